This is an optimization exercise on Yosys and OpenROAD, whose aim is small area and a short achievable clock period, not a production implementation.
At most, simulation tests tie the RTL to the original design; equivalence was not proved.
Runs are listed by start time; runs that overlapped did not see each other's results, and the first one shown may already differ from the original design.
Some runs may be left out. An edit can pass the tests and still lose a function that they never use.
Function not checked in runs 3 to 5, 10, 16 to 19 and 21: the RTL went through the layout flow alone.

`design.v`:
```
`timescale 1ns / 1ps
module cmp(
    input clk,
    input rst,
    input [31:0] a,
    input [31:0] b,
    output reg [2:0] con
);
    always @(posedge clk or posedge rst) begin
        if (rst) begin
            con <= 3'b000;
        end else begin
            con[2] <= a[31];  
            con[1] <= b[31];  
            con[0] <= (a[30:0] == b[30:0]) ? 1'b1 : 1'b0;  
        end
    end
endmodule
module addsub(input clk, input rst, input [31:0] a, input [31:0] b, input x, output reg [31:0] out);
    reg [2:0] pipe1;
    reg [22:0] c, d; 
    reg [7:0] e;
    reg sign;
    always @(posedge clk or posedge rst) begin
        if (rst) begin
            pipe1 <= 3'b0;
        end else begin
            pipe1 <= {a[31], b[31], a[30:0] > b[30:0]};
        end
    end
    always @(posedge clk or posedge rst) begin
        if (rst) begin
            c <= 23'b0;
            d <= 23'b0;
            out[30:23] <= 8'b0;
            out[31] <= 1'b0;
        end else begin
            case (pipe1)
                3'b000, 3'b110: begin  
                    out[30:23] <= b[30:23];
                    c <= b[22:0];
                    d <= a[22:0] >> (b[30:23] - a[30:23]);
                    out[31] <= b[31];
                end
                3'b001, 3'b111: begin  
                    out[30:23] <= a[30:23];
                    c <= a[22:0];
                    d <= b[22:0] >> (a[30:23] - b[30:23]);
                    out[31] <= a[31];
                end
                3'b010: begin  
                    out[30:23] <= a[30:23];
                    c <= a[22:0];
                    d <= b[22:0] >> (a[30:23] - b[30:23]);
                    out[31] <= a[31];
                end
                3'b101: begin  
                    out[30:23] <= b[30:23];
                    c <= b[22:0];
                    d <= a[22:0] >> (b[30:23] - a[30:23]);
                    out[31] <= b[31];
                end
                default: begin
                    c <= 23'b0;
                    d <= 23'b0;
                    out[30:23] <= 8'b0;
                    out[31] <= 1'b0;
                end
            endcase
        end
    end
    reg [22:0] adder_a, adder_b;
    reg adder_cin;
    wire [22:0] adder_sum;
    wire adder_cout;
    kogge_stone ks_inst(.x(adder_a), .y(adder_b), .sum(adder_sum), .cin(adder_cin), .cout(adder_cout));
    always @(posedge clk or posedge rst) begin
        if (rst) begin
            adder_a <= 23'b0;
            adder_b <= 23'b0;
            adder_cin <= 1'b0;
        end else begin
            case (pipe1)
                3'b000: begin  
                    if (x == 1'b0) begin  
                        adder_a <= c;
                        adder_b <= d;
                        adder_cin <= 1'b0;
                    end else begin  
                        adder_a <= d;
                        adder_b <= ~c;
                        adder_cin <= 1'b1;
                    end
                end
                3'b001: begin  
                    if (x == 1'b0) begin  
                        adder_a <= c;
                        adder_b <= d;
                        adder_cin <= 1'b0;
                    end else begin  
                        adder_a <= c;
                        adder_b <= ~d;
                        adder_cin <= 1'b1;
                    end
                end
                3'b010: begin  
                    if (x == 1'b0) begin  
                        adder_a <= c;
                        adder_b <= d;
                        adder_cin <= 1'b0;
                    end else begin  
                        adder_a <= c;
                        adder_b <= ~d;
                        adder_cin <= 1'b1;
                    end
                end
                3'b100: begin  
                    if (x == 1'b0) begin  
                        adder_a <= c;
                        adder_b <= d;
                        adder_cin <= 1'b0;
                    end else begin  
                        adder_a <= d;
                        adder_b <= ~c;
                        adder_cin <= 1'b1;
                    end
                end
                3'b110: begin  
                    if (x == 1'b0) begin  
                        adder_a <= c;
                        adder_b <= d;
                        adder_cin <= 1'b0;
                    end else begin  
                        adder_a <= d;
                        adder_b <= ~c;
                        adder_cin <= 1'b1;
                    end
                end
                3'b111: begin  
                    if (x == 1'b0) begin  
                        adder_a <= c;
                        adder_b <= d;
                        adder_cin <= 1'b0;
                    end else begin  
                        adder_a <= c;
                        adder_b <= ~d;
                        adder_cin <= 1'b1;
                    end
                end
                default: begin
                    adder_a <= 23'b0;
                    adder_b <= 23'b0;
                    adder_cin <= 1'b0;
                end
            endcase
        end
    end
    always @(posedge clk or posedge rst) begin
        if (rst) begin
            out[22:0] <= 23'b0;
        end else begin
            out[22:0] <= adder_sum;
        end
    end
endmodule
module gray_cell(Gkj, Pik, Gik, G);
    input Gkj, Pik, Gik;
    output G;
    wire Y;
    and(Y, Gkj, Pik);
    or(G, Y, Gik);
endmodule
module black_cell(Gkj, Pik, Gik, Pkj, G, P);
    input Gkj, Pik, Gik, Pkj;
    output G, P;
    wire Y;
    and(Y, Gkj, Pik);
    or(G, Gik, Y);
    and(P, Pkj, Pik);
endmodule
module and_xor(a, b, p, g);
    input a, b;
    output p, g;
    xor(p, a, b);
    and(g, a, b);
endmodule
module kogge_stone(
    input        [22:0]  x,
    input        [22:0]  y,
    input                cin,
    output       [22:0]  sum,
    output               cout
);
    localparam STAGES = 5;  
    wire [22:0] p [0:STAGES];
    wire [22:0] g [0:STAGES];
    wire [23:0] c;
    genvar i;
    generate
        for (i = 0; i < 23; i = i + 1) begin : precomputation
            wire g_raw;
            and_xor init_pg (
                .a(x[i]), 
                .b(y[i]), 
                .p(p[0][i]), 
                .g(g_raw)
            );
            if (i == 0) begin : cin_merge
                assign g[0][i] = g_raw | (p[0][i] & cin);
            end else begin : no_cin
                assign g[0][i] = g_raw;
            end
        end
    endgenerate
    genvar s;  
    generate
        for (s = 0; s < STAGES; s = s + 1) begin : prefix_network_stage
            genvar j;  
            for (j = 0; j < 23; j = j + 1) begin : bit_logic
                if (j >= (1 << s)) begin
                    black_cell bc (
                        .Gkj(g[s][j - (1 << s)]),  
                        .Pkj(p[s][j - (1 << s)]),  
                        .Gik(g[s][j]),            
                        .Pik(p[s][j]),            
                        .G(g[s+1][j]),            
                        .P(p[s+1][j])             
                    );
                end else begin
                    assign g[s+1][j] = g[s][j];
                    assign p[s+1][j] = p[s][j];
                end
            end
        end
    endgenerate
    assign c[0] = cin;
    assign c[23:1] = g[STAGES][22:0];
    assign cout = c[23];
    assign sum = p[0] ^ c[22:0];
endmodule
`timescale 1ns / 1ps
module muldiv(
    input               clk,
    input               rst,
    input       [31:0]  a,
    input       [31:0]  b,
    output reg  [31:0]  result
);
    wire sign_a = a[31];
    wire sign_b = b[31];
    wire [7:0] exp_a = a[30:23];
    wire [7:0] exp_b = b[30:23];
    wire [23:0] mant_a = {1'b1, a[22:0]};  
    wire [23:0] mant_b = {1'b1, b[22:0]};
    wire [7:0] exp_sum_ks;
    wire       exp_sum_cout;
    wire [9:0] exp_result_logic;
    wire       in_zero = (exp_a == 8'd0) | (exp_b == 8'd0);
    kogge_stone8 exp_adder (
        .x(exp_a),
        .y(exp_b),
        .sum(exp_sum_ks),
        .cin(1'b0),
        .cout(exp_sum_cout)
    );
    assign exp_result_logic = {1'b0, exp_sum_cout, exp_sum_ks} - 10'd127;
    reg         p1_sign;
    reg [9:0]   p1_exp;
    reg         p1_zero;
    reg [23:0]  p1_mant_a;
    reg [23:0]  p1_mant_b;
    always @(posedge clk or posedge rst) begin
        if (rst) begin
            p1_sign   <= 1'b0;
            p1_exp    <= 10'd0;
            p1_zero   <= 1'b0;
            p1_mant_a <= 24'd0;
            p1_mant_b <= 24'd0;
        end else begin
            p1_sign   <= sign_a ^ sign_b;
            p1_exp    <= exp_result_logic;
            p1_zero   <= in_zero;
            p1_mant_a <= mant_a;  
            p1_mant_b <= mant_b;  
        end
    end
    wire [47:0] mant_prod;
    mult wallace_mult (
        .a(p1_mant_a),
        .b(p1_mant_b),
        .product(mant_prod)
    );
    wire [9:0] exp_incremented = p1_exp + 10'd1;
    wire [9:0] exp_decremented = p1_exp - 10'd1;
    reg [4:0] leading_zeros;
    reg [22:0] normalized_mantissa;
    reg [9:0] final_exponent;
    always @(*) begin
        leading_zeros = 5'd0;
        normalized_mantissa = 23'b0;
        final_exponent = p1_exp;
        casez (mant_prod[47:23])  
            25'b1????????????????????????: begin  
                leading_zeros = 5'd0;
                normalized_mantissa = mant_prod[46:24];
                final_exponent = exp_incremented;
            end
            25'b01???????????????????????: begin  
                leading_zeros = 5'd0;
                normalized_mantissa = mant_prod[45:23];
                final_exponent = p1_exp;
            end
            25'b001??????????????????????: begin  
                leading_zeros = 5'd1;
                normalized_mantissa = mant_prod[44:22];
                final_exponent = exp_decremented;
            end
            25'b0001?????????????????????: begin  
                leading_zeros = 5'd2;
                normalized_mantissa = mant_prod[43:21];
                final_exponent = p1_exp - 10'd2;
            end
            25'b00001????????????????????: begin  
                leading_zeros = 5'd3;
                normalized_mantissa = mant_prod[42:20];
                final_exponent = p1_exp - 10'd3;
            end
            25'b000001???????????????????: begin  
                leading_zeros = 5'd4;
                normalized_mantissa = mant_prod[41:19];
                final_exponent = p1_exp - 10'd4;
            end
            25'b0000001??????????????????: begin  
                leading_zeros = 5'd5;
                normalized_mantissa = mant_prod[40:18];
                final_exponent = p1_exp - 10'd5;
            end
            25'b00000001?????????????????: begin  
                leading_zeros = 5'd6;
                normalized_mantissa = mant_prod[39:17];
                final_exponent = p1_exp - 10'd6;
            end
            25'b000000001????????????????: begin  
                leading_zeros = 5'd7;
                normalized_mantissa = mant_prod[38:16];
                final_exponent = p1_exp - 10'd7;
            end
            25'b0000000001???????????????: begin  
                leading_zeros = 5'd8;
                normalized_mantissa = mant_prod[37:15];
                final_exponent = p1_exp - 10'd8;
            end
            25'b00000000001??????????????: begin  
                leading_zeros = 5'd9;
                normalized_mantissa = mant_prod[36:14];
                final_exponent = p1_exp - 10'd9;
            end
            25'b000000000001?????????????: begin  
                leading_zeros = 5'd10;
                normalized_mantissa = mant_prod[35:13];
                final_exponent = p1_exp - 10'd10;
            end
            25'b0000000000001????????????: begin  
                leading_zeros = 5'd11;
                normalized_mantissa = mant_prod[34:12];
                final_exponent = p1_exp - 10'd11;
            end
            25'b00000000000001???????????: begin  
                leading_zeros = 5'd12;
                normalized_mantissa = mant_prod[33:11];
                final_exponent = p1_exp - 10'd12;
            end
            25'b000000000000001??????????: begin  
                leading_zeros = 5'd13;
                normalized_mantissa = mant_prod[32:10];
                final_exponent = p1_exp - 10'd13;
            end
            25'b0000000000000001?????????: begin  
                leading_zeros = 5'd14;
                normalized_mantissa = mant_prod[31:9];
                final_exponent = p1_exp - 10'd14;
            end
            25'b00000000000000001????????: begin  
                leading_zeros = 5'd15;
                normalized_mantissa = mant_prod[30:8];
                final_exponent = p1_exp - 10'd15;
            end
            25'b000000000000000001???????: begin  
                leading_zeros = 5'd16;
                normalized_mantissa = mant_prod[29:7];
                final_exponent = p1_exp - 10'd16;
            end
            25'b0000000000000000001??????: begin  
                leading_zeros = 5'd17;
                normalized_mantissa = mant_prod[28:6];
                final_exponent = p1_exp - 10'd17;
            end
            25'b00000000000000000001?????: begin  
                leading_zeros = 5'd18;
                normalized_mantissa = mant_prod[27:5];
                final_exponent = p1_exp - 10'd18;
            end
            25'b000000000000000000001????: begin  
                leading_zeros = 5'd19;
                normalized_mantissa = mant_prod[26:4];
                final_exponent = p1_exp - 10'd19;
            end
            25'b0000000000000000000001???: begin  
                leading_zeros = 5'd20;
                normalized_mantissa = mant_prod[25:3];
                final_exponent = p1_exp - 10'd20;
            end
            25'b00000000000000000000001??: begin  
                leading_zeros = 5'd21;
                normalized_mantissa = mant_prod[24:2];
                final_exponent = p1_exp - 10'd21;
            end
            25'b000000000000000000000001?: begin  
                leading_zeros = 5'd22;
                normalized_mantissa = mant_prod[23:1];
                final_exponent = p1_exp - 10'd22;
            end
            25'b0000000000000000000000001: begin  
                leading_zeros = 5'd23;
                normalized_mantissa = mant_prod[22:0];
                final_exponent = p1_exp - 10'd23;
            end
            default: begin  
                leading_zeros = 5'd24;
                normalized_mantissa = 23'b0;
                final_exponent = 10'b0;  
            end
        endcase
    end
    always @(posedge clk or posedge rst) begin
        if (rst) begin
            result <= 32'b0;
        end else begin
            if (p1_zero || final_exponent == 10'b0 || final_exponent[9] == 1'b1) begin
                result <= {p1_sign, 31'b0};
            end else if (final_exponent >= 10'd255) begin
                result <= {p1_sign, 8'hFF, 23'b0};
            end else begin
                result <= {p1_sign, final_exponent[7:0], normalized_mantissa};
            end
        end
    end
endmodule
module mult(
    input [23:0] a,
    input [23:0] b,
    output [47:0] product
);
    wire [47:0] pp [0:23];  
    genvar i, j;
    generate
        for (i = 0; i < 24; i = i + 1) begin : pp_gen
            for (j = 0; j < 24; j = j + 1) begin : bit_gen
                if (j + i < 48) begin
                    assign pp[i][j + i] = a[j] & b[i];
                end
            end
            for (j = 0; j < i; j = j + 1) begin : zero_fill_low
                assign pp[i][j] = 1'b0;
            end
            for (j = i + 24; j < 48; j = j + 1) begin : zero_fill_high
                assign pp[i][j] = 1'b0;
            end
        end
    endgenerate
    wire [47:0] level1 [0:15];
    generate
        for (i = 0; i < 16; i = i + 1) begin : level1_reduction
            if (i < 8) begin
                wallace_csa_48bit csa1_l1 (
                    .a(pp[i*3]),
                    .b(pp[i*3 + 1]),
                    .c(pp[i*3 + 2]),
                    .sum(level1[i*2]),
                    .carry(level1[i*2 + 1])
                );
            end
        end
    endgenerate
    wire [47:0] level2 [0:10];
    generate
        for (i = 0; i < 5; i = i + 1) begin : level2_reduction
            wallace_csa_48bit csa2_l2 (
                .a(level1[i*3]),
                .b(level1[i*3 + 1]),
                .c(level1[i*3 + 2]),
                .sum(level2[i*2]),
                .carry(level2[i*2 + 1])
            );
        end
        assign level2[10] = level1[15];
    endgenerate
    wire [47:0] level3 [0:7];
    generate
        for (i = 0; i < 3; i = i + 1) begin : level3_reduction
            wallace_csa_48bit csa3_l3 (
                .a(level2[i*3]),
                .b(level2[i*3 + 1]),
                .c(level2[i*3 + 2]),
                .sum(level3[i*2]),
                .carry(level3[i*2 + 1])
            );
        end
        assign level3[6] = level2[9];
        assign level3[7] = level2[10];
    endgenerate
    wire [47:0] level4 [0:5];
    generate
        for (i = 0; i < 2; i = i + 1) begin : level4_reduction
            wallace_csa_48bit csa4_l4 (
                .a(level3[i*3]),
                .b(level3[i*3 + 1]),
                .c(level3[i*3 + 2]),
                .sum(level4[i*2]),
                .carry(level4[i*2 + 1])
            );
        end
        assign level4[4] = level3[6];
        assign level4[5] = level3[7];
    endgenerate
    wire [47:0] level5 [0:3];
    generate
        for (i = 0; i < 2; i = i + 1) begin : level5_reduction
            wallace_csa_48bit csa5_l5 (
                .a(level4[i*3]),
                .b(level4[i*3 + 1]),
                .c(level4[i*3 + 2]),
                .sum(level5[i*2]),
                .carry(level5[i*2 + 1])
            );
        end
    endgenerate
    wire [47:0] level6 [0:2];
    wallace_csa_48bit csa6_l6 (
        .a(level5[0]),
        .b(level5[1]),
        .c(level5[2]),
        .sum(level6[0]),
        .carry(level6[1])
    );
    assign level6[2] = level5[3];
    wire [47:0] final_sum, final_carry;
    wallace_csa_48bit csa7_final (
        .a(level6[0]),
        .b(level6[1]),
        .c(level6[2]),
        .sum(final_sum),
        .carry(final_carry)
    );
    wire [47:0] shifted_carry;
    assign shifted_carry = final_carry;  
    wire [5:0] carry_chain;  
    kogge_stone_48bit final_adder (
        .a(final_sum),
        .b(shifted_carry),
        .sum(product)
    );
endmodule
module wallace_csa_48bit(
    input [47:0] a,
    input [47:0] b,
    input [47:0] c,
    output [47:0] sum,
    output [47:0] carry
);
    wire [47:0] cy;
    assign carry = {cy[46:0], 1'b0};
    genvar i;
    generate
        for (i = 0; i < 48; i = i + 1) begin : csa_bits
            full_adder fa (
                .a(a[i]),
                .b(b[i]),
                .cin(c[i]),
                .sum(sum[i]),
                .cout(cy[i])
            );
        end
    endgenerate
endmodule
module kogge_stone_48bit(
    input [47:0] a,
    input [47:0] b,
    output [47:0] sum
);
    wire [5:0] carry_out;
    kogge_stone8 add0 (.x(a[7:0]),   .y(b[7:0]),   .sum(sum[7:0]),   .cin(1'b0),        .cout(carry_out[0]));
    kogge_stone8 add1 (.x(a[15:8]),  .y(b[15:8]),  .sum(sum[15:8]),  .cin(carry_out[0]), .cout(carry_out[1]));
    kogge_stone8 add2 (.x(a[23:16]), .y(b[23:16]), .sum(sum[23:16]), .cin(carry_out[1]), .cout(carry_out[2]));
    kogge_stone8 add3 (.x(a[31:24]), .y(b[31:24]), .sum(sum[31:24]), .cin(carry_out[2]), .cout(carry_out[3]));
    kogge_stone8 add4 (.x(a[39:32]), .y(b[39:32]), .sum(sum[39:32]), .cin(carry_out[3]), .cout(carry_out[4]));
    kogge_stone8 add5 (.x(a[47:40]), .y(b[47:40]), .sum(sum[47:40]), .cin(carry_out[4]), .cout(carry_out[5]));
endmodule
module full_adder(
    input a,
    input b,
    input cin,
    output sum,
    output cout
);
    assign sum = a ^ b ^ cin;
    assign cout = (a & b) | (cin & (a ^ b));
endmodule
module kogge_stone8(x, y, sum, cin, cout);
    input [7:0] y, x;
    output [7:0] sum;
    input cin;
    output cout;
    wire [7:0] G_Z, P_Z;
    wire [7:0] G_A, P_A;
    wire [7:0] G_B, P_B;
    wire [7:0] G_C, P_C;
    genvar i;
    generate
        for (i = 0; i < 8; i = i + 1) begin : gen0
            and_xor ax(x[i], y[i], P_Z[i], G_Z[i]);
        end
    endgenerate
    gray_cell gc0(cin, P_Z[0], G_Z[0], G_A[0]);
    black_cell bc1(G_Z[0], P_Z[1], G_Z[1], P_Z[0], G_A[1], P_A[1]);
    black_cell bc2(G_Z[1], P_Z[2], G_Z[2], P_Z[1], G_A[2], P_A[2]);
    black_cell bc3(G_Z[2], P_Z[3], G_Z[3], P_Z[2], G_A[3], P_A[3]);
    black_cell bc4(G_Z[3], P_Z[4], G_Z[4], P_Z[3], G_A[4], P_A[4]);
    black_cell bc5(G_Z[4], P_Z[5], G_Z[5], P_Z[4], G_A[5], P_A[5]);
    black_cell bc6(G_Z[5], P_Z[6], G_Z[6], P_Z[5], G_A[6], P_A[6]);
    black_cell bc7(G_Z[6], P_Z[7], G_Z[7], P_Z[6], G_A[7], P_A[7]);
    gray_cell gc1(cin, P_A[1], G_A[1], G_B[1]);
    gray_cell gc2(G_A[0], P_A[2], G_A[2], G_B[2]);
    black_cell bc3b(G_A[1], P_A[3], G_A[3], P_A[1], G_B[3], P_B[3]);
    black_cell bc4b(G_A[2], P_A[4], G_A[4], P_A[2], G_B[4], P_B[4]);
    black_cell bc5b(G_A[3], P_A[5], G_A[5], P_A[3], G_B[5], P_B[5]);
    black_cell bc6b(G_A[4], P_A[6], G_A[6], P_A[4], G_B[6], P_B[6]);
    black_cell bc7b(G_A[5], P_A[7], G_A[7], P_A[5], G_B[7], P_B[7]);
    gray_cell gc3(cin, P_B[3], G_B[3], G_C[3]);
    gray_cell gc4(G_A[0], P_B[4], G_B[4], G_C[4]);
    gray_cell gc5(G_B[1], P_B[5], G_B[5], G_C[5]);
    gray_cell gc6(G_B[2], P_B[6], G_B[6], G_C[6]);
    black_cell bc7c(G_B[3], P_B[7], G_B[7], P_B[3], G_C[7], P_C[7]);
    gray_cell gc7(cin, P_C[7], G_C[7], cout);
    xor(sum[0], cin, P_Z[0]);
    xor(sum[1], G_A[0], P_Z[1]);
    xor(sum[2], G_B[1], P_Z[2]);
    xor(sum[3], G_B[2], P_Z[3]);
    xor(sum[4], G_C[3], P_Z[4]);
    xor(sum[5], G_C[4], P_Z[5]);
    xor(sum[6], G_C[5], P_Z[6]);
    xor(sum[7], G_C[6], P_Z[7]);
endmodule
module fpu_top(
    input        clk,
    input        rst,
    input [31:0] a,
    input [31:0] b,
    input  [2:0] consig,  
    output reg [31:0] out,
    output reg [2:0] cmp_out
);
    wire [31:0] addsub_out;
    wire [2:0]  cmp_con;
    wire [31:0] muldiv_out;
    cmp cmp_inst (
        .clk(clk),
        .rst(rst),
        .a(a),
        .b(b),
        .con(cmp_con)
    );
    addsub addsub_inst (
        .clk(clk),
        .rst(rst),
        .a(a),
        .b(b),
        .x(consig[0]),  
        .out(addsub_out)
    );
    muldiv muldiv_inst (
        .clk(clk),
        .rst(rst),
        .a(a),
        .b(b),
        .result(muldiv_out)
    );
    always @(*) begin
        case (consig)
            3'b000: begin  
                out = 32'b0;
                cmp_out = cmp_con;
            end
            3'b001: begin  
                out = addsub_out;
                cmp_out = 3'b0;
            end
            3'b010: begin  
                out = addsub_out;
                cmp_out = 3'b0;
            end
            3'b011: begin  
                out = muldiv_out;
                cmp_out = 3'b0;
            end
            default: begin
                out = 32'b0;
                cmp_out = 3'b0;
            end
        endcase
    end
endmodule
```
`run.sh`:
```
#!/bin/bash
# synth_recipe.tcl (not shown) runs the flow's synth.tcl, then flattens the netlist and writes it again
# the make line also repeats each setting of config.mk as NAME=value (left out here)
make -C /OpenROAD-flow-scripts/flow DESIGN_CONFIG=/design/flow/config.mk WORK_HOME=/design/flow/orfs CLKGATE_MAP_FILE= SYNTH_SCRIPT=/design/flow/synth_recipe.tcl finish
```
`config.mk`:
```
export PLATFORM = sky130hd
export DESIGN_NAME = fpu_top
export DESIGN_NICKNAME = fpu_top
export VERILOG_FILES = /design/flow/design.v
export SDC_FILE = /design/flow/constraint.sdc
export NUM_CORES = 4
export LEC_CHECK = 0
export CAP_MARGIN = 20
export CORE_MARGIN = 2
export CORE_UTILIZATION = 40
export SLEW_MARGIN = 20
```
`constraint.sdc`:
```
create_clock -name core_clock -period 14.0 [get_ports {clk}]
set_input_delay 2.8000 -clock core_clock [delete_from_list [all_inputs] [get_ports {clk}]]
set_output_delay 2.8000 -clock core_clock [all_outputs]
set_load 0.01 [all_outputs]
```
==> results of run 1 <==
layout by cell type (no fill, tap or decap), types with 117 or more instances in the layout:
master and n:
a21oi_1 138, and2_1 400, buf_4 117, dfrtp_1 176
fa_1 502, ha_1 222, inv_1 537, nand2_1 411
nor2_1 164, o21ai_0 123, o22ai_1 140
what timing repair did:
action | CTS | global route
endpoints found under the setup margin | 0 | 31
resized for setup | 0 | 53
setup buffers | 0 | 2
hold buffers | 0 | 0
final timing paths:
check | to | cells after the start
setup reg to reg | muldiv_inst.result[10] | 48
hold / removal | muldiv_inst.result[31] | 0
max in group asynchronous | muldiv_inst.p1_mant_b[21] | 3
setup / recovery | muldiv_inst.result[10] | 48
min in group asynchronous | addsub_inst.out[29] | 2
hold reg to reg | muldiv_inst.result[31] | 0
registers in the layout, indices dropped and copies added (netlist names):
name and cells:
muldiv_inst.p1_exp 10, muldiv_inst.result 32, addsub_inst.out 32, addsub_inst.c 23
cmp_inst.con 1, muldiv_inst.p1_mant_b 23, muldiv_inst.p1_mant_a 24, muldiv_inst.p1_sign 1
muldiv_inst.p1_zero 1, addsub_inst.d 23, addsub_inst.adder_a 23, addsub_inst.adder_cin 1
addsub_inst.adder_b 23, addsub_inst.pipe1 3
cell type report:
class	instances	area, um2	share of cell area (%)
Antenna cell	3	7.51	0.0191
Clock buffer	35	693	1.76
Timing Repair Buffer	222	1940	4.94
Tap cell	1165	1460	3.71
Sequential cell	220	5560	14.2
Inverter	541	2040	5.19
Clock inverter	10	133	0.338
Multi-Input combinational cell	3053	27400	69.9
metal layers:
metal	vias up	GRT usage [%]	share of wire (%)	wire length [um]
met3	453	5.40	9.3	11800
met5	-	0	0.014	18
li1	13700	-	-	-
met1	15600	37.6	42	53200
met2	1768	42.9	44	55900
met4	2	10.5	5.0	6410
through the flow:
step	utilization (%)	instance area (um2)	worst slack, ps
final	44.2	39300	826
after global routing	44.2	39300	64.9
after CTS	44.1	39200	317
after detailed placement	43.2	38300	369
after global placement	43.2	38300	597
after floorplan	-	36000	1720
cells by family (layout without fill, tap and decap cells):
logic type	after synthesis	in the layout	synth area share [%]
AND/OR/NAND/NOR	1323	1323	19.1
AO/OA/AOI/OAI	840	840	16.4
buffers and inverters	819	808	8.74
adder cells (fa/ha/maj)	725	725	35.7
flip-flops	220	220	15.3
XOR/XNOR	106	106	2.58
multiplexers	58	58	2.12
other	1	4	0.0104
==> metrics.md, run 1 <==
| Metric | Value |
|---|---|
| Root Driver | `clkbuf_16` |
| Die H | `just over 300 um` |
| Routed via count | `31500` |
| Fillers | `between 8000 and 9000` |
| Most instantiated cells after synthesis | `inv_1, fa_1, nand2_1, and2_1, clkbuf_1` |
| Drt first pass iters | `8` |
| Seq/Total Area, Yosys | `15.3%` |
| CTS Sinks | `220` |
| FP Rows | `109` |
| Status | `complete, no violations` |
| Number of synthesized flops with an enable pin | `0` |
| Post-layout nets | `between 4000 and 5000` |
| H-tree depth | `1` |
| First-pass GRT wire length | `between 150000 and 200000 um` |
| Top Ports | `roughly 100` |
| Synthesis-to-layout area growth | `9.23%` |
| DPL Wire Length | `95400 um` |
| Synthesized flop and latch total | `220` |
| Initial DRC count | `between 3000 and 4000` |
| # port buffers | `between 100 and 150` |
| Largest delay contributor family on the critical path | `adder cells` |
| Cell taking the most area after synthesis | `fa_1` |
| Final WL | `about 130000 um` |
| Post-synth top flop | `dfrtp_1` |
| Slowest CP cell | `a2111oi_1` |
| Crit path from | `muldiv_inst.p1_mant_a[7]` |
| Count of different cell masters after synthesis | `97` |
| Clock transition at the registers of the reported paths | `approximately 60 ps` |
| Min Clock Period, post-route | `around 13000 ps` |
| Syn Nets | `slightly below 5000` |
| Mapped cell area | `between 30000 and 40000 um2` |
| Total global routing overflow | `0` |
| RSZ-0062 raised after global routing | `false` |
| Min Hold Slack | `about 350 ps` |
| Post-DRT Antenna Nets | `0` |
| Mean post-synth cell area | `8.79 um2` |
| Crit path largest cell delay | `about 800 ps` |
| Fin. Hold Viols | `0` |
| Via density | `between 6 and 7` |
| Clock latency on the worst-skew pair | `550 ps` |
| Most frequent cell after synthesis | `inv_1` |
| CP dominant cell by count | `fa_1` |
| All-layer global routing usage | `a little over a quarter` |
| Ys async rst share | `100%` |
| Sum of buffers and inverters on the critical path | `10` |
| Slew Limit Headroom | `about a quarter` |
| Largest net degree at the start of global routing | `roughly 140` |
| Worst Setup Start Kind | `flop` |
| CP endpoint kind | `flop` |
| Fin crit share | `a little over nine tenths` |
| Setup slack, reg-to-reg | `830 ps` |
| Final setup vio count | `0` |
| CTS tree | `yes` |
| Initial Utilization | `approximately two fifths` |
| Routability cong. | `between 1 and 1.5` |
| Data arrival, critical path | `between 10000 and 15000 ps` |
| Longest Clk Path Bufs | `3` |
| Post-Layout Cell Count | `5249` |
| Initial antenna violation count | `3` |
| Worst Tran Pin Value | `roughly 1100 ps` |
| Synth top area cells | `fa_1, dfrtp_1, ha_1` |
| Critical path fanouts, max | `23` |
| Final setup TNS | `0 ps` |
| Die W | `304 um` |
| Req. time, crit path | `~14000 ps` |
| Layout cells sized above 1 | `under 10%` |
| Min-delay src | `muldiv_inst.p1_sign` |
| Maxcap violations | `0` |
| Total number of yosys warnings | `6` |
| Vias in the first global route | `32000` |
| Die area | `around 92000 um2` |
| DRC | `0` |
| RR Startpoint | `muldiv_inst.p1_mant_a[7]` |
| Fmax | `75.9 MHz` |
| Placed insts | `5199` |
| Post-synth top area share | `between 20% and 30%` |
| Core Region | `a little under 90000 um2` |
| Syn Inst Count | `~4100` |
| Crit Path Category | `flop to flop` |
| Worst hold path type | `flop to flop` |
| Clock skew | `approximately 21 ps` |
| Routed WL per cell | `24.3 um` |
| CTS buffer count | `25` |
| Final Slew Violations | `0` |
Power of run 1 is not shown: default switching activity piles up to over one toggle a cycle in this logic, so the estimate is an artifact.
==> inputs of run 2 (changes only) <==
==> design.v (replaced) <==
`timescale 1ns / 1ps
module fpu_top(
    input         clk,
    input         rst,
    input  [31:0] a,
    input  [31:0] b,
    input  [2:0]  consig,
    output [31:0] out,
    output [2:0]  cmp_out
);
    reg         sa, sb;      
    reg         eq;          
    reg         gt;          
    reg  [22:0] ma, mb;      
    reg  [8:0]  sx;          
    reg         lsel;        
    reg         cz;          
    reg         dz;          
    reg  [4:0]  sh;          
    reg         ez;          
    reg         eo;          
    reg  [7:0]  e8;          
    wire [2:0]  p = {sa, sb, gt};            
    wire        psel_a = (p == 3'b001) | (p == 3'b111) | (p == 3'b010);
    wire        pclr   = (p == 3'b011) | (p == 3'b100);
    wire [7:0]  ea = a[30:23];
    wire [7:0]  eb = b[30:23];
    wire [7:0]  diff = psel_a ? (ea - eb) : (eb - ea);
    wire [8:0]  esum = {1'b0, ea} + {1'b0, eb};
    wire        in_zero = (ea == 8'd0) | (eb == 8'd0);
    wire        e_neg = esum < 9'd127;
    wire        e_big = esum >= 9'd382;
    wire [7:0]  e_low = esum[7:0] + 8'd129;
    always @(posedge clk or posedge rst) begin
        if (rst) begin
            sa <= 1'b0; sb <= 1'b0; eq <= 1'b0; gt <= 1'b0;
            ma <= 23'd0; mb <= 23'd0;
            sx <= 9'd0; lsel <= 1'b0; cz <= 1'b0; dz <= 1'b0; sh <= 5'd0;
            ez <= 1'b0; eo <= 1'b0; e8 <= 8'd0;
        end else begin
            sa <= a[31];
            sb <= b[31];
            eq <= a[30:0] == b[30:0];
            gt <= a[30:0] > b[30:0];
            ma <= a[22:0];
            mb <= b[22:0];
            sx <= pclr ? 9'd0 : (psel_a ? a[31:23] : b[31:23]);
            lsel <= psel_a;
            cz <= pclr;
            dz <= pclr | (diff >= 8'd23);
            sh <= diff[4:0];
            ez <= in_zero | e_neg;
            eo <= ~(in_zero | e_neg) & e_big;
            e8 <= e_low;
        end
    end
    wire [22:0] c = cz ? 23'd0 : (lsel ? ma : mb);
    wire [22:0] dsrc = lsel ? mb : ma;
    wire [22:0] d = dz ? 23'd0 : (dsrc >> sh);
    wire        x = consig[0];
    wire        aclr = (p == 3'b011) | (p == 3'b101);
    wire        swap = (p == 3'b000) | (p == 3'b100) | (p == 3'b110);
    wire [22:0] opx = (x & swap) ? d : c;
    wire [22:0] opy = (x & swap) ? c : d;
    wire [22:0] fsum = opx + (x ? ~opy : opy) + {22'd0, x};
    reg  [22:0] snext;       
    reg  [22:0] afrac;       
    wire [47:0] prod;
    mant_mul mm (.ma(ma), .mb(mb), .p(prod));
    wire        h = prod[47];
    wire        msign = sa ^ sb;
    wire        mzero = ez | (~eo & (e8 == 8'd0) & ~h);
    wire        minf  = ~mzero & (eo | ((e8 == 8'd254) & h));
    wire [7:0]  mexp  = e8 + {7'd0, h};
    wire [22:0] mfrac = h ? prod[46:24] : prod[45:23];
    reg  [31:0] mres;
    always @(posedge clk or posedge rst) begin
        if (rst) begin
            snext <= 23'd0;
            afrac <= 23'd0;
            mres  <= 32'd0;
        end else begin
            snext <= aclr ? 23'd0 : fsum;
            afrac <= snext;
            mres  <= mzero ? {msign, 31'd0} :
                     minf  ? {msign, 8'hff, 23'd0} :
                             {msign, mexp, mfrac};
        end
    end
    assign cmp_out = (consig == 3'b000) ? {sa, sb, eq} : 3'b000;
    assign out = (consig == 3'b001 || consig == 3'b010) ? {sx, afrac} :
                 (consig == 3'b011) ? mres : 32'd0;
endmodule
module mant_mul(
    input  [22:0] ma,
    input  [22:0] mb,
    output [47:0] p
);
  wire neg1 = mb[1];
  wire one2 = mb[0];
  wire two3 = mb[1] & ~mb[0];
  wire pp4 = ((one2 & ma[0])) ^ neg1;
  wire pp5 = ((one2 & ma[1]) | (two3 & ma[0])) ^ neg1;
  wire pp6 = ((one2 & ma[2]) | (two3 & ma[1])) ^ neg1;
  wire pp7 = ((one2 & ma[3]) | (two3 & ma[2])) ^ neg1;
  wire pp8 = ((one2 & ma[4]) | (two3 & ma[3])) ^ neg1;
  wire pp9 = ((one2 & ma[5]) | (two3 & ma[4])) ^ neg1;
  wire pp10 = ((one2 & ma[6]) | (two3 & ma[5])) ^ neg1;
  wire pp11 = ((one2 & ma[7]) | (two3 & ma[6])) ^ neg1;
  wire pp12 = ((one2 & ma[8]) | (two3 & ma[7])) ^ neg1;
  wire pp13 = ((one2 & ma[9]) | (two3 & ma[8])) ^ neg1;
  wire pp14 = ((one2 & ma[10]) | (two3 & ma[9])) ^ neg1;
  wire pp15 = ((one2 & ma[11]) | (two3 & ma[10])) ^ neg1;
  wire pp16 = ((one2 & ma[12]) | (two3 & ma[11])) ^ neg1;
  wire pp17 = ((one2 & ma[13]) | (two3 & ma[12])) ^ neg1;
  wire pp18 = ((one2 & ma[14]) | (two3 & ma[13])) ^ neg1;
  wire pp19 = ((one2 & ma[15]) | (two3 & ma[14])) ^ neg1;
  wire pp20 = ((one2 & ma[16]) | (two3 & ma[15])) ^ neg1;
  wire pp21 = ((one2 & ma[17]) | (two3 & ma[16])) ^ neg1;
  wire pp22 = ((one2 & ma[18]) | (two3 & ma[17])) ^ neg1;
  wire pp23 = ((one2 & ma[19]) | (two3 & ma[18])) ^ neg1;
  wire pp24 = ((one2 & ma[20]) | (two3 & ma[19])) ^ neg1;
  wire pp25 = ((one2 & ma[21]) | (two3 & ma[20])) ^ neg1;
  wire pp26 = ((one2 & ma[22]) | (two3 & ma[21])) ^ neg1;
  wire pp27 = (one2 | (two3 & ma[22])) ^ neg1;
  wire pp28 = (two3) ^ neg1;
  wire ns29 = ~neg1;
  wire neg30 = mb[3];
  wire one31 = mb[2] ^ mb[1];
  wire two32 = (mb[3] & ~mb[2] & ~mb[1]) | (~mb[3] & mb[2] & mb[1]);
  wire pp33 = ((one31 & ma[0])) ^ neg30;
  wire pp34 = ((one31 & ma[1]) | (two32 & ma[0])) ^ neg30;
  wire pp35 = ((one31 & ma[2]) | (two32 & ma[1])) ^ neg30;
  wire pp36 = ((one31 & ma[3]) | (two32 & ma[2])) ^ neg30;
  wire pp37 = ((one31 & ma[4]) | (two32 & ma[3])) ^ neg30;
  wire pp38 = ((one31 & ma[5]) | (two32 & ma[4])) ^ neg30;
  wire pp39 = ((one31 & ma[6]) | (two32 & ma[5])) ^ neg30;
  wire pp40 = ((one31 & ma[7]) | (two32 & ma[6])) ^ neg30;
  wire pp41 = ((one31 & ma[8]) | (two32 & ma[7])) ^ neg30;
  wire pp42 = ((one31 & ma[9]) | (two32 & ma[8])) ^ neg30;
  wire pp43 = ((one31 & ma[10]) | (two32 & ma[9])) ^ neg30;
  wire pp44 = ((one31 & ma[11]) | (two32 & ma[10])) ^ neg30;
  wire pp45 = ((one31 & ma[12]) | (two32 & ma[11])) ^ neg30;
  wire pp46 = ((one31 & ma[13]) | (two32 & ma[12])) ^ neg30;
  wire pp47 = ((one31 & ma[14]) | (two32 & ma[13])) ^ neg30;
  wire pp48 = ((one31 & ma[15]) | (two32 & ma[14])) ^ neg30;
  wire pp49 = ((one31 & ma[16]) | (two32 & ma[15])) ^ neg30;
  wire pp50 = ((one31 & ma[17]) | (two32 & ma[16])) ^ neg30;
  wire pp51 = ((one31 & ma[18]) | (two32 & ma[17])) ^ neg30;
  wire pp52 = ((one31 & ma[19]) | (two32 & ma[18])) ^ neg30;
  wire pp53 = ((one31 & ma[20]) | (two32 & ma[19])) ^ neg30;
  wire pp54 = ((one31 & ma[21]) | (two32 & ma[20])) ^ neg30;
  wire pp55 = ((one31 & ma[22]) | (two32 & ma[21])) ^ neg30;
  wire pp56 = (one31 | (two32 & ma[22])) ^ neg30;
  wire pp57 = (two32) ^ neg30;
  wire ns58 = ~neg30;
  wire neg59 = mb[5];
  wire one60 = mb[4] ^ mb[3];
  wire two61 = (mb[5] & ~mb[4] & ~mb[3]) | (~mb[5] & mb[4] & mb[3]);
  wire pp62 = ((one60 & ma[0])) ^ neg59;
  wire pp63 = ((one60 & ma[1]) | (two61 & ma[0])) ^ neg59;
  wire pp64 = ((one60 & ma[2]) | (two61 & ma[1])) ^ neg59;
  wire pp65 = ((one60 & ma[3]) | (two61 & ma[2])) ^ neg59;
  wire pp66 = ((one60 & ma[4]) | (two61 & ma[3])) ^ neg59;
  wire pp67 = ((one60 & ma[5]) | (two61 & ma[4])) ^ neg59;
  wire pp68 = ((one60 & ma[6]) | (two61 & ma[5])) ^ neg59;
  wire pp69 = ((one60 & ma[7]) | (two61 & ma[6])) ^ neg59;
  wire pp70 = ((one60 & ma[8]) | (two61 & ma[7])) ^ neg59;
  wire pp71 = ((one60 & ma[9]) | (two61 & ma[8])) ^ neg59;
  wire pp72 = ((one60 & ma[10]) | (two61 & ma[9])) ^ neg59;
  wire pp73 = ((one60 & ma[11]) | (two61 & ma[10])) ^ neg59;
  wire pp74 = ((one60 & ma[12]) | (two61 & ma[11])) ^ neg59;
  wire pp75 = ((one60 & ma[13]) | (two61 & ma[12])) ^ neg59;
  wire pp76 = ((one60 & ma[14]) | (two61 & ma[13])) ^ neg59;
  wire pp77 = ((one60 & ma[15]) | (two61 & ma[14])) ^ neg59;
  wire pp78 = ((one60 & ma[16]) | (two61 & ma[15])) ^ neg59;
  wire pp79 = ((one60 & ma[17]) | (two61 & ma[16])) ^ neg59;
  wire pp80 = ((one60 & ma[18]) | (two61 & ma[17])) ^ neg59;
  wire pp81 = ((one60 & ma[19]) | (two61 & ma[18])) ^ neg59;
  wire pp82 = ((one60 & ma[20]) | (two61 & ma[19])) ^ neg59;
  wire pp83 = ((one60 & ma[21]) | (two61 & ma[20])) ^ neg59;
  wire pp84 = ((one60 & ma[22]) | (two61 & ma[21])) ^ neg59;
  wire pp85 = (one60 | (two61 & ma[22])) ^ neg59;
  wire pp86 = (two61) ^ neg59;
  wire ns87 = ~neg59;
  wire neg88 = mb[7];
  wire one89 = mb[6] ^ mb[5];
  wire two90 = (mb[7] & ~mb[6] & ~mb[5]) | (~mb[7] & mb[6] & mb[5]);
  wire pp91 = ((one89 & ma[0])) ^ neg88;
  wire pp92 = ((one89 & ma[1]) | (two90 & ma[0])) ^ neg88;
  wire pp93 = ((one89 & ma[2]) | (two90 & ma[1])) ^ neg88;
  wire pp94 = ((one89 & ma[3]) | (two90 & ma[2])) ^ neg88;
  wire pp95 = ((one89 & ma[4]) | (two90 & ma[3])) ^ neg88;
  wire pp96 = ((one89 & ma[5]) | (two90 & ma[4])) ^ neg88;
  wire pp97 = ((one89 & ma[6]) | (two90 & ma[5])) ^ neg88;
  wire pp98 = ((one89 & ma[7]) | (two90 & ma[6])) ^ neg88;
  wire pp99 = ((one89 & ma[8]) | (two90 & ma[7])) ^ neg88;
  wire pp100 = ((one89 & ma[9]) | (two90 & ma[8])) ^ neg88;
  wire pp101 = ((one89 & ma[10]) | (two90 & ma[9])) ^ neg88;
  wire pp102 = ((one89 & ma[11]) | (two90 & ma[10])) ^ neg88;
  wire pp103 = ((one89 & ma[12]) | (two90 & ma[11])) ^ neg88;
  wire pp104 = ((one89 & ma[13]) | (two90 & ma[12])) ^ neg88;
  wire pp105 = ((one89 & ma[14]) | (two90 & ma[13])) ^ neg88;
  wire pp106 = ((one89 & ma[15]) | (two90 & ma[14])) ^ neg88;
  wire pp107 = ((one89 & ma[16]) | (two90 & ma[15])) ^ neg88;
  wire pp108 = ((one89 & ma[17]) | (two90 & ma[16])) ^ neg88;
  wire pp109 = ((one89 & ma[18]) | (two90 & ma[17])) ^ neg88;
  wire pp110 = ((one89 & ma[19]) | (two90 & ma[18])) ^ neg88;
  wire pp111 = ((one89 & ma[20]) | (two90 & ma[19])) ^ neg88;
  wire pp112 = ((one89 & ma[21]) | (two90 & ma[20])) ^ neg88;
  wire pp113 = ((one89 & ma[22]) | (two90 & ma[21])) ^ neg88;
  wire pp114 = (one89 | (two90 & ma[22])) ^ neg88;
  wire pp115 = (two90) ^ neg88;
  wire ns116 = ~neg88;
  wire neg117 = mb[9];
  wire one118 = mb[8] ^ mb[7];
  wire two119 = (mb[9] & ~mb[8] & ~mb[7]) | (~mb[9] & mb[8] & mb[7]);
  wire pp120 = ((one118 & ma[0])) ^ neg117;
  wire pp121 = ((one118 & ma[1]) | (two119 & ma[0])) ^ neg117;
  wire pp122 = ((one118 & ma[2]) | (two119 & ma[1])) ^ neg117;
  wire pp123 = ((one118 & ma[3]) | (two119 & ma[2])) ^ neg117;
  wire pp124 = ((one118 & ma[4]) | (two119 & ma[3])) ^ neg117;
  wire pp125 = ((one118 & ma[5]) | (two119 & ma[4])) ^ neg117;
  wire pp126 = ((one118 & ma[6]) | (two119 & ma[5])) ^ neg117;
  wire pp127 = ((one118 & ma[7]) | (two119 & ma[6])) ^ neg117;
  wire pp128 = ((one118 & ma[8]) | (two119 & ma[7])) ^ neg117;
  wire pp129 = ((one118 & ma[9]) | (two119 & ma[8])) ^ neg117;
  wire pp130 = ((one118 & ma[10]) | (two119 & ma[9])) ^ neg117;
  wire pp131 = ((one118 & ma[11]) | (two119 & ma[10])) ^ neg117;
  wire pp132 = ((one118 & ma[12]) | (two119 & ma[11])) ^ neg117;
  wire pp133 = ((one118 & ma[13]) | (two119 & ma[12])) ^ neg117;
  wire pp134 = ((one118 & ma[14]) | (two119 & ma[13])) ^ neg117;
  wire pp135 = ((one118 & ma[15]) | (two119 & ma[14])) ^ neg117;
  wire pp136 = ((one118 & ma[16]) | (two119 & ma[15])) ^ neg117;
  wire pp137 = ((one118 & ma[17]) | (two119 & ma[16])) ^ neg117;
  wire pp138 = ((one118 & ma[18]) | (two119 & ma[17])) ^ neg117;
  wire pp139 = ((one118 & ma[19]) | (two119 & ma[18])) ^ neg117;
  wire pp140 = ((one118 & ma[20]) | (two119 & ma[19])) ^ neg117;
  wire pp141 = ((one118 & ma[21]) | (two119 & ma[20])) ^ neg117;
  wire pp142 = ((one118 & ma[22]) | (two119 & ma[21])) ^ neg117;
  wire pp143 = (one118 | (two119 & ma[22])) ^ neg117;
  wire pp144 = (two119) ^ neg117;
  wire ns145 = ~neg117;
  wire neg146 = mb[11];
  wire one147 = mb[10] ^ mb[9];
  wire two148 = (mb[11] & ~mb[10] & ~mb[9]) | (~mb[11] & mb[10] & mb[9]);
  wire pp149 = ((one147 & ma[0])) ^ neg146;
  wire pp150 = ((one147 & ma[1]) | (two148 & ma[0])) ^ neg146;
  wire pp151 = ((one147 & ma[2]) | (two148 & ma[1])) ^ neg146;
  wire pp152 = ((one147 & ma[3]) | (two148 & ma[2])) ^ neg146;
  wire pp153 = ((one147 & ma[4]) | (two148 & ma[3])) ^ neg146;
  wire pp154 = ((one147 & ma[5]) | (two148 & ma[4])) ^ neg146;
  wire pp155 = ((one147 & ma[6]) | (two148 & ma[5])) ^ neg146;
  wire pp156 = ((one147 & ma[7]) | (two148 & ma[6])) ^ neg146;
  wire pp157 = ((one147 & ma[8]) | (two148 & ma[7])) ^ neg146;
  wire pp158 = ((one147 & ma[9]) | (two148 & ma[8])) ^ neg146;
  wire pp159 = ((one147 & ma[10]) | (two148 & ma[9])) ^ neg146;
  wire pp160 = ((one147 & ma[11]) | (two148 & ma[10])) ^ neg146;
  wire pp161 = ((one147 & ma[12]) | (two148 & ma[11])) ^ neg146;
  wire pp162 = ((one147 & ma[13]) | (two148 & ma[12])) ^ neg146;
  wire pp163 = ((one147 & ma[14]) | (two148 & ma[13])) ^ neg146;
  wire pp164 = ((one147 & ma[15]) | (two148 & ma[14])) ^ neg146;
  wire pp165 = ((one147 & ma[16]) | (two148 & ma[15])) ^ neg146;
  wire pp166 = ((one147 & ma[17]) | (two148 & ma[16])) ^ neg146;
  wire pp167 = ((one147 & ma[18]) | (two148 & ma[17])) ^ neg146;
  wire pp168 = ((one147 & ma[19]) | (two148 & ma[18])) ^ neg146;
  wire pp169 = ((one147 & ma[20]) | (two148 & ma[19])) ^ neg146;
  wire pp170 = ((one147 & ma[21]) | (two148 & ma[20])) ^ neg146;
  wire pp171 = ((one147 & ma[22]) | (two148 & ma[21])) ^ neg146;
  wire pp172 = (one147 | (two148 & ma[22])) ^ neg146;
  wire pp173 = (two148) ^ neg146;
  wire ns174 = ~neg146;
  wire neg175 = mb[13];
  wire one176 = mb[12] ^ mb[11];
  wire two177 = (mb[13] & ~mb[12] & ~mb[11]) | (~mb[13] & mb[12] & mb[11]);
  wire pp178 = ((one176 & ma[0])) ^ neg175;
  wire pp179 = ((one176 & ma[1]) | (two177 & ma[0])) ^ neg175;
  wire pp180 = ((one176 & ma[2]) | (two177 & ma[1])) ^ neg175;
  wire pp181 = ((one176 & ma[3]) | (two177 & ma[2])) ^ neg175;
  wire pp182 = ((one176 & ma[4]) | (two177 & ma[3])) ^ neg175;
  wire pp183 = ((one176 & ma[5]) | (two177 & ma[4])) ^ neg175;
  wire pp184 = ((one176 & ma[6]) | (two177 & ma[5])) ^ neg175;
  wire pp185 = ((one176 & ma[7]) | (two177 & ma[6])) ^ neg175;
  wire pp186 = ((one176 & ma[8]) | (two177 & ma[7])) ^ neg175;
  wire pp187 = ((one176 & ma[9]) | (two177 & ma[8])) ^ neg175;
  wire pp188 = ((one176 & ma[10]) | (two177 & ma[9])) ^ neg175;
  wire pp189 = ((one176 & ma[11]) | (two177 & ma[10])) ^ neg175;
  wire pp190 = ((one176 & ma[12]) | (two177 & ma[11])) ^ neg175;
  wire pp191 = ((one176 & ma[13]) | (two177 & ma[12])) ^ neg175;
  wire pp192 = ((one176 & ma[14]) | (two177 & ma[13])) ^ neg175;
  wire pp193 = ((one176 & ma[15]) | (two177 & ma[14])) ^ neg175;
  wire pp194 = ((one176 & ma[16]) | (two177 & ma[15])) ^ neg175;
  wire pp195 = ((one176 & ma[17]) | (two177 & ma[16])) ^ neg175;
  wire pp196 = ((one176 & ma[18]) | (two177 & ma[17])) ^ neg175;
  wire pp197 = ((one176 & ma[19]) | (two177 & ma[18])) ^ neg175;
  wire pp198 = ((one176 & ma[20]) | (two177 & ma[19])) ^ neg175;
  wire pp199 = ((one176 & ma[21]) | (two177 & ma[20])) ^ neg175;
  wire pp200 = ((one176 & ma[22]) | (two177 & ma[21])) ^ neg175;
  wire pp201 = (one176 | (two177 & ma[22])) ^ neg175;
  wire pp202 = (two177) ^ neg175;
  wire ns203 = ~neg175;
  wire neg204 = mb[15];
  wire one205 = mb[14] ^ mb[13];
  wire two206 = (mb[15] & ~mb[14] & ~mb[13]) | (~mb[15] & mb[14] & mb[13]);
  wire pp207 = ((one205 & ma[0])) ^ neg204;
  wire pp208 = ((one205 & ma[1]) | (two206 & ma[0])) ^ neg204;
  wire pp209 = ((one205 & ma[2]) | (two206 & ma[1])) ^ neg204;
  wire pp210 = ((one205 & ma[3]) | (two206 & ma[2])) ^ neg204;
  wire pp211 = ((one205 & ma[4]) | (two206 & ma[3])) ^ neg204;
  wire pp212 = ((one205 & ma[5]) | (two206 & ma[4])) ^ neg204;
  wire pp213 = ((one205 & ma[6]) | (two206 & ma[5])) ^ neg204;
  wire pp214 = ((one205 & ma[7]) | (two206 & ma[6])) ^ neg204;
  wire pp215 = ((one205 & ma[8]) | (two206 & ma[7])) ^ neg204;
  wire pp216 = ((one205 & ma[9]) | (two206 & ma[8])) ^ neg204;
  wire pp217 = ((one205 & ma[10]) | (two206 & ma[9])) ^ neg204;
  wire pp218 = ((one205 & ma[11]) | (two206 & ma[10])) ^ neg204;
  wire pp219 = ((one205 & ma[12]) | (two206 & ma[11])) ^ neg204;
  wire pp220 = ((one205 & ma[13]) | (two206 & ma[12])) ^ neg204;
  wire pp221 = ((one205 & ma[14]) | (two206 & ma[13])) ^ neg204;
  wire pp222 = ((one205 & ma[15]) | (two206 & ma[14])) ^ neg204;
  wire pp223 = ((one205 & ma[16]) | (two206 & ma[15])) ^ neg204;
  wire pp224 = ((one205 & ma[17]) | (two206 & ma[16])) ^ neg204;
  wire pp225 = ((one205 & ma[18]) | (two206 & ma[17])) ^ neg204;
  wire pp226 = ((one205 & ma[19]) | (two206 & ma[18])) ^ neg204;
  wire pp227 = ((one205 & ma[20]) | (two206 & ma[19])) ^ neg204;
  wire pp228 = ((one205 & ma[21]) | (two206 & ma[20])) ^ neg204;
  wire pp229 = ((one205 & ma[22]) | (two206 & ma[21])) ^ neg204;
  wire pp230 = (one205 | (two206 & ma[22])) ^ neg204;
  wire pp231 = (two206) ^ neg204;
  wire ns232 = ~neg204;
  wire neg233 = mb[17];
  wire one234 = mb[16] ^ mb[15];
  wire two235 = (mb[17] & ~mb[16] & ~mb[15]) | (~mb[17] & mb[16] & mb[15]);
  wire pp236 = ((one234 & ma[0])) ^ neg233;
  wire pp237 = ((one234 & ma[1]) | (two235 & ma[0])) ^ neg233;
  wire pp238 = ((one234 & ma[2]) | (two235 & ma[1])) ^ neg233;
  wire pp239 = ((one234 & ma[3]) | (two235 & ma[2])) ^ neg233;
  wire pp240 = ((one234 & ma[4]) | (two235 & ma[3])) ^ neg233;
  wire pp241 = ((one234 & ma[5]) | (two235 & ma[4])) ^ neg233;
  wire pp242 = ((one234 & ma[6]) | (two235 & ma[5])) ^ neg233;
  wire pp243 = ((one234 & ma[7]) | (two235 & ma[6])) ^ neg233;
  wire pp244 = ((one234 & ma[8]) | (two235 & ma[7])) ^ neg233;
  wire pp245 = ((one234 & ma[9]) | (two235 & ma[8])) ^ neg233;
  wire pp246 = ((one234 & ma[10]) | (two235 & ma[9])) ^ neg233;
  wire pp247 = ((one234 & ma[11]) | (two235 & ma[10])) ^ neg233;
  wire pp248 = ((one234 & ma[12]) | (two235 & ma[11])) ^ neg233;
  wire pp249 = ((one234 & ma[13]) | (two235 & ma[12])) ^ neg233;
  wire pp250 = ((one234 & ma[14]) | (two235 & ma[13])) ^ neg233;
  wire pp251 = ((one234 & ma[15]) | (two235 & ma[14])) ^ neg233;
  wire pp252 = ((one234 & ma[16]) | (two235 & ma[15])) ^ neg233;
  wire pp253 = ((one234 & ma[17]) | (two235 & ma[16])) ^ neg233;
  wire pp254 = ((one234 & ma[18]) | (two235 & ma[17])) ^ neg233;
  wire pp255 = ((one234 & ma[19]) | (two235 & ma[18])) ^ neg233;
  wire pp256 = ((one234 & ma[20]) | (two235 & ma[19])) ^ neg233;
  wire pp257 = ((one234 & ma[21]) | (two235 & ma[20])) ^ neg233;
  wire pp258 = ((one234 & ma[22]) | (two235 & ma[21])) ^ neg233;
  wire pp259 = (one234 | (two235 & ma[22])) ^ neg233;
  wire pp260 = (two235) ^ neg233;
  wire ns261 = ~neg233;
  wire neg262 = mb[19];
  wire one263 = mb[18] ^ mb[17];
  wire two264 = (mb[19] & ~mb[18] & ~mb[17]) | (~mb[19] & mb[18] & mb[17]);
  wire pp265 = ((one263 & ma[0])) ^ neg262;
  wire pp266 = ((one263 & ma[1]) | (two264 & ma[0])) ^ neg262;
  wire pp267 = ((one263 & ma[2]) | (two264 & ma[1])) ^ neg262;
  wire pp268 = ((one263 & ma[3]) | (two264 & ma[2])) ^ neg262;
  wire pp269 = ((one263 & ma[4]) | (two264 & ma[3])) ^ neg262;
  wire pp270 = ((one263 & ma[5]) | (two264 & ma[4])) ^ neg262;
  wire pp271 = ((one263 & ma[6]) | (two264 & ma[5])) ^ neg262;
  wire pp272 = ((one263 & ma[7]) | (two264 & ma[6])) ^ neg262;
  wire pp273 = ((one263 & ma[8]) | (two264 & ma[7])) ^ neg262;
  wire pp274 = ((one263 & ma[9]) | (two264 & ma[8])) ^ neg262;
  wire pp275 = ((one263 & ma[10]) | (two264 & ma[9])) ^ neg262;
  wire pp276 = ((one263 & ma[11]) | (two264 & ma[10])) ^ neg262;
  wire pp277 = ((one263 & ma[12]) | (two264 & ma[11])) ^ neg262;
  wire pp278 = ((one263 & ma[13]) | (two264 & ma[12])) ^ neg262;
  wire pp279 = ((one263 & ma[14]) | (two264 & ma[13])) ^ neg262;
  wire pp280 = ((one263 & ma[15]) | (two264 & ma[14])) ^ neg262;
  wire pp281 = ((one263 & ma[16]) | (two264 & ma[15])) ^ neg262;
  wire pp282 = ((one263 & ma[17]) | (two264 & ma[16])) ^ neg262;
  wire pp283 = ((one263 & ma[18]) | (two264 & ma[17])) ^ neg262;
  wire pp284 = ((one263 & ma[19]) | (two264 & ma[18])) ^ neg262;
  wire pp285 = ((one263 & ma[20]) | (two264 & ma[19])) ^ neg262;
  wire pp286 = ((one263 & ma[21]) | (two264 & ma[20])) ^ neg262;
  wire pp287 = ((one263 & ma[22]) | (two264 & ma[21])) ^ neg262;
  wire pp288 = (one263 | (two264 & ma[22])) ^ neg262;
  wire pp289 = (two264) ^ neg262;
  wire ns290 = ~neg262;
  wire neg291 = mb[21];
  wire one292 = mb[20] ^ mb[19];
  wire two293 = (mb[21] & ~mb[20] & ~mb[19]) | (~mb[21] & mb[20] & mb[19]);
  wire pp294 = ((one292 & ma[0])) ^ neg291;
  wire pp295 = ((one292 & ma[1]) | (two293 & ma[0])) ^ neg291;
  wire pp296 = ((one292 & ma[2]) | (two293 & ma[1])) ^ neg291;
  wire pp297 = ((one292 & ma[3]) | (two293 & ma[2])) ^ neg291;
  wire pp298 = ((one292 & ma[4]) | (two293 & ma[3])) ^ neg291;
  wire pp299 = ((one292 & ma[5]) | (two293 & ma[4])) ^ neg291;
  wire pp300 = ((one292 & ma[6]) | (two293 & ma[5])) ^ neg291;
  wire pp301 = ((one292 & ma[7]) | (two293 & ma[6])) ^ neg291;
  wire pp302 = ((one292 & ma[8]) | (two293 & ma[7])) ^ neg291;
  wire pp303 = ((one292 & ma[9]) | (two293 & ma[8])) ^ neg291;
  wire pp304 = ((one292 & ma[10]) | (two293 & ma[9])) ^ neg291;
  wire pp305 = ((one292 & ma[11]) | (two293 & ma[10])) ^ neg291;
  wire pp306 = ((one292 & ma[12]) | (two293 & ma[11])) ^ neg291;
  wire pp307 = ((one292 & ma[13]) | (two293 & ma[12])) ^ neg291;
  wire pp308 = ((one292 & ma[14]) | (two293 & ma[13])) ^ neg291;
  wire pp309 = ((one292 & ma[15]) | (two293 & ma[14])) ^ neg291;
  wire pp310 = ((one292 & ma[16]) | (two293 & ma[15])) ^ neg291;
  wire pp311 = ((one292 & ma[17]) | (two293 & ma[16])) ^ neg291;
  wire pp312 = ((one292 & ma[18]) | (two293 & ma[17])) ^ neg291;
  wire pp313 = ((one292 & ma[19]) | (two293 & ma[18])) ^ neg291;
  wire pp314 = ((one292 & ma[20]) | (two293 & ma[19])) ^ neg291;
  wire pp315 = ((one292 & ma[21]) | (two293 & ma[20])) ^ neg291;
  wire pp316 = ((one292 & ma[22]) | (two293 & ma[21])) ^ neg291;
  wire pp317 = (one292 | (two293 & ma[22])) ^ neg291;
  wire pp318 = (two293) ^ neg291;
  wire ns319 = ~neg291;
  wire one320 = mb[22] ^ mb[21];
  wire two321 = ~mb[22] & ~mb[21];
  wire pp322 = ~((one320 & ma[0]));
  wire pp323 = ~((one320 & ma[1]) | (two321 & ma[0]));
  wire pp324 = ~((one320 & ma[2]) | (two321 & ma[1]));
  wire pp325 = ~((one320 & ma[3]) | (two321 & ma[2]));
  wire pp326 = ~((one320 & ma[4]) | (two321 & ma[3]));
  wire pp327 = ~((one320 & ma[5]) | (two321 & ma[4]));
  wire pp328 = ~((one320 & ma[6]) | (two321 & ma[5]));
  wire pp329 = ~((one320 & ma[7]) | (two321 & ma[6]));
  wire pp330 = ~((one320 & ma[8]) | (two321 & ma[7]));
  wire pp331 = ~((one320 & ma[9]) | (two321 & ma[8]));
  wire pp332 = ~((one320 & ma[10]) | (two321 & ma[9]));
  wire pp333 = ~((one320 & ma[11]) | (two321 & ma[10]));
  wire pp334 = ~((one320 & ma[12]) | (two321 & ma[11]));
  wire pp335 = ~((one320 & ma[13]) | (two321 & ma[12]));
  wire pp336 = ~((one320 & ma[14]) | (two321 & ma[13]));
  wire pp337 = ~((one320 & ma[15]) | (two321 & ma[14]));
  wire pp338 = ~((one320 & ma[16]) | (two321 & ma[15]));
  wire pp339 = ~((one320 & ma[17]) | (two321 & ma[16]));
  wire pp340 = ~((one320 & ma[18]) | (two321 & ma[17]));
  wire pp341 = ~((one320 & ma[19]) | (two321 & ma[18]));
  wire pp342 = ~((one320 & ma[20]) | (two321 & ma[19]));
  wire pp343 = ~((one320 & ma[21]) | (two321 & ma[20]));
  wire pp344 = ~((one320 & ma[22]) | (two321 & ma[21]));
  wire pp345 = ~(one320 | (two321 & ma[22]));
  wire pp346 = ~(two321);
  wire s347 = neg30 ^ pp6 ^ pp33;
  wire c348 = (neg30 & pp6) | (neg30 & pp33) | (pp6 & pp33);
  wire s349 = pp7 ^ pp34 ^ c348;
  wire c350 = (pp7 & pp34) | (pp7 & c348) | (pp34 & c348);
  wire s351 = neg59 ^ pp8 ^ pp35;
  wire c352 = (neg59 & pp8) | (neg59 & pp35) | (pp8 & pp35);
  wire s353 = pp62 ^ s351 ^ c350;
  wire c354 = (pp62 & s351) | (pp62 & c350) | (s351 & c350);
  wire s355 = pp9 ^ pp36 ^ pp63;
  wire c356 = (pp9 & pp36) | (pp9 & pp63) | (pp36 & pp63);
  wire s357 = c352 ^ s355 ^ c354;
  wire c358 = (c352 & s355) | (c352 & c354) | (s355 & c354);
  wire s359 = neg88 ^ pp10 ^ pp37;
  wire c360 = (neg88 & pp10) | (neg88 & pp37) | (pp10 & pp37);
  wire s361 = pp64 ^ pp91 ^ c356;
  wire c362 = (pp64 & pp91) | (pp64 & c356) | (pp91 & c356);
  wire s363 = s359 ^ s361 ^ c358;
  wire c364 = (s359 & s361) | (s359 & c358) | (s361 & c358);
  wire s365 = pp11 ^ pp38 ^ pp65;
  wire c366 = (pp11 & pp38) | (pp11 & pp65) | (pp38 & pp65);
  wire s367 = pp92 ^ c360 ^ s365;
  wire c368 = (pp92 & c360) | (pp92 & s365) | (c360 & s365);
  wire s369 = c362 ^ s367 ^ c364;
  wire c370 = (c362 & s367) | (c362 & c364) | (s367 & c364);
  wire s371 = neg117 ^ pp12 ^ pp39;
  wire c372 = (neg117 & pp12) | (neg117 & pp39) | (pp12 & pp39);
  wire s373 = pp66 ^ pp93 ^ pp120;
  wire c374 = (pp66 & pp93) | (pp66 & pp120) | (pp93 & pp120);
  wire s375 = c366 ^ s371 ^ s373;
  wire c376 = (c366 & s371) | (c366 & s373) | (s371 & s373);
  wire s377 = c368 ^ s375;
  wire c378 = c368 & s375;
  wire s379 = pp13 ^ pp40 ^ pp67;
  wire c380 = (pp13 & pp40) | (pp13 & pp67) | (pp40 & pp67);
  wire s381 = pp94 ^ pp121 ^ c372;
  wire c382 = (pp94 & pp121) | (pp94 & c372) | (pp121 & c372);
  wire s383 = c374 ^ s379 ^ c376;
  wire c384 = (c374 & s379) | (c374 & c376) | (s379 & c376);
  wire s385 = s381 ^ c378 ^ s383;
  wire c386 = (s381 & c378) | (s381 & s383) | (c378 & s383);
  wire s387 = neg146 ^ pp14 ^ pp41;
  wire c388 = (neg146 & pp14) | (neg146 & pp41) | (pp14 & pp41);
  wire s389 = pp68 ^ pp95 ^ pp122;
  wire c390 = (pp68 & pp95) | (pp68 & pp122) | (pp95 & pp122);
  wire s391 = pp149 ^ c380 ^ s387;
  wire c392 = (pp149 & c380) | (pp149 & s387) | (c380 & s387);
  wire s393 = s389 ^ c382 ^ s391;
  wire c394 = (s389 & c382) | (s389 & s391) | (c382 & s391);
  wire s395 = c384 ^ s393 ^ c386;
  wire c396 = (c384 & s393) | (c384 & c386) | (s393 & c386);
  wire s397 = pp15 ^ pp42 ^ pp69;
  wire c398 = (pp15 & pp42) | (pp15 & pp69) | (pp42 & pp69);
  wire s399 = pp96 ^ pp123 ^ pp150;
  wire c400 = (pp96 & pp123) | (pp96 & pp150) | (pp123 & pp150);
  wire s401 = c388 ^ c390 ^ s397;
  wire c402 = (c388 & c390) | (c388 & s397) | (c390 & s397);
  wire s403 = s399 ^ c392 ^ s401;
  wire c404 = (s399 & c392) | (s399 & s401) | (c392 & s401);
  wire s405 = c394 ^ s403 ^ c396;
  wire c406 = (c394 & s403) | (c394 & c396) | (s403 & c396);
  wire s407 = neg175 ^ pp16 ^ pp43;
  wire c408 = (neg175 & pp16) | (neg175 & pp43) | (pp16 & pp43);
  wire s409 = pp70 ^ pp97 ^ pp124;
  wire c410 = (pp70 & pp97) | (pp70 & pp124) | (pp97 & pp124);
  wire s411 = pp151 ^ pp178 ^ c398;
  wire c412 = (pp151 & pp178) | (pp151 & c398) | (pp178 & c398);
  wire s413 = c400 ^ s407 ^ s409;
  wire c414 = (c400 & s407) | (c400 & s409) | (s407 & s409);
  wire s415 = c402 ^ s411 ^ s413;
  wire c416 = (c402 & s411) | (c402 & s413) | (s411 & s413);
  wire s417 = c404 ^ s415;
  wire c418 = c404 & s415;
  wire s419 = pp17 ^ pp44 ^ pp71;
  wire c420 = (pp17 & pp44) | (pp17 & pp71) | (pp44 & pp71);
  wire s421 = pp98 ^ pp125 ^ pp152;
  wire c422 = (pp98 & pp125) | (pp98 & pp152) | (pp125 & pp152);
  wire s423 = pp179 ^ c408 ^ c410;
  wire c424 = (pp179 & c408) | (pp179 & c410) | (c408 & c410);
  wire s425 = s419 ^ s421 ^ c412;
  wire c426 = (s419 & s421) | (s419 & c412) | (s421 & c412);
  wire s427 = c414 ^ s423 ^ s425;
  wire c428 = (c414 & s423) | (c414 & s425) | (s423 & s425);
  wire s429 = c416 ^ s427 ^ c418;
  wire c430 = (c416 & s427) | (c416 & c418) | (s427 & c418);
  wire s431 = neg204 ^ pp18 ^ pp45;
  wire c432 = (neg204 & pp18) | (neg204 & pp45) | (pp18 & pp45);
  wire s433 = pp72 ^ pp99 ^ pp126;
  wire c434 = (pp72 & pp99) | (pp72 & pp126) | (pp99 & pp126);
  wire s435 = pp153 ^ pp180 ^ pp207;
  wire c436 = (pp153 & pp180) | (pp153 & pp207) | (pp180 & pp207);
  wire s437 = c420 ^ c422 ^ s431;
  wire c438 = (c420 & c422) | (c420 & s431) | (c422 & s431);
  wire s439 = s433 ^ s435 ^ c424;
  wire c440 = (s433 & s435) | (s433 & c424) | (s435 & c424);
  wire s441 = s437 ^ c426 ^ s439;
  wire c442 = (s437 & c426) | (s437 & s439) | (c426 & s439);
  wire s443 = c428 ^ s441;
  wire c444 = c428 & s441;
  wire s445 = pp19 ^ pp46 ^ pp73;
  wire c446 = (pp19 & pp46) | (pp19 & pp73) | (pp46 & pp73);
  wire s447 = pp100 ^ pp127 ^ pp154;
  wire c448 = (pp100 & pp127) | (pp100 & pp154) | (pp127 & pp154);
  wire s449 = pp181 ^ pp208 ^ c432;
  wire c450 = (pp181 & pp208) | (pp181 & c432) | (pp208 & c432);
  wire s451 = c434 ^ c436 ^ s445;
  wire c452 = (c434 & c436) | (c434 & s445) | (c436 & s445);
  wire s453 = s447 ^ c438 ^ s449;
  wire c454 = (s447 & c438) | (s447 & s449) | (c438 & s449);
  wire s455 = s451 ^ c440 ^ s453;
  wire c456 = (s451 & c440) | (s451 & s453) | (c440 & s453);
  wire s457 = c442 ^ s455 ^ c444;
  wire c458 = (c442 & s455) | (c442 & c444) | (s455 & c444);
  wire s459 = neg233 ^ pp20 ^ pp47;
  wire c460 = (neg233 & pp20) | (neg233 & pp47) | (pp20 & pp47);
  wire s461 = pp74 ^ pp101 ^ pp128;
  wire c462 = (pp74 & pp101) | (pp74 & pp128) | (pp101 & pp128);
  wire s463 = pp155 ^ pp182 ^ pp209;
  wire c464 = (pp155 & pp182) | (pp155 & pp209) | (pp182 & pp209);
  wire s465 = pp236 ^ c446 ^ c448;
  wire c466 = (pp236 & c446) | (pp236 & c448) | (c446 & c448);
  wire s467 = s459 ^ s461 ^ s463;
  wire c468 = (s459 & s461) | (s459 & s463) | (s461 & s463);
  wire s469 = c450 ^ c452 ^ s465;
  wire c470 = (c450 & c452) | (c450 & s465) | (c452 & s465);
  wire s471 = s467 ^ c454 ^ s469;
  wire c472 = (s467 & c454) | (s467 & s469) | (c454 & s469);
  wire s473 = c456 ^ s471;
  wire c474 = c456 & s471;
  wire s475 = pp21 ^ pp48 ^ pp75;
  wire c476 = (pp21 & pp48) | (pp21 & pp75) | (pp48 & pp75);
  wire s477 = pp102 ^ pp129 ^ pp156;
  wire c478 = (pp102 & pp129) | (pp102 & pp156) | (pp129 & pp156);
  wire s479 = pp183 ^ pp210 ^ pp237;
  wire c480 = (pp183 & pp210) | (pp183 & pp237) | (pp210 & pp237);
  wire s481 = c460 ^ c462 ^ c464;
  wire c482 = (c460 & c462) | (c460 & c464) | (c462 & c464);
  wire s483 = s475 ^ s477 ^ s479;
  wire c484 = (s475 & s477) | (s475 & s479) | (s477 & s479);
  wire s485 = c466 ^ c468 ^ s481;
  wire c486 = (c466 & c468) | (c466 & s481) | (c468 & s481);
  wire s487 = s483 ^ c470 ^ s485;
  wire c488 = (s483 & c470) | (s483 & s485) | (c470 & s485);
  wire s489 = c472 ^ s487;
  wire c490 = c472 & s487;
  wire s491 = neg262 ^ pp22 ^ pp49;
  wire c492 = (neg262 & pp22) | (neg262 & pp49) | (pp22 & pp49);
  wire s493 = pp76 ^ pp103 ^ pp130;
  wire c494 = (pp76 & pp103) | (pp76 & pp130) | (pp103 & pp130);
  wire s495 = pp157 ^ pp184 ^ pp211;
  wire c496 = (pp157 & pp184) | (pp157 & pp211) | (pp184 & pp211);
  wire s497 = pp238 ^ pp265 ^ c476;
  wire c498 = (pp238 & pp265) | (pp238 & c476) | (pp265 & c476);
  wire s499 = c478 ^ c480 ^ s491;
  wire c500 = (c478 & c480) | (c478 & s491) | (c480 & s491);
  wire s501 = s493 ^ s495 ^ c482;
  wire c502 = (s493 & s495) | (s493 & c482) | (s495 & c482);
  wire s503 = c484 ^ s497 ^ s499;
  wire c504 = (c484 & s497) | (c484 & s499) | (s497 & s499);
  wire s505 = c486 ^ s501 ^ s503;
  wire c506 = (c486 & s501) | (c486 & s503) | (s501 & s503);
  wire s507 = c488 ^ s505;
  wire c508 = c488 & s505;
  wire s509 = pp23 ^ pp50 ^ pp77;
  wire c510 = (pp23 & pp50) | (pp23 & pp77) | (pp50 & pp77);
  wire s511 = pp104 ^ pp131 ^ pp158;
  wire c512 = (pp104 & pp131) | (pp104 & pp158) | (pp131 & pp158);
  wire s513 = pp185 ^ pp212 ^ pp239;
  wire c514 = (pp185 & pp212) | (pp185 & pp239) | (pp212 & pp239);
  wire s515 = pp266 ^ c492 ^ c494;
  wire c516 = (pp266 & c492) | (pp266 & c494) | (c492 & c494);
  wire s517 = c496 ^ s509 ^ s511;
  wire c518 = (c496 & s509) | (c496 & s511) | (s509 & s511);
  wire s519 = s513 ^ c498 ^ c500;
  wire c520 = (s513 & c498) | (s513 & c500) | (c498 & c500);
  wire s521 = s515 ^ s517 ^ c502;
  wire c522 = (s515 & s517) | (s515 & c502) | (s517 & c502);
  wire s523 = c504 ^ s519 ^ s521;
  wire c524 = (c504 & s519) | (c504 & s521) | (s519 & s521);
  wire s525 = c506 ^ s523;
  wire c526 = c506 & s523;
  wire s527 = neg291 ^ pp24 ^ pp51;
  wire c528 = (neg291 & pp24) | (neg291 & pp51) | (pp24 & pp51);
  wire s529 = pp78 ^ pp105 ^ pp132;
  wire c530 = (pp78 & pp105) | (pp78 & pp132) | (pp105 & pp132);
  wire s531 = pp159 ^ pp186 ^ pp213;
  wire c532 = (pp159 & pp186) | (pp159 & pp213) | (pp186 & pp213);
  wire s533 = pp240 ^ pp267 ^ pp294;
  wire c534 = (pp240 & pp267) | (pp240 & pp294) | (pp267 & pp294);
  wire s535 = c510 ^ c512 ^ c514;
  wire c536 = (c510 & c512) | (c510 & c514) | (c512 & c514);
  wire s537 = s527 ^ s529 ^ s531;
  wire c538 = (s527 & s529) | (s527 & s531) | (s529 & s531);
  wire s539 = s533 ^ c516 ^ c518;
  wire c540 = (s533 & c516) | (s533 & c518) | (c516 & c518);
  wire s541 = s535 ^ s537 ^ c520;
  wire c542 = (s535 & s537) | (s535 & c520) | (s537 & c520);
  wire s543 = s539 ^ c522 ^ s541;
  wire c544 = (s539 & c522) | (s539 & s541) | (c522 & s541);
  wire s545 = c524 ^ s543;
  wire c546 = c524 & s543;
  wire s547 = pp25 ^ pp52 ^ pp79;
  wire c548 = (pp25 & pp52) | (pp25 & pp79) | (pp52 & pp79);
  wire s549 = pp106 ^ pp133 ^ pp160;
  wire c550 = (pp106 & pp133) | (pp106 & pp160) | (pp133 & pp160);
  wire s551 = pp187 ^ pp214 ^ pp241;
  wire c552 = (pp187 & pp214) | (pp187 & pp241) | (pp214 & pp241);
  wire s553 = pp268 ^ pp295 ^ c528;
  wire c554 = (pp268 & pp295) | (pp268 & c528) | (pp295 & c528);
  wire s555 = c530 ^ c532 ^ c534;
  wire c556 = (c530 & c532) | (c530 & c534) | (c532 & c534);
  wire s557 = s547 ^ s549 ^ s551;
  wire c558 = (s547 & s549) | (s547 & s551) | (s549 & s551);
  wire s559 = c536 ^ c538 ^ s553;
  wire c560 = (c536 & c538) | (c536 & s553) | (c538 & s553);
  wire s561 = s555 ^ s557 ^ c540;
  wire c562 = (s555 & s557) | (s555 & c540) | (s557 & c540);
  wire s563 = s559 ^ c542 ^ s561;
  wire c564 = (s559 & c542) | (s559 & s561) | (c542 & s561);
  wire s565 = c544 ^ s563;
  wire c566 = c544 & s563;
  wire s567 = ~(pp26 ^ pp53);
  wire c568 = pp26 | pp53;
  wire s569 = pp80 ^ pp107 ^ pp134;
  wire c570 = (pp80 & pp107) | (pp80 & pp134) | (pp107 & pp134);
  wire s571 = pp161 ^ pp188 ^ pp215;
  wire c572 = (pp161 & pp188) | (pp161 & pp215) | (pp188 & pp215);
  wire s573 = pp242 ^ pp269 ^ pp296;
  wire c574 = (pp242 & pp269) | (pp242 & pp296) | (pp269 & pp296);
  wire s575 = pp322 ^ c548 ^ c550;
  wire c576 = (pp322 & c548) | (pp322 & c550) | (c548 & c550);
  wire s577 = c552 ^ s567 ^ s569;
  wire c578 = (c552 & s567) | (c552 & s569) | (s567 & s569);
  wire s579 = s571 ^ s573 ^ c554;
  wire c580 = (s571 & s573) | (s571 & c554) | (s573 & c554);
  wire s581 = c556 ^ c558 ^ s575;
  wire c582 = (c556 & c558) | (c556 & s575) | (c558 & s575);
  wire s583 = s577 ^ c560 ^ s579;
  wire c584 = (s577 & c560) | (s577 & s579) | (c560 & s579);
  wire s585 = s581 ^ c562 ^ s583;
  wire c586 = (s581 & c562) | (s581 & s583) | (c562 & s583);
  wire s587 = c564 ^ s585;
  wire c588 = c564 & s585;
  wire s589 = pp27 ^ pp54 ^ pp81;
  wire c590 = (pp27 & pp54) | (pp27 & pp81) | (pp54 & pp81);
  wire s591 = pp108 ^ pp135 ^ pp162;
  wire c592 = (pp108 & pp135) | (pp108 & pp162) | (pp135 & pp162);
  wire s593 = pp189 ^ pp216 ^ pp243;
  wire c594 = (pp189 & pp216) | (pp189 & pp243) | (pp216 & pp243);
  wire s595 = pp270 ^ pp297 ^ pp323;
  wire c596 = (pp270 & pp297) | (pp270 & pp323) | (pp297 & pp323);
  wire s597 = c568 ^ c570 ^ c572;
  wire c598 = (c568 & c570) | (c568 & c572) | (c570 & c572);
  wire s599 = c574 ^ s589 ^ s591;
  wire c600 = (c574 & s589) | (c574 & s591) | (s589 & s591);
  wire s601 = s593 ^ s595 ^ c576;
  wire c602 = (s593 & s595) | (s593 & c576) | (s595 & c576);
  wire s603 = c578 ^ s597 ^ s599;
  wire c604 = (c578 & s597) | (c578 & s599) | (s597 & s599);
  wire s605 = c580 ^ c582 ^ s601;
  wire c606 = (c580 & c582) | (c580 & s601) | (c582 & s601);
  wire s607 = s603 ^ c584 ^ s605;
  wire c608 = (s603 & c584) | (s603 & s605) | (c584 & s605);
  wire s609 = c586 ^ s607;
  wire c610 = c586 & s607;
  wire s611 = ma[0] ^ pp28 ^ pp55;
  wire c612 = (ma[0] & pp28) | (ma[0] & pp55) | (pp28 & pp55);
  wire s613 = pp82 ^ pp109 ^ pp136;
  wire c614 = (pp82 & pp109) | (pp82 & pp136) | (pp109 & pp136);
  wire s615 = pp163 ^ pp190 ^ pp217;
  wire c616 = (pp163 & pp190) | (pp163 & pp217) | (pp190 & pp217);
  wire s617 = pp244 ^ pp271 ^ pp298;
  wire c618 = (pp244 & pp271) | (pp244 & pp298) | (pp271 & pp298);
  wire s619 = pp324 ^ c590 ^ c592;
  wire c620 = (pp324 & c590) | (pp324 & c592) | (c590 & c592);
  wire s621 = c594 ^ c596 ^ s611;
  wire c622 = (c594 & c596) | (c594 & s611) | (c596 & s611);
  wire s623 = s613 ^ s615 ^ s617;
  wire c624 = (s613 & s615) | (s613 & s617) | (s615 & s617);
  wire s625 = c598 ^ c600 ^ s619;
  wire c626 = (c598 & c600) | (c598 & s619) | (c600 & s619);
  wire s627 = s621 ^ s623 ^ c602;
  wire c628 = (s621 & s623) | (s621 & c602) | (s623 & c602);
  wire s629 = c604 ^ s625 ^ c606;
  wire c630 = (c604 & s625) | (c604 & c606) | (s625 & c606);
  wire s631 = s627 ^ c608 ^ s629;
  wire c632 = (s627 & c608) | (s627 & s629) | (c608 & s629);
  wire s633 = ~(ma[1] ^ ns29);
  wire c634 = ma[1] | ns29;
  wire s635 = s633 ^ pp56 ^ pp83;
  wire c636 = (s633 & pp56) | (s633 & pp83) | (pp56 & pp83);
  wire s637 = pp110 ^ pp137 ^ pp164;
  wire c638 = (pp110 & pp137) | (pp110 & pp164) | (pp137 & pp164);
  wire s639 = pp191 ^ pp218 ^ pp245;
  wire c640 = (pp191 & pp218) | (pp191 & pp245) | (pp218 & pp245);
  wire s641 = pp272 ^ pp299 ^ pp325;
  wire c642 = (pp272 & pp299) | (pp272 & pp325) | (pp299 & pp325);
  wire s643 = c612 ^ c614 ^ c616;
  wire c644 = (c612 & c614) | (c612 & c616) | (c614 & c616);
  wire s645 = c618 ^ s635 ^ s637;
  wire c646 = (c618 & s635) | (c618 & s637) | (s635 & s637);
  wire s647 = s639 ^ s641 ^ c620;
  wire c648 = (s639 & s641) | (s639 & c620) | (s641 & c620);
  wire s649 = c622 ^ c624 ^ s643;
  wire c650 = (c622 & c624) | (c622 & s643) | (c624 & s643);
  wire s651 = s645 ^ c626 ^ s647;
  wire c652 = (s645 & c626) | (s645 & s647) | (c626 & s647);
  wire s653 = s649 ^ c628 ^ s651;
  wire c654 = (s649 & c628) | (s649 & s651) | (c628 & s651);
  wire s655 = c630 ^ s653;
  wire c656 = c630 & s653;
  wire s657 = ~(ma[2] ^ c634);
  wire c658 = ma[2] | c634;
  wire s659 = s657 ^ pp57 ^ pp84;
  wire c660 = (s657 & pp57) | (s657 & pp84) | (pp57 & pp84);
  wire s661 = pp111 ^ pp138 ^ pp165;
  wire c662 = (pp111 & pp138) | (pp111 & pp165) | (pp138 & pp165);
  wire s663 = pp192 ^ pp219 ^ pp246;
  wire c664 = (pp192 & pp219) | (pp192 & pp246) | (pp219 & pp246);
  wire s665 = pp273 ^ pp300 ^ pp326;
  wire c666 = (pp273 & pp300) | (pp273 & pp326) | (pp300 & pp326);
  wire s667 = c636 ^ c638 ^ c640;
  wire c668 = (c636 & c638) | (c636 & c640) | (c638 & c640);
  wire s669 = c642 ^ s659 ^ s661;
  wire c670 = (c642 & s659) | (c642 & s661) | (s659 & s661);
  wire s671 = s663 ^ s665 ^ c644;
  wire c672 = (s663 & s665) | (s663 & c644) | (s665 & c644);
  wire s673 = c646 ^ s667 ^ s669;
  wire c674 = (c646 & s667) | (c646 & s669) | (s667 & s669);
  wire s675 = c648 ^ c650 ^ s671;
  wire c676 = (c648 & c650) | (c648 & s671) | (c650 & s671);
  wire s677 = s673 ^ c652 ^ s675;
  wire c678 = (s673 & c652) | (s673 & s675) | (c652 & s675);
  wire s679 = c654 ^ s677;
  wire c680 = c654 & s677;
  wire s681 = ma[3] ^ ns58 ^ c658;
  wire c682 = (ma[3] & ns58) | (ma[3] & c658) | (ns58 & c658);
  wire s683 = pp85 ^ pp112 ^ pp139;
  wire c684 = (pp85 & pp112) | (pp85 & pp139) | (pp112 & pp139);
  wire s685 = pp166 ^ pp193 ^ pp220;
  wire c686 = (pp166 & pp193) | (pp166 & pp220) | (pp193 & pp220);
  wire s687 = pp247 ^ pp274 ^ pp301;
  wire c688 = (pp247 & pp274) | (pp247 & pp301) | (pp274 & pp301);
  wire s689 = pp327 ^ s681 ^ c660;
  wire c690 = (pp327 & s681) | (pp327 & c660) | (s681 & c660);
  wire s691 = c662 ^ c664 ^ c666;
  wire c692 = (c662 & c664) | (c662 & c666) | (c664 & c666);
  wire s693 = s683 ^ s685 ^ s687;
  wire c694 = (s683 & s685) | (s683 & s687) | (s685 & s687);
  wire s695 = c668 ^ c670 ^ s689;
  wire c696 = (c668 & c670) | (c668 & s689) | (c670 & s689);
  wire s697 = s691 ^ s693 ^ c672;
  wire c698 = (s691 & s693) | (s691 & c672) | (s693 & c672);
  wire s699 = c674 ^ s695 ^ c676;
  wire c700 = (c674 & s695) | (c674 & c676) | (s695 & c676);
  wire s701 = s697 ^ c678 ^ s699;
  wire c702 = (s697 & c678) | (s697 & s699) | (c678 & s699);
  wire s703 = ~(ma[4] ^ pp86);
  wire c704 = ma[4] | pp86;
  wire s705 = pp113 ^ pp140 ^ pp167;
  wire c706 = (pp113 & pp140) | (pp113 & pp167) | (pp140 & pp167);
  wire s707 = pp194 ^ pp221 ^ pp248;
  wire c708 = (pp194 & pp221) | (pp194 & pp248) | (pp221 & pp248);
  wire s709 = pp275 ^ pp302 ^ pp328;
  wire c710 = (pp275 & pp302) | (pp275 & pp328) | (pp302 & pp328);
  wire s711 = c682 ^ c684 ^ c686;
  wire c712 = (c682 & c684) | (c682 & c686) | (c684 & c686);
  wire s713 = c688 ^ s703 ^ s705;
  wire c714 = (c688 & s703) | (c688 & s705) | (s703 & s705);
  wire s715 = s707 ^ s709 ^ c690;
  wire c716 = (s707 & s709) | (s707 & c690) | (s709 & c690);
  wire s717 = c692 ^ c694 ^ s711;
  wire c718 = (c692 & c694) | (c692 & s711) | (c694 & s711);
  wire s719 = s713 ^ c696 ^ s715;
  wire c720 = (s713 & c696) | (s713 & s715) | (c696 & s715);
  wire s721 = s717 ^ c698 ^ s719;
  wire c722 = (s717 & c698) | (s717 & s719) | (c698 & s719);
  wire s723 = c700 ^ s721;
  wire c724 = c700 & s721;
  wire s725 = ma[5] ^ ns87 ^ pp114;
  wire c726 = (ma[5] & ns87) | (ma[5] & pp114) | (ns87 & pp114);
  wire s727 = pp141 ^ pp168 ^ pp195;
  wire c728 = (pp141 & pp168) | (pp141 & pp195) | (pp168 & pp195);
  wire s729 = pp222 ^ pp249 ^ pp276;
  wire c730 = (pp222 & pp249) | (pp222 & pp276) | (pp249 & pp276);
  wire s731 = pp303 ^ pp329 ^ c704;
  wire c732 = (pp303 & pp329) | (pp303 & c704) | (pp329 & c704);
  wire s733 = c706 ^ c708 ^ c710;
  wire c734 = (c706 & c708) | (c706 & c710) | (c708 & c710);
  wire s735 = s725 ^ s727 ^ s729;
  wire c736 = (s725 & s727) | (s725 & s729) | (s727 & s729);
  wire s737 = c712 ^ c714 ^ s731;
  wire c738 = (c712 & c714) | (c712 & s731) | (c714 & s731);
  wire s739 = s733 ^ s735 ^ c716;
  wire c740 = (s733 & s735) | (s733 & c716) | (s735 & c716);
  wire s741 = c718 ^ s737 ^ c720;
  wire c742 = (c718 & s737) | (c718 & c720) | (s737 & c720);
  wire s743 = s739 ^ c722 ^ s741;
  wire c744 = (s739 & c722) | (s739 & s741) | (c722 & s741);
  wire s745 = ~(ma[6] ^ pp115);
  wire c746 = ma[6] | pp115;
  wire s747 = pp142 ^ pp169 ^ pp196;
  wire c748 = (pp142 & pp169) | (pp142 & pp196) | (pp169 & pp196);
  wire s749 = pp223 ^ pp250 ^ pp277;
  wire c750 = (pp223 & pp250) | (pp223 & pp277) | (pp250 & pp277);
  wire s751 = pp304 ^ pp330 ^ c726;
  wire c752 = (pp304 & pp330) | (pp304 & c726) | (pp330 & c726);
  wire s753 = c728 ^ c730 ^ s745;
  wire c754 = (c728 & c730) | (c728 & s745) | (c730 & s745);
  wire s755 = s747 ^ s749 ^ c732;
  wire c756 = (s747 & s749) | (s747 & c732) | (s749 & c732);
  wire s757 = c734 ^ c736 ^ s751;
  wire c758 = (c734 & c736) | (c734 & s751) | (c736 & s751);
  wire s759 = s753 ^ c738 ^ s755;
  wire c760 = (s753 & c738) | (s753 & s755) | (c738 & s755);
  wire s761 = s757 ^ c740 ^ s759;
  wire c762 = (s757 & c740) | (s757 & s759) | (c740 & s759);
  wire s763 = c742 ^ s761;
  wire c764 = c742 & s761;
  wire s765 = ma[7] ^ ns116 ^ pp143;
  wire c766 = (ma[7] & ns116) | (ma[7] & pp143) | (ns116 & pp143);
  wire s767 = pp170 ^ pp197 ^ pp224;
  wire c768 = (pp170 & pp197) | (pp170 & pp224) | (pp197 & pp224);
  wire s769 = pp251 ^ pp278 ^ pp305;
  wire c770 = (pp251 & pp278) | (pp251 & pp305) | (pp278 & pp305);
  wire s771 = pp331 ^ c746 ^ c748;
  wire c772 = (pp331 & c746) | (pp331 & c748) | (c746 & c748);
  wire s773 = c750 ^ s765 ^ s767;
  wire c774 = (c750 & s765) | (c750 & s767) | (s765 & s767);
  wire s775 = s769 ^ c752 ^ c754;
  wire c776 = (s769 & c752) | (s769 & c754) | (c752 & c754);
  wire s777 = s771 ^ s773 ^ c756;
  wire c778 = (s771 & s773) | (s771 & c756) | (s773 & c756);
  wire s779 = c758 ^ s775 ^ c760;
  wire c780 = (c758 & s775) | (c758 & c760) | (s775 & c760);
  wire s781 = s777 ^ c762 ^ s779;
  wire c782 = (s777 & c762) | (s777 & s779) | (c762 & s779);
  wire s783 = ~(ma[8] ^ pp144);
  wire c784 = ma[8] | pp144;
  wire s785 = pp171 ^ pp198 ^ pp225;
  wire c786 = (pp171 & pp198) | (pp171 & pp225) | (pp198 & pp225);
  wire s787 = pp252 ^ pp279 ^ pp306;
  wire c788 = (pp252 & pp279) | (pp252 & pp306) | (pp279 & pp306);
  wire s789 = pp332 ^ c766 ^ c768;
  wire c790 = (pp332 & c766) | (pp332 & c768) | (c766 & c768);
  wire s791 = c770 ^ s783 ^ s785;
  wire c792 = (c770 & s783) | (c770 & s785) | (s783 & s785);
  wire s793 = s787 ^ c772 ^ c774;
  wire c794 = (s787 & c772) | (s787 & c774) | (c772 & c774);
  wire s795 = s789 ^ s791 ^ c776;
  wire c796 = (s789 & s791) | (s789 & c776) | (s791 & c776);
  wire s797 = s793 ^ c778 ^ s795;
  wire c798 = (s793 & c778) | (s793 & s795) | (c778 & s795);
  wire s799 = c780 ^ s797;
  wire c800 = c780 & s797;
  wire s801 = ma[9] ^ ns145 ^ pp172;
  wire c802 = (ma[9] & ns145) | (ma[9] & pp172) | (ns145 & pp172);
  wire s803 = pp199 ^ pp226 ^ pp253;
  wire c804 = (pp199 & pp226) | (pp199 & pp253) | (pp226 & pp253);
  wire s805 = pp280 ^ pp307 ^ pp333;
  wire c806 = (pp280 & pp307) | (pp280 & pp333) | (pp307 & pp333);
  wire s807 = c784 ^ c786 ^ c788;
  wire c808 = (c784 & c786) | (c784 & c788) | (c786 & c788);
  wire s809 = s801 ^ s803 ^ s805;
  wire c810 = (s801 & s803) | (s801 & s805) | (s803 & s805);
  wire s811 = c790 ^ c792 ^ s807;
  wire c812 = (c790 & c792) | (c790 & s807) | (c792 & s807);
  wire s813 = s809 ^ c794 ^ s811;
  wire c814 = (s809 & c794) | (s809 & s811) | (c794 & s811);
  wire s815 = c796 ^ s813 ^ c798;
  wire c816 = (c796 & s813) | (c796 & c798) | (s813 & c798);
  wire s817 = ~(ma[10] ^ pp173);
  wire c818 = ma[10] | pp173;
  wire s819 = pp200 ^ pp227 ^ pp254;
  wire c820 = (pp200 & pp227) | (pp200 & pp254) | (pp227 & pp254);
  wire s821 = pp281 ^ pp308 ^ pp334;
  wire c822 = (pp281 & pp308) | (pp281 & pp334) | (pp308 & pp334);
  wire s823 = c802 ^ c804 ^ c806;
  wire c824 = (c802 & c804) | (c802 & c806) | (c804 & c806);
  wire s825 = s817 ^ s819 ^ s821;
  wire c826 = (s817 & s819) | (s817 & s821) | (s819 & s821);
  wire s827 = c808 ^ c810 ^ s823;
  wire c828 = (c808 & c810) | (c808 & s823) | (c810 & s823);
  wire s829 = s825 ^ c812 ^ s827;
  wire c830 = (s825 & c812) | (s825 & s827) | (c812 & s827);
  wire s831 = c814 ^ s829;
  wire c832 = c814 & s829;
  wire s833 = ma[11] ^ ns174 ^ pp201;
  wire c834 = (ma[11] & ns174) | (ma[11] & pp201) | (ns174 & pp201);
  wire s835 = pp228 ^ pp255 ^ pp282;
  wire c836 = (pp228 & pp255) | (pp228 & pp282) | (pp255 & pp282);
  wire s837 = pp309 ^ pp335 ^ c818;
  wire c838 = (pp309 & pp335) | (pp309 & c818) | (pp335 & c818);
  wire s839 = c820 ^ c822 ^ s833;
  wire c840 = (c820 & c822) | (c820 & s833) | (c822 & s833);
  wire s841 = s835 ^ c824 ^ c826;
  wire c842 = (s835 & c824) | (s835 & c826) | (c824 & c826);
  wire s843 = s837 ^ s839 ^ c828;
  wire c844 = (s837 & s839) | (s837 & c828) | (s839 & c828);
  wire s845 = s841 ^ c830 ^ s843;
  wire c846 = (s841 & c830) | (s841 & s843) | (c830 & s843);
  wire s847 = ~(ma[12] ^ pp202);
  wire c848 = ma[12] | pp202;
  wire s849 = pp229 ^ pp256 ^ pp283;
  wire c850 = (pp229 & pp256) | (pp229 & pp283) | (pp256 & pp283);
  wire s851 = pp310 ^ pp336 ^ c834;
  wire c852 = (pp310 & pp336) | (pp310 & c834) | (pp336 & c834);
  wire s853 = c836 ^ s847 ^ s849;
  wire c854 = (c836 & s847) | (c836 & s849) | (s847 & s849);
  wire s855 = c838 ^ c840 ^ s851;
  wire c856 = (c838 & c840) | (c838 & s851) | (c840 & s851);
  wire s857 = s853 ^ c842 ^ s855;
  wire c858 = (s853 & c842) | (s853 & s855) | (c842 & s855);
  wire s859 = c844 ^ s857 ^ c846;
  wire c860 = (c844 & s857) | (c844 & c846) | (s857 & c846);
  wire s861 = ma[13] ^ ns203 ^ pp230;
  wire c862 = (ma[13] & ns203) | (ma[13] & pp230) | (ns203 & pp230);
  wire s863 = pp257 ^ pp284 ^ pp311;
  wire c864 = (pp257 & pp284) | (pp257 & pp311) | (pp284 & pp311);
  wire s865 = pp337 ^ c848 ^ c850;
  wire c866 = (pp337 & c848) | (pp337 & c850) | (c848 & c850);
  wire s867 = s861 ^ s863 ^ c852;
  wire c868 = (s861 & s863) | (s861 & c852) | (s863 & c852);
  wire s869 = c854 ^ s865 ^ c856;
  wire c870 = (c854 & s865) | (c854 & c856) | (s865 & c856);
  wire s871 = s867 ^ c858 ^ s869;
  wire c872 = (s867 & c858) | (s867 & s869) | (c858 & s869);
  wire s873 = ~(ma[14] ^ pp231);
  wire c874 = ma[14] | pp231;
  wire s875 = pp258 ^ pp285 ^ pp312;
  wire c876 = (pp258 & pp285) | (pp258 & pp312) | (pp285 & pp312);
  wire s877 = pp338 ^ c862 ^ c864;
  wire c878 = (pp338 & c862) | (pp338 & c864) | (c862 & c864);
  wire s879 = s873 ^ s875 ^ c866;
  wire c880 = (s873 & s875) | (s873 & c866) | (s875 & c866);
  wire s881 = s877 ^ c868 ^ s879;
  wire c882 = (s877 & c868) | (s877 & s879) | (c868 & s879);
  wire s883 = c870 ^ s881 ^ c872;
  wire c884 = (c870 & s881) | (c870 & c872) | (s881 & c872);
  wire s885 = ma[15] ^ ns232 ^ pp259;
  wire c886 = (ma[15] & ns232) | (ma[15] & pp259) | (ns232 & pp259);
  wire s887 = pp286 ^ pp313 ^ pp339;
  wire c888 = (pp286 & pp313) | (pp286 & pp339) | (pp313 & pp339);
  wire s889 = c874 ^ c876 ^ s885;
  wire c890 = (c874 & c876) | (c874 & s885) | (c876 & s885);
  wire s891 = s887 ^ c878 ^ s889;
  wire c892 = (s887 & c878) | (s887 & s889) | (c878 & s889);
  wire s893 = c880 ^ s891 ^ c882;
  wire c894 = (c880 & s891) | (c880 & c882) | (s891 & c882);
  wire s895 = ~(ma[16] ^ pp260);
  wire c896 = ma[16] | pp260;
  wire s897 = pp287 ^ pp314 ^ pp340;
  wire c898 = (pp287 & pp314) | (pp287 & pp340) | (pp314 & pp340);
  wire s899 = c886 ^ c888 ^ s895;
  wire c900 = (c886 & c888) | (c886 & s895) | (c888 & s895);
  wire s901 = s897 ^ c890 ^ s899;
  wire c902 = (s897 & c890) | (s897 & s899) | (c890 & s899);
  wire s903 = c892 ^ s901 ^ c894;
  wire c904 = (c892 & s901) | (c892 & c894) | (s901 & c894);
  wire s905 = ma[17] ^ ns261 ^ pp288;
  wire c906 = (ma[17] & ns261) | (ma[17] & pp288) | (ns261 & pp288);
  wire s907 = pp315 ^ pp341 ^ c896;
  wire c908 = (pp315 & pp341) | (pp315 & c896) | (pp341 & c896);
  wire s909 = c898 ^ s905 ^ c900;
  wire c910 = (c898 & s905) | (c898 & c900) | (s905 & c900);
  wire s911 = s907 ^ c902 ^ s909;
  wire c912 = (s907 & c902) | (s907 & s909) | (c902 & s909);
  wire s913 = ~(ma[18] ^ pp289);
  wire c914 = ma[18] | pp289;
  wire s915 = pp316 ^ pp342 ^ c906;
  wire c916 = (pp316 & pp342) | (pp316 & c906) | (pp342 & c906);
  wire s917 = s913 ^ c908 ^ s915;
  wire c918 = (s913 & c908) | (s913 & s915) | (c908 & s915);
  wire s919 = c910 ^ s917 ^ c912;
  wire c920 = (c910 & s917) | (c910 & c912) | (s917 & c912);
  wire s921 = ma[19] ^ ns290 ^ pp317;
  wire c922 = (ma[19] & ns290) | (ma[19] & pp317) | (ns290 & pp317);
  wire s923 = pp343 ^ c914 ^ s921;
  wire c924 = (pp343 & c914) | (pp343 & s921) | (c914 & s921);
  wire s925 = c916 ^ s923 ^ c918;
  wire c926 = (c916 & s923) | (c916 & c918) | (s923 & c918);
  wire s927 = ~(ma[20] ^ pp318);
  wire c928 = ma[20] | pp318;
  wire s929 = pp344 ^ c922 ^ s927;
  wire c930 = (pp344 & c922) | (pp344 & s927) | (c922 & s927);
  wire s931 = c924 ^ s929 ^ c926;
  wire c932 = (c924 & s929) | (c924 & c926) | (s929 & c926);
  wire s933 = ma[21] ^ ns319 ^ pp345;
  wire c934 = (ma[21] & ns319) | (ma[21] & pp345) | (ns319 & pp345);
  wire s935 = c928 ^ s933 ^ c930;
  wire c936 = (c928 & s933) | (c928 & c930) | (s933 & c930);
  wire s937 = ~(ma[22] ^ pp346);
  wire c938 = ma[22] | pp346;
  wire s939 = c934 ^ s937 ^ c936;
  wire c940 = (c934 & s937) | (c934 & c936) | (s937 & c936);
  wire s941 = ~(c938 ^ c940);
  wire c942 = c938 | c940;
  wire [47:0] r0 = {s941, s939, c932, s931, c920, s919, c904, s903, c884, s883, c860, s859, c832, c816, c800, c782, c764, c744, c724, c702, c680, c656, c632, c610, c588, c566, c546, c526, c508, c490, c474, c458, s457, c430, s429, c406, s405, s395, s385, c370, s369, s363, s357, s353, s349, s347, pp5, pp4};
  wire [47:0] r1 = {1'b0, 1'b0, s935, 1'b0, s925, 1'b0, s911, 1'b0, s893, 1'b0, s871, 1'b0, s845, s831, s815, s799, s781, s763, s743, s723, s701, s679, s655, s631, s609, s587, s565, s545, s525, s507, s489, s473, 1'b0, s443, 1'b0, s417, 1'b0, 1'b0, 1'b0, s377, 1'b0, 1'b0, 1'b0, 1'b0, 1'b0, 1'b0, 1'b0, neg1};
  assign p = r0 + r1;
endmodule
==> metrics.md, run 2 <==
| Metric | Value |
|---|---|
| Routability cong. | `0.919 (-9.0%)` |
| CP endpoint kind | `flop` |
| Most common cell after layout, fill and taps aside | `inv_1` |
| Layout cells sized above 1 | `6.38% (-1.1 points)` |
| Worst hold path type | `flop to flop` |
| Initial antenna violation count | `1 (-2)` |
| Mean post-synth cell area | `7.77 um2 (-12%)` |
| Initial DRC count | `3771 (-2.8%)` |
| Most flops, register | `mres` |
| Die area | `72900 um2 (-21%)` |
| Ant. Diodes | `0 (-3)` |
| FP Rows | `97 (-11%)` |
| CTS Sinks | `155 (-30%)` |
| Root Driver | `clkbuf_16` |
| Syn Inst Count | `3646 (-11%)` |
| Mapped cell area | `28300 um2 (-21%)` |
| Cell taking the most area after synthesis | `fa_1` |
| Worst Tran Pin Value | `1130 ps (+2.58 ps)` |
| Fillers | `7072 (-18%)` |
| Clock transition at the registers of the reported paths | `70 ps (about the same)` |
| Ys async rst share | `100% (unchanged)` |
| Final WL | `105000 um (-17%)` |
| Synthesized flop and latch total | `155 (-30%)` |
| All-layer global routing usage | `28.4% (+0.94 points)` |
| Hold-fix buffers, CTS | `0 (unchanged)` |
| Synthesis-to-layout area growth | `7.16%` |
| DRC | `0 (unchanged)` |
| H-tree depth | `4 (+3)` |
| Die H | `270 um (-11%)` |
| Vias in the first global route | `25800 (-19%)` |
| Critical path fanouts, max | `40 (+74%)` |
| DPL Wire Length | `73900 um (-23%)` |
| Max FFs per register | `32` |
| Final setup TNS | `0 ps (unchanged)` |
| Synth top area cells | `fa_1, dfrtp_1, a21oi_1` |
| Final setup vio count | `0 (unchanged)` |
| Syn Nets | `4115 (-16%)` |
| Routed WL per cell | `23.8 um (-1.8%)` |
| Setup WS pre-CTS | `5450 ps (+5080 ps)` |
| Seq/Total Area, Yosys | `13.7% (-1.6 points)` |
| Post-synth top flop | `dfrtp_1` |
| CTS tree | `yes` |
| Final Slew Violations | `0 (unchanged)` |
| Initial Utilization | `40.4% (-0.061 points)` |
| Total number of yosys warnings | `1 (-5)` |
| First-pass GRT wire length | `161000 um (-18%)` |
| Routed via count | `27300 (-13%)` |
| Post-DRT Antenna Nets | `0 (unchanged)` |
| Core Region | `70000 um2 (-21%)` |
| Crit Path Category | `flop to flop` |
| Fin. Hold Viols | `0 (unchanged)` |
| Fmax | `113 MHz (+49%)` |
| Largest net degree at the start of global routing | `96 (-32%)` |
| CTS buffer count | `17 (-32%)` |
| Post-layout nets | `3936 (-19%)` |
| Post-layout instance area | `30300 um2 (-23%)` |
| Clock skew | `18.0 ps (-3.15 ps)` |
| Slew Limit Headroom | `23.8% (-0.99 points)` |
| Drt first pass iters | `6 (-2)` |
| Most frequent cells in the layout | `inv_1, a21oi_1, nor2_1, fa_1, nand2_1` |
| Top Ports | `104 (unchanged)` |
| Post-CTS Setup Inserts | `0 (unchanged)` |
| Data arrival, critical path | `9220 ps (-4400 ps)` |
| Most instantiated cells after synthesis | `inv_1, a21oi_1, nor2_1, clkbuf_1, fa_1` |
| Placed cell area | `29700 um2 (-22%)` |
| # port buffers | `103 (unchanged)` |
| Req. time, crit path | `14350 ps (-100 ps)` |
| Clock latency on the worst-skew pair | `450 ps (-100 ps)` |
| Die W | `270 um (-11%)` |
| Fin crit share | `63.3% (-31 points)` |
| Longest Clk Path Bufs | `2 (-1)` |
| Worst setup margin | `5130 ps (+4310 ps)` |
| RSZ-0062 raised after global routing | `false` |
| Post-synth top area share | `19.1% (-8.9 points)` |
| Worst Setup Start Kind | `flop` |
| Post-CTS resize count | `0 (unchanged)` |
| Status | `complete, no violations` |
| Total global routing overflow | `0 (unchanged)` |
| Count of different cell masters after synthesis | `81 (-16%)` |
| Number of synthesized flops with an enable pin | `0 (unchanged)` |
| Most frequent cell after synthesis | `inv_1` |
| Via density | `6.19 (+3.0%)` |
| Maxcap violations | `0 (unchanged)` |
| Min Clock Period, post-route | `8870 ps (-4310 ps)` |
run 2: cells by family after synthesis:
family,share of synthesized area [%]
adders and majority gates,25.9
xor gates and xnor gates,2.62
AOI/OAI and AO/OA,28.4
buffers and inverters,10.4
DFF,13.7
muxes,6.38
and+or+nand+nor,12.6
run 2: routing by layer:
| metal | up-vias | track usage [%] | wire length [um] |
|---|---|---|---|
| met1 | 13300 | 40.7 | 44700 |
| met2 | 1482 | 41.8 | 45100 |
| met3 | 197 | 6.52 | 11800 |
| met5 | - | 0 | 10 |
| met4 | 2 | 9.91 | 3690 |
| li1 | 12400 | - | - |
run 2: critical path: stages (launching register included):
cell and delay (ps):
dfrtp_1 320, buf_4 510, clkinv_1 1080, nor2_1 410, a211oi_1 80, o22ai_1 360, fa_1 520, fa_1 450
fa_1 430, inv_1 110, fa_1 440, fa_1 420, fa_1 470, ha_1 420, nand2_1 100, nor3_1 290
nand4_1 150, a31o_1 290, and2_4 190, o41ai_4 490, xor2_2 170, a41oi_2 440, nand2b_4 270, nor4_1 350
run 2: through the flow:
step	hold slack [ps]	std cells	util, %
after floorplan	331	3646	-
after global placement	335	4388	42.5
after detailed placement	335	4388	42.5
after CTS	349	4420	43.3
after global routing	354	4420	43.3
final	348	4420	43.3
run 2: path summary, 6_finish.rpt:
kind                           from       end  slack [ps]  cells past startpoint
setup reg to reg              ma[6]   mres[4]        5130                     23
max in group asynchronous       rst    mb[13]        9680                      3
min in group asynchronous       rst   mres[1]        2900                      2
setup / recovery              ma[6]   mres[4]        5130                     23
hold / removal             snext[2]  afrac[2]         350                      0
hold reg to reg            snext[2]  afrac[2]         350                      0
run 2: final cells by class:
| class | count | area [um2] | share of cell area (%) |
|---|---|---|---|
| Multi-Input combinational cell | 2719 | 21500 | 70.9 |
| Sequential cell | 155 | 3910 | 12.9 |
| Inverter | 383 | 1440 | 4.75 |
| Tap cell | 940 | 1180 | 3.88 |
| Timing Repair Buffer | 191 | 1690 | 5.57 |
| Clock buffer | 19 | 433 | 1.43 |
| Clock inverter | 13 | 168 | 0.552 |
Power of run 2 is not shown: the default activity estimate is doubtful for this run.
## Run 3: large edit since run 2, in outline
design.v: 1044 -> 1643 lines; modules unchanged: 1
  mant_mul: edited, 951 -> 1550 lines, shown in part
==> module mant_mul as of run 3, first 63 of 1550 lines <==
module mant_mul(
    input  [22:0] ma,
    input  [22:0] mb,
    output [47:0] p
);
  wire pp1 = ma[0] & mb[0];
  wire pp2 = ma[1] & mb[0];
  wire pp3 = ma[2] & mb[0];
  wire pp4 = ma[3] & mb[0];
  wire pp5 = ma[4] & mb[0];
  wire pp6 = ma[5] & mb[0];
  wire pp7 = ma[6] & mb[0];
  wire pp8 = ma[7] & mb[0];
  wire pp9 = ma[8] & mb[0];
  wire pp10 = ma[9] & mb[0];
  wire pp11 = ma[10] & mb[0];
  wire pp12 = ma[11] & mb[0];
  wire pp13 = ma[12] & mb[0];
  wire pp14 = ma[13] & mb[0];
  wire pp15 = ma[14] & mb[0];
  wire pp16 = ma[15] & mb[0];
  wire pp17 = ma[16] & mb[0];
  wire pp18 = ma[17] & mb[0];
  wire pp19 = ma[18] & mb[0];
  wire pp20 = ma[19] & mb[0];
  wire pp21 = ma[20] & mb[0];
  wire pp22 = ma[21] & mb[0];
  wire pp23 = ma[22] & mb[0];
  wire pp24 = ma[0] & mb[1];
  wire pp25 = ma[1] & mb[1];
  wire pp26 = ma[2] & mb[1];
  wire pp27 = ma[3] & mb[1];
  wire pp28 = ma[4] & mb[1];
  wire pp29 = ma[5] & mb[1];
  wire pp30 = ma[6] & mb[1];
  wire pp31 = ma[7] & mb[1];
  wire pp32 = ma[8] & mb[1];
  wire pp33 = ma[9] & mb[1];
  wire pp34 = ma[10] & mb[1];
  wire pp35 = ma[11] & mb[1];
  wire pp36 = ma[12] & mb[1];
  wire pp37 = ma[13] & mb[1];
  wire pp38 = ma[14] & mb[1];
  wire pp39 = ma[15] & mb[1];
  wire pp40 = ma[16] & mb[1];
  wire pp41 = ma[17] & mb[1];
  wire pp42 = ma[18] & mb[1];
  wire pp43 = ma[19] & mb[1];
  wire pp44 = ma[20] & mb[1];
  wire pp45 = ma[21] & mb[1];
  wire pp46 = ma[22] & mb[1];
  wire pp47 = ma[0] & mb[2];
  wire pp48 = ma[1] & mb[2];
  wire pp49 = ma[2] & mb[2];
  wire pp50 = ma[3] & mb[2];
  wire pp51 = ma[4] & mb[2];
  wire pp52 = ma[5] & mb[2];
  wire pp53 = ma[6] & mb[2];
  wire pp54 = ma[7] & mb[2];
  wire pp55 = ma[8] & mb[2];
  wire pp56 = ma[9] & mb[2];
  wire pp57 = ma[10] & mb[2];
  wire pp58 = ma[11] & mb[2];
removed: run.sh
==> flow/run.sh (new file) <==
#!/bin/bash
# Standard synthesis, then a netlist pass that removes the inverters Yosys
# leaves around full adders, then the standard layout with a tighter
# timing-repair target.
set -euo pipefail
R=orfs/results/sky130hd/fpu_top/base
MARGIN=$(cat flow/margin.txt)
bash standard.sh synth > log_synth.txt 2>&1
python3 flow/fixinv.py $R/1_2_yosys.v $R/1_2_yosys_fixinv.v > log_fixinv.txt 2>&1
cp $R/1_2_yosys.v $R/1_2_yosys_orig.v
cp $R/1_2_yosys_fixinv.v $R/1_2_yosys.v
rm -f $R/1_synth.odb $R/1_synth.sdc
bash standard.sh SETUP_SLACK_MARGIN=$MARGIN finish > log_layout.txt 2>&1
==> flow/fixinv.py (new file) <==
#!/usr/bin/env python3
"""Remove inverters around full adders in a flat Yosys netlist.

A full adder is self-dual: FA(~a, ~b, ~c) = (~cout, ~sum). Yosys's extract_fa
often leaves an inverter on a full adder's input or output. This pass picks,
for every fa cell, whether it computes in true or complemented polarity so
that as few inverters as possible remain, then rewrites the netlist with one
inverter per net that is still needed in complemented form.
usage: fixinv.py in.v out.v
"""
import re, sys

src = open(sys.argv[1]).read()
m = re.search(r'\bmodule\s+(\w+)\s*\((.*?)\);', src, re.S)
body_start = m.end()
end = src.rindex('endmodule')
header = src[:body_start]
body = src[body_start:end]

stmts = []           # (kind, data)
pos = 0
inst_re = re.compile(r'\s*(sky130_fd_sc_hd__\w+)\s+(\S+)\s*\((.*?)\);', re.S)
decl_re = re.compile(r'\s*(input|output|wire|inout)\b([^;]*);', re.S)
while True:
    mm = decl_re.match(body, pos)
    if mm:
        stmts.append(('decl', mm.group(0)))
        pos = mm.end(); continue
    mm = inst_re.match(body, pos)
    if mm:
        pins = []
        for pm in re.finditer(r'\.(\w+)\s*\(\s*([^()]*?)\s*\)', mm.group(3)):
            pins.append([pm.group(1), pm.group(2)])
        stmts.append(('cell', [mm.group(1), mm.group(2), pins]))
        pos = mm.end(); continue
    rest = body[pos:]
    if rest.strip() == '':
        break
    raise SystemExit('cannot parse near: ' + rest[:200])

OUTS = {'X', 'Y', 'Q', 'Q_N', 'SUM', 'COUT', 'HI', 'LO'}
ports_out = set(); ports_in = set()
def expand(decl):
    mm = re.match(r'\s*(input|output|wire|inout)\s*(\[(\d+):(\d+)\])?\s*(.*)', decl, re.S)
    kind, rng, hi, lo, names = mm.groups()
    res = []
    for n in names.split(','):
        n = n.strip()
        if not n: continue
        if rng:
            a, b = int(hi), int(lo)
            for i in range(min(a, b), max(a, b) + 1):
                res.append('%s[%d]' % (n, i))
        else:
            res.append(n)
    return kind, res, (rng is not None)
for k, d in stmts:
    if k == 'decl':
        kind, nets, _ = expand(d[:-1] if d.endswith(';') else d)
        if kind == 'output': ports_out.update(nets)
        if kind == 'input': ports_in.update(nets)

def is_inv(t): return re.match(r'sky130_fd_sc_hd__(clk)?inv_\d+$', t) is not None
def is_fa(t): return re.match(r'sky130_fd_sc_hd__fa_\d+$', t) is not None

cells = [d for k, d in stmts if k == 'cell']
driver = {}
for c in cells:
    for p, n in c[2]:
        if p in OUTS: driver[n] = c
# removable inverters: output not a port
removable = set()
for c in cells:
    if is_inv(c[0]):
        y = dict(c[2])['Y']
        if y not in ports_out:
            removable.add(id(c))
def root(n):
    q = 0
    seen = 0
    while n in driver and id(driver[n]) in removable:
        n = dict(driver[n][2])['A']; q ^= 1
        seen += 1
        if seen > 100: raise SystemExit('inverter loop')
    return n, q

fas = [c for c in cells if is_fa(c[0])]
fa_of_net = {}
for i, c in enumerate(fas):
    for p, n in c[2]:
        if p in ('SUM', 'COUT'): fa_of_net[n] = i
phase = [0] * len(fas)
# consumers: (fa index or -1, root, q)
cons = []
for c in cells:
    if id(c) in removable: continue
    fi = fas.index(c) if is_fa(c[0]) else -1
    for pi, (p, n) in enumerate(c[2]):
        if p in OUTS: continue
        if n.startswith("1'b") or n == '': continue
        r, q = root(n)
        cons.append((fi, r, q, c, pi))
for po in ports_out:
    # an output port driven through removable inverters is not possible (kept)
    pass

def need(fi, r, q):
    pr = phase[fa_of_net[r]] if r in fa_of_net else 0
    return pr ^ q ^ (phase[fi] if fi >= 0 else 0)

from collections import defaultdict
by_root = defaultdict(list)
by_fa = defaultdict(list)
for k, (fi, r, q, c, pi) in enumerate(cons):
    by_root[r].append(k)
    if fi >= 0: by_fa[fi].append(k)
def root_cost(r):
    return 1 if any(need(*cons[k][:3]) for k in by_root[r]) else 0
def fa_roots(i):
    rs = set(cons[k][1] for k in by_fa[i])
    for p, n in fas[i][2]:
        if p in ('SUM', 'COUT'): rs.add(n)
    return rs
total = sum(root_cost(r) for r in by_root)
sys.stderr.write('inverters before: %d removable, cost at phase 0: %d\n' % (len(removable), total))
improved = True
it = 0
while improved and it < 50:
    improved = False; it += 1
    for i in range(len(fas)):
        rs = fa_roots(i)
        before = sum(root_cost(r) for r in rs)
        phase[i] ^= 1
        after = sum(root_cost(r) for r in rs)
        if after < before:
            improved = True
        else:
            phase[i] ^= 1
import random
random.seed(1)
cur = sum(root_cost(r) for r in by_root)
best = cur; bestph = phase[:]
T = 0.6
for step in range(60000):
    i = random.randrange(len(fas))
    rs = fa_roots(i)
    before = sum(root_cost(r) for r in rs)
    phase[i] ^= 1
    after = sum(root_cost(r) for r in rs)
    d = after - before
    if d <= 0 or random.random() < pow(2.718, -d / T):
        cur += d
        if cur < best:
            best = cur; bestph = phase[:]
    else:
        phase[i] ^= 1
    T = max(0.05, T * 0.99995)
phase[:] = bestph
total = sum(root_cost(r) for r in by_root)
sys.stderr.write('after %d passes: %d inverters, %d adders flipped\n' % (it, total, sum(phase)))

# a root whose every consumer wants its complement: use the complementary cell
COMPL = {'nand2_1': 'and2_1', 'and2_1': 'nand2_1', 'nor2_1': 'or2_1', 'or2_1': 'nor2_1',
         'xor2_1': 'xnor2_1', 'xnor2_1': 'xor2_1', 'clkbuf_1': 'clkinv_1', 'buf_1': 'inv_1'}
OUTPIN = {'and2_1': 'X', 'or2_1': 'X', 'nand2_1': 'Y', 'nor2_1': 'Y', 'xor2_1': 'X',
          'xnor2_1': 'Y', 'clkbuf_1': 'X', 'buf_1': 'X', 'inv_1': 'Y', 'clkinv_1': 'Y'}
flipped_roots = set()
for r, ks in by_root.items():
    d = driver.get(r)
    if d is None or id(d) in removable or r in ports_out: continue
    t = d[0].replace('sky130_fd_sc_hd__', '')
    if t not in COMPL or is_fa(d[0]): continue
    if all(need(*cons[k][:3]) for k in ks):
        nt = COMPL[t]
        d[0] = 'sky130_fd_sc_hd__' + nt
        for pin in d[2]:
            if pin[0] == OUTPIN[t]: pin[0] = OUTPIN[nt]
        flipped_roots.add(r)
sys.stderr.write('%d driver cells replaced by their complement\n' % len(flipped_roots))
def need2(fi, r, q):
    return need(fi, r, q) ^ (1 if r in flipped_roots else 0)

# rewrite
comp = {}
newcells = []
cnt = [0]
def compnet(r):
    if r not in comp:
        cnt[0] += 1
        comp[r] = 'fixinv_n%d' % cnt[0]
        newcells.append(('sky130_fd_sc_hd__inv_1', 'fixinv_%d' % cnt[0], [['A', r], ['Y', comp[r]]]))
    return comp[r]
for fi, r, q, c, pi in cons:
    c[2][pi][1] = compnet(r) if need2(fi, r, q) else r
removed_nets = set()
for c in cells:
    if id(c) in removable:
        removed_nets.add(dict(c[2])['Y'])
used = set()
for c in cells:
    if id(c) in removable: continue
    for p, n in c[2]: used.add(n)
def esc(n):
    return n + ' ' if n.startswith('\\') else n
out = [header]
for k, d in stmts:
    if k == 'decl':
        mm = re.match(r'(\s*)wire\s+(\S+)\s*;', d)
        if mm and not mm.group(2).startswith('[') and mm.group(2) in removed_nets and mm.group(2) not in used:
            continue
        out.append(d)
    else:
        if id(d) in removable: continue
        out.append('\n  %s %s (%s);' % (d[0], d[1], ', '.join('.%s(%s)' % (p, esc(n)) for p, n in d[2])))
for n in comp.values():
    out.append('\n  wire %s;' % n)
for t, nm, pins in newcells:
    out.append('\n  %s %s (%s);' % (t, nm, ', '.join('.%s(%s)' % (p, esc(n)) for p, n in pins)))
out.append('\nendmodule\n')
open(sys.argv[2], 'w').write(''.join(out))
==> flow/margin.txt (new file) <==
6
==> standard.sh (new file) <==
#!/bin/bash
# synth_recipe.tcl (not shown) runs the flow's synth.tcl, then flattens the netlist and writes it again
# the make line also repeats each setting of config.mk as NAME=value (left out here)
make -C /OpenROAD-flow-scripts/flow DESIGN_CONFIG=/design/flow/config.mk WORK_HOME=/design/flow/orfs CLKGATE_MAP_FILE= SYNTH_SCRIPT=/design/flow/synth_recipe.tcl "${@:-finish}"
==> metrics.md, run 3 <==
| Metric | Value |
|---|---|
| Levels on crit path | `7 (-70%)` |
| Final setup TNS | `0 ps (unchanged)` |
| Die H | `258 um (-4.5%)` |
| H-tree depth | `4 (unchanged)` |
| Status | `complete, no violations` |
| Via density | `5.68 (-8.3%)` |
| CTS tree | `yes` |
| Most frequent cells in the layout | `fa_1, nand2_1, and2_1, inv_1, nor2_1` |
| Routed WL per cell | `23.4 um (-1.7%)` |
| Slowest CP cell | `clkdlybuf4s50_1` |
| Largest delay contributor family on the critical path | `buffers and inverters` |
| CTS Sinks | `155 (unchanged)` |
| Die W | `258 um (-4.5%)` |
| Fin crit share | `56.1% (-7.2 points)` |
| Clock transition at the registers of the reported paths | `70 ps (about the same)` |
| Final Slew Violations | `0 (unchanged)` |
| Final WL | `81600 um (-23%)` |
| Worst hold path type | `flop to flop` |
| Initial antenna violation count | `2 (+1)` |
| Root Driver | `clkbuf_16` |
| Initial Utilization | `40.2% (-0.19 points)` |
| Crit path from | `consig[0]` |
| Clock skew | `21.0 ps (+3.03 ps)` |
| First-pass GRT wire length | `128000 um (-20%)` |
| RR Startpoint | `ma[8]` |
| Setup WS pre-CTS | `4760 ps (-693 ps)` |
| Layout cells sized above 1 | `6.05% (-0.33 points)` |
| Most flops, register | `mres` |
| Fin. Hold Viols | `0 (unchanged)` |
| DRC | `0 (unchanged)` |
| Total global routing overflow | `0 (unchanged)` |
| Post-layout nets | `3325 (-16%)` |
| Final setup vio count | `0 (unchanged)` |
| Synthesis-to-layout area growth | `10.4%` |
| Worst Setup EP | `out[22]` |
| Mean post-synth cell area | `9.98 um2 (+29%)` |
| Slew Limit Headroom | `31.2% (+7.4 points)` |
| Fmax | `127 MHz (+13%)` |
| Maxcap violations | `0 (unchanged)` |
| CP endpoint kind | `output port` |
| Post-DRT Antenna Nets | `0 (unchanged)` |
| Req. time, crit path | `11200 ps (-3150 ps)` |
| Min Clock Period, post-route | `7860 ps (-1010 ps)` |
| CP dominant cell by count | `clkdlybuf4s50_1` |
| CTS buffer count | `17 (unchanged)` |
| Die area | `66600 um2 (-8.7%)` |
| Drt first pass iters | `5 (-1)` |
| Core Region | `64100 um2 (-8.4%)` |
| Post-layout instance area | `28500 um2 (-6.1%)` |
| Reg-to-reg endpoint | `mres[22]` |
| Syn Inst Count | `2585 (-29%)` |
| Mapped cell area | `25800 um2 (-8.9%)` |
| Placed cell area | `27700 um2 (-6.9%)` |
| Longest Clk Path Bufs | `2 (unchanged)` |
| Max FFs per register | `32 (unchanged)` |
| DPL Wire Length | `58700 um (-21%)` |
| Worst Setup Start Kind | `input port` |
| Worst Tran Pin Value | `1020 ps (-103 ps)` |
| Largest net degree at the start of global routing | `80 (-17%)` |
| # port buffers | `103 (unchanged)` |
| Syn Nets | `3293 (-20%)` |
| Sum of buffers and inverters on the critical path | `4 (+1)` |
| Setup slack, reg-to-reg | `6260 ps (+1130 ps)` |
| Most common cell after layout, fill and taps aside | `fa_1` |
| RSZ-0062 raised after global routing | `false` |
| All-layer global routing usage | `25.4% (-3.0 points)` |
| FP Rows | `93 (-4.1%)` |
| Worst setup margin | `6140 ps (+1010 ps)` |
| Total number of yosys warnings | `1 (unchanged)` |
| Routability cong. | `0.929 (+1.1%)` |
| Routed via count | `19800 (-28%)` |
| Initial DRC count | `1729 (-54%)` |
| Vias in the first global route | `21700 (-16%)` |
| Top Ports | `104 (unchanged)` |
| Crit path largest cell delay | `560 ps (-520 ps)` |
| R2R cell count | `22 (-4.3%)` |
| Data arrival, critical path | `5060 ps (-4160 ps)` |
| CP cell instances | `clkdlybuf4s50_1, buf_4, nand2_1, nor2_4, buf_12, a22o_1, clkdlybuf4s50_1` |
| Clock latency on the worst-skew pair | `490 ps (+40 ps)` |
| Critical path fanouts, max | `36 (-10%)` |
| Crit Path Category | `input port to output port` |
## run 3: worst reg2reg max path, cell delays in order, from the launching register on
cell and delay [ps]:
dfrtp_1 320, buf_4 390, inv_1 250, nor2_1 220, fa_1 470, fa_1 420
fa_1 430, fa_1 450, fa_1 420, fa_1 510, fa_1 420, ha_1 300
ha_1 410, nand3_1 90, nor2_1 400, nand3_1 280, a211oi_1 380, o21ai_1 160
o211ai_1 440, a41o_1 270, nand2_1 100, or3_1 400, a21oi_1 150
## run 3: worst min path at each step
stage	startpoint	end	slack [ps]	cells past startpoint
CTS	snext[17]	afrac[17]	350	0
finish	snext[17]	afrac[17]	350	0
global route	snext[20]	afrac[20]	350	0
detailed placement	snext[17]	afrac[17]	330	0
global placement	snext[18]	afrac[18]	340	0
floorplan	snext[0]	afrac[0]	330	0
## run 3: timing repair
action | 4_1_cts | 5_1_grt
resized for setup | 4 | 9
pin swaps | 2 | 5
hold endpoints to repair | 0 | 0
endpoints found under the setup margin | 63 | 48
cloned | 3 | 0
setup buffers | 3 | 7
hold buffers | 0 | 0
## run 3: area by class of cell
class / count / area [um2]
clock buffer: 17 / 425
fill: 6069 / 35600
antenna: 1 / 2.50
timing repair buffer: 164 / 1550
multi-input combinational: 2084 / 20600
tap: 855 / 1070
inverter: 195 / 737
sequential: 155 / 3890
clock inverter: 15 / 171
## run 3: per-layer routing
metal / routed length, um / up-vias / part of all wire, % / global-route usage (%)
li1: - / 8438 / - / -
met2: 39600 / 883 / 49 / 42.4
met4: 2800 / 0 / 3.4 / 9.41
met5: 0 / - / 0 / 0
met3: 6060 / 189 / 7.4 / 4.44
met1: 33100 / 10300 / 41 / 33.1
## run 3: through the flow
| stage | hold slack (ps) | utilization (%) | cells |
|---|---|---|---|
| floorplan | 331 | - | 2585 |
| global placement | 338 | 43.2 | 3440 |
| detailed placement | 335 | 43.2 | 3440 |
| CTS | 352 | 44.2 | 3478 |
| global route | 353 | 44.4 | 3485 |
| finish | 348 | 44.4 | 3486 |
Power of run 3 is left out: the tool's default activity adds up to more than one toggle a clock period on the data nets, which glitch-free logic cannot reach.
==> inputs of run 4 (changes only) <==
==> flow/margin.txt (replaced) <==
7.5
==> metrics.md, run 4 <==
| Metric | Value |
|---|---|
| Clock latency on the worst-skew pair | `470 ps (-20 ps)` |
| Critical path fanouts, max | `29 (-19%)` |
| Mean post-synth cell area | `9.98 um2 (unchanged)` |
| Req. time, crit path | `14380 ps (+3180 ps)` |
| Final WL | `90100 um (+10%)` |
| Post-DRT Antenna Nets | `0 (unchanged)` |
| Initial Utilization | `40.2% (unchanged)` |
| Drt first pass iters | `6 (+1)` |
| FP Rows | `93 (unchanged)` |
| Maxcap violations | `0 (unchanged)` |
| CP endpoint kind | `flop` |
| Longest Clk Path Bufs | `2 (unchanged)` |
| Top Ports | `104 (unchanged)` |
| DPL Wire Length | `58300 um (-0.71%)` |
| CP cell instances | `buf_8, and2_1, fa_1, fa_2, fa_2, fa_2, fa_2, fa_1, fa_1, ha_4, ha_4, a21o_1, a21o_1, a221o_1, a221o_1, o21ai_2, o211ai_1, a221o_1, xnor2_1, or3_1, a21boi_2` |
| Initial antenna violation count | `7 (+5)` |
| All-layer global routing usage | `27.9% (+2.5 points)` |
| Root Driver | `clkbuf_16` |
| Slew Limit Headroom | `31.0% (-0.22 points)` |
| Min Clock Period, post-route | `7170 ps (-684 ps)` |
| RSZ-0062 raised after global routing | `true` |
| Die H | `258 um (unchanged)` |
| Largest delay contributor family on the critical path | `adder cells` |
| Die area | `66600 um2 (unchanged)` |
| Crit path largest cell delay | `560 ps (about the same)` |
| Crit Path Category | `flop to flop` |
| Layout cells sized above 1 | `19.2% (+13 points)` |
| Mapped cell area | `25800 um2 (unchanged)` |
| Fin crit share | `51.2% (-4.9 points)` |
| CP dominant cell by count | `fa_2` |
| DRC | `0 (unchanged)` |
| Max FFs per register | `32 (unchanged)` |
| Worst Setup Start Kind | `flop` |
| Final setup vio count | `0 (unchanged)` |
| CTS buffer count | `17 (unchanged)` |
| Fin. Hold Viols | `0 (unchanged)` |
| Hold-fix buffers, CTS | `0 (unchanged)` |
| Core Region | `64100 um2 (unchanged)` |
| Most flops, register | `mres` |
| Most common cell after layout, fill and taps aside | `fa_1` |
| CTS tree | `yes` |
| Worst hold path type | `flop to flop` |
| Clock transition at the registers of the reported paths | `70 ps (about the same)` |
| Syn Nets | `3293 (unchanged)` |
| Sum of buffers and inverters on the critical path | `1 (-3)` |
| Status | `complete, no violations` |
| Routed WL per cell | `24.9 um (+6.2%)` |
| Routed via count | `20800 (+5.1%)` |
| Most frequent cells in the layout | `fa_1, nand2_1, and2_1, inv_1, nor2_1` |
| Final setup TNS | `0 ps (unchanged)` |
| Fmax | `139 MHz (+9.5%)` |
| # port buffers | `103 (unchanged)` |
| Vias in the first global route | `22800 (+5.0%)` |
| Worst Tran Pin Value | `1030 ps (+3.28 ps)` |
| Clock skew | `12.3 ps (-8.68 ps)` |
| Total global routing overflow | `0 (unchanged)` |
| Routability cong. | `0.903 (-2.8%)` |
| Slowest CP cell | `fa_1` |
| Via density | `5.74 (+1.1%)` |
| First-pass GRT wire length | `139000 um (+8.3%)` |
| CTS Sinks | `155 (unchanged)` |
| Final Slew Violations | `0 (unchanged)` |
| Synthesis-to-layout area growth | `20.7%` |
| Post-layout nets | `3457 (+4.0%)` |
| Data arrival, critical path | `7550 ps (+2490 ps)` |
| Total number of yosys warnings | `1 (unchanged)` |
| Syn Inst Count | `2585 (unchanged)` |
| H-tree depth | `4 (unchanged)` |
| Initial DRC count | `1677 (-3.0%)` |
| Largest net degree at the start of global routing | `77 (-3.8%)` |
| Die W | `258 um (unchanged)` |
==> run 4: per-stage QoR <==
| stage | setup WS (ps) | hold WS [ps] | cell area [um2] | std cells | util [%] |
|---|---|---|---|---|---|
| after global routing | 6740 | 359 | 31100 | 3621 | 48.6 |
| after detailed placement | 4800 | 335 | 27800 | 3430 | 43.4 |
| final | 6830 | 348 | 31200 | 3624 | 48.6 |
| after global placement | 5150 | 334 | 27800 | 3430 | 43.3 |
| after floorplan | 7410 | 331 | 26200 | 2585 | - |
| after CTS | 6960 | 347 | 30800 | 3599 | 48.0 |
==> run 4: final cells by class <==
type,instances,area [um2]
sequential,155,3940
inverter,195,758
multi-input combinational,2085,21600
clock buffer,17,425
clock inverter,15,199
timing repair buffer,295,3130
tap,855,1070
fill,5714,33000
antenna,7,17.5
==> run 4: timing repair <==
action	in CTS	in global routing
resized for setup	447	53
buffers inserted	126	16
gates cloned	11	2
setup endpoints to repair	75	70
pin swaps	88	20
==> run 4: metal layers <==
layer	track usage [%]	share of wire, %
met5	0	0
met4	13.7	5.0
met3	6.60	9.1
met2	44.6	47
met1	35.7	39
==> run 4: final timing paths <==
kind | start | depth (start not counted) | slack [ps] | to
max in group asynchronous | rst | 3 | 10030 | afrac[4]
min in group asynchronous | rst | 2 | 2720 | ez
max reg2reg | mb[13] | 21 | 6830 | mres[18]
min | snext[22] | 0 | 350 | afrac[22]
min reg2reg | snext[22] | 0 | 350 | afrac[22]
max | mb[13] | 21 | 6830 | mres[18]
Power of run 4 is left out for the same reason.
==> inputs of run 5 (changes only) <==
--- a/design.v
+++ b/design.v
@@ -10,53 +10,36 @@
 );
     reg         sa, sb;      
     reg         eq;          
-    reg         gt;          
+    reg  [7:0]  ea, eb;      
     reg  [22:0] ma, mb;      
-    reg  [8:0]  sx;          
     reg         lsel;        
     reg         cz;          
-    reg         dz;          
-    reg  [4:0]  sh;          
-    reg         ez;          
-    reg         eo;          
-    reg  [7:0]  e8;          
-    wire [2:0]  p = {sa, sb, gt};            
+    wire        gt = {ea, ma} > {eb, mb};
+    wire [2:0]  p = {sa, sb, gt};
     wire        psel_a = (p == 3'b001) | (p == 3'b111) | (p == 3'b010);
     wire        pclr   = (p == 3'b011) | (p == 3'b100);
-    wire [7:0]  ea = a[30:23];
-    wire [7:0]  eb = b[30:23];
-    wire [7:0]  diff = psel_a ? (ea - eb) : (eb - ea);
-    wire [8:0]  esum = {1'b0, ea} + {1'b0, eb};
-    wire        in_zero = (ea == 8'd0) | (eb == 8'd0);
-    wire        e_neg = esum < 9'd127;
-    wire        e_big = esum >= 9'd382;
-    wire [7:0]  e_low = esum[7:0] + 8'd129;
     always @(posedge clk or posedge rst) begin
         if (rst) begin
-            sa <= 1'b0; sb <= 1'b0; eq <= 1'b0; gt <= 1'b0;
-            ma <= 23'd0; mb <= 23'd0;
-            sx <= 9'd0; lsel <= 1'b0; cz <= 1'b0; dz <= 1'b0; sh <= 5'd0;
-            ez <= 1'b0; eo <= 1'b0; e8 <= 8'd0;
+            sa <= 1'b0; sb <= 1'b0; eq <= 1'b0;
+            ea <= 8'd0; eb <= 8'd0; ma <= 23'd0; mb <= 23'd0;
+            lsel <= 1'b0; cz <= 1'b0;
         end else begin
             sa <= a[31];
             sb <= b[31];
             eq <= a[30:0] == b[30:0];
-            gt <= a[30:0] > b[30:0];
+            ea <= a[30:23];
+            eb <= b[30:23];
             ma <= a[22:0];
             mb <= b[22:0];
-            sx <= pclr ? 9'd0 : (psel_a ? a[31:23] : b[31:23]);
             lsel <= psel_a;
             cz <= pclr;
-            dz <= pclr | (diff >= 8'd23);
-            sh <= diff[4:0];
-            ez <= in_zero | e_neg;
-            eo <= ~(in_zero | e_neg) & e_big;
-            e8 <= e_low;
         end
     end
+    wire [8:0]  sx = cz ? 9'd0 : (lsel ? {sa, ea} : {sb, eb});
+    wire [7:0]  diff = lsel ? (ea - eb) : (eb - ea);
     wire [22:0] c = cz ? 23'd0 : (lsel ? ma : mb);
     wire [22:0] dsrc = lsel ? mb : ma;
-    wire [22:0] d = dz ? 23'd0 : (dsrc >> sh);
+    wire [22:0] d = (cz | (diff >= 8'd23)) ? 23'd0 : (dsrc >> diff[4:0]);
     wire        x = consig[0];
     wire        aclr = (p == 3'b011) | (p == 3'b101);
     wire        swap = (p == 3'b000) | (p == 3'b100) | (p == 3'b110);
@@ -69,9 +52,15 @@
     mant_mul mm (.ma(ma), .mb(mb), .p(prod));
     wire        h = prod[47];
     wire        msign = sa ^ sb;
-    wire        mzero = ez | (~eo & (e8 == 8'd0) & ~h);
-    wire        minf  = ~mzero & (eo | ((e8 == 8'd254) & h));
-    wire [7:0]  mexp  = e8 + {7'd0, h};
+    wire [8:0]  esum = {1'b0, ea} + {1'b0, eb};
+    wire        in_zero = (ea == 8'd0) | (eb == 8'd0);
+    wire        ez = in_zero | (esum < 9'd127);             
+    wire        eo = ~ez & (esum >= 9'd382);                
+    wire [7:0]  e8 = esum[7:0] + 8'd129;                    
+    wire [7:0]  e8p = esum[7:0] + 8'd130;                   
+    wire        mzero = ez | (~eo & (esum == 9'd127) & ~h);
+    wire        minf  = ~mzero & (eo | ((esum == 9'd381) & h));
+    wire [7:0]  mexp  = h ? e8p : e8;
     wire [22:0] mfrac = h ? prod[46:24] : prod[45:23];
     reg  [31:0] mres;
     always @(posedge clk or posedge rst) begin
==> flow/run.sh (replaced) <==
#!/bin/bash
# Standard synthesis, then a netlist pass that removes the inverters Yosys
# leaves around full adders, then the standard layout with a tighter
# timing-repair target and the smallest buffer on the ports.
set -euo pipefail
R=orfs/results/sky130hd/fpu_top/base
MARGIN=$(cat flow/margin.txt)
bash standard.sh synth > log_synth.txt 2>&1
python3 flow/fixinv.py $R/1_2_yosys.v $R/1_2_yosys_fixinv.v > log_fixinv.txt 2>&1
cp $R/1_2_yosys.v $R/1_2_yosys_orig.v
cp $R/1_2_yosys_fixinv.v $R/1_2_yosys.v
rm -f $R/1_synth.odb $R/1_synth.sdc
bash standard.sh SETUP_SLACK_MARGIN=$MARGIN "BUFFER_PORTS_ARGS=-buffer_cell sky130_fd_sc_hd__buf_1" finish > log_layout.txt 2>&1
==> flow/margin.txt (replaced) <==
6.5
--- a/config.mk
+++ b/config.mk
@@ -7,5 +7,5 @@
 export LEC_CHECK = 0
 export CAP_MARGIN = 20
 export CORE_MARGIN = 2
-export CORE_UTILIZATION = 40
+export CORE_UTILIZATION = 65
 export SLEW_MARGIN = 20
==> metrics.md, run 5 <==
| Metric | Value |
|---|---|
| Status | `complete, no violations` |
| Final setup TNS | `0 ps (unchanged)` |
| Most flops, register | `mres` |
| Final WL | `90000 um (-0.18%)` |
| Post-DRT Antenna Nets | `0 (unchanged)` |
| Routed WL per cell | `28.0 um (+13%)` |
| Root Driver | `clkbuf_16` |
| Crit Path Category | `flop to flop` |
| Critical path fanouts, max | `28 (-3.4%)` |
| CTS tree | `yes` |
| Fillers | `2898 (-49%)` |
| Die W | `202 um (-22%)` |
| Total global routing overflow | `0 (unchanged)` |
| Worst hold path type | `flop to flop` |
| Vias in the first global route | `22800 (-0.092%)` |
| Setup slack, reg-to-reg | `6530 ps (-300 ps)` |
| Layout cells sized above 1 | `10.8% (-8.4 points)` |
| CTS Sinks | `145 (-6.5%)` |
| Routed via count | `21300 (+2.5%)` |
| Hold Path End | `afrac[20]` |
| Die H | `202 um (-22%)` |
| Total number of yosys warnings | `1 (unchanged)` |
| DRC | `0 (unchanged)` |
| Mapped cell area | `25500 um2 (-1.0%)` |
| Routability cong. | `0.948 (+5.0%)` |
| Slew Limit Headroom | `31.3% (+0.31 points)` |
| Crit path largest cell delay | `530 ps (-30 ps)` |
| Syn Nets | `3296 (+0.091%)` |
| Core Region | `38700 um2 (-40%)` |
| H-tree depth | `4 (unchanged)` |
| Min Clock Period, post-route | `7470 ps (+301 ps)` |
| Die area | `40900 um2 (-39%)` |
| Worst Tran Pin Value | `1010 ps (-19.3 ps)` |
| CP endpoint kind | `flop` |
| Hold path cells | `0 (unchanged)` |
| Initial Utilization | `65.9% (+26 points)` |
| Longest Clk Path Bufs | `2 (unchanged)` |
| Via density | `6.63 (+16%)` |
| Mean post-synth cell area | `9.87 um2 (-1.2%)` |
| M1 wire length | `32500 um (-6.8%)` |
| Clock latency on the worst-skew pair | `440 ps (-30 ps)` |
| Clock skew | `11.0 ps (-1.28 ps)` |
| Metal2 WL | `39200 um (-7.8%)` |
| # port buffers | `103 (unchanged)` |
| Reg-to-reg endpoint | `mres[27]` |
| Drt first pass iters | `7 (+1)` |
| Req. time, crit path | `14330 ps (-50 ps)` |
| Most frequent cells in the layout | `fa_1, nand2_1, and2_1, nor2_1, inv_1` |
| Worst Setup Start Kind | `flop` |
| Post-layout nets | `3390 (-1.9%)` |
| All-layer global routing usage | `45.1% (+17 points)` |
| Fin. Hold Viols | `0 (unchanged)` |
| Fin crit share | `53.4% (+2.1 points)` |
| R2R cell count | `23 (+9.5%)` |
| Largest net degree at the start of global routing | `75 (-2.6%)` |
| CP cell instances | `buf_6, and2_1, fa_1, fa_1, fa_1, fa_2, fa_1, fa_1, fa_1, ha_1, ha_1, a21oi_2, o21bai_1, a21o_1, a2bb2oi_2, o21ai_2, a22o_2, a221o_2, o21ai_4, buf_12, mux2i_1, or3_1, a31o_2` |
| RR Startpoint | `ma[18]` |
| RSZ-0062 raised after global routing | `true` |
| Initial antenna violation count | `2 (-5)` |
| Data arrival, critical path | `7800 ps (+250 ps)` |
| Synthesis-to-layout area growth | `10.2%` |
| First-pass GRT wire length | `136000 um (-2.3%)` |
| Min-delay src | `snext[20]` |
| DPL Wire Length | `62800 um (+7.9%)` |
| Most common cell after layout, fill and taps aside | `fa_1` |
| Fmax | `134 MHz (-4.0%)` |
| Final Slew Violations | `0 (unchanged)` |
| FP Rows | `72 (-23%)` |
| Top Ports | `104 (unchanged)` |
| Clock transition at the registers of the reported paths | `70 ps (about the same)` |
| Max FFs per register | `32 (unchanged)` |
| Initial DRC count | `2853 (+70%)` |
| WL met3 | `12200 um (+48%)` |
| Slowest CP cell | `fa_1` |
| CTS buffer count | `17 (unchanged)` |
| Final setup vio count | `0 (unchanged)` |
| Maxcap violations | `0 (unchanged)` |
| Top Layer Used | `met5` |
| CP dominant cell by count | `fa_1` |
| Syn Inst Count | `2588 (+0.12%)` |
run 5: cell count changes in the layout (fill, tap and decap cells not counted), moves of 22 or more:
cell,previous run,this run
nor2_1,152,198
xor2_1,18,42
buf_2,33,0
and2_1,302,227
fa_2,70,7
o21ai_0,39,88
buf_1,0,102
ha_4,24,2
a21o_1,49,27
buf_6,56,17
fa_1,425,488
clkdlybuf4s50_1,65,0
run 5: how the worst max path moves through the flow:
| stage | start | end | slack (ps) | cells past startpoint |
|---|---|---|---|---|
| floorplan | ma[14] | mres[12] | 6920 | 24 |
| global placement | ma[17] | mres[12] | 5240 | 22 |
| detailed placement | ma[17] | mres[12] | 5130 | 22 |
| CTS | mb[18] | mres[27] | 6500 | 24 |
| global route | mb[3] | mres[27] | 6360 | 23 |
| finish | ma[18] | mres[27] | 6530 | 23 |
run 5: final cells by class:
| class | instances | area (um2) | share of cell area [%] |
|---|---|---|---|
| diodes | 2 | 5.00 | 0.0178 |
| clock buffers | 18 | 439 | 1.56 |
| clock inverters | 14 | 119 | 0.422 |
| inverters | 193 | 816 | 2.90 |
| multi-input cells | 2098 | 20700 | 73.7 |
| flip-flops and latches | 145 | 3670 | 13.0 |
| well taps | 518 | 648 | 2.30 |
| repair buffers | 227 | 1720 | 6.11 |
run 5: through the flow:
stage                     cells  hold WS (ps)  utilization, %  instance area, um2  worst slack [ps]
after floorplan            2588           331               -               25500              6920
after global placement     3106           332            68.0               26400              5240
after detailed placement   3106           335            68.0               26400              5130
after CTS                  3205           347            72.0               27900              6500
after global routing       3213           361            72.7               28100              6360
final                      3215           347            72.7               28200              6530
run 5: repair_timing:
item / CTS / global route
hold buffers: 0 / 0
buffers inserted: 64 / 6
pin swaps: 3 / 4
setup endpoints to repair: 31 / 41
resized for setup: 107 / 38
cloned: 3 / 2
run 5: critical path, delay by kind of cell, from the launching register on:
kind	cells	cell delay [ps]
adders and majority gates	9	3810
muxes	1	90
DFF	1	370
buffers and inverters	2	540
AOI/OAI and AO/OA	9	1930
and+or+nand+nor	2	580
run 5: per-layer routing:
layer	GRT usage (%)	vias to the layer above
met1	58.5	10600
met4	23.5	4
met2	68.2	1691
met3	15.0	446
met5	0	-
li1	-	8596
Power of run 5 is left out for the same reason.
==> inputs of run 6 (changes only) <==
--- a/design.v
+++ b/design.v
@@ -9,24 +9,27 @@
     output [2:0]  cmp_out
 );
     reg         sa, sb;      
-    reg         eq;          
     reg  [7:0]  ea, eb;      
     reg  [22:0] ma, mb;      
+    reg         vld;         
     reg         lsel;        
     reg         cz;          
-    wire        gt = {ea, ma} > {eb, mb};
+    wire [30:0] ra = {ea, ma};
+    wire [30:0] rb = {eb, mb};
+    wire        gt = ra > rb;
+    wire        eq = vld & (ra == rb);
     wire [2:0]  p = {sa, sb, gt};
     wire        psel_a = (p == 3'b001) | (p == 3'b111) | (p == 3'b010);
     wire        pclr   = (p == 3'b011) | (p == 3'b100);
     always @(posedge clk or posedge rst) begin
         if (rst) begin
-            sa <= 1'b0; sb <= 1'b0; eq <= 1'b0;
+            sa <= 1'b0; sb <= 1'b0; vld <= 1'b0;
             ea <= 8'd0; eb <= 8'd0; ma <= 23'd0; mb <= 23'd0;
             lsel <= 1'b0; cz <= 1'b0;
         end else begin
             sa <= a[31];
             sb <= b[31];
-            eq <= a[30:0] == b[30:0];
+            vld <= 1'b1;
             ea <= a[30:23];
             eb <= b[30:23];
             ma <= a[22:0];
@@ -35,47 +38,55 @@
             cz <= pclr;
         end
     end
+    wire        aclr = (p == 3'b011) | (p == 3'b101);
+    wire        swap = (p == 3'b000) | (p == 3'b100) | (p == 3'b110);
     wire [8:0]  sx = cz ? 9'd0 : (lsel ? {sa, ea} : {sb, eb});
     wire [7:0]  diff = lsel ? (ea - eb) : (eb - ea);
-    wire [22:0] c = cz ? 23'd0 : (lsel ? ma : mb);
+    wire [22:0] c = (cz | aclr) ? 23'd0 : (lsel ? ma : mb);
     wire [22:0] dsrc = lsel ? mb : ma;
-    wire [22:0] d = (cz | (diff >= 8'd23)) ? 23'd0 : (dsrc >> diff[4:0]);
+    wire [22:0] d = (cz | aclr | (diff >= 8'd23)) ? 23'd0 : (dsrc >> diff[4:0]);
     wire        x = consig[0];
-    wire        aclr = (p == 3'b011) | (p == 3'b101);
-    wire        swap = (p == 3'b000) | (p == 3'b100) | (p == 3'b110);
-    wire [22:0] opx = (x & swap) ? d : c;
-    wire [22:0] opy = (x & swap) ? c : d;
-    wire [22:0] fsum = opx + (x ? ~opy : opy) + {22'd0, x};
+    wire [22:0] t = c + (x ? ~d : d) + {22'd0, x & ~swap};
+    wire [22:0] fsum = (x & swap) ? ~t : t;
     reg  [22:0] snext;       
     reg  [22:0] afrac;       
     wire [47:0] prod;
     mant_mul mm (.ma(ma), .mb(mb), .p(prod));
-    wire        h = prod[47];
-    wire        msign = sa ^ sb;
     wire [8:0]  esum = {1'b0, ea} + {1'b0, eb};
     wire        in_zero = (ea == 8'd0) | (eb == 8'd0);
-    wire        ez = in_zero | (esum < 9'd127);             
-    wire        eo = ~ez & (esum >= 9'd382);                
-    wire [7:0]  e8 = esum[7:0] + 8'd129;                    
-    wire [7:0]  e8p = esum[7:0] + 8'd130;                   
-    wire        mzero = ez | (~eo & (esum == 9'd127) & ~h);
-    wire        minf  = ~mzero & (eo | ((esum == 9'd381) & h));
-    wire [7:0]  mexp  = h ? e8p : e8;
-    wire [22:0] mfrac = h ? prod[46:24] : prod[45:23];
-    reg  [31:0] mres;
+    wire        ez_n = in_zero | (esum < 9'd127);           
+    wire        eo_n = ~ez_n & (esum >= 9'd382);            
+    reg         ms;          
+    reg  [24:0] mp;          
+    reg  [7:0]  me;          
+    reg         mz, mo;      
+    reg         mz0, mo1;    
     always @(posedge clk or posedge rst) begin
         if (rst) begin
             snext <= 23'd0;
             afrac <= 23'd0;
-            mres  <= 32'd0;
+            ms <= 1'b0; mp <= 25'd0; me <= 8'd0;
+            mz <= 1'b0; mo <= 1'b0; mz0 <= 1'b0; mo1 <= 1'b0;
         end else begin
-            snext <= aclr ? 23'd0 : fsum;
+            snext <= fsum;
             afrac <= snext;
-            mres  <= mzero ? {msign, 31'd0} :
-                     minf  ? {msign, 8'hff, 23'd0} :
-                             {msign, mexp, mfrac};
+            ms  <= sa ^ sb;
+            mp  <= prod[47:23];
+            me  <= esum[7:0] + 8'd129;
+            mz  <= ez_n;
+            mo  <= eo_n;
+            mz0 <= ~ez_n & (esum == 9'd127);
+            mo1 <= ~ez_n & (esum == 9'd381);
         end
     end
+    wire        h = mp[24];
+    wire        mzero = mz | (mz0 & ~h);
+    wire        minf  = ~mzero & (mo | (mo1 & h));
+    wire [7:0]  mexp  = me + {7'd0, h};
+    wire [22:0] mfrac = h ? mp[23:1] : mp[22:0];
+    wire [31:0] mres  = mzero ? {ms, 31'd0} :
+                        minf  ? {ms, 8'hff, 23'd0} :
+                                {ms, mexp, mfrac};
     assign cmp_out = (consig == 3'b000) ? {sa, sb, eq} : 3'b000;
     assign out = (consig == 3'b001 || consig == 3'b010) ? {sx, afrac} :
                  (consig == 3'b011) ? mres : 32'd0;
--- a/flow/fixinv.py
+++ b/flow/fixinv.py
@@ -114,15 +114,35 @@
 for k, (fi, r, q, c, pi) in enumerate(cons):
     by_root[r].append(k)
     if fi >= 0: by_fa[fi].append(k)
+COMPL = {'nand2_1': 'and2_1', 'and2_1': 'nand2_1', 'nor2_1': 'or2_1', 'or2_1': 'nor2_1',
+         'xor2_1': 'xnor2_1', 'xnor2_1': 'xor2_1', 'clkbuf_1': 'clkinv_1', 'buf_1': 'inv_1'}
+OUTPIN = {'and2_1': 'X', 'or2_1': 'X', 'nand2_1': 'Y', 'nor2_1': 'Y', 'xor2_1': 'X',
+          'xnor2_1': 'Y', 'clkbuf_1': 'X', 'buf_1': 'X', 'inv_1': 'Y', 'clkinv_1': 'Y'}
+AREA = {'nand2_1': 3.754, 'and2_1': 6.256, 'nor2_1': 3.754, 'or2_1': 6.256, 'xor2_1': 8.758,
+        'xnor2_1': 8.758, 'clkbuf_1': 3.754, 'clkinv_1': 3.754, 'buf_1': 3.754, 'inv_1': 3.754}
+INV_AREA = 3.754
+def compl_delta(r):
+    d = driver.get(r)
+    if d is None or id(d) in removable or r in ports_out or is_fa(d[0]): return None
+    t = d[0].replace('sky130_fd_sc_hd__', '')
+    if t not in COMPL: return None
+    return AREA[COMPL[t]] - AREA[t]
+delta_of = {}
 def root_cost(r):
-    return 1 if any(need(*cons[k][:3]) for k in by_root[r]) else 0
+    ns = [need(*cons[k][:3]) for k in by_root[r]]
+    if not any(ns): return 0.0
+    if all(ns):
+        if r not in delta_of: delta_of[r] = compl_delta(r)
+        dl = delta_of[r]
+        if dl is not None and dl < INV_AREA: return dl
+    return INV_AREA
 def fa_roots(i):
     rs = set(cons[k][1] for k in by_fa[i])
     for p, n in fas[i][2]:
         if p in ('SUM', 'COUT'): rs.add(n)
     return rs
 total = sum(root_cost(r) for r in by_root)
-sys.stderr.write('inverters before: %d removable, cost at phase 0: %d\n' % (len(removable), total))
+sys.stderr.write('inverters before: %d removable, cost at phase 0: %.1f\n' % (len(removable), total))
 improved = True
 it = 0
 while improved and it < 50:
@@ -138,32 +158,34 @@
             phase[i] ^= 1
 import random
 random.seed(1)
-cur = sum(root_cost(r) for r in by_root)
-best = cur; bestph = phase[:]
-T = 0.6
-for step in range(60000):
-    i = random.randrange(len(fas))
-    rs = fa_roots(i)
-    before = sum(root_cost(r) for r in rs)
-    phase[i] ^= 1
-    after = sum(root_cost(r) for r in rs)
-    d = after - before
-    if d <= 0 or random.random() < pow(2.718, -d / T):
-        cur += d
-        if cur < best:
-            best = cur; bestph = phase[:]
-    else:
+def anneal(init):
+    global phase
+    phase[:] = init
+    cur = sum(root_cost(r) for r in by_root)
+    best = cur; bestph = phase[:]
+    T = 2.0
+    for step in range(150000):
+        i = random.randrange(len(fas))
+        rs = fa_roots(i)
+        before = sum(root_cost(r) for r in rs)
         phase[i] ^= 1
-    T = max(0.05, T * 0.99995)
+        after = sum(root_cost(r) for r in rs)
+        d = after - before
+        if d <= 0 or random.random() < pow(2.718, -d / T):
+            cur += d
+            if cur < best - 1e-9:
+                best = cur; bestph = phase[:]
+        else:
+            phase[i] ^= 1
+        T = max(0.1, T * 0.99996)
+    return best, bestph
+res = [anneal([0] * len(fas)), anneal([1] * len(fas))]
+sys.stderr.write('anneal from 0: %.1f, from 1: %.1f\n' % (res[0][0], res[1][0]))
+best, bestph = min(res, key=lambda x: x[0])
 phase[:] = bestph
 total = sum(root_cost(r) for r in by_root)
-sys.stderr.write('after %d passes: %d inverters, %d adders flipped\n' % (it, total, sum(phase)))
-
-# a root whose every consumer wants its complement: use the complementary cell
-COMPL = {'nand2_1': 'and2_1', 'and2_1': 'nand2_1', 'nor2_1': 'or2_1', 'or2_1': 'nor2_1',
-         'xor2_1': 'xnor2_1', 'xnor2_1': 'xor2_1', 'clkbuf_1': 'clkinv_1', 'buf_1': 'inv_1'}
-OUTPIN = {'and2_1': 'X', 'or2_1': 'X', 'nand2_1': 'Y', 'nor2_1': 'Y', 'xor2_1': 'X',
-          'xnor2_1': 'Y', 'clkbuf_1': 'X', 'buf_1': 'X', 'inv_1': 'Y', 'clkinv_1': 'Y'}
+sys.stderr.write('after %d passes: cost %.1f um2, %d adders flipped\n' % (it, total, sum(phase)))
+
 flipped_roots = set()
 for r, ks in by_root.items():
     d = driver.get(r)
==> flow/margin.txt (replaced) <==
7
==> metrics.md, run 6 <==
| Metric | Value |
|---|---|
| Hold path cells | `0 (unchanged)` |
| DPL Wire Length | `58000 um (-7.7%)` |
| Top Layer Used | `met4` |
| Most frequent cells in the layout | `fa_1, nand2_1, nor2_1, inv_1, ha_1` |
| Worst Setup Start Kind | `input port` |
| Worst Tran Pin Value | `1010 ps (+0.762 ps)` |
| Clock transition at the registers of the reported paths | `60 ps (about the same)` |
| Fin. Hold Viols | `0 (unchanged)` |
| DRC | `0 (unchanged)` |
| Initial DRC count | `2212 (-22%)` |
| Routability cong. | `1.03 (+8.5%)` |
| Largest net degree at the start of global routing | `86 (+15%)` |
| Final WL | `81900 um (-8.9%)` |
| Post-layout nets | `3260 (-3.8%)` |
| Via density | `6.47 (-2.4%)` |
| RSZ-0062 raised after global routing | `true` |
| Mean post-synth cell area | `10.2 um2 (+3.3%)` |
| Vias in the first global route | `20500 (-10%)` |
| WL met3 | `11300 um (-7.5%)` |
| Final Slew Violations | `0 (unchanged)` |
| Clock latency on the worst-skew pair | `440 ps (about the same)` |
| Synthesis-to-layout area growth | `11.6%` |
| Status | `complete, no violations` |
| Min Clock Period, post-route | `7000 ps (-477 ps)` |
| RR Startpoint | `mb[3]` |
| Post-layout instance area | `27200 um2 (-3.3%)` |
| Reg-to-reg endpoint | `mp[7]` |
| Critical path fanouts, max | `30 (+7.1%)` |
| Top Ports | `104 (unchanged)` |
| Longest Clk Path Bufs | `2 (unchanged)` |
| Die W | `198 um (-2.2%)` |
| Root Driver | `clkbuf_16` |
| Initial antenna violation count | `2 (unchanged)` |
| Worst hold path type | `flop to flop` |
| Total global routing overflow | `0 (unchanged)` |
| Drt first pass iters | `9 (+2)` |
| Most common cell after layout, fill and taps aside | `fa_1` |
| Min-delay src | `snext[13]` |
| Syn Inst Count | `2392 (-7.6%)` |
| R2R cell count | `25 (+8.7%)` |
| Core Region | `36800 um2 (-5.0%)` |
| Req. time, crit path | `11200 ps (-3130 ps)` |
| Post-DRT Antenna Nets | `0 (unchanged)` |
| Crit path from | `consig[0]` |
| Setup slack, reg-to-reg | `7160 ps (+630 ps)` |
| All-layer global routing usage | `43.9% (-1.3 points)` |
| Data arrival, critical path | `4200 ps (-3600 ps)` |
| Hold Path End | `afrac[13]` |
| CTS buffer count | `17 (unchanged)` |
| Syn Nets | `3102 (-5.9%)` |
| Slew Limit Headroom | `31.3% (-0.052 points)` |
| Final setup vio count | `0 (unchanged)` |
| Initial Utilization | `66.3% (+0.39 points)` |
| Routed via count | `19600 (-8.0%)` |
| Mapped cell area | `24400 um2 (-4.5%)` |
| Die area | `39100 um2 (-4.4%)` |
| Placed cell area | `25200 um2 (-4.3%)` |
| M1 wire length | `29900 um (-8.2%)` |
| Layout cells sized above 1 | `11.9% (+1.0 points)` |
| Max FFs per register | `25 (-22%)` |
| CTS Sinks | `151 (+4.1%)` |
| Fmax | `143 MHz (+6.8%)` |
| FP Rows | `70 (-2.8%)` |
| Die H | `198 um (-2.2%)` |
| Most flops, register | `mp` |
| Metal2 WL | `35000 um (-11%)` |
| # port buffers | `103 (unchanged)` |
| Final setup TNS | `0 ps (unchanged)` |
| Fin crit share | `50.0% (-3.4 points)` |
| CP endpoint kind | `output port` |
| H-tree depth | `4 (unchanged)` |
| Clock skew | `10.4 ps (-0.682 ps)` |
| Total number of yosys warnings | `1 (unchanged)` |
| CTS tree | `yes` |
| Maxcap violations | `0 (unchanged)` |
| Routed WL per cell | `27.0 um (-3.4%)` |
| Crit Path Category | `input port to output port` |
| Hold-fix buffers, CTS | `0 (unchanged)` |
| First-pass GRT wire length | `123000 um (-9.3%)` |
## run 6: cell types whose count changed in the layout (fill, tap and decap cells not counted), moves of 19 or more
cell,before,now
a22o_1,23,0
o211ai_1,24,4
nand2_1,326,288
nor2_1,198,218
inv_1,169,147
xnor2_1,41,76
buf_4,82,139
and2_1,227,120
o21ai_0,88,69
a21oi_1,99,59
or2_1,1,89
mux2i_1,62,97
## run 6: cell type report
| cell class | count | area, um2 |
|---|---|---|
| diodes | 2 | 5.00 |
| clock buffers | 21 | 450 |
| clock inverters | 8 | 126 |
| fillers | 2701 | 9570 |
| inverters | 183 | 823 |
| multi-input cells | 1930 | 19600 |
| flip-flops and latches | 151 | 3810 |
| well taps | 468 | 586 |
| repair buffers | 267 | 1840 |
## run 6: routing by layer
metal	global-route usage [%]	vias to the layer above
met5	0	-
li1	-	7916
met1	57.2	9762
met3	15.6	409
met2	64.4	1517
met4	24.0	0
## run 6: worst max-delay path by stage
stage / end
3_5_place_dp: mp[20]
6_report: cmp_out[0]
4_1_cts: out[9]
2_1_floorplan: afrac[0]
5_1_grt: out[23]
3_3_place_gp: out[1]
## run 6: metrics by stage
step / instances / hold WS (ps) / util (%) / worst slack [ps]
2_1_floorplan: 2392 / 331 / - / 7140
3_3_place_gp: 2882 / 332 / 68.6 / 6240
3_5_place_dp: 2882 / 335 / 68.6 / 6120
4_1_cts: 2975 / 348 / 72.1 / 6940
5_1_grt: 3029 / 351 / 74.0 / 6970
6_report: 3030 / 345 / 74.0 / 7000
## run 6: critical path, cell delays in order
cell      delay, ps
clkbuf_8        230
nor3_2          340
nand3_1         160
nor4_2          430
buf_1           210
## run 6: repair_timing
item,in CTS,in global routing
setup endpoints to repair,61,40
pin swaps,2,7
endpoints found under the hold margin,0,0
cloned,1,1
setup buffers,63,52
gates resized for setup,66,71
Power of run 6 is not shown: the default activity estimate is doubtful for this run.
==> inputs of run 7 (changes only) <==
==> flow/margin.txt (replaced) <==
7.5
==> metrics.md, run 7 <==
| Metric | Value |
|---|---|
| Crit Path Category | `input port to output port` |
| Final setup vio count | `0 (unchanged)` |
| R2R cell count | `25 (unchanged)` |
| Fin. Hold Viols | `0 (unchanged)` |
| Mean post-synth cell area | `10.2 um2 (unchanged)` |
| Slew Limit Headroom | `24.0% (-7.3 points)` |
| Most common cell after layout, fill and taps aside | `fa_1` |
| Status | `complete, no violations` |
| Crit path from | `consig[0]` |
| Final Slew Violations | `0 (unchanged)` |
| Mapped cell area | `24400 um2 (unchanged)` |
| Clock latency on the worst-skew pair | `460 ps (+20 ps)` |
| Initial DRC count | `2450 (+11%)` |
| Setup slack, reg-to-reg | `7380 ps (+220 ps)` |
| Die H | `198 um (unchanged)` |
| Initial antenna violation count | `4 (+2)` |
| Post-layout nets | `3335 (+2.3%)` |
| # port buffers | `103 (unchanged)` |
| Data arrival, critical path | `3940 ps (-260 ps)` |
| H-tree depth | `4 (unchanged)` |
| Post-DRT Antenna Nets | `0 (unchanged)` |
| Clock skew | `13.1 ps (+2.70 ps)` |
| Total number of yosys warnings | `1 (unchanged)` |
| Req. time, crit path | `11200 ps (about the same)` |
| Fillers | `2400 (-11%)` |
| Worst Setup Start Kind | `input port` |
| DPL Wire Length | `56900 um (-1.9%)` |
| Fin crit share | `48.2% (-1.8 points)` |
| Drt first pass iters | `5 (-4)` |
| Synthesis-to-layout area growth | `18.8%` |
| All-layer global routing usage | `48.5% (+4.7 points)` |
| CTS tree | `yes` |
| CTS buffer count | `17 (unchanged)` |
| Final WL | `90800 um (+11%)` |
| Max FFs per register | `25 (unchanged)` |
| Syn Inst Count | `2392 (unchanged)` |
| RSZ-0062 raised after global routing | `true` |
| First-pass GRT wire length | `134000 um (+9.2%)` |
| FP Rows | `70 (unchanged)` |
| Vias in the first global route | `22000 (+7.3%)` |
| CP endpoint kind | `output port` |
| Maxcap violations | `0 (unchanged)` |
| Final Util | `78.7% (+4.8 points)` |
| Routability cong. | `0.994 (-3.3%)` |
| RR Startpoint | `mb[9]` |
| Worst Tran Pin Value | `1130 ps (+119 ps)` |
| Die W | `198 um (unchanged)` |
| Critical path fanouts, max | `5 (-83%)` |
| Syn Nets | `3102 (unchanged)` |
| Longest Clk Path Bufs | `2 (unchanged)` |
| Die area | `39100 um2 (unchanged)` |
| Via density | `6.61 (+2.1%)` |
| Routed via count | `20600 (+4.9%)` |
| Most flops, register | `mp` |
| Initial Utilization | `66.3% (unchanged)` |
| Core Region | `36800 um2 (unchanged)` |
| Most frequent cells in the layout | `fa_1, nand2_1, nor2_1, buf_4, inv_1` |
| Largest net degree at the start of global routing | `71 (-17%)` |
| Reg-to-reg endpoint | `mp[17]` |
| Routed WL per cell | `29.2 um (+7.9%)` |
| Final setup TNS | `0 ps (unchanged)` |
| Min Clock Period, post-route | `6740 ps (-253 ps)` |
| Worst hold path type | `flop to flop` |
| Layout cells sized above 1 | `20.0% (+8.1 points)` |
| Top Ports | `104 (unchanged)` |
| Worst Setup EP | `cmp_out[0]` |
| Total global routing overflow | `0 (unchanged)` |
| DRC | `0 (unchanged)` |
| Root Driver | `clkbuf_16` |
| Fmax | `148 MHz (+3.7%)` |
| CTS Sinks | `151 (unchanged)` |
| Clock transition at the registers of the reported paths | `60 ps (about the same)` |
-- run 7: changes by cell type in the layout (fill, tap and decap cells not counted), moves of 12 or more --
cell / previous run / this run
fa_1: 492 / 466
fa_2: 3 / 29
nand2_1: 288 / 276
buf_12: 12 / 35
o21ai_2: 3 / 20
buf_6: 10 / 24
o21ai_0: 69 / 44
buf_4: 139 / 177
buf_1: 102 / 68
buf_2: 0 / 26
-- run 7: timing repair --
action	CTS	global route
gates resized for setup	258	74
buffers inserted	162	21
hold buffers	0	0
endpoints found under the setup margin	67	54
pin swaps	58	37
gates cloned	10	0
-- run 7: layout make-up --
class	instances	area, um2	area share, %
flip-flops and latches	151	3810	13.2
clock buffers	20	467	1.61
well taps	468	586	2.02
diodes	6	15.0	0.0518
repair buffers	338	2880	9.93
clock inverters	12	164	0.566
multi-input cells	1934	20200	69.8
inverters	183	822	2.84
-- run 7: critical path, cell delays in order --
cell	delay, ps
buf_8	100
buf_12	140
nor3_4	260
nand3_1	180
nor4_4	270
buf_1	190
-- run 7: metal layers --
layer,track usage [%],vias to the layer above,wire [um]
met4,32.7,2,7740
met2,69.8,1756,37900
met5,0,-,10
li1,-,8089,-
met1,60.2,10200,31500
met3,20.1,556,13800
-- run 7: stage by stage --
stage	hold slack, ps	area [um2]	worst slack [ps]	instances
after CTS	347	28500	7280	3085
after global placement	332	25400	6240	2881
after floorplan	331	24600	7470	2392
final	347	29000	7260	3112
after global routing	351	29000	7250	3106
after detailed placement	335	25400	6210	2881
-- run 7: worst min-delay path by stage --
stage	startpoint	end	slack (ps)	cells after the start
2_1_floorplan	snext[0]	afrac[0]	330	0
3_5_place_dp	snext[0]	afrac[0]	330	0
4_1_cts	snext[13]	afrac[13]	350	0
3_3_place_gp	snext[8]	afrac[8]	330	0
5_1_grt	snext[13]	afrac[13]	350	0
6_report	snext[8]	afrac[8]	350	0
Power of run 7 is not shown: the default activity estimate is doubtful for this run.
==> inputs of run 8 (changes only) <==
--- a/design.v
+++ b/design.v
@@ -11,25 +11,23 @@
     reg         sa, sb;      
     reg  [7:0]  ea, eb;      
     reg  [22:0] ma, mb;      
-    reg         vld;         
+    reg         eq;          
+    reg         gt;          
     reg         lsel;        
     reg         cz;          
-    wire [30:0] ra = {ea, ma};
-    wire [30:0] rb = {eb, mb};
-    wire        gt = ra > rb;
-    wire        eq = vld & (ra == rb);
     wire [2:0]  p = {sa, sb, gt};
     wire        psel_a = (p == 3'b001) | (p == 3'b111) | (p == 3'b010);
     wire        pclr   = (p == 3'b011) | (p == 3'b100);
     always @(posedge clk or posedge rst) begin
         if (rst) begin
-            sa <= 1'b0; sb <= 1'b0; vld <= 1'b0;
+            sa <= 1'b0; sb <= 1'b0; eq <= 1'b0; gt <= 1'b0;
             ea <= 8'd0; eb <= 8'd0; ma <= 23'd0; mb <= 23'd0;
             lsel <= 1'b0; cz <= 1'b0;
         end else begin
             sa <= a[31];
             sb <= b[31];
-            vld <= 1'b1;
+            eq <= a[30:0] == b[30:0];
+            gt <= a[30:0] > b[30:0];
             ea <= a[30:23];
             eb <= b[30:23];
             ma <= a[22:0];
@@ -1639,5 +1637,288 @@
   wire c1541 = (ma[22] & mb[22]) | (ma[22] & c1537) | (mb[22] & c1537);
   wire [47:0] r0 = {1'b0, 1'b1, c1539, c1535, c1529, c1521, c1511, c1499, c1485, c1469, c1451, c1431, c1409, c1385, c1359, c1331, c1301, c1269, c1235, c1199, c1161, c1121, c1079, c1035, c991, c949, c909, c871, c835, c801, c769, c739, c711, c685, c661, c639, c619, s618, c585, s584, s570, s558, s548, s540, s534, s530, pp2, pp1};
   wire [47:0] r1 = {1'b0, c1541, s1540, s1538, s1534, s1528, s1520, s1510, s1498, s1484, s1468, s1450, s1430, s1408, s1384, s1358, s1330, s1300, s1268, s1234, s1198, s1160, s1120, s1078, s1034, s990, s948, s908, s870, s834, s800, s768, s738, s710, s684, s660, s638, 1'b0, s600, 1'b0, 1'b0, 1'b0, 1'b0, 1'b0, 1'b0, 1'b0, pp24, 1'b0};
-  assign p = r0 + r1;
+  wire [47:0] g0 = r0 & r1;
+  wire [47:0] p0 = r0 ^ r1;
+  wire sg1 = g0[1] | (p0[1] & g0[0]);
+  wire sp1 = p0[1] & p0[0];
+  wire sg2 = g0[3] | (p0[3] & g0[2]);
+  wire sp2 = p0[3] & p0[2];
+  wire sg3 = g0[5] | (p0[5] & g0[4]);
+  wire sp3 = p0[5] & p0[4];
+  wire sg4 = g0[7] | (p0[7] & g0[6]);
+  wire sp4 = p0[7] & p0[6];
+  wire sg5 = g0[9] | (p0[9] & g0[8]);
+  wire sp5 = p0[9] & p0[8];
+  wire sg6 = g0[11] | (p0[11] & g0[10]);
+  wire sp6 = p0[11] & p0[10];
+  wire sg7 = g0[13] | (p0[13] & g0[12]);
+  wire sp7 = p0[13] & p0[12];
+  wire sg8 = g0[15] | (p0[15] & g0[14]);
+  wire sp8 = p0[15] & p0[14];
+  wire sg9 = g0[17] | (p0[17] & g0[16]);
+  wire sp9 = p0[17] & p0[16];
+  wire sg10 = g0[19] | (p0[19] & g0[18]);
+  wire sp10 = p0[19] & p0[18];
+  wire sg11 = g0[21] | (p0[21] & g0[20]);
+  wire sp11 = p0[21] & p0[20];
+  wire sg12 = g0[23] | (p0[23] & g0[22]);
+  wire sp12 = p0[23] & p0[22];
+  wire sg13 = g0[25] | (p0[25] & g0[24]);
+  wire sp13 = p0[25] & p0[24];
+  wire sg14 = g0[27] | (p0[27] & g0[26]);
+  wire sp14 = p0[27] & p0[26];
+  wire sg15 = g0[29] | (p0[29] & g0[28]);
+  wire sp15 = p0[29] & p0[28];
+  wire sg16 = g0[31] | (p0[31] & g0[30]);
+  wire sp16 = p0[31] & p0[30];
+  wire sg17 = g0[33] | (p0[33] & g0[32]);
+  wire sp17 = p0[33] & p0[32];
+  wire sg18 = g0[35] | (p0[35] & g0[34]);
+  wire sp18 = p0[35] & p0[34];
+  wire sg19 = g0[37] | (p0[37] & g0[36]);
+  wire sp19 = p0[37] & p0[36];
+  wire sg20 = g0[39] | (p0[39] & g0[38]);
+  wire sp20 = p0[39] & p0[38];
+  wire sg21 = g0[41] | (p0[41] & g0[40]);
+  wire sp21 = p0[41] & p0[40];
+  wire sg22 = g0[43] | (p0[43] & g0[42]);
+  wire sp22 = p0[43] & p0[42];
+  wire sg23 = g0[45] | (p0[45] & g0[44]);
+  wire sp23 = p0[45] & p0[44];
+  wire sg24 = g0[47] | (p0[47] & g0[46]);
+  wire sp24 = p0[47] & p0[46];
+  wire sg25 = g0[2] | (p0[2] & sg1);
+  wire sp25 = p0[2] & sp1;
+  wire sg26 = sg2 | (sp2 & sg1);
+  wire sp26 = sp2 & sp1;
+  wire sg27 = g0[6] | (p0[6] & sg3);
+  wire sp27 = p0[6] & sp3;
+  wire sg28 = sg4 | (sp4 & sg3);
+  wire sp28 = sp4 & sp3;
+  wire sg29 = g0[10] | (p0[10] & sg5);
+  wire sp29 = p0[10] & sp5;
+  wire sg30 = sg6 | (sp6 & sg5);
+  wire sp30 = sp6 & sp5;
+  wire sg31 = g0[14] | (p0[14] & sg7);
+  wire sp31 = p0[14] & sp7;
+  wire sg32 = sg8 | (sp8 & sg7);
+  wire sp32 = sp8 & sp7;
+  wire sg33 = g0[18] | (p0[18] & sg9);
+  wire sp33 = p0[18] & sp9;
+  wire sg34 = sg10 | (sp10 & sg9);
+  wire sp34 = sp10 & sp9;
+  wire sg35 = g0[22] | (p0[22] & sg11);
+  wire sp35 = p0[22] & sp11;
+  wire sg36 = sg12 | (sp12 & sg11);
+  wire sp36 = sp12 & sp11;
+  wire sg37 = g0[26] | (p0[26] & sg13);
+  wire sp37 = p0[26] & sp13;
+  wire sg38 = sg14 | (sp14 & sg13);
+  wire sp38 = sp14 & sp13;
+  wire sg39 = g0[30] | (p0[30] & sg15);
+  wire sp39 = p0[30] & sp15;
+  wire sg40 = sg16 | (sp16 & sg15);
+  wire sp40 = sp16 & sp15;
+  wire sg41 = g0[34] | (p0[34] & sg17);
+  wire sp41 = p0[34] & sp17;
+  wire sg42 = sg18 | (sp18 & sg17);
+  wire sp42 = sp18 & sp17;
+  wire sg43 = g0[38] | (p0[38] & sg19);
+  wire sp43 = p0[38] & sp19;
+  wire sg44 = sg20 | (sp20 & sg19);
+  wire sp44 = sp20 & sp19;
+  wire sg45 = g0[42] | (p0[42] & sg21);
+  wire sp45 = p0[42] & sp21;
+  wire sg46 = sg22 | (sp22 & sg21);
+  wire sp46 = sp22 & sp21;
+  wire sg47 = g0[46] | (p0[46] & sg23);
+  wire sp47 = p0[46] & sp23;
+  wire sg48 = sg24 | (sp24 & sg23);
+  wire sp48 = sp24 & sp23;
+  wire sg49 = g0[4] | (p0[4] & sg26);
+  wire sp49 = p0[4] & sp26;
+  wire sg50 = sg3 | (sp3 & sg26);
+  wire sp50 = sp3 & sp26;
+  wire sg51 = sg27 | (sp27 & sg26);
+  wire sp51 = sp27 & sp26;
+  wire sg52 = sg28 | (sp28 & sg26);
+  wire sp52 = sp28 & sp26;
+  wire sg53 = g0[12] | (p0[12] & sg30);
+  wire sp53 = p0[12] & sp30;
+  wire sg54 = sg7 | (sp7 & sg30);
+  wire sp54 = sp7 & sp30;
+  wire sg55 = sg31 | (sp31 & sg30);
+  wire sp55 = sp31 & sp30;
+  wire sg56 = sg32 | (sp32 & sg30);
+  wire sp56 = sp32 & sp30;
+  wire sg57 = g0[20] | (p0[20] & sg34);
+  wire sp57 = p0[20] & sp34;
+  wire sg58 = sg11 | (sp11 & sg34);
+  wire sp58 = sp11 & sp34;
+  wire sg59 = sg35 | (sp35 & sg34);
+  wire sp59 = sp35 & sp34;
+  wire sg60 = sg36 | (sp36 & sg34);
+  wire sp60 = sp36 & sp34;
+  wire sg61 = g0[28] | (p0[28] & sg38);
+  wire sp61 = p0[28] & sp38;
+  wire sg62 = sg15 | (sp15 & sg38);
+  wire sp62 = sp15 & sp38;
+  wire sg63 = sg39 | (sp39 & sg38);
+  wire sp63 = sp39 & sp38;
+  wire sg64 = sg40 | (sp40 & sg38);
+  wire sp64 = sp40 & sp38;
+  wire sg65 = g0[36] | (p0[36] & sg42);
+  wire sp65 = p0[36] & sp42;
+  wire sg66 = sg19 | (sp19 & sg42);
+  wire sp66 = sp19 & sp42;
+  wire sg67 = sg43 | (sp43 & sg42);
+  wire sp67 = sp43 & sp42;
+  wire sg68 = sg44 | (sp44 & sg42);
+  wire sp68 = sp44 & sp42;
+  wire sg69 = g0[44] | (p0[44] & sg46);
+  wire sp69 = p0[44] & sp46;
+  wire sg70 = sg23 | (sp23 & sg46);
+  wire sp70 = sp23 & sp46;
+  wire sg71 = sg47 | (sp47 & sg46);
+  wire sp71 = sp47 & sp46;
+  wire sg72 = sg48 | (sp48 & sg46);
+  wire sp72 = sp48 & sp46;
+  wire sg73 = g0[8] | (p0[8] & sg52);
+  wire sp73 = p0[8] & sp52;
+  wire sg74 = sg5 | (sp5 & sg52);
+  wire sp74 = sp5 & sp52;
+  wire sg75 = sg29 | (sp29 & sg52);
+  wire sp75 = sp29 & sp52;
+  wire sg76 = sg30 | (sp30 & sg52);
+  wire sp76 = sp30 & sp52;
+  wire sg77 = sg53 | (sp53 & sg52);
+  wire sp77 = sp53 & sp52;
+  wire sg78 = sg54 | (sp54 & sg52);
+  wire sp78 = sp54 & sp52;
+  wire sg79 = sg55 | (sp55 & sg52);
+  wire sp79 = sp55 & sp52;
+  wire sg80 = sg56 | (sp56 & sg52);
+  wire sp80 = sp56 & sp52;
+  wire sg81 = g0[24] | (p0[24] & sg60);
+  wire sp81 = p0[24] & sp60;
+  wire sg82 = sg13 | (sp13 & sg60);
+  wire sp82 = sp13 & sp60;
+  wire sg83 = sg37 | (sp37 & sg60);
+  wire sp83 = sp37 & sp60;
+  wire sg84 = sg38 | (sp38 & sg60);
+  wire sp84 = sp38 & sp60;
+  wire sg85 = sg61 | (sp61 & sg60);
+  wire sp85 = sp61 & sp60;
+  wire sg86 = sg62 | (sp62 & sg60);
+  wire sp86 = sp62 & sp60;
+  wire sg87 = sg63 | (sp63 & sg60);
+  wire sp87 = sp63 & sp60;
+  wire sg88 = sg64 | (sp64 & sg60);
+  wire sp88 = sp64 & sp60;
+  wire sg89 = g0[40] | (p0[40] & sg68);
+  wire sp89 = p0[40] & sp68;
+  wire sg90 = sg21 | (sp21 & sg68);
+  wire sp90 = sp21 & sp68;
+  wire sg91 = sg45 | (sp45 & sg68);
+  wire sp91 = sp45 & sp68;
+  wire sg92 = sg46 | (sp46 & sg68);
+  wire sp92 = sp46 & sp68;
+  wire sg93 = sg69 | (sp69 & sg68);
+  wire sp93 = sp69 & sp68;
+  wire sg94 = sg70 | (sp70 & sg68);
+  wire sp94 = sp70 & sp68;
+  wire sg95 = sg71 | (sp71 & sg68);
+  wire sp95 = sp71 & sp68;
+  wire sg96 = sg72 | (sp72 & sg68);
+  wire sp96 = sp72 & sp68;
+  wire sg97 = g0[16] | (p0[16] & sg80);
+  wire sp97 = p0[16] & sp80;
+  wire sg98 = sg9 | (sp9 & sg80);
+  wire sp98 = sp9 & sp80;
+  wire sg99 = sg33 | (sp33 & sg80);
+  wire sp99 = sp33 & sp80;
+  wire sg100 = sg34 | (sp34 & sg80);
+  wire sp100 = sp34 & sp80;
+  wire sg101 = sg57 | (sp57 & sg80);
+  wire sp101 = sp57 & sp80;
+  wire sg102 = sg58 | (sp58 & sg80);
+  wire sp102 = sp58 & sp80;
+  wire sg103 = sg59 | (sp59 & sg80);
+  wire sp103 = sp59 & sp80;
+  wire sg104 = sg60 | (sp60 & sg80);
+  wire sp104 = sp60 & sp80;
+  wire sg105 = sg81 | (sp81 & sg80);
+  wire sp105 = sp81 & sp80;
+  wire sg106 = sg82 | (sp82 & sg80);
+  wire sp106 = sp82 & sp80;
+  wire sg107 = sg83 | (sp83 & sg80);
+  wire sp107 = sp83 & sp80;
+  wire sg108 = sg84 | (sp84 & sg80);
+  wire sp108 = sp84 & sp80;
+  wire sg109 = sg85 | (sp85 & sg80);
+  wire sp109 = sp85 & sp80;
+  wire sg110 = sg86 | (sp86 & sg80);
+  wire sp110 = sp86 & sp80;
+  wire sg111 = sg87 | (sp87 & sg80);
+  wire sp111 = sp87 & sp80;
+  wire sg112 = sg88 | (sp88 & sg80);
+  wire sp112 = sp88 & sp80;
+  wire sg113 = g0[32] | (p0[32] & sg112);
+  wire sp113 = p0[32] & sp112;
+  wire sg114 = sg17 | (sp17 & sg112);
+  wire sp114 = sp17 & sp112;
+  wire sg115 = sg41 | (sp41 & sg112);
+  wire sp115 = sp41 & sp112;
+  wire sg116 = sg42 | (sp42 & sg112);
+  wire sp116 = sp42 & sp112;
+  wire sg117 = sg65 | (sp65 & sg112);
+  wire sp117 = sp65 & sp112;
+  wire sg118 = sg66 | (sp66 & sg112);
+  wire sp118 = sp66 & sp112;
+  wire sg119 = sg67 | (sp67 & sg112);
+  wire sp119 = sp67 & sp112;
+  wire sg120 = sg68 | (sp68 & sg112);
+  wire sp120 = sp68 & sp112;
+  wire sg121 = sg89 | (sp89 & sg112);
+  wire sp121 = sp89 & sp112;
+  wire sg122 = sg90 | (sp90 & sg112);
+  wire sp122 = sp90 & sp112;
+  wire sg123 = sg91 | (sp91 & sg112);
+  wire sp123 = sp91 & sp112;
+  wire sg124 = sg92 | (sp92 & sg112);
+  wire sp124 = sp92 & sp112;
+  wire sg125 = sg93 | (sp93 & sg112);
+  wire sp125 = sp93 & sp112;
+  wire sg126 = sg94 | (sp94 & sg112);
+  wire sp126 = sp94 & sp112;
+  wire sg127 = sg95 | (sp95 & sg112);
+  wire sp127 = sp95 & sp112;
+  wire sg128 = sg96 | (sp96 & sg112);
+  wire sp128 = sp96 & sp112;
+  assign p[22:0] = 23'd0;
+  assign p[23] = p0[23] ^ sg103;
+  assign p[24] = p0[24] ^ sg104;
+  assign p[25] = p0[25] ^ sg105;
+  assign p[26] = p0[26] ^ sg106;
+  assign p[27] = p0[27] ^ sg107;
+  assign p[28] = p0[28] ^ sg108;
+  assign p[29] = p0[29] ^ sg109;
+  assign p[30] = p0[30] ^ sg110;
+  assign p[31] = p0[31] ^ sg111;
+  assign p[32] = p0[32] ^ sg112;
+  assign p[33] = p0[33] ^ sg113;
+  assign p[34] = p0[34] ^ sg114;
+  assign p[35] = p0[35] ^ sg115;
+  assign p[36] = p0[36] ^ sg116;
+  assign p[37] = p0[37] ^ sg117;
+  assign p[38] = p0[38] ^ sg118;
+  assign p[39] = p0[39] ^ sg119;
+  assign p[40] = p0[40] ^ sg120;
+  assign p[41] = p0[41] ^ sg121;
+  assign p[42] = p0[42] ^ sg122;
+  assign p[43] = p0[43] ^ sg123;
+  assign p[44] = p0[44] ^ sg124;
+  assign p[45] = p0[45] ^ sg125;
+  assign p[46] = p0[46] ^ sg126;
+  assign p[47] = p0[47] ^ sg127;
 endmodule
==> flow/margin.txt (replaced) <==
7
==> metrics.md, run 8 <==
| Metric | Value |
|---|---|
| Status | `complete, no violations` |
| Mapped cell area | `24300 um2 (-0.29%)` |
| Final Slew Violations | `0 (unchanged)` |
| Req. time, crit path | `11200 ps (about the same)` |
| First-pass GRT wire length | `115000 um (-14%)` |
| Max FFs per register | `25 (unchanged)` |
| Synthesis-to-layout area growth | `7.49%` |
| Routed via count | `18500 (-10%)` |
| Final Util | `71.2% (-7.5 points)` |
| Vias in the first global route | `20100 (-8.8%)` |
| Maxcap violations | `0 (unchanged)` |
| Final setup vio count | `0 (unchanged)` |
| Die W | `197 um (-0.14%)` |
| Grt peak-use layer | `met2` |
| M1 GR Usage | `54.6% (-5.5 points)` |
| Total global routing overflow | `0 (unchanged)` |
| Data arrival, critical path | `4170 ps (+230 ps)` |
| Die area | `39000 um2 (-0.28%)` |
| RSZ-0062 raised after global routing | `true` |
| DPL Wire Length | `53200 um (-6.5%)` |
| Syn Inst Count | `2402 (+0.42%)` |
| GR Util met2 | `62.3% (-7.5 points)` |
| CTS buffer count | `17 (unchanged)` |
| Most flops, register | `mp` |
| CP endpoint kind | `output port` |
| Post-layout nets | `3182 (-4.6%)` |
| Via density | `6.27 (-5.1%)` |
| Most frequent cells in the layout | `fa_1, nand2_1, inv_1, ha_1, dfrtp_1` |
| Slew Limit Headroom | `28.2% (+4.2 points)` |
| Drt first pass iters | `6 (+1)` |
| Register Area | `3810 um2 (about the same)` |
| Total number of yosys warnings | `1 (unchanged)` |
| Die H | `197 um (-0.14%)` |
| Met3 Usage GRT | `10.2% (-9.9 points)` |
| Routability cong. | `0.984 (-1.0%)` |
| CTS tree | `yes` |
| Final WL | `73800 um (-19%)` |
| Largest net degree at the start of global routing | `82 (+15%)` |
| # port buffers | `103 (unchanged)` |
| Core Region | `36700 um2 (-0.24%)` |
| Fillers | `2788 (+16%)` |
| Worst hold path type | `flop to flop` |
| Layout cells sized above 1 | `6.42% (-14 points)` |
| Longest Clk Path Bufs | `2 (unchanged)` |
| Fmax | `143 MHz (-3.3%)` |
| Worst Tran Pin Value | `1080 ps (-50.4 ps)` |
| Min Clock Period, post-route | `6970 ps (+227 ps)` |
| Worst Setup Start Kind | `input port` |
| Setup WS pre-CTS | `6280 ps (+66.6 ps)` |
| Initial antenna violation count | `1 (-3)` |
| Mean post-synth cell area | `10.1 um2 (-0.70%)` |
| Routed WL per cell | `25.1 um (-14%)` |
| Fin crit share | `49.8% (+1.6 points)` |
| Clock transition at the registers of the reported paths | `60 ps (about the same)` |
| Clock latency on the worst-skew pair | `450 ps (about the same)` |
| Syn Nets | `3120 (+0.58%)` |
| Multi-input logic area | `19300 um2 (-4.4%)` |
| Worst setup margin | `7030 ps (-227 ps)` |
| Initial Utilization | `66.3% (about the same)` |
| DRC | `0 (unchanged)` |
| Root Driver | `clkbuf_16` |
| Top Ports | `104 (unchanged)` |
| Initial DRC count | `1567 (-36%)` |
| Ant. Diodes | `0 (-6)` |
| FP Rows | `70 (unchanged)` |
| Post-DRT Antenna Nets | `0 (unchanged)` |
| H-tree depth | `4 (unchanged)` |
| Critical path fanouts, max | `31 (+26)` |
| All-layer global routing usage | `40.3% (-8.2 points)` |
| Crit Path Category | `input port to output port` |
| CTS Sinks | `152 (+0.66%)` |
| Most common cell after layout, fill and taps aside | `fa_1` |
| Fin. Hold Viols | `0 (unchanged)` |
| Final setup TNS | `0 ps (unchanged)` |
| Clock skew | `11.7 ps (-1.34 ps)` |
| Hold-fix buffers, CTS | `0 (unchanged)` |
[run 8: per-stage QoR]
stage / cells / hold WS (ps) / instance area [um2]
detailed placement: 2896 / 335 / 25200
global placement: 2896 / 335 / 25200
CTS: 2930 / 345 / 25900
global route: 2944 / 359 / 26100
floorplan: 2402 / 331 / 24300
finish: 2944 / 344 / 26100
[run 8: critical path: stages]
cell and delay [ps]:
clkbuf_16 210, nor4bb_4 280, o21ai_4 150, or2_4 340, o21ai_0 210, clkbuf_2 170
[run 8: cell type report]
| class | count | share of cell area (%) |
|---|---|---|
| multi-input combinational | 1921 | 73.9 |
| sequential | 152 | 14.6 |
| timing repair buffer | 174 | 4.09 |
| inverter | 198 | 2.93 |
| tap | 468 | 2.24 |
| clock buffer | 20 | 1.67 |
| clock inverter | 11 | 0.574 |
[run 8: repair_timing]
| action | 4_1_cts | 5_1_grt |
|---|---|---|
| endpoints found under the hold margin | 0 | 0 |
| gates resized for setup | 28 | 42 |
| cloned | 1 | 1 |
| setup endpoints to repair | 45 | 37 |
| buffers inserted | 2 | 13 |
| pin swaps | 1 | 3 |
[run 8: final timing paths]
kind                           start        end  slack [ps]  depth (start not counted)
min                         snext[0]   afrac[0]         340                          0
max                        consig[0]     out[9]        7030                          6
max in group asynchronous        rst     mb[13]       10340                          3
max reg2reg                   ma[13]     mp[15]        7200                         18
min reg2reg                 snext[0]   afrac[0]         340                          0
min in group asynchronous        rst  snext[20]        2460                          2
[run 8: metal layers]
metal	up-vias	share of wire (%)
li1	7732	-
met1	9319	39
met2	1152	45
met3	245	11
met4	2	4.8
met5	-	0.015
Power of run 8 is not shown: the default activity estimate is doubtful for this run.
==> inputs of run 9 (changes only) <==
==> design.v: back to that of run 6 <==
--- a/config.mk
+++ b/config.mk
@@ -8,4 +8,5 @@
 export CAP_MARGIN = 20
 export CORE_MARGIN = 2
 export CORE_UTILIZATION = 65
+export CTS_BUF_LIST = sky130_fd_sc_hd__clkbuf_4 sky130_fd_sc_hd__clkbuf_8
 export SLEW_MARGIN = 20
==> metrics.md, run 9 <==
| Metric | Value |
|---|---|
| RSZ-0062 raised after global routing | `true` |
| Final WL | `82100 um (+11%)` |
| Min Clock Period, post-route | `6990 ps (+18.5 ps)` |
| Crit path largest cell delay | `400 ps (+60 ps)` |
| First-pass GRT wire length | `122000 um (+6.4%)` |
| Sum of buffers and inverters on the critical path | `2 (unchanged)` |
| Die H | `198 um (+0.14%)` |
| Most common cell after layout, fill and taps aside | `fa_1` |
| Final setup vio count | `0 (unchanged)` |
| Vias in the first global route | `20400 (+1.4%)` |
| WL met3 | `11700 um (+42%)` |
| Worst hold path type | `flop to flop` |
| CP cell instances | `clkbuf_8, nor3_2, nand3_1, nor4_2, buf_1` |
| Worst Setup Start Kind | `input port` |
| Syn Inst Count | `2392 (-0.42%)` |
| Drt first pass iters | `7 (+1)` |
| Fin. Hold Viols | `0 (unchanged)` |
| Most flops, register | `mp` |
| Mapped cell area | `24400 um2 (+0.29%)` |
| Largest delay contributor family on the critical path | `simple AND/OR/NAND/NOR gates` |
| Die W | `198 um (+0.14%)` |
| Synthesis-to-layout area growth | `10.9%` |
| Slew Limit Headroom | `30.7% (+2.5 points)` |
| Fillers | `2737 (-1.8%)` |
| Via density | `6.46 (+3.0%)` |
| Top Layer Used | `met4` |
| Slowest CP cell | `nor4_2` |
| M1 wire length | `29600 um (+3.4%)` |
| Final setup TNS | `0 ps (unchanged)` |
| Final Util | `73.6% (+2.3 points)` |
| Layout cells sized above 1 | `12.1% (+5.7 points)` |
| CTS buffer count | `17 (unchanged)` |
| Syn Nets | `3102 (-0.58%)` |
| Critical path fanouts, max | `30 (-3.2%)` |
| Largest net degree at the start of global routing | `86 (+4.9%)` |
| Metal2 WL | `34900 um (+4.6%)` |
| # port buffers | `103 (unchanged)` |
| Clock skew | `9.86 ps (-1.86 ps)` |
| Initial DRC count | `2162 (+38%)` |
| Clock transition at the registers of the reported paths | `70 ps (about the same)` |
| Initial antenna violation count | `1 (unchanged)` |
| Routed via count | `19600 (+6.2%)` |
| Maxcap violations | `0 (unchanged)` |
| Placed insts | `2882 (-0.48%)` |
| Routed WL per cell | `27.0 um (+7.9%)` |
| Multi-input logic area | `19600 um2 (+1.4%)` |
| Max FFs per register | `25 (unchanged)` |
| Routability cong. | `1.03 (+4.5%)` |
| Mean post-synth cell area | `10.2 um2 (+0.71%)` |
| FP Rows | `70 (unchanged)` |
| Worst Tran Pin Value | `1030 ps (-48.2 ps)` |
| Req. time, crit path | `11200 ps (about the same)` |
| H-tree depth | `4 (unchanged)` |
| Post-DRT Antenna Nets | `0 (unchanged)` |
| Die area | `39100 um2 (+0.28%)` |
| Most frequent cells in the layout | `fa_1, nand2_1, nor2_1, inv_1, ha_1` |
| Crit Path Category | `input port to output port` |
| Total number of yosys warnings | `1 (unchanged)` |
| DRC | `0 (unchanged)` |
| Root Driver | `clkbuf_8` |
| Clock latency on the worst-skew pair | `480 ps (+30 ps)` |
| Final Slew Violations | `0 (unchanged)` |
| Fin crit share | `49.9% (+0.13 points)` |
| Status | `complete, no violations` |
| Longest Clk Path Bufs | `2 (unchanged)` |
| Register Area | `3810 um2 (-0.13%)` |
| Initial Utilization | `66.3% (about the same)` |
| Fmax | `143 MHz (-0.27%)` |
| Post-Layout Cell Count | `3034 (+3.1%)` |
| Data arrival, critical path | `4190 ps (+20 ps)` |
| Hold-fix buffers, CTS | `0 (unchanged)` |
| CP endpoint kind | `output port` |
| Post-layout nets | `3262 (+2.5%)` |
| Placed cell area | `25200 um2 (+0.12%)` |
| DPL Wire Length | `58000 um (+8.9%)` |
| Post-layout instance area | `27100 um2 (+3.5%)` |
| CTS tree | `yes` |
| Core Region | `36800 um2 (+0.24%)` |
| Total global routing overflow | `0 (unchanged)` |
| All-layer global routing usage | `43.7% (+3.4 points)` |
| CTS Sinks | `151 (-0.66%)` |
| Top Ports | `104 (unchanged)` |
==> run 9: final cells by class <==
type	instances	share of cell area, %
multi-input combinational	1930	72.4
sequential	151	14.1
timing repair buffer	269	6.80
inverter	183	3.04
tap	468	2.16
clock buffer	21	0.999
clock inverter	8	0.467
antenna	4	0.0370
==> run 9: repair_timing <==
item / CTS / global route
resized for setup: 66 / 70
cloned: 1 / 1
buffers inserted: 63 / 54
endpoints found under the setup margin: 61 / 40
pin swaps: 2 / 10
==> run 9: worst reg2reg max path, stage by stage, from the launching register on <==
cell	delay [ps]
dfrtp_1	400
buf_12	190
clkinvlp_4	180
buf_4	160
buf_4	150
or2_1	230
fa_1	450
fa_1	500
inv_1	50
fa_1	380
fa_1	410
fa_1	510
fa_1	450
ha_1	310
ha_1	330
nand4_1	100
nor3_1	200
a221oi_2	90
buf_4	190
a21oi_4	240
o2111ai_2	280
a21oi_4	260
o211ai_1	140
a31oi_2	270
a21oi_2	100
xnor2_1	130
==> run 9: worst paths after layout <==
check	cells past startpoint	startpoint	end	slack, ps
worst max-delay path	5	consig[0]	cmp_out[0]	7010
worst min-delay path	0	snext[11]	afrac[11]	350
worst max register to register	25	mb[3]	mp[23]	7200
worst min register to register	0	snext[11]	afrac[11]	350
max in group asynchronous	3	rst	mb[8]	10200
min in group asynchronous	2	rst	afrac[21]	2420
==> run 9: through the flow <==
step | setup slack, ps | hold slack [ps]
2_1_floorplan | 7140 | 331
3_3_place_gp | 6240 | 332
3_5_place_dp | 6120 | 335
4_1_cts | 6930 | 351
5_1_grt | 6970 | 352
6_report | 7010 | 350
==> run 9: per-layer routing <==
layer  track usage [%]  vias to the layer above
met1              57.5                     9813
met3              15.2                      409
li1                  -                     7910
met5                 0                        -
met4              23.2                        0
met2              64.4                     1457
Power of run 9 is not shown: the default activity estimate is doubtful for this run.
==> inputs of run 10 (changes only) <==
--- a/design.v
+++ b/design.v
@@ -11,25 +11,23 @@
     reg         sa, sb;      
     reg  [7:0]  ea, eb;      
     reg  [22:0] ma, mb;      
-    reg         vld;         
+    reg         eq;          
+    reg         gt;          
     reg         lsel;        
     reg         cz;          
-    wire [30:0] ra = {ea, ma};
-    wire [30:0] rb = {eb, mb};
-    wire        gt = ra > rb;
-    wire        eq = vld & (ra == rb);
     wire [2:0]  p = {sa, sb, gt};
     wire        psel_a = (p == 3'b001) | (p == 3'b111) | (p == 3'b010);
     wire        pclr   = (p == 3'b011) | (p == 3'b100);
     always @(posedge clk or posedge rst) begin
         if (rst) begin
-            sa <= 1'b0; sb <= 1'b0; vld <= 1'b0;
+            sa <= 1'b0; sb <= 1'b0; eq <= 1'b0; gt <= 1'b0;
             ea <= 8'd0; eb <= 8'd0; ma <= 23'd0; mb <= 23'd0;
             lsel <= 1'b0; cz <= 1'b0;
         end else begin
             sa <= a[31];
             sb <= b[31];
-            vld <= 1'b1;
+            eq <= a[30:0] == b[30:0];
+            gt <= a[30:0] > b[30:0];
             ea <= a[30:23];
             eb <= b[30:23];
             ma <= a[22:0];
@@ -87,9 +85,22 @@
     wire [31:0] mres  = mzero ? {ms, 31'd0} :
                         minf  ? {ms, 8'hff, 23'd0} :
                                 {ms, mexp, mfrac};
-    assign cmp_out = (consig == 3'b000) ? {sa, sb, eq} : 3'b000;
-    assign out = (consig == 3'b001 || consig == 3'b010) ? {sx, afrac} :
-                 (consig == 3'b011) ? mres : 32'd0;
+    out_sel osel (.consig(consig), .add_res({sx, afrac}), .mul_res(mres),
+                  .cmp_res({sa, sb, eq}), .out(out), .cmp_out(cmp_out));
+endmodule
+module out_sel(
+    input  [2:0]  consig,
+    input  [31:0] add_res,
+    input  [31:0] mul_res,
+    input  [2:0]  cmp_res,
+    output [31:0] out,
+    output [2:0]  cmp_out
+);
+    wire sel_cmp = consig == 3'b000;
+    wire sel_add = consig == 3'b001 || consig == 3'b010;
+    wire sel_mul = consig == 3'b011;
+    assign cmp_out = {3{sel_cmp}} & cmp_res;
+    assign out = ({32{sel_add}} & add_res) | ({32{sel_mul}} & mul_res);
 endmodule
 module mant_mul(
     input  [22:0] ma,
@@ -1639,5 +1650,288 @@
   wire c1541 = (ma[22] & mb[22]) | (ma[22] & c1537) | (mb[22] & c1537);
   wire [47:0] r0 = {1'b0, 1'b1, c1539, c1535, c1529, c1521, c1511, c1499, c1485, c1469, c1451, c1431, c1409, c1385, c1359, c1331, c1301, c1269, c1235, c1199, c1161, c1121, c1079, c1035, c991, c949, c909, c871, c835, c801, c769, c739, c711, c685, c661, c639, c619, s618, c585, s584, s570, s558, s548, s540, s534, s530, pp2, pp1};
   wire [47:0] r1 = {1'b0, c1541, s1540, s1538, s1534, s1528, s1520, s1510, s1498, s1484, s1468, s1450, s1430, s1408, s1384, s1358, s1330, s1300, s1268, s1234, s1198, s1160, s1120, s1078, s1034, s990, s948, s908, s870, s834, s800, s768, s738, s710, s684, s660, s638, 1'b0, s600, 1'b0, 1'b0, 1'b0, 1'b0, 1'b0, 1'b0, 1'b0, pp24, 1'b0};
-  assign p = r0 + r1;
+  wire [47:0] g0 = r0 & r1;
+  wire [47:0] p0 = r0 ^ r1;
+  wire sg1 = g0[1] | (p0[1] & g0[0]);
+  wire sp1 = p0[1] & p0[0];
+  wire sg2 = g0[3] | (p0[3] & g0[2]);
+  wire sp2 = p0[3] & p0[2];
+  wire sg3 = g0[5] | (p0[5] & g0[4]);
+  wire sp3 = p0[5] & p0[4];
+  wire sg4 = g0[7] | (p0[7] & g0[6]);
+  wire sp4 = p0[7] & p0[6];
+  wire sg5 = g0[9] | (p0[9] & g0[8]);
+  wire sp5 = p0[9] & p0[8];
+  wire sg6 = g0[11] | (p0[11] & g0[10]);
+  wire sp6 = p0[11] & p0[10];
+  wire sg7 = g0[13] | (p0[13] & g0[12]);
+  wire sp7 = p0[13] & p0[12];
+  wire sg8 = g0[15] | (p0[15] & g0[14]);
+  wire sp8 = p0[15] & p0[14];
+  wire sg9 = g0[17] | (p0[17] & g0[16]);
+  wire sp9 = p0[17] & p0[16];
+  wire sg10 = g0[19] | (p0[19] & g0[18]);
+  wire sp10 = p0[19] & p0[18];
+  wire sg11 = g0[21] | (p0[21] & g0[20]);
+  wire sp11 = p0[21] & p0[20];
+  wire sg12 = g0[23] | (p0[23] & g0[22]);
+  wire sp12 = p0[23] & p0[22];
+  wire sg13 = g0[25] | (p0[25] & g0[24]);
+  wire sp13 = p0[25] & p0[24];
+  wire sg14 = g0[27] | (p0[27] & g0[26]);
+  wire sp14 = p0[27] & p0[26];
+  wire sg15 = g0[29] | (p0[29] & g0[28]);
+  wire sp15 = p0[29] & p0[28];
+  wire sg16 = g0[31] | (p0[31] & g0[30]);
+  wire sp16 = p0[31] & p0[30];
+  wire sg17 = g0[33] | (p0[33] & g0[32]);
+  wire sp17 = p0[33] & p0[32];
+  wire sg18 = g0[35] | (p0[35] & g0[34]);
+  wire sp18 = p0[35] & p0[34];
+  wire sg19 = g0[37] | (p0[37] & g0[36]);
+  wire sp19 = p0[37] & p0[36];
+  wire sg20 = g0[39] | (p0[39] & g0[38]);
+  wire sp20 = p0[39] & p0[38];
+  wire sg21 = g0[41] | (p0[41] & g0[40]);
+  wire sp21 = p0[41] & p0[40];
+  wire sg22 = g0[43] | (p0[43] & g0[42]);
+  wire sp22 = p0[43] & p0[42];
+  wire sg23 = g0[45] | (p0[45] & g0[44]);
+  wire sp23 = p0[45] & p0[44];
+  wire sg24 = g0[47] | (p0[47] & g0[46]);
+  wire sp24 = p0[47] & p0[46];
+  wire sg25 = g0[2] | (p0[2] & sg1);
+  wire sp25 = p0[2] & sp1;
+  wire sg26 = sg2 | (sp2 & sg1);
+  wire sp26 = sp2 & sp1;
+  wire sg27 = g0[6] | (p0[6] & sg3);
+  wire sp27 = p0[6] & sp3;
+  wire sg28 = sg4 | (sp4 & sg3);
+  wire sp28 = sp4 & sp3;
+  wire sg29 = g0[10] | (p0[10] & sg5);
+  wire sp29 = p0[10] & sp5;
+  wire sg30 = sg6 | (sp6 & sg5);
+  wire sp30 = sp6 & sp5;
+  wire sg31 = g0[14] | (p0[14] & sg7);
+  wire sp31 = p0[14] & sp7;
+  wire sg32 = sg8 | (sp8 & sg7);
+  wire sp32 = sp8 & sp7;
+  wire sg33 = g0[18] | (p0[18] & sg9);
+  wire sp33 = p0[18] & sp9;
+  wire sg34 = sg10 | (sp10 & sg9);
+  wire sp34 = sp10 & sp9;
+  wire sg35 = g0[22] | (p0[22] & sg11);
+  wire sp35 = p0[22] & sp11;
+  wire sg36 = sg12 | (sp12 & sg11);
+  wire sp36 = sp12 & sp11;
+  wire sg37 = g0[26] | (p0[26] & sg13);
+  wire sp37 = p0[26] & sp13;
+  wire sg38 = sg14 | (sp14 & sg13);
+  wire sp38 = sp14 & sp13;
+  wire sg39 = g0[30] | (p0[30] & sg15);
+  wire sp39 = p0[30] & sp15;
+  wire sg40 = sg16 | (sp16 & sg15);
+  wire sp40 = sp16 & sp15;
+  wire sg41 = g0[34] | (p0[34] & sg17);
+  wire sp41 = p0[34] & sp17;
+  wire sg42 = sg18 | (sp18 & sg17);
+  wire sp42 = sp18 & sp17;
+  wire sg43 = g0[38] | (p0[38] & sg19);
+  wire sp43 = p0[38] & sp19;
+  wire sg44 = sg20 | (sp20 & sg19);
+  wire sp44 = sp20 & sp19;
+  wire sg45 = g0[42] | (p0[42] & sg21);
+  wire sp45 = p0[42] & sp21;
+  wire sg46 = sg22 | (sp22 & sg21);
+  wire sp46 = sp22 & sp21;
+  wire sg47 = g0[46] | (p0[46] & sg23);
+  wire sp47 = p0[46] & sp23;
+  wire sg48 = sg24 | (sp24 & sg23);
+  wire sp48 = sp24 & sp23;
+  wire sg49 = g0[4] | (p0[4] & sg26);
+  wire sp49 = p0[4] & sp26;
+  wire sg50 = sg3 | (sp3 & sg26);
+  wire sp50 = sp3 & sp26;
+  wire sg51 = sg27 | (sp27 & sg26);
+  wire sp51 = sp27 & sp26;
+  wire sg52 = sg28 | (sp28 & sg26);
+  wire sp52 = sp28 & sp26;
+  wire sg53 = g0[12] | (p0[12] & sg30);
+  wire sp53 = p0[12] & sp30;
+  wire sg54 = sg7 | (sp7 & sg30);
+  wire sp54 = sp7 & sp30;
+  wire sg55 = sg31 | (sp31 & sg30);
+  wire sp55 = sp31 & sp30;
+  wire sg56 = sg32 | (sp32 & sg30);
+  wire sp56 = sp32 & sp30;
+  wire sg57 = g0[20] | (p0[20] & sg34);
+  wire sp57 = p0[20] & sp34;
+  wire sg58 = sg11 | (sp11 & sg34);
+  wire sp58 = sp11 & sp34;
+  wire sg59 = sg35 | (sp35 & sg34);
+  wire sp59 = sp35 & sp34;
+  wire sg60 = sg36 | (sp36 & sg34);
+  wire sp60 = sp36 & sp34;
+  wire sg61 = g0[28] | (p0[28] & sg38);
+  wire sp61 = p0[28] & sp38;
+  wire sg62 = sg15 | (sp15 & sg38);
+  wire sp62 = sp15 & sp38;
+  wire sg63 = sg39 | (sp39 & sg38);
+  wire sp63 = sp39 & sp38;
+  wire sg64 = sg40 | (sp40 & sg38);
+  wire sp64 = sp40 & sp38;
+  wire sg65 = g0[36] | (p0[36] & sg42);
+  wire sp65 = p0[36] & sp42;
+  wire sg66 = sg19 | (sp19 & sg42);
+  wire sp66 = sp19 & sp42;
+  wire sg67 = sg43 | (sp43 & sg42);
+  wire sp67 = sp43 & sp42;
+  wire sg68 = sg44 | (sp44 & sg42);
+  wire sp68 = sp44 & sp42;
+  wire sg69 = g0[44] | (p0[44] & sg46);
+  wire sp69 = p0[44] & sp46;
+  wire sg70 = sg23 | (sp23 & sg46);
+  wire sp70 = sp23 & sp46;
+  wire sg71 = sg47 | (sp47 & sg46);
+  wire sp71 = sp47 & sp46;
+  wire sg72 = sg48 | (sp48 & sg46);
+  wire sp72 = sp48 & sp46;
+  wire sg73 = g0[8] | (p0[8] & sg52);
+  wire sp73 = p0[8] & sp52;
+  wire sg74 = sg5 | (sp5 & sg52);
+  wire sp74 = sp5 & sp52;
+  wire sg75 = sg29 | (sp29 & sg52);
+  wire sp75 = sp29 & sp52;
+  wire sg76 = sg30 | (sp30 & sg52);
+  wire sp76 = sp30 & sp52;
+  wire sg77 = sg53 | (sp53 & sg52);
+  wire sp77 = sp53 & sp52;
+  wire sg78 = sg54 | (sp54 & sg52);
+  wire sp78 = sp54 & sp52;
+  wire sg79 = sg55 | (sp55 & sg52);
+  wire sp79 = sp55 & sp52;
+  wire sg80 = sg56 | (sp56 & sg52);
+  wire sp80 = sp56 & sp52;
+  wire sg81 = g0[24] | (p0[24] & sg60);
+  wire sp81 = p0[24] & sp60;
+  wire sg82 = sg13 | (sp13 & sg60);
+  wire sp82 = sp13 & sp60;
+  wire sg83 = sg37 | (sp37 & sg60);
+  wire sp83 = sp37 & sp60;
+  wire sg84 = sg38 | (sp38 & sg60);
+  wire sp84 = sp38 & sp60;
+  wire sg85 = sg61 | (sp61 & sg60);
+  wire sp85 = sp61 & sp60;
+  wire sg86 = sg62 | (sp62 & sg60);
+  wire sp86 = sp62 & sp60;
+  wire sg87 = sg63 | (sp63 & sg60);
+  wire sp87 = sp63 & sp60;
+  wire sg88 = sg64 | (sp64 & sg60);
+  wire sp88 = sp64 & sp60;
+  wire sg89 = g0[40] | (p0[40] & sg68);
+  wire sp89 = p0[40] & sp68;
+  wire sg90 = sg21 | (sp21 & sg68);
+  wire sp90 = sp21 & sp68;
+  wire sg91 = sg45 | (sp45 & sg68);
+  wire sp91 = sp45 & sp68;
+  wire sg92 = sg46 | (sp46 & sg68);
+  wire sp92 = sp46 & sp68;
+  wire sg93 = sg69 | (sp69 & sg68);
+  wire sp93 = sp69 & sp68;
+  wire sg94 = sg70 | (sp70 & sg68);
+  wire sp94 = sp70 & sp68;
+  wire sg95 = sg71 | (sp71 & sg68);
+  wire sp95 = sp71 & sp68;
+  wire sg96 = sg72 | (sp72 & sg68);
+  wire sp96 = sp72 & sp68;
+  wire sg97 = g0[16] | (p0[16] & sg80);
+  wire sp97 = p0[16] & sp80;
+  wire sg98 = sg9 | (sp9 & sg80);
+  wire sp98 = sp9 & sp80;
+  wire sg99 = sg33 | (sp33 & sg80);
+  wire sp99 = sp33 & sp80;
+  wire sg100 = sg34 | (sp34 & sg80);
+  wire sp100 = sp34 & sp80;
+  wire sg101 = sg57 | (sp57 & sg80);
+  wire sp101 = sp57 & sp80;
+  wire sg102 = sg58 | (sp58 & sg80);
+  wire sp102 = sp58 & sp80;
+  wire sg103 = sg59 | (sp59 & sg80);
+  wire sp103 = sp59 & sp80;
+  wire sg104 = sg60 | (sp60 & sg80);
+  wire sp104 = sp60 & sp80;
+  wire sg105 = sg81 | (sp81 & sg80);
+  wire sp105 = sp81 & sp80;
+  wire sg106 = sg82 | (sp82 & sg80);
+  wire sp106 = sp82 & sp80;
+  wire sg107 = sg83 | (sp83 & sg80);
+  wire sp107 = sp83 & sp80;
+  wire sg108 = sg84 | (sp84 & sg80);
+  wire sp108 = sp84 & sp80;
+  wire sg109 = sg85 | (sp85 & sg80);
+  wire sp109 = sp85 & sp80;
+  wire sg110 = sg86 | (sp86 & sg80);
+  wire sp110 = sp86 & sp80;
+  wire sg111 = sg87 | (sp87 & sg80);
+  wire sp111 = sp87 & sp80;
+  wire sg112 = sg88 | (sp88 & sg80);
+  wire sp112 = sp88 & sp80;
+  wire sg113 = g0[32] | (p0[32] & sg112);
+  wire sp113 = p0[32] & sp112;
+  wire sg114 = sg17 | (sp17 & sg112);
+  wire sp114 = sp17 & sp112;
+  wire sg115 = sg41 | (sp41 & sg112);
+  wire sp115 = sp41 & sp112;
+  wire sg116 = sg42 | (sp42 & sg112);
+  wire sp116 = sp42 & sp112;
+  wire sg117 = sg65 | (sp65 & sg112);
+  wire sp117 = sp65 & sp112;
+  wire sg118 = sg66 | (sp66 & sg112);
+  wire sp118 = sp66 & sp112;
+  wire sg119 = sg67 | (sp67 & sg112);
+  wire sp119 = sp67 & sp112;
+  wire sg120 = sg68 | (sp68 & sg112);
+  wire sp120 = sp68 & sp112;
+  wire sg121 = sg89 | (sp89 & sg112);
+  wire sp121 = sp89 & sp112;
+  wire sg122 = sg90 | (sp90 & sg112);
+  wire sp122 = sp90 & sp112;
+  wire sg123 = sg91 | (sp91 & sg112);
+  wire sp123 = sp91 & sp112;
+  wire sg124 = sg92 | (sp92 & sg112);
+  wire sp124 = sp92 & sp112;
+  wire sg125 = sg93 | (sp93 & sg112);
+  wire sp125 = sp93 & sp112;
+  wire sg126 = sg94 | (sp94 & sg112);
+  wire sp126 = sp94 & sp112;
+  wire sg127 = sg95 | (sp95 & sg112);
+  wire sp127 = sp95 & sp112;
+  wire sg128 = sg96 | (sp96 & sg112);
+  wire sp128 = sp96 & sp112;
+  assign p[22:0] = 23'd0;
+  assign p[23] = p0[23] ^ sg103;
+  assign p[24] = p0[24] ^ sg104;
+  assign p[25] = p0[25] ^ sg105;
+  assign p[26] = p0[26] ^ sg106;
+  assign p[27] = p0[27] ^ sg107;
+  assign p[28] = p0[28] ^ sg108;
+  assign p[29] = p0[29] ^ sg109;
+  assign p[30] = p0[30] ^ sg110;
+  assign p[31] = p0[31] ^ sg111;
+  assign p[32] = p0[32] ^ sg112;
+  assign p[33] = p0[33] ^ sg113;
+  assign p[34] = p0[34] ^ sg114;
+  assign p[35] = p0[35] ^ sg115;
+  assign p[36] = p0[36] ^ sg116;
+  assign p[37] = p0[37] ^ sg117;
+  assign p[38] = p0[38] ^ sg118;
+  assign p[39] = p0[39] ^ sg119;
+  assign p[40] = p0[40] ^ sg120;
+  assign p[41] = p0[41] ^ sg121;
+  assign p[42] = p0[42] ^ sg122;
+  assign p[43] = p0[43] ^ sg123;
+  assign p[44] = p0[44] ^ sg124;
+  assign p[45] = p0[45] ^ sg125;
+  assign p[46] = p0[46] ^ sg126;
+  assign p[47] = p0[47] ^ sg127;
 endmodule
--- a/config.mk
+++ b/config.mk
@@ -10,3 +10,5 @@
 export CORE_UTILIZATION = 65
 export CTS_BUF_LIST = sky130_fd_sc_hd__clkbuf_4 sky130_fd_sc_hd__clkbuf_8
 export SLEW_MARGIN = 20
+export SYNTH_HIERARCHICAL = 1
+export SYNTH_MINIMUM_KEEP_SIZE = 0
==> metrics.md, run 10 <==
| Metric | Value |
|---|---|
| Status | `complete, no violations` |
| Maxcap violations | `0 (unchanged)` |
| Reg-to-reg endpoint | `mp[15]` |
| Largest net degree at the start of global routing | `82 (-4.7%)` |
| Largest delay contributor family on the critical path | `buffers and inverters` |
| Synthesis-to-layout area growth | `8.74%` |
| Critical path fanouts, max | `48 (+60%)` |
| DPL Wire Length | `55300 um (-4.6%)` |
| Worst hold path type | `flop to flop` |
| Worst Setup Start Kind | `input port` |
| Max FFs per register | `25 (unchanged)` |
| Syn Nets | `3192 (+2.9%)` |
| DRC | `0 (unchanged)` |
| CTS buffer count | `17 (unchanged)` |
| RSZ-0062 raised after global routing | `false` |
| Routed via count | `19300 (-1.3%)` |
| Routability cong. | `0.980 (-4.6%)` |
| Initial antenna violation count | `1 (unchanged)` |
| Final Slew Violations | `0 (unchanged)` |
| Vias in the first global route | `21000 (+3.0%)` |
| Clock latency on the worst-skew pair | `490 ps (about the same)` |
| Final WL | `77500 um (-5.5%)` |
| Mapped cell area | `25100 um2 (+3.0%)` |
| Die H | `201 um (+1.5%)` |
| Final setup TNS | `0 ps (unchanged)` |
| All-layer global routing usage | `39.8% (-3.9 points)` |
| Placed cell area | `26000 um2 (+3.0%)` |
| Hold path cells | `0 (unchanged)` |
| Top Layer Used | `met4` |
| Req. time, crit path | `11200 ps (about the same)` |
| First-pass GRT wire length | `120000 um (-2.0%)` |
| M1 wire length | `29600 um (-0.18%)` |
| Setup slack, reg-to-reg | `7180 ps (-20 ps)` |
| Ant. Diodes | `0 (-4)` |
| Worst Tran Pin Value | `1060 ps (+26.8 ps)` |
| Drt first pass iters | `5 (-2)` |
| Initial DRC count | `2054 (-5.0%)` |
| Slowest CP cell | `clkbuf_8` |
| Metal2 WL | `34300 um (-1.7%)` |
| Fin crit share | `49.2% (-0.76 points)` |
| Data arrival, critical path | `4080 ps (-110 ps)` |
| Final setup vio count | `0 (unchanged)` |
| Die area | `40300 um2 (+3.0%)` |
| Via density | `6.27 (-2.9%)` |
| WL met3 | `10400 um (-11%)` |
| Syn Inst Count | `2472 (+3.3%)` |
| Mean post-synth cell area | `10.2 um2 (-0.29%)` |
| Fin. Hold Viols | `0 (unchanged)` |
| Min-delay src | `snext[21]` |
| Total number of yosys warnings | `7 (+6)` |
| Clock transition at the registers of the reported paths | `100 ps (+30 ps)` |
| Slew Limit Headroom | `28.1% (-2.6 points)` |
| CTS tree | `yes` |
| CP endpoint kind | `output port` |
| R2R cell count | `22 (-12%)` |
| Most common cell after layout, fill and taps aside | `fa_1` |
| Initial Utilization | `65.5% (-0.82 points)` |
| Most flops, register | `mp` |
| Post-layout instance area | `27300 um2 (+1.0%)` |
| Layout cells sized above 1 | `9.63% (-2.5 points)` |
| Post-layout nets | `3273 (+0.34%)` |
| Fmax | `145 MHz (+1.6%)` |
| Fillers | `2914 (+6.5%)` |
| Crit Path Category | `input port to output port` |
| CTS Sinks | `152 (+0.66%)` |
| Total global routing overflow | `0 (unchanged)` |
| Clock skew | `18.6 ps (+8.77 ps)` |
| Placed insts | `3010 (+4.4%)` |
| Most frequent cells in the layout | `fa_1, nand2_1, inv_1, ha_1, dfrtp_1` |
| Sum of buffers and inverters on the critical path | `3 (+1)` |
| Core Region | `38400 um2 (+4.3%)` |
| Root Driver | `clkbuf_8` |
| Post-Layout Cell Count | `3084 (+1.6%)` |
| RR Startpoint | `ma[17]` |
| Hold Path End | `afrac[21]` |
| H-tree depth | `4 (unchanged)` |
| Die W | `201 um (+1.5%)` |
| Crit path largest cell delay | `340 ps (-60 ps)` |
| Min Clock Period, post-route | `6880 ps (-107 ps)` |
| FP Rows | `72 (+2.9%)` |
| Post-DRT Antenna Nets | `0 (unchanged)` |
| Longest Clk Path Bufs | `2 (unchanged)` |
| # port buffers | `103 (unchanged)` |
| Top Ports | `104 (unchanged)` |
| Routed WL per cell | `25.1 um (-7.1%)` |
| Hold-fix buffers, CTS | `0 (unchanged)` |
| CP cell instances | `clkbuf_8, buf_12, mux2i_1, a211oi_1, buf_1` |
| Final Util | `71.2% (-2.3 points)` |
[run 10: stage by stage]
| stage | hold WS (ps) | setup WS (ps) |
|---|---|---|
| finish | 338 | 7120 |
| global route | 343 | 6970 |
| CTS | 341 | 7010 |
| detailed placement | 335 | 6480 |
| global placement | 332 | 6540 |
| floorplan | 331 | 7110 |
[run 10: cell type report]
type	count	area (um2)	share of cell area (%)
Clock buffer	18	241	0.883
Clock inverter	14	139	0.508
Inverter	197	790	2.89
Multi-Input combinational cell	1982	20000	73.3
Sequential cell	152	3820	14.0
Tap cell	518	648	2.37
Timing Repair Buffer	203	1640	6.02
[run 10: worst register-to-register path, delay by kind of cell, from the launching register on]
kind	cells	cell delay, ps
AOI/OAI and AO/OA	4	1210
xor gates and xnor gates	1	130
adders and majority gates	9	3700
buffers and inverters	4	620
DFF	1	400
and+or+nand+nor	4	700
[run 10: repair_timing]
| item | in CTS | in global routing |
|---|---|---|
| buffers inserted | 9 | 22 |
| cloned | 3 | 8 |
| endpoints found under the hold margin | 0 | 0 |
| setup endpoints to repair | 27 | 24 |
| gates resized for setup | 49 | 69 |
| pin swaps | 4 | 9 |
[run 10: how the worst max path moves through the flow]
stage	from	endpoint	slack, ps	depth (start not counted)
final	consig[0]	out[27]	7120	5
after global routing	mb[11]	mp[23]	6970	21
after CTS	ma[11]	mp[15]	7010	20
after detailed placement	ma[1]	mp[23]	6480	21
after global placement	ma[3]	mp[23]	6540	21
after floorplan	rst	afrac[0]	7110	1
[run 10: routing by layer]
metal	global-route usage (%)	up-vias
met1	54.0	9663
met3	13.5	262
met5	0	-
met4	14.3	0
met2	60.4	1314
li1	-	8096
Power of run 10 is not shown: the default activity estimate is doubtful for this run.
==> inputs of run 11 (changes only) <==
--- a/design.v
+++ b/design.v
@@ -85,22 +85,9 @@
     wire [31:0] mres  = mzero ? {ms, 31'd0} :
                         minf  ? {ms, 8'hff, 23'd0} :
                                 {ms, mexp, mfrac};
-    out_sel osel (.consig(consig), .add_res({sx, afrac}), .mul_res(mres),
-                  .cmp_res({sa, sb, eq}), .out(out), .cmp_out(cmp_out));
-endmodule
-module out_sel(
-    input  [2:0]  consig,
-    input  [31:0] add_res,
-    input  [31:0] mul_res,
-    input  [2:0]  cmp_res,
-    output [31:0] out,
-    output [2:0]  cmp_out
-);
-    wire sel_cmp = consig == 3'b000;
-    wire sel_add = consig == 3'b001 || consig == 3'b010;
-    wire sel_mul = consig == 3'b011;
-    assign cmp_out = {3{sel_cmp}} & cmp_res;
-    assign out = ({32{sel_add}} & add_res) | ({32{sel_mul}} & mul_res);
+    assign cmp_out = (consig == 3'b000) ? {sa, sb, eq} : 3'b000;
+    assign out = (consig == 3'b001 || consig == 3'b010) ? {sx, afrac} :
+                 (consig == 3'b011) ? mres : 32'd0;
 endmodule
 module mant_mul(
     input  [22:0] ma,
==> flow/margin.txt (replaced) <==
6.75
--- a/config.mk
+++ b/config.mk
@@ -10,5 +10,3 @@
 export CORE_UTILIZATION = 65
 export CTS_BUF_LIST = sky130_fd_sc_hd__clkbuf_4 sky130_fd_sc_hd__clkbuf_8
 export SLEW_MARGIN = 20
-export SYNTH_HIERARCHICAL = 1
-export SYNTH_MINIMUM_KEEP_SIZE = 0
==> metrics.md, run 11 <==
| Metric | Value |
|---|---|
| H-tree depth | `4 (unchanged)` |
| Root Driver | `clkbuf_8` |
| Maxcap violations | `0 (unchanged)` |
| DPL Wire Length | `53200 um (-3.7%)` |
| Fin crit share | `50.6% (+1.4 points)` |
| Routed WL per cell | `24.7 um (-1.6%)` |
| Ant. Diodes | `0 (unchanged)` |
| Drt first pass iters | `6 (+1)` |
| Min Clock Period, post-route | `7080 ps (+197 ps)` |
| Post-layout nets | `3172 (-3.1%)` |
| Syn Nets | `3120 (-2.3%)` |
| Final WL | `72500 um (-6.4%)` |
| Die W | `197 um (-1.6%)` |
| First-pass GRT wire length | `114000 um (-5.1%)` |
| Max FFs per register | `25 (unchanged)` |
| Mapped cell area | `24300 um2 (-3.2%)` |
| Crit path largest cell delay | `360 ps (+20 ps)` |
| FP Rows | `70 (-2.8%)` |
| Initial antenna violation count | `1 (unchanged)` |
| Crit Path Category | `input port to output port` |
| Fmax | `141 MHz (-2.8%)` |
| Fin. Hold Viols | `0 (unchanged)` |
| Req. time, crit path | `11200 ps (about the same)` |
| Total number of yosys warnings | `1 (-6)` |
| Slowest CP cell | `or2_4` |
| Final setup vio count | `0 (unchanged)` |
| Layout cells sized above 1 | `5.56% (-4.1 points)` |
| Via density | `6.28 (+0.20%)` |
| Longest Clk Path Bufs | `2 (unchanged)` |
| Hold-fix buffers, CTS | `0 (unchanged)` |
| Most flops, register | `mp` |
| CTS Sinks | `152 (unchanged)` |
| CTS tree | `yes` |
| Routability cong. | `0.984 (+0.35%)` |
| Final Slew Violations | `0 (unchanged)` |
| Post-DRT Antenna Nets | `0 (unchanged)` |
| RSZ-0062 raised after global routing | `false` |
| Worst hold path type | `flop to flop` |
| DRC | `0 (unchanged)` |
| Fillers | `2842 (-2.5%)` |
| Clock transition at the registers of the reported paths | `80 ps (-20 ps)` |
| Most common cell after layout, fill and taps aside | `fa_1` |
| Initial DRC count | `1453 (-29%)` |
| Clock skew | `14.5 ps (-4.11 ps)` |
| Syn Inst Count | `2402 (-2.8%)` |
| CP cell instances | `buf_8, nor4bb_2, o21ai_2, or2_4, o21ai_0, buf_1` |
| Mean post-synth cell area | `10.1 um2 (-0.41%)` |
| CP endpoint kind | `output port` |
| Most frequent cells in the layout | `fa_1, nand2_1, inv_1, ha_1, dfrtp_1` |
| Routed via count | `18400 (-4.7%)` |
| Synthesis-to-layout area growth | `5.93%` |
| Critical path fanouts, max | `31 (-35%)` |
| Data arrival, critical path | `4280 ps (+200 ps)` |
| All-layer global routing usage | `39.8% (about the same)` |
| # port buffers | `103 (unchanged)` |
| Slew Limit Headroom | `37.1% (+9.0 points)` |
| Top Ports | `104 (unchanged)` |
| Final setup TNS | `0 ps (unchanged)` |
| Die H | `197 um (-1.6%)` |
| Worst Tran Pin Value | `937 ps (-120 ps)` |
| Die area | `39000 um2 (-3.2%)` |
| Core Region | `36700 um2 (-4.4%)` |
| Vias in the first global route | `20000 (-4.8%)` |
| Clock latency on the worst-skew pair | `480 ps (about the same)` |
| Total global routing overflow | `0 (unchanged)` |
| Worst Setup Start Kind | `input port` |
| CTS buffer count | `17 (unchanged)` |
| Largest net degree at the start of global routing | `82 (unchanged)` |
| Initial Utilization | `66.3% (+0.78 points)` |
| Status | `complete, no violations` |
run 11: cell types whose count changed in the layout (fill, tap and decap cells not counted), moves of 14 or more:
cell | previous run | this run
a21oi_1 | 109 | 57
and2_1 | 59 | 94
o21ai_0 | 39 | 70
a211oi_1 | 35 | 6
nand2_1 | 474 | 446
mux2i_1 | 106 | 83
or2_1 | 28 | 47
buf_12 | 14 | 0
fa_1 | 482 | 496
fa_2 | 14 | 0
run 11: path summary, 6_finish.rpt:
kind                       slack [ps]        end  cells after the start       from
min in group asynchronous        2410  snext[20]                      2        rst
setup / recovery                 6920     out[9]                      6  consig[0]
hold / removal                    350   afrac[8]                      0   snext[8]
hold reg to reg                   350   afrac[8]                      0   snext[8]
max in group asynchronous       10400     mb[13]                      3        rst
setup reg to reg                 6960     mp[15]                     20     ma[17]
run 11: metal layers:
metal	vias up	part of all wire, %	global-route usage [%]
met1	9319	38	54.3
met3	247	12	9.78
met4	2	5.0	17.3
met5	-	0.014	0
li1	7702	-	-
met2	1162	45	61.4
run 11: through the flow:
stage | utilization, % | setup slack (ps) | hold slack, ps | instances | cell area (um2)
3_3_place_gp | 68.7 | 6380 | 335 | 2896 | 25200
5_1_grt | 70.2 | 6750 | 364 | 2934 | 25800
6_report | 70.2 | 6920 | 348 | 2934 | 25800
3_5_place_dp | 68.7 | 6280 | 335 | 2896 | 25200
4_1_cts | 69.8 | 6820 | 351 | 2927 | 25600
2_1_floorplan | - | 7110 | 331 | 2402 | 24300
run 11: timing repair:
action,in CTS,in global routing
pin swaps,0,0
endpoints found under the setup margin,28,32
gates resized for setup,4,24
setup buffers,0,7
run 11: final cells by class:
| class | instances | area [um2] | area share [%] |
|---|---|---|---|
| clock buffer | 20 | 256 | 0.995 |
| clock inverter | 11 | 150 | 0.583 |
| inverter | 198 | 759 | 2.95 |
| multi-input combinational | 1919 | 19300 | 74.8 |
| sequential | 152 | 3810 | 14.8 |
| tap | 468 | 586 | 2.27 |
| timing repair buffer | 166 | 925 | 3.59 |
run 11: critical path, delay by kind of cell:
kind / cells / cell delay [ps]
and+or+nand+nor: 2 / 660
buffers and inverters: 2 / 400
AOI/OAI and AO/OA: 2 / 390
Power of run 11 is not shown: the default activity estimate is doubtful for this run.
==> inputs of run 12 (changes only) <==
==> flow/margin.txt (replaced) <==
7
==> metrics.md, run 12 <==
| Metric | Value |
|---|---|
| Status | `complete, no violations` |
| DPL Wire Length | `53200 um (unchanged)` |
| Most flops, register | `mp` |
| RR Startpoint | `ma[17]` |
| Most frequent cells in the layout | `fa_1, nand2_1, inv_1, ha_1, dfrtp_1` |
| Min-delay src | `snext[5]` |
| Initial DRC count | `1440 (-0.89%)` |
| Register Area | `3820 um2 (+0.16%)` |
| Mean post-synth cell area | `10.1 um2 (unchanged)` |
| # port buffers | `103 (unchanged)` |
| Req. time, crit path | `11200 ps (about the same)` |
| Syn Nets | `3120 (unchanged)` |
| Final Slew Violations | `0 (unchanged)` |
| Worst Setup Start Kind | `input port` |
| Final setup TNS | `0 ps (unchanged)` |
| Crit Path Category | `input port to output port` |
| Fin. Hold Viols | `0 (unchanged)` |
| Total number of yosys warnings | `1 (unchanged)` |
| Fin crit share | `49.8% (-0.77 points)` |
| Die H | `197 um (unchanged)` |
| Die area | `39000 um2 (unchanged)` |
| Sum of buffers and inverters on the critical path | `2 (unchanged)` |
| Max FFs per register | `25 (unchanged)` |
| Slowest CP cell | `or2_4` |
| Initial antenna violation count | `0 (-1)` |
| Final Util | `71.1% (+0.85 points)` |
| DRC | `0 (unchanged)` |
| Multi-input logic area | `19300 um2 (+0.27%)` |
| Crit path largest cell delay | `340 ps (-20 ps)` |
| Layout cells sized above 1 | `7.13% (+1.6 points)` |
| Largest delay contributor family on the critical path | `simple AND/OR/NAND/NOR gates` |
| Synthesis-to-layout area growth | `7.21%` |
| Largest net degree at the start of global routing | `82 (unchanged)` |
| Hold-fix buffers, CTS | `0 (unchanged)` |
| Critical path fanouts, max | `31 (unchanged)` |
| Data arrival, critical path | `4170 ps (-110 ps)` |
| Die W | `197 um (unchanged)` |
| Mapped cell area | `24300 um2 (unchanged)` |
| Final WL | `73500 um (+1.3%)` |
| Routed WL per cell | `24.9 um (+0.82%)` |
| Worst hold path type | `flop to flop` |
| Final setup vio count | `0 (unchanged)` |
| All-layer global routing usage | `40.0% (+0.24 points)` |
| Routed via count | `18500 (+0.62%)` |
| Via density | `6.29 (+0.11%)` |
| Syn Inst Count | `2402 (unchanged)` |
| RSZ-0062 raised after global routing | `true` |
| Ant. Diodes | `0 (unchanged)` |
| Most common cell after layout, fill and taps aside | `fa_1` |
| CTS buffer count | `17 (unchanged)` |
| Maxcap violations | `0 (unchanged)` |
| Clock transition at the registers of the reported paths | `80 ps (about the same)` |
| Drt first pass iters | `6 (unchanged)` |
| CP endpoint kind | `output port` |
| Crit path from | `consig[0]` |
| Worst Tran Pin Value | `1030 ps (+97.7 ps)` |
| FP Rows | `70 (unchanged)` |
| CTS tree | `yes` |
| Routability cong. | `0.984 (unchanged)` |
| Post-layout nets | `3187 (+0.47%)` |
| Total global routing overflow | `0 (unchanged)` |
| Root Driver | `clkbuf_8` |
| Post-DRT Antenna Nets | `0 (unchanged)` |
| Fmax | `143 MHz (+1.6%)` |
| Fillers | `2806 (-1.3%)` |
| Min Clock Period, post-route | `6970 ps (-108 ps)` |
| Core Region | `36700 um2 (unchanged)` |
| Initial Utilization | `66.3% (unchanged)` |
| Longest Clk Path Bufs | `2 (unchanged)` |
| Clock skew | `15.3 ps (+0.820 ps)` |
| Clock latency on the worst-skew pair | `480 ps (about the same)` |
| Top Ports | `104 (unchanged)` |
| First-pass GRT wire length | `114000 um (+0.51%)` |
| Vias in the first global route | `20000 (+0.28%)` |
| H-tree depth | `4 (unchanged)` |
| CTS Sinks | `152 (unchanged)` |
| CP cell instances | `clkbuf_16, nor4bb_4, o21ai_4, or2_4, o21ai_0, buf_1` |
| Slew Limit Headroom | `31.0% (-6.1 points)` |
run 12: cell count changes in the layout (fill, tap and decap cells not counted), sizes merged:
cell,change
clkbuf,+10
clkinvlp,+5
inv,-5
buf,+3
or2,+2
run 12: path summary, 6_finish.rpt:
path	endpoint	slack, ps	depth (start not counted)
worst min-delay path	afrac[5]	350	0
worst max-delay path	out[5]	7030	6
worst min register to register	afrac[5]	350	0
min in group asynchronous	afrac[12]	2410	2
max in group asynchronous	ma[4]	10400	3
worst max register to register	mp[24]	7140	22
run 12: routing by layer:
metal	track usage [%]	part of all wire (%)	vias up
met5	0	0	-
met4	17.7	5.0	0
met3	9.94	12	261
met2	61.6	45	1198
met1	54.6	38	9340
li1	-	-	7747
run 12: through the flow:
step | worst slack, ps | area [um2] | instances | hold WS, ps
2_1_floorplan | 7110 | 24300 | 2402 | 331
3_3_place_gp | 6380 | 25200 | 2896 | 335
3_5_place_dp | 6280 | 25200 | 2896 | 335
4_1_cts | 7000 | 25700 | 2930 | 351
5_1_grt | 6920 | 26100 | 2949 | 364
6_report | 7030 | 26100 | 2949 | 350
run 12: worst register-to-register path, cell delays in order (launching register included):
cell        delay [ps]
dfrtp_1            370
buf_12             200
clkinvlp_4         170
or2_1              260
fa_1               510
fa_1               540
fa_1               430
fa_2               390
fa_2               380
fa_1               460
fa_1               400
fa_1               490
inv_1               40
ha_1               320
a21o_1             170
a21o_1             200
a21boi_0           190
o21a_1             220
o32ai_1            150
a21o_1             240
a211oi_2           300
o21bai_1           120
or2_1              220
run 12: what timing repair did:
item	4_1_cts	5_1_grt
endpoints found under the setup margin	45	39
setup buffers	2	17
cloned	1	2
pin swaps	1	3
gates resized for setup	25	62
run 12: area by class of cell:
class                   count  share of cell area (%)
well taps                 468                    2.25
repair buffers            179                    4.44
inverters                 198                    2.98
multi-input cells        1921                    74.1
clock buffers              20                   0.984
flip-flops and latches    152                    14.6
clock inverters            11                   0.576
Power of run 12 is not shown: the default activity estimate is doubtful for this run.
==> inputs of run 13 (changes only) <==
--- a/config.mk
+++ b/config.mk
@@ -7,6 +7,6 @@
 export LEC_CHECK = 0
 export CAP_MARGIN = 20
 export CORE_MARGIN = 2
-export CORE_UTILIZATION = 65
+export CORE_UTILIZATION = 72
 export CTS_BUF_LIST = sky130_fd_sc_hd__clkbuf_4 sky130_fd_sc_hd__clkbuf_8
 export SLEW_MARGIN = 20
==> metrics.md, run 13 <==
| Metric | Value |
|---|---|
| Status | `complete, no violations` |
| Top Ports | `104 (unchanged)` |
| DRC | `0 (unchanged)` |
| First-pass GRT wire length | `115000 um (+0.77%)` |
| Mean post-synth cell area | `10.1 um2 (unchanged)` |
| M1 GR Usage | `58.3% (+3.8 points)` |
| H-tree depth | `4 (unchanged)` |
| Final setup vio count | `0 (unchanged)` |
| RSZ-0062 raised after global routing | `true` |
| CTS buffer count | `17 (unchanged)` |
| Synthesis-to-layout area growth | `8.18%` |
| Final setup TNS | `0 ps (unchanged)` |
| Max FFs per register | `25 (unchanged)` |
| # port buffers | `103 (unchanged)` |
| Ant. Diodes | `0 (unchanged)` |
| Most flops, register | `mp` |
| FP Rows | `67 (-4.3%)` |
| Initial DRC count | `2128 (+48%)` |
| Crit Path Category | `input port to output port` |
| Met3 Usage GRT | `14.3% (+4.4 points)` |
| Layout cells sized above 1 | `8.57% (+1.4 points)` |
| Data arrival, critical path | `4160 ps (about the same)` |
| Clock latency on the worst-skew pair | `490 ps (about the same)` |
| Total number of yosys warnings | `1 (unchanged)` |
| Post-DRT Antenna Nets | `0 (unchanged)` |
| Fillers | `2221 (-21%)` |
| Grt peak-use layer | `met2` |
| Total global routing overflow | `0 (unchanged)` |
| Core Region | `33400 um2 (-9.1%)` |
| Fin crit share | `49.7% (-0.11 points)` |
| Critical path fanouts, max | `31 (unchanged)` |
| Worst Setup Start Kind | `input port` |
| Syn Nets | `3120 (unchanged)` |
| Most common cell after layout, fill and taps aside | `fa_1` |
| Min Clock Period, post-route | `6960 ps (-15.2 ps)` |
| Syn Inst Count | `2402 (unchanged)` |
| Slew Limit Headroom | `21.7% (-9.3 points)` |
| Root Driver | `clkbuf_8` |
| Drt first pass iters | `6 (unchanged)` |
| Multi-input logic area | `19300 um2 (about the same)` |
| Register Area | `3840 um2 (+0.69%)` |
| CTS Sinks | `152 (unchanged)` |
| DPL Wire Length | `53400 um (+0.24%)` |
| CTS tree | `yes` |
| All-layer global routing usage | `43.7% (+3.7 points)` |
| Via density | `6.43 (+2.2%)` |
| Initial antenna violation count | `1 (+1)` |
| Mapped cell area | `24300 um2 (unchanged)` |
| Clock transition at the registers of the reported paths | `90 ps (about the same)` |
| Worst Tran Pin Value | `1170 ps (+140 ps)` |
| Largest net degree at the start of global routing | `81 (-1.2%)` |
| Routed via count | `18900 (+2.1%)` |
| Final WL | `74500 um (+1.3%)` |
| Longest Clk Path Bufs | `2 (unchanged)` |
| Initial Utilization | `72.9% (+6.6 points)` |
| Fmax | `144 MHz (+0.22%)` |
| Fin. Hold Viols | `0 (unchanged)` |
| Most frequent cells in the layout | `fa_1, nand2_1, inv_1, ha_1, dfrtp_1` |
| Routability cong. | `0.951 (-3.4%)` |
| Final Slew Violations | `0 (unchanged)` |
| Routed WL per cell | `25.3 um (+1.5%)` |
| Die H | `188 um (-4.9%)` |
| Die W | `188 um (-4.9%)` |
| Post-layout nets | `3202 (+0.47%)` |
| Worst hold path type | `flop to flop` |
| Req. time, crit path | `11200 ps (about the same)` |
| Maxcap violations | `0 (unchanged)` |
| Die area | `35300 um2 (-9.5%)` |
| Clock skew | `22.9 ps (+7.58 ps)` |
| Hold-fix buffers, CTS | `0 (unchanged)` |
| CP endpoint kind | `output port` |
| Vias in the first global route | `20400 (+2.0%)` |
| GR Util met2 | `66.8% (+5.1 points)` |
run 13: final cells by class:
class / count / area share, %
multi-input cells: 1921 / 73.5
clock buffers: 17 / 0.889
repair buffers: 194 / 5.34
clock inverters: 15 / 0.537
inverters: 198 / 3.01
well taps: 448 / 2.13
flip-flops and latches: 152 / 14.6
run 13: worst max-delay path, stage by stage:
cell	delay, ps
clkbuf_16	200
nor4bb_4	300
o21ai_4	160
or2_4	320
o21ai_0	190
clkbuf_2	160
run 13: repair_timing:
action                                  CTS  global route
setup buffers                            19            12
pin swaps                                 3             3
endpoints found under the setup margin   48            38
gates cloned                              3             6
resized for setup                        60            61
endpoints found under the hold margin     0             0
run 13: worst paths after layout:
path / start / to / slack (ps) / cells past startpoint
worst min-delay path: snext[17] / afrac[17] / 350 / 0
worst max-delay path: consig[0] / out[11] / 7040 / 6
min in group asynchronous: rst / sb / 2400 / 2
max in group asynchronous: rst / snext[5] / 10180 / 3
worst max register to register: mb[14] / mp[24] / 7070 / 22
worst min register to register: snext[17] / afrac[17] / 350 / 0
run 13: per-stage QoR:
| step | hold WS [ps] | area [um2] | std cells | setup slack, ps | util, % |
|---|---|---|---|---|---|
| 2_1_floorplan | 331 | 24300 | 2402 | 7110 | - |
| 3_3_place_gp | 332 | 25200 | 2873 | 6390 | 75.4 |
| 3_5_place_dp | 336 | 25200 | 2873 | 6180 | 75.4 |
| 4_1_cts | 354 | 25900 | 2927 | 6930 | 77.7 |
| 5_1_grt | 357 | 26300 | 2945 | 6940 | 78.9 |
| 6_report | 350 | 26300 | 2945 | 7040 | 78.9 |
run 13: per-layer routing:
layer	wire length (um)	part of all wire, %	up-vias
met4	3820	5.1	0
met3	10500	14	328
met2	33000	44	1431
met1	27100	36	9392
met5	0	0	-
li1	-	-	7778
Power of run 13 is not shown: the default activity estimate is doubtful for this run.
==> inputs of run 14 (changes only) <==
--- a/flow/fixinv.py
+++ b/flow/fixinv.py
@@ -128,10 +128,23 @@
     if t not in COMPL: return None
     return AREA[COMPL[t]] - AREA[t]
 delta_of = {}
+# half adders whose two inputs both arrive complemented become xor2 + nor2
+partner = {}
+ha_pins = defaultdict(dict)
+for k, (fi, r, q, c, pi) in enumerate(cons):
+    if re.match(r'sky130_fd_sc_hd__ha_1$', c[0]):
+        ha_pins[id(c)][c[2][pi][0]] = k
+for d in ha_pins.values():
+    if 'A' in d and 'B' in d:
+        partner[d['A']] = d['B']; partner[d['B']] = d['A']
+def absorbed(k):
+    return k in partner and need(*cons[k][:3]) and need(*cons[partner[k]][:3])
 def root_cost(r):
-    ns = [need(*cons[k][:3]) for k in by_root[r]]
+    ks = by_root[r]
+    ab = [absorbed(k) for k in ks]
+    ns = [need(*cons[k][:3]) and not a for k, a in zip(ks, ab)]
     if not any(ns): return 0.0
-    if all(ns):
+    if all(need(*cons[k][:3]) for k in ks) and not any(ab):
         if r not in delta_of: delta_of[r] = compl_delta(r)
         dl = delta_of[r]
         if dl is not None and dl < INV_AREA: return dl
@@ -140,6 +153,9 @@
     rs = set(cons[k][1] for k in by_fa[i])
     for p, n in fas[i][2]:
         if p in ('SUM', 'COUT'): rs.add(n)
+    for r in list(rs):
+        for k in by_root[r]:
+            if k in partner: rs.add(cons[partner[k]][1])
     return rs
 total = sum(root_cost(r) for r in by_root)
 sys.stderr.write('inverters before: %d removable, cost at phase 0: %.1f\n' % (len(removable), total))
@@ -186,8 +202,20 @@
 total = sum(root_cost(r) for r in by_root)
 sys.stderr.write('after %d passes: cost %.1f um2, %d adders flipped\n' % (it, total, sum(phase)))
 
+absorbed_set = set(k for k in range(len(cons)) if absorbed(k))
+nconv = 0
+for k in absorbed_set:
+    c = cons[k][3]
+    if c[0] == 'sky130_fd_sc_hd__ha_1':
+        pins = dict(c[2])
+        c[0] = 'sky130_fd_sc_hd__xor2_1'
+        c[2] = [['A', pins['A']], ['B', pins['B']], ['X', pins['SUM']]]
+        c.append(['sky130_fd_sc_hd__nor2_1', c[1] + '_nor', [['A', pins['A']], ['B', pins['B']], ['Y', pins['COUT']]]])
+        nconv += 1
+sys.stderr.write('%d half adders turned into xor2 + nor2\n' % nconv)
 flipped_roots = set()
 for r, ks in by_root.items():
+    if any(k in absorbed_set for k in ks): continue
     d = driver.get(r)
     if d is None or id(d) in removable or r in ports_out: continue
     t = d[0].replace('sky130_fd_sc_hd__', '')
@@ -212,7 +240,12 @@
         comp[r] = 'fixinv_n%d' % cnt[0]
         newcells.append(('sky130_fd_sc_hd__inv_1', 'fixinv_%d' % cnt[0], [['A', r], ['Y', comp[r]]]))
     return comp[r]
-for fi, r, q, c, pi in cons:
+for k, (fi, r, q, c, pi) in enumerate(cons):
+    if k in absorbed_set:
+        # pins A/B keep their index in the rewritten xor2/nor2 lists
+        c[2][pi][1] = r
+        c[3][2][pi][1] = r
+        continue
     c[2][pi][1] = compnet(r) if need2(fi, r, q) else r
 removed_nets = set()
 for c in cells:
@@ -234,6 +267,9 @@
     else:
         if id(d) in removable: continue
         out.append('\n  %s %s (%s);' % (d[0], d[1], ', '.join('.%s(%s)' % (p, esc(n)) for p, n in d[2])))
+        if len(d) > 3:
+            e = d[3]
+            out.append('\n  %s %s (%s);' % (e[0], esc(e[1]), ', '.join('.%s(%s)' % (p, esc(n)) for p, n in e[2])))
 for n in comp.values():
     out.append('\n  wire %s;' % n)
 for t, nm, pins in newcells:
==> flow/margin.txt (replaced) <==
7.25
--- a/config.mk
+++ b/config.mk
@@ -7,6 +7,6 @@
 export LEC_CHECK = 0
 export CAP_MARGIN = 20
 export CORE_MARGIN = 2
-export CORE_UTILIZATION = 72
+export CORE_UTILIZATION = 65
 export CTS_BUF_LIST = sky130_fd_sc_hd__clkbuf_4 sky130_fd_sc_hd__clkbuf_8
 export SLEW_MARGIN = 20
==> metrics.md, run 14 <==
| Metric | Value |
|---|---|
| FP Rows | `70 (+4.5%)` |
| CTS buffer count | `17 (unchanged)` |
| Die W | `196 um (+4.4%)` |
| Clock skew | `22.7 ps (-0.193 ps)` |
| Final setup vio count | `0 (unchanged)` |
| Hold Path End | `afrac[19]` |
| Ant. Diodes | `0 (unchanged)` |
| Critical path fanouts, max | `6 (-81%)` |
| First-pass GRT wire length | `115000 um (-0.27%)` |
| Core Region | `36400 um2 (+9.2%)` |
| Grt peak-use layer | `met2` |
| Final setup TNS | `0 ps (unchanged)` |
| DRC | `0 (unchanged)` |
| Most flops, register | `mp` |
| Final WL | `74400 um (about the same)` |
| Sum of buffers and inverters on the critical path | `2 (unchanged)` |
| Reg-to-reg endpoint | `mp[15]` |
| All-layer global routing usage | `40.6% (-3.2 points)` |
| Crit Path Category | `input port to output port` |
| CTS Sinks | `152 (unchanged)` |
| Crit path largest cell delay | `340 ps (+20 ps)` |
| GR Util met2 | `61.8% (-5.0 points)` |
| Via density | `6.30 (-1.9%)` |
| Routability cong. | `0.956 (+0.52%)` |
| Largest net degree at the start of global routing | `74 (-8.6%)` |
| Clock latency on the worst-skew pair | `490 ps (about the same)` |
| Syn Inst Count | `2387 (-0.62%)` |
| Status | `complete, no violations` |
| R2R cell count | `20 (-9.1%)` |
| Min Clock Period, post-route | `6830 ps (-121 ps)` |
| Req. time, crit path | `11200 ps (about the same)` |
| M1 GR Usage | `55.6% (-2.7 points)` |
| CP endpoint kind | `output port` |
| Largest delay contributor family on the critical path | `simple AND/OR/NAND/NOR gates` |
| Drt first pass iters | `8 (+2)` |
| RR Startpoint | `mb[4]` |
| Fillers | `2746 (+24%)` |
| Hold-fix buffers, CTS | `0 (unchanged)` |
| Routed via count | `18700 (-1.3%)` |
| Data arrival, critical path | `4030 ps (-130 ps)` |
| Die area | `38400 um2 (+8.9%)` |
| Post-DRT Antenna Nets | `0 (unchanged)` |
| Vias in the first global route | `19900 (-2.6%)` |
| Most common cell after layout, fill and taps aside | `nand2_1` |
| Slew Limit Headroom | `39.3% (+18 points)` |
| Mapped cell area | `24000 um2 (-1.5%)` |
| Maxcap violations | `0 (unchanged)` |
| Initial antenna violation count | `1 (unchanged)` |
| Slowest CP cell | `or2_4` |
| Layout cells sized above 1 | `10.8% (+2.3 points)` |
| CP cell instances | `clkbuf_16, nor4bb_4, o21ai_4, or2_4, o21ai_2, buf_2` |
| Met3 Usage GRT | `11.2% (-3.1 points)` |
| Fin crit share | `48.8% (-0.87 points)` |
| Total global routing overflow | `0 (unchanged)` |
| Root Driver | `clkbuf_8` |
| Top Ports | `104 (unchanged)` |
| Min-delay src | `snext[19]` |
| Synthesis-to-layout area growth | `9.85%` |
| Final Slew Violations | `0 (unchanged)` |
| Post-layout nets | `3165 (-1.2%)` |
| Initial DRC count | `1990 (-6.5%)` |
| Most frequent cells in the layout | `nand2_1, fa_1, dfrtp_1, nor2_1, inv_1` |
| Fin. Hold Viols | `0 (unchanged)` |
| Mean post-synth cell area | `10.0 um2 (-0.87%)` |
| Routed WL per cell | `25.1 um (-0.68%)` |
| RSZ-0062 raised after global routing | `true` |
| Worst hold path type | `flop to flop` |
| H-tree depth | `4 (unchanged)` |
| Fmax | `146 MHz (+1.8%)` |
| Longest Clk Path Bufs | `2 (unchanged)` |
| Clock transition at the registers of the reported paths | `100 ps (about the same)` |
| Max FFs per register | `25 (unchanged)` |
| DPL Wire Length | `52400 um (-1.8%)` |
| Hold path cells | `0 (unchanged)` |
| CTS tree | `yes` |
| Syn Nets | `3070 (-1.6%)` |
| Total number of yosys warnings | `1 (unchanged)` |
| Worst Setup Start Kind | `input port` |
| Initial Utilization | `65.8% (-7.1 points)` |
| Die H | `196 um (+4.4%)` |
| Worst Tran Pin Value | `911 ps (-263 ps)` |
| # port buffers | `103 (unchanged)` |
| Setup slack, reg-to-reg | `7380 ps (+310 ps)` |
## run 14: changes by cell type in the layout (fill, tap and decap cells not counted), sizes merged, moves of 5 or more
cell    previous run  this run
inv              192       141
and2              95        17
ha               153       118
or2               52        63
nor2             109       134
nand2            446       524
xor2              41        74
buf              175       192
clkbuf            35        30
## run 14: final cells by class
class / instances / area [um2] / share of cell area [%]
tap: 468 / 586 / 2.22
timing repair buffer: 206 / 1560 / 5.92
inverter: 149 / 616 / 2.34
clock buffer: 18 / 241 / 0.917
clock inverter: 14 / 180 / 0.685
sequential: 152 / 3820 / 14.5
multi-input combinational: 1956 / 19300 / 73.4
## run 14: what timing repair did
item | in CTS | in global routing
gates resized for setup | 117 | 69
gates cloned | 6 | 4
buffers inserted | 16 | 24
endpoints found under the hold margin | 0 | 0
endpoints found under the setup margin | 52 | 52
pin swaps | 25 | 13
## run 14: routing by layer
layer / up-vias / wire (um)
li1: 7776 / -
met1: 9384 / 28000
met2: 1255 / 33000
met3: 263 / 9570
met4: 2 / 3850
met5: - / 9
## run 14: worst max path at each step
stage | start | endpoint | slack [ps] | cells past startpoint
after floorplan | consig[2] | out[11] | 7150 | 5
after global placement | consig[0] | out[11] | 6400 | 6
after detailed placement | consig[0] | out[1] | 6290 | 6
after CTS | consig[0] | out[6] | 7210 | 6
after global routing | lsel | snext[22] | 7100 | 22
final | consig[0] | out[13] | 7170 | 6
## run 14: through the flow
stage / hold slack (ps) / instances / setup WS, ps / area (um2) / util, %
floorplan: 331 / 2387 / 7150 / 24000 / -
global placement: 333 / 2881 / 6400 / 24900 / 68.2
detailed placement: 335 / 2881 / 6290 / 24900 / 68.2
CTS: 350 / 2935 / 7210 / 25800 / 70.8
global route: 363 / 2963 / 7100 / 26300 / 72.2
finish: 348 / 2963 / 7170 / 26300 / 72.2
## run 14: worst register-to-register path, stage by stage, from the launching register on
cell        delay (ps)
dfrtp_1            410
buf_12             160
clkinvlp_4         170
or2_1              260
fa_1               540
fa_1               460
fa_2               390
fa_2               400
fa_2               380
fa_1               470
fa_2               360
fa_1               480
inv_1               60
ha_4               290
nand3_1            100
or4_1              600
a21oi_4            240
o21bai_2           230
a21oi_2            150
o21bai_1           210
xor2_1             190
Power of run 14 is not shown: the default activity estimate is doubtful for this run.
==> inputs of run 15 (changes only) <==
==> flow/margin.txt (replaced) <==
7
==> metrics.md, run 15 <==
| Metric | Value |
|---|---|
| Status | `complete, no violations` |
| Worst Tran Pin Value | `1140 ps (+233 ps)` |
| Clock latency on the worst-skew pair | `480 ps (about the same)` |
| Routability cong. | `0.949 (-0.71%)` |
| Core Region | `36400 um2 (unchanged)` |
| Slew Limit Headroom | `23.8% (-16 points)` |
| Post-DRT Antenna Nets | `0 (unchanged)` |
| FP Rows | `70 (unchanged)` |
| Fillers | `2786 (+1.5%)` |
| CTS buffer count | `17 (unchanged)` |
| Final setup vio count | `0 (unchanged)` |
| Initial Utilization | `65.8% (unchanged)` |
| Top Ports | `104 (unchanged)` |
| DRC | `0 (unchanged)` |
| Largest net degree at the start of global routing | `82 (+11%)` |
| Final WL | `73900 um (-0.71%)` |
| Total number of yosys warnings | `1 (unchanged)` |
| DPL Wire Length | `53600 um (+2.2%)` |
| Total global routing overflow | `0 (unchanged)` |
| Via density | `6.31 (+0.11%)` |
| CP endpoint kind | `output port` |
| Data arrival, critical path | `4130 ps (+100 ps)` |
| Die area | `38400 um2 (unchanged)` |
| Mapped cell area | `24000 um2 (unchanged)` |
| Clock skew | `19.5 ps (-3.22 ps)` |
| Most frequent cells in the layout | `nand2_1, fa_1, dfrtp_1, inv_1, nor2_1` |
| # port buffers | `103 (unchanged)` |
| First-pass GRT wire length | `116000 um (+0.58%)` |
| Ant. Diodes | `0 (unchanged)` |
| RSZ-0062 raised after global routing | `true` |
| Drt first pass iters | `6 (-2)` |
| Synthesis-to-layout area growth | `7.12%` |
| Worst hold path type | `flop to flop` |
| H-tree depth | `4 (unchanged)` |
| Most flops, register | `mp` |
| Syn Nets | `3070 (unchanged)` |
| Fin crit share | `49.5% (+0.69 points)` |
| Maxcap violations | `0 (unchanged)` |
| Post-layout nets | `3135 (-0.95%)` |
| Req. time, crit path | `11200 ps (about the same)` |
| Longest Clk Path Bufs | `2 (unchanged)` |
| All-layer global routing usage | `40.8% (+0.20 points)` |
| Initial antenna violation count | `0 (-1)` |
| Worst Setup Start Kind | `input port` |
| Root Driver | `clkbuf_8` |
| Crit Path Category | `input port to output port` |
| Initial DRC count | `1750 (-12%)` |
| Vias in the first global route | `20100 (+1.2%)` |
| Fin. Hold Viols | `0 (unchanged)` |
| Max FFs per register | `25 (unchanged)` |
| Die H | `196 um (unchanged)` |
| Routed via count | `18500 (-0.90%)` |
| Layout cells sized above 1 | `7.26% (-3.6 points)` |
| Fmax | `144 MHz (-1.4%)` |
| Hold-fix buffers, CTS | `0 (unchanged)` |
| Routed WL per cell | `25.2 um (+0.31%)` |
| Mean post-synth cell area | `10.0 um2 (unchanged)` |
| Die W | `196 um (unchanged)` |
| Syn Inst Count | `2387 (unchanged)` |
| Min Clock Period, post-route | `6930 ps (+96.3 ps)` |
| CTS tree | `yes` |
| Clock transition at the registers of the reported paths | `90 ps (about the same)` |
| Critical path fanouts, max | `11 (+5)` |
| Final Slew Violations | `0 (unchanged)` |
| CTS Sinks | `152 (unchanged)` |
| Most common cell after layout, fill and taps aside | `nand2_1` |
| Final setup TNS | `0 ps (unchanged)` |
[run 15: through the flow]
step                instances  hold slack [ps]  util, %  setup WS [ps]  cell area (um2)
detailed placement       2880              335     68.1           6270            24800
CTS                      2928              346     70.0           7000            25500
finish                   2933              344     70.4           7070            25700
global placement         2880              332     68.1           6380            24800
floorplan                2387              331        -           7110            24000
global route             2933              363     70.4           6940            25700
[run 15: path summary, 6_finish.rpt]
check / start / to / slack (ps) / cells past startpoint
max reg2reg: mb[16] / mp[24] / 7140 / 21
max: consig[1] / out[12] / 7070 / 6
min in group asynchronous: rst / snext[20] / 2420 / 2
min: snext[17] / afrac[17] / 340 / 0
max in group asynchronous: rst / mb[9] / 10370 / 3
min reg2reg: snext[17] / afrac[17] / 340 / 0
[run 15: critical path, cell delays in order]
cell and delay, ps:
buf_2 150, nor4bb_4 360, o21ai_4 160, or2_4 330, o21ai_0 170, buf_1 160
[run 15: final cells by class]
type	count	area (um2)	area share, %
sequential	152	3810	14.9
clock inverter	15	158	0.614
clock buffer	17	234	0.912
tap	468	586	2.28
timing repair buffer	177	1100	4.29
inverter	149	602	2.34
multi-input combinational	1955	19200	74.7
[run 15: per-layer routing]
| metal | vias to the layer above | GRT usage (%) | wire length [um] |
|---|---|---|---|
| met1 | 9348 | 54.1 | 28000 |
| met4 | 0 | 15.4 | 3320 |
| li1 | 7700 | - | - |
| met3 | 246 | 13.2 | 8820 |
| met5 | - | 0 | 0 |
| met2 | 1217 | 63.4 | 33700 |
[run 15: what timing repair did]
item / 4_1_cts / 5_1_grt
buffers inserted: 15 / 3
endpoints found under the setup margin: 47 / 35
cloned: 1 / 2
resized for setup: 45 / 37
pin swaps: 1 / 3
Power of run 15 is not shown: the default activity estimate is doubtful for this run.
==> inputs of run 16 (changes only) <==
--- a/design.v
+++ b/design.v
@@ -693,8 +693,8 @@
   wire c597 = (s590 & c579) | (s590 & s592) | (c579 & s592);
   wire s598 = s594 ^ c581 ^ s596;
   wire c599 = (s594 & c581) | (s594 & s596) | (c581 & s596);
-  wire s600 = c583 ^ s598;
-  wire c601 = c583 & s598;
+  wire s600 = c583 ^ s598 ^ c585;
+  wire c601 = (c583 & s598) | (c583 & c585) | (s598 & c585);
   wire s602 = pp11 ^ pp33 ^ pp55;
   wire c603 = (pp11 & pp33) | (pp11 & pp55) | (pp33 & pp55);
   wire s604 = pp77 ^ pp99 ^ pp121;
@@ -753,8 +753,8 @@
   wire c657 = (s650 & s652) | (s650 & c633) | (s652 & c633);
   wire s658 = s654 ^ c635 ^ s656;
   wire c659 = (s654 & c635) | (s654 & s656) | (c635 & s656);
-  wire s660 = c637 ^ s658;
-  wire c661 = c637 & s658;
+  wire s660 = c637 ^ s658 ^ c639;
+  wire c661 = (c637 & s658) | (c637 & c639) | (s658 & c639);
   wire s662 = pp14 ^ pp36 ^ pp58;
   wire c663 = (pp14 & pp36) | (pp14 & pp58) | (pp36 & pp58);
   wire s664 = pp80 ^ pp102 ^ pp124;
@@ -777,8 +777,8 @@
   wire c681 = (s674 & c655) | (s674 & s676) | (c655 & s676);
   wire s682 = s678 ^ c657 ^ s680;
   wire c683 = (s678 & c657) | (s678 & s680) | (c657 & s680);
-  wire s684 = c659 ^ s682;
-  wire c685 = c659 & s682;
+  wire s684 = c659 ^ s682 ^ c661;
+  wire c685 = (c659 & s682) | (c659 & c661) | (s682 & c661);
   wire s686 = pp15 ^ pp37 ^ pp59;
   wire c687 = (pp15 & pp37) | (pp15 & pp59) | (pp37 & pp59);
   wire s688 = pp81 ^ pp103 ^ pp125;
@@ -803,8 +803,8 @@
   wire c707 = (c677 & c679) | (c677 & s702) | (c679 & s702);
   wire s708 = s704 ^ c681 ^ s706;
   wire c709 = (s704 & c681) | (s704 & s706) | (c681 & s706);
-  wire s710 = c683 ^ s708;
-  wire c711 = c683 & s708;
+  wire s710 = c683 ^ s708 ^ c685;
+  wire c711 = (c683 & s708) | (c683 & c685) | (s708 & c685);
   wire s712 = pp16 ^ pp38 ^ pp60;
   wire c713 = (pp16 & pp38) | (pp16 & pp60) | (pp38 & pp60);
   wire s714 = pp82 ^ pp104 ^ pp126;
@@ -861,8 +861,8 @@
   wire c765 = (s758 & s760) | (s758 & c733) | (s760 & c733);
   wire s766 = c735 ^ s762 ^ s764;
   wire c767 = (c735 & s762) | (c735 & s764) | (s762 & s764);
-  wire s768 = c737 ^ s766;
-  wire c769 = c737 & s766;
+  wire s768 = c737 ^ s766 ^ c739;
+  wire c769 = (c737 & s766) | (c737 & c739) | (s766 & c739);
   wire s770 = pp18 ^ pp40 ^ pp62;
   wire c771 = (pp18 & pp40) | (pp18 & pp62) | (pp40 & pp62);
   wire s772 = pp84 ^ pp106 ^ pp128;
@@ -893,8 +893,8 @@
   wire c797 = (s790 & s792) | (s790 & c763) | (s792 & c763);
   wire s798 = s794 ^ c765 ^ s796;
   wire c799 = (s794 & c765) | (s794 & s796) | (c765 & s796);
-  wire s800 = c767 ^ s798;
-  wire c801 = c767 & s798;
+  wire s800 = c767 ^ s798 ^ c769;
+  wire c801 = (c767 & s798) | (c767 & c769) | (s798 & c769);
   wire s802 = pp19 ^ pp41 ^ pp63;
   wire c803 = (pp19 & pp41) | (pp19 & pp63) | (pp41 & pp63);
   wire s804 = pp85 ^ pp107 ^ pp129;
@@ -963,8 +963,8 @@
   wire c867 = (c827 & c829) | (c827 & s862) | (c829 & s862);
   wire s868 = s864 ^ c831 ^ s866;
   wire c869 = (s864 & c831) | (s864 & s866) | (c831 & s866);
-  wire s870 = c833 ^ s868;
-  wire c871 = c833 & s868;
+  wire s870 = c833 ^ s868 ^ c835;
+  wire c871 = (c833 & s868) | (c833 & c835) | (s868 & c835);
   wire s872 = pp21 ^ pp43 ^ pp65;
   wire c873 = (pp21 & pp43) | (pp21 & pp65) | (pp43 & pp65);
   wire s874 = pp87 ^ pp109 ^ pp131;
@@ -1041,8 +1041,8 @@
   wire c945 = (c901 & c903) | (c901 & s940) | (c903 & s940);
   wire s946 = s942 ^ c905 ^ s944;
   wire c947 = (s942 & c905) | (s942 & s944) | (c905 & s944);
-  wire s948 = c907 ^ s946;
-  wire c949 = c907 & s946;
+  wire s948 = c907 ^ s946 ^ c909;
+  wire c949 = (c907 & s946) | (c907 & c909) | (s946 & c909);
   wire s950 = pp23 ^ pp45 ^ pp67;
   wire c951 = (pp23 & pp45) | (pp23 & pp67) | (pp45 & pp67);
   wire s952 = pp89 ^ pp111 ^ pp133;
@@ -1127,8 +1127,8 @@
   wire c1031 = (s1024 & s1026) | (s1024 & c985) | (s1026 & c985);
   wire s1032 = c987 ^ s1028 ^ s1030;
   wire c1033 = (c987 & s1028) | (c987 & s1030) | (s1028 & s1030);
-  wire s1034 = c989 ^ s1032;
-  wire c1035 = c989 & s1032;
+  wire s1034 = c989 ^ s1032 ^ c991;
+  wire c1035 = (c989 & s1032) | (c989 & c991) | (s1032 & c991);
   wire s1036 = ma[1] ^ mb[1] ^ pp69;
   wire c1037 = (ma[1] & mb[1]) | (ma[1] & pp69) | (mb[1] & pp69);
   wire s1038 = pp91 ^ pp113 ^ pp135;
@@ -1635,8 +1635,8 @@
   wire c1539 = (c1531 & s1536) | (c1531 & c1533) | (s1536 & c1533);
   wire s1540 = ma[22] ^ mb[22] ^ c1537;
   wire c1541 = (ma[22] & mb[22]) | (ma[22] & c1537) | (mb[22] & c1537);
-  wire [47:0] r0 = {1'b0, 1'b1, c1539, c1535, c1529, c1521, c1511, c1499, c1485, c1469, c1451, c1431, c1409, c1385, c1359, c1331, c1301, c1269, c1235, c1199, c1161, c1121, c1079, c1035, c991, c949, c909, c871, c835, c801, c769, c739, c711, c685, c661, c639, c619, s618, c585, s584, s570, s558, s548, s540, s534, s530, pp2, pp1};
-  wire [47:0] r1 = {1'b0, c1541, s1540, s1538, s1534, s1528, s1520, s1510, s1498, s1484, s1468, s1450, s1430, s1408, s1384, s1358, s1330, s1300, s1268, s1234, s1198, s1160, s1120, s1078, s1034, s990, s948, s908, s870, s834, s800, s768, s738, s710, s684, s660, s638, 1'b0, s600, 1'b0, 1'b0, 1'b0, 1'b0, 1'b0, 1'b0, 1'b0, pp24, 1'b0};
+  wire [47:0] r0 = {1'b0, 1'b1, c1539, c1535, c1529, c1521, c1511, c1499, c1485, c1469, c1451, c1431, c1409, c1385, c1359, c1331, c1301, c1269, c1235, c1199, c1161, c1121, c1079, c1035, s1034, c949, s948, c871, s870, c801, s800, s768, c711, s710, s684, s660, c619, s618, s600, s584, s570, s558, s548, s540, s534, s530, pp2, pp1};
+  wire [47:0] r1 = {1'b0, c1541, s1540, s1538, s1534, s1528, s1520, s1510, s1498, s1484, s1468, s1450, s1430, s1408, s1384, s1358, s1330, s1300, s1268, s1234, s1198, s1160, s1120, s1078, 1'b0, s990, 1'b0, s908, 1'b0, s834, 1'b0, 1'b0, s738, 1'b0, 1'b0, 1'b0, s638, 1'b0, 1'b0, 1'b0, 1'b0, 1'b0, 1'b0, 1'b0, 1'b0, 1'b0, pp24, 1'b0};
   wire [47:0] g0 = r0 & r1;
   wire [47:0] p0 = r0 ^ r1;
   wire sg1 = g0[1] | (p0[1] & g0[0]);
==> metrics.md, run 16 <==
| Metric | Value |
|---|---|
| Status | `complete, no violations` |
| Syn Nets | `3043 (-0.88%)` |
| Initial antenna violation count | `1 (+1)` |
| First-pass GRT wire length | `114000 um (-1.5%)` |
| Maxcap violations | `0 (unchanged)` |
| Most frequent cells in the layout | `nand2_1, fa_1, inv_1, dfrtp_1, nor2_1` |
| Worst Tran Pin Value | `1090 ps (-52.2 ps)` |
| Crit path from | `consig[1]` |
| Worst hold path type | `flop to flop` |
| Routed via count | `18700 (+1.3%)` |
| H-tree depth | `4 (unchanged)` |
| Syn Inst Count | `2361 (-1.1%)` |
| Post-layout nets | `3153 (+0.57%)` |
| CTS tree | `yes` |
| Most common cell after layout, fill and taps aside | `nand2_1` |
| Mapped cell area | `23900 um2 (-0.15%)` |
| Fillers | `2708 (-2.8%)` |
| Root Driver | `clkbuf_8` |
| Routability cong. | `0.939 (-1.0%)` |
| Die area | `38400 um2 (-0.15%)` |
| CP endpoint kind | `output port` |
| Fmax | `144 MHz (-0.17%)` |
| Post-Layout Cell Count | `2952 (+0.65%)` |
| Clock transition at the registers of the reported paths | `100 ps (about the same)` |
| Die W | `196 um (about the same)` |
| All-layer global routing usage | `40.0% (-0.79 points)` |
| Placed insts | `2853 (-0.94%)` |
| Fin. Hold Viols | `0 (unchanged)` |
| Largest net degree at the start of global routing | `78 (-4.9%)` |
| Die H | `196 um (about the same)` |
| RR Startpoint | `ma[20]` |
| Final setup vio count | `0 (unchanged)` |
| Initial DRC count | `1905 (+8.9%)` |
| Req. time, crit path | `11200 ps (about the same)` |
| Total number of yosys warnings | `1 (unchanged)` |
| DPL Wire Length | `51200 um (-4.4%)` |
| Min-delay src | `snext[19]` |
| Post-DRT Antenna Nets | `0 (unchanged)` |
| Clock skew | `20.2 ps (+0.693 ps)` |
| Drt first pass iters | `5 (-1)` |
| Mean post-synth cell area | `10.1 um2 (+0.95%)` |
| Worst Setup Start Kind | `input port` |
| Total global routing overflow | `0 (unchanged)` |
| Layout cells sized above 1 | `10.7% (+3.4 points)` |
| # port buffers | `103 (unchanged)` |
| Top Ports | `104 (unchanged)` |
| Clock latency on the worst-skew pair | `500 ps (+20 ps)` |
| Data arrival, critical path | `4140 ps (about the same)` |
| Initial Utilization | `65.7% (-0.10 points)` |
| DRC | `0 (unchanged)` |
| Ant. Diodes | `0 (unchanged)` |
| Vias in the first global route | `20200 (+0.31%)` |
| Routed WL per cell | `25.5 um (+1.1%)` |
| Final setup TNS | `0 ps (unchanged)` |
| Final Slew Violations | `0 (unchanged)` |
| Max FFs per register | `25 (unchanged)` |
| Synthesis-to-layout area growth | `10.9%` |
| RSZ-0062 raised after global routing | `true` |
| Hold-fix buffers, CTS | `0 (unchanged)` |
| Critical path fanouts, max | `6 (-5)` |
| Final WL | `75200 um (+1.7%)` |
| Most flops, register | `mp` |
| Register Area | `3820 um2 (+0.20%)` |
| Via density | `6.35 (+0.60%)` |
| Core Region | `36400 um2 (unchanged)` |
| FP Rows | `70 (unchanged)` |
| Fin crit share | `49.6% (+0.083 points)` |
| Slew Limit Headroom | `27.2% (+3.5 points)` |
| CTS buffer count | `17 (unchanged)` |
| Longest Clk Path Bufs | `2 (unchanged)` |
| CTS Sinks | `152 (unchanged)` |
| Min Clock Period, post-route | `6940 ps (+11.6 ps)` |
| Crit Path Category | `input port to output port` |
| Multi-input logic area | `19200 um2 (+0.38%)` |
==> run 16: final timing paths <==
path / end / slack (ps) / cells past startpoint
worst min register to register: afrac[19] / 350 / 0
worst max register to register: mp[23] / 7080 / 20
min in group asynchronous: me[6] / 2390 / 2
worst min-delay path: afrac[19] / 350 / 0
worst max-delay path: out[9] / 7060 / 6
max in group asynchronous: afrac[1] / 10220 / 3
==> run 16: area by class of cell <==
cell class,instances,area share [%]
clock buffer,18,0.911
multi-input combinational,1920,72.6
sequential,152,14.4
tap,468,2.21
inverter,154,2.34
clock inverter,14,0.656
timing repair buffer,226,6.91
==> run 16: per-layer routing <==
metal	part of all wire, %	track usage (%)
met3	12	10.8
met2	46	62.5
met1	37	53.3
met5	0.013	0
met4	5.2	17.5
==> run 16: repair_timing <==
item / 4_1_cts / 5_1_grt
setup buffers: 25 / 31
gates resized for setup: 55 / 109
endpoints found under the setup margin: 51 / 29
pin swaps: 8 / 21
hold endpoints to repair: 0 / 0
gates cloned: 3 / 8
==> run 16: through the flow <==
step | util (%) | instance area (um2) | hold slack (ps) | setup WS, ps
2_1_floorplan | - | 23900 | 331 | 7110
3_3_place_gp | 68.1 | 24800 | 333 | 6380
3_5_place_dp | 68.1 | 24800 | 336 | 6250
4_1_cts | 70.5 | 25700 | 351 | 7000
5_1_grt | 72.8 | 26500 | 345 | 6940
6_report | 72.8 | 26500 | 351 | 7060
==> run 16: worst max-delay path: stages <==
cell,delay (ps)
buf_2,140
nor4bb_4,350
o21ai_4,150
or2_4,310
o21ai_0,210
clkbuf_2,170
Power of run 16 is left out: the tool's default activity adds up to more than one toggle a clock period on the data nets, which glitch-free logic cannot reach.
==> inputs of run 17 (changes only) <==
--- a/config.mk
+++ b/config.mk
@@ -7,6 +7,6 @@
 export LEC_CHECK = 0
 export CAP_MARGIN = 20
 export CORE_MARGIN = 2
-export CORE_UTILIZATION = 65
+export CORE_UTILIZATION = 58
 export CTS_BUF_LIST = sky130_fd_sc_hd__clkbuf_4 sky130_fd_sc_hd__clkbuf_8
 export SLEW_MARGIN = 20
==> metrics.md, run 17 <==
| Metric | Value |
|---|---|
| Via density | `6.06 (-4.5%)` |
| Initial Utilization | `58.7% (-6.9 points)` |
| Min Hold Slack | `334 ps (-16.5 ps)` |
| Critical path fanouts, max | `21 (+15)` |
| Layout cells sized above 1 | `9.21% (-1.5 points)` |
| Final Slew Violations | `0 (unchanged)` |
| Top Ports | `104 (unchanged)` |
| Final WL | `75100 um (-0.16%)` |
| RR Startpoint | `ma[17]` |
| RSZ-0062 raised after global routing | `true` |
| Slew Limit Headroom | `28.1% (+0.85 points)` |
| Die area | `42900 um2 (+12%)` |
| Req. time, crit path | `14390 ps (+3190 ps)` |
| All-layer global routing usage | `35.5% (-4.5 points)` |
| Most flops, register | `mp` |
| Initial antenna violation count | `0 (-1)` |
| Fmax | `144 MHz (-0.19%)` |
| Syn Nets | `3043 (unchanged)` |
| Fin crit share | `49.7% (+0.094 points)` |
| Max FFs per register | `25 (unchanged)` |
| First-pass GRT wire length | `115000 um (+0.62%)` |
| Worst Tran Pin Value | `1080 ps (-12.7 ps)` |
| Fin. Hold Viols | `0 (unchanged)` |
| Crit Path Category | `flop to flop` |
| DPL Wire Length | `52500 um (+2.5%)` |
| Maxcap violations | `0 (unchanged)` |
| Total number of yosys warnings | `1 (unchanged)` |
| Longest Clk Path Bufs | `2 (unchanged)` |
| Mapped cell area | `23900 um2 (unchanged)` |
| Routability cong. | `0.946 (+0.68%)` |
| Vias in the first global route | `19700 (-2.3%)` |
| Synthesis-to-layout area growth | `9.64%` |
| Data arrival, critical path | `7350 ps (+3210 ps)` |
| Initial DRC count | `1700 (-11%)` |
| Total global routing overflow | `0 (unchanged)` |
| Min Clock Period, post-route | `6960 ps (+13.2 ps)` |
| Most common cell after layout, fill and taps aside | `nand2_1` |
| Root Driver | `clkbuf_8` |
| Worst Setup Start Kind | `flop` |
| Crit path from | `ma[17]` |
| Routed via count | `18200 (-3.0%)` |
| FP Rows | `74 (+5.7%)` |
| Placed cell area | `24900 um2 (+0.32%)` |
| H-tree depth | `4 (unchanged)` |
| Most frequent cells in the layout | `nand2_1, fa_1, inv_1, dfrtp_1, nor2_1` |
| Syn Inst Count | `2361 (unchanged)` |
| Routed WL per cell | `25.0 um (-1.7%)` |
| Clock transition at the registers of the reported paths | `100 ps (about the same)` |
| Die H | `207 um (+5.7%)` |
| CTS buffer count | `17 (unchanged)` |
| Largest net degree at the start of global routing | `78 (unchanged)` |
| Hold-fix buffers, CTS | `0 (unchanged)` |
| Fillers | `3383 (+25%)` |
| DRC | `0 (unchanged)` |
| CP endpoint kind | `flop` |
| Post-layout nets | `3136 (-0.54%)` |
| CTS tree | `yes` |
| Drt first pass iters | `6 (+1)` |
| Status | `complete, no violations` |
| Final setup vio count | `0 (unchanged)` |
| CTS Sinks | `152 (unchanged)` |
| Worst hold path type | `flop to flop` |
| Min-delay src | `snext[17]` |
| Core Region | `40700 um2 (+12%)` |
| Post-Layout Cell Count | `2999 (+1.6%)` |
| Clock skew | `20.9 ps (+0.726 ps)` |
| # port buffers | `103 (unchanged)` |
| Post-DRT Antenna Nets | `0 (unchanged)` |
| Die W | `207 um (+5.7%)` |
| Placed insts | `2917 (+2.2%)` |
| Mean post-synth cell area | `10.1 um2 (unchanged)` |
| Final setup TNS | `0 ps (unchanged)` |
| Clock latency on the worst-skew pair | `500 ps (about the same)` |
| Post-layout instance area | `26200 um2 (-1.1%)` |
## run 17: cell types whose count changed in the layout (fill, tap and decap cells not counted), moves of 3 or more
cell,before,now
inv_8,4,1
buf_4,72,65
dfrtp_1,140,143
buf_6,19,22
fa_1,488,496
clkbuf_2,5,2
fa_2,17,9
inv_1,143,146
dfrtp_2,11,8
buf_12,16,9
buf_8,5,2
buf_1,96,99
## run 17: worst paths after layout
kind / endpoint / slack, ps / cells after the start
worst max-delay path: mp[23] / 7040 / 21
worst min-delay path: afrac[17] / 330 / 0
worst max register to register: mp[23] / 7040 / 21
worst min register to register: afrac[17] / 330 / 0
max in group asynchronous: mp[0] / 10190 / 3
min in group asynchronous: ms / 2410 / 2
## run 17: cell type report
type	instances	area (um2)	share of cell area (%)
Multi-Input combinational cell	1920	19200	73.2
Sequential cell	152	3820	14.6
Timing Repair Buffer	209	1560	5.95
Tap cell	532	666	2.54
Inverter	154	609	2.32
Clock buffer	17	234	0.892
Clock inverter	14	138	0.525
Antenna cell	1	2.50	0.00954
## run 17: timing repair
action,in CTS,in global routing
setup endpoints to repair,52,37
pin swaps,8,16
cloned,3,6
setup buffers,23,18
resized for setup,45,71
## run 17: layer usage
layer,routed length (um),global-route usage [%],vias to the layer above
met1,29400,48.1,9251
met5,0,0,-
met4,3010,12.2,0
li1,-,-,7670
met2,34800,56.5,1065
met3,7830,8.79,202
## run 17: stage by stage
| stage | setup slack [ps] | utilization (%) |
|---|---|---|
| 5_1_grt | 6860 | 64.4 |
| 3_5_place_dp | 6230 | 61.1 |
| 2_1_floorplan | 7110 | - |
| 6_report | 7040 | 64.4 |
| 3_3_place_gp | 6340 | 61.1 |
| 4_1_cts | 7020 | 63.0 |
## run 17: worst max-delay path: stages (launching register included)
cell and delay (ps):
dfrtp_1 360, buf_8 240, inv_1 200, or2_1 280, fa_1 460, fa_1 450, fa_1 540, fa_1 490
fa_1 530, fa_1 470, fa_1 550, inv_1 70, ha_4 290, nand3_1 140, nor3_4 260, nand3b_1 160
a31oi_4 310, a41oi_4 180, o21ai_2 220, a2111oi_2 90, or3_4 410, xnor2_2 130
Power of run 17 is not shown: the default activity estimate is doubtful for this run.
==> inputs of run 18 (changes only) <==
--- a/design.v
+++ b/design.v
@@ -57,34 +57,30 @@
     reg         ms;          
     reg  [24:0] mp;          
     reg  [7:0]  me;          
-    reg         mz, mo;      
-    reg         mz0, mo1;    
+    reg         mk;          
+    reg         mi;          
+    wire        hn = prod[47];
+    wire        zero_n = ez_n | ((esum == 9'd127) & ~hn);
+    wire        inf_n  = ~zero_n & (eo_n | ((esum == 9'd381) & hn));
     always @(posedge clk or posedge rst) begin
         if (rst) begin
             snext <= 23'd0;
             afrac <= 23'd0;
-            ms <= 1'b0; mp <= 25'd0; me <= 8'd0;
-            mz <= 1'b0; mo <= 1'b0; mz0 <= 1'b0; mo1 <= 1'b0;
+            ms <= 1'b0; mp <= 25'd0; me <= 8'd0; mk <= 1'b0; mi <= 1'b0;
         end else begin
             snext <= fsum;
             afrac <= snext;
             ms  <= sa ^ sb;
             mp  <= prod[47:23];
             me  <= esum[7:0] + 8'd129;
-            mz  <= ez_n;
-            mo  <= eo_n;
-            mz0 <= ~ez_n & (esum == 9'd127);
-            mo1 <= ~ez_n & (esum == 9'd381);
+            mk  <= zero_n | inf_n;
+            mi  <= inf_n;
         end
     end
     wire        h = mp[24];
-    wire        mzero = mz | (mz0 & ~h);
-    wire        minf  = ~mzero & (mo | (mo1 & h));
     wire [7:0]  mexp  = me + {7'd0, h};
     wire [22:0] mfrac = h ? mp[23:1] : mp[22:0];
-    wire [31:0] mres  = mzero ? {ms, 31'd0} :
-                        minf  ? {ms, 8'hff, 23'd0} :
-                                {ms, mexp, mfrac};
+    wire [31:0] mres  = {ms, {8{mi}} | ({8{~mk}} & mexp), {23{~mk}} & mfrac};
     assign cmp_out = (consig == 3'b000) ? {sa, sb, eq} : 3'b000;
     assign out = (consig == 3'b001 || consig == 3'b010) ? {sx, afrac} :
                  (consig == 3'b011) ? mres : 32'd0;
@@ -693,8 +689,8 @@
   wire c597 = (s590 & c579) | (s590 & s592) | (c579 & s592);
   wire s598 = s594 ^ c581 ^ s596;
   wire c599 = (s594 & c581) | (s594 & s596) | (c581 & s596);
-  wire s600 = c583 ^ s598 ^ c585;
-  wire c601 = (c583 & s598) | (c583 & c585) | (s598 & c585);
+  wire s600 = c583 ^ s598;
+  wire c601 = c583 & s598;
   wire s602 = pp11 ^ pp33 ^ pp55;
   wire c603 = (pp11 & pp33) | (pp11 & pp55) | (pp33 & pp55);
   wire s604 = pp77 ^ pp99 ^ pp121;
@@ -753,8 +749,8 @@
   wire c657 = (s650 & s652) | (s650 & c633) | (s652 & c633);
   wire s658 = s654 ^ c635 ^ s656;
   wire c659 = (s654 & c635) | (s654 & s656) | (c635 & s656);
-  wire s660 = c637 ^ s658 ^ c639;
-  wire c661 = (c637 & s658) | (c637 & c639) | (s658 & c639);
+  wire s660 = c637 ^ s658;
+  wire c661 = c637 & s658;
   wire s662 = pp14 ^ pp36 ^ pp58;
   wire c663 = (pp14 & pp36) | (pp14 & pp58) | (pp36 & pp58);
   wire s664 = pp80 ^ pp102 ^ pp124;
@@ -777,8 +773,8 @@
   wire c681 = (s674 & c655) | (s674 & s676) | (c655 & s676);
   wire s682 = s678 ^ c657 ^ s680;
   wire c683 = (s678 & c657) | (s678 & s680) | (c657 & s680);
-  wire s684 = c659 ^ s682 ^ c661;
-  wire c685 = (c659 & s682) | (c659 & c661) | (s682 & c661);
+  wire s684 = c659 ^ s682;
+  wire c685 = c659 & s682;
   wire s686 = pp15 ^ pp37 ^ pp59;
   wire c687 = (pp15 & pp37) | (pp15 & pp59) | (pp37 & pp59);
   wire s688 = pp81 ^ pp103 ^ pp125;
@@ -803,8 +799,8 @@
   wire c707 = (c677 & c679) | (c677 & s702) | (c679 & s702);
   wire s708 = s704 ^ c681 ^ s706;
   wire c709 = (s704 & c681) | (s704 & s706) | (c681 & s706);
-  wire s710 = c683 ^ s708 ^ c685;
-  wire c711 = (c683 & s708) | (c683 & c685) | (s708 & c685);
+  wire s710 = c683 ^ s708;
+  wire c711 = c683 & s708;
   wire s712 = pp16 ^ pp38 ^ pp60;
   wire c713 = (pp16 & pp38) | (pp16 & pp60) | (pp38 & pp60);
   wire s714 = pp82 ^ pp104 ^ pp126;
@@ -861,8 +857,8 @@
   wire c765 = (s758 & s760) | (s758 & c733) | (s760 & c733);
   wire s766 = c735 ^ s762 ^ s764;
   wire c767 = (c735 & s762) | (c735 & s764) | (s762 & s764);
-  wire s768 = c737 ^ s766 ^ c739;
-  wire c769 = (c737 & s766) | (c737 & c739) | (s766 & c739);
+  wire s768 = c737 ^ s766;
+  wire c769 = c737 & s766;
   wire s770 = pp18 ^ pp40 ^ pp62;
   wire c771 = (pp18 & pp40) | (pp18 & pp62) | (pp40 & pp62);
   wire s772 = pp84 ^ pp106 ^ pp128;
@@ -893,8 +889,8 @@
   wire c797 = (s790 & s792) | (s790 & c763) | (s792 & c763);
   wire s798 = s794 ^ c765 ^ s796;
   wire c799 = (s794 & c765) | (s794 & s796) | (c765 & s796);
-  wire s800 = c767 ^ s798 ^ c769;
-  wire c801 = (c767 & s798) | (c767 & c769) | (s798 & c769);
+  wire s800 = c767 ^ s798;
+  wire c801 = c767 & s798;
   wire s802 = pp19 ^ pp41 ^ pp63;
   wire c803 = (pp19 & pp41) | (pp19 & pp63) | (pp41 & pp63);
   wire s804 = pp85 ^ pp107 ^ pp129;
@@ -963,8 +959,8 @@
   wire c867 = (c827 & c829) | (c827 & s862) | (c829 & s862);
   wire s868 = s864 ^ c831 ^ s866;
   wire c869 = (s864 & c831) | (s864 & s866) | (c831 & s866);
-  wire s870 = c833 ^ s868 ^ c835;
-  wire c871 = (c833 & s868) | (c833 & c835) | (s868 & c835);
+  wire s870 = c833 ^ s868;
+  wire c871 = c833 & s868;
   wire s872 = pp21 ^ pp43 ^ pp65;
   wire c873 = (pp21 & pp43) | (pp21 & pp65) | (pp43 & pp65);
   wire s874 = pp87 ^ pp109 ^ pp131;
@@ -1041,8 +1037,8 @@
   wire c945 = (c901 & c903) | (c901 & s940) | (c903 & s940);
   wire s946 = s942 ^ c905 ^ s944;
   wire c947 = (s942 & c905) | (s942 & s944) | (c905 & s944);
-  wire s948 = c907 ^ s946 ^ c909;
-  wire c949 = (c907 & s946) | (c907 & c909) | (s946 & c909);
+  wire s948 = c907 ^ s946;
+  wire c949 = c907 & s946;
   wire s950 = pp23 ^ pp45 ^ pp67;
   wire c951 = (pp23 & pp45) | (pp23 & pp67) | (pp45 & pp67);
   wire s952 = pp89 ^ pp111 ^ pp133;
@@ -1127,8 +1123,8 @@
   wire c1031 = (s1024 & s1026) | (s1024 & c985) | (s1026 & c985);
   wire s1032 = c987 ^ s1028 ^ s1030;
   wire c1033 = (c987 & s1028) | (c987 & s1030) | (s1028 & s1030);
-  wire s1034 = c989 ^ s1032 ^ c991;
-  wire c1035 = (c989 & s1032) | (c989 & c991) | (s1032 & c991);
+  wire s1034 = c989 ^ s1032;
+  wire c1035 = c989 & s1032;
   wire s1036 = ma[1] ^ mb[1] ^ pp69;
   wire c1037 = (ma[1] & mb[1]) | (ma[1] & pp69) | (mb[1] & pp69);
   wire s1038 = pp91 ^ pp113 ^ pp135;
@@ -1635,8 +1631,8 @@
   wire c1539 = (c1531 & s1536) | (c1531 & c1533) | (s1536 & c1533);
   wire s1540 = ma[22] ^ mb[22] ^ c1537;
   wire c1541 = (ma[22] & mb[22]) | (ma[22] & c1537) | (mb[22] & c1537);
-  wire [47:0] r0 = {1'b0, 1'b1, c1539, c1535, c1529, c1521, c1511, c1499, c1485, c1469, c1451, c1431, c1409, c1385, c1359, c1331, c1301, c1269, c1235, c1199, c1161, c1121, c1079, c1035, s1034, c949, s948, c871, s870, c801, s800, s768, c711, s710, s684, s660, c619, s618, s600, s584, s570, s558, s548, s540, s534, s530, pp2, pp1};
-  wire [47:0] r1 = {1'b0, c1541, s1540, s1538, s1534, s1528, s1520, s1510, s1498, s1484, s1468, s1450, s1430, s1408, s1384, s1358, s1330, s1300, s1268, s1234, s1198, s1160, s1120, s1078, 1'b0, s990, 1'b0, s908, 1'b0, s834, 1'b0, 1'b0, s738, 1'b0, 1'b0, 1'b0, s638, 1'b0, 1'b0, 1'b0, 1'b0, 1'b0, 1'b0, 1'b0, 1'b0, 1'b0, pp24, 1'b0};
+  wire [47:0] r0 = {1'b0, 1'b1, c1539, c1535, c1529, c1521, c1511, c1499, c1485, c1469, c1451, c1431, c1409, c1385, c1359, c1331, c1301, c1269, c1235, c1199, c1161, c1121, c1079, c1035, c991, c949, c909, c871, c835, c801, c769, c739, c711, c685, c661, c639, c619, s618, c585, s584, s570, s558, s548, s540, s534, s530, pp2, pp1};
+  wire [47:0] r1 = {1'b0, c1541, s1540, s1538, s1534, s1528, s1520, s1510, s1498, s1484, s1468, s1450, s1430, s1408, s1384, s1358, s1330, s1300, s1268, s1234, s1198, s1160, s1120, s1078, s1034, s990, s948, s908, s870, s834, s800, s768, s738, s710, s684, s660, s638, 1'b0, s600, 1'b0, 1'b0, 1'b0, 1'b0, 1'b0, 1'b0, 1'b0, pp24, 1'b0};
   wire [47:0] g0 = r0 & r1;
   wire [47:0] p0 = r0 ^ r1;
   wire sg1 = g0[1] | (p0[1] & g0[0]);
--- a/config.mk
+++ b/config.mk
@@ -7,6 +7,6 @@
 export LEC_CHECK = 0
 export CAP_MARGIN = 20
 export CORE_MARGIN = 2
-export CORE_UTILIZATION = 58
+export CORE_UTILIZATION = 65
 export CTS_BUF_LIST = sky130_fd_sc_hd__clkbuf_4 sky130_fd_sc_hd__clkbuf_8
 export SLEW_MARGIN = 20
==> metrics.md, run 18 <==
| Metric | Value |
|---|---|
| Most frequent cells in the layout | `nand2_1, fa_1, dfrtp_1, nor2_1, inv_1` |
| Vias in the first global route | `20200 (+2.3%)` |
| Root Driver | `clkbuf_8` |
| Status | `complete, no violations` |
| Initial Utilization | `65.7% (+7.0 points)` |
| Fmax | `145 MHz (+0.62%)` |
| CP cell instances | `buf_12, clkinvlp_4, or2_1, fa_1, fa_1, fa_1, fa_1, fa_1, fa_1, fa_1, fa_1, inv_1, ha_1, a21o_1, a211oi_2, o21ai_1, a31o_2, a21oi_4, o31ai_4, a21oi_2, a2bb2oi_2, o211ai_1` |
| Min Hold Slack | `352 ps (+17.5 ps)` |
| Final setup vio count | `0 (unchanged)` |
| All-layer global routing usage | `41.6% (+6.1 points)` |
| Most flops, register | `mp` |
| Initial antenna violation count | `2 (+2)` |
| Drt first pass iters | `10 (+4)` |
| Min Clock Period, post-route | `6910 ps (-42.7 ps)` |
| Final WL | `78000 um (+3.9%)` |
| Die W | `196 um (-5.3%)` |
| Crit Path Category | `flop to flop` |
| Worst setup margin | `7090 ps (+42.7 ps)` |
| Hold-fix buffers, CTS | `0 (unchanged)` |
| Total global routing overflow | `0 (unchanged)` |
| Die H | `196 um (-5.3%)` |
| Setup WS pre-CTS | `6220 ps (-10.1 ps)` |
| Routability cong. | `0.980 (+3.7%)` |
| RSZ-0062 raised after global routing | `true` |
| Crit path largest cell delay | `540 ps (about the same)` |
| Layout cells sized above 1 | `9.03% (-0.18 points)` |
| Largest net degree at the start of global routing | `78 (unchanged)` |
| Via density | `6.40 (+5.6%)` |
| CP dominant cell by count | `fa_1` |
| # port buffers | `103 (unchanged)` |
| Routed WL per cell | `26.1 um (+4.3%)` |
| Die area | `38500 um2 (-10%)` |
| Syn Inst Count | `2393 (+1.4%)` |
| Mean post-synth cell area | `10.0 um2 (-1.1%)` |
| DRC | `0 (unchanged)` |
| Routed via count | `19100 (+5.1%)` |
| Worst Setup Start Kind | `flop` |
| Worst hold path type | `flop to flop` |
| First-pass GRT wire length | `117000 um (+2.3%)` |
| Post-DRT Antenna Nets | `0 (unchanged)` |
| Fin. Hold Viols | `0 (unchanged)` |
| Data arrival, critical path | `7240 ps (-110 ps)` |
| Maxcap violations | `0 (unchanged)` |
| Top Ports | `104 (unchanged)` |
| Synthesis-to-layout area growth | `9.31%` |
| Slowest CP cell | `fa_1` |
| Fillers | `2738 (-19%)` |
| Total number of yosys warnings | `1 (unchanged)` |
| DPL Wire Length | `55300 um (+5.5%)` |
| Final setup TNS | `0 ps (unchanged)` |
| Worst Tran Pin Value | `1040 ps (-36.5 ps)` |
| Clock latency on the worst-skew pair | `490 ps (about the same)` |
| Clock skew | `19.5 ps (-1.46 ps)` |
| Max FFs per register | `25 (unchanged)` |
| FP Rows | `70 (-5.4%)` |
| Initial DRC count | `2004 (+18%)` |
| CTS Sinks | `150 (-1.3%)` |
| Syn Nets | `3075 (+1.1%)` |
| Critical path fanouts, max | `10 (-52%)` |
| Most common cell after layout, fill and taps aside | `nand2_1` |
| Longest Clk Path Bufs | `2 (unchanged)` |
| Final Util | `71.8% (+7.4 points)` |
| H-tree depth | `4 (unchanged)` |
| Req. time, crit path | `14330 ps (-60 ps)` |
| Mapped cell area | `24000 um2 (+0.28%)` |
| Clock transition at the registers of the reported paths | `100 ps (about the same)` |
| Fin crit share | `49.4% (-0.30 points)` |
| Final Slew Violations | `0 (unchanged)` |
| CP endpoint kind | `flop` |
| CTS tree | `yes` |
| Core Region | `36500 um2 (-10%)` |
| CTS buffer count | `17 (unchanged)` |
| Post-layout nets | `3184 (+1.5%)` |
| Slew Limit Headroom | `30.0% (+1.9 points)` |
## run 18: area by class of cell
| cell class | instances | area [um2] | share of cell area (%) |
|---|---|---|---|
| inverters | 147 | 636 | 2.42 |
| well taps | 468 | 586 | 2.23 |
| diodes | 3 | 7.51 | 0.0286 |
| flip-flops and latches | 150 | 3780 | 14.4 |
| multi-input cells | 1965 | 19200 | 73.3 |
| clock buffers | 17 | 234 | 0.892 |
| repair buffers | 221 | 1620 | 6.17 |
| clock inverters | 15 | 134 | 0.510 |
## run 18: repair_timing
action	CTS	global route
gates resized for setup	40	61
pin swaps	0	4
setup endpoints to repair	54	35
hold endpoints to repair	0	0
cloned	0	7
setup buffers	21	39
## run 18: worst max-delay path: cells and delay by family (launching register included)
kind	cells	cell delay (ps)
AO/OA/AOI/OAI	9	1760
buffers and inverters	3	360
AND/OR/NAND/NOR	1	250
adder cells (fa/ha/maj)	9	3960
flip-flops	1	410
## run 18: worst paths after layout
path | startpoint | end | slack (ps) | cells past startpoint
max in group asynchronous | rst | mp[15] | 10180 | 3
hold / removal | snext[3] | afrac[3] | 350 | 0
setup / recovery | mb[4] | mk | 7090 | 22
min in group asynchronous | rst | lsel | 2430 | 2
hold reg to reg | snext[3] | afrac[3] | 350 | 0
setup reg to reg | mb[4] | mk | 7090 | 22
## run 18: per-layer routing
layer	vias to the layer above	wire, um	global-route usage (%)
met5	-	11	0
met4	2	4200	20.2
met3	312	10400	11.8
met2	1434	34700	63.3
met1	9520	28700	55.8
li1	7850	-	-
## run 18: metrics by stage
step                cells  cell area (um2)
floorplan            2393            24000
global placement     2884            24800
detailed placement   2884            24800
CTS                  2937            25500
global route         2984            26200
finish               2986            26200
Power of run 18 is not shown: the default activity estimate is doubtful for this run.
==> inputs of run 19 (changes only) <==
--- a/flow/fixinv.py
+++ b/flow/fixinv.py
@@ -203,16 +203,6 @@
 sys.stderr.write('after %d passes: cost %.1f um2, %d adders flipped\n' % (it, total, sum(phase)))
 
 absorbed_set = set(k for k in range(len(cons)) if absorbed(k))
-nconv = 0
-for k in absorbed_set:
-    c = cons[k][3]
-    if c[0] == 'sky130_fd_sc_hd__ha_1':
-        pins = dict(c[2])
-        c[0] = 'sky130_fd_sc_hd__xor2_1'
-        c[2] = [['A', pins['A']], ['B', pins['B']], ['X', pins['SUM']]]
-        c.append(['sky130_fd_sc_hd__nor2_1', c[1] + '_nor', [['A', pins['A']], ['B', pins['B']], ['Y', pins['COUT']]]])
-        nconv += 1
-sys.stderr.write('%d half adders turned into xor2 + nor2\n' % nconv)
 flipped_roots = set()
 for r, ks in by_root.items():
     if any(k in absorbed_set for k in ks): continue
@@ -227,6 +217,18 @@
             if pin[0] == OUTPIN[t]: pin[0] = OUTPIN[nt]
         flipped_roots.add(r)
 sys.stderr.write('%d driver cells replaced by their complement\n' % len(flipped_roots))
+# convert the absorbing half adders only now, so that the driver table above
+# still shows them as half adders
+nconv = 0
+for k in absorbed_set:
+    c = cons[k][3]
+    if c[0] == 'sky130_fd_sc_hd__ha_1':
+        pins = dict(c[2])
+        c[0] = 'sky130_fd_sc_hd__xor2_1'
+        c[2] = [['A', pins['A']], ['B', pins['B']], ['X', pins['SUM']]]
+        c.append(['sky130_fd_sc_hd__nor2_1', c[1] + '_nor', [['A', pins['A']], ['B', pins['B']], ['Y', pins['COUT']]]])
+        nconv += 1
+sys.stderr.write('%d half adders turned into xor2 + nor2\n' % nconv)
 def need2(fi, r, q):
     return need(fi, r, q) ^ (1 if r in flipped_roots else 0)
 
==> metrics.md, run 19 <==
| Metric | Value |
|---|---|
| RSZ-0062 raised after global routing | `true` |
| Worst Setup Start Kind | `flop` |
| DRC | `0 (unchanged)` |
| Clock skew | `19.5 ps (unchanged)` |
| Fin crit share | `49.4% (unchanged)` |
| CP endpoint kind | `flop` |
| Most common cell after layout, fill and taps aside | `nand2_1` |
| Initial Utilization | `65.7% (unchanged)` |
| Fmax | `145 MHz (unchanged)` |
| First-pass GRT wire length | `117000 um (unchanged)` |
| Min Clock Period, post-route | `6910 ps (unchanged)` |
| Top Ports | `104 (unchanged)` |
| Longest Clk Path Bufs | `2 (unchanged)` |
| Data arrival, critical path | `7240 ps (about the same)` |
| Post-layout nets | `3184 (unchanged)` |
| Most frequent cells in the layout | `nand2_1, fa_1, dfrtp_1, nor2_1, inv_1` |
| Status | `complete, no violations` |
| Mapped cell area | `24000 um2 (unchanged)` |
| Total global routing overflow | `0 (unchanged)` |
| Critical path fanouts, max | `10 (unchanged)` |
| All-layer global routing usage | `41.6% (unchanged)` |
| Crit Path Category | `flop to flop` |
| # port buffers | `103 (unchanged)` |
| Root Driver | `clkbuf_8` |
| Final setup vio count | `0 (unchanged)` |
| Final setup TNS | `0 ps (unchanged)` |
| Worst Tran Pin Value | `1040 ps (unchanged)` |
| Mean post-synth cell area | `10.0 um2 (unchanged)` |
| Total number of yosys warnings | `1 (unchanged)` |
| Routability cong. | `0.980 (unchanged)` |
| Final Slew Violations | `0 (unchanged)` |
| Most flops, register | `mp` |
| Drt first pass iters | `10 (unchanged)` |
| Syn Inst Count | `2393 (unchanged)` |
| FP Rows | `70 (unchanged)` |
| Synthesis-to-layout area growth | `9.31% (unchanged)` |
| Die W | `196 um (unchanged)` |
| Clock transition at the registers of the reported paths | `100 ps (about the same)` |
| Final WL | `78000 um (unchanged)` |
| Initial antenna violation count | `2 (unchanged)` |
| Routed via count | `19100 (unchanged)` |
| Fin. Hold Viols | `0 (unchanged)` |
| Worst hold path type | `flop to flop` |
| Clock latency on the worst-skew pair | `490 ps (about the same)` |
| Initial DRC count | `2004 (unchanged)` |
| Layout cells sized above 1 | `9.03% (unchanged)` |
| Req. time, crit path | `14330 ps (about the same)` |
| Routed WL per cell | `26.1 um (unchanged)` |
| CTS tree | `yes` |
| DPL Wire Length | `55300 um (unchanged)` |
| Multi-input logic area | `19200 um2 (unchanged)` |
| H-tree depth | `4 (unchanged)` |
| Die H | `196 um (unchanged)` |
| CTS buffer count | `17 (unchanged)` |
| Core Region | `36500 um2 (unchanged)` |
| Max FFs per register | `25 (unchanged)` |
| Vias in the first global route | `20200 (unchanged)` |
| Via density | `6.40 (unchanged)` |
| CTS Sinks | `150 (unchanged)` |
| Largest net degree at the start of global routing | `78 (unchanged)` |
| Post-DRT Antenna Nets | `0 (unchanged)` |
| Maxcap violations | `0 (unchanged)` |
| Syn Nets | `3075 (unchanged)` |
| Die area | `38500 um2 (unchanged)` |
| Slew Limit Headroom | `30.0% (unchanged)` |
| Register Area | `3780 um2 (unchanged)` |
| Fillers | `2738 (unchanged)` |
[run 19: critical path: stages (launching register included)]
cell and delay, ps:
dfrtp_2 410, buf_12 160, clkinvlp_4 130, or2_1 250, fa_1 490, fa_1 540, fa_1 430, fa_1 410
fa_1 410, fa_1 460, fa_1 390, fa_1 510, inv_1 70, ha_1 320, a21o_1 190, a211oi_2 260
o21ai_1 120, a31o_2 280, a21oi_4 260, o31ai_4 160, a21oi_2 200, a2bb2oi_2 170, o211ai_1 120
[run 19: metal layers]
layer  routed length [um]  global-route usage [%]  up-vias
li1                     -                       -     7850
met2                34700                    63.3     1434
met5                   11                       0        -
met4                 4200                    20.2        2
met3                10400                    11.8      312
met1                28700                    55.8     9520
[run 19: layout make-up]
| cell class | count | area share [%] |
|---|---|---|
| clock inverter | 15 | 0.510 |
| timing repair buffer | 221 | 6.17 |
| antenna | 3 | 0.0286 |
| inverter | 147 | 2.42 |
| multi-input combinational | 1965 | 73.3 |
| tap | 468 | 2.23 |
| clock buffer | 17 | 0.892 |
| sequential | 150 | 14.4 |
[run 19: stage by stage]
stage	hold slack, ps	area [um2]	instances	setup slack (ps)	util, %
6_report	352	26200	2986	7090	71.8
5_1_grt	361	26200	2984	6900	71.8
4_1_cts	353	25500	2937	6910	69.9
3_5_place_dp	335	24800	2884	6220	68.0
3_3_place_gp	333	24800	2884	6400	68.0
2_1_floorplan	331	24000	2393	7160	-
[run 19: what timing repair did]
| action | 4_1_cts | 5_1_grt |
|---|---|---|
| setup endpoints to repair | 54 | 35 |
| hold buffers | 0 | 0 |
| resized for setup | 40 | 61 |
| gates cloned | 0 | 7 |
| pin swaps | 0 | 4 |
| endpoints found under the hold margin | 0 | 0 |
| setup buffers | 21 | 39 |
[run 19: worst paths after layout]
check	startpoint	cells after the start	slack [ps]	end
max	mb[4]	22	7090	mk
min	snext[3]	0	350	afrac[3]
max reg2reg	mb[4]	22	7090	mk
min reg2reg	snext[3]	0	350	afrac[3]
max in group asynchronous	rst	3	10180	mp[15]
min in group asynchronous	rst	2	2430	lsel
Power of run 19 is not shown: the default activity estimate is doubtful for this run.
==> inputs of run 20 (changes only) <==
--- a/design.v
+++ b/design.v
@@ -57,30 +57,34 @@
     reg         ms;          
     reg  [24:0] mp;          
     reg  [7:0]  me;          
-    reg         mk;          
-    reg         mi;          
-    wire        hn = prod[47];
-    wire        zero_n = ez_n | ((esum == 9'd127) & ~hn);
-    wire        inf_n  = ~zero_n & (eo_n | ((esum == 9'd381) & hn));
+    reg         mz, mo;      
+    reg         mz0, mo1;    
     always @(posedge clk or posedge rst) begin
         if (rst) begin
             snext <= 23'd0;
             afrac <= 23'd0;
-            ms <= 1'b0; mp <= 25'd0; me <= 8'd0; mk <= 1'b0; mi <= 1'b0;
+            ms <= 1'b0; mp <= 25'd0; me <= 8'd0;
+            mz <= 1'b0; mo <= 1'b0; mz0 <= 1'b0; mo1 <= 1'b0;
         end else begin
             snext <= fsum;
             afrac <= snext;
             ms  <= sa ^ sb;
             mp  <= prod[47:23];
             me  <= esum[7:0] + 8'd129;
-            mk  <= zero_n | inf_n;
-            mi  <= inf_n;
+            mz  <= ez_n;
+            mo  <= eo_n;
+            mz0 <= ~ez_n & (esum == 9'd127);
+            mo1 <= ~ez_n & (esum == 9'd381);
         end
     end
     wire        h = mp[24];
+    wire        mzero = mz | (mz0 & ~h);
+    wire        minf  = ~mzero & (mo | (mo1 & h));
     wire [7:0]  mexp  = me + {7'd0, h};
     wire [22:0] mfrac = h ? mp[23:1] : mp[22:0];
-    wire [31:0] mres  = {ms, {8{mi}} | ({8{~mk}} & mexp), {23{~mk}} & mfrac};
+    wire [31:0] mres  = mzero ? {ms, 31'd0} :
+                        minf  ? {ms, 8'hff, 23'd0} :
+                                {ms, mexp, mfrac};
     assign cmp_out = (consig == 3'b000) ? {sa, sb, eq} : 3'b000;
     assign out = (consig == 3'b001 || consig == 3'b010) ? {sx, afrac} :
                  (consig == 3'b011) ? mres : 32'd0;
==> metrics.md, run 20 <==
| Metric | Value |
|---|---|
| CTS tree | `yes` |
| Final setup TNS | `0 ps (unchanged)` |
| Die W | `196 um (about the same)` |
| Mean post-synth cell area | `10.0 um2 (about the same)` |
| Clock transition at the registers of the reported paths | `100 ps (about the same)` |
| Worst hold path type | `flop to flop` |
| CTS buffer count | `17 (unchanged)` |
| Post-layout nets | `3145 (-1.2%)` |
| Mapped cell area | `24000 um2 (-0.11%)` |
| Top Ports | `104 (unchanged)` |
| Most flops, register | `mp` |
| Post-layout instance area | `25800 um2 (-1.5%)` |
| Longest Clk Path Bufs | `2 (unchanged)` |
| Crit path largest cell delay | `370 ps (-170 ps)` |
| First-pass GRT wire length | `114000 um (-2.7%)` |
| Min Clock Period, post-route | `6980 ps (+68.1 ps)` |
| Maxcap violations | `0 (unchanged)` |
| Final setup vio count | `0 (unchanged)` |
| H-tree depth | `4 (unchanged)` |
| Routed WL per cell | `25.1 um (-3.8%)` |
| Initial antenna violation count | `3 (+1)` |
| Fin. Hold Viols | `0 (unchanged)` |
| Syn Nets | `3071 (-0.13%)` |
| Via density | `6.31 (-1.4%)` |
| Drt first pass iters | `6 (-4)` |
| Total number of yosys warnings | `1 (unchanged)` |
| Largest net degree at the start of global routing | `82 (+5.1%)` |
| Setup slack, reg-to-reg | `7160 ps (+70 ps)` |
| Syn Inst Count | `2388 (-0.21%)` |
| Clock latency on the worst-skew pair | `490 ps (about the same)` |
| DPL Wire Length | `53000 um (-4.3%)` |
| Fillers | `2831 (+3.4%)` |
| All-layer global routing usage | `40.1% (-1.5 points)` |
| Post-DRT Antenna Nets | `0 (unchanged)` |
| RSZ-0062 raised after global routing | `true` |
| Die area | `38400 um2 (-0.11%)` |
| Slowest CP cell | `nor4bb_4` |
| Initial DRC count | `1922 (-4.1%)` |
| Routability cong. | `0.958 (-2.2%)` |
| Crit Path Category | `input port to output port` |
| CP endpoint kind | `output port` |
| Critical path fanouts, max | `6 (-4)` |
| Req. time, crit path | `11200 ps (-3130 ps)` |
| Layout cells sized above 1 | `7.56% (-1.5 points)` |
| Most common cell after layout, fill and taps aside | `nand2_1` |
| Routed via count | `18600 (-2.8%)` |
| Most frequent cells in the layout | `nand2_1, fa_1, dfrtp_1, inv_1, nor2_1` |
| Data arrival, critical path | `4180 ps (-3060 ps)` |
| Multi-input logic area | `19200 um2 (-0.42%)` |
| Synthesis-to-layout area growth | `7.76%` |
| Register Area | `3820 um2 (+1.1%)` |
| Root Driver | `clkbuf_8` |
| Placed cell area | `24800 um2 (about the same)` |
| # port buffers | `103 (unchanged)` |
| Fin crit share | `49.9% (+0.49 points)` |
| Total global routing overflow | `0 (unchanged)` |
| Initial Utilization | `65.8% (+0.082 points)` |
| Max FFs per register | `25 (unchanged)` |
| Vias in the first global route | `20000 (-1.1%)` |
| DRC | `0 (unchanged)` |
| Worst Setup Start Kind | `input port` |
| CP cell instances | `buf_2, nor4bb_4, o21ai_4, or2_4, o21ai_0, buf_1` |
| Core Region | `36400 um2 (-0.24%)` |
| Slew Limit Headroom | `26.1% (-3.9 points)` |
| CTS Sinks | `152 (+1.3%)` |
| Fmax | `143 MHz (-0.98%)` |
| Final WL | `74000 um (-5.1%)` |
| Worst Tran Pin Value | `1110 ps (+66.4 ps)` |
| Final Slew Violations | `0 (unchanged)` |
| FP Rows | `70 (unchanged)` |
| Status | `complete, no violations` |
| Clock skew | `24.2 ps (+4.76 ps)` |
| Die H | `196 um (about the same)` |
## run 20: path summary, 6_finish.rpt
kind                             end       from  cells past startpoint
max                          out[13]  consig[1]                      6
min                        afrac[19]  snext[19]                      0
max reg2reg                   mp[24]      mb[4]                     22
min reg2reg                afrac[19]  snext[19]                      0
max in group asynchronous     ma[11]        rst                      3
min in group asynchronous  snext[20]        rst                      2
## run 20: critical path, delay by kind of cell
| family | cells | cell delay, ps |
|---|---|---|
| and+or+nand+nor | 2 | 710 |
| buffers and inverters | 2 | 330 |
| AOI/OAI and AO/OA | 2 | 340 |
## run 20: layer usage
layer / GRT usage [%] / vias up / part of all wire, %
li1: - / 7736 / -
met1: 55.2 / 9290 / 38
met2: 61.5 / 1276 / 45
met3: 10.1 / 284 / 12
met4: 17.3 / 4 / 5.2
met5: 0 / - / 0.042
## run 20: per-stage QoR
stage | utilization (%) | worst slack [ps] | std cells | hold slack, ps
6_report | 70.9 | 7020 | 2945 | 339
5_1_grt | 70.9 | 6950 | 2943 | 344
4_1_cts | 69.6 | 7040 | 2918 | 344
3_5_place_dp | 68.2 | 6280 | 2882 | 335
3_3_place_gp | 68.2 | 6390 | 2882 | 333
2_1_floorplan | - | 7110 | 2388 | 331
## run 20: layout make-up
cell class | instances | area share [%]
diodes | 2 | 0.0194
repair buffers | 185 | 4.87
clock buffers | 18 | 0.935
multi-input cells | 1955 | 74.2
well taps | 468 | 2.27
repair inverters | 1 | 0.0194
flip-flops and latches | 152 | 14.8
clock inverters | 14 | 0.596
inverters | 150 | 2.33
## run 20: what timing repair did
action	CTS	global route
pin swaps	1	2
cloned	1	7
hold buffers	0	0
setup buffers	3	18
setup endpoints to repair	44	35
gates resized for setup	26	60
Power of run 20 is not shown: the default activity estimate is doubtful for this run.
==> inputs of run 21 (changes only) <==
--- a/design.v
+++ b/design.v
@@ -57,34 +57,33 @@
     reg         ms;          
     reg  [24:0] mp;          
     reg  [7:0]  me;          
-    reg         mz, mo;      
-    reg         mz0, mo1;    
+    reg         mk;          
+    reg         mi;          
+    wire        hn = prod[47];
+    wire        zero0 = ez_n | (esum == 9'd127);                
+    wire        inf0  = ~zero0 & eo_n;
+    wire        zero1 = ez_n;                                   
+    wire        inf1  = ~zero1 & (eo_n | (esum == 9'd381));
+    wire        k0 = zero0 | inf0, k1 = zero1 | inf1;
     always @(posedge clk or posedge rst) begin
         if (rst) begin
             snext <= 23'd0;
             afrac <= 23'd0;
-            ms <= 1'b0; mp <= 25'd0; me <= 8'd0;
-            mz <= 1'b0; mo <= 1'b0; mz0 <= 1'b0; mo1 <= 1'b0;
+            ms <= 1'b0; mp <= 25'd0; me <= 8'd0; mk <= 1'b0; mi <= 1'b0;
         end else begin
             snext <= fsum;
             afrac <= snext;
             ms  <= sa ^ sb;
             mp  <= prod[47:23];
             me  <= esum[7:0] + 8'd129;
-            mz  <= ez_n;
-            mo  <= eo_n;
-            mz0 <= ~ez_n & (esum == 9'd127);
-            mo1 <= ~ez_n & (esum == 9'd381);
+            mk  <= hn ? k1 : k0;
+            mi  <= hn ? inf1 : inf0;
         end
     end
     wire        h = mp[24];
-    wire        mzero = mz | (mz0 & ~h);
-    wire        minf  = ~mzero & (mo | (mo1 & h));
     wire [7:0]  mexp  = me + {7'd0, h};
     wire [22:0] mfrac = h ? mp[23:1] : mp[22:0];
-    wire [31:0] mres  = mzero ? {ms, 31'd0} :
-                        minf  ? {ms, 8'hff, 23'd0} :
-                                {ms, mexp, mfrac};
+    wire [31:0] mres  = {ms, {8{mi}} | ({8{~mk}} & mexp), {23{~mk}} & mfrac};
     assign cmp_out = (consig == 3'b000) ? {sa, sb, eq} : 3'b000;
     assign out = (consig == 3'b001 || consig == 3'b010) ? {sx, afrac} :
                  (consig == 3'b011) ? mres : 32'd0;
==> metrics.md, run 21 <==
| Metric | Value |
|---|---|
| DRC | `0 (unchanged)` |
| DPL Wire Length | `53600 um (+1.2%)` |
| Status | `complete, no violations` |
| Final setup vio count | `0 (unchanged)` |
| Initial Utilization | `65.7% (-0.072 points)` |
| Final WL | `75500 um (+2.0%)` |
| Critical path fanouts, max | `16 (+10)` |
| Clock skew | `17.2 ps (-7.05 ps)` |
| CTS Sinks | `150 (-1.3%)` |
| Die W | `196 um (about the same)` |
| First-pass GRT wire length | `116000 um (+1.3%)` |
| Core Region | `36500 um2 (+0.24%)` |
| All-layer global routing usage | `40.8% (+0.65 points)` |
| Fin. Hold Viols | `0 (unchanged)` |
| Largest net degree at the start of global routing | `99 (+21%)` |
| Routed WL per cell | `25.5 um (+1.5%)` |
| Min Clock Period, post-route | `6970 ps (-11.0 ps)` |
| Clock transition at the registers of the reported paths | `100 ps (about the same)` |
| CTS buffer count | `17 (unchanged)` |
| Vias in the first global route | `20400 (+2.3%)` |
| R2R cell count | `23 (+4.5%)` |
| RSZ-0062 raised after global routing | `true` |
| Fillers | `2781 (-1.8%)` |
| Initial DRC count | `1862 (-3.1%)` |
| Top Ports | `104 (unchanged)` |
| Hold-fix buffers, CTS | `0 (unchanged)` |
| Post-DRT Antenna Nets | `0 (unchanged)` |
| Most flops, register | `mp` |
| Worst hold path type | `flop to flop` |
| Hold path cells | `0 (unchanged)` |
| CTS tree | `yes` |
| Mean post-synth cell area | `10.0 um2 (about the same)` |
| Routability cong. | `0.943 (-1.6%)` |
| Total number of yosys warnings | `1 (unchanged)` |
| Total global routing overflow | `0 (unchanged)` |
| Layout cells sized above 1 | `8.52% (+0.96 points)` |
| Post-layout nets | `3158 (+0.41%)` |
| Syn Nets | `3074 (+0.098%)` |
| Syn Inst Count | `2392 (+0.17%)` |
| Worst Setup Start Kind | `input port` |
| Maxcap violations | `0 (unchanged)` |
| Slew Limit Headroom | `31.4% (+5.3 points)` |
| Longest Clk Path Bufs | `2 (unchanged)` |
| Crit Path Category | `input port to output port` |
| Most common cell after layout, fill and taps aside | `nand2_1` |
| Fmax | `143 MHz (+0.16%)` |
| Via density | `6.38 (+1.0%)` |
| Clock latency on the worst-skew pair | `520 ps (+30 ps)` |
| FP Rows | `70 (unchanged)` |
| Initial antenna violation count | `1 (-2)` |
| Max FFs per register | `25 (unchanged)` |
| Final setup TNS | `0 ps (unchanged)` |
| CP endpoint kind | `output port` |
| Data arrival, critical path | `4170 ps (about the same)` |
| Worst Tran Pin Value | `1020 ps (-86.4 ps)` |
| Die H | `196 um (about the same)` |
| Req. time, crit path | `11200 ps (about the same)` |
| Routed via count | `18900 (+1.5%)` |
| # port buffers | `103 (unchanged)` |
| Most frequent cells in the layout | `nand2_1, fa_1, dfrtp_1, inv_1, nor2_1` |
| Drt first pass iters | `6 (unchanged)` |
| Final Slew Violations | `0 (unchanged)` |
| Root Driver | `clkbuf_8` |
| Die area | `38500 um2 (+0.13%)` |
| Synthesis-to-layout area growth | `7.89%` |
| Mapped cell area | `24000 um2 (+0.13%)` |
| H-tree depth | `4 (unchanged)` |
| Fin crit share | `49.8% (-0.078 points)` |
run 21: cell count changes in the layout (fill, tap and decap cells not counted), sizes merged, moves of 10 or more:
| cell | change |
|---|---|
| buf | +19 |
| nand2 | +10 |
| nor3 | +11 |
| a21oi | +16 |
| mux2i | -10 |
run 21: critical path, stage by stage:
cell and delay (ps):
clkbuf_2 160, buf_12 180, nand2_2 130, or3_4 490
o221ai_1 240, clkbuf_2 170
run 21: routing by layer:
| metal | part of all wire (%) | track usage (%) | routed length [um] | vias up |
|---|---|---|---|---|
| met2 | 45 | 64.5 | 34100 | 1189 |
| met1 | 37 | 51.9 | 27600 | 9560 |
| met3 | 12 | 12.4 | 9330 | 323 |
| met4 | 5.8 | 19.6 | 4400 | 0 |
| met5 | 0 | 0 | 0 | - |
| li1 | - | - | - | 7788 |
run 21: path summary, 6_finish.rpt:
path | startpoint | end | slack (ps)
min | snext[8] | afrac[8] | 340
max | consig[0] | out[30] | 7030
max in group asynchronous | rst | mb[12] | 10220
max reg2reg | ma[12] | mp[21] | 7170
min in group asynchronous | rst | afrac[9] | 2460
min reg2reg | snext[8] | afrac[8] | 340
run 21: through the flow:
| stage | utilization, % | instance area (um2) | setup slack (ps) | hold WS [ps] | instances |
|---|---|---|---|---|---|
| 2_1_floorplan | - | 24000 | 7160 | 331 | 2392 |
| 3_3_place_gp | 68.2 | 24900 | 6670 | 332 | 2886 |
| 3_5_place_dp | 68.2 | 24900 | 6570 | 335 | 2886 |
| 4_1_cts | 69.4 | 25400 | 6950 | 336 | 2925 |
| 5_1_grt | 70.9 | 25900 | 7000 | 334 | 2958 |
| 6_report | 70.9 | 25900 | 7030 | 336 | 2958 |
run 21: final cells by class:
| class | count | area [um2] | area share, % |
|---|---|---|---|
| repair buffers | 197 | 1340 | 5.16 |
| inverters | 149 | 617 | 2.38 |
| multi-input cells | 1961 | 19200 | 74.3 |
| diodes | 1 | 2.50 | 0.00967 |
| clock inverters | 14 | 116 | 0.449 |
| well taps | 468 | 586 | 2.26 |
| clock buffers | 18 | 241 | 0.933 |
| flip-flops and latches | 150 | 3760 | 14.5 |
run 21: repair_timing:
action,4_1_cts,5_1_grt
pin swaps,0,3
gates cloned,0,6
gates resized for setup,16,67
buffers inserted,7,26
setup endpoints to repair,46,49
Power of run 21 is not shown: the default activity estimate is doubtful for this run.

==> separate check: timing with driven ports <==
No port has a modelled driver above. Below, the same layouts with a new extraction and two added sets of constraints.
Step 1 (the two cells are an assumption about what drives the block):
set clk [get_ports {clk}]
set_driving_cell -lib_cell sky130_fd_sc_hd__clkbuf_16 $clk
set_driving_cell -lib_cell sky130_fd_sc_hd__buf_2 [delete_from_list [all_inputs] $clk]
Step 2 adds t to the input delays and takes it off the output delays; t is the mean of the earliest and latest rising clock arrival at the registers after step 1. Input paths then give back, and output paths get back, about the clock's delay inside the block.
Slacks: ideal ports / drivers / drivers and shift; pairs: ideal ports / drivers.
run	shift t [ns]	setup slack, ns	hold slack, ns	slew at the worst register clock pin (ns)
run 1	0.601	0.826 / 0.826 / 0.826	0.347 / 0.347 / 0.347	0.06 / 0.06
run 2	0.508	5.134 / 5.134 / 5.134	0.348 / 0.348 / 0.348	0.07 / 0.07
run 3	0.542	6.144 / 6.116 / 6.116	0.348 / 0.348 / 0.348	0.07 / 0.07
run 4	0.518	6.828 / 6.828 / 6.828	0.348 / 0.348 / 0.348	0.07 / 0.07
run 5	0.483	6.527 / 6.527 / 6.527	0.347 / 0.347 / 0.347	0.07 / 0.07
run 6	0.486	7.004 / 6.971 / 6.971	0.345 / 0.345 / 0.345	0.06 / 0.06
run 7	0.502	7.257 / 7.212 / 7.212	0.347 / 0.347 / 0.347	0.07 / 0.07
run 8	0.491	7.030 / 6.973 / 6.973	0.344 / 0.344 / 0.344	0.06 / 0.06
run 9	0.525	7.011 / 6.978 / 6.978	0.350 / 0.350 / 0.350	0.08 / 0.08
run 10	0.528	7.118 / 7.084 / 7.084	0.338 / 0.338 / 0.338	0.10 / 0.10
run 11	0.520	6.921 / 6.867 / 6.867	0.348 / 0.348 / 0.348	0.09 / 0.09
run 12	0.524	7.029 / 6.972 / 6.972	0.350 / 0.350 / 0.350	0.09 / 0.09
run 13	0.520	7.044 / 6.990 / 6.990	0.350 / 0.350 / 0.350	0.10 / 0.10
run 14	0.524	7.165 / 7.075 / 7.075	0.348 / 0.348 / 0.348	0.11 / 0.11
run 15	0.512	7.069 / 7.017 / 7.017	0.344 / 0.344 / 0.344	0.10 / 0.10
run 16	0.537	7.057 / 7.009 / 7.009	0.351 / 0.351 / 0.351	0.10 / 0.10
run 17	0.536	7.044 / 7.009 / 7.009	0.334 / 0.334 / 0.334	0.10 / 0.10
run 18	0.527	7.087 / 7.065 / 7.065	0.352 / 0.352 / 0.352	0.11 / 0.11
run 19	0.527	7.087 / 7.065 / 7.065	0.352 / 0.352 / 0.352	0.11 / 0.11
run 20	0.524	7.019 / 6.970 / 6.970	0.339 / 0.339 / 0.339	0.11 / 0.11
run 21	0.566	7.030 / 7.005 / 7.005	0.336 / 0.336 / 0.336	0.10 / 0.10
After both steps every run listed still meets setup and hold. The setup slack of run 14, which loses most, moves by -0.090 ns with the drivers and by -0.090 ns with both steps.
